Context: an optimization exercise on an open-source flow, tuned for small area, a short achievable clock period and few clock cycles per item. The choices shown serve that exercise and are no tape-out recipe.
RTL that was checked went through simulation tests only; none was proved equivalent to the original.
Order is by start time. A run may have started before the one above it ended, and the first run may already hold edits.
Not every run is shown, and edits may drop behaviour that the tests do not exercise.
The RTL of runs 1 to 13, 16 to 23, 25, 26, 30, 31 and 34 to 37 was laid out without a check of its function.
In runs 10, 12, 13 and 15 to 42 the design's own scripts or RTL, not TritonCTS, make the clock network.
The flow treats the clock pin as an ideal source. Dropping or thinning the clock tree relies on that and would not hold on a real chip.

<file path="flow/config.mk">
export PLATFORM = sky130hd
export DESIGN_NAME = full_hash
export DESIGN_NICKNAME = full_hash
export VERILOG_FILES = /design/flow/design.v
export SDC_FILE = /design/flow/constraint.sdc
export NUM_CORES = 4
export LEC_CHECK = 0
export CAP_MARGIN = 20
export CORE_MARGIN = 2
export CORE_UTILIZATION = 40
export PLACE_DENSITY = 0.6
export SLEW_MARGIN = 20
</file>
<file path="flow/constraint.sdc">
create_clock -name core_clock -period 5.0 [get_ports {clk}]
set_input_delay 1.0000 -clock core_clock [delete_from_list [all_inputs] [get_ports {clk}]]
set_output_delay 1.0000 -clock core_clock [all_outputs]
set_load 0.01 [all_outputs]
</file>
<file path="flow/design.v">
module sbox (
    input   wire [5:0] in
    ,output wire [3:0] out
);
        reg [3:0] sup_out;
        assign out = sup_out;
        always_comb
          case (in)
            6'b000000: sup_out = 4'b0010;
            6'b000001: sup_out = 4'b1110;
            6'b000010: sup_out = 4'b1100;
            6'b000011: sup_out = 4'b1011;
            6'b000100: sup_out = 4'b0100;
            6'b000101: sup_out = 4'b0010;
            6'b000110: sup_out = 4'b0001;
            6'b000111: sup_out = 4'b1100;
            6'b001000: sup_out = 4'b0111;
            6'b001001: sup_out = 4'b0100;
            6'b001010: sup_out = 4'b1010;
            6'b001011: sup_out = 4'b0111;
            6'b001100: sup_out = 4'b1011;
            6'b001101: sup_out = 4'b1101;
            6'b001110: sup_out = 4'b0110;
            6'b001111: sup_out = 4'b0001;
            6'b010000: sup_out = 4'b1000;
            6'b010001: sup_out = 4'b0101;
            6'b010010: sup_out = 4'b0101;
            6'b010011: sup_out = 4'b0000;
            6'b010100: sup_out = 4'b0011;
            6'b010101: sup_out = 4'b1111;
            6'b010110: sup_out = 4'b1111;
            6'b010111: sup_out = 4'b1100;
            6'b011000: sup_out = 4'b1101;
            6'b011001: sup_out = 4'b0011;
            6'b011010: sup_out = 4'b0000;
            6'b011011: sup_out = 4'b1001;
            6'b011100: sup_out = 4'b1110;
            6'b011101: sup_out = 4'b1000;
            6'b011110: sup_out = 4'b1001;
            6'b011111: sup_out = 4'b0110;
            6'b100000: sup_out = 4'b0100;
            6'b100001: sup_out = 4'b1011;
            6'b100010: sup_out = 4'b0010;
            6'b100011: sup_out = 4'b1000;
            6'b100100: sup_out = 4'b0001;
            6'b100101: sup_out = 4'b1100;
            6'b100110: sup_out = 4'b1011;
            6'b100111: sup_out = 4'b0111;
            6'b101000: sup_out = 4'b1100;
            6'b101001: sup_out = 4'b0001;
            6'b101010: sup_out = 4'b1101;
            6'b101011: sup_out = 4'b1110;
            6'b101100: sup_out = 4'b0111;
            6'b101101: sup_out = 4'b0010;
            6'b101110: sup_out = 4'b1000;
            6'b101111: sup_out = 4'b1101;
            6'b110000: sup_out = 4'b1111;
            6'b110001: sup_out = 4'b0110;
            6'b110010: sup_out = 4'b1001;
            6'b110011: sup_out = 4'b1111;
            6'b110100: sup_out = 4'b1100;
            6'b110101: sup_out = 4'b0000;
            6'b110110: sup_out = 4'b0101;
            6'b110111: sup_out = 4'b1001;
            6'b111000: sup_out = 4'b0110;
            6'b111001: sup_out = 4'b1100;
            6'b111010: sup_out = 4'b0011;
            6'b111011: sup_out = 4'b0100;
            6'b111100: sup_out = 4'b0000;
            6'b111101: sup_out = 4'b0101;
            6'b111110: sup_out = 4'b1110;
            6'b111111: sup_out = 4'b0011;
        endcase
endmodule
module C6 (
    input   wire [7:0] C6_in
    ,output wire [5:0] C6_out
);
assign C6_out[0] = C6_in[6];
assign C6_out[1] = C6_in[4];
assign C6_out[2] = C6_in[5] ^ C6_in[0];
assign C6_out[3] = C6_in[2];
assign C6_out[4] = C6_in[3];
assign C6_out[5] = C6_in[7] ^ C6_in[1];
endmodule
module M6 (
     input  wire [7:0] a
    ,output wire [5:0] b 
);
assign b[0] = a[5] ^ a[4] ;
assign b[1] = a[6];
assign b[2] = a[7];
assign b[3] = a[0];
assign b[4] = a[1];
assign b[5] = a[3] ^ a[2];
endmodule
module full_hash (
    input wire clk
    ,input wire rst_n
    ,input wire start
    ,input wire [7:0] Byte
    ,input wire End_of_File
    ,input wire F_dr
    ,output wire [0:31] R_h
    ,output wire F_rtr
    ,output wire H_ready
);
    reg  [31:4] g;         
    reg  [3:0]  s;         
    reg         v;         
    reg  [15:0] R_c;       
    reg         done;      
    reg         rdy;       
    wire        xfer = F_dr & rdy;
    wire        start_now = start & (R_c == 16'd0);
    wire        fin = End_of_File & ~done;
    wire [5:0]  m6_out;
    wire [3:0]  s_in;
    wire [5:0]  c6_lo, c6_hi;
    wire [3:0]  s_lo, s_hi;
    M6 modulo_m6 (.a(Byte), .b(m6_out));
    sbox sbox_msg (.in(m6_out), .out(s_in));
    C6 modulo_c6_lo (.C6_in(R_c[7:0]), .C6_out(c6_lo));
    C6 modulo_c6_hi (.C6_in(R_c[15:8]), .C6_out(c6_hi));
    sbox sbox_lo (.in(c6_lo), .out(s_lo));
    sbox sbox_hi (.in(c6_hi), .out(s_hi));
    wire sp01, sp02, sp03, sp12, sp13, sp23;
    assign sp01 = s[0] ^ s[1];
    assign sp02 = s[0] ^ s[2];
    assign sp03 = s[0] ^ s[3];
    assign sp12 = s[1] ^ s[2];
    assign sp13 = s[1] ^ s[3];
    assign sp23 = s[2] ^ s[3];
    wire [31:4] f;
    assign f[4] = g[26] ^ s[3];
    assign f[5] = g[27] ^ s[0];
    assign f[6] = g[24] ^ s[1];
    assign f[7] = ~(g[25] ^ s[2]);
    assign f[8] = g[31] ^ s[0];
    assign f[9] = g[28] ^ s[1];
    assign f[10] = ~(g[29] ^ s[2]);
    assign f[11] = g[30] ^ s[3];
    assign f[12] = g[5] ^ sp01;
    assign f[13] = ~(g[6] ^ sp12);
    assign f[14] = g[7] ^ sp23;
    assign f[15] = g[4] ^ sp03;
    assign f[16] = g[10] ^ sp01;
    assign f[17] = ~(g[11] ^ sp12);
    assign f[18] = g[8] ^ sp23;
    assign f[19] = g[9] ^ sp03;
    assign f[20] = g[15] ^ sp02;
    assign f[21] = ~(g[12] ^ sp13);
    assign f[22] = ~(g[13] ^ sp02);
    assign f[23] = g[14] ^ sp13;
    assign f[24] = g[16] ^ sp02;
    assign f[25] = g[17] ^ sp13;
    assign f[26] = g[18] ^ sp02;
    assign f[27] = g[19] ^ sp13;
    assign f[28] = ~(g[21] ^ sp03);
    assign f[29] = ~(g[22] ^ sp01);
    assign f[30] = g[23] ^ sp12;
    assign f[31] = g[20] ^ sp23;
    wire [31:4] g_step = v ? f : g;
    wire [31:4] g_fin = g_step ^ {20'd0, s_hi & {4{fin}}, s_lo & {4{fin}}};
    always_ff @(posedge clk)
        s <= s_in;
    always_ff @(posedge clk or negedge rst_n)
        if (!rst_n) begin
            g    <= 28'h10DC3AF;
            v    <= 1'b0;
            R_c  <= 16'd0;
            done <= 1'b0;
            rdy  <= 1'b1;
        end else begin
            v    <= xfer;
            if (xfer)
                R_c <= R_c + 16'd1;
            done <= ~start_now & (done | End_of_File);
            rdy  <= start_now | (rdy & ~End_of_File);
            g    <= start_now ? 28'h10DC3AF : g_fin;
        end
    assign F_rtr = rdy;
    assign H_ready = done;
    assign R_h[3] = g[4];
    assign R_h[2] = g[5];
    assign R_h[1] = g[6];
    assign R_h[0] = g[7];
    assign R_h[7] = g[8];
    assign R_h[6] = g[9];
    assign R_h[5] = g[10];
    assign R_h[4] = g[11];
    assign R_h[11] = g[15];
    assign R_h[10] = g[12];
    assign R_h[9] = g[13];
    assign R_h[8] = g[14];
    assign R_h[15] = g[19];
    assign R_h[14] = g[16];
    assign R_h[13] = g[17];
    assign R_h[12] = g[18];
    assign R_h[19] = g[22];
    assign R_h[18] = g[23];
    assign R_h[17] = g[20];
    assign R_h[16] = g[21];
    assign R_h[23] = g[26];
    assign R_h[22] = g[27];
    assign R_h[21] = g[24];
    assign R_h[20] = g[25];
    assign R_h[27] = g[29];
    assign R_h[26] = g[30];
    assign R_h[25] = g[31];
    assign R_h[24] = g[28];
    assign R_h[31] = ~g[5];
    assign R_h[30] = g[6];
    assign R_h[29] = g[7];
    assign R_h[28] = g[4];
endmodule
</file>
<file path="flow/run.sh">
#!/bin/bash
# synth_recipe.tcl (not shown) runs the flow's synth.tcl, then flattens the netlist and writes it again
# the make line also repeats each setting of config.mk as NAME=value (left out here)
make -C /OpenROAD-flow-scripts/flow DESIGN_CONFIG=/design/flow/config.mk WORK_HOME=/design/flow/orfs CLKGATE_MAP_FILE= SYNTH_SCRIPT=/design/flow/synth_recipe.tcl finish
</file>
==> results.txt, run 1 <==
- Kind of critical path: input port to flip-flop
- Setup slack closes at approximately 1.9 ns.
* Die area: 12150 µm²
* Syn Std Cell Area: around 4500 µm²
* Gate count after technology mapping: 493
* Largest fanout on the critical path: 6
* Upper clock frequency limit: roughly 320 MHz
- Effective utilization at floorplan: 0.4127
- Share of cells above drive strength 1: 0.1070
- The floorplan has 38 rows.
* Half-perimeter wire length of the detailed placement result: 7.614 mm
- At the later pin of the worst-skew pair, clock insertion delay measures 0.29 ns.
- Vert. Die Dim: ~110 µm
- Sequential share of the synthesized area: 0.2825
* Die boundary width: 110.2 µm
* Total routed wirelength: 10.38 mm
- Met1 routed wirelength after detailed routing: 4.886 mm
- Yosys attributes the largest share of cell area to sky130_fd_sc_hd__dfrtp_1, sky130_fd_sc_hd__xnor2_1, sky130_fd_sc_hd__dfstp_2.
* Post-cts gate resize count: 0
* Fill cell total of the finished layout: 1050
- Post-layout min period: 3.139 ns
- In this run the deepest clock path goes through 2 buffers.
* Clock skew after layout: 0.01068 ns
- Aggregate global-route resource usage: 0.1800
- Yosys mapped the design onto 57 distinct sky130hd cell types.
- TritonCTS built the clock tree.
- In this run the mean area of a mapped cell was 9.154 µm².
* Worst-path clk slew: 0.07 ns
* Setup repair after global routing missed its margin: false
- The tree is rooted in a sky130_fd_sc_hd__clkbuf_16.
- Reg2reg setup slack: 2.20 ns
* Buffers added on ports: 46
- Wire length of the first global-routing pass: 17.48 mm
* Worst slack after detailed placement: 1.561 ns
* Result of the run: timing/DRC/antenna clean
- Clock Sinks: 51
* Total Neg Setup Slack: 0 ns
* Wire length on met2: 5.060 mm
* Worst rel slew slack: 0.2778
- Top Ports: 47
- The worst setup path is captured at a flip-flop.
- The initial antenna violation count came to 0.
* RD Place Congestion: 0.9119
- For the worst setup path, the data required time is 5.16 ns.
* Highest metal layer with signal wires: met4
- The biggest area contributor in the post-synthesis netlist is sky130_fd_sc_hd__dfrtp_1.
- Final Setup Violations: 0
- After detailed routing, the number of remaining DRC violations is 0.
- Placeable core region: 10940 µm²
* Count of max-cap constraint violations: 0
- The first TritonRoute pass finished after 4 iterations.
* Count of warnings emitted by yosys: 2
* Total inserted antenna cells: 0
* Clock buffer count from CTS: 5
* Post-synth EDFFs: 0
- Iteration-0 DRC Markers: 314
- Wire length on met3: 268 µm
- In the synthesized netlist the dominant register cell turns out to be sky130_fd_sc_hd__dfrtp_1.
* Worst min path class: flip-flop to flip-flop
- For the pin with the worst max-slew slack, the measured transition is around 1.1 ns.
- Dividing the detail-routed via count by the number of cells gives around 5.5.
- Count of vias placed by the detailed router: 3585
- Largest net degree at the start of global routing: 48
- After global routing the overflow that remains totals 0.
* Area share of the largest cell type after synthesis: 0.1774
* Number of pins with negative max-slew slack in the final report: 0
- CP Data Arrival Time: 3.30 ns
- #FFs+latches synth: 51
- Detail Route Antenna Nets: 0
- After clock tree synthesis, the setup repair step added 0 buffers.
- Synthesis produced a netlist with a net count of 532.
* Post-synthesis async set-or-reset flop share: 0.9216
- The via count of the first global-routing pass is around 3500.
- Type of origin of the critical path: input port
- The final layout contains 552 nets.
- For this run, the share of the core covered by cells in the final layout is 0.4732.
- Buffers inserted to repair hold after CTS numbered 0.
* Total count of hold-check failures in the final report: 0
* Share of the cycle needed by the critical path after routing: 0.6278
* H-tree depth: 2
* Growth of design area from synthesis to finish: 14.67%
* Average wire length per cell after detail routing: 15.87 µm
[layout make-up]
cell class / count / area [µm²] / area share
Sequential cell: 51 / 1275 / 0.2464
Tap cell: 140 / 175.2 / 0.03385
Clock buffer: 5 / 125.1 / 0.02418
Timing Repair Buffer: 50 / 485.5 / 0.09381
Multi-Input combinational cell: 380 / 2974 / 0.5747
Clock inverter: 3 / 46.29 / 0.008946
Inverter: 25 / 93.84 / 0.01813
[metal layers]
metal | vias to the layer above | GRT usage
met5 | - | 0
met4 | 0 | 0.05179
li1 | 1760 | -
met1 | 1732 | 0.2490
met2 | 78 | 0.3015
met3 | 15 | 0.01529
[critical path: stages]
cell and delay, ns:
sky130_fd_sc_hd__clkdlybuf4s50_1 0.47, sky130_fd_sc_hd__xor2_1 0.39, sky130_fd_sc_hd__inv_1 0.19, sky130_fd_sc_hd__ha_1 0.31, sky130_fd_sc_hd__o311ai_0 0.32, sky130_fd_sc_hd__o21ai_0 0.14, sky130_fd_sc_hd__mux4_2 0.48
[cell families (layout without fill, tap and decap cells)]
group	after synthesis	count (layout)	synth area share
AOI/OAI and AO/OA	95	95	0.1364
xor gates and xnor gates	69	69	0.1480
adders and majority gates	26	26	0.07208
buffers and inverters	62	83	0.05850
DFF	51	51	0.2825
muxes	49	49	0.1580
and+or+nand+nor	141	141	0.1444
[through the flow]
step | std cells | hold slack [ns] | cell area [µm²]
2_1_floorplan | 493 | 0.4782 | 4513
3_3_place_gp | 646 | 0.4667 | 5004
3_5_place_dp | 646 | 0.4708 | 5004
4_1_cts | 654 | 0.4854 | 5175
5_1_grt | 654 | 0.5208 | 5175
6_report | 654 | 0.4810 | 5175
[state kept, by name (all words and copies together), names as in the netlist]
register  count
rdy           1
done          1
g            28
s             4
v             1
R_c          16
[synthesized netlist by cell type (all sizes together), types with 8 or more instances]
| master | number |
|---|---|
| a211oi | 10 |
| a21oi | 15 |
| buf | 12 |
| clkbuf | 25 |
| dfrtp | 32 |
| dfstp | 15 |
| ha | 26 |
| inv | 25 |
| mux2i | 30 |
| mux4 | 17 |
| nand2 | 55 |
| nand3 | 11 |
| nor2 | 38 |
| o211ai | 8 |
| o21ai | 38 |
| xnor2 | 52 |
| xor2 | 16 |
[final timing paths]
| kind | cells after the start | end | startpoint |
|---|---|---|---|
| worst max-delay path | 7 | s[2] | Byte[5] |
| max in group asynchronous | 2 | g[29] | rst_n |
| worst min-delay path | 2 | rdy | rdy |
| worst min register to register | 2 | rdy | rdy |
| worst max register to register | 8 | g[11] | R_c[12] |
| min in group asynchronous | 2 | R_c[15] | rst_n |
[cells in the final DEF (no fill, tap or decap), types with 25 or more instances in the layout]
cell type                         count
sky130_fd_sc_hd__clkdlybuf4s50_1     45
sky130_fd_sc_hd__dfrtp_1             32
sky130_fd_sc_hd__inv_1               25
sky130_fd_sc_hd__xnor2_1             50
sky130_fd_sc_hd__ha_1                26
sky130_fd_sc_hd__mux2i_1             30
sky130_fd_sc_hd__nand2_1             55
sky130_fd_sc_hd__o21ai_0             38
sky130_fd_sc_hd__nor2_1              38
Power of run 1 is not shown: the default activity estimate is doubtful for this run.
==> run 2, diff against run 1 <==
--- a/flow/design.v
+++ b/flow/design.v
@@ -109,21 +109,19 @@
     reg  [3:0]  s;         
     reg         v;         
     reg  [15:0] R_c;       
+    reg         fin;       
     reg         done;      
     reg         rdy;       
     wire        xfer = F_dr & rdy;
     wire        start_now = start & (R_c == 16'd0);
-    wire        fin = End_of_File & ~done;
     wire [5:0]  m6_out;
-    wire [3:0]  s_in;
     wire [5:0]  c6_lo, c6_hi;
-    wire [3:0]  s_lo, s_hi;
+    wire [3:0]  s_out;
+    wire [5:0]  c6_sel = fin ? c6_hi : c6_lo;
     M6 modulo_m6 (.a(Byte), .b(m6_out));
-    sbox sbox_msg (.in(m6_out), .out(s_in));
     C6 modulo_c6_lo (.C6_in(R_c[7:0]), .C6_out(c6_lo));
     C6 modulo_c6_hi (.C6_in(R_c[15:8]), .C6_out(c6_hi));
-    sbox sbox_lo (.in(c6_lo), .out(s_lo));
-    sbox sbox_hi (.in(c6_hi), .out(s_hi));
+    sbox modulo_sbox (.in(F_dr ? m6_out : c6_sel), .out(s_out));
     wire sp01, sp02, sp03, sp12, sp13, sp23;
     assign sp01 = s[0] ^ s[1];
     assign sp02 = s[0] ^ s[2];
@@ -160,24 +158,25 @@
     assign f[29] = ~(g[22] ^ sp01);
     assign f[30] = g[23] ^ sp12;
     assign f[31] = g[20] ^ sp23;
-    wire [31:4] g_step = v ? f : g;
-    wire [31:4] g_fin = g_step ^ {20'd0, s_hi & {4{fin}}, s_lo & {4{fin}}};
+    wire [31:4] g_fold = g ^ {20'd0, s_out & {4{fin}}, s & {4{fin}}};
     always_ff @(posedge clk)
-        s <= s_in;
+        s <= s_out;
     always_ff @(posedge clk or negedge rst_n)
         if (!rst_n) begin
             g    <= 28'h10DC3AF;
             v    <= 1'b0;
             R_c  <= 16'd0;
+            fin  <= 1'b0;
             done <= 1'b0;
             rdy  <= 1'b1;
         end else begin
             v    <= xfer;
             if (xfer)
                 R_c <= R_c + 16'd1;
-            done <= ~start_now & (done | End_of_File);
+            fin  <= rdy & End_of_File;
+            done <= ~start_now & (done | fin);
             rdy  <= start_now | (rdy & ~End_of_File);
-            g    <= start_now ? 28'h10DC3AF : g_fin;
+            g    <= start_now ? 28'h10DC3AF : v ? f : g_fold;
         end
     assign F_rtr = rdy;
     assign H_ready = done;
==> run 2 against run 1 <==
  * Still clean
  * First-iteration DRC count decreased by 36%
  * Cell count decreased by 19%
  * Synthesized cell count decreased by 22%
  * Global-route usage increased by 1.4 points
  * Design area decreased by 20%
  * Die area decreased by 20%
  * Via count decreased by 17%
  * Sequential cell count increased by 1
  * Sequential share of layout area increased by 6.6 points
==> results.txt, run 2 <==
- The flow ran to the end and the layout has no timing, DRC or antenna violations.
- Placeable core region: 8721 µm² (-20%)
- Average wire length per cell after detail routing: 17.29 µm (+9.0%)
- The worst path required time came to 5.21 ns (+0.05 ns).
- The count of input and output buffers came to 46 (unchanged).
- Counting flops per register, the top entry is g.
- Setup repair after global routing missed its margin: false
- Top Ports: 47 (unchanged)
* Die area: 9738 µm² (-20%)
* Synth Net Count: 410 (-23%)
* Area contributors post-synth: sky130_fd_sc_hd__dfrtp_1, sky130_fd_sc_hd__dfstp_2, sky130_fd_sc_hd__xnor2_1
- The initial antenna violation count came to 0 (unchanged).
* Number of global-route vias before repair: 2906 (-16%)
* Kind of critical path: input port to flip-flop
- Clock skew after layout: 0.01185 ns (+0.001165 ns)
- H-tree depth: 2 (unchanged)
* Worst-Skew Late Latency: 0.32 ns (+0.03 ns)
- The effective utilization at floorplan is 0.4112 (-0.001509).
- Post-Synthesis Mean Instance Area: 9.266 µm² (+1.2%)
- Hold-fix buffers at CTS: 0 (unchanged)
* Number of distinct library cells after synthesis: 69 (+21%)
- The number of DRC markers after the initial detailed-route iteration was 202 (-36%).
* Post-cts gate resize count: 0 (unchanged)
* Cells along the critical path: clkdlybuf4s50_1, buf_4, inv_2, mux2i_1, ha_1, o211ai_1, o21ai_0, a21oi_1, a22o_1, or2_4, a311o_1
* Type of origin of the critical path: input port
- CP peak stage delay: 0.60 ns (+0.12 ns)
* Share of the cycle needed by the critical path after routing: 0.7564 (+0.1286)
- The wire length of the first global-routing pass was 15.10 mm (-14%).
- The HPWL after detailed placement came to 6.617 mm (-13%).
* Gate count after technology mapping: 387 (-22%)
* CTS tree: done
* Total count of hold-check failures in the final report: 0 (unchanged)
* Upper clock frequency limit: 264.4 MHz (-17%)
* Post-CTS Setup Repair Bufs: 0 (unchanged)
* Worst rel slew slack: 0.4342 (+0.1564)
* Post-layout min period: 3.782 ns (+0.6431 ns)
- Count of max-cap constraint violations: 0 (unchanged)
- The total of endpoints with negative setup slack in the final report came to 0 (unchanged).
- The count of TritonRoute iterations in the first routing pass is 4 (unchanged).
- Leading cell type in the layout, fill and taps excluded: sky130_fd_sc_hd__clkdlybuf4s50_1
- The area of the mapped netlist came to 3586 µm² (-21%).
- The placer's final routability congestion estimate was 0.9149 (+0.33%).
* Commonest cells in the synthesized netlist: sky130_fd_sc_hd__nand2_1, sky130_fd_sc_hd__xnor2_1, sky130_fd_sc_hd__dfrtp_1, sky130_fd_sc_hd__nor2_1, sky130_fd_sc_hd__xor2_1
- The number of antenna diodes is 0 (unchanged).
- Vert. Die Dim: 98.68 µm (-10%)
* Count of vias placed by the detailed router: 2959 (-17%)
- #FFs+latches synth: 52 (+2.0%)
- The fraction of layout instances using a drive strength above 1 was 0.1122 (+0.005168).
- Maximum root-to-sink buffer count: 2 (unchanged)
- CTS root buffer: sky130_fd_sc_hd__clkbuf_8
- The most common cell in the synthesized netlist is sky130_fd_sc_hd__nand2_1.
- Clock buffer count from CTS: 5 (unchanged)
- The biggest fanout along the worst timing path came to 18 (+12).
- The detailed-route DRC error count came to 0 (unchanged).
- Aggregate global-route resource usage: 0.1943 (+0.01434)
* Worst-path clk slew: 0.10 ns (+0.03 ns)
* FP Rows: 34 (-11%)
* Number of pins with negative max-slew slack in the final report: 0 (unchanged)
* Post-synth EDFFs: 0 (unchanged)
* Total routed wirelength: 9.114 mm (-12%)
- Among all flip-flop cells after synthesis, the most frequent one is sky130_fd_sc_hd__dfrtp_1.
- Broken down by cell family, the worst path's largest delay share belongs to compound AO/OA/AOI/OAI gates.
* Buf/Inv on CP: 3 (+1)
- The library cells used most frequently in the layout, excluding fill and tap cells, are sky130_fd_sc_hd__clkdlybuf4s50_1, sky130_fd_sc_hd__nand2_1, sky130_fd_sc_hd__xnor2_1, sky130_fd_sc_hd__dfrtp_1, sky130_fd_sc_hd__nor2_1.
- Largest net degree at the start of global routing: 49 (+2.1%)
* GR Overflow Total: 0 (unchanged)
- Number of flip-flops under the largest register name: 28 (unchanged)
- The share of the synthesized area in the top cell type came to 0.2303 (+0.05285).
- The number of synthesis warnings is 2 (unchanged).
* Total Neg Setup Slack: 0 ns (unchanged)
* Largest registers ranked by flip-flop count: g (28), R_c (16), s (4)
- sky130_fd_sc_hd__dfrtp_1 takes more of the synthesized area than any other cell.
- Detail Route Antenna Nets: 0 (unchanged)
- The CTS sink count was 52 (+2.0%).
* Die boundary width: 98.68 µm (-10%)
- Worst min path class: flip-flop to flip-flop
- The worst setup path is captured at a flip-flop.
* Measured slew at the worst slew-check pin: 0.8487 ns (-0.2196 ns)
- CP Data Arrival Time: 3.99 ns (+0.69 ns)
- The detailed-route vias per instance was 5.615 (+2.4%).
- Post-synthesis async set-or-reset flop share: 0.9231 (+0.001508)
- Growth of design area from synthesis to finish: 15.98%
* Final layout net count: 441 (-20%)
- CP max-delay cell: sky130_fd_sc_hd__mux2i_1
- Sequential share of the synthesized area: 0.3625 (+0.08002)
## run 2: cell types whose count changed in the layout (fill, tap and decap cells not counted), moves of 13 or more
| cell | delta |
|---|---|
| sky130_fd_sc_hd__mux2i_1 | -15 |
| sky130_fd_sc_hd__mux4_2 | -15 |
| sky130_fd_sc_hd__nor2_1 | -13 |
| sky130_fd_sc_hd__inv_1 | -14 |
| sky130_fd_sc_hd__ha_1 | -16 |
| sky130_fd_sc_hd__o21ai_0 | -22 |
## run 2: cells by family after synthesis
family / share of synthesized area
AND/OR/NAND/NOR: 0.1664
XOR/XNOR: 0.1507
multiplexers: 0.05233
buffers and inverters: 0.05303
AO/OA/AOI/OAI: 0.1800
adder cells (fa/ha/maj): 0.03489
flip-flops: 0.3625
## run 2: per-stage QoR
stage                     instances  cell area [µm²]  setup WS (ns)  hold WS, ns    util
after detailed placement        519             4069         0.8716       0.5095  0.4666
after CTS                       527             4159          1.208       0.5389  0.4769
after global placement          519             4069         0.8086       0.4986  0.4666
after global routing            527             4159         0.9611       0.5592  0.4769
after floorplan                 387             3586          1.605       0.4861       -
final                           527             4159          1.218       0.5292  0.4769
## run 2: worst min-delay path: cells and delay by family (launching register included)
kind	cells	cell delay [ns]
and+or+nand+nor	2	0.12
DFF	1	0.38
## run 2: routing by layer
| metal | track usage | vias to the layer above | routed length, µm |
|---|---|---|---|
| met4 | 0.05796 | 0 | 175 |
| met5 | 0 | - | 0 |
| met2 | 0.2983 | 82 | 4149 |
| met3 | 0.02908 | 15 | 528 |
| li1 | - | 1420 | - |
| met1 | 0.2846 | 1442 | 4261 |
## run 2: final cells by class
class / instances / area (µm²)
clock buffers: 5 / 68.82
clock inverters: 3 / 21.27
fillers: 824 / 4562
inverters: 12 / 45.04
multi-input cells: 296 / 2096
flip-flops and latches: 52 / 1300
well taps: 108 / 135.1
repair buffers: 51 / 493.0
## run 2: path summary, 6_finish.rpt
check	from	to	slack [ns]	cells past startpoint
setup / recovery	F_dr	g[8]	1.22	11
max in group asynchronous	rst_n	g[24]	3.82	2
hold reg to reg	done	done	0.53	2
setup reg to reg	fin	g[8]	1.40	9
min in group asynchronous	rst_n	R_c[13]	0.76	2
hold / removal	done	done	0.53	2
Power of run 2 is not shown: the default activity estimate is doubtful for this run.
==> run 3, diff against run 2 <==
--- a/flow/config.mk
+++ b/flow/config.mk
@@ -5,8 +5,10 @@
 export SDC_FILE = /design/flow/constraint.sdc
 export NUM_CORES = 4
 export LEC_CHECK = 0
+export ABC_CLOCK_PERIOD_IN_PS = 1700
 export CAP_MARGIN = 20
 export CORE_MARGIN = 2
 export CORE_UTILIZATION = 40
 export PLACE_DENSITY = 0.6
+export SETUP_SLACK_MARGIN = 3.3
 export SLEW_MARGIN = 20
==> run 3 against run 2 <==
  * Still clean on timing, DRC and antenna
  * Worst setup slack better by 1.0 ns
  * Synthesized cell count did not move
  * Clock skew is 0.0034 ns higher
  * Fmax grew 36%
  * Design area increased by 24%
  * Register-to-register slack improved by 0.84 ns
  * Sequential cell count did not move
  * Global-route usage up 1.7 points
  * Hold slack got worse by 0.0083 ns
  * Critical path type unchanged
==> results.txt, run 3 <==
- The residual overflow from global routing is 0 (unchanged).
- Kind of critical path: input port to flip-flop
* Drc violations: 0 (unchanged)
- The CTS sink count is 52 (unchanged).
* Number of distinct library cells after synthesis: 69 (unchanged)
- Hold-fix buffers at CTS: 0 (unchanged)
* Type of origin of the critical path: input port
- Aggregate global-route resource usage: 0.2114 (+0.01706)
- The count of TritonRoute iterations in the first routing pass is 4 (unchanged).
- Post-synthesis async set-or-reset flop share: 0.9231 (unchanged)
* Leading cell type by number of instances after synthesis: sky130_fd_sc_hd__nand2_1
- Count of vias placed by the detailed router: 3294 (+11%)
- The largest registers in the layout are g (28), R_c (16), s (4).
* Share of the cycle needed by the critical path after routing: 0.5554 (-0.2010)
* Total count of hold-check failures in the final report: 0 (unchanged)
* Highest metal layer with signal wires: met4
- The via count of the first global-routing pass came to 3262 (+12%).
- The number of synthesis warnings is 2 (unchanged).
- Largest fanout on the critical path: 8 (-10)
- The number of standard cells after synthesis was 387 (unchanged).
* Leading cell type in the layout, fill and taps excluded: sky130_fd_sc_hd__buf_4
- The total length of routed met3 wires was 358 µm (-32%).
- The number of DRC markers after the initial detailed-route iteration is 150 (-26%).
* Worst Setup Slack, final: 2.223 ns (+1.005 ns)
- The largest total area in the synthesized netlist belongs to sky130_fd_sc_hd__dfrtp_1.
* Top Ports: 47 (unchanged)
- The final sum of negative setup slack came to 0 ns (unchanged).
- The net count after synthesis came to 410 (unchanged).
* Total inserted antenna cells: 0 (unchanged)
* CTS root buffer: sky130_fd_sc_hd__clkbuf_8
* Post-Synthesis Mean Instance Area: 9.266 µm² (unchanged)
- The final period demand of the worst path was 2.777 ns (-1.005 ns).
- Area contributors post-synth: sky130_fd_sc_hd__dfrtp_1, sky130_fd_sc_hd__dfstp_2, sky130_fd_sc_hd__xnor2_1
* Syn Std Cell Area: 3586 µm² (unchanged)
- Most used cells in the layout excluding fill and tap cells: sky130_fd_sc_hd__buf_4, sky130_fd_sc_hd__xnor2_1, sky130_fd_sc_hd__nand2_1, sky130_fd_sc_hd__dfrtp_1, sky130_fd_sc_hd__buf_6
* Worst-Skew Late Latency: 0.31 ns (about the same)
* Kind of end point of the critical path: flip-flop
- The met2 wire length was 4.987 mm (+20%).
- Worst rel slew slack: 0.4461 (+0.01186)
- The count of input and output buffers is 46 (unchanged).
- The detail-routed net length per standard cell is 17.09 µm (-1.2%).
- Detail Route Antenna Nets: 0 (unchanged)
- Growth of design area from synthesis to finish: 43.72%
- Ranked by flip-flop count, first place goes to g.
* Routed vias/inst: 5.445 (-3.0%)
- The flow ran to the end and the layout has no timing, DRC or antenna violations.
- Worst slack after detailed placement: 0.9360 ns (+0.06438 ns)
- The maximum number of pins on one net before global-route repair came to 51 (+4.1%).
- Worst min path class: flip-flop to flip-flop
- The total of endpoints with negative setup slack in the final report was 0 (unchanged).
- The critical path data arrival time came to 2.97 ns (-1.02 ns).
- Half-perimeter wire length of the detailed placement result: 6.441 mm (-2.7%)
* Clock buffer count from CTS: 5 (unchanged)
* FP Rows: 34 (unchanged)
* Area share of the largest cell type after synthesis: 0.2303 (unchanged)
- Among all flip-flop cells after synthesis, the most frequent one is sky130_fd_sc_hd__dfrtp_1.
- The non-filler instance count after layout was 605 (+15%).
* Commonest cells in the synthesized netlist: sky130_fd_sc_hd__nand2_1, sky130_fd_sc_hd__xnor2_1, sky130_fd_sc_hd__dfrtp_1, sky130_fd_sc_hd__nor2_1, sky130_fd_sc_hd__xor2_1
- Upper clock frequency limit: 360.1 MHz (+36%)
* Setup repair after global routing missed its margin: true
- Clock skew after layout: 0.01526 ns (+0.003408 ns)
- The wire length of the first global-routing pass came to 16.61 mm (+10%).
* Measured slew at the worst slew-check pin: 0.8078 ns (-0.04090 ns)
- The clock-pin slew reported for the worst setup and hold paths after clock tree synthesis is 0.09 ns (about the same).
- The number of flip-flops under the largest register name came to 28 (unchanged).
- Required @ worst endpoint: 5.19 ns (-0.02 ns)
* CTS tree: done
- The die area came to 9738 µm² (unchanged).
* Die boundary width: 98.68 µm (unchanged)
- The net count of the finished layout was 519 (+18%).
- Placeable core region: 8721 µm² (unchanged)
* #FFs+latches synth: 52 (unchanged)
* Share of cells above drive strength 1: 0.4306 (+0.3184)
* Post-synth EDFFs: 0 (unchanged)
- Count of max-cap constraint violations: 0 (unchanged)
- The depth of the CTS H-tree is 2 (unchanged).
* Number of pins with negative max-slew slack in the final report: 0 (unchanged)
- The placer's final routability congestion estimate came to 0.9113 (-0.39%).
- The post-placement cell count came to 518 (-0.19%).
- The routed metal-1 wire length is 4.770 mm (+12%).
* Effective utilization at floorplan: 0.4112 (unchanged)
- The maximum number of buffers from clock root to sink came to 2 (unchanged).
- The initial antenna violation count came to 0 (unchanged).
- Total routed wirelength: 10.34 mm (+13%)
* Vert. Die Dim: 98.68 µm (unchanged)
- The part of the Yosys area used for sequential elements was 0.3625 (unchanged).
==> run 3: cell types whose count changed in the layout (fill, tap and decap cells not counted), moves of 6 or more <==
cell,before,now
sky130_fd_sc_hd__nor2_1,25,18
sky130_fd_sc_hd__nand2_2,0,8
sky130_fd_sc_hd__buf_6,0,29
sky130_fd_sc_hd__nand2_1,43,34
sky130_fd_sc_hd__ha_1,10,4
sky130_fd_sc_hd__clkdlybuf4s50_1,45,5
sky130_fd_sc_hd__buf_2,1,18
sky130_fd_sc_hd__buf_4,5,68
==> run 3: area by class of cell <==
cell class	count	area [µm²]
Timing Repair Buffer	129	1142
Inverter	12	52.55
Multi-Input combinational cell	296	2397
Fill cell	752	3567
Tap cell	108	135.1
Clock buffer	6	82.58
Clock inverter	2	38.79
Sequential cell	52	1305
==> run 3: final timing paths <==
check                        start  endpoint  slack, ns  cells past startpoint
max                        Byte[1]      g[8]       2.22                      7
min                           done      done       0.52                      2
min reg2reg                   done      done       0.52                      2
max in group asynchronous    rst_n       fin       3.75                      2
max reg2reg                    fin      g[8]       2.24                      7
min in group asynchronous    rst_n   R_c[11]       0.77                      2
==> run 3: critical path: stages <==
cell and delay [ns]:
sky130_fd_sc_hd__clkdlybuf4s50_1 0.46, sky130_fd_sc_hd__nand2_1 0.09, sky130_fd_sc_hd__o21ai_1 0.39, sky130_fd_sc_hd__a211oi_1 0.21, sky130_fd_sc_hd__a22o_1 0.30, sky130_fd_sc_hd__or2_4 0.26, sky130_fd_sc_hd__a311o_1 0.25
==> run 3: layer usage <==
| layer | vias to the layer above | GRT usage |
|---|---|---|
| met5 | - | 0 |
| met4 | 0 | 0.07482 |
| met3 | 18 | 0.02695 |
| met2 | 74 | 0.3370 |
| met1 | 1618 | 0.2969 |
| li1 | 1584 | - |
==> run 3: through the flow <==
stage / utilization / instance area (µm²) / hold slack, ns
finish: 0.5910 / 5154 / 0.5209
global route: 0.5910 / 5154 / 0.5552
CTS: 0.5492 / 4790 / 0.5293
detailed placement: 0.4746 / 4139 / 0.4882
global placement: 0.4746 / 4139 / 0.4987
floorplan: - / 3706 / 0.4861
==> run 3: repair_timing <==
action | in CTS | in global routing
cloned | 1 | 1
buffers inserted | 54 | 23
endpoints found under the setup margin | 85 | 63
gates resized for setup | 220 | 35
pin swaps | 26 | 16
==> run 3: kinds of logic after synthesis <==
kind of cell / share of synthesized area
AOI/OAI and AO/OA: 0.1800
adders and majority gates: 0.03489
buffers and inverters: 0.05303
and+or+nand+nor: 0.1664
xor gates and xnor gates: 0.1507
muxes: 0.05233
DFF: 0.3625
Power of run 3 is not shown: the default activity estimate is doubtful for this run.
==> run 4, diff against run 3 <==
--- a/flow/design.v
+++ b/flow/design.v
@@ -110,10 +110,12 @@
     reg         v;         
     reg  [15:0] R_c;       
     reg         fin;       
+    reg         fin2;      
     reg         done;      
     reg         rdy;       
     wire        xfer = F_dr & rdy;
-    wire        start_now = start & (R_c == 16'd0);
+    wire        hi_zero = (R_c[15:8] == 8'd0);
+    wire        start_now = start & hi_zero & (R_c[7:0] == 8'd0);
     wire [5:0]  m6_out;
     wire [5:0]  c6_lo, c6_hi;
     wire [3:0]  s_out;
@@ -158,7 +160,8 @@
     assign f[29] = ~(g[22] ^ sp01);
     assign f[30] = g[23] ^ sp12;
     assign f[31] = g[20] ^ sp23;
-    wire [31:4] g_fold = g ^ {20'd0, s_out & {4{fin}}, s & {4{fin}}};
+    wire        fin_short = fin & hi_zero;
+    wire [31:4] g_fold = g ^ {20'd0, s & {4{fin2}} | {2'b00, fin_short, 1'b0}, s & {4{fin}}};
     always_ff @(posedge clk)
         s <= s_out;
     always_ff @(posedge clk or negedge rst_n)
@@ -167,6 +170,7 @@
             v    <= 1'b0;
             R_c  <= 16'd0;
             fin  <= 1'b0;
+            fin2 <= 1'b0;
             done <= 1'b0;
             rdy  <= 1'b1;
         end else begin
@@ -174,7 +178,8 @@
             if (xfer)
                 R_c <= R_c + 16'd1;
             fin  <= rdy & End_of_File;
-            done <= ~start_now & (done | fin);
+            fin2 <= fin & ~hi_zero;
+            done <= ~start_now & (done | fin_short | fin2);
             rdy  <= start_now | (rdy & ~End_of_File);
             g    <= start_now ? 28'h10DC3AF : v ? f : g_fold;
         end
--- a/flow/config.mk
+++ b/flow/config.mk
@@ -5,7 +5,6 @@
 export SDC_FILE = /design/flow/constraint.sdc
 export NUM_CORES = 4
 export LEC_CHECK = 0
-export ABC_CLOCK_PERIOD_IN_PS = 1700
 export CAP_MARGIN = 20
 export CORE_MARGIN = 2
 export CORE_UTILIZATION = 40
==> run 4 against run 3 <==
  * Still clean
  * First-iteration DRC count is 12% lower
  * Fmax is 19% higher
  * Global-route usage is 0.54 points lower
  * Register-to-register slack better by 0.55 ns
  * Hold slack better by 0.0088 ns
  * Design area is 7.2% lower
  * Critical path type unchanged
  * Critical endpoint is now s[0]
  * Largest cell class unchanged
==> results.txt, run 4 <==
- The number of standard cells after synthesis came to 374 (-3.4%).
* CTS root buffer: sky130_fd_sc_hd__clkbuf_8
- The number of inserted filler cells in the final layout was 710 (-5.6%).
- The final period demand of the worst path came to 2.332 ns (-0.4448 ns).
- The part of the Yosys area used for sequential elements was 0.3881 (+0.02553).
- The final hold violation count was 0 (unchanged).
* GR Overflow Total: 0 (unchanged)
- Die area: 9291 µm² (-4.6%)
- Aggregate global-route resource usage: 0.2060 (-0.005397)
- In the synthesized netlist the dominant register cell turns out to be sky130_fd_sc_hd__dfrtp_1.
- The storage element area was 1335 µm² (+2.3%).
* Wire length of the first global-routing pass: 15.06 mm (-9.4%)
- The biggest fanout along the worst timing path was 5 (-3).
- The setup path with the least slack is of type input port to flip-flop.
* H-tree depth: 2 (unchanged)
- Cell taking the most area after synthesis: sky130_fd_sc_hd__dfrtp_1
- Worst Setup SP: Byte[5]
- Leading cell type in the layout, fill and taps excluded: sky130_fd_sc_hd__buf_4
- Type of origin of the critical path: input port
* Routed vias/inst: 5.414 (-0.57%)
- Top Ports: 47 (unchanged)
- The number of flip-flops under the largest register name is 28 (unchanged).
* Critical R2R Capture: s[0]
- In the post-synthesis netlist, the biggest area contributors are sky130_fd_sc_hd__dfrtp_1, sky130_fd_sc_hd__dfstp_2, sky130_fd_sc_hd__xnor2_1.
- The clock-pin slew reported for the worst setup and hold paths after clock tree synthesis was 0.10 ns (about the same).
* Post-Synthesis Mean Instance Area: 9.130 µm² (-1.5%)
* Total Neg Setup Slack: 0 ns (unchanged)
* Drc violations: 0 (unchanged)
* Largest registers ranked by flip-flop count: g (28), R_c (16), s (4)
- Source of the worst register-to-register timing path: fin
* Kind of end point of the critical path: flip-flop
* Commonest cells in the synthesized netlist: sky130_fd_sc_hd__nand2_1, sky130_fd_sc_hd__xnor2_1, sky130_fd_sc_hd__dfrtp_1, sky130_fd_sc_hd__nor2_1, sky130_fd_sc_hd__xor2_1
* Top reg by flops: g
- The initial antenna violation count is 0 (unchanged).
- The count of TritonRoute iterations in the first routing pass was 5 (+1).
- The worst slack on hold paths is 0.5297 ns (+0.008816 ns).
- The clock skew after layout is 0.01333 ns (-0.001921 ns).
- Leading cell type by number of instances after synthesis: sky130_fd_sc_hd__nand2_1
* Post-synth EDFFs: 0 (unchanged)
- Die boundary width: 96.39 µm (-2.3%)
- Setup repair after global routing missed its margin: true
* Buffers added on ports: 46 (unchanged)
* Final Setup Violations: 0 (unchanged)
- The final count of pins violating max slew is 0 (unchanged).
- The run finished with no timing, DRC or antenna violations.
- The final wirelength was 9.449 mm (-8.6%).
* Syn Std Cell Area: 3415 µm² (-4.8%)
- Worst min path class: flip-flop to flip-flop
- Area share of the largest cell type after synthesis: 0.2492 (+0.01889)
* Growth of design area from synthesis to finish: 40.05%
- The HPWL after detailed placement is 5.746 mm (-11%).
* RD Place Congestion: 0.9453 (+3.7%)
* Share of the cycle needed by the critical path after routing: 0.4664 (-0.08895)
- Required @ worst endpoint: 5.25 ns (+0.06 ns)
- The number of nets with antenna violations after routing was 0 (unchanged).
- The number of synthesis warnings came to 2 (unchanged).
* Vert. Die Dim: 96.39 µm (-2.3%)
- Reg2reg setup slack: 2.79 ns (+0.55 ns)
- The maximum number of pins on one net before global-route repair was 50 (-2.0%).
- CTS tree: done
- Post-synthesis async set-or-reset flop share: 0.9245 (+0.001451)
- The via count of the first global-routing pass was 3040 (-6.8%).
- The clock insertion delay at the later pin of the skew report is 0.31 ns (about the same).
- Utilization after layout: 0.5791 (-0.01187)
- Total inserted antenna cells: 0 (unchanged)
* Count of vias placed by the detailed router: 3102 (-5.8%)
- The number of standard-cell rows in the floorplan was 33 (-2.9%).
- The critical path data arrival time was 2.59 ns (-0.38 ns).
- Combined area of the multi-input logic cells: 2241 µm² (-6.5%)
- Final layout net count: 490 (-5.6%)
- The maximum number of buffers from clock root to sink is 2 (unchanged).
- Count of max-cap constraint violations: 0 (unchanged)
- The detail-routed net length per standard cell came to 16.49 µm (-3.5%).
* Worst rel slew slack: 0.5810 (+0.1349)
- The slew at the pin closest to its max-slew limit is 0.6285 ns (-0.1793 ns).
- The number of buffers created by CTS is 5 (unchanged).
- The number of distinct library cell variants in the gate-level netlist after synthesis was 47 (-32%).
* Share of cells above drive strength 1: 0.4017 (-0.02887)
- The number of cells traversed by the worst register-to-register path came to 9 (+2).
* Effective utilization at floorplan: 0.4135 (+0.002294)
- Most used cells in the layout excluding fill and tap cells: sky130_fd_sc_hd__buf_4, sky130_fd_sc_hd__nand2_1, sky130_fd_sc_hd__xnor2_1, sky130_fd_sc_hd__dfrtp_1, sky130_fd_sc_hd__buf_6
- The most critical setup path has its endpoint at s[0].
* Upper clock frequency limit: 428.8 MHz (+19%)
* Synth Net Count: 397 (-3.2%)
- Iteration-0 DRC Markers: 132 (-12%)
* #FFs+latches synth: 53 (+1.9%)
* Clock Sinks: 53 (+1.9%)
* Placeable core region: 8258 µm² (-5.3%)
## run 4: cell count changes after synthesis, sizes merged, moves of 4 or more
cell,before,now
nand2,43,58
nand3,17,7
a21oi,11,7
clkbuf,16,12
inv,12,8
xnor2,38,42
## run 4: cell type report
type,count,share of cell area
well taps,105,0.02747
clock buffers,6,0.01727
inverters,8,0.008373
repair buffers,107,0.1957
flip-flops and latches,53,0.2792
clock inverters,2,0.003401
multi-input cells,292,0.4686
## run 4: layer usage
| metal | part of all wire | up-vias | GRT usage | wire (µm) |
|---|---|---|---|---|
| met3 | 0.065 | 24 | 0.02793 | 616 |
| met1 | 0.42 | 1467 | 0.2664 | 3950 |
| met5 | 0 | - | 0 | 0 |
| met4 | 0.026 | 0 | 0.04930 | 242 |
| li1 | - | 1471 | - | - |
| met2 | 0.49 | 140 | 0.3646 | 4640 |
## run 4: worst min path at each step
stage	slack (ns)	from	endpoint	cells past startpoint
2_1_floorplan	0.47	R_c[12]	R_c[12]	1
3_3_place_gp	0.48	rdy	rdy	2
3_5_place_dp	0.50	rdy	rdy	2
4_1_cts	0.53	R_c[15]	R_c[15]	1
5_1_grt	0.57	R_c[13]	R_c[13]	1
6_report	0.53	R_c[13]	R_c[13]	1
## run 4: worst max-delay path, stage by stage
cell and delay (ns):
sky130_fd_sc_hd__buf_6 0.10, sky130_fd_sc_hd__xnor2_2 0.13, sky130_fd_sc_hd__mux2_4 0.31, sky130_fd_sc_hd__ha_4 0.34, sky130_fd_sc_hd__buf_4 0.13, sky130_fd_sc_hd__mux2i_1 0.06
sky130_fd_sc_hd__a221o_1 0.29, sky130_fd_sc_hd__o22ai_1 0.12, sky130_fd_sc_hd__a211o_1 0.11
## run 4: kinds of logic after synthesis
logic type | after synthesis | synth area share
buffers and inverters | 34 | 0.04947
adder cells (fa/ha/maj) | 10 | 0.03664
multiplexers | 22 | 0.06596
flip-flops | 53 | 0.3881
XOR/XNOR | 64 | 0.1642
AND/OR/NAND/NOR | 124 | 0.1609
AO/OA/AOI/OAI | 67 | 0.1348
## run 4: repair_timing
action / CTS / global route
endpoints found under the setup margin: 85 / 67
resized for setup: 213 / 31
hold buffers: 0 / 0
gates cloned: 5 / 2
setup buffers: 46 / 11
pin swaps: 16 / 11
## run 4: per-stage QoR
stage	std cells	setup slack, ns	instance area, µm²
6_report	573	2.668	4782
4_1_cts	560	2.659	4546
2_1_floorplan	374	2.547	3526
5_1_grt	573	2.618	4782
3_3_place_gp	501	1.617	3953
3_5_place_dp	501	1.649	3953
Power of run 4 is not shown: the default activity estimate is doubtful for this run.
==> run 5, diff against run 4 <==
==> flow/flow/run.sh (new file) <==
#!/bin/bash
# Standard ORFS layout, with the port buffers made of buf_2 cells instead of
# the cell buffer_ports picks by default (a slow delay buffer).
set -euo pipefail
export BUFFER_PORTS_ARGS="-buffer_cell sky130_fd_sc_hd__buf_2"
bash standard.sh > make.log 2>&1
==> flow/standard.sh (new file) <==
#!/bin/bash
# synth_recipe.tcl (not shown) runs the flow's synth.tcl, then flattens the netlist and writes it again
# the make line also repeats each setting of config.mk as NAME=value (left out here)
make -C /OpenROAD-flow-scripts/flow DESIGN_CONFIG=/design/flow/config.mk WORK_HOME=/design/flow/orfs CLKGATE_MAP_FILE= SYNTH_SCRIPT=/design/flow/synth_recipe.tcl "${@:-finish}"
removed: flow/run.sh
==> run 5 against run 4 <==
  * Die area stayed put
  * Non-clock buffer count decreased by 9
  * First-iteration DRC count grew 6.1%
  * Hold slack better by 0.0026 ns
  * Routed wire length down 5.5%
  * Clock-buffer cell count unchanged
  * Highest routed layer unchanged
==> results.txt, run 5 <==
- Antenna violations before repair: 0 (unchanged)
- Setup repair after global routing missed its margin: true
- The final wirelength was 8.925 mm (-5.5%).
* Half-perimeter wire length of the detailed placement result: 5.680 mm (-1.1%)
- Die boundary width: 96.39 µm (unchanged)
- Total count of hold-check failures in the final report: 0 (unchanged)
- The run finished with no timing, DRC or antenna violations.
- The detail-routed net length per standard cell is 15.91 µm (-3.5%).
- The number of standard cells after synthesis was 374 (unchanged).
- Effective utilization at floorplan: 0.4135 (unchanged)
- The met3 routing resource usage after global routing was 0.02793 (unchanged).
- CTS tree: done
- Placeable core region: 8258 µm² (unchanged)
- The library cells used most frequently in the layout, excluding fill and tap cells, are sky130_fd_sc_hd__nand2_1, sky130_fd_sc_hd__buf_4, sky130_fd_sc_hd__xnor2_1, sky130_fd_sc_hd__dfrtp_1, sky130_fd_sc_hd__buf_6.
* Number of distinct library cells after synthesis: 47 (unchanged)
- The count of pins on the block boundary is 47 (unchanged).
- The clock-pin slew reported for the worst setup and hold paths after clock tree synthesis was 0.10 ns (about the same).
* Most instantiated flip-flop cell in the synthesis netlist: sky130_fd_sc_hd__dfrtp_1
- Routing usage on met1: 0.2730 (+0.006632)
- The worst setup path is launched from an input port.
- The detailed-route vias per instance was 5.262 (-2.8%).
- Area share of the largest cell type after synthesis: 0.2492 (unchanged)
* Synth Net Count: 397 (unchanged)
* Met2 track utilization from global routing: 0.3293 (-0.03530)
* Final hold slack: 0.5324 ns (+0.002634 ns)
- Clock skew after layout: 0.01594 ns (+0.002603 ns)
- Share of cells above drive strength 1: 0.3640 (-0.03767)
- The global-route usage over all layers was 0.1968 (-0.009174).
- Leading cell type in the layout, fill and taps excluded: sky130_fd_sc_hd__nand2_1
* Number of global-route vias before repair: 2875 (-5.4%)
- Count of warnings emitted by yosys: 2 (unchanged)
- Syn Std Cell Area: 3415 µm² (unchanged)
* GR Overflow Total: 0 (unchanged)
- The biggest fanout along the worst timing path was 6 (+1).
- DRT Pass-1 Iters: 4 (-1)
* Clock buffer count from CTS: 5 (unchanged)
- The maximum number of pins on one net before global-route repair came to 50 (unchanged).
* Kind of critical path: input port to flip-flop
* Number of flip-flops under the largest register name: 28 (unchanged)
* Upper clock frequency limit: 428.8 MHz (about the same)
* Clock Sinks: 53 (unchanged)
* CTS root buffer: sky130_fd_sc_hd__clkbuf_8
- Maximum root-to-sink buffer count: 2 (unchanged)
* Worst min path class: flip-flop to flip-flop
* Area contributors post-synth: sky130_fd_sc_hd__dfrtp_1, sky130_fd_sc_hd__dfstp_2, sky130_fd_sc_hd__xnor2_1
- The largest registers in the layout are g (28), R_c (16), s (4).
- The relative max-transition margin came to 0.5830 (+0.001951).
- Worst-Skew Late Latency: 0.31 ns (about the same)
- The synthesized design spends more area on one cell type than any other, namely sky130_fd_sc_hd__dfrtp_1.
- Count of vias placed by the detailed router: 2952 (-4.8%)
* Post-Synthesis Mean Instance Area: 9.130 µm² (unchanged)
* FP Rows: 33 (unchanged)
- The slew at the pin closest to its max-slew limit is 0.6256 ns (-0.002928 ns).
- Commonest cells in the synthesized netlist: sky130_fd_sc_hd__nand2_1, sky130_fd_sc_hd__xnor2_1, sky130_fd_sc_hd__dfrtp_1, sky130_fd_sc_hd__nor2_1, sky130_fd_sc_hd__xor2_1
- Post-synth EDFFs: 0 (unchanged)
* Buffers added on ports: 46 (unchanged)
- The die area came to 9291 µm² (unchanged).
* H-tree depth: 2 (unchanged)
- The final period demand of the worst path came to 2.332 ns (-0.00005000 ns).
- The final sum of negative setup slack came to 0 ns (unchanged).
- The flop and latch count out of synthesis is 53 (unchanged).
- The wire length of the first global-routing pass came to 14.28 mm (-5.1%).
- Total inserted antenna cells: 0 (unchanged)
* Growth of design area from synthesis to finish: 32.10%
- Top reg by flops: g
- CP Data Arrival Time: 2.54 ns (-0.05 ns)
- Detail Route Antenna Nets: 0 (unchanged)
* Kind of end point of the critical path: flip-flop
- The final count of pins violating max slew was 0 (unchanged).
* Post-synthesis async set-or-reset flop share: 0.9245 (unchanged)
- Hold-fix buffers at CTS: 0 (unchanged)
- The post-route cell area is 4511 µm² (-5.7%).
- RD Place Congestion: 0.8977 (-5.0%)
- Final Setup Violations: 0 (unchanged)
* Iteration-0 DRC Markers: 140 (+6.1%)
- DP Area: 3727 µm² (-5.7%)
- The die extent in y was 96.39 µm (unchanged).
- The worst path required time is 5.21 ns (-0.04 ns).
* Sequential share of the synthesized area: 0.3881 (unchanged)
- The part of the cycle the worst path needs came to 0.4664 (about the same).
* Global-route layer with the greatest usage: met2
- In the post-synthesis netlist, the cell with the most instances is sky130_fd_sc_hd__nand2_1.
- The total of max-cap violations is 0 (unchanged).
- The net count of the finished layout came to 478 (-2.4%).
* Drc violations: 0 (unchanged)
run 5: cell count changes in the layout (fill, tap and decap cells not counted), sizes merged:
cell,previous run,this run
dlymetal6s2s,1,0
clkdlybuf4s50,5,0
o21a,7,5
dlygate4sd2,1,0
o21ai,18,17
clkinv,0,1
clkinvlp,1,0
buf,99,97
run 5: stage by stage:
stage / instances / utilization / setup WS [ns]
after detailed placement: 501 / 0.4514 / 2.208
after global routing: 561 / 0.5462 / 2.599
after floorplan: 374 / - / 2.547
final: 561 / 0.5462 / 2.668
after global placement: 501 / 0.4514 / 2.191
after CTS: 547 / 0.5261 / 2.692
run 5: area by class of cell:
class | count | area, µm²
clock buffers | 6 | 72.57
multi-input cells | 289 | 2123
flip-flops and latches | 53 | 1331
well taps | 105 | 131.4
repair buffers | 98 | 800.8
clock inverters | 2 | 13.76
inverters | 8 | 37.54
fillers | 766 | 3747
run 5: worst paths after layout:
kind | endpoint | startpoint | slack, ns | cells after the start
max in group asynchronous | fin | rst_n | 3.75 | 2
min in group asynchronous | g[26] | rst_n | 0.77 | 2
worst min-delay path | R_c[3] | R_c[3] | 0.53 | 1
worst min register to register | R_c[3] | R_c[3] | 0.53 | 1
worst max-delay path | s[0] | Byte[4] | 2.67 | 8
worst max register to register | s[0] | fin | 2.79 | 6
run 5: kinds of logic after synthesis:
| family | synth area share |
|---|---|
| AND/OR/NAND/NOR | 0.1609 |
| multiplexers | 0.06596 |
| AO/OA/AOI/OAI | 0.1348 |
| flip-flops | 0.3881 |
| buffers and inverters | 0.04947 |
| adder cells (fa/ha/maj) | 0.03664 |
| XOR/XNOR | 0.1642 |
run 5: what timing repair did:
action                                 in CTS  in global routing
resized for setup                          48                 14
buffers inserted                           37                 12
endpoints found under the hold margin       0                  0
pin swaps                                   8                  9
gates cloned                                1                  2
setup endpoints to repair                  81                 51
run 5: worst max-delay path, stage by stage:
cell	delay, ns
sky130_fd_sc_hd__buf_6	0.09
sky130_fd_sc_hd__xnor2_2	0.12
sky130_fd_sc_hd__mux2_4	0.31
sky130_fd_sc_hd__ha_4	0.26
sky130_fd_sc_hd__nor2_1	0.20
sky130_fd_sc_hd__nand2_1	0.12
sky130_fd_sc_hd__o2111a_1	0.14
sky130_fd_sc_hd__a211o_1	0.29
run 5: layer usage:
metal,part of all wire,up-vias,wire length (µm)
li1,-,1443,-
met1,0.46,1400,4119
met2,0.48,101,4290
met3,0.050,8,446
met4,0.0077,0,69
met5,0,-,0
Power of run 5 is not shown: the default activity estimate is doubtful for this run.
==> run 6, diff against run 5 <==
--- a/flow/design.v
+++ b/flow/design.v
@@ -2,75 +2,14 @@
     input   wire [5:0] in
     ,output wire [3:0] out
 );
-        reg [3:0] sup_out;
-        assign out = sup_out;
-        always_comb
-          case (in)
-            6'b000000: sup_out = 4'b0010;
-            6'b000001: sup_out = 4'b1110;
-            6'b000010: sup_out = 4'b1100;
-            6'b000011: sup_out = 4'b1011;
-            6'b000100: sup_out = 4'b0100;
-            6'b000101: sup_out = 4'b0010;
-            6'b000110: sup_out = 4'b0001;
-            6'b000111: sup_out = 4'b1100;
-            6'b001000: sup_out = 4'b0111;
-            6'b001001: sup_out = 4'b0100;
-            6'b001010: sup_out = 4'b1010;
-            6'b001011: sup_out = 4'b0111;
-            6'b001100: sup_out = 4'b1011;
-            6'b001101: sup_out = 4'b1101;
-            6'b001110: sup_out = 4'b0110;
-            6'b001111: sup_out = 4'b0001;
-            6'b010000: sup_out = 4'b1000;
-            6'b010001: sup_out = 4'b0101;
-            6'b010010: sup_out = 4'b0101;
-            6'b010011: sup_out = 4'b0000;
-            6'b010100: sup_out = 4'b0011;
-            6'b010101: sup_out = 4'b1111;
-            6'b010110: sup_out = 4'b1111;
-            6'b010111: sup_out = 4'b1100;
-            6'b011000: sup_out = 4'b1101;
-            6'b011001: sup_out = 4'b0011;
-            6'b011010: sup_out = 4'b0000;
-            6'b011011: sup_out = 4'b1001;
-            6'b011100: sup_out = 4'b1110;
-            6'b011101: sup_out = 4'b1000;
-            6'b011110: sup_out = 4'b1001;
-            6'b011111: sup_out = 4'b0110;
-            6'b100000: sup_out = 4'b0100;
-            6'b100001: sup_out = 4'b1011;
-            6'b100010: sup_out = 4'b0010;
-            6'b100011: sup_out = 4'b1000;
-            6'b100100: sup_out = 4'b0001;
-            6'b100101: sup_out = 4'b1100;
-            6'b100110: sup_out = 4'b1011;
-            6'b100111: sup_out = 4'b0111;
-            6'b101000: sup_out = 4'b1100;
-            6'b101001: sup_out = 4'b0001;
-            6'b101010: sup_out = 4'b1101;
-            6'b101011: sup_out = 4'b1110;
-            6'b101100: sup_out = 4'b0111;
-            6'b101101: sup_out = 4'b0010;
-            6'b101110: sup_out = 4'b1000;
-            6'b101111: sup_out = 4'b1101;
-            6'b110000: sup_out = 4'b1111;
-            6'b110001: sup_out = 4'b0110;
-            6'b110010: sup_out = 4'b1001;
-            6'b110011: sup_out = 4'b1111;
-            6'b110100: sup_out = 4'b1100;
-            6'b110101: sup_out = 4'b0000;
-            6'b110110: sup_out = 4'b0101;
-            6'b110111: sup_out = 4'b1001;
-            6'b111000: sup_out = 4'b0110;
-            6'b111001: sup_out = 4'b1100;
-            6'b111010: sup_out = 4'b0011;
-            6'b111011: sup_out = 4'b0100;
-            6'b111100: sup_out = 4'b0000;
-            6'b111101: sup_out = 4'b0101;
-            6'b111110: sup_out = 4'b1110;
-            6'b111111: sup_out = 4'b0011;
-        endcase
+    localparam [63:0] T0 = 64'hA4CD96D24B76B948;
+    localparam [63:0] T1 = 64'hC50B38C692705D2B;
+    localparam [63:0] T2 = 64'h6B5B9DA191E66B96;
+    localparam [63:0] T3 = 64'h429DCD6A79E1348E;
+    assign out[0] = T0[in];
+    assign out[1] = T1[in];
+    assign out[2] = T2[in];
+    assign out[3] = T3[in];
 endmodule
 module C6 (
     input   wire [7:0] C6_in
@@ -106,7 +45,7 @@
     ,output wire H_ready
 );
     reg  [31:4] g;         
-    reg  [3:0]  s;         
+    reg  [5:0]  x;         
     reg         v;         
     reg  [15:0] R_c;       
     reg         fin;       
@@ -118,12 +57,12 @@
     wire        start_now = start & hi_zero & (R_c[7:0] == 8'd0);
     wire [5:0]  m6_out;
     wire [5:0]  c6_lo, c6_hi;
-    wire [3:0]  s_out;
+    wire [3:0]  s;
     wire [5:0]  c6_sel = fin ? c6_hi : c6_lo;
     M6 modulo_m6 (.a(Byte), .b(m6_out));
     C6 modulo_c6_lo (.C6_in(R_c[7:0]), .C6_out(c6_lo));
     C6 modulo_c6_hi (.C6_in(R_c[15:8]), .C6_out(c6_hi));
-    sbox modulo_sbox (.in(F_dr ? m6_out : c6_sel), .out(s_out));
+    sbox modulo_sbox (.in(x), .out(s));
     wire sp01, sp02, sp03, sp12, sp13, sp23;
     assign sp01 = s[0] ^ s[1];
     assign sp02 = s[0] ^ s[2];
@@ -163,7 +102,7 @@
     wire        fin_short = fin & hi_zero;
     wire [31:4] g_fold = g ^ {20'd0, s & {4{fin2}} | {2'b00, fin_short, 1'b0}, s & {4{fin}}};
     always_ff @(posedge clk)
-        s <= s_out;
+        x <= F_dr ? m6_out : c6_sel;
     always_ff @(posedge clk or negedge rst_n)
         if (!rst_n) begin
             g    <= 28'h10DC3AF;
--- a/flow/config.mk
+++ b/flow/config.mk
@@ -9,5 +9,5 @@
 export CORE_MARGIN = 2
 export CORE_UTILIZATION = 40
 export PLACE_DENSITY = 0.6
-export SETUP_SLACK_MARGIN = 3.3
+export SETUP_SLACK_MARGIN = 3.0
 export SLEW_MARGIN = 20
==> run 6 against run 5 <==
  * Still clean on timing, DRC and antenna
  * Worst setup slack lost 0.22 ns
  * Critical path depth rose by 2
  * Core utilization rose by 3.6 points
  * Register-to-register slack got worse by 0.34 ns
  * First-iteration DRC count increased by 51%
  * Highest routed layer unchanged
==> results.txt, run 6 <==
- The CTS sink count came to 55 (+3.8%).
- Counting flops per register, the top entry is g.
- The overall die width was 97.07 µm (+0.70%).
- The relative max-transition margin came to 0.5787 (-0.004272).
- The tree is rooted in a sky130_fd_sc_hd__clkbuf_8.
* CP max-delay cell: sky130_fd_sc_hd__or4b_4
- The share of flip-flops with an asynchronous set or reset is 0.8909 (-0.03362).
* Worst slack after detailed placement: 1.924 ns (-0.2839 ns)
* Clock skew after layout: 0.009879 ns (-0.006059 ns)
* Measured slew at the worst slew-check pin: 0.6262 ns (+0.0006348 ns)
- Buf/Inv on CP: 2 (+1)
- CTS tree: done
* GR Overflow Total: 0 (unchanged)
* Worst Setup Slack, final: 2.453 ns (-0.2151 ns)
- Kind of end point of the critical path: flip-flop
* H-tree depth: 2 (unchanged)
- The setup slack of the most critical reg-to-reg path is 2.45 ns (-0.34 ns).
- The net count after synthesis came to 387 (-2.5%).
- The number of inserted filler cells in the final layout was 659 (-14%).
* Aggregate global-route resource usage: 0.1927 (-0.004114)
* Post-synth EDFFs: 0 (unchanged)
* Buffers added on ports: 46 (unchanged)
* Total count of hold-check failures in the final report: 0 (unchanged)
- Cells along the critical path: inv_6, ha_4, and2_4, or3_4, a211o_1, o211ai_4, buf_12, xnor2_4, or4b_4, o311a_1
* RD Place Congestion: 0.8503 (-5.3%)
* Wire length of the first global-routing pass: 14.83 mm (+3.8%)
- Stages on the worst setup path: 10 (+2)
- The HPWL after detailed placement was 5.566 mm (-2.0%).
- The detail-routed net length per standard cell is 16.91 µm (+6.3%).
- The via count of the first global-routing pass was 2886 (+0.38%).
* Type of origin of the critical path: flip-flop
- Sequential share of the synthesized area: 0.3940 (+0.005951)
- Commonest cells in the synthesized netlist: sky130_fd_sc_hd__dfrtp_1, sky130_fd_sc_hd__xnor2_1, sky130_fd_sc_hd__nor2_1, sky130_fd_sc_hd__nand2_1, sky130_fd_sc_hd__o21ai_0
- The library cell used most frequently in the layout, excluding fill and tap cells, is sky130_fd_sc_hd__buf_4.
- The mean post-synth cell area was 9.492 µm² (+4.0%).
* Drc violations: 0 (unchanged)
- The count of pins on the block boundary was 47 (unchanged).
- Cell taking the most area after synthesis: sky130_fd_sc_hd__dfrtp_1
- The clock insertion delay at the later pin of the skew report is 0.32 ns (about the same).
- Final hold slack: 0.5052 ns (-0.02721 ns)
* Clock buffer count from CTS: 5 (unchanged)
- The fraction of layout instances using a drive strength above 1 was 0.4120 (+0.04799).
- The final sum of negative setup slack is 0 ns (unchanged).
* Final Setup Violations: 0 (unchanged)
- The net count of the finished layout is 470 (-1.7%).
* Leading cell type by number of instances after synthesis: sky130_fd_sc_hd__dfrtp_1
- Setup repair after global routing could not meet its margin everywhere.
- The total of max-cap violations is 0 (unchanged).
- The share of the synthesized area in the top cell type was 0.2456 (-0.003600).
- The delay contributed by the slowest stage of the critical path was 0.50 ns (+0.19 ns).
* Routed vias/inst: 5.366 (+2.0%)
- The top cell types in the final layout, fill and taps aside, are sky130_fd_sc_hd__buf_4, sky130_fd_sc_hd__dfrtp_1, sky130_fd_sc_hd__xnor2_1, sky130_fd_sc_hd__buf_6, sky130_fd_sc_hd__buf_2.
- The clock-pin slew reported for the worst setup and hold paths after clock tree synthesis was 0.12 ns (+0.02 ns).
* Number of flip-flops under the largest register name: 28 (unchanged)
- The number of DRC markers after the initial detailed-route iteration came to 211 (+51%).
* Vert. Die Dim: 97.07 µm (+0.70%)
- Share of the cycle needed by the critical path after routing: 0.5094 (+0.04301)
* DP Cell Count: 492 (-1.8%)
- Area contributors post-synth: sky130_fd_sc_hd__dfrtp_1, sky130_fd_sc_hd__dfstp_2, sky130_fd_sc_hd__xnor2_1
- Grouping stages by cell kind, the critical path spends the most delay in simple AND/OR/NAND/NOR gates.
- Effective utilization at floorplan: 0.4175 (+0.003973)
- Compared with the post-synthesis result, the final layout area differs by 39.55%.
- Post-layout min period: 2.547 ns (+0.2151 ns)
- Largest fanout on the critical path: 7 (+1)
- Die area: 9422 µm² (+1.4%)
* Count of vias placed by the detailed router: 2973 (+0.71%)
* Placeable core region: 8299 µm² (+0.50%)
- The maximum number of buffers from clock root to sink came to 2 (unchanged).
* Required @ worst endpoint: 5.26 ns (+0.05 ns)
- The final count of pins violating max slew is 0 (unchanged).
- Syn Std Cell Area: 3465 µm² (+1.5%)
- The largest registers in the layout are g (28), R_c (16), x (6).
* Worst hold path cell count: 1 (unchanged)
- The number of standard-cell rows in the floorplan was 33 (unchanged).
- The maximum number of pins on one net before global-route repair came to 50 (unchanged).
- In this run the worst hold path is classified as flip-flop to flip-flop.
- The critical path is of the flip-flop to flip-flop type.
- The initial antenna violation count is 0 (unchanged).
- The critical path data arrival time came to 2.81 ns (+0.27 ns).
* Upper clock frequency limit: 392.6 MHz (-8.4%)
* Reg2Reg Depth: 10 (+4)
- Most instantiated flip-flop cell in the synthesis netlist: sky130_fd_sc_hd__dfrtp_1
- Count of warnings emitted by yosys: 1 (-1)
- Detail Route Antenna Nets: 0 (unchanged)
- Total inserted antenna cells: 0 (unchanged)
* DRT Pass-1 Iters: 4 (unchanged)
* Number of distinct library cells after synthesis: 57 (+21%)
- The number of standard cells after synthesis came to 365 (-2.4%).
- Total routed wirelength: 9.366 mm (+4.9%)
- Result of the run: timing/DRC/antenna clean
- The flop and latch count out of synthesis was 55 (+3.8%).
* Non-filler cells in the finished layout: 554 (-1.2%)
[run 6: metrics by stage]
| step | utilization | cell area (µm²) |
|---|---|---|
| CTS | 0.5584 | 4634 |
| global placement | 0.4604 | 3821 |
| finish | 0.5825 | 4835 |
| global route | 0.5825 | 4835 |
| detailed placement | 0.4604 | 3821 |
| floorplan | - | 3597 |
[run 6: path summary, 6_finish.rpt]
check                           to  startpoint
hold reg to reg            R_c[15]     R_c[15]
max in group asynchronous        v       rst_n
setup reg to reg             g[18]        x[0]
hold / removal             R_c[15]     R_c[15]
min in group asynchronous    g[14]       rst_n
setup / recovery             g[18]        x[0]
[run 6: layout make-up]
cell class	count	area [µm²]	area share
Sequential cell	55	1381	0.2857
Inverter	12	55.05	0.01139
Clock inverter	2	20.02	0.004141
Timing Repair Buffer	102	904.6	0.1871
Tap cell	105	131.4	0.02717
Clock buffer	6	82.58	0.01708
Multi-Input combinational cell	272	2260	0.4674
[run 6: worst register-to-register path, delay by kind of cell, from the launching register on]
| kind | cells | cell delay [ns] |
|---|---|---|
| adders and majority gates | 1 | 0.18 |
| xor gates and xnor gates | 1 | 0.08 |
| DFF | 1 | 0.41 |
| buffers and inverters | 2 | 0.22 |
| AOI/OAI and AO/OA | 3 | 0.58 |
| and+or+nand+nor | 3 | 1.02 |
[run 6: cells by family (layout without fill, tap and decap cells)]
kind of cell / count (synthesis) / count (layout) / synth area share
and+or+nand+nor: 124 / 124 / 0.1878
AOI/OAI and AO/OA: 71 / 71 / 0.1394
xor gates and xnor gates: 56 / 56 / 0.1481
DFF: 55 / 55 / 0.3940
buffers and inverters: 38 / 122 / 0.05020
muxes: 12 / 12 / 0.04803
adders and majority gates: 9 / 9 / 0.03250
[run 6: per-layer routing]
layer | track usage | up-vias | routed length, µm
met3 | 0.02590 | 15 | 359
met1 | 0.2585 | 1442 | 4204
met4 | 0.04009 | 0 | 132
met5 | 0 | - | 0
li1 | - | 1434 | -
met2 | 0.3339 | 82 | 4670
[run 6: what timing repair did]
| action | in CTS | in global routing |
|---|---|---|
| hold buffers | 0 | 0 |
| gates cloned | 0 | 0 |
| gates resized for setup | 53 | 34 |
| buffers inserted | 50 | 4 |
| pin swaps | 27 | 14 |
| setup endpoints to repair | 51 | 49 |
Power of run 6 is not shown: the default activity estimate is doubtful for this run.
==> run 7, diff against run 6 <==
--- a/flow/config.mk
+++ b/flow/config.mk
@@ -8,6 +8,8 @@
 export CAP_MARGIN = 20
 export CORE_MARGIN = 2
 export CORE_UTILIZATION = 40
+export CTS_CLUSTER_DIAMETER = 200
+export CTS_CLUSTER_SIZE = 64
 export PLACE_DENSITY = 0.6
 export SETUP_SLACK_MARGIN = 3.0
 export SLEW_MARGIN = 20
==> run 7 against run 6 <==
  * Cell count unchanged
  * Hold slack unchanged
  * Area after synthesis unchanged
  * Still clean on timing, DRC and antenna
  * Worst setup slack unchanged
==> results.txt, run 7 <==
- The detailed-route DRC error count came to 0 (unchanged).
- The worst path required time is 5.26 ns (about the same).
- Reg2reg setup slack: 2.45 ns (about the same)
- Most instantiated flip-flop cell in the synthesis netlist: sky130_fd_sc_hd__dfrtp_1
- Growth of design area from synthesis to finish: 39.55% (unchanged)
- Type of origin of the critical path: flip-flop
- Worst Hold Path EP: R_c[15]
- Wire length of the first global-routing pass: 14.83 mm (unchanged)
- The arithmetic-cell share of the synthesized area counting full adders, half adders and majority gates is 0.03250 (unchanged).
- RD Place Congestion: 0.8503 (unchanged)
* H-tree depth: 2 (unchanged)
- Total inserted antenna cells: 0 (unchanged)
* Top reg by flops: g
- The worst setup path is of the flip-flop to flip-flop kind.
- Beginning of the worst hold path: R_c[15]
- The worst register-to-register path ends at g[18].
- Area contributors post-synth: sky130_fd_sc_hd__dfrtp_1, sky130_fd_sc_hd__dfstp_2, sky130_fd_sc_hd__xnor2_1
- The number of instances on the worst hold path was 1 (unchanged).
- Post-layout min period: 2.547 ns (unchanged)
- The number of enable flip-flop cells after synthesis is 0 (unchanged).
- The detail-routed net length per standard cell came to 16.91 µm (unchanged).
* Clock Sinks: 55 (unchanged)
- The biggest fanout along the worst timing path is 7 (unchanged).
* CP Data Arrival Time: 2.81 ns (about the same)
- The die extent in y is 97.07 µm (unchanged).
- Count of max-cap constraint violations: 0 (unchanged)
* Upper clock frequency limit: 392.6 MHz (unchanged)
- #FFs+latches synth: 55 (unchanged)
* Worst rel slew slack: 0.5787 (unchanged)
- The number of buffers created by CTS came to 5 (unchanged).
* Maximum root-to-sink buffer count: 2 (unchanged)
- Die boundary width: 97.07 µm (unchanged)
- Cell taking the most area after synthesis: sky130_fd_sc_hd__dfrtp_1
* Worst-Skew Late Latency: 0.32 ns (about the same)
* Leading cell type in the layout, fill and taps excluded: sky130_fd_sc_hd__buf_4
- Clock tree synthesis selected as its root buffer the cell sky130_fd_sc_hd__clkbuf_8.
- The number of standard-cell rows in the floorplan is 33 (unchanged).
* Worst-path clk slew: 0.12 ns (about the same)
* Xor and xnor fraction of the mapped netlist area: 0.1481 (unchanged)
- Synth Area in Compound Gates: 0.1394 (unchanged)
* Dominant combinational cell family by area after synthesis: simple AND/OR/NAND/NOR gates
- Number of pins with negative max-slew slack in the final report: 0 (unchanged)
- The post-synthesis mux area share came to 0.04803 (unchanged).
- The initial antenna violation count was 0 (unchanged).
* Total routed wirelength: 9.366 mm (unchanged)
- The fraction of layout instances using a drive strength above 1 is 0.4120 (unchanged).
- Kind of end point of the critical path: flip-flop
- Total count of hold-check failures in the final report: 0 (unchanged)
- Result of the run: timing/DRC/antenna clean
- The share of the synthesized area in the top cell type came to 0.2456 (unchanged).
* GR Overflow Total: 0 (unchanged)
* Number of global-route vias before repair: 2886 (unchanged)
- The number of vias in the routed layout was 2973 (unchanged).
- Count of warnings emitted by yosys: 1 (unchanged)
- Largest net degree at the start of global routing: 50 (unchanged)
- The number of cells traversed by the worst register-to-register path is 10 (unchanged).
- The total core area was 8299 µm² (unchanged).
* Number of distinct library cells after synthesis: 57 (unchanged)
- Gate count after technology mapping: 365 (unchanged)
- Largest registers ranked by flip-flop count: g (28), R_c (16), x (6)
* Synth Net Count: 387 (unchanged)
- The total of endpoints with negative setup slack in the final report is 0 (unchanged).
- Simple-Gate Fraction of Synth Area: 0.1878 (unchanged)
- Iteration-0 DRC Markers: 211 (unchanged)
- The path class of the tightest hold or removal check is flip-flop to flip-flop.
- Measured slew at the worst slew-check pin: 0.6262 ns (unchanged)
* Most used cells in the layout excluding fill and tap cells: sky130_fd_sc_hd__buf_4, sky130_fd_sc_hd__dfrtp_1, sky130_fd_sc_hd__xnor2_1, sky130_fd_sc_hd__buf_6, sky130_fd_sc_hd__buf_2
- The number of nets with antenna violations after routing was 0 (unchanged).
- DRT Pass-1 Iters: 4 (unchanged)
- The net count of the finished layout came to 470 (unchanged).
* Commonest cells in the synthesized netlist: sky130_fd_sc_hd__dfrtp_1, sky130_fd_sc_hd__xnor2_1, sky130_fd_sc_hd__nor2_1, sky130_fd_sc_hd__nand2_1, sky130_fd_sc_hd__o21ai_0
* Total Neg Setup Slack: 0 ns (unchanged)
- Post-Synthesis Mean Instance Area: 9.492 µm² (unchanged)
* Leading cell type by number of instances after synthesis: sky130_fd_sc_hd__dfrtp_1
* Die area: 9422 µm² (unchanged)
- Fill cell total of the finished layout: 659 (unchanged)
- The HPWL after detailed placement came to 5.566 mm (unchanged).
- The number of flip-flops under the largest register name is 28 (unchanged).
- CTS tree: done
- The detailed-route vias per instance is 5.366 (unchanged).
- The clock skew after layout came to 0.009879 ns (unchanged).
- Buffers added on ports: 46 (unchanged)
- The worst register-to-register path begins at x[0].
* Syn Std Cell Area: 3465 µm² (unchanged)
* Sequential share of the synthesized area: 0.3940 (unchanged)
- Setup repair after global routing missed its margin: true
* Share of the cycle needed by the critical path after routing: 0.5094 (unchanged)
* Post-synthesis async set-or-reset flop share: 0.8909 (unchanged)
- The global-route usage over all layers came to 0.1927 (unchanged).
- Effective utilization at floorplan: 0.4175 (unchanged)
- The count of pins on the block boundary was 47 (unchanged).
==> run 7: cell families after synthesis <==
| kind of cell | after synthesis |
|---|---|
| AND/OR/NAND/NOR | 124 |
| AO/OA/AOI/OAI | 71 |
| XOR/XNOR | 56 |
| flip-flops | 55 |
| buffers and inverters | 38 |
| multiplexers | 12 |
| adder cells (fa/ha/maj) | 9 |
==> run 7: worst max-delay path by stage <==
| stage | from | endpoint | slack [ns] | depth (start not counted) |
|---|---|---|---|---|
| floorplan | x[0] | g[18] | 2.47 | 9 |
| global placement | x[3] | g[23] | 2.01 | 6 |
| detailed placement | x[3] | g[28] | 1.92 | 7 |
| CTS | x[1] | g[18] | 2.54 | 9 |
| global route | x[0] | g[18] | 2.40 | 10 |
| finish | x[0] | g[18] | 2.45 | 10 |
==> run 7: worst max-delay path, stage by stage (launching register included) <==
cell                       delay (ns)
sky130_fd_sc_hd__dfxtp_4         0.41
sky130_fd_sc_hd__inv_6           0.06
sky130_fd_sc_hd__ha_4            0.18
sky130_fd_sc_hd__and2_4          0.14
sky130_fd_sc_hd__or3_4           0.37
sky130_fd_sc_hd__a211o_1         0.35
sky130_fd_sc_hd__o211ai_4        0.09
sky130_fd_sc_hd__buf_12          0.16
sky130_fd_sc_hd__xnor2_4         0.08
sky130_fd_sc_hd__or4b_4          0.50
sky130_fd_sc_hd__o311a_1         0.14
==> run 7: metrics by stage <==
stage | area, µm² | hold slack [ns] | setup slack, ns | instances | utilization
finish | 4835 | 0.5052 | 2.453 | 554 | 0.5825
CTS | 4634 | 0.5128 | 2.537 | 550 | 0.5584
detailed placement | 3821 | 0.4819 | 1.924 | 492 | 0.4604
global route | 4835 | 0.5536 | 2.401 | 554 | 0.5825
global placement | 3821 | 0.4794 | 2.007 | 492 | 0.4604
floorplan | 3597 | 0.4691 | 2.474 | 365 | -
==> run 7: final cells by class <==
type / count / area [µm²] / area share
clock inverters: 2 / 20.02 / 0.004141
flip-flops and latches: 55 / 1381 / 0.2857
multi-input cells: 272 / 2260 / 0.4674
well taps: 105 / 131.4 / 0.02717
inverters: 12 / 55.05 / 0.01139
repair buffers: 102 / 904.6 / 0.1871
clock buffers: 6 / 82.58 / 0.01708
==> run 7: routing by layer <==
| layer | GRT usage | routed length (µm) | share of wire | up-vias |
|---|---|---|---|---|
| met1 | 0.2585 | 4204 | 0.45 | 1442 |
| li1 | - | - | - | 1434 |
| met4 | 0.04009 | 132 | 0.014 | 0 |
| met5 | 0 | 0 | 0 | - |
| met3 | 0.02590 | 359 | 0.038 | 15 |
| met2 | 0.3339 | 4670 | 0.50 | 82 |
==> run 7: timing repair <==
item | 4_1_cts | 5_1_grt
hold endpoints to repair | 0 | 0
hold buffers | 0 | 0
setup buffers | 50 | 4
setup endpoints to repair | 51 | 49
pin swaps | 27 | 14
resized for setup | 53 | 34
Power of run 7 is not shown: the default activity estimate is doubtful for this run.
==> run 8, diff against run 7 <==
==> flow/design.v (replaced) <==
module sbox (
    input   wire [5:0] in
    ,output wire [3:0] out
);
    localparam [63:0] T0 = 64'hA4CD96D24B76B948;
    localparam [63:0] T1 = 64'hC50B38C692705D2B;
    localparam [63:0] T2 = 64'h6B5B9DA191E66B96;
    localparam [63:0] T3 = 64'h429DCD6A79E1348E;
    assign out[0] = T0[in];
    assign out[1] = T1[in];
    assign out[2] = T2[in];
    assign out[3] = T3[in];
endmodule
module C6 (
    input   wire [7:0] C6_in
    ,output wire [5:0] C6_out
);
assign C6_out[0] = C6_in[6];
assign C6_out[1] = C6_in[4];
assign C6_out[2] = C6_in[5] ^ C6_in[0];
assign C6_out[3] = C6_in[2];
assign C6_out[4] = C6_in[3];
assign C6_out[5] = C6_in[7] ^ C6_in[1];
endmodule
module M6 (
     input  wire [7:0] a
    ,output wire [5:0] b 
);
assign b[0] = a[5] ^ a[4] ;
assign b[1] = a[6];
assign b[2] = a[7];
assign b[3] = a[0];
assign b[4] = a[1];
assign b[5] = a[3] ^ a[2];
endmodule
module full_hash (
    input wire clk
    ,input wire rst_n
    ,input wire start
    ,input wire [7:0] Byte
    ,input wire End_of_File
    ,input wire F_dr
    ,output wire [0:31] R_h
    ,output wire F_rtr
    ,output wire H_ready
);
    reg  [31:4] g;         
    reg  [5:0]  x;         
    reg  [3:0]  s;         
    reg         v1;        
    reg         v2;        
    reg  [15:0] R_c;       
    reg         eof1;      
    reg         fin;       
    reg         fin2;      
    reg         done;      
    wire        xfer = F_dr & ~done;
    wire        hi_zero = (R_c[15:8] == 8'd0);
    wire        start_now = start & hi_zero & (R_c[7:0] == 8'd0);
    wire [5:0]  m6_out;
    wire [5:0]  c6_lo, c6_hi;
    wire [3:0]  s_out;
    M6 modulo_m6 (.a(Byte), .b(m6_out));
    C6 modulo_c6_lo (.C6_in(R_c[7:0]), .C6_out(c6_lo));
    C6 modulo_c6_hi (.C6_in(R_c[15:8]), .C6_out(c6_hi));
    sbox modulo_sbox (.in(x), .out(s_out));
    wire sp01, sp02, sp03, sp12, sp13, sp23;
    assign sp01 = s[0] ^ s[1];
    assign sp02 = s[0] ^ s[2];
    assign sp03 = s[0] ^ s[3];
    assign sp12 = s[1] ^ s[2];
    assign sp13 = s[1] ^ s[3];
    assign sp23 = s[2] ^ s[3];
    wire [31:4] f;
    assign f[4] = ~(g[26] ^ s[3]);
    assign f[5] = ~(g[27] ^ s[0]);
    assign f[6] = ~(g[24] ^ s[1]);
    assign f[7] = g[25] ^ s[2];
    assign f[8] = g[31] ^ s[0];
    assign f[9] = g[28] ^ s[1];
    assign f[10] = ~(g[29] ^ s[2]);
    assign f[11] = ~(g[30] ^ s[3]);
    assign f[12] = g[5] ^ sp01;
    assign f[13] = ~(g[6] ^ sp12);
    assign f[14] = ~(g[7] ^ sp23);
    assign f[15] = ~(g[4] ^ sp03);
    assign f[16] = g[10] ^ sp01;
    assign f[17] = g[11] ^ sp12;
    assign f[18] = ~(g[8] ^ sp23);
    assign f[19] = g[9] ^ sp03;
    assign f[20] = ~(g[15] ^ sp02);
    assign f[21] = g[12] ^ sp13;
    assign f[22] = ~(g[13] ^ sp02);
    assign f[23] = ~(g[14] ^ sp13);
    assign f[24] = g[16] ^ sp02;
    assign f[25] = g[17] ^ sp13;
    assign f[26] = ~(g[18] ^ sp02);
    assign f[27] = ~(g[19] ^ sp13);
    assign f[28] = g[21] ^ sp03;
    assign f[29] = g[22] ^ sp01;
    assign f[30] = ~(g[23] ^ sp12);
    assign f[31] = ~(g[20] ^ sp23);
    wire        fin_short = fin & hi_zero;
    wire [31:4] g_fold = g ^ {20'd0, s & {4{fin2}} | {2'b00, fin_short, 1'b0}, s & {4{fin}}};
    always_ff @(posedge clk) begin
        x <= F_dr ? m6_out : eof1 ? c6_hi : c6_lo;
        s <= s_out;
    end
    always_ff @(posedge clk or negedge rst_n)
        if (!rst_n) begin
            g    <= 28'h0000000;
            v1   <= 1'b0;
            v2   <= 1'b0;
            R_c  <= 16'd0;
            eof1 <= 1'b0;
            fin  <= 1'b0;
            fin2 <= 1'b0;
            done <= 1'b0;
        end else begin
            v1   <= xfer;
            v2   <= v1 & ~start_now;
            if (xfer)
                R_c <= R_c + 16'd1;
            eof1 <= End_of_File & ~(eof1 | fin | fin2 | done);
            fin  <= eof1;
            fin2 <= fin & ~hi_zero;
            done <= ~start_now & (done | fin_short | fin2);
            g    <= start_now ? 28'h0000000 : v2 ? f : g_fold;
        end
    assign F_rtr = ~done;
    assign H_ready = done;
    assign R_h[3] = ~g[4];
    assign R_h[2] = ~g[5];
    assign R_h[1] = ~g[6];
    assign R_h[0] = ~g[7];
    assign R_h[7] = g[8];
    assign R_h[6] = ~g[9];
    assign R_h[5] = g[10];
    assign R_h[4] = ~g[11];
    assign R_h[11] = g[15];
    assign R_h[10] = ~g[12];
    assign R_h[9] = ~g[13];
    assign R_h[8] = g[14];
    assign R_h[15] = ~g[19];
    assign R_h[14] = g[16];
    assign R_h[13] = g[17];
    assign R_h[12] = ~g[18];
    assign R_h[19] = ~g[22];
    assign R_h[18] = ~g[23];
    assign R_h[17] = ~g[20];
    assign R_h[16] = g[21];
    assign R_h[23] = g[26];
    assign R_h[22] = g[27];
    assign R_h[21] = g[24];
    assign R_h[20] = g[25];
    assign R_h[27] = g[29];
    assign R_h[26] = g[30];
    assign R_h[25] = g[31];
    assign R_h[24] = ~g[28];
    assign R_h[31] = g[5];
    assign R_h[30] = ~g[6];
    assign R_h[29] = ~g[7];
    assign R_h[28] = ~g[4];
endmodule
--- a/flow/config.mk
+++ b/flow/config.mk
@@ -8,8 +8,6 @@
 export CAP_MARGIN = 20
 export CORE_MARGIN = 2
 export CORE_UTILIZATION = 40
-export CTS_CLUSTER_DIAMETER = 200
-export CTS_CLUSTER_SIZE = 64
 export PLACE_DENSITY = 0.6
 export SETUP_SLACK_MARGIN = 3.0
 export SLEW_MARGIN = 20
==> run 8 against run 7 <==
  * Sequential cell count grew 5
  * Area after synthesis grew 8.3%
  * Routed wire length shrank 19%
  * Core utilization shrank 13 points
  * Critical endpoint is now s[0]
  * Die area grew 8.0%
  * Non-clock buffer count shrank 46
  * Still clean on timing, DRC and antenna
  * Synthesized cell count grew 10%
  * Via count shrank 6.9%
==> results.txt, run 8 <==
* Clock skew after layout: 0.01108 ns (+0.001198 ns)
* Upper clock frequency limit: 504.5 MHz (+29%)
- Result of the run: timing/DRC/antenna clean
* Drc violations: 0 (unchanged)
* Worst min path class: flip-flop to flip-flop
- The CTS sink count was 60 (+9.1%).
- Layout Cell Area excl Fill: 4139 µm² (-14%)
- The number of standard-cell rows in the floorplan is 35 (+6.1%).
- CP peak stage delay: 0.44 ns (-0.06 ns)
* Detail Route Antenna Nets: 0 (unchanged)
* Hold-fix buffers at CTS: 0 (unchanged)
* Count of warnings emitted by yosys: 1 (unchanged)
- Relative to the synthesized area, the layout overhead comes to 10.27%.
- The part of the cycle the worst path needs was 0.3964 (-0.1130).
- The number of DRC markers after the initial detailed-route iteration came to 181 (-14%).
- The depth of the CTS H-tree was 3 (+1).
- The placer's final routability congestion estimate came to 0.9243 (+8.7%).
* Sequential share of the synthesized area: 0.3867 (-0.007338)
* Worst Setup Slack, final: 3.018 ns (+0.5650 ns)
* Leading cell type in the layout, fill and taps excluded: sky130_fd_sc_hd__dfrtp_1
* Area share of the largest cell type after synthesis: 0.3333 (+0.08776)
- Sorting the synthesized cells by area gives the leading types as sky130_fd_sc_hd__dfrtp_1, sky130_fd_sc_hd__xnor2_1, sky130_fd_sc_hd__dfxtp_1.
* Global-route layer with the greatest usage: met2
- Tracing the worst setup path back leads to its startpoint at x[0].
- Setup repair after global routing could not meet its margin everywhere.
- The detailed-route vias per instance is 5.145 (-4.1%).
- Critical R2R Capture: s[0]
* Number of flip-flops under the largest register name: 28 (unchanged)
- Worst slack after detailed placement: 2.718 ns (+0.7940 ns)
* Kind of end point of the critical path: flip-flop
- Kind of critical path: flip-flop to flip-flop
- The count of input and output buffers was 46 (unchanged).
- Number of global-route vias before repair: 2641 (-8.5%)
- Synth Net Count: 425 (+9.8%)
- Count of vias placed by the detailed router: 2768 (-6.9%)
* CTS root buffer: sky130_fd_sc_hd__clkbuf_8
- Met2 track utilization from global routing: 0.2456 (-0.08823)
* Top Ports: 47 (unchanged)
- Among all stages on the critical path, the largest delay is contributed by sky130_fd_sc_hd__mux4_2.
- g holds more flip-flops than any other register.
- Post-Synthesis Mean Instance Area: 9.337 µm² (-1.6%)
* Total Neg Setup Slack: 0 ns (unchanged)
* Buf/Inv on CP: 1 (-1)
* Die area: 10170 µm² (+8.0%)
- Number of distinct library cells after synthesis: 52 (-8.8%)
- The wire length of the first global-routing pass came to 12.79 mm (-14%).
- Final layout net count: 446 (-5.1%)
- CTS tree: done
* Largest net degree at the start of global routing: 54 (+8.0%)
- The global-route usage over all layers was 0.1588 (-0.03383).
- The residual overflow from global routing was 0 (unchanged).
- Most instantiated flip-flop cell in the synthesis netlist: sky130_fd_sc_hd__dfrtp_1
- The number of stages on the worst setup path is 6 (-4).
- The number of buffers created by CTS is 9 (+4).
- Yosys instantiated no cell more often than sky130_fd_sc_hd__dfrtp_1.
- The clock-pin slew reported for the worst setup and hold paths after clock tree synthesis came to 0.06 ns (-0.06 ns).
* Post-layout min period: 1.982 ns (-0.5650 ns)
- The slew at the pin closest to its max-slew limit was 0.8532 ns (+0.2270 ns).
- The final hold violation count came to 0 (unchanged).
- Half-perimeter wire length of the detailed placement result: 5.384 mm (-3.3%)
* Placeable core region: 9153 µm² (+10%)
- The synthesized design spends more area on one cell type than any other, namely sky130_fd_sc_hd__dfrtp_1.
- In the final layout, the registers with the most flip-flops are g (28), R_c (16), x (6).
- Fill cell total of the finished layout: 894 (+36%)
- Antenna violations before repair: 0 (unchanged)
* Source of the worst register-to-register timing path: x[0]
- The detail-routed net length per standard cell came to 14.17 µm (-16%).
- STA classifies the critical path startpoint as a flip-flop.
* #FFs+latches synth: 60 (+9.1%)
* Maximum root-to-sink buffer count: 2 (unchanged)
- The final count of pins violating max slew came to 0 (unchanged).
* Commonest cells in the synthesized netlist: sky130_fd_sc_hd__dfrtp_1, sky130_fd_sc_hd__xnor2_1, sky130_fd_sc_hd__nor2_1, sky130_fd_sc_hd__nand2_1, sky130_fd_sc_hd__inv_1
- Most used cells in the layout excluding fill and tap cells: sky130_fd_sc_hd__dfrtp_1, sky130_fd_sc_hd__buf_2, sky130_fd_sc_hd__xnor2_1, sky130_fd_sc_hd__nor2_1, sky130_fd_sc_hd__nand2_1
- The worst path required time was 5.22 ns (-0.04 ns).
* Routing usage on met1: 0.2127 (-0.04584)
* Die boundary width: 100.9 µm (+3.9%)
- In this run the worst setup path terminates at s[0].
* Share of cells above drive strength 1: 0.2155 (-0.1966)
- The effective utilization at floorplan came to 0.4101 (-0.007342).
- Worst rel slew slack: 0.4304 (-0.1483)
* Syn Std Cell Area: 3754 µm² (+8.3%)
* Count of max-cap constraint violations: 0 (unchanged)
- Post-synthesis async set-or-reset flop share: 0.8333 (-0.05758)
- The critical path data arrival time was 2.20 ns (-0.61 ns).
- The final wirelength is 7.625 mm (-19%).
- Worst-Skew Late Latency: 0.34 ns (+0.02 ns)
* Final Setup Violations: 0 (unchanged)
* DP Area: 3879 µm² (+1.5%)
- Walking the worst path, the cells encountered are inv_1, ha_4, nand2b_1, o21a_1, mux4_2, mux2_2.
- Gate family responsible for the most delay along the worst path: multiplexers
* Reg2reg setup slack: 3.02 ns (+0.57 ns)
* DRT Pass-1 Iters: 4 (unchanged)
- The number of standard cells after synthesis was 402 (+10%).
* Post-synth EDFFs: 0 (unchanged)
- Met3 track utilization from global routing: 0.04993 (+0.02403)
- The biggest fanout along the worst timing path was 9 (+2).
- The number of antenna diodes is 0 (unchanged).
* Reg2Reg Depth: 6 (-4)
- The die extent in y came to 100.9 µm (+3.9%).
## run 8: cell types whose count changed in the layout (fill, tap and decap cells not counted), moves of 10 or more
cell                       previous run  this run
sky130_fd_sc_hd__buf_6               29         0
sky130_fd_sc_hd__dfstp_2             15         0
sky130_fd_sc_hd__a211oi_1             9        19
sky130_fd_sc_hd__buf_2               26        46
sky130_fd_sc_hd__xnor2_1             30        44
sky130_fd_sc_hd__dfrtp_1             33        49
sky130_fd_sc_hd__nor2_1              24        42
sky130_fd_sc_hd__inv_1                8        21
sky130_fd_sc_hd__buf_4               39        10
## run 8: per-stage QoR
stage / hold slack [ns] / util / std cells
after CTS: 0.4741 / 0.4477 / 535
after detailed placement: 0.4586 / 0.4238 / 517
after global routing: 0.4859 / 0.4522 / 538
after global placement: 0.4679 / 0.4238 / 517
after floorplan: 0.3519 / - / 402
final: 0.4667 / 0.4522 / 538
## run 8: logic make-up (layout without fill, tap and decap cells)
group / Yosys count / count (layout) / share of synthesized area
AO/OA/AOI/OAI: 70 / 70 / 0.1230
XOR/XNOR: 61 / 61 / 0.1523
adder cells (fa/ha/maj): 10 / 10 / 0.03333
buffers and inverters: 70 / 95 / 0.09833
flip-flops: 60 / 60 / 0.3867
multiplexers: 18 / 18 / 0.06167
AND/OR/NAND/NOR: 113 / 113 / 0.1447
## run 8: how the worst min path moves through the flow
stage / from / depth (start not counted) / endpoint / slack, ns
2_1_floorplan: eof1 / 0 / fin / 0.35
3_3_place_gp: v1 / 1 / v2 / 0.47
3_5_place_dp: v1 / 1 / v2 / 0.46
4_1_cts: v1 / 1 / v2 / 0.47
5_1_grt: v1 / 1 / v2 / 0.49
6_report: v1 / 1 / v2 / 0.47
## run 8: area by class of cell
class,count,area [µm²],area share
multi-input combinational,272,1963,0.4743
clock buffer,13,148.9,0.03597
inverter,24,90.09,0.02177
clock inverter,2,35.03,0.008464
timing repair buffer,56,305.3,0.07376
sequential,60,1458,0.3522
tap,111,138.9,0.03355
## run 8: repair_timing
item                                    in CTS  in global routing
resized for setup                            2                  7
setup buffers                                3                  3
endpoints found under the setup margin       6                 14
## run 8: layer usage
| metal | wire, µm | vias to the layer above |
|---|---|---|
| met2 | 3476 | 75 |
| met3 | 418 | 4 |
| li1 | - | 1386 |
| met5 | 0 | - |
| met4 | 49 | 0 |
| met1 | 3680 | 1303 |
## run 8: worst register-to-register path: cells and delay by family, from the launching register on
family                     cells  cell delay [ns]
AOI/OAI and AO/OA              1             0.12
DFF                            1             0.39
and+or+nand+nor                1             0.18
adders and majority gates      1             0.30
buffers and inverters          1             0.15
muxes                          2             0.72
Power of run 8 is not shown: the default activity estimate is doubtful for this run.
==> run 9, diff against run 8 <==
--- a/flow/config.mk
+++ b/flow/config.mk
@@ -9,5 +9,5 @@
 export CORE_MARGIN = 2
 export CORE_UTILIZATION = 40
 export PLACE_DENSITY = 0.6
-export SETUP_SLACK_MARGIN = 3.0
+export SETUP_SLACK_MARGIN = 3.4
 export SLEW_MARGIN = 20
==> run 9 against run 8 <==
  * Critical path depth decreased by 4
  * Cell count up 12%
  * Still clean
  * Hold slack better by 0.055 ns
  * Sequential share of layout area down 6.3 points
  * First-iteration DRC count up 5.0%
  * Clock skew down 0.0011 ns
  * Fmax grew 2.9%
  * Core utilization up 11 points
==> results.txt, run 9 <==
* Kind of critical path: flip-flop to output pin
- Number of flip-flops under the largest register name: 28 (unchanged)
- The largest registers in the layout are g (28), R_c (16), x (6).
* RD Place Congestion: 0.8516 (-7.9%)
- The commonest cells after synthesis are sky130_fd_sc_hd__dfrtp_1, sky130_fd_sc_hd__xnor2_1, sky130_fd_sc_hd__nor2_1, sky130_fd_sc_hd__nand2_1, sky130_fd_sc_hd__inv_1.
- Share of cells above drive strength 1: 0.4370 (+0.2215)
- The share of flip-flops with an asynchronous set or reset came to 0.8333 (unchanged).
* CTS root buffer: sky130_fd_sc_hd__clkbuf_8
- Most used cells in the layout excluding fill and tap cells: sky130_fd_sc_hd__buf_4, sky130_fd_sc_hd__xnor2_1, sky130_fd_sc_hd__dfrtp_1, sky130_fd_sc_hd__buf_2, sky130_fd_sc_hd__nor2_1
- Kind of end point of the critical path: output pin
- Non-filler cells in the finished layout: 603 (+12%)
* CTS tree: done
- DP Area: 3906 µm² (+0.71%)
* Buffers added on ports: 46 (unchanged)
- Upper clock frequency limit: 519.4 MHz (+2.9%)
- Number of pins with negative max-slew slack in the final report: 0 (unchanged)
- The worst path required time came to 4.00 ns (-1.22 ns).
* Clock Sinks: 60 (unchanged)
- Growth of design area from synthesis to finish: 36.07%
- The area of the mapped netlist came to 3754 µm² (unchanged).
* Effective utilization at floorplan: 0.4101 (unchanged)
- The number of nets with antenna violations after routing was 0 (unchanged).
- The register with the most flip-flops in the final layout is g.
* Total routed wirelength: 9.203 mm (+21%)
* Gate count after technology mapping: 402 (unchanged)
- The HPWL after detailed placement is 5.293 mm (-1.7%).
- The depth of the CTS H-tree came to 3 (unchanged).
- The count of TritonRoute iterations in the first routing pass came to 4 (unchanged).
* Sequential share of the synthesized area: 0.3867 (unchanged)
- Count of vias placed by the detailed router: 3166 (+14%)
- The number of buffers created by CTS came to 9 (unchanged).
* Largest fanout on the critical path: 2 (-7)
* Count of warnings emitted by yosys: 1 (unchanged)
* Wire length of the first global-routing pass: 13.70 mm (+7.1%)
- The clock skew after layout came to 0.009942 ns (-0.001135 ns).
- #FFs+latches synth: 60 (unchanged)
- Routed vias/inst: 5.250 (+2.0%)
- The number of inserted filler cells in the final layout was 767 (-14%).
- The largest total area in the synthesized netlist belongs to sky130_fd_sc_hd__dfrtp_1.
- Total inserted antenna cells: 0 (unchanged)
* Final Setup Violations: 0 (unchanged)
- The detailed-route DRC error count was 0 (unchanged).
- Worst-Skew Late Latency: 0.34 ns (about the same)
* Final layout net count: 510 (+14%)
- Area share of the largest cell type after synthesis: 0.3333 (unchanged)
- Worst-path clk slew: 0.07 ns (about the same)
* Maximum root-to-sink buffer count: 2 (unchanged)
* Number of global-route vias before repair: 2881 (+9.1%)
- Total count of hold-check failures in the final report: 0 (unchanged)
* Total Neg Setup Slack: 0 ns (unchanged)
- Placeable core region: 9153 µm² (unchanged)
- The number of standard-cell rows in the floorplan was 35 (unchanged).
- Share of the cycle needed by the critical path after routing: 0.3851 (-0.01135)
- The run finished with no timing, DRC or antenna violations.
- Average wire length per cell after detail routing: 15.26 µm (+7.7%)
* Count of max-cap constraint violations: 0 (unchanged)
- GR Overflow Total: 0 (unchanged)
- Type of origin of the critical path: flip-flop
- Die boundary width: 100.9 µm (unchanged)
- Seq. cell area: 1475 µm² (+1.2%)
* Post-Synthesis Mean Instance Area: 9.337 µm² (unchanged)
- Reg2reg setup slack: 3.20 ns (+0.18 ns)
* Worst rel slew slack: 0.5613 (+0.1309)
- Leading cell type by number of instances after synthesis: sky130_fd_sc_hd__dfrtp_1
- Setup repair after global routing missed its margin: true
* CP Data Arrival Time: 0.93 ns (-1.27 ns)
- The die extent in y is 100.9 µm (unchanged).
* DP Cell Count: 517 (unchanged)
* Top Ports: 47 (unchanged)
- Antenna violations before repair: 0 (unchanged)
- The net count after synthesis came to 425 (unchanged).
- The final period demand of the worst path is 1.925 ns (-0.05673 ns).
- Number of distinct library cells after synthesis: 52 (unchanged)
* Combined area of the multi-input logic cells: 2231 µm² (+14%)
- The library cell used most frequently in the layout, excluding fill and tap cells, is sky130_fd_sc_hd__buf_4.
- The number of DRC markers after the initial detailed-route iteration is 190 (+5.0%).
* Measured slew at the worst slew-check pin: 0.6580 ns (-0.1952 ns)
- The global-route usage over all layers was 0.1695 (+0.01062).
* Area contributors post-synth: sky130_fd_sc_hd__dfrtp_1, sky130_fd_sc_hd__xnor2_1, sky130_fd_sc_hd__dfxtp_1
* Largest net degree at the start of global routing: 51 (-5.6%)
- Post-synth EDFFs: 0 (unchanged)
- The die area came to 10170 µm² (unchanged).
- The post-route cell area came to 5107 µm² (+23%).
* Most instantiated flip-flop cell in the synthesis netlist: sky130_fd_sc_hd__dfrtp_1
- Worst min path class: flip-flop to flip-flop
==> run 9: cell types whose count changed in the layout (fill, tap and decap cells not counted), sizes merged <==
| cell | previous run | this run |
|---|---|---|
| buf | 56 | 118 |
| clkinv | 1 | 3 |
| bufinv | 1 | 2 |
==> run 9: cell families (layout without fill, tap and decap cells) <==
group | after synthesis | count (layout) | synth area share
compound gates | 70 | 70 | 0.1230
xor+xnor | 61 | 61 | 0.1523
fa+ha+maj | 10 | 10 | 0.03333
buf+inv | 70 | 160 | 0.09833
flops | 60 | 60 | 0.3867
mux | 18 | 18 | 0.06167
simple gates | 113 | 113 | 0.1447
==> run 9: final timing paths <==
path | endpoint | cells after the start | startpoint
max | R_h[3] | 2 | g[4]
min | v2 | 1 | v1
max reg2reg | s[0] | 6 | x[0]
min reg2reg | v2 | 1 | v1
max in group asynchronous | v2 | 2 | rst_n
min in group asynchronous | g[17] | 2 | rst_n
==> run 9: layout make-up <==
cell class	count	share of cell area
Multi-Input combinational cell	272	0.4368
Tap cell	111	0.02719
Clock inverter	5	0.01470
Clock buffer	11	0.02768
Sequential cell	60	0.2888
Inverter	24	0.01911
Timing Repair Buffer	120	0.1857
==> run 9: critical path, stage by stage (launching register included) <==
cell                      delay [ns]
sky130_fd_sc_hd__dfrtp_1        0.40
sky130_fd_sc_hd__inv_2          0.09
sky130_fd_sc_hd__buf_6          0.10
==> run 9: metrics by stage <==
step	hold WS [ns]	worst slack, ns	utilization
6_report	0.5213	3.075	0.5580
5_1_grt	0.5662	3.038	0.5580
4_1_cts	0.5013	3.048	0.4991
3_5_place_dp	0.4779	2.707	0.4268
3_3_place_gp	0.4805	2.748	0.4268
2_1_floorplan	0.3519	3.125	-
==> run 9: what timing repair did <==
action,CTS,global route
gates resized for setup,33,71
gates cloned,0,3
hold buffers,0,0
endpoints found under the setup margin,79,77
buffers inserted,40,27
pin swaps,3,27
==> run 9: layer usage <==
layer	track usage	routed length, µm
met3	0.04161	368
met4	0.05479	129
met5	0	0
met2	0.2795	4558
met1	0.2184	4146
Power of run 9 is not shown: the default activity estimate is doubtful for this run.
==> run 10, diff against run 9 <==
==> flow/flow/run.sh (replaced) <==
#!/bin/bash
# Standard ORFS layout with two changes:
#  - the port buffers are buf_2 cells instead of the cell buffer_ports picks by
#    default (a slow delay buffer);
#  - after CTS, the clock tree is rebuilt with one level of buffers
#    (flow/post_cts.tcl): the clock port drives 3 clkbuf_16 cells, each
#    driving the registers of one slice of the core.
set -euo pipefail
export BUFFER_PORTS_ARGS="-buffer_cell sky130_fd_sc_hd__buf_2"
export POST_CTS_TCL="$PWD/flow/post_cts.tcl"
bash standard.sh > make.log 2>&1
==> flow/flow/post_cts.tcl (new file) <==
# POST_CTS hook: replace the clock tree TritonCTS built (two levels of
# buffers) by one level: the clock port drives 3 clkbuf_16 buffers, each driving
# the flip-flops in one slice of the core, split by x position. A shallower
# tree makes every register's clock arrive earlier by the same amount.
set block [ord::get_db_block]
set db [ord::get_db]
set clknet [$block findNet clk]

# every register clock pin reached from the clock port through buffers
proc clock_sinks {net} {
  set sinks {}
  foreach it [$net getITerms] {
    if {[$it isInputSignal] == 0 && [$it isOutputSignal]} continue
    set inst [$it getInst]
    set m [$inst getMaster]
    if {[string match "*clkbuf*" [$m getName]] && [[$it getMTerm] getName] eq "A"} {
      set out [$inst findITerm X]
      set onet [$out getNet]
      if {$onet ne "NULL"} { set sinks [concat $sinks [clock_sinks $onet]] }
    } else {
      lappend sinks $it
    }
  }
  return $sinks
}

set sinks [clock_sinks $clknet]
puts "manual clock tree: [llength $sinks] sinks"

# remove the buffers and nets of the old tree
proc clock_tree_bufs {net} {
  set bufs {}
  foreach it [$net getITerms] {
    set inst [$it getInst]
    if {[string match "*clkbuf*" [[$inst getMaster] getName]] && [[$it getMTerm] getName] eq "A"} {
      lappend bufs $inst
      set onet [[$inst findITerm X] getNet]
      if {$onet ne "NULL"} { set bufs [concat $bufs [clock_tree_bufs $onet]] }
    }
  }
  return $bufs
}
set old [clock_tree_bufs $clknet]
set oldnets {}
foreach inst $old {
  set onet [[$inst findITerm X] getNet]
  if {$onet ne "NULL"} { lappend oldnets $onet }
}
foreach it $sinks { $it disconnect }
foreach inst $old { odb::dbInst_destroy $inst }
foreach n $oldnets { if {[llength [$n getITerms]] == 0} { odb::dbNet_destroy $n } }
puts "removed [llength $old] clock buffers"

set nb 3
set master [$db findMaster sky130_fd_sc_hd__clkbuf_16]
set pts {}
foreach it $sinks {
  lassign [[$it getInst] getLocation] x y
  lappend pts [list $x $y $it]
}
set pts [lsort -integer -index 0 $pts]
set n [llength $pts]
set per [expr {int(ceil(double($n)/$nb))}]
for {set b 0} {$b < $nb} {incr b} {
  set grp [lrange $pts [expr {$b*$per}] [expr {min($n,($b+1)*$per)-1}]]
  if {[llength $grp] == 0} continue
  set sx 0; set sy 0
  foreach s $grp { set sx [expr {$sx+[lindex $s 0]}]; set sy [expr {$sy+[lindex $s 1]}] }
  set cx [expr {$sx/[llength $grp]}]; set cy [expr {$sy/[llength $grp]}]
  set inst [odb::dbInst_create $block $master "clkbuf_leaf_$b"]
  $inst setLocation $cx $cy
  $inst setPlacementStatus PLACED
  set net [odb::dbNet_create $block "clknet_leaf_$b"]
  $net setSigType CLOCK
  foreach s $grp { [lindex $s 2] connect $net }
  [$inst findITerm X] connect $net
  [$inst findITerm A] connect $clknet
  puts "clock buffer $b: [llength $grp] sinks"
}
detailed_placement
check_placement -verbose
estimate_parasitics -placement
report_clock_latency
--- a/flow/config.mk
+++ b/flow/config.mk
@@ -9,5 +9,5 @@
 export CORE_MARGIN = 2
 export CORE_UTILIZATION = 40
 export PLACE_DENSITY = 0.6
-export SETUP_SLACK_MARGIN = 3.4
+export SETUP_SLACK_MARGIN = 3.0
 export SLEW_MARGIN = 20
==> run 10 against run 9 <==
  * Still clean on timing, DRC and antenna
  * Area after synthesis is the same
  * Cell count shrank 12%
  * Synthesized cell count is the same
  * Worst setup slack gained 0.0059 ns
  * Global-route usage shrank 1.8 points
  * Sequential share of layout area grew 6.6 points
  * Core utilization shrank 11 points
  * Design area shrank 20%
  * Hold slack lost 0.050 ns
  * Routed wire length shrank 18%
  * Critical path type is now flip-flop to flip-flop
  * Largest cell class unchanged
==> results.txt, run 10 <==
- The global-route usage over all layers is 0.1514 (-0.01810).
* Leading cell type by number of instances after synthesis: sky130_fd_sc_hd__dfrtp_1
* Final Setup Violations: 0 (unchanged)
- The clock insertion delay at the later pin of the skew report is 0.16 ns (-0.18 ns).
- g holds more flip-flops than any other register.
- Cell taking the most area after synthesis: sky130_fd_sc_hd__dfrtp_1
- Count of warnings emitted by yosys: 1 (unchanged)
* Routed vias/inst: 5.138 (-2.1%)
* Share of cells above drive strength 1: 0.2129 (-0.2241)
* Commonest cells in the synthesized netlist: sky130_fd_sc_hd__dfrtp_1, sky130_fd_sc_hd__xnor2_1, sky130_fd_sc_hd__nor2_1, sky130_fd_sc_hd__nand2_1, sky130_fd_sc_hd__inv_1
- The part of the Yosys area used for sequential elements is 0.3867 (unchanged).
* Cells along the critical path: clkinvlp_4, ha_4, nand2b_4, o21a_1, mux4_2, mux2_2
- Post-Synth Adder-Cell Area: 0.03333 (unchanged)
- The residual overflow from global routing is 0 (unchanged).
- Clock skew after layout: 0.009576 ns (-0.0003663 ns)
- Area share of the largest cell type after synthesis: 0.3333 (unchanged)
- Placeable core region: 9153 µm² (unchanged)
* Gate count after technology mapping: 402 (unchanged)
- The number of antenna diodes was 0 (unchanged).
* Worst min path class: flip-flop to flip-flop
- Total count of hold-check failures in the final report: 0 (unchanged)
* Leading cell type in the layout, fill and taps excluded: sky130_fd_sc_hd__dfrtp_1
* CP max-delay cell: sky130_fd_sc_hd__mux4_2
* Seq. cell area: 1458 µm² (-1.2%)
- The maximum number of pins on one net before global-route repair was 54 (+5.9%).
- The flop and latch count out of synthesis was 60 (unchanged).
- The mean post-synth cell area is 9.337 µm² (unchanged).
- The number of enable flip-flop cells after synthesis came to 0 (unchanged).
- Number of global-route vias before repair: 2586 (-10%)
* Area contributors post-synth: sky130_fd_sc_hd__dfrtp_1, sky130_fd_sc_hd__xnor2_1, sky130_fd_sc_hd__dfxtp_1
* CP peak stage delay: 0.44 ns (+0.04 ns)
- Antenna violations before repair: 0 (unchanged)
- The worst setup path is captured at a flip-flop.
* Share of the cycle needed by the critical path after routing: 0.3839 (-0.001172)
- Most used cells in the layout excluding fill and tap cells: sky130_fd_sc_hd__dfrtp_1, sky130_fd_sc_hd__buf_2, sky130_fd_sc_hd__xnor2_1, sky130_fd_sc_hd__nor2_1, sky130_fd_sc_hd__nand2_1
* Required @ worst endpoint: 5.05 ns (+1.05 ns)
- Kind of critical path: flip-flop to flip-flop
- Final layout net count: 441 (-14%)
- Largest registers ranked by flip-flop count: g (28), R_c (16), x (6)
- The number of vias in the routed layout came to 2718 (-14%).
- The number of standard-cell rows in the floorplan was 35 (unchanged).
- The die extent in y was 100.9 µm (unchanged).
- The detail-routed net length per standard cell came to 14.24 µm (-6.7%).
- The biggest fanout along the worst timing path came to 8 (+6).
- After synthesis, the largest family of logic cells by area is XOR/XNOR gates.
- Die area: 10170 µm² (unchanged)
- The number of DRC markers after the initial detailed-route iteration was 144 (-24%).
- The multi-input logic area came to 1992 µm² (-11%).
- Top Ports: 47 (unchanged)
* Upper clock frequency limit: 521.0 MHz (+0.30%)
- Number of distinct library cells after synthesis: 52 (unchanged)
* DRT Pass-1 Iters: 4 (unchanged)
* Result of the run: timing/DRC/antenna clean
- Clock Sinks: 60 (unchanged)
- The number of nets with antenna violations after routing came to 0 (unchanged).
- Worst rel slew slack: 0.5649 (+0.003513)
- Buffers added on ports: 46 (unchanged)
- The area of the mapped netlist came to 3754 µm² (unchanged).
* Fill cell total of the finished layout: 893 (+16%)
- The overall die width was 100.9 µm (unchanged).
- Total Neg Setup Slack: 0 ns (unchanged)
- Measured slew at the worst slew-check pin: 0.6527 ns (-0.005270 ns)
- Simple-Gate Fraction of Synth Area: 0.1447 (unchanged)
- The placer's final routability congestion estimate is 0.9243 (+8.5%).
- The number of flip-flops under the largest register name came to 28 (unchanged).
* Half-perimeter wire length of the detailed placement result: 5.384 mm (+1.7%)
- The compound-cell area share of the yosys netlist was 0.1230 (unchanged).
- The post-synthesis mux area share came to 0.06167 (unchanged).
* Count of max-cap constraint violations: 0 (unchanged)
- The worst setup path is launched from a flip-flop.
* Number of pins with negative max-slew slack in the final report: 0 (unchanged)
- Relative to the synthesized area, the layout overhead comes to 9.533%.
* Post-layout min period: 1.920 ns (-0.005860 ns)
- For this run, the leading register cell type out of synthesis is sky130_fd_sc_hd__dfrtp_1.
- Setup repair after global routing could not meet its margin everywhere.
* Wire length of the first global-routing pass: 12.61 mm (-7.9%)
* Xor and xnor fraction of the mapped netlist area: 0.1523 (unchanged)
* Synth Net Count: 425 (unchanged)
* CP Data Arrival Time: 1.97 ns (+1.04 ns)
* Effective utilization at floorplan: 0.4101 (unchanged)
- Post-synthesis async set-or-reset flop share: 0.8333 (unchanged)
- The clock-pin slew reported for the worst setup and hold paths after clock tree synthesis was 0.09 ns (+0.02 ns).
- Drc violations: 0 (unchanged)
- The final wirelength is 7.532 mm (-18%).
-- run 10: final cells by class --
cell class / instances / share of cell area
repair buffers: 57 / 0.07760
inverters: 24 / 0.02282
well taps: 111 / 0.03378
clock inverters: 2 / 0.008521
multi-input cells: 272 / 0.4845
plain buffers: 3 / 0.01826
flip-flops and latches: 60 / 0.3545
-- run 10: kinds of logic (layout without fill, tap and decap cells) --
| family | Yosys count | in the layout |
|---|---|---|
| compound gates | 70 | 70 |
| xor+xnor | 61 | 61 |
| fa+ha+maj | 10 | 10 |
| buf+inv | 70 | 86 |
| flops | 60 | 60 |
| mux | 18 | 18 |
| simple gates | 113 | 113 |
-- run 10: per-layer routing --
layer  up-vias  GRT usage  wire [µm]  part of all wire
li1       1369          -          -                 -
met1      1282     0.2135       3661              0.49
met2        61     0.2477       3473              0.46
met3         6    0.02913        352             0.047
met4         0    0.02107         44            0.0058
met5         -          0          0                 0
-- run 10: per-stage QoR --
stage	setup WS [ns]	hold slack, ns	util	std cells	cell area [µm²]
6_report	3.080	0.4715	0.4492	529	4111
3_5_place_dp	2.718	0.4586	0.4238	517	3879
2_1_floorplan	3.048	0.3519	-	402	3756
3_3_place_gp	2.762	0.4679	0.4238	517	3879
5_1_grt	2.989	0.4965	0.4492	529	4111
-- run 10: worst paths after layout --
check                               to  slack, ns  cells past startpoint  startpoint
worst max-delay path              s[0]       3.08                      6        x[1]
worst min-delay path                v2       0.47                      1          v1
worst max register to register    s[0]       3.08                      6        x[1]
worst min register to register      v2       0.47                      1          v1
max in group asynchronous       R_c[4]       3.61                      2       rst_n
min in group asynchronous          fin       0.95                      2       rst_n
-- run 10: critical path: cells and delay by family, from the launching register on --
| kind | cells | cell delay [ns] |
|---|---|---|
| simple gates | 1 | 0.15 |
| buf+inv | 1 | 0.14 |
| mux | 2 | 0.72 |
| flops | 1 | 0.38 |
| compound gates | 1 | 0.11 |
| fa+ha+maj | 1 | 0.31 |
Power of run 10 is not shown: the default activity estimate is doubtful for this run.
==> run 11, diff against run 10 <==
--- a/flow/design.v
+++ b/flow/design.v
@@ -1,15 +1,28 @@
 module sbox (
-    input   wire [5:0] in
+    input   wire [3:0] col
+    ,input  wire [3:0] row_oh
     ,output wire [3:0] out
 );
-    localparam [63:0] T0 = 64'hA4CD96D24B76B948;
-    localparam [63:0] T1 = 64'hC50B38C692705D2B;
-    localparam [63:0] T2 = 64'h6B5B9DA191E66B96;
-    localparam [63:0] T3 = 64'h429DCD6A79E1348E;
-    assign out[0] = T0[in];
-    assign out[1] = T1[in];
-    assign out[2] = T2[in];
-    assign out[3] = T3[in];
+    localparam [15:0] R0_0 = 16'h9E58;
+    localparam [15:0] R0_1 = 16'h4CF1;
+    localparam [15:0] R0_2 = 16'h5A96;
+    localparam [15:0] R0_3 = 16'hD962;
+    localparam [15:0] R1_0 = 16'h35E2;
+    localparam [15:0] R1_1 = 16'h9427;
+    localparam [15:0] R1_2 = 16'h8D79;
+    localparam [15:0] R1_3 = 16'h6C4B;
+    localparam [15:0] R2_0 = 16'h2B6C;
+    localparam [15:0] R2_1 = 16'hB14A;
+    localparam [15:0] R2_2 = 16'h9D71;
+    localparam [15:0] R2_3 = 16'h87B8;
+    localparam [15:0] R3_0 = 16'hCA99;
+    localparam [15:0] R3_1 = 16'h8369;
+    localparam [15:0] R3_2 = 16'h73AC;
+    localparam [15:0] R3_3 = 16'h1AA7;
+    assign out[0] = |(row_oh & {R3_0[col], R2_0[col], R1_0[col], R0_0[col]});
+    assign out[1] = |(row_oh & {R3_1[col], R2_1[col], R1_1[col], R0_1[col]});
+    assign out[2] = |(row_oh & {R3_2[col], R2_2[col], R1_2[col], R0_2[col]});
+    assign out[3] = |(row_oh & {R3_3[col], R2_3[col], R1_3[col], R0_3[col]});
 endmodule
 module C6 (
     input   wire [7:0] C6_in
@@ -45,7 +58,8 @@
     ,output wire H_ready
 );
     reg  [31:4] g;         
-    reg  [5:0]  x;         
+    reg  [3:0]  x_col;     
+    reg  [3:0]  x_row;     
     reg  [3:0]  s;         
     reg         v1;        
     reg         v2;        
@@ -63,7 +77,8 @@
     M6 modulo_m6 (.a(Byte), .b(m6_out));
     C6 modulo_c6_lo (.C6_in(R_c[7:0]), .C6_out(c6_lo));
     C6 modulo_c6_hi (.C6_in(R_c[15:8]), .C6_out(c6_hi));
-    sbox modulo_sbox (.in(x), .out(s_out));
+    wire [5:0]  x = F_dr ? m6_out : eof1 ? c6_hi : c6_lo;
+    sbox modulo_sbox (.col(x_col), .row_oh(x_row), .out(s_out));
     wire sp01, sp02, sp03, sp12, sp13, sp23;
     assign sp01 = s[0] ^ s[1];
     assign sp02 = s[0] ^ s[2];
@@ -103,7 +118,8 @@
     wire        fin_short = fin & hi_zero;
     wire [31:4] g_fold = g ^ {20'd0, s & {4{fin2}} | {2'b00, fin_short, 1'b0}, s & {4{fin}}};
     always_ff @(posedge clk) begin
-        x <= F_dr ? m6_out : eof1 ? c6_hi : c6_lo;
+        x_col <= x[4:1];
+        x_row <= 4'b0001 << {x[5], x[0]};
         s <= s_out;
     end
     always_ff @(posedge clk or negedge rst_n)
==> run 11 against run 10 <==
  * Core utilization is 1.1 points lower
  * Hold slack better by 0.019 ns
  * Fmax is 3.8% lower
  * Worst setup slack worse by 0.077 ns
  * Design area is 2.9% lower
  * First-iteration DRC count is 1.4% lower
  * Synthesized cell count stayed put
==> results.txt, run 11 <==
- Routed vias/inst: 5.196 (+1.1%)
* Effective utilization at floorplan: 0.4071 (-0.002973)
* Count of warnings emitted by yosys: 1 (unchanged)
- Gate family responsible for the most delay along the worst path: simple AND/OR/NAND/NOR gates
- The setup path with the least slack is of type input port to flip-flop.
- Post-synthesis async set-or-reset flop share: 0.8065 (-0.02688)
- Final hold slack: 0.4910 ns (+0.01941 ns)
* Top Ports: 47 (unchanged)
* RD Place Congestion: 0.8840 (-4.4%)
- The count of input and output buffers came to 46 (unchanged).
* Post-Synthesis Mean Instance Area: 9.225 µm² (-1.2%)
- The detailed-route DRC error count was 0 (unchanged).
- The worst setup path is captured at a flip-flop.
* FP Rows: 35 (unchanged)
- Worst-path clk slew: 0.10 ns (about the same)
- The flop and latch count out of synthesis was 62 (+3.3%).
* Cell taking the most area after synthesis: sky130_fd_sc_hd__dfrtp_1
- Number of pins with negative max-slew slack in the final report: 0 (unchanged)
* Vert. Die Dim: 100.3 µm (-0.57%)
- Buf/Inv on CP: 1 (unchanged)
- The net count of the finished layout came to 437 (-0.91%).
- The die area came to 10060 µm² (-1.1%).
- Total routed wirelength: 7.652 mm (+1.6%)
* Clock Sinks: 62 (+3.3%)
- The number of cells traversed by the worst register-to-register path was 6 (unchanged).
* Number of distinct library cells after synthesis: 48 (-7.7%)
* Utilization after layout: 0.4383 (-0.01089)
- Average wire length per cell after detail routing: 14.44 µm (+1.4%)
- The maximum number of pins on one net before global-route repair is 54 (unchanged).
- Upper clock frequency limit: 501.0 MHz (-3.8%)
- Setup repair after global routing could not meet its margin everywhere.
* Number of flip-flops under the largest register name: 28 (unchanged)
* Placeable core region: 9109 µm² (-0.48%)
- The area of the mapped netlist was 3709 µm² (-1.2%).
* Most used cells in the layout excluding fill and tap cells: sky130_fd_sc_hd__dfrtp_1, sky130_fd_sc_hd__xnor2_1, sky130_fd_sc_hd__buf_2, sky130_fd_sc_hd__nor2_1, sky130_fd_sc_hd__nand2_1
* Half-perimeter wire length of the detailed placement result: 5.277 mm (-2.0%)
- Stages on the worst setup path: 5 (-1)
- Top reg by flops: g
- The via count of the first global-routing pass came to 2576 (-0.39%).
- Cells along the critical path: buf_2, nand2_1, nor3_1, and3_4, a211oi_1
- CP peak stage delay: 0.42 ns (-0.02 ns)
- Total inserted antenna cells: 0 (unchanged)
- The overall die width came to 100.3 µm (-0.57%).
- The number of vias in the routed layout came to 2754 (+1.3%).
- Largest registers ranked by flip-flop count: g (28), R_c (16)
- The slowest stage of the critical path is the sky130_fd_sc_hd__and3_4 cell.
- By count the netlist is led by sky130_fd_sc_hd__dfrtp_1, sky130_fd_sc_hd__xnor2_1, sky130_fd_sc_hd__nor2_1, sky130_fd_sc_hd__nand2_1, sky130_fd_sc_hd__inv_1.
- The fraction of layout instances using a drive strength above 1 is 0.1695 (-0.04347).
- Total Neg Setup Slack: 0 ns (unchanged)
- Total count of hold-check failures in the final report: 0 (unchanged)
* Wire length of the first global-routing pass: 12.54 mm (-0.60%)
- The initial antenna violation count came to 0 (unchanged).
- Area contributors post-synth: sky130_fd_sc_hd__dfrtp_1, sky130_fd_sc_hd__xnor2_1, sky130_fd_sc_hd__dfxtp_1
* Leading cell type in the layout, fill and taps excluded: sky130_fd_sc_hd__dfrtp_1
- Compared with the post-synthesis result, the final layout area differs by 7.659%.
* Leading cell type by number of instances after synthesis: sky130_fd_sc_hd__dfrtp_1
* Aggregate global-route resource usage: 0.1514 (about the same)
* Iteration-0 DRC Markers: 142 (-1.4%)
- The relative max-transition margin is 0.5727 (+0.007844).
* Final Setup Violations: 0 (unchanged)
- Global-route layer with the greatest usage: met2
- Type of origin of the critical path: input port
* Largest fanout on the critical path: 15 (+7)
* Post-layout min period: 1.996 ns (+0.07658 ns)
* DRT Pass-1 Iters: 4 (unchanged)
- Result of the run: timing/DRC/antenna clean
* Met2 track utilization from global routing: 0.2416 (-0.006082)
- Met3 track utilization from global routing: 0.02437 (-0.004753)
* Sequential share of the synthesized area: 0.4022 (+0.01549)
- The min-delay analysis places its worst path in the category flip-flop to flip-flop.
- The total of max-cap violations came to 0 (unchanged).
- Clock skew after layout: 0.007336 ns (-0.002239 ns)
- The slew at the pin closest to its max-slew limit is 0.6351 ns (-0.01762 ns).
* Detail Route Antenna Nets: 0 (unchanged)
- Routing usage on met1: 0.2212 (+0.007714)
* Most instantiated flip-flop cell in the synthesis netlist: sky130_fd_sc_hd__dfrtp_1
- The residual overflow from global routing came to 0 (unchanged).
- Post-synth EDFFs: 0 (unchanged)
- The worst path required time came to 5.02 ns (-0.03 ns).
- Worst-Skew Late Latency: 0.16 ns (about the same)
- The number of instances on the worst hold path is 1 (unchanged).
- Synth Net Count: 424 (-0.24%)
* Area share of the largest cell type after synthesis: 0.3374 (+0.004049)
- The critical path data arrival time was 2.01 ns (+0.04 ns).
- Share of the cycle needed by the critical path after routing: 0.3992 (+0.01532)
- Gate count after technology mapping: 402 (unchanged)
==> run 11: cell types whose count changed after synthesis, sizes merged, moves of 4 or more <==
cell / delta
buf: -6
a21oi: -6
nand3: +4
nand2: +5
nor3: +4
==> run 11: layout make-up <==
| class | instances | area [µm²] |
|---|---|---|
| Buffer | 3 | 75.07 |
| Clock inverter | 6 | 28.78 |
| Fill cell | 897 | 5116 |
| Inverter | 22 | 82.58 |
| Multi-Input combinational cell | 276 | 1904 |
| Sequential cell | 62 | 1500 |
| Tap cell | 111 | 138.9 |
| Timing Repair Buffer | 50 | 262.8 |
==> run 11: kinds of logic (layout without fill, tap and decap cells) <==
logic type	after synthesis	in the layout	share of synthesized area
AND/OR/NAND/NOR	127	128	0.1636
XOR/XNOR	60	60	0.1417
AO/OA/AOI/OAI	61	61	0.1144
buffers and inverters	65	81	0.09244
multiplexers	18	18	0.05533
flip-flops	62	62	0.4022
adder cells (fa/ha/maj)	9	9	0.03036
==> run 11: path summary, 6_finish.rpt <==
| check | startpoint | to | slack, ns |
|---|---|---|---|
| max in group asynchronous | rst_n | done | 3.60 |
| min in group asynchronous | rst_n | g[17] | 0.93 |
| max | start | g[13] | 3.00 |
| min | v1 | v2 | 0.49 |
| max reg2reg | x_col[1] | s[2] | 3.07 |
| min reg2reg | v1 | v2 | 0.49 |
==> run 11: stage by stage <==
stage / instance area (µm²) / cells / setup slack, ns
3_3_place_gp: 3842 / 518 / 2.860
6_report: 3993 / 530 / 3.004
3_5_place_dp: 3842 / 518 / 2.834
2_1_floorplan: 3719 / 402 / 3.000
5_1_grt: 3993 / 530 / 2.938
==> run 11: routing by layer <==
layer,up-vias,share of wire
li1,1372,-
met1,1299,0.51
met2,75,0.44
met3,8,0.040
met4,0,0.010
met5,-,0
Power of run 11 is not shown: the default activity estimate is doubtful for this run.
==> run 12, diff against run 11 <==
--- a/flow/design.v
+++ b/flow/design.v
@@ -1,28 +1,15 @@
 module sbox (
-    input   wire [3:0] col
-    ,input  wire [3:0] row_oh
+    input   wire [5:0] in
     ,output wire [3:0] out
 );
-    localparam [15:0] R0_0 = 16'h9E58;
-    localparam [15:0] R0_1 = 16'h4CF1;
-    localparam [15:0] R0_2 = 16'h5A96;
-    localparam [15:0] R0_3 = 16'hD962;
-    localparam [15:0] R1_0 = 16'h35E2;
-    localparam [15:0] R1_1 = 16'h9427;
-    localparam [15:0] R1_2 = 16'h8D79;
-    localparam [15:0] R1_3 = 16'h6C4B;
-    localparam [15:0] R2_0 = 16'h2B6C;
-    localparam [15:0] R2_1 = 16'hB14A;
-    localparam [15:0] R2_2 = 16'h9D71;
-    localparam [15:0] R2_3 = 16'h87B8;
-    localparam [15:0] R3_0 = 16'hCA99;
-    localparam [15:0] R3_1 = 16'h8369;
-    localparam [15:0] R3_2 = 16'h73AC;
-    localparam [15:0] R3_3 = 16'h1AA7;
-    assign out[0] = |(row_oh & {R3_0[col], R2_0[col], R1_0[col], R0_0[col]});
-    assign out[1] = |(row_oh & {R3_1[col], R2_1[col], R1_1[col], R0_1[col]});
-    assign out[2] = |(row_oh & {R3_2[col], R2_2[col], R1_2[col], R0_2[col]});
-    assign out[3] = |(row_oh & {R3_3[col], R2_3[col], R1_3[col], R0_3[col]});
+    localparam [63:0] T0 = 64'hA4CD96D24B76B948;
+    localparam [63:0] T1 = 64'hC50B38C692705D2B;
+    localparam [63:0] T2 = 64'h6B5B9DA191E66B96;
+    localparam [63:0] T3 = 64'h429DCD6A79E1348E;
+    assign out[0] = T0[in];
+    assign out[1] = T1[in];
+    assign out[2] = T2[in];
+    assign out[3] = T3[in];
 endmodule
 module C6 (
     input   wire [7:0] C6_in
@@ -58,8 +45,7 @@
     ,output wire H_ready
 );
     reg  [31:4] g;         
-    reg  [3:0]  x_col;     
-    reg  [3:0]  x_row;     
+    reg  [5:0]  x;         
     reg  [3:0]  s;         
     reg         v1;        
     reg         v2;        
@@ -68,6 +54,7 @@
     reg         fin;       
     reg         fin2;      
     reg         done;      
+    reg         restart;   
     wire        xfer = F_dr & ~done;
     wire        hi_zero = (R_c[15:8] == 8'd0);
     wire        start_now = start & hi_zero & (R_c[7:0] == 8'd0);
@@ -77,8 +64,7 @@
     M6 modulo_m6 (.a(Byte), .b(m6_out));
     C6 modulo_c6_lo (.C6_in(R_c[7:0]), .C6_out(c6_lo));
     C6 modulo_c6_hi (.C6_in(R_c[15:8]), .C6_out(c6_hi));
-    wire [5:0]  x = F_dr ? m6_out : eof1 ? c6_hi : c6_lo;
-    sbox modulo_sbox (.col(x_col), .row_oh(x_row), .out(s_out));
+    sbox modulo_sbox (.in(x), .out(s_out));
     wire sp01, sp02, sp03, sp12, sp13, sp23;
     assign sp01 = s[0] ^ s[1];
     assign sp02 = s[0] ^ s[2];
@@ -118,8 +104,7 @@
     wire        fin_short = fin & hi_zero;
     wire [31:4] g_fold = g ^ {20'd0, s & {4{fin2}} | {2'b00, fin_short, 1'b0}, s & {4{fin}}};
     always_ff @(posedge clk) begin
-        x_col <= x[4:1];
-        x_row <= 4'b0001 << {x[5], x[0]};
+        x <= F_dr ? m6_out : eof1 ? c6_hi : c6_lo;
         s <= s_out;
     end
     always_ff @(posedge clk or negedge rst_n)
@@ -132,6 +117,7 @@
             fin  <= 1'b0;
             fin2 <= 1'b0;
             done <= 1'b0;
+            restart <= 1'b0;
         end else begin
             v1   <= xfer;
             v2   <= v1 & ~start_now;
@@ -141,7 +127,8 @@
             fin  <= eof1;
             fin2 <= fin & ~hi_zero;
             done <= ~start_now & (done | fin_short | fin2);
-            g    <= start_now ? 28'h0000000 : v2 ? f : g_fold;
+            restart <= start_now;
+            g    <= restart ? 28'h0000000 : v2 ? f : g_fold;
         end
     assign F_rtr = ~done;
     assign H_ready = done;
==> run 12 against run 11 <==
  * Critical path type unchanged
  * Die area stayed put
  * Synthesized cell count is 2.5% lower
  * Fmax is 1.6% lower
  * Global-route usage is 0.054 points lower
  * Area after synthesis stayed put
  * Sequential cell count is 1 lower
  * Sequential share of layout area is 0.76 points lower
  * Via count is 2.5% lower
  * Critical path depth is 1 lower
  * Design area is 1.0% higher
  * Largest cell class unchanged
  * Hold slack better by 0.011 ns
==> results.txt, run 12 <==
* Result of the run: timing/DRC/antenna clean
- Effective utilization at floorplan: 0.4071 (unchanged)
- Count of vias placed by the detailed router: 2685 (-2.5%)
* Post-synthesis async set-or-reset flop share: 0.8361 (+0.02961)
- Top reg by flops: g
- Type of origin of the critical path: input port
- By area the synthesized netlist is led by sky130_fd_sc_hd__dfrtp_1, sky130_fd_sc_hd__xnor2_1, sky130_fd_sc_hd__dfxtp_1.
* Synth Net Count: 415 (-2.1%)
- The library cell used most frequently in the layout, excluding fill and tap cells, is sky130_fd_sc_hd__dfrtp_1.
* Beginning of the worst hold path: v1
- DP Cell Count: 508 (-1.9%)
- Upper clock frequency limit: 492.8 MHz (-1.6%)
* Reg2reg setup slack: 3.05 ns (-0.02 ns)
- The total core area is 9109 µm² (unchanged).
- The number of instances on the worst hold path came to 1 (unchanged).
- Share of the cycle needed by the critical path after routing: 0.4059 (+0.006654)
* Post-Synthesis Mean Instance Area: 9.461 µm² (+2.6%)
- Worst slack after detailed placement: 2.673 ns (-0.1612 ns)
* Top Ports: 47 (unchanged)
* Required @ worst endpoint: 5.03 ns (about the same)
- Source of the worst register-to-register timing path: x[0]
- Die boundary width: 100.3 µm (unchanged)
* Largest fanout on the critical path: 15 (unchanged)
- Die area: 10060 µm² (unchanged)
- The final count of pins violating max slew is 0 (unchanged).
- Antenna violations before repair: 0 (unchanged)
* Aggregate global-route resource usage: 0.1509 (-0.0005443)
- Count of warnings emitted by yosys: 1 (unchanged)
* DRT Pass-1 Iters: 4 (unchanged)
- The area of the mapped netlist is 3709 µm² (unchanged).
- The net count of the finished layout is 428 (-2.1%).
- Seq. cell area: 1485 µm² (-1.0%)
- FP Rows: 35 (unchanged)
* Detail Route Antenna Nets: 0 (unchanged)
- Average wire length per cell after detail routing: 14.46 µm (+0.14%)
- Worst Setup Slack, final: 2.971 ns (-0.03327 ns)
- The count of input and output buffers was 46 (unchanged).
- Commonest cells in the synthesized netlist: sky130_fd_sc_hd__dfrtp_1, sky130_fd_sc_hd__xnor2_1, sky130_fd_sc_hd__nor2_1, sky130_fd_sc_hd__a211oi_1, sky130_fd_sc_hd__nand2_1
- The clock skew after layout was 0.01649 ns (+0.009154 ns).
* Vert. Die Dim: 100.3 µm (unchanged)
* Final Setup Violations: 0 (unchanged)
- The wire length of the first global-routing pass came to 12.41 mm (-0.99%).
- From synthesis to final layout, the design area changed by 8.772%.
- The detailed-route DRC error count is 0 (unchanged).
- The placer's final routability congestion estimate came to 0.8761 (-0.89%).
- The clock insertion delay at the later pin of the skew report came to 0.16 ns (about the same).
- The maximum number of pins on one net before global-route repair was 52 (-3.7%).
- Most instantiated flip-flop cell in the synthesis netlist: sky130_fd_sc_hd__dfrtp_1
- The delay contributed by the slowest stage of the critical path is 0.60 ns (+0.18 ns).
* Total Neg Setup Slack: 0 ns (unchanged)
- Worst rel slew slack: 0.3512 (-0.2215)
- The worst setup path is of the input port to flip-flop kind.
- Total inserted antenna cells: 0 (unchanged)
- The post-route cell area is 4034 µm² (+1.0%).
- Leading cell type by number of instances after synthesis: sky130_fd_sc_hd__dfrtp_1
- Reg2Reg Depth: 6 (unchanged)
- For this design, the slowest cell found on the critical path is sky130_fd_sc_hd__or4_1.
- Cells along the critical path: buf_6, nand3b_1, or4_1, xnor2_1
* Sequential share of the synthesized area: 0.3981 (-0.004049)
- The number of distinct library cell variants in the gate-level netlist after synthesis is 46 (-4.2%).
* Iteration-0 DRC Markers: 170 (+20%)
* Worst Hold Path EP: v2
* Non-filler cells in the finished layout: 517 (-2.5%)
- In this run the critical register-to-register path is captured at s[0].
* Worst min path class: flip-flop to flip-flop
- Largest registers ranked by flip-flop count: g (28), R_c (16), x (6)
- Share of cells above drive strength 1: 0.1798 (+0.01035)
- The critical path data arrival time is 2.06 ns (+0.05 ns).
- The number of standard cells after synthesis was 392 (-2.5%).
- Number of global-route vias before repair: 2580 (+0.16%)
* Total routed wirelength: 7.475 mm (-2.3%)
- Setup repair after global routing could not meet its margin everywhere.
- The HPWL after detailed placement came to 5.252 mm (-0.49%).
- The flop and latch count out of synthesis came to 61 (-1.6%).
* Kind of end point of the critical path: flip-flop
- GR Overflow Total: 0 (unchanged)
* DP Area: 3840 µm² (about the same)
- The total of max-cap violations is 0 (unchanged).
* Area share of the largest cell type after synthesis: 0.3441 (+0.006748)
* Combined area of the multi-input logic cells: 1928 µm² (+1.2%)
- The number of enable flip-flop cells after synthesis is 0 (unchanged).
- Number of flip-flops under the largest register name: 28 (unchanged)
* Worst-path clk slew: 0.10 ns (about the same)
- The library cells used most frequently in the layout, excluding fill and tap cells, are sky130_fd_sc_hd__dfrtp_1, sky130_fd_sc_hd__xnor2_1, sky130_fd_sc_hd__buf_2, sky130_fd_sc_hd__nor2_1.
- Cell taking the most area after synthesis: sky130_fd_sc_hd__dfrtp_1
- Post-layout min period: 2.029 ns (+0.03327 ns)
- The CTS sink count was 61 (-1.6%).
- Total count of hold-check failures in the final report: 0 (unchanged)
- The slew at the pin closest to its max-slew limit came to 0.9731 ns (+0.3381 ns).
- The number of inserted filler cells in the final layout is 906 (+1.0%).
* Routed vias/inst: 5.193 (about the same)
run 12: cell count changes in the layout (fill, tap and decap cells not counted), sizes merged, moves of 4 or more:
| cell | delta |
|---|---|
| a21oi | +9 |
| xnor2 | +4 |
| nor2 | -4 |
| a211o | +4 |
| clkinv | -5 |
| nand3 | -4 |
| a211oi | +6 |
| o21ai | -5 |
| nand2 | -10 |
run 12: cells by family after synthesis:
logic type	count (synthesis)	synth area share
AND/OR/NAND/NOR	106	0.1366
XOR/XNOR	64	0.1552
buffers and inverters	65	0.09177
AO/OA/AOI/OAI	66	0.1201
multiplexers	20	0.06444
adder cells (fa/ha/maj)	10	0.03374
flip-flops	61	0.3981
run 12: area by class of cell:
class | instances | share of cell area
buffer | 3 | 0.01861
sequential | 61 | 0.3682
clock inverter | 3 | 0.01055
timing repair buffer | 52 | 0.06979
inverter | 21 | 0.02047
tap | 111 | 0.03443
multi-input combinational | 266 | 0.4780
run 12: how the worst max path moves through the flow:
stage,start,endpoint
finish,F_dr,R_c[10]
global route,F_dr,R_c[10]
detailed placement,F_dr,R_c[15]
global placement,F_dr,R_c[15]
floorplan,x[0],s[0]
run 12: worst max-delay path: cells and delay by family:
kind | cells | cell delay [ns]
XOR/XNOR | 1 | 0.16
buffers and inverters | 1 | 0.12
AND/OR/NAND/NOR | 2 | 0.78
run 12: routing by layer:
layer  vias up  routed length [µm]  track usage
met2        82                3499       0.2483
met4         0                 104      0.02845
met1      1257                3565       0.2127
met5         -                   0            0
li1       1334                   -            -
met3        12                 305      0.02298
run 12: stage by stage:
| step | hold WS, ns | utilization |
|---|---|---|
| global route | 0.5352 | 0.4429 |
| finish | 0.5020 | 0.4429 |
| detailed placement | 0.4911 | 0.4216 |
| floorplan | 0.3519 | - |
| global placement | 0.4643 | 0.4216 |
Power of run 12 is not shown: the default activity estimate is doubtful for this run.
==> run 13, diff against run 12 <==
--- a/flow/config.mk
+++ b/flow/config.mk
@@ -9,5 +9,5 @@
 export CORE_MARGIN = 2
 export CORE_UTILIZATION = 40
 export PLACE_DENSITY = 0.6
-export SETUP_SLACK_MARGIN = 3.0
+export SETUP_SLACK_MARGIN = 3.2
 export SLEW_MARGIN = 20
==> run 13 against run 12 <==
  * Sequential share of layout area decreased by 2.7 points
  * Routed wire length up 5.2%
  * Still clean on timing, DRC and antenna
  * Core utilization up 3.4 points
  * Cell count rose by 6.2%
  * Highest routed layer unchanged
  * Design area grew 7.8%
  * Critical path depth up 2
  * Worst setup slack improved by 0.23 ns
  * First-iteration DRC count increased by 24%
  * Area after synthesis stayed put
  * Hold slack worse by 0.026 ns
  * Via count increased by 4.0%
  * Critical path type is now flip-flop to flip-flop
==> results.txt, run 13 <==
- The flow ran to the end and the layout has no timing, DRC or antenna violations.
* Worst rel slew slack: 0.3823 (+0.03106)
- Share of the cycle needed by the critical path after routing: 0.3605 (-0.04537)
* Seq. cell area: 1485 µm² (unchanged)
* Growth of design area from synthesis to finish: 17.24%
* Detail Route Antenna Nets: 0 (unchanged)
* Clock skew after layout: 0.01560 ns (-0.0008945 ns)
- Fill cell total of the finished layout: 873 (-3.6%)
* Count of warnings emitted by yosys: 1 (unchanged)
- Syn Std Cell Area: 3709 µm² (unchanged)
- Aggregate global-route resource usage: 0.1594 (+0.008485)
* Kind of end point of the critical path: flip-flop
* Drc violations: 0 (unchanged)
* Measured slew at the worst slew-check pin: 0.9266 ns (-0.04659 ns)
- The residual overflow from global routing came to 0 (unchanged).
- The critical path data arrival time is 1.85 ns (-0.21 ns).
- The effective utilization at floorplan is 0.4071 (unchanged).
* Worst min path class: flip-flop to flip-flop
- The total of endpoints with negative setup slack in the final report was 0 (unchanged).
* Synth Net Count: 415 (unchanged)
* Commonest cells in the synthesized netlist: sky130_fd_sc_hd__dfrtp_1, sky130_fd_sc_hd__xnor2_1, sky130_fd_sc_hd__nor2_1, sky130_fd_sc_hd__a211oi_1, sky130_fd_sc_hd__nand2_1
* Die area: 10060 µm² (unchanged)
* Number of pins with negative max-slew slack in the final report: 0 (unchanged)
* Combined area of the multi-input logic cells: 1954 µm² (+1.4%)
- The maximum clock rate was 554.8 MHz (+13%).
* Largest net degree at the start of global routing: 52 (unchanged)
- The number of antenna diodes was 0 (unchanged).
* Top reg by flops: g
- The mean post-synth cell area is 9.461 µm² (unchanged).
- Cells along the critical path: inv_6, ha_4, nand2b_4, o21a_1, mux4_2, mux2_2
- The CTS sink count is 61 (unchanged).
* Count of max-cap constraint violations: 0 (unchanged)
* FP Rows: 35 (unchanged)
- Post-synth EDFFs: 0 (unchanged)
* #FFs+latches synth: 61 (unchanged)
- Half-perimeter wire length of the detailed placement result: 5.265 mm (+0.26%)
- The count of pins on the block boundary was 47 (unchanged).
- The part of the Yosys area used for sequential elements is 0.3981 (unchanged).
- The total core area came to 9109 µm² (unchanged).
- The via count of the first global-routing pass is 2729 (+5.8%).
- The detail-routed net length per standard cell was 14.33 µm (-0.90%).
- The overall die width is 100.3 µm (unchanged).
* Largest fanout on the critical path: 8 (-7)
* Leading cell type in the layout, fill and taps excluded: sky130_fd_sc_hd__dfrtp_1
- Setup repair after global routing could not meet its margin everywhere.
- Worst-Skew Late Latency: 0.16 ns (about the same)
- The largest registers in the layout are g (28), R_c (16), x (6).
* Required @ worst endpoint: 5.05 ns (+0.02 ns)
- Total routed wirelength: 7.866 mm (+5.2%)
* Iteration-0 DRC Markers: 211 (+24%)
* Post-synthesis async set-or-reset flop share: 0.8361 (unchanged)
- Gate count after technology mapping: 392 (unchanged)
- Most used cells in the layout excluding fill and tap cells: sky130_fd_sc_hd__dfrtp_1, sky130_fd_sc_hd__xnor2_1, sky130_fd_sc_hd__buf_2, sky130_fd_sc_hd__nor2_1, sky130_fd_sc_hd__buf_4
- The final hold violation count was 0 (unchanged).
- Ranked by total cell area, the synthesized netlist is headed by sky130_fd_sc_hd__dfrtp_1, sky130_fd_sc_hd__xnor2_1, sky130_fd_sc_hd__dfxtp_1.
- Post-layout min period: 1.803 ns (-0.2268 ns)
- Area share of the largest cell type after synthesis: 0.3441 (unchanged)
* Cell taking the most area after synthesis: sky130_fd_sc_hd__dfrtp_1
* Type of origin of the critical path: flip-flop
- The net count of the finished layout came to 460 (+7.5%).
* Worst-path clk slew: 0.09 ns (about the same)
- The setup path with the least slack is of type flip-flop to flip-flop.
- Share of cells above drive strength 1: 0.2557 (+0.07590)
- The wire length of the first global-routing pass is 13.12 mm (+5.7%).
* Buffers added on ports: 46 (unchanged)
- Number of distinct library cells after synthesis: 46 (unchanged)
- In the synthesized netlist the dominant register cell turns out to be sky130_fd_sc_hd__dfrtp_1.
- RD Place Congestion: 0.8812 (+0.58%)
* CP max-delay cell: sky130_fd_sc_hd__mux4_2
* Antenna violations before repair: 0 (unchanged)
- The detailed-route vias per instance came to 5.087 (-2.0%).
- Count of vias placed by the detailed router: 2793 (+4.0%)
- DRT Pass-1 Iters: 4 (unchanged)
- CP peak stage delay: 0.44 ns (-0.16 ns)
- Leading cell type by number of instances after synthesis: sky130_fd_sc_hd__dfrtp_1
- Vert. Die Dim: 100.3 µm (unchanged)
* Number of flip-flops under the largest register name: 28 (unchanged)
- The final sum of negative setup slack came to 0 ns (unchanged).
## run 13: worst paths after layout
kind | start | cells past startpoint | slack (ns) | endpoint
min reg2reg | v1 | 1 | 0.48 | v2
min | v1 | 1 | 0.48 | v2
max reg2reg | x[0] | 6 | 3.20 | s[0]
max | x[0] | 6 | 3.20 | s[0]
max in group asynchronous | rst_n | 2 | 3.61 | R_c[9]
min in group asynchronous | rst_n | 2 | 0.94 | g[29]
## run 13: through the flow
stage | util | instance area [µm²] | worst slack [ns] | std cells | hold slack (ns)
2_1_floorplan | - | 3731 | 3.126 | 392 | 0.3519
3_3_place_gp | 0.4232 | 3855 | 2.838 | 508 | 0.4616
3_5_place_dp | 0.4232 | 3855 | 2.823 | 508 | 0.4624
5_1_grt | 0.4773 | 4348 | 3.150 | 549 | 0.5249
6_report | 0.4773 | 4348 | 3.197 | 549 | 0.4764
## run 13: layout make-up
cell class,count,share of cell area
Multi-Input combinational cell,266,0.4495
Clock inverter,3,0.01554
Inverter,21,0.01986
Buffer,3,0.01727
Timing Repair Buffer,84,0.1243
Tap cell,111,0.03194
Sequential cell,61,0.3416
## run 13: metal layers
metal / up-vias / global-route usage / routed length (µm)
li1: 1390 / - / -
met1: 1330 / 0.2258 / 3832
met2: 61 / 0.2617 / 3699
met3: 12 / 0.02507 / 269
met4: 0 / 0.02740 / 64
met5: - / 0 / 0
## run 13: worst max-delay path: cells and delay by family (launching register included)
family                   cells  cell delay (ns)
multiplexers                 2             0.71
AND/OR/NAND/NOR              1             0.15
AO/OA/AOI/OAI                1             0.11
adder cells (fa/ha/maj)      1             0.28
buffers and inverters        1             0.05
flip-flops                   1             0.40
## run 13: cells by family after synthesis
logic type	after synthesis	synth area share
and+or+nand+nor	106	0.1366
DFF	61	0.3981
muxes	20	0.06444
AOI/OAI and AO/OA	66	0.1201
adders and majority gates	10	0.03374
buffers and inverters	65	0.09177
xor gates and xnor gates	64	0.1552
Power of run 13 is not shown: the default activity estimate is doubtful for this run.
==> run 14, diff against run 13 <==
--- a/flow/design.v
+++ b/flow/design.v
@@ -109,7 +109,6 @@
     end
     always_ff @(posedge clk or negedge rst_n)
         if (!rst_n) begin
-            g    <= 28'h0000000;
             v1   <= 1'b0;
             v2   <= 1'b0;
             R_c  <= 16'd0;
@@ -128,8 +127,9 @@
             fin2 <= fin & ~hi_zero;
             done <= ~start_now & (done | fin_short | fin2);
             restart <= start_now;
-            g    <= restart ? 28'h0000000 : v2 ? f : g_fold;
         end
+    always_ff @(posedge clk)
+        g <= (~rst_n | restart) ? 28'h0000000 : v2 ? f : g_fold;
     assign F_rtr = ~done;
     assign H_ready = done;
     assign R_h[3] = ~g[4];
==> run 14 against run 13 <==
  * Core utilization up 1.4 points
  * Worst setup slack better by 0.026 ns
  * Routed wire length down 3.1%
  * Critical path depth down 4
  * Synthesized cell count down 0.26%
  * Die area down 1.4%
  * Via count down 0.82%
  * Cell count down 0.91%
  * Hold slack about the same
  * Still clean on timing, DRC and antenna
  * Fmax up 1.5%
  * Clock skew down 0.0059 ns
==> results.txt, run 14 <==
* Fill cell total of the finished layout: 823 (-5.7%)
- Walking the worst path, the cells encountered are inv_1, buf_2.
- Number of pins with negative max-slew slack in the final report: 0 (unchanged)
- Clock Sinks: 61 (unchanged)
- Placeable core region: 8806 µm² (-3.3%)
- Growth of design area from synthesis to finish: 18.42%
* Top reg by flops: g
- CP Data Arrival Time: 0.78 ns (-1.07 ns)
* Antenna violations before repair: 0 (unchanged)
- Worst min path class: flip-flop to flip-flop
- Iteration-0 DRC Markers: 83 (-61%)
* Share of cells above drive strength 1: 0.3509 (+0.09521)
* Number of distinct library cells after synthesis: 53 (+15%)
- Average wire length per cell after detail routing: 14.01 µm (-2.2%)
* Buffers added on ports: 46 (unchanged)
* Wire length of the first global-routing pass: 12.92 mm (-1.5%)
* Worst-Skew Late Latency: 0.16 ns (about the same)
- The number of vias in the routed layout came to 2770 (-0.82%).
- Upper clock frequency limit: 563.0 MHz (+1.5%)
- Type of origin of the critical path: flip-flop
* CP peak stage delay: 0.45 ns (about the same)
* Routed vias/inst: 5.092 (about the same)
* Die area: 9914 µm² (-1.4%)
- The slew at the pin closest to its max-slew limit was 0.6133 ns (-0.3133 ns).
- The number of standard-cell rows in the floorplan is 34 (-2.9%).
- Total count of hold-check failures in the final report: 0 (unchanged)
- Most instantiated flip-flop cell in the synthesis netlist: sky130_fd_sc_hd__dfxtp_1
* Number of flip-flops under the largest register name: 28 (unchanged)
- Total Neg Setup Slack: 0 ns (unchanged)
- The residual overflow from global routing was 0 (unchanged).
* CP max-delay cell: sky130_fd_sc_hd__dfrtp_2
- The die extent in y is 99.57 µm (-0.72%).
* Post-layout min period: 1.776 ns (-0.02626 ns)
* Required @ worst endpoint: 4.00 ns (-1.05 ns)
- The area of the mapped netlist was 3654 µm² (-1.5%).
- Top Ports: 47 (unchanged)
* Number of global-route vias before repair: 2671 (-2.1%)
- Synth Net Count: 414 (-0.24%)
* Aggregate global-route resource usage: 0.1591 (-0.0002980)
- The relative max-transition margin came to 0.5906 (+0.2083).
- Kind of end point of the critical path: output pin
* Largest registers ranked by flip-flop count: g (28), R_c (16), x (6)
* DP Cell Count: 502 (-1.2%)
- Area contributors post-synth: sky130_fd_sc_hd__dfxtp_1, sky130_fd_sc_hd__dfrtp_1, sky130_fd_sc_hd__xnor2_1
* Half-perimeter wire length of the detailed placement result: 5.177 mm (-1.7%)
* Cell taking the most area after synthesis: sky130_fd_sc_hd__dfxtp_1
- The share of flip-flops with an asynchronous set or reset came to 0.3770 (-0.4590).
* Non-filler cells in the finished layout: 544 (-0.91%)
- Gate count after technology mapping: 391 (-0.26%)
- The maximum number of pins on one net before global-route repair was 49 (-5.8%).
* Kind of critical path: flip-flop to output pin
* DRT Pass-1 Iters: 4 (unchanged)
- The effective utilization at floorplan is 0.4149 (+0.007748).
- Most used cells in the layout excluding fill and tap cells: sky130_fd_sc_hd__nor2_1, sky130_fd_sc_hd__xnor2_1, sky130_fd_sc_hd__buf_4, sky130_fd_sc_hd__buf_2, sky130_fd_sc_hd__dfxtp_2
* Post-Synthesis Mean Instance Area: 9.344 µm² (-1.2%)
- Die boundary width: 99.57 µm (-0.72%)
* Drc violations: 0 (unchanged)
* Sequential share of the synthesized area: 0.3658 (-0.03236)
- Worst-path clk slew: 0.09 ns (about the same)
- The number of synthesis warnings is 1 (unchanged).
- The part of the cycle the worst path needs came to 0.3553 (-0.005252).
- Detail Route Antenna Nets: 0 (unchanged)
- Area share of the largest cell type after synthesis: 0.2082 (-0.1359)
- The final wirelength was 7.619 mm (-3.1%).
- The flow ran to the end and the layout has no timing, DRC or antenna violations.
- Largest fanout on the critical path: 5 (-3)
- The placer's final routability congestion estimate was 0.8230 (-6.6%).
- Final Setup Violations: 0 (unchanged)
- The number of enable flip-flop cells after synthesis was 0 (unchanged).
* Count of max-cap constraint violations: 0 (unchanged)
- Final layout net count: 456 (-0.87%)
* Total inserted antenna cells: 0 (unchanged)
- The flop and latch count out of synthesis is 61 (unchanged).
- Setup repair after global routing could not meet its margin everywhere.
- Clock skew after layout: 0.009684 ns (-0.005912 ns)
- Counting instances in the post-synthesis netlist gives the leading cell types as sky130_fd_sc_hd__nor2_1, sky130_fd_sc_hd__xnor2_1, sky130_fd_sc_hd__dfxtp_1, sky130_fd_sc_hd__nand2_1, sky130_fd_sc_hd__dfrtp_1.
## run 14: cell count changes in the layout (fill, tap and decap cells not counted), sizes merged, moves of 3 or more
cell    previous run  this run
clkinv             0         4
nand2b             7         4
dfrtp             51        23
buf               84        81
a21oi             12         9
dfxtp             10        38
a211o              4         1
nand2             22        25
o21ai             14        11
## run 14: cell families after synthesis
logic type / synth area share
adder cells (fa/ha/maj): 0.03425
XOR/XNOR: 0.1695
AO/OA/AOI/OAI: 0.1219
AND/OR/NAND/NOR: 0.1370
buffers and inverters: 0.1003
multiplexers: 0.07123
flip-flops: 0.3658
## run 14: critical path: cells and delay by family (launching register included)
kind | cells | cell delay (ns)
buffers and inverters | 2 | 0.18
DFF | 1 | 0.45
## run 14: layout make-up
type	count	area, µm²	share of cell area
Multi-Input combinational cell	263	2013	0.4653
Sequential cell	61	1388	0.3207
Inverter	23	95.09	0.02198
Clock inverter	5	27.53	0.006362
Tap cell	108	135.1	0.03123
Timing Repair Buffer	81	593.1	0.1371
Buffer	3	75.07	0.01735
## run 14: layer usage
layer,part of all wire,global-route usage,wire length [µm]
met1,0.45,0.2156,3397
met2,0.51,0.2677,3851
met3,0.038,0.02600,286
met4,0.011,0.03583,83
met5,0,0,0
## run 14: per-stage QoR
step	utilization	area, µm²	setup slack, ns	hold WS [ns]
after floorplan	-	3655	3.201	0.3519
after global placement	0.4257	3749	2.343	0.4616
after detailed placement	0.4257	3749	2.281	0.4553
after global routing	0.4913	4327	3.137	0.5153
final	0.4913	4327	3.224	0.4763
## run 14: worst paths after layout
| check | startpoint | endpoint | slack (ns) | cells after the start |
|---|---|---|---|---|
| setup / recovery | done | F_rtr | 3.22 | 2 |
| hold / removal | v1 | v2 | 0.48 | 1 |
| setup reg to reg | x[0] | s[3] | 3.27 | 4 |
| hold reg to reg | v1 | v2 | 0.48 | 1 |
| max in group asynchronous | rst_n | done | 4.11 | 1 |
| min in group asynchronous | rst_n | fin2 | 0.67 | 1 |
Testbench counts for the RTL of run 14, summed over its fixed seeds: cycles 8,189, bytes 7,421.
Power of run 14 is not shown: the default activity estimate is doubtful for this run.
==> run 15, diff against run 14 <==
--- a/flow/config.mk
+++ b/flow/config.mk
@@ -9,5 +9,5 @@
 export CORE_MARGIN = 2
 export CORE_UTILIZATION = 40
 export PLACE_DENSITY = 0.6
-export SETUP_SLACK_MARGIN = 3.2
+export SETUP_SLACK_MARGIN = 3.1
 export SLEW_MARGIN = 20
==> run 15 against run 14 <==
  * Highest routed layer unchanged
  * Area after synthesis stayed put
  * Cell count is 6.3% lower
  * Fmax is 2.0% lower
  * Worst setup slack worse by 0.037 ns
  * Register-to-register slack worse by 0.07 ns
  * Via count is 5.2% lower
==> results.txt, run 15 <==
* Clock skew after layout: 0.007978 ns (-0.001706 ns)
* Post-layout min period: 1.813 ns (+0.03696 ns)
- The die area is 9914 µm² (unchanged).
- The number of flip-flops under the largest register name came to 28 (unchanged).
- Antenna violations before repair: 0 (unchanged)
- The share of flip-flops with an asynchronous set or reset was 0.3770 (unchanged).
* Count of vias placed by the detailed router: 2625 (-5.2%)
- The fraction of layout instances using a drive strength above 1 came to 0.2413 (-0.1096).
* Final Setup Violations: 0 (unchanged)
- Sequential share of the synthesized area: 0.3658 (unchanged)
- Worst-path clk slew: 0.09 ns (about the same)
- Total count of hold-check failures in the final report: 0 (unchanged)
* Met2 track utilization from global routing: 0.2531 (-0.01455)
- The setup path with the least slack is of type input port to flip-flop.
- The number of synthesis warnings came to 1 (unchanged).
- The flop and latch count out of synthesis came to 61 (unchanged).
* CP peak stage delay: 0.20 ns (-0.25 ns)
- Post-synth EDFFs: 0 (unchanged)
* Largest fanout on the critical path: 14 (+9)
- Worst min path class: flip-flop to flip-flop
- The total of max-cap violations is 0 (unchanged).
* RD Place Congestion: 0.8307 (+0.94%)
- Combined area of the multi-input logic cells: 1999 µm² (-0.68%)
- The number of inserted filler cells in the final layout is 852 (+3.5%).
- The flow ran to the end and the layout has no timing, DRC or antenna violations.
- The clock insertion delay at the later pin of the skew report was 0.16 ns (about the same).
- Number of pins with negative max-slew slack in the final report: 0 (unchanged)
- Type of origin of the critical path: input port
- Final layout net count: 425 (-6.8%)
- The number of DRC markers after the initial detailed-route iteration came to 75 (-9.6%).
* Required @ worst endpoint: 5.07 ns (+1.07 ns)
- Number of distinct library cells after synthesis: 53 (unchanged)
- Met3 track utilization from global routing: 0.02811 (+0.002108)
- The number of buffer and inverter instances along the worst setup path came to 1 (-1).
* Aggregate global-route resource usage: 0.1489 (-0.01014)
- The residual overflow from global routing was 0 (unchanged).
- The number of antenna diodes came to 0 (unchanged).
- Routed vias/inst: 5.147 (+1.1%)
- The share of the core filled with cells in the final layout is 0.4498 (-0.04149).
- The maximum clock rate came to 551.5 MHz (-2.0%).
- Gate count after technology mapping: 391 (unchanged)
- CP Data Arrival Time: 1.89 ns (+1.11 ns)
* Cells along the critical path: clkbuf_4, nand3b_4, nor2_1, and3_1, xor2_1
* Average wire length per cell after detail routing: 14.08 µm (+0.56%)
* Setup repair after global routing missed its margin: false
- The area of the mapped netlist came to 3654 µm² (unchanged).
- The effective utilization at floorplan was 0.4149 (unchanged).
- The biggest area contributor in the post-synthesis netlist is sky130_fd_sc_hd__dfxtp_1.
- The number of standard-cell rows in the floorplan came to 34 (unchanged).
- Grouping stages by cell kind, the critical path spends the most delay in simple AND/OR/NAND/NOR gates.
- The via count of the first global-routing pass came to 2503 (-6.3%).
* Leading cell type in the layout, fill and taps excluded: sky130_fd_sc_hd__buf_2
- Clock Sinks: 61 (unchanged)
- Seq. cell area: 1363 µm² (-1.8%)
- Kind of end point of the critical path: flip-flop
- Post-Synthesis Mean Instance Area: 9.344 µm² (unchanged)
- Drc violations: 0 (unchanged)
- The setup slack of the most critical reg-to-reg path came to 3.20 ns (-0.07 ns).
- Largest registers ranked by flip-flop count: g (28), R_c (16), x (6)
* Commonest cells in the synthesized netlist: sky130_fd_sc_hd__nor2_1, sky130_fd_sc_hd__xnor2_1, sky130_fd_sc_hd__dfxtp_1, sky130_fd_sc_hd__nand2_1, sky130_fd_sc_hd__dfrtp_1
* CP max-delay cell: sky130_fd_sc_hd__clkbuf_4
* Buffers added on ports: 46 (unchanged)
- The share of the synthesized area in the top cell type came to 0.2082 (unchanged).
- The part of the cycle the worst path needs was 0.3627 (+0.007392).
- Most used cells in the layout excluding fill and tap cells: sky130_fd_sc_hd__buf_2, sky130_fd_sc_hd__nor2_1, sky130_fd_sc_hd__xnor2_1, sky130_fd_sc_hd__nand2_1, sky130_fd_sc_hd__dfrtp_1
- The final wirelength is 7.183 mm (-5.7%).
- Top reg by flops: g
- The maximum number of pins on one net before global-route repair was 49 (unchanged).
- The HPWL after detailed placement came to 5.111 mm (-1.3%).
- By area the synthesized netlist is led by sky130_fd_sc_hd__dfxtp_1, sky130_fd_sc_hd__dfrtp_1, sky130_fd_sc_hd__xnor2_1.
* Most instantiated flip-flop cell in the synthesis netlist: sky130_fd_sc_hd__dfxtp_1
- Total Neg Setup Slack: 0 ns (unchanged)
- Vert. Die Dim: 99.57 µm (unchanged)
- The met1 layer usage reported by global route is 0.2004 (-0.01513).
- Top Ports: 47 (unchanged)
* Worst rel slew slack: 0.5917 (+0.001157)
* Global-route layer with the greatest usage: met2
- Growth of design area from synthesis to finish: 8.425%
- Synth Net Count: 414 (unchanged)
* Wire length of the first global-routing pass: 12.10 mm (-6.4%)
* Placeable core region: 8806 µm² (unchanged)
* Final hold slack: 0.4718 ns (-0.004441 ns)
* Detail Route Antenna Nets: 0 (unchanged)
- Die boundary width: 99.57 µm (unchanged)
- DRT Pass-1 Iters: 4 (unchanged)
- The slew at the pin closest to its max-slew limit was 0.6116 ns (-0.001735 ns).
-- run 15: cell counts after synthesis --
No cell type changed its count.
-- run 15: metrics by stage --
stage	std cells	worst slack (ns)	area, µm²
final	510	3.187	3961
after global routing	510	3.114	3961
after detailed placement	502	2.302	3749
after global placement	502	2.335	3749
after floorplan	391	3.196	3654
-- run 15: layer usage --
layer,vias up,share of wire
met5,-,0
met4,0,0.012
met3,7,0.029
met2,37,0.47
met1,1257,0.49
li1,1324,-
-- run 15: worst reg2reg max path, delay by kind of cell (launching register included) --
kind                       cells  cell delay [ns]
DFF                            1             0.38
adders and majority gates      1             0.29
muxes                          1             0.46
AOI/OAI and AO/OA              1             0.35
buffers and inverters          2             0.22
-- run 15: cell type report --
class,instances,share of cell area
well taps,108,0.03411
repair buffers,50,0.06696
plain buffers,3,0.01895
flip-flops and latches,61,0.3440
multi-input cells,263,0.5047
inverters,23,0.02243
clock inverters,2,0.008844
-- run 15: path summary, 6_finish.rpt --
kind,start,end,cells past startpoint
max in group asynchronous,rst_n,R_c[11],1
worst min-delay path,v1,v2,1
worst max-delay path,F_dr,R_c[7],5
worst max register to register,x[1],s[3],5
min in group asynchronous,rst_n,v1,1
worst min register to register,v1,v2,1
-- run 15: cell families after synthesis --
kind of cell,count (synthesis),share of synthesized area
and+or+nand+nor,107,0.1370
buffers and inverters,67,0.1003
xor gates and xnor gates,63,0.1695
AOI/OAI and AO/OA,61,0.1219
DFF,61,0.3658
muxes,22,0.07123
adders and majority gates,10,0.03425
Power of run 15 is not shown: the default activity estimate is doubtful for this run.
==> run 16, diff against run 15 <==
--- a/flow/design.v
+++ b/flow/design.v
@@ -55,7 +55,8 @@
     reg         fin2;      
     reg         done;      
     reg         restart;   
-    wire        xfer = F_dr & ~done;
+    reg         rdy;       
+    wire        xfer = F_dr & rdy;
     wire        hi_zero = (R_c[15:8] == 8'd0);
     wire        start_now = start & hi_zero & (R_c[7:0] == 8'd0);
     wire [5:0]  m6_out;
@@ -73,35 +74,36 @@
     assign sp13 = s[1] ^ s[3];
     assign sp23 = s[2] ^ s[3];
     wire [31:4] f;
-    assign f[4] = ~(g[26] ^ s[3]);
-    assign f[5] = ~(g[27] ^ s[0]);
-    assign f[6] = ~(g[24] ^ s[1]);
-    assign f[7] = g[25] ^ s[2];
+    assign f[4] = g[26] ^ s[3];
+    assign f[5] = g[27] ^ s[0];
+    assign f[6] = g[24] ^ s[1];
+    assign f[7] = ~(g[25] ^ s[2]);
     assign f[8] = g[31] ^ s[0];
     assign f[9] = g[28] ^ s[1];
     assign f[10] = ~(g[29] ^ s[2]);
-    assign f[11] = ~(g[30] ^ s[3]);
+    assign f[11] = g[30] ^ s[3];
     assign f[12] = g[5] ^ sp01;
     assign f[13] = ~(g[6] ^ sp12);
-    assign f[14] = ~(g[7] ^ sp23);
-    assign f[15] = ~(g[4] ^ sp03);
+    assign f[14] = g[7] ^ sp23;
+    assign f[15] = g[4] ^ sp03;
     assign f[16] = g[10] ^ sp01;
-    assign f[17] = g[11] ^ sp12;
-    assign f[18] = ~(g[8] ^ sp23);
+    assign f[17] = ~(g[11] ^ sp12);
+    assign f[18] = g[8] ^ sp23;
     assign f[19] = g[9] ^ sp03;
-    assign f[20] = ~(g[15] ^ sp02);
-    assign f[21] = g[12] ^ sp13;
+    assign f[20] = g[15] ^ sp02;
+    assign f[21] = ~(g[12] ^ sp13);
     assign f[22] = ~(g[13] ^ sp02);
-    assign f[23] = ~(g[14] ^ sp13);
+    assign f[23] = g[14] ^ sp13;
     assign f[24] = g[16] ^ sp02;
     assign f[25] = g[17] ^ sp13;
-    assign f[26] = ~(g[18] ^ sp02);
-    assign f[27] = ~(g[19] ^ sp13);
-    assign f[28] = g[21] ^ sp03;
-    assign f[29] = g[22] ^ sp01;
-    assign f[30] = ~(g[23] ^ sp12);
-    assign f[31] = ~(g[20] ^ sp23);
+    assign f[26] = g[18] ^ sp02;
+    assign f[27] = g[19] ^ sp13;
+    assign f[28] = ~(g[21] ^ sp03);
+    assign f[29] = ~(g[22] ^ sp01);
+    assign f[30] = g[23] ^ sp12;
+    assign f[31] = g[20] ^ sp23;
     wire        fin_short = fin & hi_zero;
+    wire        done_next = ~start_now & (done | fin_short | fin2);
     wire [31:4] g_fold = g ^ {20'd0, s & {4{fin2}} | {2'b00, fin_short, 1'b0}, s & {4{fin}}};
     always_ff @(posedge clk) begin
         x <= F_dr ? m6_out : eof1 ? c6_hi : c6_lo;
@@ -125,32 +127,34 @@
             eof1 <= End_of_File & ~(eof1 | fin | fin2 | done);
             fin  <= eof1;
             fin2 <= fin & ~hi_zero;
-            done <= ~start_now & (done | fin_short | fin2);
+            done <= done_next;
             restart <= start_now;
         end
     always_ff @(posedge clk)
-        g <= (~rst_n | restart) ? 28'h0000000 : v2 ? f : g_fold;
-    assign F_rtr = ~done;
+        g <= (~rst_n | restart) ? 28'h10DC3AF : v2 ? f : g_fold;
+    always_ff @(posedge clk)
+        rdy <= ~rst_n | ~done_next;
+    assign F_rtr = rdy;
     assign H_ready = done;
-    assign R_h[3] = ~g[4];
-    assign R_h[2] = ~g[5];
-    assign R_h[1] = ~g[6];
-    assign R_h[0] = ~g[7];
+    assign R_h[3] = g[4];
+    assign R_h[2] = g[5];
+    assign R_h[1] = g[6];
+    assign R_h[0] = g[7];
     assign R_h[7] = g[8];
-    assign R_h[6] = ~g[9];
+    assign R_h[6] = g[9];
     assign R_h[5] = g[10];
-    assign R_h[4] = ~g[11];
+    assign R_h[4] = g[11];
     assign R_h[11] = g[15];
-    assign R_h[10] = ~g[12];
-    assign R_h[9] = ~g[13];
+    assign R_h[10] = g[12];
+    assign R_h[9] = g[13];
     assign R_h[8] = g[14];
-    assign R_h[15] = ~g[19];
+    assign R_h[15] = g[19];
     assign R_h[14] = g[16];
     assign R_h[13] = g[17];
-    assign R_h[12] = ~g[18];
-    assign R_h[19] = ~g[22];
-    assign R_h[18] = ~g[23];
-    assign R_h[17] = ~g[20];
+    assign R_h[12] = g[18];
+    assign R_h[19] = g[22];
+    assign R_h[18] = g[23];
+    assign R_h[17] = g[20];
     assign R_h[16] = g[21];
     assign R_h[23] = g[26];
     assign R_h[22] = g[27];
@@ -159,9 +163,9 @@
     assign R_h[27] = g[29];
     assign R_h[26] = g[30];
     assign R_h[25] = g[31];
-    assign R_h[24] = ~g[28];
-    assign R_h[31] = g[5];
-    assign R_h[30] = ~g[6];
-    assign R_h[29] = ~g[7];
-    assign R_h[28] = ~g[4];
+    assign R_h[24] = g[28];
+    assign R_h[31] = ~g[5];
+    assign R_h[30] = g[6];
+    assign R_h[29] = g[7];
+    assign R_h[28] = g[4];
 endmodule
--- a/flow/flow/post_cts.tcl
+++ b/flow/flow/post_cts.tcl
@@ -17,13 +17,17 @@
       set out [$inst findITerm X]
       set onet [$out getNet]
       if {$onet ne "NULL"} { set sinks [concat $sinks [clock_sinks $onet]] }
+    } elseif {[$m isSequential]} {
+      lappend sinks $it
     } else {
-      lappend sinks $it
+      # a dummy load CTS added for balancing
+      lappend ::dummy_loads $inst
     }
   }
   return $sinks
 }
 
+set ::dummy_loads {}
 set sinks [clock_sinks $clknet]
 puts "manual clock tree: [llength $sinks] sinks"
 
@@ -48,6 +52,8 @@
 }
 foreach it $sinks { $it disconnect }
 foreach inst $old { odb::dbInst_destroy $inst }
+foreach inst $::dummy_loads { odb::dbInst_destroy $inst }
+puts "removed [llength $::dummy_loads] dummy clock loads"
 foreach n $oldnets { if {[llength [$n getITerms]] == 0} { odb::dbNet_destroy $n } }
 puts "removed [llength $old] clock buffers"
 
==> run 16 against run 15 <==
  * Cell count decreased by 3.7%
  * Sequential cell count increased by 1
  * Global-route usage increased by 0.84 points
  * Die area decreased by 5.5%
  * Fmax decreased by 4.0%
  * Design area decreased by 0.85%
  * First-iteration DRC count increased by 11%
  * Critical path depth unchanged
  * Worst setup slack got worse by 0.076 ns
  * Via count decreased by 3.1%
  * Routed wire length increased by 1.7%
  * Largest cell class unchanged
  * Highest routed layer unchanged
==> results.txt, run 16 <==
* GR Overflow Total: 0 (unchanged)
* Number of global-route vias before repair: 2485 (-0.72%)
* Clock skew after layout: 0.005289 ns (-0.002689 ns)
- Summed over all instances, the cell type with the most area after synthesis is sky130_fd_sc_hd__dfxtp_1.
- The worst setup path is of the input port to flip-flop kind.
- Worst-Skew Late Latency: 0.15 ns (about the same)
* RD Place Congestion: 0.8565 (+3.1%)
* DRT Pass-1 Iters: 4 (unchanged)
* Growth of design area from synthesis to finish: 14.06%
- #FFs+latches synth: 62 (+1.6%)
* CP peak stage delay: 0.40 ns (+0.20 ns)
* Worst min path class: flip-flop to flip-flop
- The path with the worst hold slack has its endpoint at v2.
- Xor and xnor fraction of the mapped netlist area: 0.1715 (+0.001991)
* Result of the run: timing/DRC/antenna clean
* Final Setup Violations: 0 (unchanged)
* Area share of the largest cell type after synthesis: 0.2267 (+0.01853)
- The fraction of layout instances using a drive strength above 1 is 0.2383 (-0.002952).
* Gate count after technology mapping: 355 (-9.2%)
- DP Area: 3695 µm² (-1.4%)
- Leading cell type in the layout, fill and taps excluded: sky130_fd_sc_hd__buf_2
- Commonest cells in the synthesized netlist: sky130_fd_sc_hd__dfxtp_1, sky130_fd_sc_hd__nand2_1, sky130_fd_sc_hd__xnor2_1, sky130_fd_sc_hd__nor2_1, sky130_fd_sc_hd__mux2i_1
- The worst setup path is launched from an input port.
- The final period demand of the worst path came to 1.889 ns (+0.07587 ns).
- Average wire length per cell after detail routing: 14.88 µm (+5.6%)
- The setup slack of the most critical reg-to-reg path is 3.17 ns (-0.03 ns).
- Count of max-cap constraint violations: 0 (unchanged)
- The largest registers in the layout are g (28), R_c (16), x (6).
* Upper clock frequency limit: 529.3 MHz (-4.0%)
- The final hold violation count came to 0 (unchanged).
* Effective utilization at floorplan: 0.4149 (about the same)
* Number of distinct library cells after synthesis: 46 (-13%)
- The detailed-route vias per instance was 5.181 (+0.66%).
- Detail Route Antenna Nets: 0 (unchanged)
- Required @ worst endpoint: 5.04 ns (-0.03 ns)
- The HPWL after detailed placement was 5.267 mm (+3.1%).
- Combined area of the multi-input logic cells: 2002 µm² (+0.13%)
* Layout Cell Area excl Fill: 3928 µm² (-0.85%)
- The number of antenna diodes is 0 (unchanged).
- Reg2Reg Depth: 6 (+1)
- Count of warnings emitted by yosys: 1 (unchanged)
* Beginning of the worst hold path: v1
- The global-route usage over all layers was 0.1573 (+0.008356).
- The die extent in y came to 96.78 µm (-2.8%).
- STA classifies the critical path endpoint as a flip-flop.
* Synth Area in Compound Gates: 0.09557 (-0.02635)
- Die boundary width: 96.78 µm (-2.8%)
* Total Neg Setup Slack: 0 ns (unchanged)
- Sequential share of the synthesized area: 0.3939 (+0.02814)
- The post-synthesis mux area share was 0.1181 (+0.04686).
- The slowest stage of the critical path belongs to the cell sky130_fd_sc_hd__nor4_4.
- Leading cell type by number of instances after synthesis: sky130_fd_sc_hd__dfxtp_1
- The post-synthesis simple-gate area fraction came to 0.1381 (+0.001095).
- Share of the cycle needed by the critical path after routing: 0.3778 (+0.01517)
* Worst rel slew slack: 0.5120 (-0.07970)
* CP Data Arrival Time: 1.93 ns (+0.04 ns)
- Total routed wirelength: 7.304 mm (+1.7%)
- The arithmetic-cell share of the synthesized area counting full adders, half adders and majority gates is 0.03634 (+0.002091).
* Most instantiated flip-flop cell in the synthesis netlist: sky130_fd_sc_hd__dfxtp_1
* Top reg by flops: g
- The maximum number of pins on one net before global-route repair was 40 (-18%).
- Most used cells in the layout excluding fill and tap cells: sky130_fd_sc_hd__buf_2, sky130_fd_sc_hd__nand2_1, sky130_fd_sc_hd__xnor2_1, sky130_fd_sc_hd__nor2_1
- Antenna violations before repair: 0 (unchanged)
- Worst-path clk slew: 0.08 ns (about the same)
* Setup repair after global routing missed its margin: true
* Buffers added on ports: 46 (unchanged)
- The number of flip-flops under the largest register name is 28 (unchanged).
- The slew at the pin closest to its max-slew limit was 0.7253 ns (+0.1137 ns).
- Source of the worst register-to-register timing path: x[1]
- DP Cell Count: 484 (-3.6%)
- The number of inserted filler cells in the final layout was 817 (-4.1%).
- The area of the mapped netlist came to 3443 µm² (-5.8%).
* Die area: 9366 µm² (-5.5%)
* Number of pins with negative max-slew slack in the final report: 0 (unchanged)
* Critical R2R Capture: s[1]
- The net count of the finished layout was 411 (-3.3%).
- Sorting the synthesized cells by area gives the leading types as sky130_fd_sc_hd__dfxtp_1, sky130_fd_sc_hd__dfrtp_1, sky130_fd_sc_hd__xnor2_1.
- Drc violations: 0 (unchanged)
- The number of DRC markers after the initial detailed-route iteration came to 83 (+11%).
- Post-Synthesis Mean Instance Area: 9.699 µm² (+3.8%)
* Cells along the critical path: buf_12, nand4_1, nor4_4, nand3_2, xnor2_2
- Placeable core region: 8299 µm² (-5.8%)
- The non-filler instance count after layout is 491 (-3.7%).
* Largest fanout on the critical path: 4 (-10)
- The number of instances on the worst hold path came to 1 (unchanged).
- Post-synth EDFFs: 0 (unchanged)
- FP Rows: 33 (-2.9%)
* Seq. cell area: 1380 µm² (+1.3%)
- The net count after synthesis came to 378 (-8.7%).
- Count of vias placed by the detailed router: 2544 (-3.1%)
- The CTS sink count is 62 (+1.6%).
- Wire length of the first global-routing pass: 12.34 mm (+1.9%)
* Post-synthesis async set-or-reset flop share: 0.3710 (-0.006081)
- Top Ports: 47 (unchanged)
* Dominant combinational cell family by area after synthesis: XOR/XNOR gates
[run 16: through the flow]
step,utilization,setup slack (ns),hold WS [ns]
floorplan,-,3.111,0.3519
global placement,0.4452,2.390,0.4454
detailed placement,0.4452,2.331,0.4529
global route,0.4732,3.064,0.4873
finish,0.4732,3.111,0.4679
[run 16: cell type report]
cell class | instances | share of cell area
Multi-Input combinational cell | 259 | 0.5097
Tap cell | 105 | 0.03345
Sequential cell | 62 | 0.3514
Buffer | 3 | 0.01911
Timing Repair Buffer | 51 | 0.07582
Inverter | 11 | 0.01051
[run 16: logic make-up after synthesis]
kind of cell | count (synthesis)
AO/OA/AOI/OAI | 50
adder cells (fa/ha/maj) | 10
XOR/XNOR | 64
AND/OR/NAND/NOR | 101
flip-flops | 62
buffers and inverters | 34
multiplexers | 34
[run 16: routing by layer]
layer / GRT usage / wire [µm]
met5: 0 / 0
met4: 0.03034 / 64
met3: 0.02601 / 255
met2: 0.2612 / 3519
met1: 0.2186 / 3464
[run 16: how the worst max path moves through the flow]
stage	start	endpoint	slack (ns)	cells after the start
floorplan	x[0]	s[1]	3.11	6
global placement	rst_n	g[6]	2.39	3
detailed placement	rst_n	g[5]	2.33	3
global route	x[1]	s[1]	3.06	6
finish	F_dr	R_c[15]	3.11	5
[run 16: critical path, delay by kind of cell]
| kind | cells | cell delay, ns |
|---|---|---|
| and+or+nand+nor | 3 | 0.71 |
| xor gates and xnor gates | 1 | 0.14 |
| buffers and inverters | 1 | 0.07 |
Power of run 16 is not shown: the default activity estimate is doubtful for this run.
==> run 17, diff against run 16 <==
--- a/flow/config.mk
+++ b/flow/config.mk
@@ -7,7 +7,7 @@
 export LEC_CHECK = 0
 export CAP_MARGIN = 20
 export CORE_MARGIN = 2
-export CORE_UTILIZATION = 40
-export PLACE_DENSITY = 0.6
+export CORE_UTILIZATION = 55
+export PLACE_DENSITY = 0.7
 export SETUP_SLACK_MARGIN = 3.1
 export SLEW_MARGIN = 20
==> run 17 against run 16 <==
  * Fmax decreased by 0.93%
  * Sequential cell count unchanged
  * Synthesized cell count stayed put
  * Core utilization rose by 17 points
  * Clock skew decreased by 0.00086 ns
  * Critical path type unchanged
  * Critical endpoint is now R_c[13]
  * Largest cell class unchanged
  * Highest routed layer unchanged
==> results.txt, run 17 <==
- The final hold violation count came to 0 (unchanged).
- Count of warnings emitted by yosys: 1 (unchanged)
- Sorting the synthesized cells by how often they occur yields sky130_fd_sc_hd__dfxtp_1, sky130_fd_sc_hd__nand2_1, sky130_fd_sc_hd__xnor2_1, sky130_fd_sc_hd__nor2_1, sky130_fd_sc_hd__mux2i_1.
- The met3 routing resource usage after global routing came to 0.03181 (+0.005798).
- Share of cells above drive strength 1: 0.2320 (-0.006383)
- Worst-Skew Late Latency: 0.15 ns (about the same)
- Vert. Die Dim: 83.13 µm (-14%)
- Routed vias/inst: 5.419 (+4.6%)
- Growth of design area from synthesis to finish: 12.43%
* Count of max-cap constraint violations: 0 (unchanged)
- Average wire length per cell after detail routing: 15.26 µm (+2.6%)
* Final Setup Violations: 0 (unchanged)
- The net count after synthesis came to 378 (unchanged).
- STA classifies the critical path startpoint as an input port.
- The relative max-transition margin is 0.5912 (+0.07919).
* Final layout net count: 413 (+0.49%)
- g holds more flip-flops than any other register.
* Total Neg Setup Slack: 0 ns (unchanged)
- Detail Route Antenna Nets: 0 (unchanged)
- The maximum clock rate came to 524.4 MHz (-0.93%).
- The total core area came to 5991 µm² (-28%).
- The biggest fanout along the worst timing path is 4 (unchanged).
- Share of the cycle needed by the critical path after routing: 0.3814 (+0.003540)
- The flow ran to the end and the layout has no timing, DRC or antenna violations.
* Source of the worst register-to-register timing path: x[0]
- The biggest area contributor in the post-synthesis netlist is sky130_fd_sc_hd__dfxtp_1.
* Effective utilization at floorplan: 0.5748 (+0.1599)
* Measured slew at the worst slew-check pin: 0.6076 ns (-0.1177 ns)
* RD Place Congestion: 0.8664 (+1.2%)
- Number of pins with negative max-slew slack in the final report: 0 (unchanged)
- The CTS sink count was 62 (unchanged).
- The critical path data arrival time was 1.97 ns (+0.04 ns).
* Largest registers ranked by flip-flop count: g (28), R_c (16), x (6)
- Iteration-0 DRC Markers: 108 (+30%)
- GR Overflow Total: 0 (unchanged)
- In this run the most used layer during global routing was met2.
- The share of the synthesized area in the top cell type was 0.2267 (unchanged).
- The area of the mapped netlist was 3443 µm² (unchanged).
- Sequential share of the synthesized area: 0.3939 (unchanged)
- Most instantiated flip-flop cell in the synthesis netlist: sky130_fd_sc_hd__dfxtp_1
- The maximum number of pins on one net before global-route repair came to 40 (unchanged).
- DRT Pass-1 Iters: 4 (unchanged)
* Antenna violations before repair: 0 (unchanged)
- Worst Setup SP: F_dr
* Drc violations: 0 (unchanged)
- Count of vias placed by the detailed router: 2509 (-1.4%)
* Worst min path class: flip-flop to flip-flop
* Post-synth EDFFs: 0 (unchanged)
- Leaving out fill and tap cells, the most frequent cell in the layout is sky130_fd_sc_hd__buf_2.
* Met2 track utilization from global routing: 0.3350 (+0.07383)
* Number of global-route vias before repair: 2435 (-2.0%)
- Most used cells in the layout excluding fill and tap cells: sky130_fd_sc_hd__buf_2, sky130_fd_sc_hd__nand2_1, sky130_fd_sc_hd__xnor2_1, sky130_fd_sc_hd__nor2_1
* Wire length of the first global-routing pass: 12.02 mm (-2.6%)
- Buffers added on ports: 46 (unchanged)
* Worst-path clk slew: 0.08 ns (about the same)
- Post-layout min period: 1.907 ns (+0.01770 ns)
- FP Rows: 28 (-15%)
- Die boundary width: 83.13 µm (-14%)
- Top Ports: 47 (unchanged)
- Number of flip-flops under the largest register name: 28 (unchanged)
- Area contributors post-synth: sky130_fd_sc_hd__dfxtp_1, sky130_fd_sc_hd__dfrtp_1, sky130_fd_sc_hd__xnor2_1
* Die area: 6910 µm² (-26%)
* Kind of end point of the critical path: flip-flop
* Number of distinct library cells after synthesis: 46 (unchanged)
* Required @ worst endpoint: 5.06 ns (+0.02 ns)
- Post-synthesis async set-or-reset flop share: 0.3710 (unchanged)
* Clock skew after layout: 0.004428 ns (-0.0008610 ns)
* Routing usage on met1: 0.2956 (+0.07698)
* Setup repair after global routing missed its margin: true
- Gate count after technology mapping: 355 (unchanged)
* Aggregate global-route resource usage: 0.2063 (+0.04898)
- Total routed wirelength: 7.064 mm (-3.3%)
- Kind of critical path: input port to flip-flop
* Post-Synthesis Mean Instance Area: 9.699 µm² (unchanged)
* Half-perimeter wire length of the detailed placement result: 4.990 mm (-5.2%)
- The number of antenna diodes is 0 (unchanged).
- In the post-synthesis netlist, the cell with the most instances is sky130_fd_sc_hd__dfxtp_1.
* Fill cell total of the finished layout: 519 (-36%)
- #FFs+latches synth: 62 (unchanged)
- Beginning of the worst hold path: v1
[run 17: layout make-up]
type | instances | area [µm²] | share of cell area
Inverter | 11 | 41.29 | 0.01067
Multi-Input combinational cell | 259 | 1968 | 0.5084
Tap cell | 75 | 93.84 | 0.02424
Sequential cell | 62 | 1380 | 0.3565
Buffer | 3 | 75.07 | 0.01939
Timing Repair Buffer | 53 | 312.8 | 0.08080
[run 17: metrics by stage]
step / area [µm²] / utilization / cells / setup slack, ns / hold WS (ns)
floorplan: 3445 / - / 355 / 3.111 / 0.3519
global placement: 3657 / 0.6105 / 454 / 2.466 / 0.4494
detailed placement: 3657 / 0.6105 / 454 / 2.395 / 0.4754
global route: 3871 / 0.6462 / 463 / 3.035 / 0.5149
finish: 3871 / 0.6462 / 463 / 3.093 / 0.4847
[run 17: path summary, 6_finish.rpt]
| kind | endpoint | slack (ns) | cells after the start |
|---|---|---|---|
| worst min register to register | v2 | 0.48 | 1 |
| min in group asynchronous | R_c[4] | 0.74 | 1 |
| max in group asynchronous | eof1 | 4.00 | 1 |
| worst max-delay path | R_c[13] | 3.09 | 5 |
| worst min-delay path | v2 | 0.48 | 1 |
| worst max register to register | s[1] | 3.14 | 6 |
[run 17: worst max-delay path, cell delays in order]
cell and delay [ns]:
sky130_fd_sc_hd__buf_12 0.08, sky130_fd_sc_hd__nand4_1 0.16, sky130_fd_sc_hd__nor4_4 0.39, sky130_fd_sc_hd__nand3_1 0.14, sky130_fd_sc_hd__xnor2_1 0.20
[run 17: logic make-up after synthesis]
logic type	synth area share
buffers and inverters	0.04651
AND/OR/NAND/NOR	0.1381
flip-flops	0.3939
adder cells (fa/ha/maj)	0.03634
AO/OA/AOI/OAI	0.09557
multiplexers	0.1181
XOR/XNOR	0.1715
[run 17: per-layer routing]
layer	wire length (µm)	vias to the layer above	share of wire
met1	3336	1195	0.47
li1	-	1267	-
met5	0	-	0
met4	55	0	0.0078
met2	3447	42	0.49
met3	225	5	0.032
Power of run 17 is not shown: the default activity estimate is doubtful for this run.
==> run 18, diff against run 17 <==
--- a/flow/design.v
+++ b/flow/design.v
@@ -1,15 +1,77 @@
 module sbox (
-    input   wire [5:0] in
+    input   wire [3:0] row_oh
+    ,input  wire [3:0] col_hi
+    ,input  wire [3:0] col_lo
     ,output wire [3:0] out
 );
-    localparam [63:0] T0 = 64'hA4CD96D24B76B948;
-    localparam [63:0] T1 = 64'hC50B38C692705D2B;
-    localparam [63:0] T2 = 64'h6B5B9DA191E66B96;
-    localparam [63:0] T3 = 64'h429DCD6A79E1348E;
-    assign out[0] = T0[in];
-    assign out[1] = T1[in];
-    assign out[2] = T2[in];
-    assign out[3] = T3[in];
+    assign out[0] =
+          (row_oh[0] & (col_hi[0] & (col_lo[3])
+            | col_hi[1] & (col_lo[0] | col_lo[2])
+            | col_hi[2] & (col_lo[1] | col_lo[2] | col_lo[3])
+            | col_hi[3] & (col_lo[0] | col_lo[3])))
+        | (row_oh[1] & (col_hi[0] & (col_lo[1])
+            | col_hi[1] & (col_lo[1] | col_lo[2] | col_lo[3])
+            | col_hi[2] & (col_lo[0] | col_lo[2])
+            | col_hi[3] & (col_lo[0] | col_lo[1])))
+        | (row_oh[2] & (col_hi[0] & (col_lo[2] | col_lo[3])
+            | col_hi[1] & (col_lo[1] | col_lo[2])
+            | col_hi[2] & (col_lo[0] | col_lo[1] | col_lo[3])
+            | col_hi[3] & (col_lo[1])))
+        | (row_oh[3] & (col_hi[0] & (col_lo[0] | col_lo[3])
+            | col_hi[1] & (col_lo[0] | col_lo[3])
+            | col_hi[2] & (col_lo[1] | col_lo[3])
+            | col_hi[3] & (col_lo[2] | col_lo[3])));
+    assign out[1] =
+          (row_oh[0] & (col_hi[0] & (col_lo[0])
+            | col_hi[1]
+            | col_hi[2] & (col_lo[2] | col_lo[3])
+            | col_hi[3] & (col_lo[2])))
+        | (row_oh[1] & (col_hi[0] & (col_lo[0] | col_lo[1] | col_lo[2])
+            | col_hi[1] & (col_lo[1])
+            | col_hi[2] & (col_lo[2])
+            | col_hi[3] & (col_lo[0] | col_lo[3])))
+        | (row_oh[2] & (col_hi[0] & (col_lo[1] | col_lo[3])
+            | col_hi[1] & (col_lo[2])
+            | col_hi[2] & (col_lo[0])
+            | col_hi[3] & (col_lo[0] | col_lo[1] | col_lo[3])))
+        | (row_oh[3] & (col_hi[0] & (col_lo[0] | col_lo[3])
+            | col_hi[1] & (col_lo[1] | col_lo[2])
+            | col_hi[2] & (col_lo[0] | col_lo[1])
+            | col_hi[3] & (col_lo[3])));
+    assign out[2] =
+          (row_oh[0] & (col_hi[0] & (col_lo[1] | col_lo[2])
+            | col_hi[1] & (col_lo[0] | col_lo[3])
+            | col_hi[2] & (col_lo[1] | col_lo[3])
+            | col_hi[3] & (col_lo[0] | col_lo[2])))
+        | (row_oh[1] & (col_hi[0] & (col_lo[0] | col_lo[3])
+            | col_hi[1] & (col_lo[0] | col_lo[1] | col_lo[2])
+            | col_hi[2] & (col_lo[0] | col_lo[2] | col_lo[3])
+            | col_hi[3] & (col_lo[3])))
+        | (row_oh[2] & (col_hi[0] & (col_lo[0])
+            | col_hi[1] & (col_lo[0] | col_lo[1] | col_lo[2])
+            | col_hi[2] & (col_lo[0] | col_lo[2] | col_lo[3])
+            | col_hi[3] & (col_lo[0] | col_lo[3])))
+        | (row_oh[3] & (col_hi[0] & (col_lo[2] | col_lo[3])
+            | col_hi[1] & (col_lo[1] | col_lo[3])
+            | col_hi[2] & (col_lo[0] | col_lo[1])
+            | col_hi[3] & (col_lo[0] | col_lo[1] | col_lo[2])));
+    assign out[3] =
+          (row_oh[0] & (col_hi[0] & (col_lo[1])
+            | col_hi[1] & (col_lo[1] | col_lo[2])
+            | col_hi[2] & (col_lo[0] | col_lo[3])
+            | col_hi[3] & (col_lo[0] | col_lo[2] | col_lo[3])))
+        | (row_oh[1] & (col_hi[0] & (col_lo[0] | col_lo[1] | col_lo[3])
+            | col_hi[1] & (col_lo[2])
+            | col_hi[2] & (col_lo[2] | col_lo[3])
+            | col_hi[3] & (col_lo[1] | col_lo[2])))
+        | (row_oh[2] & (col_hi[0] & (col_lo[3])
+            | col_hi[1] & (col_lo[0] | col_lo[1] | col_lo[3])
+            | col_hi[2] & (col_lo[0] | col_lo[1] | col_lo[2])
+            | col_hi[3] & (col_lo[3])))
+        | (row_oh[3] & (col_hi[0] & (col_lo[0] | col_lo[1] | col_lo[2])
+            | col_hi[1] & (col_lo[1] | col_lo[3])
+            | col_hi[2] & (col_lo[1] | col_lo[3])
+            | col_hi[3] & (col_lo[0])));
 endmodule
 module C6 (
     input   wire [7:0] C6_in
@@ -45,7 +107,9 @@
     ,output wire H_ready
 );
     reg  [31:4] g;         
-    reg  [5:0]  x;         
+    reg  [3:0]  x_row;     
+    reg  [3:0]  x_hi;      
+    reg  [3:0]  x_lo;      
     reg  [3:0]  s;         
     reg         v1;        
     reg         v2;        
@@ -65,7 +129,8 @@
     M6 modulo_m6 (.a(Byte), .b(m6_out));
     C6 modulo_c6_lo (.C6_in(R_c[7:0]), .C6_out(c6_lo));
     C6 modulo_c6_hi (.C6_in(R_c[15:8]), .C6_out(c6_hi));
-    sbox modulo_sbox (.in(x), .out(s_out));
+    wire [5:0]  x = F_dr ? m6_out : eof1 ? c6_hi : c6_lo;
+    sbox modulo_sbox (.row_oh(x_row), .col_hi(x_hi), .col_lo(x_lo), .out(s_out));
     wire sp01, sp02, sp03, sp12, sp13, sp23;
     assign sp01 = s[0] ^ s[1];
     assign sp02 = s[0] ^ s[2];
@@ -106,7 +171,9 @@
     wire        done_next = ~start_now & (done | fin_short | fin2);
     wire [31:4] g_fold = g ^ {20'd0, s & {4{fin2}} | {2'b00, fin_short, 1'b0}, s & {4{fin}}};
     always_ff @(posedge clk) begin
-        x <= F_dr ? m6_out : eof1 ? c6_hi : c6_lo;
+        x_row <= 4'b0001 << {x[5], x[0]};
+        x_hi  <= 4'b0001 << x[4:3];
+        x_lo  <= 4'b0001 << x[2:1];
         s <= s_out;
     end
     always_ff @(posedge clk or negedge rst_n)
--- a/flow/config.mk
+++ b/flow/config.mk
@@ -7,7 +7,7 @@
 export LEC_CHECK = 0
 export CAP_MARGIN = 20
 export CORE_MARGIN = 2
-export CORE_UTILIZATION = 55
-export PLACE_DENSITY = 0.7
+export CORE_UTILIZATION = 40
+export PLACE_DENSITY = 0.6
 export SETUP_SLACK_MARGIN = 3.1
 export SLEW_MARGIN = 20
==> run 18 against run 17 <==
  * Critical path depth unchanged
  * Cell count up 10%
  * Fmax up 3.6%
  * Synthesized cell count up 7.3%
  * Worst setup slack better by 0.066 ns
  * Core utilization down 19 points
  * Die area up 42%
  * Sequential share of layout area up 1.9 points
  * Design area up 2.7%
  * Critical endpoint unchanged
  * First-iteration DRC count down 19%
==> results.txt, run 18 <==
* Largest registers ranked by flip-flop count: g (28), R_c (16)
- The mean post-synth cell area was 9.497 µm² (-2.1%).
* Total routed wirelength: 7.503 mm (+6.2%)
- Area share of the largest cell type after synthesis: 0.2490 (+0.02222)
* Measured slew at the worst slew-check pin: 0.7634 ns (+0.1558 ns)
* Top Ports: 47 (unchanged)
- Die boundary width: 99.11 µm (+19%)
- The final count of pins violating max slew was 0 (unchanged).
- The number of standard cells after synthesis came to 381 (+7.3%).
- Clock Sinks: 68 (+9.7%)
- Counting flops per register, the top entry is g.
- STA classifies the critical path endpoint as a flip-flop.
* Number of global-route vias before repair: 2590 (+6.4%)
* Count of vias placed by the detailed router: 2713 (+8.1%)
- Setup repair after global routing left no endpoint under its margin.
- Total inserted antenna cells: 0 (unchanged)
- FP Rows: 34 (+21%)
* Aggregate global-route resource usage: 0.1564 (-0.04991)
* Commonest cells in the synthesized netlist: sky130_fd_sc_hd__dfxtp_1, sky130_fd_sc_hd__nand2_1, sky130_fd_sc_hd__nor2_1, sky130_fd_sc_hd__xnor2_1, sky130_fd_sc_hd__o21ai_0
- Post-layout min period: 1.841 ns (-0.06573 ns)
* Area contributors post-synth: sky130_fd_sc_hd__dfxtp_1, sky130_fd_sc_hd__dfrtp_1, sky130_fd_sc_hd__xnor2_1
- Sequential share of the synthesized area: 0.4080 (+0.01413)
* Upper clock frequency limit: 543.2 MHz (+3.6%)
* Number of distinct library cells after synthesis: 43 (-6.5%)
- The flop and latch count out of synthesis was 68 (+9.7%).
- Leading cell type in the layout, fill and taps excluded: sky130_fd_sc_hd__nand2_1
- GR Overflow Total: 0 (unchanged)
- Iteration-0 DRC Markers: 88 (-19%)
- Placeable core region: 8763 µm² (+46%)
- The detail-routed net length per standard cell is 14.68 µm (-3.8%).
- Reg2reg setup slack: 3.48 ns (+0.34 ns)
- The number of enable flip-flop cells after synthesis came to 0 (unchanged).
- Cell taking the most area after synthesis: sky130_fd_sc_hd__dfxtp_1
* Type of origin of the critical path: input port
- From synthesis to final layout, the design area changed by 9.855%.
* Leading cell type by number of instances after synthesis: sky130_fd_sc_hd__dfxtp_1
- Wire length of the first global-routing pass: 12.81 mm (+6.5%)
- Drc violations: 0 (unchanged)
- The effective utilization at floorplan is 0.4129 (-0.1619).
* Most used cells in the layout excluding fill and tap cells: sky130_fd_sc_hd__nand2_1, sky130_fd_sc_hd__buf_2, sky130_fd_sc_hd__nor2_1, sky130_fd_sc_hd__xnor2_1, sky130_fd_sc_hd__dfxtp_1
- Detail Route Antenna Nets: 0 (unchanged)
* RD Place Congestion: 0.8231 (-5.0%)
- The clock skew after layout is 0.004543 ns (+0.0001145 ns).
- Largest fanout on the critical path: 21 (+17)
- Synth Net Count: 396 (+4.8%)
- The area of the mapped netlist came to 3618 µm² (+5.1%).
- The total of endpoints with negative setup slack in the final report came to 0 (unchanged).
* Total Neg Setup Slack: 0 ns (unchanged)
- The detailed-route vias per instance is 5.309 (-2.0%).
- Number of flip-flops under the largest register name: 28 (unchanged)
- Vert. Die Dim: 99.11 µm (+19%)
- The critical path data arrival time was 1.89 ns (-0.08 ns).
- The count of input and output buffers was 46 (unchanged).
* Result of the run: timing/DRC/antenna clean
- Count of max-cap constraint violations: 0 (unchanged)
- Fill cell total of the finished layout: 865 (+67%)
- The worst path required time is 5.05 ns (about the same).
- The count of TritonRoute iterations in the first routing pass is 4 (unchanged).
- Half-perimeter wire length of the detailed placement result: 5.336 mm (+6.9%)
* Die area: 9823 µm² (+42%)
- The maximum number of pins on one net before global-route repair was 40 (unchanged).
- The share of flip-flops with an asynchronous set or reset came to 0.3382 (-0.03273).
- The net count of the finished layout came to 420 (+1.7%).
* Worst rel slew slack: 0.4904 (-0.1008)
* Count of warnings emitted by yosys: 1 (unchanged)
- The fraction of layout instances using a drive strength above 1 is 0.2035 (-0.02848).
- Worst-path clk slew: 0.09 ns (about the same)
- The final hold violation count came to 0 (unchanged).
* Antenna violations before repair: 0 (unchanged)
- The clock insertion delay at the later pin of the skew report is 0.16 ns (about the same).
* Worst min path class: flip-flop to flip-flop
- Kind of critical path: input port to flip-flop
- Most instantiated flip-flop cell in the synthesis netlist: sky130_fd_sc_hd__dfxtp_1
- Share of the cycle needed by the critical path after routing: 0.3682 (-0.01315)
run 18: cell count changes after synthesis, moves of 6 or more:
cell,previous run,this run
sky130_fd_sc_hd__inv_1,11,5
sky130_fd_sc_hd__nand4_1,1,8
sky130_fd_sc_hd__nand3_1,6,12
sky130_fd_sc_hd__o21a_1,0,6
sky130_fd_sc_hd__ha_1,10,2
sky130_fd_sc_hd__nor2_1,29,37
sky130_fd_sc_hd__dfxtp_1,39,45
sky130_fd_sc_hd__o21ai_0,12,25
sky130_fd_sc_hd__nand2_1,38,44
run 18: per-stage QoR:
step	cells	setup slack [ns]	hold WS, ns	cell area (µm²)	util
floorplan	381	3.199	0.3487	3618	-
global placement	506	2.401	0.4561	3807	0.4345
detailed placement	506	2.326	0.4759	3807	0.4345
global route	511	3.112	0.5239	3975	0.4536
finish	511	3.159	0.4803	3975	0.4536
run 18: layout make-up:
cell class,instances,area (µm²),area share
Sequential cell,68,1494,0.3758
Buffer,3,75.07,0.01889
Tap cell,108,135.1,0.03399
Timing Repair Buffer,49,284.0,0.07145
Multi-Input combinational cell,278,1968,0.4951
Inverter,5,18.77,0.004721
run 18: worst max-delay path, cell delays in order:
cell and delay [ns]:
sky130_fd_sc_hd__buf_8 0.14, sky130_fd_sc_hd__and4_4 0.26, sky130_fd_sc_hd__and3_4 0.22, sky130_fd_sc_hd__nand4_1 0.12, sky130_fd_sc_hd__xnor2_1 0.15
run 18: kinds of logic after synthesis:
| kind of cell | count (synthesis) | share of synthesized area |
|---|---|---|
| simple gates | 117 | 0.1580 |
| flops | 68 | 0.4080 |
| xor+xnor | 63 | 0.1774 |
| buf+inv | 35 | 0.05602 |
| mux | 23 | 0.06362 |
| compound gates | 73 | 0.1300 |
| fa+ha+maj | 2 | 0.006915 |
run 18: per-layer routing:
metal / GRT usage / wire length [µm] / part of all wire / up-vias
li1: - / - / - / 1345
met1: 0.2207 / 3614 / 0.48 / 1304
met2: 0.2578 / 3524 / 0.47 / 57
met3: 0.02389 / 294 / 0.039 / 7
met4: 0.02845 / 70 / 0.0093 / 0
met5: 0 / 0 / 0 / -
run 18: final timing paths:
| kind | startpoint | end | cells after the start |
|---|---|---|---|
| min reg2reg | v1 | v2 | 1 |
| min | v1 | v2 | 1 |
| max | F_dr | R_c[13] | 5 |
| min in group asynchronous | rst_n | R_c[0] | 1 |
| max in group asynchronous | rst_n | R_c[9] | 1 |
| max reg2reg | s[1] | g[23] | 4 |
Power of run 18 is not shown: the default activity estimate is doubtful for this run.
==> run 19, diff against run 18 <==
--- a/flow/config.mk
+++ b/flow/config.mk
@@ -9,5 +9,5 @@
 export CORE_MARGIN = 2
 export CORE_UTILIZATION = 40
 export PLACE_DENSITY = 0.6
-export SETUP_SLACK_MARGIN = 3.1
+export SETUP_SLACK_MARGIN = 3.2
 export SLEW_MARGIN = 20
==> run 19 against run 18 <==
  * Area after synthesis did not move
  * Routed wire length rose by 7.6%
  * Still clean on timing, DRC and antenna
  * Critical endpoint is now R_c[15]
  * Die area did not move
  * Critical path depth did not move
  * Core utilization rose by 5.8 points
  * Synthesized cell count did not move
  * Via count rose by 3.7%
  * Sequential cell count did not move
  * Critical path type unchanged
==> results.txt, run 19 <==
- The slew at the pin closest to its max-slew limit came to 0.7404 ns (-0.02293 ns).
- Area share of the largest cell type after synthesis: 0.2490 (unchanged)
- The critical path data arrival time is 1.80 ns (-0.09 ns).
- Routing usage on met1: 0.2225 (+0.001773)
* Synth Net Count: 396 (unchanged)
* Upper clock frequency limit: 568.1 MHz (+4.6%)
* Worst Setup SP: F_dr
* Post-synth EDFFs: 0 (unchanged)
* CP max-delay cell: sky130_fd_sc_hd__and4_4
* Die boundary width: 99.11 µm (unchanged)
* Share of cells above drive strength 1: 0.3075 (+0.1040)
- Setup repair after global routing left no endpoint under its margin.
* Met3 track utilization from global routing: 0.02249 (-0.001405)
- Post-synthesis async set-or-reset flop share: 0.3382 (unchanged)
* Sequential share of the synthesized area: 0.4080 (unchanged)
- The number of inserted filler cells in the final layout is 793 (-8.3%).
- The number of flip-flops under the largest register name was 28 (unchanged).
- The biggest fanout along the worst timing path came to 4 (-81%).
* Buffers added on ports: 46 (unchanged)
* Most instantiated flip-flop cell in the synthesis netlist: sky130_fd_sc_hd__dfxtp_1
- g holds more flip-flops than any other register.
* CP peak stage delay: 0.24 ns (-0.02 ns)
- Half-perimeter wire length of the detailed placement result: 5.267 mm (-1.3%)
- Leaving out fill and tap cells, the most frequent cell in the layout is sky130_fd_sc_hd__nand2_1.
* Commonest cells in the synthesized netlist: sky130_fd_sc_hd__dfxtp_1, sky130_fd_sc_hd__nand2_1, sky130_fd_sc_hd__nor2_1, sky130_fd_sc_hd__xnor2_1, sky130_fd_sc_hd__o21ai_0
* DRT Pass-1 Iters: 4 (unchanged)
- Kind of end point of the critical path: flip-flop
- Count of max-cap constraint violations: 0 (unchanged)
- Aggregate global-route resource usage: 0.1647 (+0.008300)
* Number of distinct library cells after synthesis: 43 (unchanged)
- The final period demand of the worst path was 1.760 ns (-0.08081 ns).
* Largest registers ranked by flip-flop count: g (28), R_c (16)
- The initial antenna violation count is 0 (unchanged).
- FP Rows: 34 (unchanged)
- Beginning of the worst hold path: v1
- Gate count after technology mapping: 381 (unchanged)
- The number of vias in the routed layout was 2813 (+3.7%).
- Total count of hold-check failures in the final report: 0 (unchanged)
- The total of endpoints with negative setup slack in the final report came to 0 (unchanged).
* Placeable core region: 8763 µm² (unchanged)
- The final sum of negative setup slack was 0 ns (unchanged).
* Number of pins with negative max-slew slack in the final report: 0 (unchanged)
- Kind of critical path: input port to flip-flop
- The via count of the first global-routing pass is 2750 (+6.2%).
* Source of the worst register-to-register timing path: x_lo[1]
- Worst-path clk slew: 0.09 ns (about the same)
- Largest net degree at the start of global routing: 40 (unchanged)
* Post-Synthesis Mean Instance Area: 9.497 µm² (unchanged)
* Total routed wirelength: 8.071 mm (+7.6%)
* Global-route layer with the greatest usage: met2
- Met2 track utilization from global routing: 0.2890 (+0.03119)
- Required @ worst endpoint: 5.04 ns (about the same)
- Result of the run: timing/DRC/antenna clean
- The post-route cell area was 4486 µm² (+13%).
- Count of warnings emitted by yosys: 1 (unchanged)
- The detail-routed net length per standard cell was 14.76 µm (+0.49%).
- Vert. Die Dim: 99.11 µm (unchanged)
- Effective utilization at floorplan: 0.4129 (unchanged)
- The worst setup path is launched from an input port.
- Routed vias/inst: 5.143 (-3.1%)
- Final layout net count: 456 (+8.6%)
* Syn Std Cell Area: 3618 µm² (unchanged)
- Clock skew after layout: 0.007077 ns (+0.002534 ns)
- Growth of design area from synthesis to finish: 23.96%
* Most used cells in the layout excluding fill and tap cells: sky130_fd_sc_hd__nand2_1, sky130_fd_sc_hd__buf_4, sky130_fd_sc_hd__nor2_1, sky130_fd_sc_hd__xnor2_1, sky130_fd_sc_hd__buf_6
- Yosys attributes the largest share of cell area to sky130_fd_sc_hd__dfxtp_1, sky130_fd_sc_hd__dfrtp_1, sky130_fd_sc_hd__xnor2_1.
* Iteration-0 DRC Markers: 142 (+61%)
- The tightest min-delay check is of the flip-flop to flip-flop type.
- Detail Route Antenna Nets: 0 (unchanged)
* Share of the cycle needed by the critical path after routing: 0.3521 (-0.01616)
* Wire length of the first global-routing pass: 13.52 mm (+5.6%)
* Top Ports: 47 (unchanged)
- The detailed-route DRC error count was 0 (unchanged).
- The number of antenna diodes was 0 (unchanged).
* Clock Sinks: 68 (unchanged)
* GR Overflow Total: 0 (unchanged)
- The relative max-transition margin was 0.5057 (+0.01531).
* RD Place Congestion: 0.8689 (+5.6%)
- By instance count, the leading cell after synthesis is sky130_fd_sc_hd__dfxtp_1.
* Cells along the critical path: buf_12, and4_4, and3_4, nand4_1, xnor2_1
- DP Area: 3810 µm² (about the same)
- Die area: 9823 µm² (unchanged)
- #FFs+latches synth: 68 (unchanged)
- sky130_fd_sc_hd__dfxtp_1 takes more of the synthesized area than any other cell.
- Worst-Skew Late Latency: 0.15 ns (about the same)
-- run 19: per-stage QoR --
| stage | std cells | util | setup slack, ns | hold slack [ns] |
|---|---|---|---|---|
| final | 547 | 0.5119 | 3.240 | 0.4980 |
| after global routing | 547 | 0.5119 | 3.207 | 0.5487 |
| after detailed placement | 506 | 0.4348 | 2.328 | 0.4825 |
| after global placement | 506 | 0.4348 | 2.431 | 0.4612 |
| after floorplan | 381 | - | 3.216 | 0.3487 |
-- run 19: worst paths after layout --
| path | cells after the start | slack [ns] | end |
|---|---|---|---|
| min in group asynchronous | 1 | 0.68 | done |
| worst min register to register | 1 | 0.50 | v2 |
| max in group asynchronous | 1 | 4.10 | R_c[14] |
| worst min-delay path | 1 | 0.50 | v2 |
| worst max register to register | 4 | 3.41 | s[3] |
| worst max-delay path | 5 | 3.24 | R_c[15] |
-- run 19: critical path, delay by kind of cell --
kind	cells	cell delay, ns
xor gates and xnor gates	1	0.15
buffers and inverters	1	0.08
and+or+nand+nor	3	0.57
-- run 19: cells by family (layout without fill, tap and decap cells) --
logic type                 count (synthesis)  after routing  synth area share
AOI/OAI and AO/OA                         73             73            0.1300
and+or+nand+nor                          117            117            0.1580
xor gates and xnor gates                  63             63            0.1774
muxes                                     23             23           0.06362
buffers and inverters                     35             93           0.05602
adders and majority gates                  2              2          0.006915
DFF                                       68             68            0.4080
-- run 19: cell type report --
cell class	instances	area (µm²)	share of cell area
multi-input combinational	278	1968	0.4388
inverter	5	18.77	0.004184
sequential	68	1520	0.3389
tap	108	135.1	0.03013
buffer	3	75.07	0.01674
timing repair buffer	85	768.2	0.1713
-- run 19: metal layers --
metal,share of wire,up-vias
met5,0,-
met4,0.0057,0
met3,0.039,5
met2,0.50,70
met1,0.45,1318
li1,-,1420
Power of run 19 is not shown: the default activity estimate is doubtful for this run.
==> run 20, diff against run 19 <==
--- a/flow/design.v
+++ b/flow/design.v
@@ -121,14 +121,15 @@
     reg         restart;   
     reg         rdy;       
     wire        xfer = F_dr & rdy;
-    wire        hi_zero = (R_c[15:8] == 8'd0);
-    wire        start_now = start & hi_zero & (R_c[7:0] == 8'd0);
+    wire [15:0] count = R_c + {15'd0, v1};
+    wire        hi_zero = (count[15:8] == 8'd0);
+    wire        start_now = start & hi_zero & (count[7:0] == 8'd0);
     wire [5:0]  m6_out;
     wire [5:0]  c6_lo, c6_hi;
     wire [3:0]  s_out;
     M6 modulo_m6 (.a(Byte), .b(m6_out));
-    C6 modulo_c6_lo (.C6_in(R_c[7:0]), .C6_out(c6_lo));
-    C6 modulo_c6_hi (.C6_in(R_c[15:8]), .C6_out(c6_hi));
+    C6 modulo_c6_lo (.C6_in(count[7:0]), .C6_out(c6_lo));
+    C6 modulo_c6_hi (.C6_in(count[15:8]), .C6_out(c6_hi));
     wire [5:0]  x = F_dr ? m6_out : eof1 ? c6_hi : c6_lo;
     sbox modulo_sbox (.row_oh(x_row), .col_hi(x_hi), .col_lo(x_lo), .out(s_out));
     wire sp01, sp02, sp03, sp12, sp13, sp23;
@@ -189,8 +190,7 @@
         end else begin
             v1   <= xfer;
             v2   <= v1 & ~start_now;
-            if (xfer)
-                R_c <= R_c + 16'd1;
+            R_c  <= count;
             eof1 <= End_of_File & ~(eof1 | fin | fin2 | done);
             fin  <= eof1;
             fin2 <= fin & ~hi_zero;
--- a/flow/config.mk
+++ b/flow/config.mk
@@ -9,5 +9,5 @@
 export CORE_MARGIN = 2
 export CORE_UTILIZATION = 40
 export PLACE_DENSITY = 0.6
-export SETUP_SLACK_MARGIN = 3.2
+export SETUP_SLACK_MARGIN = 3.1
 export SLEW_MARGIN = 20
==> run 20 against run 19 <==
  * Worst setup slack got worse by 0.37 ns
  * Hold slack lost 0.026 ns
  * Register-to-register slack worse by 0.54 ns
  * Sequential share of layout area up 0.60 points
  * Design area is 2.7% lower
  * First-iteration DRC count decreased by 4.9%
  * Die area up 0.30%
  * Critical path type is now flip-flop to flip-flop
  * Clock skew is 0.0041 ns lower
  * Core utilization decreased by 1.4 points
  * Synthesized cell count grew 11%
==> results.txt, run 20 <==
- The flow ran to the end and the layout has no timing, DRC or antenna violations.
* Met2 track utilization from global routing: 0.2978 (+0.008836)
- Total Neg Setup Slack: 0 ns (unchanged)
* Number of pins with negative max-slew slack in the final report: 0 (unchanged)
- Average wire length per cell after detail routing: 15.06 µm (+2.1%)
* Most used cells in the layout excluding fill and tap cells: sky130_fd_sc_hd__nand2_1, sky130_fd_sc_hd__buf_2, sky130_fd_sc_hd__nor2_1, sky130_fd_sc_hd__o21ai_0, sky130_fd_sc_hd__dfxtp_1
- The initial antenna violation count came to 0 (unchanged).
- Buffers added on ports: 46 (unchanged)
* #FFs+latches synth: 68 (unchanged)
- Worst Setup SP: v1
- The met3 routing resource usage after global routing came to 0.02319 (+0.0007027).
- In this run the worst hold path is classified as flip-flop to flip-flop.
* Beginning of the worst hold path: rdy
- Fill cell total of the finished layout: 845 (+6.6%)
* Drc violations: 0 (unchanged)
- Total count of hold-check failures in the final report: 0 (unchanged)
- Post-synthesis async set-or-reset flop share: 0.3382 (unchanged)
- RD Place Congestion: 0.9106 (+4.8%)
- The number of standard-cell rows in the floorplan is 34 (unchanged).
- Cell taking the most area after synthesis: sky130_fd_sc_hd__dfxtp_1
* Kind of critical path: flip-flop to flip-flop
- Clock skew after layout: 0.002985 ns (-0.004092 ns)
- The part of the Yosys area used for sequential elements was 0.4068 (-0.001266).
- Kind of end point of the critical path: flip-flop
- For this run, the leading register cell type out of synthesis is sky130_fd_sc_hd__dfxtp_1.
- The number of enable flip-flop cells after synthesis came to 0 (unchanged).
- Worst hold path cell count: 1 (unchanged)
- Largest fanout on the critical path: 4 (unchanged)
- The number of flip-flops under the largest register name came to 28 (unchanged).
- Gate count after technology mapping: 422 (+11%)
- The number of vias in the routed layout was 3053 (+8.5%).
- The library cell used most frequently in the layout, excluding fill and tap cells, is sky130_fd_sc_hd__nand2_1.
* Total routed wirelength: 8.554 mm (+6.0%)
- Area contributors post-synth: sky130_fd_sc_hd__dfxtp_1, sky130_fd_sc_hd__dfrtp_1, sky130_fd_sc_hd__xnor2_1
- The number of nets with antenna violations after routing came to 0 (unchanged).
* Setup repair after global routing missed its margin: true
* Worst Hold Path EP: v1
* Source of the worst register-to-register timing path: v1
- Clock Sinks: 68 (unchanged)
- The total of endpoints with negative setup slack in the final report came to 0 (unchanged).
- Worst-Skew Late Latency: 0.15 ns (about the same)
* Syn Std Cell Area: 3630 µm² (+0.31%)
- Top Ports: 47 (unchanged)
* Worst-path clk slew: 0.09 ns (about the same)
* Share of cells above drive strength 1: 0.2891 (-0.01839)
- Upper clock frequency limit: 470.2 MHz (-17%)
* Required @ worst endpoint: 5.10 ns (+0.06 ns)
- The via count of the first global-routing pass is 2835 (+3.1%).
* Count of max-cap constraint violations: 0 (unchanged)
* Share of the cycle needed by the critical path after routing: 0.4253 (+0.07326)
- In the post-synthesis netlist, the cell with the most instances is sky130_fd_sc_hd__nand2_1.
- Post-Synthesis Mean Instance Area: 8.601 µm² (-9.4%)
- The relative max-transition margin was 0.6203 (+0.1145).
- The critical path data arrival time is 2.22 ns (+0.42 ns).
* Effective utilization at floorplan: 0.4142 (+0.001285)
* Growth of design area from synthesis to finish: 20.23%
- The overall die width came to 99.26 µm (+0.15%).
- In this run the critical register-to-register path is captured at rdy.
- By count the netlist is led by sky130_fd_sc_hd__nand2_1, sky130_fd_sc_hd__dfxtp_1, sky130_fd_sc_hd__nor2_1, sky130_fd_sc_hd__xnor2_1, sky130_fd_sc_hd__o21ai_0.
* Vert. Die Dim: 99.26 µm (+0.15%)
* Top reg by flops: g
- Area share of the largest cell type after synthesis: 0.2482 (-0.0007724)
- Aggregate global-route resource usage: 0.1740 (+0.009363)
* Number of distinct library cells after synthesis: 54 (+26%)
- The setup slack of the most critical reg-to-reg path was 2.87 ns (-0.54 ns).
- The slew at the pin closest to its max-slew limit came to 0.5656 ns (-0.1749 ns).
- Largest net degree at the start of global routing: 49 (+23%)
- The number of antenna diodes is 0 (unchanged).
* DRT Pass-1 Iters: 4 (unchanged)
- Final layout net count: 477 (+4.6%)
- The die area came to 9853 µm² (+0.30%).
- The met1 layer usage reported by global route came to 0.2395 (+0.01695).
- The final period demand of the worst path is 2.127 ns (+0.3663 ns).
* Placeable core region: 8763 µm² (unchanged)
- Routed vias/inst: 5.375 (+4.5%)
* Synth Net Count: 437 (+10%)
- Reg2Reg Depth: 9 (+5)
- The largest registers in the layout are g (28), R_c (16).
* Type of origin of the critical path: flip-flop
* Half-perimeter wire length of the detailed placement result: 5.973 mm (+13%)
- GR Overflow Total: 0 (unchanged)
* Global-route layer with the greatest usage: met2
- Count of warnings emitted by yosys: 1 (unchanged)
- Iteration-0 DRC Markers: 135 (-4.9%)
- The wire length of the first global-routing pass was 14.15 mm (+4.7%).
[run 20: kinds of logic (layout without fill, tap and decap cells)]
group                    count (synthesis)  after routing  share of synthesized area
AND/OR/NAND/NOR                        155            155                     0.2013
AO/OA/AOI/OAI                           82             82                     0.1431
flip-flops                              68             68                     0.4068
XOR/XNOR                                63             63                     0.1596
buffers and inverters                   40             78                    0.04895
multiplexers                            12             12                    0.03344
adder cells (fa/ha/maj)                  2              2                   0.006893
[run 20: how the worst max path moves through the flow]
stage	to	cells past startpoint
floorplan	v2	5
finish	rdy	9
global route	rdy	9
global placement	g[9]	4
detailed placement	g[9]	4
[run 20: stage by stage]
stage	utilization	worst slack, ns	instance area, µm²	cells	hold slack (ns)
2_1_floorplan	-	3.068	3662	422	0.3519
3_3_place_gp	0.4435	2.209	3886	546	0.4514
3_5_place_dp	0.4435	2.171	3886	546	0.4582
5_1_grt	0.4980	2.789	4364	568	0.5118
6_report	0.4980	2.873	4364	568	0.4720
[run 20: metal layers]
metal,up-vias,wire (µm)
met5,-,0
met4,0,108
met3,10,408
met2,92,4113
met1,1436,3924
li1,1515,-
[run 20: layout make-up]
class,count,area (µm²),area share
Inverter,9,33.78,0.007741
Multi-Input combinational cell,314,2216,0.5077
Tap cell,108,135.1,0.03096
Sequential cell,68,1505,0.3449
Timing Repair Buffer,66,399.1,0.09146
Buffer,3,75.07,0.01720
[run 20: worst max-delay path, stage by stage (launching register included)]
cell                       delay, ns
sky130_fd_sc_hd__dfrtp_1        0.40
sky130_fd_sc_hd__ha_4           0.18
sky130_fd_sc_hd__ha_4           0.16
sky130_fd_sc_hd__and4_4         0.24
sky130_fd_sc_hd__nand4_1        0.16
sky130_fd_sc_hd__xor2_2         0.26
sky130_fd_sc_hd__buf_4          0.16
sky130_fd_sc_hd__and4_4         0.22
sky130_fd_sc_hd__and3_4         0.19
sky130_fd_sc_hd__nand3b_1       0.11
Power of run 20 is not shown: the default activity estimate is doubtful for this run.
==> run 21, diff against run 20 <==
--- a/flow/config.mk
+++ b/flow/config.mk
@@ -9,5 +9,5 @@
 export CORE_MARGIN = 2
 export CORE_UTILIZATION = 40
 export PLACE_DENSITY = 0.6
-export SETUP_SLACK_MARGIN = 3.1
+export SETUP_SLACK_MARGIN = 3.2
 export SLEW_MARGIN = 20
==> run 21 against run 20 <==
  * Global-route usage increased by 0.82 points
  * Worst setup slack improved by 0.018 ns
  * Die area unchanged
  * Critical path type unchanged
  * Largest cell class unchanged
==> results.txt, run 21 <==
- Number of distinct library cells after synthesis: 54 (unchanged)
* Total Neg Setup Slack: 0 ns (unchanged)
- The fraction of layout instances using a drive strength above 1 came to 0.3137 (+0.02455).
- Wire length of the first global-routing pass: 14.86 mm (+5.0%)
* Layout Cell Area excl Fill: 4606 µm² (+5.5%)
- The worst setup path is captured at a flip-flop.
- The die area is 9853 µm² (unchanged).
* Clock Sinks: 68 (unchanged)
- CP max-delay cell: sky130_fd_sc_hd__or4_4
* Detail Route Antenna Nets: 0 (unchanged)
* Total routed wirelength: 8.847 mm (+3.4%)
- FP Rows: 34 (unchanged)
- Antenna violations before repair: 0 (unchanged)
- Largest net degree at the start of global routing: 49 (unchanged)
* Upper clock frequency limit: 474.3 MHz (+0.86%)
* Kind of critical path: flip-flop to flip-flop
- Total count of hold-check failures in the final report: 0 (unchanged)
- The mean post-synth cell area was 8.601 µm² (unchanged).
- Walking the worst path, the cells encountered are ha_4, ha_4, nand3_4, xnor2_2, or4_4, a211oi_2, and3_4, nand3b_1.
- Largest registers ranked by flip-flop count: g (28), R_c (16)
- Placeable core region: 8763 µm² (unchanged)
- Among the stages of the critical path, the cell type that occurs most often is sky130_fd_sc_hd__ha_4.
* Required @ worst endpoint: 5.10 ns (about the same)
- Die boundary width: 99.26 µm (unchanged)
- The net count of the finished layout is 492 (+3.1%).
- Post-synthesis async set-or-reset flop share: 0.3382 (unchanged)
* Syn Std Cell Area: 3630 µm² (unchanged)
- The residual overflow from global routing is 0 (unchanged).
* Synth Net Count: 437 (unchanged)
- Half-perimeter wire length of the detailed placement result: 6.095 mm (+2.0%)
- Leaving out fill and tap cells, the most frequent cell in the layout is sky130_fd_sc_hd__nand2_1.
* CP peak stage delay: 0.54 ns (+0.14 ns)
- The clock-pin slew reported for the worst setup and hold paths after clock tree synthesis was 0.09 ns (about the same).
* Worst-Skew Late Latency: 0.15 ns (about the same)
* DRT Pass-1 Iters: 4 (unchanged)
- Leading cell type by number of instances after synthesis: sky130_fd_sc_hd__nand2_1
- Number of flip-flops under the largest register name: 28 (unchanged)
- After synthesis, the cell types taking the most area are sky130_fd_sc_hd__dfxtp_1, sky130_fd_sc_hd__dfrtp_1, sky130_fd_sc_hd__xnor2_1.
- The number of buffer and inverter instances along the worst setup path is 0 (-1).
* Iteration-0 DRC Markers: 135 (unchanged)
* DP Area: 3897 µm² (+0.29%)
* Type of origin of the critical path: flip-flop
* Clock skew after layout: 0.004984 ns (+0.001999 ns)
* Growth of design area from synthesis to finish: 26.89%
- Count of max-cap constraint violations: 0 (unchanged)
* Aggregate global-route resource usage: 0.1822 (+0.008179)
- Vert. Die Dim: 99.26 µm (unchanged)
- Number of pins with negative max-slew slack in the final report: 0 (unchanged)
- Share of the cycle needed by the critical path after routing: 0.4217 (-0.003642)
- Worst min path class: flip-flop to flip-flop
- The critical path data arrival time is 2.21 ns (about the same).
- Count of vias placed by the detailed router: 3137 (+2.8%)
- Top reg by flops: g
- The final period demand of the worst path was 2.108 ns (-0.01821 ns).
- Final Setup Violations: 0 (unchanged)
* Result of the run: timing/DRC/antenna clean
- Top Ports: 47 (unchanged)
* Cell taking the most area after synthesis: sky130_fd_sc_hd__dfxtp_1
- The detail-routed net length per standard cell was 15.17 µm (+0.76%).
- Gate count after technology mapping: 422 (unchanged)
- Worst Setup Slack, final: 2.892 ns (+0.01821 ns)
- The part of the Yosys area used for sequential elements was 0.4068 (unchanged).
* Total inserted antenna cells: 0 (unchanged)
- Setup repair after global routing missed its margin: true
* Number of global-route vias before repair: 3065 (+8.1%)
- Grouping stages by cell kind, the critical path spends the most delay in simple AND/OR/NAND/NOR gates.
- The slew at the pin closest to its max-slew limit is 0.6533 ns (+0.08777 ns).
- Commonest cells in the synthesized netlist: sky130_fd_sc_hd__nand2_1, sky130_fd_sc_hd__dfxtp_1, sky130_fd_sc_hd__nor2_1, sky130_fd_sc_hd__xnor2_1, sky130_fd_sc_hd__o21ai_0
- Drc violations: 0 (unchanged)
- Fill cell total of the finished layout: 799 (-5.4%)
* Most instantiated flip-flop cell in the synthesis netlist: sky130_fd_sc_hd__dfxtp_1
- The effective utilization at floorplan is 0.4142 (unchanged).
- The count of input and output buffers came to 46 (unchanged).
* Utilization after layout: 0.5256 (+0.02756)
- The number of enable flip-flop cells after synthesis came to 0 (unchanged).
* Worst slack after detailed placement: 2.133 ns (-0.03777 ns)
- The flop and latch count out of synthesis is 68 (unchanged).
- The top cell types in the final layout, fill and taps aside, are sky130_fd_sc_hd__nand2_1, sky130_fd_sc_hd__nor2_1, sky130_fd_sc_hd__xnor2_1, sky130_fd_sc_hd__buf_4, sky130_fd_sc_hd__o21ai_0.
* Routed vias/inst: 5.381 (+0.11%)
- Largest fanout on the critical path: 4 (unchanged)
- The number of synthesis warnings is 1 (unchanged).
- RD Place Congestion: 0.8652 (-5.0%)
- Area share of the largest cell type after synthesis: 0.2482 (unchanged)
- Worst rel slew slack: 0.5613 (-0.05893)
## run 21: cell types whose count changed in the layout (fill, tap and decap cells not counted), moves of 4 or more
cell,before,now
sky130_fd_sc_hd__buf_6,1,33
sky130_fd_sc_hd__dfxtp_4,1,5
sky130_fd_sc_hd__buf_2,45,13
sky130_fd_sc_hd__xnor2_1,31,36
sky130_fd_sc_hd__buf_4,19,35
sky130_fd_sc_hd__dfxtp_2,11,23
sky130_fd_sc_hd__dfxtp_1,33,17
sky130_fd_sc_hd__xnor2_2,8,3
## run 21: cell families (layout without fill, tap and decap cells)
| group | count (synthesis) | count (layout) | synth area share |
|---|---|---|---|
| flip-flops | 68 | 68 | 0.4068 |
| buffers and inverters | 40 | 93 | 0.04895 |
| AO/OA/AOI/OAI | 82 | 82 | 0.1431 |
| adder cells (fa/ha/maj) | 2 | 2 | 0.006893 |
| AND/OR/NAND/NOR | 155 | 155 | 0.2013 |
| XOR/XNOR | 63 | 63 | 0.1596 |
| multiplexers | 12 | 12 | 0.03344 |
## run 21: metal layers
layer,up-vias,part of all wire,GRT usage
met5,-,0,0
met2,101,0.49,0.3160
met3,15,0.049,0.02952
li1,1540,-,-
met4,0,0.020,0.03899
met1,1481,0.44,0.2402
## run 21: final cells by class
cell class | instances | area, µm² | area share
buffer | 3 | 75.07 | 0.01630
timing repair buffer | 81 | 699.4 | 0.1519
inverter | 9 | 33.78 | 0.007335
tap | 108 | 135.1 | 0.02934
multi-input combinational | 314 | 2130 | 0.4624
sequential | 68 | 1533 | 0.3328
## run 21: worst paths after layout
check                      endpoint  slack (ns)  start  cells after the start
min reg2reg                      v1        0.48    rdy                      1
max reg2reg                     rdy        2.89     v1                      8
min                              v1        0.48    rdy                      1
min in group asynchronous        v1        0.69  rst_n                      1
max                             rdy        2.89     v1                      8
max in group asynchronous   R_c[11]        4.10  rst_n                      1
## run 21: per-stage QoR
stage	hold WS (ns)	instances
floorplan	0.3519	422
global placement	0.4548	546
detailed placement	0.4564	546
global route	0.5153	583
finish	0.4759	583
## run 21: worst register-to-register path: stages, from the launching register on
cell and delay (ns):
sky130_fd_sc_hd__dfrtp_1 0.39, sky130_fd_sc_hd__ha_4 0.17, sky130_fd_sc_hd__ha_4 0.16, sky130_fd_sc_hd__nand3_4 0.08, sky130_fd_sc_hd__xnor2_2 0.16, sky130_fd_sc_hd__or4_4 0.54, sky130_fd_sc_hd__a211oi_2 0.19, sky130_fd_sc_hd__and3_4 0.24
sky130_fd_sc_hd__nand3b_1 0.11
Power of run 21 is not shown: the default activity estimate is doubtful for this run.
==> run 22, diff against run 21 <==
--- a/flow/design.v
+++ b/flow/design.v
@@ -122,8 +122,9 @@
     reg         rdy;       
     wire        xfer = F_dr & rdy;
     wire [15:0] count = R_c + {15'd0, v1};
-    wire        hi_zero = (count[15:8] == 8'd0);
-    wire        start_now = start & hi_zero & (count[7:0] == 8'd0);
+    wire        count_zero = v1 ? (&R_c) : ~(|R_c);
+    wire        start_now = start & count_zero;
+    wire        hi_zero = (R_c[15:8] == 8'd0);
     wire [5:0]  m6_out;
     wire [5:0]  c6_lo, c6_hi;
     wire [3:0]  s_out;
--- a/flow/config.mk
+++ b/flow/config.mk
@@ -9,5 +9,5 @@
 export CORE_MARGIN = 2
 export CORE_UTILIZATION = 40
 export PLACE_DENSITY = 0.6
-export SETUP_SLACK_MARGIN = 3.2
+export SETUP_SLACK_MARGIN = 3.1
 export SLEW_MARGIN = 20
==> run 22 against run 21 <==
  * Critical path type is now input port to flip-flop
  * Sequential cell count did not move
  * Largest cell class unchanged
  * Area after synthesis fell by 3.1%
  * Design area fell by 11%
  * Global-route usage fell by 2.1 points
  * Cell count fell by 8.1%
  * Still clean on timing, DRC and antenna
  * Register-to-register slack improved by 0.11 ns
==> results.txt, run 22 <==
* Type of origin of the critical path: input port
- Post-layout min period: 2.031 ns (-0.07751 ns)
- Share of the cycle needed by the critical path after routing: 0.4062 (-0.01550)
* Cell taking the most area after synthesis: sky130_fd_sc_hd__dfxtp_1
- The final count of pins violating max slew is 0 (unchanged).
- In the synthesized netlist the dominant register cell turns out to be sky130_fd_sc_hd__dfxtp_1.
- Final Setup Violations: 0 (unchanged)
* Largest fanout on the critical path: 16 (+12)
* Number of distinct library cells after synthesis: 50 (-7.4%)
* Die boundary width: 97.76 µm (-1.5%)
- The slew at the pin closest to its max-slew limit was 0.6380 ns (-0.01536 ns).
* Total inserted antenna cells: 0 (unchanged)
* Buf/Inv on CP: 1 (+1)
- Fill cell total of the finished layout: 833 (+4.3%)
- #FFs+latches synth: 68 (unchanged)
- GR Overflow Total: 0 (unchanged)
- The die area came to 9556 µm² (-3.0%).
- The total length of routed met3 wires is 334 µm (-23%).
* Post-synthesis async set-or-reset flop share: 0.3382 (unchanged)
- Largest net degree at the start of global routing: 48 (-2.0%)
- The relative max-transition margin is 0.5716 (+0.01032).
- The clock-pin slew reported for the worst setup and hold paths after clock tree synthesis came to 0.09 ns (about the same).
* Met1 routed wirelength after detailed routing: 3.706 mm (-5.3%)
* Drc violations: 0 (unchanged)
- CP Data Arrival Time: 2.12 ns (-0.09 ns)
- Kind of critical path: input port to flip-flop
* Area contributors post-synth: sky130_fd_sc_hd__dfxtp_1, sky130_fd_sc_hd__dfrtp_1, sky130_fd_sc_hd__xnor2_1
- The path class of the tightest hold or removal check is flip-flop to flip-flop.
- Setup repair after global routing could not meet its margin everywhere.
* Top reg by flops: g
- Result of the run: timing/DRC/antenna clean
- Clock Sinks: 68 (unchanged)
* Gate count after technology mapping: 392 (-7.1%)
- Vert. Die Dim: 97.76 µm (-1.5%)
* Commonest cells in the synthesized netlist: sky130_fd_sc_hd__nand2_1, sky130_fd_sc_hd__nor2_1, sky130_fd_sc_hd__dfxtp_1, sky130_fd_sc_hd__xnor2_1, sky130_fd_sc_hd__o21ai_0
- Upper clock frequency limit: 492.4 MHz (+3.8%)
* Highest metal layer with signal wires: met4
- Combined area of the multi-input logic cells: 2037 µm² (-4.3%)
- Aggregate global-route resource usage: 0.1610 (-0.02120)
- Post-synth EDFFs: 0 (unchanged)
- The fraction of layout instances using a drive strength above 1 came to 0.2360 (-0.07770).
* DP Cell Count: 523 (-4.2%)
- The count of pins on the block boundary was 47 (unchanged).
- The net count after synthesis came to 407 (-6.9%).
- Largest registers ranked by flip-flop count: g (28), R_c (16)
- Final hold slack: 0.5043 ns (+0.02841 ns)
- Syn Std Cell Area: 3516 µm² (-3.1%)
* Worst-Skew Late Latency: 0.15 ns (about the same)
* CP peak stage delay: 0.28 ns (-0.26 ns)
* Half-perimeter wire length of the detailed placement result: 5.623 mm (-7.7%)
- The number of synthesis warnings is 1 (unchanged).
- The count of TritonRoute iterations in the first routing pass is 4 (unchanged).
- The number of DRC markers after the initial detailed-route iteration is 130 (-3.7%).
* Number of flip-flops under the largest register name: 28 (unchanged)
* Gate family responsible for the most delay along the worst path: simple AND/OR/NAND/NOR gates
* Clock skew after layout: 0.003023 ns (-0.001961 ns)
* Buffers added on ports: 46 (unchanged)
- Final layout net count: 445 (-9.6%)
* RD Place Congestion: 0.8435 (-2.5%)
- STA classifies the critical path endpoint as a flip-flop.
- The slowest stage of the critical path is the sky130_fd_sc_hd__mux2_4 cell.
* Total Neg Setup Slack: 0 ns (unchanged)
- Antenna violations before repair: 0 (unchanged)
- Count of max-cap constraint violations: 0 (unchanged)
* Sequential share of the synthesized area: 0.4199 (+0.01317)
* Wire length of the first global-routing pass: 12.78 mm (-14%)
- The storage element area came to 1489 µm² (-2.9%).
- Non-filler cells in the finished layout: 536 (-8.1%)
- Routed vias/inst: 5.259 (-2.3%)
- Total count of hold-check failures in the final report: 0 (unchanged)
- Count of vias placed by the detailed router: 2819 (-10%)
- The final wirelength is 7.908 mm (-11%).
- Area share of the largest cell type after synthesis: 0.2562 (+0.008037)
* Detail Route Antenna Nets: 0 (unchanged)
* Effective utilization at floorplan: 0.4071 (-0.007063)
- Required @ worst endpoint: 5.09 ns (about the same)
- Relative to the synthesized area, the layout overhead comes to 16.62%.
- The detail-routed net length per standard cell was 14.75 µm (-2.8%).
* Placeable core region: 8636 µm² (-1.5%)
- The number of standard-cell rows in the floorplan is 34 (unchanged).
- The met2 wire length was 3.838 mm (-11%).
* Number of global-route vias before repair: 2578 (-16%)
- Traced cell by cell, the critical path runs through buf_4, nand2b_4, nor2b_1, mux2_4, a221o_1, nor2_1.
- Leading cell type in the layout, fill and taps excluded: sky130_fd_sc_hd__nand2_1
- Post-Synthesis Mean Instance Area: 8.969 µm² (+4.3%)
- In the layout the commonest cells are sky130_fd_sc_hd__nand2_1, sky130_fd_sc_hd__nor2_1, sky130_fd_sc_hd__buf_2, sky130_fd_sc_hd__dfxtp_1, sky130_fd_sc_hd__xnor2_1.
==> run 22: per-stage QoR <==
step	util	setup WS (ns)	cell area (µm²)
detailed placement	0.4413	2.311	3811
global placement	0.4413	2.357	3811
global route	0.4748	2.907	4100
floorplan	-	3.116	3547
finish	0.4748	2.969	4100
==> run 22: final timing paths <==
path | from | to | slack (ns) | cells past startpoint
min in group asynchronous | rst_n | R_c[3] | 0.69 | 1
worst min register to register | rdy | v1 | 0.50 | 1
worst max-delay path | F_dr | x_lo[0] | 2.97 | 6
max in group asynchronous | rst_n | R_c[10] | 4.10 | 1
worst min-delay path | rdy | v1 | 0.50 | 1
worst max register to register | R_c[0] | x_lo[0] | 3.00 | 8
==> run 22: layer usage <==
layer / vias to the layer above / GRT usage
met1: 1316 / 0.2186
li1: 1417 / -
met5: - / 0
met3: 2 / 0.02434
met2: 84 / 0.2833
met4: 0 / 0.01603
==> run 22: layout make-up <==
cell class | instances | area share
Inverter | 8 | 0.007324
Buffer | 3 | 0.01831
Multi-Input combinational cell | 292 | 0.4968
Timing Repair Buffer | 57 | 0.08148
Tap cell | 108 | 0.03296
Sequential cell | 68 | 0.3631
==> run 22: cells by family after synthesis <==
kind of cell	after synthesis	synth area share
flops	68	0.4199
fa+ha+maj	2	0.007116
buf+inv	32	0.03950
compound gates	75	0.1349
xor+xnor	62	0.1648
simple gates	142	0.2011
mux	11	0.03274
==> run 22: worst reg2reg max path: cells and delay by family (launching register included) <==
family	cells	cell delay (ns)
simple gates	3	0.49
mux	2	0.43
flops	1	0.42
fa+ha+maj	2	0.32
compound gates	1	0.28
Power of run 22 is not shown: the default activity estimate is doubtful for this run.
==> run 23, diff against run 22 <==
--- a/flow/design.v
+++ b/flow/design.v
@@ -1,77 +1,28 @@
 module sbox (
-    input   wire [3:0] row_oh
-    ,input  wire [3:0] col_hi
-    ,input  wire [3:0] col_lo
+    input   wire [3:0] col
+    ,input  wire [3:0] row_oh
     ,output wire [3:0] out
 );
-    assign out[0] =
-          (row_oh[0] & (col_hi[0] & (col_lo[3])
-            | col_hi[1] & (col_lo[0] | col_lo[2])
-            | col_hi[2] & (col_lo[1] | col_lo[2] | col_lo[3])
-            | col_hi[3] & (col_lo[0] | col_lo[3])))
-        | (row_oh[1] & (col_hi[0] & (col_lo[1])
-            | col_hi[1] & (col_lo[1] | col_lo[2] | col_lo[3])
-            | col_hi[2] & (col_lo[0] | col_lo[2])
-            | col_hi[3] & (col_lo[0] | col_lo[1])))
-        | (row_oh[2] & (col_hi[0] & (col_lo[2] | col_lo[3])
-            | col_hi[1] & (col_lo[1] | col_lo[2])
-            | col_hi[2] & (col_lo[0] | col_lo[1] | col_lo[3])
-            | col_hi[3] & (col_lo[1])))
-        | (row_oh[3] & (col_hi[0] & (col_lo[0] | col_lo[3])
-            | col_hi[1] & (col_lo[0] | col_lo[3])
-            | col_hi[2] & (col_lo[1] | col_lo[3])
-            | col_hi[3] & (col_lo[2] | col_lo[3])));
-    assign out[1] =
-          (row_oh[0] & (col_hi[0] & (col_lo[0])
-            | col_hi[1]
-            | col_hi[2] & (col_lo[2] | col_lo[3])
-            | col_hi[3] & (col_lo[2])))
-        | (row_oh[1] & (col_hi[0] & (col_lo[0] | col_lo[1] | col_lo[2])
-            | col_hi[1] & (col_lo[1])
-            | col_hi[2] & (col_lo[2])
-            | col_hi[3] & (col_lo[0] | col_lo[3])))
-        | (row_oh[2] & (col_hi[0] & (col_lo[1] | col_lo[3])
-            | col_hi[1] & (col_lo[2])
-            | col_hi[2] & (col_lo[0])
-            | col_hi[3] & (col_lo[0] | col_lo[1] | col_lo[3])))
-        | (row_oh[3] & (col_hi[0] & (col_lo[0] | col_lo[3])
-            | col_hi[1] & (col_lo[1] | col_lo[2])
-            | col_hi[2] & (col_lo[0] | col_lo[1])
-            | col_hi[3] & (col_lo[3])));
-    assign out[2] =
-          (row_oh[0] & (col_hi[0] & (col_lo[1] | col_lo[2])
-            | col_hi[1] & (col_lo[0] | col_lo[3])
-            | col_hi[2] & (col_lo[1] | col_lo[3])
-            | col_hi[3] & (col_lo[0] | col_lo[2])))
-        | (row_oh[1] & (col_hi[0] & (col_lo[0] | col_lo[3])
-            | col_hi[1] & (col_lo[0] | col_lo[1] | col_lo[2])
-            | col_hi[2] & (col_lo[0] | col_lo[2] | col_lo[3])
-            | col_hi[3] & (col_lo[3])))
-        | (row_oh[2] & (col_hi[0] & (col_lo[0])
-            | col_hi[1] & (col_lo[0] | col_lo[1] | col_lo[2])
-            | col_hi[2] & (col_lo[0] | col_lo[2] | col_lo[3])
-            | col_hi[3] & (col_lo[0] | col_lo[3])))
-        | (row_oh[3] & (col_hi[0] & (col_lo[2] | col_lo[3])
-            | col_hi[1] & (col_lo[1] | col_lo[3])
-            | col_hi[2] & (col_lo[0] | col_lo[1])
-            | col_hi[3] & (col_lo[0] | col_lo[1] | col_lo[2])));
-    assign out[3] =
-          (row_oh[0] & (col_hi[0] & (col_lo[1])
-            | col_hi[1] & (col_lo[1] | col_lo[2])
-            | col_hi[2] & (col_lo[0] | col_lo[3])
-            | col_hi[3] & (col_lo[0] | col_lo[2] | col_lo[3])))
-        | (row_oh[1] & (col_hi[0] & (col_lo[0] | col_lo[1] | col_lo[3])
-            | col_hi[1] & (col_lo[2])
-            | col_hi[2] & (col_lo[2] | col_lo[3])
-            | col_hi[3] & (col_lo[1] | col_lo[2])))
-        | (row_oh[2] & (col_hi[0] & (col_lo[3])
-            | col_hi[1] & (col_lo[0] | col_lo[1] | col_lo[3])
-            | col_hi[2] & (col_lo[0] | col_lo[1] | col_lo[2])
-            | col_hi[3] & (col_lo[3])))
-        | (row_oh[3] & (col_hi[0] & (col_lo[0] | col_lo[1] | col_lo[2])
-            | col_hi[1] & (col_lo[1] | col_lo[3])
-            | col_hi[2] & (col_lo[1] | col_lo[3])
-            | col_hi[3] & (col_lo[0])));
+    localparam [15:0] R0_0 = 16'h9E58;
+    localparam [15:0] R0_1 = 16'h4CF1;
+    localparam [15:0] R0_2 = 16'h5A96;
+    localparam [15:0] R0_3 = 16'hD962;
+    localparam [15:0] R1_0 = 16'h35E2;
+    localparam [15:0] R1_1 = 16'h9427;
+    localparam [15:0] R1_2 = 16'h8D79;
+    localparam [15:0] R1_3 = 16'h6C4B;
+    localparam [15:0] R2_0 = 16'h2B6C;
+    localparam [15:0] R2_1 = 16'hB14A;
+    localparam [15:0] R2_2 = 16'h9D71;
+    localparam [15:0] R2_3 = 16'h87B8;
+    localparam [15:0] R3_0 = 16'hCA99;
+    localparam [15:0] R3_1 = 16'h8369;
+    localparam [15:0] R3_2 = 16'h73AC;
+    localparam [15:0] R3_3 = 16'h1AA7;
+    assign out[0] = |(row_oh & {R3_0[col], R2_0[col], R1_0[col], R0_0[col]});
+    assign out[1] = |(row_oh & {R3_1[col], R2_1[col], R1_1[col], R0_1[col]});
+    assign out[2] = |(row_oh & {R3_2[col], R2_2[col], R1_2[col], R0_2[col]});
+    assign out[3] = |(row_oh & {R3_3[col], R2_3[col], R1_3[col], R0_3[col]});
 endmodule
 module C6 (
     input   wire [7:0] C6_in
@@ -108,8 +59,7 @@
 );
     reg  [31:4] g;         
     reg  [3:0]  x_row;     
-    reg  [3:0]  x_hi;      
-    reg  [3:0]  x_lo;      
+    reg  [3:0]  x_col;     
     reg  [3:0]  s;         
     reg         v1;        
     reg         v2;        
@@ -132,7 +82,7 @@
     C6 modulo_c6_lo (.C6_in(count[7:0]), .C6_out(c6_lo));
     C6 modulo_c6_hi (.C6_in(count[15:8]), .C6_out(c6_hi));
     wire [5:0]  x = F_dr ? m6_out : eof1 ? c6_hi : c6_lo;
-    sbox modulo_sbox (.row_oh(x_row), .col_hi(x_hi), .col_lo(x_lo), .out(s_out));
+    sbox modulo_sbox (.col(x_col), .row_oh(x_row), .out(s_out));
     wire sp01, sp02, sp03, sp12, sp13, sp23;
     assign sp01 = s[0] ^ s[1];
     assign sp02 = s[0] ^ s[2];
@@ -174,8 +124,7 @@
     wire [31:4] g_fold = g ^ {20'd0, s & {4{fin2}} | {2'b00, fin_short, 1'b0}, s & {4{fin}}};
     always_ff @(posedge clk) begin
         x_row <= 4'b0001 << {x[5], x[0]};
-        x_hi  <= 4'b0001 << x[4:3];
-        x_lo  <= 4'b0001 << x[2:1];
+        x_col <= x[4:1];
         s <= s_out;
     end
     always_ff @(posedge clk or negedge rst_n)
==> run 23 against run 22 <==
  * Synthesized cell count grew 0.51%
  * Sequential share of layout area is 1.2 points lower
  * Routed wire length down 1.7%
  * Still clean
  * Area after synthesis fell by 0.36%
  * Worst setup slack gained 0.15 ns
  * Critical path depth grew 1
  * Largest cell class unchanged
  * Register-to-register slack gained 0.13 ns
  * First-iteration DRC count shrank 12%
  * Core utilization decreased by 0.35 points
  * Hold slack improved by 0.00070 ns
==> results.txt, run 23 <==
* Result of the run: timing/DRC/antenna clean
* Largest fanout on the critical path: 2 (-14)
- The final wirelength was 7.772 mm (-1.7%).
- The number of standard cells after synthesis came to 394 (+0.51%).
- Worst min path class: flip-flop to flip-flop
- Wire length on met3: 279 µm (-16%)
- The net count of the finished layout was 444 (-0.22%).
- The detailed-route DRC error count was 0 (unchanged).
* Post-layout min period: 1.880 ns (-0.1507 ns)
* Effective utilization at floorplan: 0.4077 (+0.0005594)
- The share of flip-flops with an asynchronous set or reset was 0.3594 (+0.02114).
- Number of distinct library cells after synthesis: 51 (+2.0%)
- The placer's final routability congestion estimate is 0.8723 (+3.4%).
- Gate family responsible for the most delay along the worst path: compound AO/OA/AOI/OAI gates
* Post-Synthesis Mean Instance Area: 8.892 µm² (-0.86%)
* Most instantiated flip-flop cell in the synthesis netlist: sky130_fd_sc_hd__dfxtp_1
* Detail Route Antenna Nets: 0 (unchanged)
* Worst hold path cell count: 1 (unchanged)
- Synth Net Count: 416 (+2.2%)
- Vert. Die Dim: 97.59 µm (-0.17%)
- Cell taking the most area after synthesis: sky130_fd_sc_hd__dfxtp_1
- The delay contributed by the slowest stage of the critical path is 0.20 ns (-0.08 ns).
- Beginning of the worst hold path: rdy
* Number of global-route vias before repair: 2691 (+4.4%)
- The number of inserted filler cells in the final layout is 823 (-1.2%).
- The number of vias in the routed layout is 2800 (-0.67%).
- The library cell used most frequently in the layout, excluding fill and tap cells, is sky130_fd_sc_hd__nand2_1.
- Buf/Inv on CP: 1 (unchanged)
* Largest registers ranked by flip-flop count: g (28), R_c (16)
- Average wire length per cell after detail routing: 14.72 µm (-0.23%)
- The area growth from synthesis to layout is 15.61%.
* Worst-path clk slew: 0.09 ns (about the same)
* Share of the cycle needed by the critical path after routing: 0.3760 (-0.03014)
- The die area was 9523 µm² (-0.35%).
- The part of the Yosys area used for sequential elements was 0.3986 (-0.02136).
* Die boundary width: 97.59 µm (-0.17%)
- The routed metal-1 wire length was 3.576 mm (-3.5%).
* Count of warnings emitted by yosys: 1 (unchanged)
- Seq. cell area: 1423 µm² (-4.5%)
- The global-route usage over all layers came to 0.1632 (+0.002155).
- Share of cells above drive strength 1: 0.2476 (+0.01164)
- Type of origin of the critical path: input port
- Wire length of the first global-routing pass: 12.93 mm (+1.2%)
- The area of the mapped netlist was 3503 µm² (-0.36%).
- The count of pins on the block boundary is 47 (unchanged).
* Leading cell type by number of instances after synthesis: sky130_fd_sc_hd__nand2_1
- The number of antenna diodes is 0 (unchanged).
- By area the synthesized netlist is led by sky130_fd_sc_hd__dfxtp_1, sky130_fd_sc_hd__dfrtp_1, sky130_fd_sc_hd__xnor2_1.
- The critical path starts at Byte[3].
* Commonest cells in the synthesized netlist: sky130_fd_sc_hd__nand2_1, sky130_fd_sc_hd__dfxtp_1, sky130_fd_sc_hd__nor2_1, sky130_fd_sc_hd__xnor2_1, sky130_fd_sc_hd__xor2_1
- The clock insertion delay at the later pin of the skew report came to 0.15 ns (about the same).
- The slowest stage of the critical path is the sky130_fd_sc_hd__o211a_1 cell.
- The worst setup path is of the input port to flip-flop kind.
- The critical path data arrival time was 1.93 ns (-0.19 ns).
- Number of flip-flops under the largest register name: 28 (unchanged)
- Half-perimeter wire length of the detailed placement result: 5.702 mm (+1.4%)
- The count of input and output buffers was 46 (unchanged).
* Most used cells in the layout excluding fill and tap cells: sky130_fd_sc_hd__nand2_1, sky130_fd_sc_hd__buf_2, sky130_fd_sc_hd__xnor2_1, sky130_fd_sc_hd__nor2_1, sky130_fd_sc_hd__dfxtp_1
* Largest net degree at the start of global routing: 48 (unchanged)
- Walking the worst path, the cells encountered are buf_8, xnor2_4, o21ai_2, nor2_2, a31oi_2, o211a_1, nor2_1.
- Clock skew after layout: 0.004496 ns (+0.001473 ns)
- The flop and latch count out of synthesis came to 64 (-5.9%).
* Highest metal layer with signal wires: met4
- Placeable core region: 8593 µm² (-0.49%)
- Area share of the largest cell type after synthesis: 0.2343 (-0.02194)
* Setup repair after global routing missed its margin: true
- The number of standard-cell rows in the floorplan was 34 (unchanged).
- g holds more flip-flops than any other register.
- GR Overflow Total: 0 (unchanged)
- Routed vias/inst: 5.303 (+0.83%)
- The final count of pins violating max slew is 0 (unchanged).
- Post-synth EDFFs: 0 (unchanged)
- Worst rel slew slack: 0.5798 (+0.008163)
- The number of DRC markers after the initial detailed-route iteration was 114 (-12%).
- Wire length on met2: 3.816 mm (-0.57%)
- Stages on the worst setup path: 7 (+1)
* DRT Pass-1 Iters: 5 (+1)
- Total count of hold-check failures in the final report: 0 (unchanged)
* Clock Sinks: 64 (-5.9%)
- The multi-input logic area came to 2088 µm² (+2.5%).
- Required @ worst endpoint: 5.05 ns (-0.04 ns)
- The initial antenna violation count came to 0 (unchanged).
* Source of the worst register-to-register timing path: R_c[5]
- The slew at the pin closest to its max-slew limit was 0.6258 ns (-0.01216 ns).
- Final Setup Violations: 0 (unchanged)
- The maximum clock rate is 531.9 MHz (+8.0%).
- The number of cells traversed by the worst register-to-register path came to 5 (-3).
* Kind of end point of the critical path: flip-flop
- Total Neg Setup Slack: 0 ns (unchanged)
* Count of max-cap constraint violations: 0 (unchanged)
## run 23: cell count changes after synthesis, moves of 3 or more
cell	change
sky130_fd_sc_hd__o21a_1	-3
sky130_fd_sc_hd__nand2_1	+7
sky130_fd_sc_hd__and2_1	+3
sky130_fd_sc_hd__nor4_1	+3
sky130_fd_sc_hd__nor2_1	-10
sky130_fd_sc_hd__o21ai_0	-3
sky130_fd_sc_hd__o221ai_1	+3
sky130_fd_sc_hd__dfxtp_1	-4
sky130_fd_sc_hd__o311ai_0	+3
sky130_fd_sc_hd__ha_1	+7
## run 23: worst paths after layout
path                       endpoint  slack [ns]
setup / recovery           x_row[0]        3.12
hold / removal                   v1        0.51
setup reg to reg               done        3.13
hold reg to reg                  v1        0.51
max in group asynchronous    R_c[9]        3.97
min in group asynchronous    R_c[2]        0.75
## run 23: final cells by class
| type | instances | share of cell area |
|---|---|---|
| timing repair buffer | 51 | 0.07291 |
| inverter | 9 | 0.008341 |
| sequential | 64 | 0.3513 |
| multi-input combinational | 293 | 0.5156 |
| tap | 108 | 0.03336 |
| buffer | 3 | 0.01854 |
## run 23: worst register-to-register path, cell delays in order, from the launching register on
cell	delay, ns
sky130_fd_sc_hd__dfrtp_2	0.44
sky130_fd_sc_hd__nand4_2	0.16
sky130_fd_sc_hd__or2_4	0.32
sky130_fd_sc_hd__nor4_1	0.49
sky130_fd_sc_hd__a32o_2	0.29
sky130_fd_sc_hd__nor2_2	0.05
## run 23: layer usage
metal	global-route usage	vias up
met5	0	-
met4	0.03419	0
met3	0.02446	7
met2	0.2875	59
met1	0.2122	1338
li1	-	1396
## run 23: cell families (layout without fill, tap and decap cells)
kind of cell,count (synthesis),after routing,synth area share
AO/OA/AOI/OAI,71,71,0.1346
XOR/XNOR,64,64,0.1621
adder cells (fa/ha/maj),9,9,0.03214
buffers and inverters,37,63,0.04678
flip-flops,64,64,0.3986
multiplexers,12,12,0.04143
AND/OR/NAND/NOR,137,137,0.1843
## run 23: metrics by stage
step | std cells | cell area (µm²) | hold WS (ns) | worst slack (ns) | utilization
floorplan | 394 | 3532 | 0.4406 | 3.027 | -
global placement | 521 | 3761 | 0.4789 | 2.426 | 0.4377
detailed placement | 521 | 3761 | 0.5048 | 2.369 | 0.4377
global route | 528 | 4050 | 0.5340 | 3.037 | 0.4713
finish | 528 | 4050 | 0.5050 | 3.120 | 0.4713
Power of run 23 is not shown: the default activity estimate is doubtful for this run.
==> run 24, diff against run 23 <==
--- a/flow/design.v
+++ b/flow/design.v
@@ -1,28 +1,15 @@
 module sbox (
-    input   wire [3:0] col
-    ,input  wire [3:0] row_oh
+    input   wire [5:0] in
     ,output wire [3:0] out
 );
-    localparam [15:0] R0_0 = 16'h9E58;
-    localparam [15:0] R0_1 = 16'h4CF1;
-    localparam [15:0] R0_2 = 16'h5A96;
-    localparam [15:0] R0_3 = 16'hD962;
-    localparam [15:0] R1_0 = 16'h35E2;
-    localparam [15:0] R1_1 = 16'h9427;
-    localparam [15:0] R1_2 = 16'h8D79;
-    localparam [15:0] R1_3 = 16'h6C4B;
-    localparam [15:0] R2_0 = 16'h2B6C;
-    localparam [15:0] R2_1 = 16'hB14A;
-    localparam [15:0] R2_2 = 16'h9D71;
-    localparam [15:0] R2_3 = 16'h87B8;
-    localparam [15:0] R3_0 = 16'hCA99;
-    localparam [15:0] R3_1 = 16'h8369;
-    localparam [15:0] R3_2 = 16'h73AC;
-    localparam [15:0] R3_3 = 16'h1AA7;
-    assign out[0] = |(row_oh & {R3_0[col], R2_0[col], R1_0[col], R0_0[col]});
-    assign out[1] = |(row_oh & {R3_1[col], R2_1[col], R1_1[col], R0_1[col]});
-    assign out[2] = |(row_oh & {R3_2[col], R2_2[col], R1_2[col], R0_2[col]});
-    assign out[3] = |(row_oh & {R3_3[col], R2_3[col], R1_3[col], R0_3[col]});
+    localparam [63:0] T0 = 64'hA4CD96D24B76B948;
+    localparam [63:0] T1 = 64'hC50B38C692705D2B;
+    localparam [63:0] T2 = 64'h6B5B9DA191E66B96;
+    localparam [63:0] T3 = 64'h429DCD6A79E1348E;
+    assign out[0] = T0[in];
+    assign out[1] = T1[in];
+    assign out[2] = T2[in];
+    assign out[3] = T3[in];
 endmodule
 module C6 (
     input   wire [7:0] C6_in
@@ -58,8 +45,7 @@
     ,output wire H_ready
 );
     reg  [31:4] g;         
-    reg  [3:0]  x_row;     
-    reg  [3:0]  x_col;     
+    reg  [5:0]  x;         
     reg  [3:0]  s;         
     reg         v1;        
     reg         v2;        
@@ -69,20 +55,16 @@
     reg         fin2;      
     reg         done;      
     reg         restart;   
-    reg         rdy;       
-    wire        xfer = F_dr & rdy;
-    wire [15:0] count = R_c + {15'd0, v1};
-    wire        count_zero = v1 ? (&R_c) : ~(|R_c);
-    wire        start_now = start & count_zero;
+    wire        xfer = F_dr & ~done;
     wire        hi_zero = (R_c[15:8] == 8'd0);
+    wire        start_now = start & hi_zero & (R_c[7:0] == 8'd0);
     wire [5:0]  m6_out;
     wire [5:0]  c6_lo, c6_hi;
     wire [3:0]  s_out;
     M6 modulo_m6 (.a(Byte), .b(m6_out));
-    C6 modulo_c6_lo (.C6_in(count[7:0]), .C6_out(c6_lo));
-    C6 modulo_c6_hi (.C6_in(count[15:8]), .C6_out(c6_hi));
-    wire [5:0]  x = F_dr ? m6_out : eof1 ? c6_hi : c6_lo;
-    sbox modulo_sbox (.col(x_col), .row_oh(x_row), .out(s_out));
+    C6 modulo_c6_lo (.C6_in(R_c[7:0]), .C6_out(c6_lo));
+    C6 modulo_c6_hi (.C6_in(R_c[15:8]), .C6_out(c6_hi));
+    sbox modulo_sbox (.in(x), .out(s_out));
     wire sp01, sp02, sp03, sp12, sp13, sp23;
     assign sp01 = s[0] ^ s[1];
     assign sp02 = s[0] ^ s[2];
@@ -120,11 +102,9 @@
     assign f[30] = g[23] ^ sp12;
     assign f[31] = g[20] ^ sp23;
     wire        fin_short = fin & hi_zero;
-    wire        done_next = ~start_now & (done | fin_short | fin2);
     wire [31:4] g_fold = g ^ {20'd0, s & {4{fin2}} | {2'b00, fin_short, 1'b0}, s & {4{fin}}};
     always_ff @(posedge clk) begin
-        x_row <= 4'b0001 << {x[5], x[0]};
-        x_col <= x[4:1];
+        x <= F_dr ? m6_out : eof1 ? c6_hi : c6_lo;
         s <= s_out;
     end
     always_ff @(posedge clk or negedge rst_n)
@@ -140,18 +120,17 @@
         end else begin
             v1   <= xfer;
             v2   <= v1 & ~start_now;
-            R_c  <= count;
+            if (xfer)
+                R_c <= R_c + 16'd1;
             eof1 <= End_of_File & ~(eof1 | fin | fin2 | done);
             fin  <= eof1;
             fin2 <= fin & ~hi_zero;
-            done <= done_next;
+            done <= ~start_now & (done | fin_short | fin2);
             restart <= start_now;
         end
     always_ff @(posedge clk)
         g <= (~rst_n | restart) ? 28'h10DC3AF : v2 ? f : g_fold;
-    always_ff @(posedge clk)
-        rdy <= ~rst_n | ~done_next;
-    assign F_rtr = rdy;
+    assign F_rtr = ~done;
     assign H_ready = done;
     assign R_h[3] = g[4];
     assign R_h[2] = g[5];
==> run 24 against run 23 <==
  * Die area decreased by 1.7%
  * Via count decreased by 5.2%
  * Critical path depth decreased by 2
  * Critical path type unchanged
  * Critical endpoint is now R_c[8]
==> results.txt, run 24 <==
- Yosys attributes the largest share of cell area to sky130_fd_sc_hd__dfxtp_1, sky130_fd_sc_hd__dfrtp_1, sky130_fd_sc_hd__xnor2_1.
* Vert. Die Dim: 96.75 µm (-0.86%)
- Worst rel slew slack: 0.6605 (+0.08073)
- Result of the run: timing/DRC/antenna clean
- The top cell types in the final layout, fill and taps aside, are sky130_fd_sc_hd__nand2_1, sky130_fd_sc_hd__buf_2, sky130_fd_sc_hd__xnor2_1, sky130_fd_sc_hd__nor2_1, sky130_fd_sc_hd__xor2_1.
- Required @ worst endpoint: 5.08 ns (+0.03 ns)
- The register with the most flip-flops in the final layout is g.
- Gate count after technology mapping: 370 (-6.1%)
* Leading cell type by number of instances after synthesis: sky130_fd_sc_hd__nand2_1
- Number of distinct library cells after synthesis: 48 (-5.9%)
- The final sum of negative setup slack came to 0 ns (unchanged).
* FP Rows: 33 (-2.9%)
- Measured slew at the worst slew-check pin: 0.5056 ns (-0.1202 ns)
* Post-layout min period: 1.807 ns (-0.07270 ns)
* Post-synthesis async set-or-reset flop share: 0.3770 (+0.01767)
- STA classifies the critical path startpoint as an input port.
- STA classifies the critical path endpoint as a flip-flop.
* Detail Route Antenna Nets: 0 (unchanged)
- Largest fanout on the critical path: 4 (+2)
- The die area was 9360 µm² (-1.7%).
- DRT Pass-1 Iters: 4 (-1)
- Count of warnings emitted by yosys: 1 (unchanged)
* Fill cell total of the finished layout: 818 (-0.61%)
- The number of DRC markers after the initial detailed-route iteration was 177 (+55%).
* Number of pins with negative max-slew slack in the final report: 0 (unchanged)
* Kind of critical path: input port to flip-flop
* Share of cells above drive strength 1: 0.2400 (-0.007619)
- The flop and latch count out of synthesis came to 61 (-4.7%).
- The number of flip-flops under the largest register name was 28 (unchanged).
- The overall die width is 96.75 µm (-0.86%).
- Share of the cycle needed by the critical path after routing: 0.3615 (-0.01454)
- The detailed-route vias per instance was 5.257 (-0.86%).
- Cell taking the most area after synthesis: sky130_fd_sc_hd__dfxtp_1
* Effective utilization at floorplan: 0.4167 (+0.008979)
- The via count of the first global-routing pass came to 2477 (-8.0%).
- The number of enable flip-flop cells after synthesis was 0 (unchanged).
- The total core area is 8258 µm² (-3.9%).
* Clock skew after layout: 0.005807 ns (+0.001311 ns)
- In the synthesized netlist, the cells that appear most often are sky130_fd_sc_hd__nand2_1, sky130_fd_sc_hd__dfxtp_1, sky130_fd_sc_hd__xnor2_1, sky130_fd_sc_hd__nor2_1, sky130_fd_sc_hd__xor2_1.
* Worst min path class: flip-flop to flip-flop
* Average wire length per cell after detail routing: 14.59 µm (-0.89%)
* Antenna violations before repair: 0 (unchanged)
- Drc violations: 0 (unchanged)
- Post-Synthesis Mean Instance Area: 9.299 µm² (+4.6%)
- The number of antenna diodes was 0 (unchanged).
- Half-perimeter wire length of the detailed placement result: 5.201 mm (-8.8%)
- The share of the core filled with cells in the final layout is 0.4752 (+0.003836).
- The part of the Yosys area used for sequential elements is 0.3884 (-0.01021).
* Final Setup Violations: 0 (unchanged)
- Wire length of the first global-routing pass: 12.29 mm (-5.0%)
- Worst-path clk slew: 0.08 ns (about the same)
- Buffers added on ports: 46 (unchanged)
* Aggregate global-route resource usage: 0.1545 (-0.008660)
- The total of max-cap violations came to 0 (unchanged).
- The maximum number of pins on one net before global-route repair was 40 (-17%).
- Final hold slack: 0.4711 ns (-0.03397 ns)
* GR Overflow Total: 0 (unchanged)
* Source of the worst register-to-register timing path: x[2]
* CP Data Arrival Time: 1.88 ns (-0.05 ns)
- The area growth from synthesis to layout is 14.04%.
- The net count of the finished layout came to 425 (-4.3%).
- Total count of hold-check failures in the final report: 0 (unchanged)
* Worst Setup SP: F_dr
* Area share of the largest cell type after synthesis: 0.2211 (-0.01319)
- Reg2reg setup slack: 3.23 ns (+0.10 ns)
- RD Place Congestion: 0.8345 (-4.3%)
* Synth Net Count: 393 (-5.5%)
- The most used flip-flop cell after synthesis is sky130_fd_sc_hd__dfxtp_1.
* Upper clock frequency limit: 553.3 MHz (+4.0%)
- The count of pins on the block boundary was 47 (unchanged).
* Beginning of the worst hold path: v1
* Setup repair after global routing missed its margin: false
* Clock Sinks: 61 (-4.7%)
- Worst-Skew Late Latency: 0.15 ns (about the same)
* Syn Std Cell Area: 3441 µm² (-1.8%)
- Count of vias placed by the detailed router: 2655 (-5.2%)
- Total routed wirelength: 7.367 mm (-5.2%)
- Largest registers ranked by flip-flop count: g (28), R_c (16), x (6)
-- run 24: cell types whose count changed in the layout (fill, tap and decap cells not counted), sizes merged, moves of 4 or more --
cell / change
nor2: -7
nor2b: +4
nand2: -10
mux2i: +13
o21ai: -7
and2: -4
nor4: -4
o221ai: -4
a22oi: -4
nand3: -5
-- run 24: final timing paths --
| check | endpoint | cells past startpoint |
|---|---|---|
| setup reg to reg | s[3] | 4 |
| min in group asynchronous | v2 | 1 |
| setup / recovery | R_c[8] | 5 |
| max in group asynchronous | done | 1 |
| hold / removal | v2 | 1 |
| hold reg to reg | v2 | 1 |
-- run 24: cell families after synthesis --
kind of cell,after synthesis,synth area share
flip-flops,61,0.3884
AO/OA/AOI/OAI,58,0.1142
buffers and inverters,37,0.05163
XOR/XNOR,63,0.1625
AND/OR/NAND/NOR,114,0.1538
multiplexers,27,0.09309
adder cells (fa/ha/maj),10,0.03636
-- run 24: per-layer routing --
| metal | share of wire | GRT usage | routed length, µm | vias up |
|---|---|---|---|---|
| li1 | - | - | - | 1316 |
| met1 | 0.48 | 0.2193 | 3556 | 1271 |
| met2 | 0.47 | 0.2511 | 3454 | 65 |
| met3 | 0.044 | 0.02746 | 321 | 3 |
| met4 | 0.0048 | 0.02600 | 35 | 0 |
| met5 | 0 | 0 | 0 | - |
-- run 24: per-stage QoR --
step | cell area [µm²] | worst slack [ns] | std cells
floorplan | 3447 | 3.117 | 370
global placement | 3680 | 2.447 | 496
detailed placement | 3680 | 2.391 | 496
global route | 3924 | 3.118 | 505
finish | 3924 | 3.193 | 505
-- run 24: area by class of cell --
| type | instances | area [µm²] | share of cell area |
|---|---|---|---|
| buffer | 3 | 75.07 | 0.01913 |
| inverter | 11 | 41.29 | 0.01052 |
| timing repair buffer | 53 | 312.8 | 0.07972 |
| tap | 105 | 131.4 | 0.03348 |
| sequential | 61 | 1358 | 0.3460 |
| multi-input combinational | 272 | 2006 | 0.5112 |
-- run 24: critical path, stage by stage --
cell and delay [ns]:
sky130_fd_sc_hd__buf_12 0.07, sky130_fd_sc_hd__nand3b_1 0.20, sky130_fd_sc_hd__nor3_2 0.28, sky130_fd_sc_hd__and3_1 0.19, sky130_fd_sc_hd__xor2_1 0.14
Testbench counts for the RTL of run 24, summed over its fixed seeds: cycles 8,189, bytes 7,421.
Power of run 24 is not shown: the default activity estimate is doubtful for this run.
==> run 25, diff against run 24 <==
--- a/flow/design.v
+++ b/flow/design.v
@@ -1,15 +1,28 @@
 module sbox (
-    input   wire [5:0] in
+    input   wire [3:0] col
+    ,input  wire [3:0] row_oh
     ,output wire [3:0] out
 );
-    localparam [63:0] T0 = 64'hA4CD96D24B76B948;
-    localparam [63:0] T1 = 64'hC50B38C692705D2B;
-    localparam [63:0] T2 = 64'h6B5B9DA191E66B96;
-    localparam [63:0] T3 = 64'h429DCD6A79E1348E;
-    assign out[0] = T0[in];
-    assign out[1] = T1[in];
-    assign out[2] = T2[in];
-    assign out[3] = T3[in];
+    localparam [15:0] R0_0 = 16'h9E58;
+    localparam [15:0] R0_1 = 16'h4CF1;
+    localparam [15:0] R0_2 = 16'h5A96;
+    localparam [15:0] R0_3 = 16'hD962;
+    localparam [15:0] R1_0 = 16'h35E2;
+    localparam [15:0] R1_1 = 16'h9427;
+    localparam [15:0] R1_2 = 16'h8D79;
+    localparam [15:0] R1_3 = 16'h6C4B;
+    localparam [15:0] R2_0 = 16'h2B6C;
+    localparam [15:0] R2_1 = 16'hB14A;
+    localparam [15:0] R2_2 = 16'h9D71;
+    localparam [15:0] R2_3 = 16'h87B8;
+    localparam [15:0] R3_0 = 16'hCA99;
+    localparam [15:0] R3_1 = 16'h8369;
+    localparam [15:0] R3_2 = 16'h73AC;
+    localparam [15:0] R3_3 = 16'h1AA7;
+    assign out[0] = |(row_oh & {R3_0[col], R2_0[col], R1_0[col], R0_0[col]});
+    assign out[1] = |(row_oh & {R3_1[col], R2_1[col], R1_1[col], R0_1[col]});
+    assign out[2] = |(row_oh & {R3_2[col], R2_2[col], R1_2[col], R0_2[col]});
+    assign out[3] = |(row_oh & {R3_3[col], R2_3[col], R1_3[col], R0_3[col]});
 endmodule
 module C6 (
     input   wire [7:0] C6_in
@@ -45,7 +58,8 @@
     ,output wire H_ready
 );
     reg  [31:4] g;         
-    reg  [5:0]  x;         
+    reg  [3:0]  x_row;     
+    reg  [3:0]  x_col;     
     reg  [3:0]  s;         
     reg         v1;        
     reg         v2;        
@@ -55,16 +69,20 @@
     reg         fin2;      
     reg         done;      
     reg         restart;   
-    wire        xfer = F_dr & ~done;
+    reg         rdy;       
+    wire        xfer = F_dr & rdy;
+    wire [15:0] count = R_c + {15'd0, v1};
+    wire        count_zero = v1 ? (&R_c) : ~(|R_c);
+    wire        start_now = start & count_zero;
     wire        hi_zero = (R_c[15:8] == 8'd0);
-    wire        start_now = start & hi_zero & (R_c[7:0] == 8'd0);
     wire [5:0]  m6_out;
     wire [5:0]  c6_lo, c6_hi;
     wire [3:0]  s_out;
     M6 modulo_m6 (.a(Byte), .b(m6_out));
-    C6 modulo_c6_lo (.C6_in(R_c[7:0]), .C6_out(c6_lo));
-    C6 modulo_c6_hi (.C6_in(R_c[15:8]), .C6_out(c6_hi));
-    sbox modulo_sbox (.in(x), .out(s_out));
+    C6 modulo_c6_lo (.C6_in(count[7:0]), .C6_out(c6_lo));
+    C6 modulo_c6_hi (.C6_in(count[15:8]), .C6_out(c6_hi));
+    wire [5:0]  c6_sel = eof1 ? c6_hi : c6_lo;
+    sbox modulo_sbox (.col(x_col), .row_oh(x_row), .out(s_out));
     wire sp01, sp02, sp03, sp12, sp13, sp23;
     assign sp01 = s[0] ^ s[1];
     assign sp02 = s[0] ^ s[2];
@@ -102,9 +120,11 @@
     assign f[30] = g[23] ^ sp12;
     assign f[31] = g[20] ^ sp23;
     wire        fin_short = fin & hi_zero;
+    wire        done_next = ~restart & (done | fin_short | fin2);
     wire [31:4] g_fold = g ^ {20'd0, s & {4{fin2}} | {2'b00, fin_short, 1'b0}, s & {4{fin}}};
     always_ff @(posedge clk) begin
-        x <= F_dr ? m6_out : eof1 ? c6_hi : c6_lo;
+        x_row <= F_dr ? 4'b0001 << {m6_out[5], m6_out[0]} : 4'b0001 << {c6_sel[5], c6_sel[0]};
+        x_col <= F_dr ? m6_out[4:1] : c6_sel[4:1];
         s <= s_out;
     end
     always_ff @(posedge clk or negedge rst_n)
@@ -120,17 +140,18 @@
         end else begin
             v1   <= xfer;
             v2   <= v1 & ~start_now;
-            if (xfer)
-                R_c <= R_c + 16'd1;
+            R_c  <= count;
             eof1 <= End_of_File & ~(eof1 | fin | fin2 | done);
             fin  <= eof1;
             fin2 <= fin & ~hi_zero;
-            done <= ~start_now & (done | fin_short | fin2);
+            done <= done_next;
             restart <= start_now;
         end
     always_ff @(posedge clk)
         g <= (~rst_n | restart) ? 28'h10DC3AF : v2 ? f : g_fold;
-    assign F_rtr = ~done;
+    always_ff @(posedge clk)
+        rdy <= ~rst_n | ~done_next;
+    assign F_rtr = rdy;
     assign H_ready = done;
     assign R_h[3] = g[4];
     assign R_h[2] = g[5];
==> run 25 against run 24 <==
  * Highest routed layer unchanged
  * Design area increased by 2.8%
  * Register-to-register slack worse by 0.05 ns
  * Sequential share of layout area grew 0.64 points
  * Core utilization decreased by 0.80 points
  * Still clean on timing, DRC and antenna
  * Critical path type unchanged
==> results.txt, run 25 <==
* Leading cell type by number of instances after synthesis: sky130_fd_sc_hd__nand2_1
- Wire length of the first global-routing pass: 13.14 mm (+6.9%)
- The number of enable flip-flop cells after synthesis came to 0 (unchanged).
- The worst hold path begins at rdy.
- The detailed-route vias per instance is 5.386 (+2.5%).
* Antenna violations before repair: 0 (unchanged)
- Reg2Reg Depth: 6 (+2)
- The CTS sink count came to 64 (+4.9%).
- Area share of the largest cell type after synthesis: 0.2316 (+0.01055)
- The arithmetic-cell share of the synthesized area counting full adders, half adders and majority gates was 0.03178 (-0.004584).
- Leaving out fill and tap cells, the most frequent cell in the layout is sky130_fd_sc_hd__nand2_1.
* Buffers added on ports: 46 (unchanged)
- DP Area: 3795 µm² (+3.1%)
- The most used flip-flop cell after synthesis is sky130_fd_sc_hd__dfxtp_1.
- Area contributors post-synth: sky130_fd_sc_hd__dfxtp_1, sky130_fd_sc_hd__dfrtp_1, sky130_fd_sc_hd__xnor2_1
- Top Ports: 47 (unchanged)
* #FFs+latches synth: 64 (+4.9%)
* Commonest cells in the synthesized netlist: sky130_fd_sc_hd__nand2_1, sky130_fd_sc_hd__dfxtp_1, sky130_fd_sc_hd__xnor2_1, sky130_fd_sc_hd__nor2_1, sky130_fd_sc_hd__o21ai_0
* Upper clock frequency limit: 536.8 MHz (-3.0%)
- Setup repair after global routing missed its margin: true
* Worst min path class: flip-flop to flip-flop
- The post-synthesis mux area share was 0.05297 (-0.04012).
- Post-layout min period: 1.863 ns (+0.05541 ns)
- By area, the combinational part of the netlist is dominated by simple AND/OR/NAND/NOR gates.
- Aggregate global-route resource usage: 0.1648 (+0.01026)
- The final count of pins violating max slew is 0 (unchanged).
- The worst register-to-register path ends at x_col[1].
* RD Place Congestion: 0.8531 (+2.2%)
- The via count of the first global-routing pass was 2629 (+6.1%).
* Top reg by flops: g
* Sequential share of the synthesized area: 0.3941 (+0.005704)
- The biggest fanout along the worst timing path is 2 (-2).
* Number of distinct library cells after synthesis: 48 (unchanged)
* CP Data Arrival Time: 1.96 ns (+0.08 ns)
* Count of vias placed by the detailed router: 2871 (+8.1%)
* Result of the run: timing/DRC/antenna clean
- Measured slew at the worst slew-check pin: 0.5610 ns (+0.05543 ns)
* Reg2reg setup slack: 3.18 ns (-0.05 ns)
- The number of instances on the worst hold path came to 1 (unchanged).
- FP Rows: 34 (+3.0%)
- Detail Route Antenna Nets: 0 (unchanged)
- For hold timing, the worst endpoint is v1.
- Share of the cycle needed by the critical path after routing: 0.3726 (+0.01108)
- Half-perimeter wire length of the detailed placement result: 5.573 mm (+7.2%)
- The residual overflow from global routing came to 0 (unchanged).
- The effective utilization at floorplan is 0.4103 (-0.006351).
- Total routed wirelength: 7.877 mm (+6.9%)
- Total count of hold-check failures in the final report: 0 (unchanged)
* Count of warnings emitted by yosys: 1 (unchanged)
- STA classifies the critical path startpoint as an input port.
- Post-Synthesis Mean Instance Area: 8.925 µm² (-4.0%)
- Drc violations: 0 (unchanged)
* Syn Std Cell Area: 3543 µm² (+3.0%)
* Worst-path clk slew: 0.09 ns (about the same)
- The worst path required time came to 5.10 ns (+0.02 ns).
* Gate count after technology mapping: 397 (+7.3%)
- Die area: 9628 µm² (+2.9%)
- The clock skew after layout was 0.007507 ns (+0.001699 ns).
* Most used cells in the layout excluding fill and tap cells: sky130_fd_sc_hd__nand2_1, sky130_fd_sc_hd__buf_2, sky130_fd_sc_hd__xnor2_1, sky130_fd_sc_hd__nor2_1, sky130_fd_sc_hd__dfxtp_1
- Kind of end point of the critical path: flip-flop
- Kind of critical path: input port to flip-flop
- The share of flip-flops with an asynchronous set or reset is 0.3594 (-0.01767).
- The overall die width came to 98.12 µm (+1.4%).
- The number of inserted filler cells in the final layout came to 837 (+2.3%).
- The total of endpoints with negative setup slack in the final report is 0 (unchanged).
- The post-route cell area came to 4034 µm² (+2.8%).
- Xor and xnor fraction of the mapped netlist area: 0.1571 (-0.005413)
- Synth Area in Compound Gates: 0.1239 (+0.009759)
- The relative max-transition margin came to 0.6233 (-0.03722).
- Source of the worst register-to-register timing path: R_c[4]
- The number of DRC markers after the initial detailed-route iteration was 105 (-41%).
- The number of antenna diodes was 0 (unchanged).
- The worst slack on hold paths was 0.4908 ns (+0.01978 ns).
* Synth Net Count: 419 (+6.6%)
* Largest net degree at the start of global routing: 48 (+20%)
- Growth of design area from synthesis to finish: 13.84%
- Worst-Skew Late Latency: 0.15 ns (about the same)
- Largest registers ranked by flip-flop count: g (28), R_c (16)
- Total Neg Setup Slack: 0 ns (unchanged)
- Placeable core region: 8636 µm² (+4.6%)
- Average wire length per cell after detail routing: 14.78 µm (+1.3%)
- Simple-Gate Fraction of Synth Area: 0.1910 (+0.03721)
- Number of flip-flops under the largest register name: 28 (unchanged)
* Count of max-cap constraint violations: 0 (unchanged)
- The die extent in y is 98.12 µm (+1.4%).
- The fraction of layout instances using a drive strength above 1 is 0.2235 (-0.01647).
- Of all cell types, the one taking the most synthesized area is sky130_fd_sc_hd__dfxtp_1.
* Final layout net count: 449 (+5.6%)
- The count of TritonRoute iterations in the first routing pass came to 5 (+1).
run 25: changes by cell type in the layout (fill, tap and decap cells not counted), sizes merged, moves of 5 or more:
cell   change
mux2i     -11
nor2       +8
nand2      +7
o21ai      +8
nand3      +7
nand4      +5
run 25: stage by stage:
step	worst slack (ns)	std cells	util
after floorplan	3.115	397	-
after global placement	2.295	525	0.4394
after detailed placement	2.265	525	0.4394
after global routing	3.080	533	0.4671
final	3.137	533	0.4671
run 25: cell families (layout without fill, tap and decap cells):
logic type / after synthesis / count (layout)
compound gates: 68 / 68
xor+xnor: 62 / 62
fa+ha+maj: 9 / 9
buf+inv: 41 / 69
flops: 64 / 64
mux: 16 / 16
simple gates: 137 / 137
run 25: layout make-up:
type	count	area, µm²	area share
plain buffers	3	75.07	0.01861
flip-flops and latches	64	1421	0.3524
well taps	108	135.1	0.03350
repair buffers	52	309.0	0.07661
multi-input cells	292	2041	0.5059
inverters	14	52.55	0.01303
run 25: worst max-delay path by stage:
stage / depth (start not counted) / endpoint / slack [ns] / startpoint
floorplan: 6 / x_row[2] / 3.11 / Byte[3]
global placement: 3 / g[5] / 2.29 / rst_n
detailed placement: 3 / g[4] / 2.27 / rst_n
global route: 7 / s[2] / 3.08 / x_col[0]
finish: 7 / x_row[2] / 3.14 / Byte[2]
run 25: worst max-delay path: stages:
cell	delay [ns]
sky130_fd_sc_hd__buf_6	0.09
sky130_fd_sc_hd__xnor2_2	0.13
sky130_fd_sc_hd__o21ai_2	0.13
sky130_fd_sc_hd__a31oi_1	0.06
sky130_fd_sc_hd__a31o_1	0.22
sky130_fd_sc_hd__or2_1	0.22
sky130_fd_sc_hd__nor2_1	0.10
run 25: routing by layer:
layer  track usage  part of all wire  vias to the layer above
met4       0.02885            0.0069                        0
met2        0.2803              0.48                       90
li1              -                 -                     1406
met5             0                 0                        -
met1        0.2263              0.46                     1370
met3       0.02362             0.054                        5
Power of run 25 is not shown: the default activity estimate is doubtful for this run.
==> run 26, diff against run 25 <==
==> flow/design.v: back to that of run 16 <==
--- a/flow/config.mk
+++ b/flow/config.mk
@@ -9,5 +9,5 @@
 export CORE_MARGIN = 2
 export CORE_UTILIZATION = 40
 export PLACE_DENSITY = 0.6
-export SETUP_SLACK_MARGIN = 3.1
+export SETUP_SLACK_MARGIN = 3.15
 export SLEW_MARGIN = 20
==> run 26 against run 25 <==
  * First-iteration DRC count down 9.5%
  * Highest routed layer unchanged
  * Clock skew shrank 0.0016 ns
  * Routed wire length is 3.1% lower
  * Die area is 2.7% lower
  * Sequential share of layout area is 1.2 points lower
  * Hold slack worse by 0.018 ns
  * Global-route usage down 0.44 points
==> results.txt, run 26 <==
- The via count of the first global-routing pass came to 2553 (-2.9%).
- Critical R2R Capture: s[2]
- The worst setup path is of the input port to flip-flop kind.
* Top Ports: 47 (unchanged)
- Growth of design area from synthesis to finish: 20.35%
- DP Area: 3696 µm² (-2.6%)
- Cells along the critical path: buf_12, nand4_1, nor4_4, nand3_2, xnor2_2
- Syn Std Cell Area: 3443 µm² (-2.8%)
* Layout Cell Area excl Fill: 4144 µm² (+2.7%)
- Counting flops per register, the top entry is g.
- The maximum number of pins on one net before global-route repair came to 40 (-17%).
- Share of cells above drive strength 1: 0.3350 (+0.1114)
- Vert. Die Dim: 96.78 µm (-1.4%)
- The number of standard cells after synthesis is 355 (-11%).
* Non-filler cells in the finished layout: 511 (-4.1%)
* Reg2reg setup slack: 3.19 ns (about the same)
* Effective utilization at floorplan: 0.4149 (+0.004579)
* Antenna violations before repair: 0 (unchanged)
- The worst hold path begins at v1.
- Aggregate global-route resource usage: 0.1603 (-0.004416)
* Upper clock frequency limit: 533.8 MHz (-0.56%)
- The biggest fanout along the worst timing path was 4 (+2).
- The clock insertion delay at the later pin of the skew report was 0.15 ns (about the same).
- The part of the Yosys area used for sequential elements came to 0.3939 (about the same).
* Die area: 9366 µm² (-2.7%)
* DP Cell Count: 484 (-7.8%)
- The number of flip-flops under the largest register name is 28 (unchanged).
- Half-perimeter wire length of the detailed placement result: 5.234 mm (-6.1%)
* Mux cell area share after synthesis: 0.1181 (+0.06513)
- The number of vias in the routed layout is 2611 (-9.1%).
* Total inserted antenna cells: 0 (unchanged)
* Count of max-cap constraint violations: 0 (unchanged)
- The count of TritonRoute iterations in the first routing pass was 4 (-1).
- Xor and xnor fraction of the mapped netlist area: 0.1715 (+0.01438)
- Placeable core region: 8299 µm² (-3.9%)
- Number of distinct library cells after synthesis: 46 (-4.2%)
- Total count of hold-check failures in the final report: 0 (unchanged)
* Commonest cells in the synthesized netlist: sky130_fd_sc_hd__dfxtp_1, sky130_fd_sc_hd__nand2_1, sky130_fd_sc_hd__xnor2_1, sky130_fd_sc_hd__nor2_1, sky130_fd_sc_hd__mux2i_1
- After synthesis, the largest family of logic cells by area is XOR/XNOR gates.
- Average wire length per cell after detail routing: 14.94 µm (+1.1%)
- The worst setup path is launched from an input port.
* FP Rows: 33 (-2.9%)
* Share of the cycle needed by the critical path after routing: 0.3747 (+0.002110)
* Wire length of the first global-routing pass: 12.53 mm (-4.6%)
- Source of the worst register-to-register timing path: x[2]
- Required @ worst endpoint: 5.04 ns (-0.06 ns)
- The net count of the finished layout came to 431 (-4.0%).
- Total Neg Setup Slack: 0 ns (unchanged)
* #FFs+latches synth: 62 (-3.1%)
* Worst-path clk slew: 0.08 ns (about the same)
* RD Place Congestion: 0.8437 (-1.1%)
- Worst min path class: flip-flop to flip-flop
- Buffers added on ports: 46 (unchanged)
- The arithmetic-cell share of the synthesized area counting full adders, half adders and majority gates was 0.03634 (+0.004558).
* Worst Hold Path EP: v2
- The overall die width is 96.78 µm (-1.4%).
- The number of instances on the worst hold path is 1 (unchanged).
- Simple-Gate Fraction of Synth Area: 0.1381 (-0.05295)
* Area contributors post-synth: sky130_fd_sc_hd__dfxtp_1, sky130_fd_sc_hd__dfrtp_1, sky130_fd_sc_hd__xnor2_1
- Leading cell type in the layout, fill and taps excluded: sky130_fd_sc_hd__buf_2
- Synth Net Count: 378 (-9.8%)
- The mean post-synth cell area is 9.699 µm² (+8.7%).
- Post-layout min period: 1.873 ns (+0.01055 ns)
* CP Data Arrival Time: 1.91 ns (-0.05 ns)
* Iteration-0 DRC Markers: 95 (-9.5%)
* CP peak stage delay: 0.39 ns (+0.17 ns)
- Among all stages on the critical path, the largest delay is contributed by sky130_fd_sc_hd__nor4_4.
* Drc violations: 0 (unchanged)
* Count of warnings emitted by yosys: 1 (unchanged)
- The slew at the pin closest to its max-slew limit was 0.6412 ns (+0.08022 ns).
- The number of buffer and inverter instances along the worst setup path was 1 (unchanged).
* Cell taking the most area after synthesis: sky130_fd_sc_hd__dfxtp_1
- GR Overflow Total: 0 (unchanged)
* Post-synthesis async set-or-reset flop share: 0.3710 (+0.01159)
- Post-synth EDFFs: 0 (unchanged)
- Leading cell type by number of instances after synthesis: sky130_fd_sc_hd__dfxtp_1
* Largest registers ranked by flip-flop count: g (28), R_c (16), x (6)
- Setup repair after global routing could not meet its margin everywhere.
- The final count of pins violating max slew is 0 (unchanged).
* Kind of end point of the critical path: flip-flop
- Routed vias/inst: 5.110 (-5.1%)
- Reg2Reg Depth: 4 (-2)
- The CTS sink count came to 62 (-3.1%).
- Result of the run: timing/DRC/antenna clean
- Most instantiated flip-flop cell in the synthesis netlist: sky130_fd_sc_hd__dfxtp_1
* Gate family responsible for the most delay along the worst path: simple AND/OR/NAND/NOR gates
- Detail Route Antenna Nets: 0 (unchanged)
- Final Setup Violations: 0 (unchanged)
* Worst rel slew slack: 0.5686 (-0.05474)
* Most used cells in the layout excluding fill and tap cells: sky130_fd_sc_hd__buf_2, sky130_fd_sc_hd__nand2_1, sky130_fd_sc_hd__xnor2_1, sky130_fd_sc_hd__nor2_1, sky130_fd_sc_hd__dfxtp_2
- The compound-cell area share of the yosys netlist was 0.09557 (-0.02837).
- Total routed wirelength: 7.636 mm (-3.1%)
- The clock skew after layout came to 0.005926 ns (-0.001581 ns).
- Area share of the largest cell type after synthesis: 0.2267 (-0.004894)
run 26: cell types whose count changed after synthesis, sizes merged, moves of 7 or more:
cell,previous run,this run
mux2i,12,26
nor2,37,29
nand4,8,1
nand2,51,39
o21ai,26,14
clkbuf,19,10
run 26: stage by stage:
| stage | setup WS, ns | utilization | hold WS [ns] |
|---|---|---|---|
| finish | 3.127 | 0.4993 | 0.4728 |
| global route | 3.017 | 0.4993 | 0.4930 |
| detailed placement | 2.383 | 0.4453 | 0.4576 |
| global placement | 2.453 | 0.4453 | 0.4462 |
| floorplan | 3.174 | - | 0.3519 |
run 26: worst max-delay path by stage:
stage | from | end | cells past startpoint
5_1_grt | F_dr | R_c[13] | 5
3_5_place_dp | rst_n | g[6] | 3
2_1_floorplan | x[1] | s[1] | 6
6_report | F_dr | R_c[15] | 5
3_3_place_gp | rst_n | g[6] | 3
run 26: final cells by class:
type	count	area, µm²
inverter	11	48.80
tap	105	131.4
multi-input combinational	260	2038
timing repair buffer	70	440.4
sequential	62	1410
buffer	3	75.07
fill	778	4155
run 26: kinds of logic after synthesis:
group / count (synthesis)
AO/OA/AOI/OAI: 50
XOR/XNOR: 64
adder cells (fa/ha/maj): 10
buffers and inverters: 34
flip-flops: 62
multiplexers: 34
AND/OR/NAND/NOR: 101
run 26: per-layer routing:
layer,share of wire,track usage,vias up
li1,-,-,1311
met1,0.48,0.2242,1256
met2,0.49,0.2671,39
met3,0.032,0.02529,5
met4,0.0047,0.02709,0
met5,0,0,-
Power of run 26 is not shown: the default activity estimate is doubtful for this run.
==> run 27, diff against run 26 <==
--- a/flow/design.v
+++ b/flow/design.v
@@ -55,8 +55,7 @@
     reg         fin2;      
     reg         done;      
     reg         restart;   
-    reg         rdy;       
-    wire        xfer = F_dr & rdy;
+    wire        xfer = F_dr & ~done;
     wire        hi_zero = (R_c[15:8] == 8'd0);
     wire        start_now = start & hi_zero & (R_c[7:0] == 8'd0);
     wire [5:0]  m6_out;
@@ -103,7 +102,6 @@
     assign f[30] = g[23] ^ sp12;
     assign f[31] = g[20] ^ sp23;
     wire        fin_short = fin & hi_zero;
-    wire        done_next = ~start_now & (done | fin_short | fin2);
     wire [31:4] g_fold = g ^ {20'd0, s & {4{fin2}} | {2'b00, fin_short, 1'b0}, s & {4{fin}}};
     always_ff @(posedge clk) begin
         x <= F_dr ? m6_out : eof1 ? c6_hi : c6_lo;
@@ -127,14 +125,12 @@
             eof1 <= End_of_File & ~(eof1 | fin | fin2 | done);
             fin  <= eof1;
             fin2 <= fin & ~hi_zero;
-            done <= done_next;
+            done <= ~start_now & (done | fin_short | fin2);
             restart <= start_now;
         end
     always_ff @(posedge clk)
         g <= (~rst_n | restart) ? 28'h10DC3AF : v2 ? f : g_fold;
-    always_ff @(posedge clk)
-        rdy <= ~rst_n | ~done_next;
-    assign F_rtr = rdy;
+    assign F_rtr = ~done;
     assign H_ready = done;
     assign R_h[3] = g[4];
     assign R_h[2] = g[5];
==> run 27 against run 26 <==
  * Clock skew decreased by 0.0012 ns
  * Worst setup slack got worse by 0.0046 ns
  * Via count increased by 2.8%
  * Hold slack improved by 0.0064 ns
  * Sequential share of layout area increased by 0.15 points
  * Routed wire length decreased by 2.0%
  * Die area about the same
==> results.txt, run 27 <==
- RD Place Congestion: 0.8718 (+3.3%)
- The wire length of the first global-routing pass came to 11.99 mm (-4.3%).
- Post-synth EDFFs: 0 (unchanged)
- The met3 routing resource usage after global routing is 0.02384 (-0.001445).
- Critical R2R Capture: s[1]
* Top reg by flops: g
- The net count after synthesis was 393 (+4.0%).
- Routed vias/inst: 5.202 (+1.8%)
- The flop and latch count out of synthesis is 61 (-1.6%).
- The relative max-transition margin came to 0.6600 (+0.09140).
* Half-perimeter wire length of the detailed placement result: 5.131 mm (-2.0%)
* Reg2reg setup slack: 3.12 ns (-0.07 ns)
- Total inserted antenna cells: 0 (unchanged)
- The final period demand of the worst path came to 1.878 ns (+0.004630 ns).
- The clock skew after layout is 0.004743 ns (-0.001183 ns).
- The overall die width is 96.75 µm (about the same).
* Number of distinct library cells after synthesis: 48 (+4.3%)
- sky130_fd_sc_hd__dfxtp_1 takes more of the synthesized area than any other cell.
- The fraction of layout instances using a drive strength above 1 was 0.3114 (-0.02354).
- The net count of the finished layout is 436 (+1.2%).
- Post-Synthesis Mean Instance Area: 9.299 µm² (-4.1%)
- Required @ worst endpoint: 5.05 ns (about the same)
- The tightest min-delay check is of the flip-flop to flip-flop type.
- DRT Pass-1 Iters: 5 (+1)
* Most instantiated flip-flop cell in the synthesis netlist: sky130_fd_sc_hd__dfxtp_1
- The layer flagged by global routing as most heavily used is met2.
- The largest registers in the layout are g (28), R_c (16), x (6).
- The detailed-route DRC error count came to 0 (unchanged).
- CP Data Arrival Time: 1.92 ns (about the same)
- Commonest cells in the synthesized netlist: sky130_fd_sc_hd__nand2_1, sky130_fd_sc_hd__dfxtp_1, sky130_fd_sc_hd__xnor2_1, sky130_fd_sc_hd__nor2_1, sky130_fd_sc_hd__xor2_1
- FP Rows: 33 (unchanged)
- Reg2Reg Depth: 6 (+2)
* Source of the worst register-to-register timing path: x[0]
- The residual overflow from global routing is 0 (unchanged).
* Detail Route Antenna Nets: 0 (unchanged)
- Kind of critical path: flip-flop to flip-flop
- The count of pins on the block boundary was 47 (unchanged).
- The final sum of negative setup slack is 0 ns (unchanged).
- The share of the synthesized area in the top cell type came to 0.2211 (-0.005653).
- The number of instances on the worst hold path came to 1 (unchanged).
- Antenna violations before repair: 0 (unchanged)
- The maximum clock rate came to 532.5 MHz (-0.25%).
- The flow ran to the end and the layout has no timing, DRC or antenna violations.
- Area contributors post-synth: sky130_fd_sc_hd__dfxtp_1, sky130_fd_sc_hd__dfrtp_1, sky130_fd_sc_hd__xnor2_1
* Count of warnings emitted by yosys: 1 (unchanged)
- The number of vias in the routed layout is 2684 (+2.8%).
- Gate count after technology mapping: 370 (+4.2%)
- Buffers added on ports: 46 (unchanged)
- Setup repair after global routing could not meet its margin everywhere.
- CP max-delay cell: sky130_fd_sc_hd__mux4_2
- Total count of hold-check failures in the final report: 0 (unchanged)
- Effective utilization at floorplan: 0.4167 (+0.001772)
- Leading cell type in the layout, fill and taps excluded: sky130_fd_sc_hd__nand2_1
- Leading cell type by number of instances after synthesis: sky130_fd_sc_hd__nand2_1
- Measured slew at the worst slew-check pin: 0.5064 ns (-0.1348 ns)
- Kind of end point of the critical path: flip-flop
- The multi-input logic area was 2037 µm² (about the same).
* Vert. Die Dim: 96.75 µm (about the same)
* Placeable core region: 8258 µm² (-0.50%)
- The area growth from synthesis to layout is 17.78%.
* Average wire length per cell after detail routing: 14.50 µm (-3.0%)
* Number of global-route vias before repair: 2413 (-5.5%)
- Met2 track utilization from global routing: 0.2527 (-0.01442)
* Number of flip-flops under the largest register name: 28 (unchanged)
* Cells along the critical path: clkinvlp_4, ha_2, nor2_1, o21ai_2, mux4_2, a22o_1
- Most used cells in the layout excluding fill and tap cells: sky130_fd_sc_hd__nand2_1, sky130_fd_sc_hd__buf_2, sky130_fd_sc_hd__xnor2_1, sky130_fd_sc_hd__nor2_1, sky130_fd_sc_hd__dfxtp_2
- Beginning of the worst hold path: v1
- Type of origin of the critical path: flip-flop
- Fill cell total of the finished layout: 778 (unchanged)
- The clock insertion delay at the later pin of the skew report is 0.15 ns (about the same).
- Total routed wirelength: 7.483 mm (-2.0%)
- Number of pins with negative max-slew slack in the final report: 0 (unchanged)
- The global-route usage over all layers was 0.1520 (-0.008324).
- Count of max-cap constraint violations: 0 (unchanged)
- Die area: 9360 µm² (about the same)
* Clock Sinks: 61 (-1.6%)
- The share of flip-flops with an asynchronous set or reset is 0.3770 (+0.006081).
- The biggest fanout along the worst timing path is 8 (+4).
* Seq. cell area: 1385 µm² (-1.8%)
- Sequential share of the synthesized area: 0.3884 (-0.005532)
* Largest net degree at the start of global routing: 40 (unchanged)
* Syn Std Cell Area: 3441 µm² (about the same)
- The part of the cycle the worst path needs is 0.3756 (+0.0009260).
- CP peak stage delay: 0.48 ns (+0.09 ns)
* Worst-path clk slew: 0.08 ns (about the same)
* Final Setup Violations: 0 (unchanged)
- The met1 layer usage reported by global route came to 0.2157 (-0.008550).
- The worst hold path terminates at v2.
- The number of DRC markers after the initial detailed-route iteration was 268 (+180%).
run 27: cell count changes in the layout (fill, tap and decap cells not counted), moves of 3 or more:
cell | before | now
sky130_fd_sc_hd__xnor2_2 | 5 | 1
sky130_fd_sc_hd__buf_4 | 25 | 17
sky130_fd_sc_hd__a21o_1 | 0 | 3
sky130_fd_sc_hd__mux2i_1 | 26 | 23
sky130_fd_sc_hd__nand2_1 | 38 | 44
sky130_fd_sc_hd__a21oi_1 | 9 | 6
sky130_fd_sc_hd__nor3_2 | 1 | 4
sky130_fd_sc_hd__o21ai_0 | 11 | 15
sky130_fd_sc_hd__a31oi_1 | 0 | 4
run 27: worst max path at each step:
stage | startpoint | end
2_1_floorplan | F_dr | R_c[13]
3_3_place_gp | rst_n | g[4]
3_5_place_dp | rst_n | g[5]
5_1_grt | x[0] | s[1]
6_report | x[0] | s[1]
run 27: layout make-up:
cell class | count | share of cell area
buffer | 3 | 0.01852
inverter | 11 | 0.01111
multi-input combinational | 273 | 0.5026
sequential | 61 | 0.3418
tap | 105 | 0.03242
timing repair buffer | 63 | 0.09355
run 27: cell families (layout without fill, tap and decap cells):
logic type | after synthesis | count (layout) | share of synthesized area
mux | 27 | 27 | 0.09309
simple gates | 114 | 115 | 0.1538
fa+ha+maj | 10 | 10 | 0.03636
flops | 61 | 61 | 0.3884
buf+inv | 37 | 77 | 0.05163
compound gates | 58 | 58 | 0.1142
xor+xnor | 63 | 63 | 0.1625
run 27: worst max-delay path: cells and delay by family, from the launching register on:
kind / cells / cell delay (ns)
fa+ha+maj: 1 / 0.28
compound gates: 2 / 0.30
flops: 1 / 0.40
mux: 1 / 0.48
simple gates: 1 / 0.16
buf+inv: 1 / 0.16
run 27: stage by stage:
stage	setup slack, ns	cell area [µm²]	instances	utilization	hold slack, ns
2_1_floorplan	3.117	3448	370	-	0.3519
3_3_place_gp	2.431	3681	496	0.4458	0.4598
3_5_place_dp	2.402	3681	496	0.4458	0.4625
5_1_grt	3.075	4053	516	0.4908	0.5125
6_report	3.122	4053	516	0.4908	0.4792
run 27: layer usage:
layer	vias to the layer above	wire [µm]	share of wire
met4	0	33	0.0044
met3	3	302	0.040
met1	1288	3495	0.47
met2	62	3651	0.49
li1	1331	-	-
met5	-	0	0
Testbench counts for the RTL of run 27, summed over its fixed seeds: cycles 8,189, bytes 7,421.
Power of run 27 is not shown: the default activity estimate is doubtful for this run.
==> run 28, diff against run 27 <==
--- a/flow/design.v
+++ b/flow/design.v
@@ -55,14 +55,17 @@
     reg         fin2;      
     reg         done;      
     reg         restart;   
-    wire        xfer = F_dr & ~done;
+    reg         rdy;       
+    wire        xfer = F_dr & rdy;
+    wire [15:0] count = R_c + {15'd0, v1};
+    wire        count_zero = v1 ? (&R_c) : ~(|R_c);
+    wire        start_now = start & count_zero;
     wire        hi_zero = (R_c[15:8] == 8'd0);
-    wire        start_now = start & hi_zero & (R_c[7:0] == 8'd0);
     wire [5:0]  m6_out;
     wire [5:0]  c6_lo, c6_hi;
     wire [3:0]  s_out;
     M6 modulo_m6 (.a(Byte), .b(m6_out));
-    C6 modulo_c6_lo (.C6_in(R_c[7:0]), .C6_out(c6_lo));
+    C6 modulo_c6_lo (.C6_in(count[7:0]), .C6_out(c6_lo));
     C6 modulo_c6_hi (.C6_in(R_c[15:8]), .C6_out(c6_hi));
     sbox modulo_sbox (.in(x), .out(s_out));
     wire sp01, sp02, sp03, sp12, sp13, sp23;
@@ -102,6 +105,7 @@
     assign f[30] = g[23] ^ sp12;
     assign f[31] = g[20] ^ sp23;
     wire        fin_short = fin & hi_zero;
+    wire        done_next = ~restart & (done | fin_short | fin2);
     wire [31:4] g_fold = g ^ {20'd0, s & {4{fin2}} | {2'b00, fin_short, 1'b0}, s & {4{fin}}};
     always_ff @(posedge clk) begin
         x <= F_dr ? m6_out : eof1 ? c6_hi : c6_lo;
@@ -120,17 +124,18 @@
         end else begin
             v1   <= xfer;
             v2   <= v1 & ~start_now;
-            if (xfer)
-                R_c <= R_c + 16'd1;
+            R_c  <= count;
             eof1 <= End_of_File & ~(eof1 | fin | fin2 | done);
             fin  <= eof1;
             fin2 <= fin & ~hi_zero;
-            done <= ~start_now & (done | fin_short | fin2);
+            done <= done_next;
             restart <= start_now;
         end
     always_ff @(posedge clk)
         g <= (~rst_n | restart) ? 28'h10DC3AF : v2 ? f : g_fold;
-    assign F_rtr = ~done;
+    always_ff @(posedge clk)
+        rdy <= ~rst_n | ~done_next;
+    assign F_rtr = rdy;
     assign H_ready = done;
     assign R_h[3] = g[4];
     assign R_h[2] = g[5];
--- a/flow/config.mk
+++ b/flow/config.mk
@@ -9,5 +9,5 @@
 export CORE_MARGIN = 2
 export CORE_UTILIZATION = 40
 export PLACE_DENSITY = 0.6
-export SETUP_SLACK_MARGIN = 3.15
+export SETUP_SLACK_MARGIN = 3.0
 export SLEW_MARGIN = 20
==> run 28 against run 27 <==
  * Still clean
  * Core utilization shrank 3.1 points
  * Synthesized cell count shrank 2.7%
  * First-iteration DRC count shrank 76%
  * Register-to-register slack is essentially flat
  * Cell count shrank 4.7%
  * Sequential cell count grew 1
  * Design area shrank 6.3%
  * Via count shrank 6.4%
  * Routed wire length shrank 6.1%
  * Sequential share of layout area grew 1.6 points
  * Worst setup slack lost 0.025 ns
  * Fmax shrank 1.3%
  * Largest cell class unchanged
==> results.txt, run 28 <==
- The flow ran to the end and the layout has no timing, DRC or antenna violations.
* Number of global-route vias before repair: 2353 (-2.5%)
* DP Cell Count: 486 (-2.0%)
- Largest registers ranked by flip-flop count: g (28), R_c (16), x (6)
* Largest net degree at the start of global routing: 40 (unchanged)
* Worst hold path cell count: 1 (unchanged)
* Seq. cell area: 1360 µm² (-1.8%)
* Clock Sinks: 62 (+1.6%)
* #FFs+latches synth: 62 (+1.6%)
- Count of vias placed by the detailed router: 2511 (-6.4%)
- The worst slack at placement is 2.184 ns (-0.2184 ns).
* Top reg by flops: g
- The number of DRC markers after the initial detailed-route iteration was 65 (-76%).
- Kind of end point of the critical path: flip-flop
- Area contributors post-synth: sky130_fd_sc_hd__dfxtp_1, sky130_fd_sc_hd__dfrtp_1, sky130_fd_sc_hd__xnor2_1
- The min-delay analysis places its worst path in the category flip-flop to flip-flop.
* Vert. Die Dim: 96.48 µm (-0.28%)
* Total inserted antenna cells: 0 (unchanged)
- The final count of pins violating max slew is 0 (unchanged).
- Aggregate global-route resource usage: 0.1571 (+0.005109)
- The final period demand of the worst path was 1.903 ns (+0.02495 ns).
- The die area was 9307 µm² (-0.56%).
- The placer's final routability congestion estimate is 0.8485 (-2.7%).
* Final Setup Violations: 0 (unchanged)
* Routed vias/inst: 5.104 (-1.9%)
- Syn Std Cell Area: 3421 µm² (-0.58%)
* Count of warnings emitted by yosys: 1 (unchanged)
- FP Rows: 33 (unchanged)
* GR Overflow Total: 0 (unchanged)
- The critical path data arrival time was 1.95 ns (+0.03 ns).
- Setup repair after global routing could not meet its margin everywhere.
- Stages on the worst setup path: 3 (-3)
- Placeable core region: 8258 µm² (unchanged)
- Critical R2R Capture: s[3]
* Die boundary width: 96.48 µm (-0.28%)
- Leaving out fill and tap cells, the most frequent cell in the layout is sky130_fd_sc_hd__buf_2.
* Effective utilization at floorplan: 0.4142 (-0.002424)
- The slew at the pin closest to its max-slew limit was 0.7885 ns (+0.2821 ns).
* Non-filler cells in the finished layout: 492 (-4.7%)
* Synth Net Count: 383 (-2.5%)
- The share of flip-flops with an asynchronous set or reset came to 0.3710 (-0.006081).
- CP peak stage delay: 0.34 ns (-0.14 ns)
- Type of origin of the critical path: input port
- The biggest fanout along the worst timing path is 25 (+17).
- The number of buffer and inverter instances along the worst setup path came to 1 (unchanged).
* Most instantiated flip-flop cell in the synthesis netlist: sky130_fd_sc_hd__dfxtp_1
* Share of cells above drive strength 1: 0.1757 (-0.1357)
- The number of standard cells after synthesis was 360 (-2.7%).
- Upper clock frequency limit: 525.5 MHz (-1.3%)
- The part of the cycle the worst path needs was 0.3806 (+0.004990).
* Worst-path clk slew: 0.08 ns (about the same)
- Buffers added on ports: 46 (unchanged)
* Gate family responsible for the most delay along the worst path: compound AO/OA/AOI/OAI gates
* Total Neg Setup Slack: 0 ns (unchanged)
* Average wire length per cell after detail routing: 14.28 µm (-1.6%)
- Source of the worst register-to-register timing path: x[0]
- The number of inserted filler cells in the final layout was 813 (+4.5%).
- Area share of the largest cell type after synthesis: 0.2282 (+0.007146)
* Half-perimeter wire length of the detailed placement result: 5.126 mm (about the same)
* Reg2Reg Depth: 6 (unchanged)
* Cells along the critical path: clkbuf_4, nand2b_2, o31a_1
- Drc violations: 0 (unchanged)
- Growth of design area from synthesis to finish: 11.05%
* Antenna violations before repair: 0 (unchanged)
- The number of distinct library cell variants in the gate-level netlist after synthesis was 47 (-2.1%).
* Reg2reg setup slack: 3.12 ns (about the same)
- The final setup slack of the worst path came to 3.097 ns (-0.02495 ns).
- The number of enable flip-flop cells after synthesis was 0 (unchanged).
- The net count of the finished layout came to 412 (-5.5%).
- Total count of hold-check failures in the final report: 0 (unchanged)
- sky130_fd_sc_hd__dfxtp_1 takes more of the synthesized area than any other cell.
- The worst hold path begins at restart.
- Worst rel slew slack: 0.4736 (-0.1864)
* Post-Synthesis Mean Instance Area: 9.502 µm² (+2.2%)
- Worst Hold Path EP: done
- The final wirelength came to 7.024 mm (-6.1%).
- Worst-Skew Late Latency: 0.15 ns (about the same)
- Combined area of the multi-input logic cells: 1927 µm² (-5.4%)
- CP max-delay cell: sky130_fd_sc_hd__o31a_1
- The count of pins on the block boundary came to 47 (unchanged).
* Number of flip-flops under the largest register name: 28 (unchanged)
- Wire length of the first global-routing pass: 11.58 mm (-3.5%)
- The top cell types in the final layout, fill and taps aside, are sky130_fd_sc_hd__buf_2, sky130_fd_sc_hd__xnor2_1, sky130_fd_sc_hd__dfxtp_1, sky130_fd_sc_hd__nand2_1, sky130_fd_sc_hd__nor2_1.
* DRT Pass-1 Iters: 4 (-1)
- The critical path is of the input port to flip-flop type.
- Required @ worst endpoint: 5.05 ns (about the same)
* Commonest cells in the synthesized netlist: sky130_fd_sc_hd__dfxtp_1, sky130_fd_sc_hd__xnor2_1, sky130_fd_sc_hd__nand2_1, sky130_fd_sc_hd__nor2_1
- Sequential share of the synthesized area: 0.3965 (+0.008125)
- The number of nets with antenna violations after routing was 0 (unchanged).
- Clock skew after layout: 0.006758 ns (+0.002015 ns)
* Count of max-cap constraint violations: 0 (unchanged)
[run 28: metrics by stage]
step / cell area [µm²] / util / hold slack (ns)
2_1_floorplan: 3421 / - / 0.4067
3_3_place_gp: 3657 / 0.4429 / 0.4428
3_5_place_dp: 3657 / 0.4429 / 0.4426
5_1_grt: 3799 / 0.4600 / 0.5325
6_report: 3799 / 0.4600 / 0.5070
[run 28: final cells by class]
| type | count | area share |
|---|---|---|
| Inverter | 8 | 0.007905 |
| Tap cell | 105 | 0.03459 |
| Buffer | 3 | 0.01976 |
| Sequential cell | 62 | 0.3580 |
| Timing Repair Buffer | 50 | 0.07246 |
| Multi-Input combinational cell | 264 | 0.5072 |
[run 28: worst max path at each step]
stage	from	endpoint	slack, ns
floorplan	x[0]	s[3]	3.01
global placement	rst_n	g[9]	2.24
detailed placement	rst_n	g[9]	2.18
global route	rst_n	g[9]	2.99
finish	rst_n	g[9]	3.10
[run 28: cells by family (layout without fill, tap and decap cells)]
kind of cell	Yosys count	count (layout)	share of synthesized area
simple gates	109	109	0.1529
flops	62	62	0.3965
xor+xnor	61	61	0.1584
compound gates	55	55	0.1013
buf+inv	34	61	0.04755
mux	29	29	0.1068
fa+ha+maj	10	10	0.03658
[run 28: per-layer routing]
layer | share of wire | GRT usage | vias to the layer above
met5 | 0 | 0 | -
met4 | 0.0051 | 0.02113 | 0
met3 | 0.042 | 0.02405 | 4
met2 | 0.46 | 0.2610 | 63
met1 | 0.50 | 0.2228 | 1160
li1 | - | - | 1284
[run 28: worst register-to-register path, cell delays in order, from the launching register on]
cell,delay (ns)
sky130_fd_sc_hd__dfxtp_2,0.42
sky130_fd_sc_hd__inv_1,0.14
sky130_fd_sc_hd__ha_4,0.31
sky130_fd_sc_hd__nor2b_2,0.20
sky130_fd_sc_hd__nor3_1,0.08
sky130_fd_sc_hd__a21o_1,0.19
sky130_fd_sc_hd__mux4_2,0.44
Testbench counts for the RTL of run 28, summed over its fixed seeds: cycles 8,189, bytes 7,421.
Power of run 28 is not shown: the default activity estimate is doubtful for this run.
==> run 29, diff against run 28 <==
--- a/flow/config.mk
+++ b/flow/config.mk
@@ -9,5 +9,5 @@
 export CORE_MARGIN = 2
 export CORE_UTILIZATION = 40
 export PLACE_DENSITY = 0.6
-export SETUP_SLACK_MARGIN = 3.0
+export SETUP_SLACK_MARGIN = 3.1
 export SLEW_MARGIN = 20
==> run 29 against run 28 <==
  * Die area did not move
  * Clock skew shrank 0.0032 ns
  * Hold slack better by 0.0092 ns
  * Still clean
  * Sequential cell count unchanged
  * Largest cell class unchanged
  * Via count increased by 0.76%
==> results.txt, run 29 <==
* Syn Std Cell Area: 3421 µm² (unchanged)
* Reg2Reg Depth: 4 (-2)
* Source of the worst register-to-register timing path: x[0]
* Beginning of the worst hold path: g[29]
- The path class of the tightest hold or removal check is flip-flop to flip-flop.
- Largest fanout on the critical path: 8 (-68%)
- In the post-synthesis netlist, the biggest area contributors are sky130_fd_sc_hd__dfxtp_1, sky130_fd_sc_hd__dfrtp_1, sky130_fd_sc_hd__xnor2_1.
- Placeable core region: 8258 µm² (unchanged)
* Buffers added on ports: 46 (unchanged)
* Final Setup Violations: 0 (unchanged)
* Wire length of the first global-routing pass: 11.54 mm (-0.36%)
- Kind of end point of the critical path: flip-flop
* DP Cell Count: 486 (unchanged)
* Result of the run: timing/DRC/antenna clean
- The share of the synthesized area in the top cell type was 0.2282 (unchanged).
- Post-layout min period: 1.833 ns (-0.07015 ns)
- The mean post-synth cell area came to 9.502 µm² (unchanged).
- Count of warnings emitted by yosys: 1 (unchanged)
- The number of DRC markers after the initial detailed-route iteration is 44 (-32%).
- Top reg by flops: g
* Number of global-route vias before repair: 2394 (+1.7%)
- The CTS sink count was 62 (unchanged).
- Upper clock frequency limit: 545.6 MHz (+3.8%)
- Number of flip-flops under the largest register name: 28 (unchanged)
- The die area came to 9307 µm² (unchanged).
- CP max-delay cell: sky130_fd_sc_hd__mux4_2
- The initial antenna violation count came to 0 (unchanged).
* Total inserted antenna cells: 0 (unchanged)
- Post-synthesis async set-or-reset flop share: 0.3710 (unchanged)
- Share of the cycle needed by the critical path after routing: 0.3666 (-0.01403)
* Reg2reg setup slack: 3.17 ns (+0.05 ns)
- Non-filler cells in the finished layout: 493 (+0.20%)
- #FFs+latches synth: 62 (unchanged)
- The detailed-route DRC error count came to 0 (unchanged).
- Total Neg Setup Slack: 0 ns (unchanged)
* Total routed wirelength: 6.975 mm (-0.70%)
- Detail Route Antenna Nets: 0 (unchanged)
- The clock insertion delay at the later pin of the skew report was 0.15 ns (about the same).
- Leading cell type in the layout, fill and taps excluded: sky130_fd_sc_hd__buf_2
- Kind of critical path: flip-flop to flip-flop
* Sequential share of the synthesized area: 0.3965 (unchanged)
- The net count after synthesis was 383 (unchanged).
- Critical R2R Capture: s[3]
* Average wire length per cell after detail routing: 14.15 µm (-0.90%)
* GR Overflow Total: 0 (unchanged)
- The placer's final routability congestion estimate is 0.8360 (-1.5%).
- Worst Hold Path EP: g[29]
* Type of origin of the critical path: flip-flop
- The number of inserted filler cells in the final layout is 820 (+0.86%).
* Effective utilization at floorplan: 0.4142 (unchanged)
- CP peak stage delay: 0.48 ns (+0.14 ns)
* DRT Pass-1 Iters: 4 (unchanged)
* Gate count after technology mapping: 360 (unchanged)
- The number of standard-cell rows in the floorplan was 33 (unchanged).
- Half-perimeter wire length of the detailed placement result: 5.091 mm (-0.69%)
- Most used cells in the layout excluding fill and tap cells: sky130_fd_sc_hd__buf_2, sky130_fd_sc_hd__xnor2_1, sky130_fd_sc_hd__nand2_1, sky130_fd_sc_hd__dfxtp_1, sky130_fd_sc_hd__nor2_1
- Number of distinct library cells after synthesis: 47 (unchanged)
- Aggregate global-route resource usage: 0.1559 (-0.001279)
- Post-synth EDFFs: 0 (unchanged)
* Vert. Die Dim: 96.48 µm (unchanged)
- Commonest cells in the synthesized netlist: sky130_fd_sc_hd__dfxtp_1, sky130_fd_sc_hd__xnor2_1, sky130_fd_sc_hd__nand2_1, sky130_fd_sc_hd__nor2_1
- CP Data Arrival Time: 1.86 ns (-0.09 ns)
* Measured slew at the worst slew-check pin: 0.5425 ns (-0.2460 ns)
- Relative to the synthesized area, the layout overhead comes to 11.52%.
* Count of max-cap constraint violations: 0 (unchanged)
- Routed vias/inst: 5.132 (+0.55%)
* Final layout net count: 413 (+0.24%)
- The fraction of layout instances using a drive strength above 1 was 0.2010 (+0.02532).
* Required @ worst endpoint: 5.02 ns (-0.03 ns)
- Top Ports: 47 (unchanged)
- Worst hold path cell count: 2 (+1)
- In the synthesized netlist the dominant register cell turns out to be sky130_fd_sc_hd__dfxtp_1.
* Worst rel slew slack: 0.6357 (+0.1621)
- Most numerous cell on the critical path: sky130_fd_sc_hd__mux4_2
- Summed over all instances, the cell type with the most area after synthesis is sky130_fd_sc_hd__dfxtp_1.
* Count of vias placed by the detailed router: 2530 (+0.76%)
* Largest registers ranked by flip-flop count: g (28), R_c (16), x (6)
- Die boundary width: 96.48 µm (unchanged)
- The clock skew after layout is 0.003605 ns (-0.003153 ns).
* Number of pins with negative max-slew slack in the final report: 0 (unchanged)
- Cells along the critical path: inv_1, ha_1, mux4_2, mux4_2
- Largest net degree at the start of global routing: 40 (unchanged)
- Total count of hold-check failures in the final report: 0 (unchanged)
* Worst-path clk slew: 0.08 ns (about the same)
- Setup repair after global routing left no endpoint under its margin.
## run 29: final cells by class
cell class,count,area (µm²),area share
Multi-Input combinational cell,264,1936,0.5074
Sequential cell,62,1373,0.3598
Timing Repair Buffer,51,270.3,0.07084
Tap cell,105,131.4,0.03444
Buffer,3,75.07,0.01968
Inverter,8,30.03,0.007871
## run 29: critical path: cells and delay by family (launching register included)
family                     cells  cell delay (ns)
adders and majority gates      1             0.26
buffers and inverters          1             0.11
DFF                            1             0.40
muxes                          2             0.95
## run 29: logic make-up after synthesis
logic type               Yosys count  share of synthesized area
flip-flops                        62                     0.3965
XOR/XNOR                          61                     0.1584
adder cells (fa/ha/maj)           10                    0.03658
AO/OA/AOI/OAI                     55                     0.1013
AND/OR/NAND/NOR                  109                     0.1529
multiplexers                      29                     0.1068
buffers and inverters             34                    0.04755
## run 29: how the worst max path moves through the flow
| stage | startpoint | endpoint | cells past startpoint |
|---|---|---|---|
| after floorplan | x[1] | s[3] | 7 |
| after global placement | rst_n | g[9] | 4 |
| after detailed placement | rst_n | g[9] | 4 |
| after global routing | R_c[0] | x[5] | 6 |
| final | x[0] | s[3] | 4 |
## run 29: layer usage
| layer | vias to the layer above | GRT usage | routed length [µm] |
|---|---|---|---|
| met5 | - | 0 | 0 |
| met4 | 0 | 0.01761 | 23 |
| met3 | 5 | 0.02560 | 349 |
| met2 | 53 | 0.2668 | 3242 |
| met1 | 1181 | 0.2144 | 3360 |
| li1 | 1291 | - | - |
## run 29: through the flow
step | hold WS (ns) | utilization | instance area (µm²) | setup WS [ns]
finish | 0.5162 | 0.4620 | 3815 | 3.167
global route | 0.5408 | 0.4620 | 3815 | 3.108
detailed placement | 0.4392 | 0.4433 | 3661 | 2.171
global placement | 0.4388 | 0.4433 | 3661 | 2.211
floorplan | 0.4067 | - | 3426 | 3.109
Power of run 29 is not shown: the default activity estimate is doubtful for this run.
==> run 30, diff against run 29 <==
--- a/flow/design.v
+++ b/flow/design.v
@@ -54,7 +54,7 @@
     reg         fin;       
     reg         fin2;      
     reg         done;      
-    reg         restart;   
+    reg         init;      
     reg         rdy;       
     wire        xfer = F_dr & rdy;
     wire [15:0] count = R_c + {15'd0, v1};
@@ -105,7 +105,7 @@
     assign f[30] = g[23] ^ sp12;
     assign f[31] = g[20] ^ sp23;
     wire        fin_short = fin & hi_zero;
-    wire        done_next = ~restart & (done | fin_short | fin2);
+    wire        done_next = ~init & (done | fin_short | fin2);
     wire [31:4] g_fold = g ^ {20'd0, s & {4{fin2}} | {2'b00, fin_short, 1'b0}, s & {4{fin}}};
     always_ff @(posedge clk) begin
         x <= F_dr ? m6_out : eof1 ? c6_hi : c6_lo;
@@ -120,7 +120,7 @@
             fin  <= 1'b0;
             fin2 <= 1'b0;
             done <= 1'b0;
-            restart <= 1'b0;
+            init <= 1'b1;
         end else begin
             v1   <= xfer;
             v2   <= v1 & ~start_now;
@@ -129,10 +129,10 @@
             fin  <= eof1;
             fin2 <= fin & ~hi_zero;
             done <= done_next;
-            restart <= start_now;
+            init <= start_now;
         end
     always_ff @(posedge clk)
-        g <= (~rst_n | restart) ? 28'h10DC3AF : v2 ? f : g_fold;
+        g <= init ? 28'h10DC3AF : v2 ? f : g_fold;
     always_ff @(posedge clk)
         rdy <= ~rst_n | ~done_next;
     assign F_rtr = rdy;
==> run 30 against run 29 <==
  * Via count up 4.0%
  * Critical path depth up 1
  * Global-route usage down 0.72 points
  * Core utilization down 0.84 points
  * Hold slack worse by 0.022 ns
  * Worst setup slack worse by 0.076 ns
  * Synthesized cell count up 3.9%
  * Fmax down 4.0%
  * First-iteration DRC count up 140%
  * Routed wire length up 2.4%
==> results.txt, run 30 <==
* CP Data Arrival Time: 1.93 ns (+0.07 ns)
* Antenna violations before repair: 0 (unchanged)
- Post-layout min period: 1.909 ns (+0.07589 ns)
- Number of distinct library cells after synthesis: 49 (+4.3%)
- Die boundary width: 97.34 µm (+0.89%)
* Worst min path class: flip-flop to flip-flop
* Total routed wirelength: 7.139 mm (+2.4%)
- Count of max-cap constraint violations: 0 (unchanged)
- Beginning of the worst hold path: rdy
- Clock Sinks: 62 (unchanged)
- The area growth from synthesis to layout is 11.85%.
- The worst setup path is captured at a flip-flop.
* Buf/Inv on CP: 2 (+1)
- The number of standard-cell rows in the floorplan was 34 (+3.0%).
- The routed metal-1 wire length was 3.540 mm (+5.4%).
* Post-synthesis async set-or-reset flop share: 0.3710 (unchanged)
- Worst hold path cell count: 1 (-1)
* Largest fanout on the critical path: 5 (-3)
- The maximum number of pins on one net before global-route repair is 48 (+20%).
- Share of the cycle needed by the critical path after routing: 0.3817 (+0.01518)
* Leading cell type in the layout, fill and taps excluded: sky130_fd_sc_hd__buf_2
- The mean post-synth cell area was 9.317 µm² (-1.9%).
* Aggregate global-route resource usage: 0.1487 (-0.007177)
- The total core area came to 8593 µm² (+4.1%).
* Detail Route Antenna Nets: 0 (unchanged)
- Effective utilization at floorplan: 0.4055 (-0.008739)
- Cells along the critical path: buf_4, buf_4, ha_1, mux4_2, mux4_2
* Reg2Reg Depth: 5 (+1)
* CP peak stage delay: 0.47 ns (about the same)
* Wire length on met2: 3.215 mm (-0.83%)
* Result of the run: timing/DRC/antenna clean
* Average wire length per cell after detail routing: 13.94 µm (-1.4%)
- The die extent in y was 97.34 µm (+0.89%).
- Source of the worst register-to-register timing path: x[1]
- Final Setup Violations: 0 (unchanged)
- Setup repair after global routing could not meet its margin everywhere.
- Gate family responsible for the most delay along the worst path: multiplexers
- The maximum clock rate is 523.9 MHz (-4.0%).
- Area contributors post-synth: sky130_fd_sc_hd__dfxtp_1, sky130_fd_sc_hd__dfrtp_1, sky130_fd_sc_hd__xnor2_1
* Half-perimeter wire length of the detailed placement result: 5.089 mm (about the same)
* CP max-delay cell: sky130_fd_sc_hd__mux4_2
- The number of flip-flops under the largest register name came to 28 (unchanged).
- In this run the top signal layer used is met4.
- The final count of pins violating max slew came to 0 (unchanged).
- Number of global-route vias before repair: 2398 (+0.17%)
* RD Place Congestion: 0.8895 (+6.4%)
* Buffers added on ports: 46 (unchanged)
* Gate count after technology mapping: 374 (+3.9%)
* DRT Pass-1 Iters: 4 (unchanged)
* Kind of critical path: flip-flop to flip-flop
* GR Overflow Total: 0 (unchanged)
* Count of warnings emitted by yosys: 1 (unchanged)
- Most instantiated flip-flop cell in the synthesis netlist: sky130_fd_sc_hd__dfxtp_1
- Routed vias/inst: 5.141 (+0.17%)
* Die area: 9474 µm² (+1.8%)
* Worst-Skew Late Latency: 0.15 ns (about the same)
* Final layout net count: 429 (+3.9%)
- The slew at the pin closest to its max-slew limit is 0.6532 ns (+0.1107 ns).
- The worst path required time was 5.02 ns (about the same).
- The part of the Yosys area used for sequential elements was 0.3896 (-0.006902).
* Most used cells in the layout excluding fill and tap cells: sky130_fd_sc_hd__buf_2, sky130_fd_sc_hd__nor2_1, sky130_fd_sc_hd__xnor2_1, sky130_fd_sc_hd__xor2_1, sky130_fd_sc_hd__dfxtp_1
- Syn Std Cell Area: 3485 µm² (+1.9%)
- Iteration-0 DRC Markers: 106 (+140%)
* Commonest cells in the synthesized netlist: sky130_fd_sc_hd__nor2_1, sky130_fd_sc_hd__dfxtp_1, sky130_fd_sc_hd__xnor2_1, sky130_fd_sc_hd__xor2_1
* Clock skew after layout: 0.01028 ns (+0.006675 ns)
- Wire length on met3: 355 µm (+1.7%)
- The flop and latch count out of synthesis was 62 (unchanged).
- The number of stages on the worst setup path came to 5 (+1).
- Total Neg Setup Slack: 0 ns (unchanged)
- Synth Net Count: 397 (+3.7%)
* Wire length of the first global-routing pass: 11.93 mm (+3.4%)
- Top reg by flops: g
* Area share of the largest cell type after synthesis: 0.2241 (-0.004180)
* Worst Setup SP: x[1]
- Top Ports: 47 (unchanged)
- Summed over all instances, the cell type with the most area after synthesis is sky130_fd_sc_hd__dfxtp_1.
- Type of origin of the critical path: flip-flop
- The clock-pin slew reported for the worst setup and hold paths after clock tree synthesis came to 0.08 ns (about the same).
- Post-synth EDFFs: 0 (unchanged)
- The setup slack of the most critical reg-to-reg path is 3.09 ns (-0.08 ns).
* Share of cells above drive strength 1: 0.2426 (+0.04154)
- The number of vias in the routed layout is 2632 (+4.0%).
- Leading cell type by number of instances after synthesis: sky130_fd_sc_hd__nor2_1
* Total inserted antenna cells: 0 (unchanged)
* Total count of hold-check failures in the final report: 0 (unchanged)
* Largest registers ranked by flip-flop count: g (28), R_c (16), x (6)
* Drc violations: 0 (unchanged)
* Worst rel slew slack: 0.5614 (-0.07432)
-- run 30: area by class of cell --
type                    count  area (µm²)
plain buffers               3       75.07
multi-input cells         276        1971
repair buffers             55       297.8
inverters                   8       37.54
flip-flops and latches     62        1381
well taps                 108       135.1
fillers                   864        4696
-- run 30: cell families after synthesis --
| kind of cell | count (synthesis) | synth area share |
|---|---|---|
| simple gates | 123 | 0.1785 |
| buf+inv | 36 | 0.05314 |
| xor+xnor | 60 | 0.1508 |
| mux | 21 | 0.08187 |
| flops | 62 | 0.3896 |
| fa+ha+maj | 10 | 0.03591 |
| compound gates | 62 | 0.1102 |
-- run 30: routing by layer --
layer  track usage  vias up
met5             0        -
met4       0.01603        0
met3       0.02662        3
met2        0.2388       69
met1        0.2179     1214
li1              -     1346
-- run 30: final timing paths --
path,endpoint
max,s[3]
min,v1
max reg2reg,s[3]
min reg2reg,v1
max in group asynchronous,init
min in group asynchronous,R_c[6]
-- run 30: per-stage QoR --
| step | worst slack [ns] | hold slack (ns) | instance area [µm²] | util | instances |
|---|---|---|---|---|---|
| after global routing | 3.030 | 0.5257 | 3897 | 0.4536 | 512 |
| final | 3.091 | 0.4942 | 3897 | 0.4536 | 512 |
| after global placement | 2.926 | 0.4690 | 3705 | 0.4311 | 501 |
| after detailed placement | 2.877 | 0.4771 | 3705 | 0.4311 | 501 |
| after floorplan | 3.101 | 0.4067 | 3487 | - | 374 |
Power of run 30 is not shown: the default activity estimate is doubtful for this run.
==> run 31, diff against run 30 <==
--- a/flow/design.v
+++ b/flow/design.v
@@ -51,7 +51,8 @@
     reg         v2;        
     reg  [15:0] R_c;       
     reg         eof1;      
-    reg         fin;       
+    reg         fin_s;     
+    reg         fin_l;     
     reg         fin2;      
     reg         done;      
     reg         init;      
@@ -104,9 +105,11 @@
     assign f[29] = ~(g[22] ^ sp01);
     assign f[30] = g[23] ^ sp12;
     assign f[31] = g[20] ^ sp23;
-    wire        fin_short = fin & hi_zero;
-    wire        done_next = ~init & (done | fin_short | fin2);
-    wire [31:4] g_fold = g ^ {20'd0, s & {4{fin2}} | {2'b00, fin_short, 1'b0}, s & {4{fin}}};
+    wire        fin = fin_s | fin_l;
+    wire        digest_ok = done | fin_s | fin2;
+    wire        done_next = ~init & digest_ok;
+    wire [31:4] g_fold = g ^ {20'd0, s & {4{fin2}} | {2'b00, fin_s, 1'b0}, s & {4{fin}}};
+    wire [31:4] gd = {g[31:12], g_fold[11:4]};
     always_ff @(posedge clk) begin
         x <= F_dr ? m6_out : eof1 ? c6_hi : c6_lo;
         s <= s_out;
@@ -117,7 +120,8 @@
             v2   <= 1'b0;
             R_c  <= 16'd0;
             eof1 <= 1'b0;
-            fin  <= 1'b0;
+            fin_s <= 1'b0;
+            fin_l <= 1'b0;
             fin2 <= 1'b0;
             done <= 1'b0;
             init <= 1'b1;
@@ -126,8 +130,9 @@
             v2   <= v1 & ~start_now;
             R_c  <= count;
             eof1 <= End_of_File & ~(eof1 | fin | fin2 | done);
-            fin  <= eof1;
-            fin2 <= fin & ~hi_zero;
+            fin_s <= eof1 & hi_zero;
+            fin_l <= eof1 & ~hi_zero;
+            fin2 <= fin_l;
             done <= done_next;
             init <= start_now;
         end
@@ -136,37 +141,37 @@
     always_ff @(posedge clk)
         rdy <= ~rst_n | ~done_next;
     assign F_rtr = rdy;
-    assign H_ready = done;
-    assign R_h[3] = g[4];
-    assign R_h[2] = g[5];
-    assign R_h[1] = g[6];
-    assign R_h[0] = g[7];
-    assign R_h[7] = g[8];
-    assign R_h[6] = g[9];
-    assign R_h[5] = g[10];
-    assign R_h[4] = g[11];
-    assign R_h[11] = g[15];
-    assign R_h[10] = g[12];
-    assign R_h[9] = g[13];
-    assign R_h[8] = g[14];
-    assign R_h[15] = g[19];
-    assign R_h[14] = g[16];
-    assign R_h[13] = g[17];
-    assign R_h[12] = g[18];
-    assign R_h[19] = g[22];
-    assign R_h[18] = g[23];
-    assign R_h[17] = g[20];
-    assign R_h[16] = g[21];
-    assign R_h[23] = g[26];
-    assign R_h[22] = g[27];
-    assign R_h[21] = g[24];
-    assign R_h[20] = g[25];
-    assign R_h[27] = g[29];
-    assign R_h[26] = g[30];
-    assign R_h[25] = g[31];
-    assign R_h[24] = g[28];
-    assign R_h[31] = ~g[5];
-    assign R_h[30] = g[6];
-    assign R_h[29] = g[7];
-    assign R_h[28] = g[4];
+    assign H_ready = digest_ok;
+    assign R_h[3] = gd[4];
+    assign R_h[2] = gd[5];
+    assign R_h[1] = gd[6];
+    assign R_h[0] = gd[7];
+    assign R_h[7] = gd[8];
+    assign R_h[6] = gd[9];
+    assign R_h[5] = gd[10];
+    assign R_h[4] = gd[11];
+    assign R_h[11] = gd[15];
+    assign R_h[10] = gd[12];
+    assign R_h[9] = gd[13];
+    assign R_h[8] = gd[14];
+    assign R_h[15] = gd[19];
+    assign R_h[14] = gd[16];
+    assign R_h[13] = gd[17];
+    assign R_h[12] = gd[18];
+    assign R_h[19] = gd[22];
+    assign R_h[18] = gd[23];
+    assign R_h[17] = gd[20];
+    assign R_h[16] = gd[21];
+    assign R_h[23] = gd[26];
+    assign R_h[22] = gd[27];
+    assign R_h[21] = gd[24];
+    assign R_h[20] = gd[25];
+    assign R_h[27] = gd[29];
+    assign R_h[26] = gd[30];
+    assign R_h[25] = gd[31];
+    assign R_h[24] = gd[28];
+    assign R_h[31] = ~gd[5];
+    assign R_h[30] = gd[6];
+    assign R_h[29] = gd[7];
+    assign R_h[28] = gd[4];
 endmodule
==> run 31 against run 30 <==
  * Clock skew decreased by 0.0016 ns
  * Cell count decreased by 0.59%
  * Via count down 0.27%
  * Area after synthesis grew 4.2%
  * First-iteration DRC count is 28% lower
  * Die area grew 4.1%
  * Fmax decreased by 10%
  * Global-route usage up 0.88 points
  * Critical endpoint is now R_h[31]
==> results.txt, run 31 <==
* Seq. cell area: 1406 µm² (+1.8%)
* Routed vias/inst: 5.157 (+0.32%)
- The maximum number of pins on one net before global-route repair was 39 (-19%).
- Buffers added on ports: 46 (unchanged)
* Number of distinct library cells after synthesis: 52 (+6.1%)
* Largest fanout on the critical path: 5 (unchanged)
- The residual overflow from global routing was 0 (unchanged).
- Kind of end point of the critical path: output pin
* Aggregate global-route resource usage: 0.1575 (+0.008843)
- The number of antenna diodes is 0 (unchanged).
* Kind of critical path: flip-flop to output pin
* Drc violations: 0 (unchanged)
- The part of the Yosys area used for sequential elements is 0.3806 (-0.008946).
* Synth Net Count: 402 (+1.3%)
- Worst hold path cell count: 1 (unchanged)
- The flow ran to the end and the layout has no timing, DRC or antenna violations.
- The clock insertion delay at the later pin of the skew report was 0.15 ns (about the same).
- Post-layout min period: 2.126 ns (+0.2177 ns)
- The die extent in y was 99.29 µm (+2.0%).
* CP Data Arrival Time: 1.13 ns (-0.80 ns)
- The clock-pin slew reported for the worst setup and hold paths after clock tree synthesis came to 0.08 ns (about the same).
- The die area is 9859 µm² (+4.1%).
* Leading cell type by number of instances after synthesis: sky130_fd_sc_hd__xnor2_1
- Total Neg Setup Slack: 0 ns (unchanged)
- STA classifies the critical path startpoint as a flip-flop.
- Gate count after technology mapping: 379 (+1.3%)
- The total core area came to 8763 µm² (+2.0%).
* Most instantiated flip-flop cell in the synthesis netlist: sky130_fd_sc_hd__dfxtp_1
- Upper clock frequency limit: 470.3 MHz (-10%)
- The signal on the critical path passes through o21ai_2, xnor2_2, inv_1, buf_2.
- Iteration-0 DRC Markers: 76 (-28%)
- The HPWL after detailed placement is 5.498 mm (+8.0%).
- The total of endpoints with negative setup slack in the final report came to 0 (unchanged).
* DP Area: 3784 µm² (+2.1%)
* Area contributors post-synth: sky130_fd_sc_hd__dfxtp_1, sky130_fd_sc_hd__dfrtp_1, sky130_fd_sc_hd__xnor2_1
- The via count of the first global-routing pass came to 2496 (+4.1%).
* FP Rows: 34 (unchanged)
- Wire length of the first global-routing pass: 12.50 mm (+4.7%)
- Clock Sinks: 63 (+1.6%)
- Worst rel slew slack: 0.6233 (+0.06192)
- The synthesized design spends more area on one cell type than any other, namely sky130_fd_sc_hd__dfxtp_1.
- The final wirelength was 7.587 mm (+6.3%).
- The fraction of layout instances using a drive strength above 1 came to 0.2918 (+0.04920).
- Average wire length per cell after detail routing: 14.91 µm (+6.9%)
* DRT Pass-1 Iters: 4 (unchanged)
* Syn Std Cell Area: 3632 µm² (+4.2%)
- Count of max-cap constraint violations: 0 (unchanged)
- Global-route layer with the greatest usage: met2
- The net count of the finished layout was 426 (-0.70%).
- Routing usage on met1: 0.2141 (-0.003798)
* Fill cell total of the finished layout: 863 (-0.12%)
* Reg2Reg Depth: 4 (-1)
- The number of flip-flops under the largest register name came to 28 (unchanged).
- The number of enable flip-flop cells after synthesis was 0 (unchanged).
- Total count of hold-check failures in the final report: 0 (unchanged)
- Setup repair after global routing missed its margin: true
- g holds more flip-flops than any other register.
* Effective utilization at floorplan: 0.4145 (+0.008974)
- For this design, the slowest cell found on the critical path is sky130_fd_sc_hd__dfrtp_2.
- Detail Route Antenna Nets: 0 (unchanged)
- The share of flip-flops with an asynchronous set or reset came to 0.3810 (+0.009985).
- The met3 routing resource usage after global routing came to 0.02670 (+0.00008544).
* Met2 track utilization from global routing: 0.2609 (+0.02213)
- Share of the cycle needed by the critical path after routing: 0.4253 (+0.04353)
- The worst path required time was 4.00 ns (-1.02 ns).
* CP peak stage delay: 0.47 ns (about the same)
* Beginning of the worst hold path: rdy
- Commonest cells in the synthesized netlist: sky130_fd_sc_hd__xnor2_1, sky130_fd_sc_hd__dfxtp_1, sky130_fd_sc_hd__nor2_1, sky130_fd_sc_hd__buf_4, sky130_fd_sc_hd__o21ai_0
- Largest registers ranked by flip-flop count: g (28), R_c (16), x (6)
- The startpoint identified for the worst register-to-register timing path is x[1].
- RD Place Congestion: 0.8513 (-4.3%)
- The initial antenna violation count is 0 (unchanged).
- The clock skew after layout came to 0.008676 ns (-0.001604 ns).
- Leaving out fill and tap cells, the most frequent cell in the layout is sky130_fd_sc_hd__buf_2.
- Die boundary width: 99.29 µm (+2.0%)
- Worst min path class: flip-flop to flip-flop
- The post-route cell area was 4055 µm² (+4.0%).
- The flop and latch count out of synthesis came to 63 (+1.6%).
* Final hold slack: 0.4743 ns (-0.01987 ns)
- The path with the worst hold slack has its endpoint at v1.
- Combined area of the multi-input logic cells: 2034 µm² (+3.2%)
* Growth of design area from synthesis to finish: 11.64%
* Reg2reg setup slack: 3.16 ns (+0.07 ns)
- Count of vias placed by the detailed router: 2625 (-0.27%)
* Post-Synthesis Mean Instance Area: 9.584 µm² (+2.9%)
- The count of pins on the block boundary was 47 (unchanged).
- Area share of the largest cell type after synthesis: 0.2150 (-0.009107)
- Critical R2R Capture: s[3]
- The final count of pins violating max slew is 0 (unchanged).
- The slew at the pin closest to its max-slew limit is 0.5643 ns (-0.08896 ns).
- Count of warnings emitted by yosys: 1 (unchanged)
- Leaving out fill and tap cells, the most frequent cells in the layout are sky130_fd_sc_hd__buf_2, sky130_fd_sc_hd__xnor2_1, sky130_fd_sc_hd__nor2_1, sky130_fd_sc_hd__dfxtp_1.
run 31: layer usage:
metal / vias up / wire length (µm)
met5: - / 0
met4: 0 / 81
met3: 5 / 296
met2: 53 / 3655
met1: 1263 / 3554
li1: 1304 / -
run 31: how the worst max path moves through the flow:
stage | depth (start not counted) | to | slack (ns) | startpoint
5_1_grt | 4 | R_h[31] | 2.83 | fin_s
3_3_place_gp | 3 | R_h[0] | 2.91 | s[3]
2_1_floorplan | 3 | R_h[0] | 3.05 | fin_s
3_5_place_dp | 4 | R_h[31] | 2.87 | s[1]
6_report | 4 | R_h[31] | 2.87 | fin_l
run 31: critical path: cells and delay by family, from the launching register on:
kind / cells / cell delay, ns
flops: 1 / 0.47
compound gates: 1 / 0.19
buf+inv: 2 / 0.18
xor+xnor: 1 / 0.14
run 31: through the flow:
| stage | setup WS (ns) | utilization | cells |
|---|---|---|---|
| after floorplan | 3.045 | - | 379 |
| after global placement | 2.914 | 0.4318 | 492 |
| after detailed placement | 2.871 | 0.4318 | 492 |
| after global routing | 2.826 | 0.4627 | 509 |
| final | 2.874 | 0.4627 | 509 |
run 31: cell type report:
| type | instances | area share |
|---|---|---|
| Buffer | 3 | 0.01851 |
| Inverter | 13 | 0.01265 |
| Multi-Input combinational cell | 261 | 0.5017 |
| Sequential cell | 63 | 0.3468 |
| Tap cell | 108 | 0.03332 |
| Timing Repair Buffer | 61 | 0.08701 |
run 31: cell families (layout without fill, tap and decap cells):
logic type | count (synthesis) | count (layout) | synth area share
XOR/XNOR | 63 | 63 | 0.1598
AND/OR/NAND/NOR | 104 | 104 | 0.1430
multiplexers | 25 | 25 | 0.09749
flip-flops | 63 | 63 | 0.3806
buffers and inverters | 55 | 77 | 0.08680
adder cells (fa/ha/maj) | 10 | 10 | 0.03445
AO/OA/AOI/OAI | 59 | 59 | 0.09784
Power of run 31 is not shown: the default activity estimate is doubtful for this run.
==> run 32, diff against run 31 <==
==> flow/design.v: back to that of run 28 <==
==> flow/flow/run.sh (replaced) <==
#!/bin/bash
# Standard ORFS layout with two changes:
#  - the port buffers are buf_1 cells instead of the cell buffer_ports picks by
#    default (a slow delay buffer);
#  - after CTS, the clock tree is rebuilt with one level of buffers
#    (flow/post_cts.tcl): the clock port drives 2 clkbuf_16 cells, each
#    driving the registers of one slice of the core.
set -euo pipefail
export BUFFER_PORTS_ARGS="-buffer_cell sky130_fd_sc_hd__buf_1"
export POST_CTS_TCL="$PWD/flow/post_cts.tcl"
bash standard.sh > make.log 2>&1
--- a/flow/flow/post_cts.tcl
+++ b/flow/flow/post_cts.tcl
@@ -1,5 +1,5 @@
 # POST_CTS hook: replace the clock tree TritonCTS built (two levels of
-# buffers) by one level: the clock port drives 3 clkbuf_16 buffers, each driving
+# buffers) by one level: the clock port drives 2 clkbuf_16 buffers, each driving
 # the flip-flops in one slice of the core, split by x position. A shallower
 # tree makes every register's clock arrive earlier by the same amount.
 set block [ord::get_db_block]
@@ -57,7 +57,7 @@
 foreach n $oldnets { if {[llength [$n getITerms]] == 0} { odb::dbNet_destroy $n } }
 puts "removed [llength $old] clock buffers"
 
-set nb 3
+set nb 2
 set master [$db findMaster sky130_fd_sc_hd__clkbuf_16]
 set pts {}
 foreach it $sinks {
==> run 32 against run 31 <==
  * Still clean
  * Design area down 6.1%
  * Register-to-register slack worse by 0.03 ns
  * Global-route usage up 0.25 points
  * Hold slack better by 0.047 ns
  * Die area down 5.6%
  * Critical path depth up 2
  * Cell count down 2.6%
  * Synthesized cell count down 5.0%
  * Clock skew down 0.0031 ns
  * Area after synthesis down 5.8%
  * Routed wire length down 5.5%
  * Largest cell class unchanged
==> results.txt, run 32 <==
- The flow ran to the end and the layout has no timing, DRC or antenna violations.
- The library cell used most frequently in the layout, excluding fill and tap cells, is sky130_fd_sc_hd__xnor2_1.
* Antenna violations before repair: 0 (unchanged)
- The count of pins on the block boundary was 47 (unchanged).
- The top cell types in the final layout, fill and taps aside, are sky130_fd_sc_hd__xnor2_1, sky130_fd_sc_hd__nand2_1, sky130_fd_sc_hd__buf_1, sky130_fd_sc_hd__dfxtp_1, sky130_fd_sc_hd__nor2_1.
- Number of distinct library cells after synthesis: 47 (-9.6%)
- Worst-path clk slew: 0.11 ns (+0.03 ns)
- Routed vias/inst: 5.185 (+0.55%)
* Total inserted antenna cells: 0 (unchanged)
* Fill cell total of the finished layout: 806 (-6.6%)
* Final layout net count: 416 (-2.3%)
- Wire length of the first global-routing pass: 11.83 mm (-5.4%)
- The die extent in y is 96.48 µm (-2.8%).
* Required @ worst endpoint: 5.06 ns (+1.06 ns)
- By area the synthesized netlist is led by sky130_fd_sc_hd__dfxtp_1, sky130_fd_sc_hd__dfrtp_1, sky130_fd_sc_hd__xnor2_1.
- Largest net degree at the start of global routing: 40 (+2.6%)
* Syn Std Cell Area: 3421 µm² (-5.8%)
- Buffers added on ports: 46 (unchanged)
- The post-detailed-placement cell area was 3611 µm² (-4.6%).
- The commonest cells after synthesis are sky130_fd_sc_hd__dfxtp_1, sky130_fd_sc_hd__xnor2_1, sky130_fd_sc_hd__nand2_1, sky130_fd_sc_hd__nor2_1.
* Count of max-cap constraint violations: 0 (unchanged)
- Area share of the largest cell type after synthesis: 0.2282 (+0.01329)
* Synth Net Count: 383 (-4.7%)
- Utilization after layout: 0.4612 (-0.001524)
* Number of global-route vias before repair: 2397 (-4.0%)
- Post-layout min period: 1.867 ns (-0.2594 ns)
* Detail Route Antenna Nets: 0 (unchanged)
* Largest registers ranked by flip-flop count: g (28), R_c (16), x (6)
- The clock insertion delay at the later pin of the skew report is 0.17 ns (+0.02 ns).
- Total routed wirelength: 7.167 mm (-5.5%)
- The detailed-route DRC error count came to 0 (unchanged).
* Gate count after technology mapping: 360 (-5.0%)
- The clock skew after layout was 0.005566 ns (-0.003110 ns).
- Die area: 9307 µm² (-5.6%)
- The part of the Yosys area used for sequential elements is 0.3965 (+0.01585).
* Total count of hold-check failures in the final report: 0 (unchanged)
* Total Neg Setup Slack: 0 ns (unchanged)
- The residual overflow from global routing was 0 (unchanged).
- Count of warnings emitted by yosys: 1 (unchanged)
- The register with the most flip-flops in the final layout is g.
- Kind of end point of the critical path: flip-flop
- The number of instances on the worst hold path came to 2 (+1).
- Largest fanout on the critical path: 9 (+4)
* Share of cells above drive strength 1: 0.1355 (-0.1562)
* Growth of design area from synthesis to finish: 11.34%
- The worst slack on hold paths came to 0.5212 ns (+0.04687 ns).
- The CTS sink count came to 62 (-1.6%).
- The effective utilization at floorplan came to 0.4142 (about the same).
- Setup repair after global routing left no endpoint under its margin.
- FP Rows: 33 (-2.9%)
- Final Setup Violations: 0 (unchanged)
* Iteration-0 DRC Markers: 63 (-17%)
- The placer's final routability congestion estimate came to 0.8417 (-1.1%).
- The final count of pins violating max slew is 0 (unchanged).
- The number of cells traversed by the worst register-to-register path was 6 (+2).
- Count of vias placed by the detailed router: 2572 (-2.0%)
* Most instantiated flip-flop cell in the synthesis netlist: sky130_fd_sc_hd__dfxtp_1
- The part of the cycle the worst path needs is 0.3734 (-0.05188).
* Post-synth EDFFs: 0 (unchanged)
* Measured slew at the worst slew-check pin: 0.5294 ns (-0.03488 ns)
- Half-perimeter wire length of the detailed placement result: 5.207 mm (-5.3%)
- The overall die width is 96.48 µm (-2.8%).
- Worst rel slew slack: 0.6471 (+0.02377)
- Average wire length per cell after detail routing: 14.45 µm (-3.1%)
- The global-route usage over all layers is 0.1600 (+0.002467).
- Layout Cell Area excl Fill: 3809 µm² (-6.1%)
* Post-synthesis async set-or-reset flop share: 0.3710 (-0.009985)
* Post-Synthesis Mean Instance Area: 9.502 µm² (-0.85%)
* Worst min path class: flip-flop to flip-flop
- The total core area is 8258 µm² (-5.8%).
- Upper clock frequency limit: 535.6 MHz (+14%)
- The critical path in this run is classified as flip-flop to flip-flop.
* #FFs+latches synth: 62 (-1.6%)
- Type of origin of the critical path: flip-flop
* Cell taking the most area after synthesis: sky130_fd_sc_hd__dfxtp_1
* Number of flip-flops under the largest register name: 28 (unchanged)
- The critical path data arrival time is 1.93 ns (+0.80 ns).
* DRT Pass-1 Iters: 4 (unchanged)
run 32: cell types whose count changed after synthesis, moves of 6 or more:
cell / before / now
sky130_fd_sc_hd__a211o_1: 6 / 0
sky130_fd_sc_hd__a21oi_1: 16 / 7
sky130_fd_sc_hd__buf_4: 24 / 4
sky130_fd_sc_hd__mux2i_1: 17 / 23
sky130_fd_sc_hd__nand2_1: 23 / 35
sky130_fd_sc_hd__nor2_1: 35 / 24
sky130_fd_sc_hd__nor3_1: 2 / 8
sky130_fd_sc_hd__xnor2_1: 47 / 39
sky130_fd_sc_hd__xor2_1: 13 / 21
run 32: layout make-up:
class,count,area [µm²],share of cell area
buffer,2,50.05,0.01314
inverter,8,33.78,0.008870
timing repair buffer,55,271.5,0.07129
tap,105,131.4,0.03449
multi-input combinational,264,1941,0.5095
sequential,62,1381,0.3627
run 32: worst paths after layout:
kind                            endpoint   from  slack [ns]
worst max-delay path                s[3]   x[1]        3.13
worst min-delay path               g[29]  g[29]        0.52
worst max register to register      s[3]   x[1]        3.13
worst min register to register     g[29]  g[29]        0.52
max in group asynchronous        R_c[12]  rst_n        4.03
min in group asynchronous         R_c[5]  rst_n        0.77
run 32: per-stage QoR:
step           setup slack, ns  cells
2_1_floorplan            3.109    360
3_3_place_gp             2.306    487
3_5_place_dp             2.317    487
5_1_grt                  3.097    496
6_report                 3.133    496
run 32: layer usage:
| metal | global-route usage | share of wire | vias to the layer above |
|---|---|---|---|
| met4 | 0.02347 | 0.0052 | 0 |
| li1 | - | - | 1291 |
| met1 | 0.2262 | 0.49 | 1210 |
| met5 | 0 | 0 | - |
| met2 | 0.2639 | 0.46 | 66 |
| met3 | 0.02638 | 0.050 | 5 |
run 32: cells by family (layout without fill, tap and decap cells):
kind of cell / count (synthesis) / in the layout / share of synthesized area
AO/OA/AOI/OAI: 55 / 55 / 0.1013
adder cells (fa/ha/maj): 10 / 10 / 0.03658
flip-flops: 62 / 62 / 0.3965
AND/OR/NAND/NOR: 109 / 109 / 0.1529
multiplexers: 29 / 29 / 0.1068
XOR/XNOR: 61 / 61 / 0.1584
buffers and inverters: 34 / 65 / 0.04755
run 32: worst max-delay path: stages, from the launching register on:
cell                         delay, ns
sky130_fd_sc_hd__dfxtp_4          0.42
sky130_fd_sc_hd__clkinvlp_4       0.15
sky130_fd_sc_hd__ha_4             0.36
sky130_fd_sc_hd__nor2b_4          0.06
sky130_fd_sc_hd__nor3_1           0.20
sky130_fd_sc_hd__a21oi_1          0.08
sky130_fd_sc_hd__mux4_2           0.48
Testbench counts for the RTL of run 32, summed over its fixed seeds: cycles 8,189, bytes 7,421.
Power of run 32 is not shown: the default activity estimate is doubtful for this run.
==> run 33, diff against run 32 <==
==> flow/flow/run.sh (replaced) <==
#!/bin/bash
# Standard ORFS layout with two changes:
#  - the port buffers are buf_2 cells instead of the cell buffer_ports picks by
#    default (a slow delay buffer);
#  - after CTS, the clock tree is rebuilt with one level of buffers
#    (flow/post_cts.tcl): the clock port drives 3 clkbuf_16 cells, each
#    driving the registers of one slice of the core.
set -euo pipefail
export BUFFER_PORTS_ARGS="-buffer_cell sky130_fd_sc_hd__buf_2"
export POST_CTS_TCL="$PWD/flow/post_cts.tcl"
bash standard.sh > make.log 2>&1
--- a/flow/flow/post_cts.tcl
+++ b/flow/flow/post_cts.tcl
@@ -1,5 +1,5 @@
 # POST_CTS hook: replace the clock tree TritonCTS built (two levels of
-# buffers) by one level: the clock port drives 2 clkbuf_16 buffers, each driving
+# buffers) by one level: the clock port drives 3 clkbuf_16 buffers, each driving
 # the flip-flops in one slice of the core, split by x position. A shallower
 # tree makes every register's clock arrive earlier by the same amount.
 set block [ord::get_db_block]
@@ -57,7 +57,7 @@
 foreach n $oldnets { if {[llength [$n getITerms]] == 0} { odb::dbNet_destroy $n } }
 puts "removed [llength $old] clock buffers"
 
-set nb 2
+set nb 3
 set master [$db findMaster sky130_fd_sc_hd__clkbuf_16]
 set pts {}
 foreach it $sinks {
--- a/flow/config.mk
+++ b/flow/config.mk
@@ -7,7 +7,7 @@
 export LEC_CHECK = 0
 export CAP_MARGIN = 20
 export CORE_MARGIN = 2
-export CORE_UTILIZATION = 40
-export PLACE_DENSITY = 0.6
+export CORE_UTILIZATION = 50
+export PLACE_DENSITY = 0.7
 export SETUP_SLACK_MARGIN = 3.1
 export SLEW_MARGIN = 20
==> run 33 against run 32 <==
  * Still clean on timing, DRC and antenna
  * Routed wire length is 6.9% lower
  * Worst setup slack better by 0.047 ns
  * Core utilization is 11 points higher
  * Critical path type unchanged
==> results.txt, run 33 <==
- The part of the cycle the worst path needs is 0.3640 (-0.009394).
* FP Rows: 30 (-9.1%)
- The worst path required time was 5.04 ns (-0.02 ns).
* Sequential share of the synthesized area: 0.3965 (unchanged)
- Worst Hold Path EP: g[29]
* Kind of critical path: flip-flop to flip-flop
* Combined area of the multi-input logic cells: 1959 µm² (+0.97%)
* GR Overflow Total: 0 (unchanged)
- The number of antenna diodes came to 0 (unchanged).
- The endpoint identified for the worst register-to-register timing path is v2.
- Area share of the largest cell type after synthesis: 0.2282 (unchanged)
- The final wirelength came to 6.669 mm (-6.9%).
- Post-layout min period: 1.820 ns (-0.04697 ns)
* Average wire length per cell after detail routing: 14.28 µm (-1.2%)
- The maximum clock rate is 549.4 MHz (+2.6%).
- The area of the mapped netlist is 3421 µm² (unchanged).
- The mean post-synth cell area came to 9.502 µm² (unchanged).
- The relative max-transition margin was 0.6509 (+0.003776).
- The number of distinct library cell variants in the gate-level netlist after synthesis came to 47 (unchanged).
* Half-perimeter wire length of the detailed placement result: 4.902 mm (-5.9%)
- The slew at the pin closest to its max-slew limit is 0.5200 ns (-0.009401 ns).
- Count of max-cap constraint violations: 0 (unchanged)
- Iteration-0 DRC Markers: 98 (+56%)
- After synthesis, the most frequently instantiated cells are sky130_fd_sc_hd__dfxtp_1, sky130_fd_sc_hd__xnor2_1, sky130_fd_sc_hd__nand2_1, sky130_fd_sc_hd__nor2_1.
- After synthesis, the cell types taking the most area are sky130_fd_sc_hd__dfxtp_1, sky130_fd_sc_hd__dfrtp_1, sky130_fd_sc_hd__xnor2_1.
- Source of the worst register-to-register timing path: R_c[5]
- Largest registers ranked by flip-flop count: g (28), R_c (16), x (6)
* Number of pins with negative max-slew slack in the final report: 0 (unchanged)
* Total Neg Setup Slack: 0 ns (unchanged)
* Synth Net Count: 383 (unchanged)
- Worst hold path cell count: 2 (unchanged)
- The total core area was 6719 µm² (-19%).
- Effective utilization at floorplan: 0.5091 (+0.09488)
- Reg2Reg Depth: 4 (-2)
* Worst Setup SP: R_c[5]
- The worst hold path belongs to the class flip-flop to flip-flop.
* Post-synthesis async set-or-reset flop share: 0.3710 (unchanged)
- Buffers added on ports: 46 (unchanged)
- Top Ports: 47 (unchanged)
- The net count of the finished layout was 412 (-0.96%).
- The final hold violation count was 0 (unchanged).
- CP Data Arrival Time: 1.86 ns (-0.07 ns)
- Fill cell total of the finished layout: 589 (-27%)
- Result of the run: timing/DRC/antenna clean
* Setup repair after global routing missed its margin: false
- The detailed-route DRC error count came to 0 (unchanged).
- The setup slack of the most critical reg-to-reg path was 3.18 ns (+0.05 ns).
- Die area: 7519 µm² (-19%)
- The CTS sink count was 62 (unchanged).
- The number of flip-flops under the largest register name was 28 (unchanged).
- Count of warnings emitted by yosys: 1 (unchanged)
* Top reg by flops: g
- The fraction of layout instances using a drive strength above 1 was 0.2119 (+0.07634).
- The most used flip-flop cell after synthesis is sky130_fd_sc_hd__dfxtp_1.
- The number of vias in the routed layout was 2568 (-0.16%).
* Final Setup Violations: 0 (unchanged)
- Antenna violations before repair: 0 (unchanged)
- The worst setup path is captured at a flip-flop.
- The top cell types in the final layout, fill and taps aside, are sky130_fd_sc_hd__buf_2, sky130_fd_sc_hd__xnor2_1, sky130_fd_sc_hd__nand2_1, sky130_fd_sc_hd__dfxtp_1, sky130_fd_sc_hd__nor2_1.
- The placer's final routability congestion estimate was 0.9191 (+9.2%).
- The maximum number of pins on one net before global-route repair is 40 (unchanged).
- Leading cell type in the layout, fill and taps excluded: sky130_fd_sc_hd__buf_2
- The overall die width is 86.72 µm (-10%).
* Vert. Die Dim: 86.72 µm (-10%)
- Number of global-route vias before repair: 2420 (+0.96%)
* Largest fanout on the critical path: 8 (-1)
- #FFs+latches synth: 62 (unchanged)
- Beginning of the worst hold path: g[29]
- Aggregate global-route resource usage: 0.1844 (+0.02439)
- The wire length of the first global-routing pass is 11.23 mm (-5.0%).
- Detail Route Antenna Nets: 0 (unchanged)
- DRT Pass-1 Iters: 4 (unchanged)
* Type of origin of the critical path: flip-flop
- The number of enable flip-flop cells after synthesis came to 0 (unchanged).
- Seq. cell area: 1374 µm² (-0.54%)
* Worst-Skew Late Latency: 0.15 ns (-0.02 ns)
* Cell taking the most area after synthesis: sky130_fd_sc_hd__dfxtp_1
- The clock-pin slew reported for the worst setup and hold paths after clock tree synthesis was 0.08 ns (-0.03 ns).
* Growth of design area from synthesis to finish: 11.49%
- The detailed-route vias per instance came to 5.499 (+6.0%).
- Clock skew after layout: 0.004861 ns (-0.0007055 ns)
* Gate count after technology mapping: 360 (unchanged)
[run 33: cell counts after synthesis]
Identical to the previous run, type by type.
[run 33: critical path, cell delays in order, from the launching register on]
cell,delay [ns]
sky130_fd_sc_hd__dfrtp_1,0.50
sky130_fd_sc_hd__nand4_1,0.36
sky130_fd_sc_hd__or2_0,0.35
sky130_fd_sc_hd__o31a_1,0.33
sky130_fd_sc_hd__o21a_1,0.18
[run 33: logic make-up after synthesis]
family                     synth area share
and+or+nand+nor                      0.1529
adders and majority gates           0.03658
DFF                                  0.3965
xor gates and xnor gates             0.1584
buffers and inverters               0.04755
AOI/OAI and AO/OA                    0.1013
muxes                                0.1068
[run 33: layout make-up]
cell class              count  share of cell area
inverters                   8            0.007874
plain buffers               3             0.01969
multi-input cells         264              0.5138
flip-flops and latches     62              0.3602
repair buffers             50             0.07218
well taps                  80             0.02625
[run 33: layer usage]
metal	wire, µm	share of wire	vias up	global-route usage
li1	-	-	1283	-
met3	266	0.040	7	0.03048
met2	3275	0.49	60	0.3315
met1	3086	0.46	1218	0.2403
met5	0	0	-	0
met4	40	0.0060	0	0.02131
[run 33: metrics by stage]
step	cells	utilization	area [µm²]	hold slack [ns]	setup WS, ns
2_1_floorplan	360	-	3426	0.4067	3.109
3_3_place_gp	461	0.5402	3630	0.4418	2.269
3_5_place_dp	461	0.5402	3630	0.4372	2.202
5_1_grt	467	0.5676	3814	0.5331	3.114
6_report	467	0.5676	3814	0.5115	3.180
[run 33: how the worst max path moves through the flow]
stage | end | cells past startpoint
2_1_floorplan | s[3] | 7
3_3_place_gp | g[9] | 4
3_5_place_dp | g[9] | 4
5_1_grt | v2 | 4
6_report | v2 | 4
Power of run 33 is not shown: the default activity estimate is doubtful for this run.
==> run 34, diff against run 33 <==
--- a/flow/design.v
+++ b/flow/design.v
@@ -1,15 +1,77 @@
 module sbox (
-    input   wire [5:0] in
+    input   wire [1:0] row
+    ,input  wire [3:0] col_hi
+    ,input  wire [3:0] col_lo
     ,output wire [3:0] out
 );
-    localparam [63:0] T0 = 64'hA4CD96D24B76B948;
-    localparam [63:0] T1 = 64'hC50B38C692705D2B;
-    localparam [63:0] T2 = 64'h6B5B9DA191E66B96;
-    localparam [63:0] T3 = 64'h429DCD6A79E1348E;
-    assign out[0] = T0[in];
-    assign out[1] = T1[in];
-    assign out[2] = T2[in];
-    assign out[3] = T3[in];
+    wire e0_0 = col_hi[0] & (col_lo[3])
+        | col_hi[1] & (col_lo[0] | col_lo[2])
+        | col_hi[2] & (col_lo[1] | col_lo[2] | col_lo[3])
+        | col_hi[3] & (col_lo[0] | col_lo[3]);
+    wire e1_0 = col_hi[0] & (col_lo[1])
+        | col_hi[1] & (col_lo[1] | col_lo[2] | col_lo[3])
+        | col_hi[2] & (col_lo[0] | col_lo[2])
+        | col_hi[3] & (col_lo[0] | col_lo[1]);
+    wire e2_0 = col_hi[0] & (col_lo[2] | col_lo[3])
+        | col_hi[1] & (col_lo[1] | col_lo[2])
+        | col_hi[2] & (col_lo[0] | col_lo[1] | col_lo[3])
+        | col_hi[3] & (col_lo[1]);
+    wire e3_0 = col_hi[0] & (col_lo[0] | col_lo[3])
+        | col_hi[1] & (col_lo[0] | col_lo[3])
+        | col_hi[2] & (col_lo[1] | col_lo[3])
+        | col_hi[3] & (col_lo[2] | col_lo[3]);
+    assign out[0] = row == 2'd0 ? e0_0 : row == 2'd1 ? e1_0 : row == 2'd2 ? e2_0 : e3_0;
+    wire e0_1 = col_hi[0] & (col_lo[0])
+        | col_hi[1]
+        | col_hi[2] & (col_lo[2] | col_lo[3])
+        | col_hi[3] & (col_lo[2]);
+    wire e1_1 = col_hi[0] & (col_lo[0] | col_lo[1] | col_lo[2])
+        | col_hi[1] & (col_lo[1])
+        | col_hi[2] & (col_lo[2])
+        | col_hi[3] & (col_lo[0] | col_lo[3]);
+    wire e2_1 = col_hi[0] & (col_lo[1] | col_lo[3])
+        | col_hi[1] & (col_lo[2])
+        | col_hi[2] & (col_lo[0])
+        | col_hi[3] & (col_lo[0] | col_lo[1] | col_lo[3]);
+    wire e3_1 = col_hi[0] & (col_lo[0] | col_lo[3])
+        | col_hi[1] & (col_lo[1] | col_lo[2])
+        | col_hi[2] & (col_lo[0] | col_lo[1])
+        | col_hi[3] & (col_lo[3]);
+    assign out[1] = row == 2'd0 ? e0_1 : row == 2'd1 ? e1_1 : row == 2'd2 ? e2_1 : e3_1;
+    wire e0_2 = col_hi[0] & (col_lo[1] | col_lo[2])
+        | col_hi[1] & (col_lo[0] | col_lo[3])
+        | col_hi[2] & (col_lo[1] | col_lo[3])
+        | col_hi[3] & (col_lo[0] | col_lo[2]);
+    wire e1_2 = col_hi[0] & (col_lo[0] | col_lo[3])
+        | col_hi[1] & (col_lo[0] | col_lo[1] | col_lo[2])
+        | col_hi[2] & (col_lo[0] | col_lo[2] | col_lo[3])
+        | col_hi[3] & (col_lo[3]);
+    wire e2_2 = col_hi[0] & (col_lo[0])
+        | col_hi[1] & (col_lo[0] | col_lo[1] | col_lo[2])
+        | col_hi[2] & (col_lo[0] | col_lo[2] | col_lo[3])
+        | col_hi[3] & (col_lo[0] | col_lo[3]);
+    wire e3_2 = col_hi[0] & (col_lo[2] | col_lo[3])
+        | col_hi[1] & (col_lo[1] | col_lo[3])
+        | col_hi[2] & (col_lo[0] | col_lo[1])
+        | col_hi[3] & (col_lo[0] | col_lo[1] | col_lo[2]);
+    assign out[2] = row == 2'd0 ? e0_2 : row == 2'd1 ? e1_2 : row == 2'd2 ? e2_2 : e3_2;
+    wire e0_3 = col_hi[0] & (col_lo[1])
+        | col_hi[1] & (col_lo[1] | col_lo[2])
+        | col_hi[2] & (col_lo[0] | col_lo[3])
+        | col_hi[3] & (col_lo[0] | col_lo[2] | col_lo[3]);
+    wire e1_3 = col_hi[0] & (col_lo[0] | col_lo[1] | col_lo[3])
+        | col_hi[1] & (col_lo[2])
+        | col_hi[2] & (col_lo[2] | col_lo[3])
+        | col_hi[3] & (col_lo[1] | col_lo[2]);
+    wire e2_3 = col_hi[0] & (col_lo[3])
+        | col_hi[1] & (col_lo[0] | col_lo[1] | col_lo[3])
+        | col_hi[2] & (col_lo[0] | col_lo[1] | col_lo[2])
+        | col_hi[3] & (col_lo[3]);
+    wire e3_3 = col_hi[0] & (col_lo[0] | col_lo[1] | col_lo[2])
+        | col_hi[1] & (col_lo[1] | col_lo[3])
+        | col_hi[2] & (col_lo[1] | col_lo[3])
+        | col_hi[3] & (col_lo[0]);
+    assign out[3] = row == 2'd0 ? e0_3 : row == 2'd1 ? e1_3 : row == 2'd2 ? e2_3 : e3_3;
 endmodule
 module C6 (
     input   wire [7:0] C6_in
@@ -45,7 +107,9 @@
     ,output wire H_ready
 );
     reg  [31:4] g;         
-    reg  [5:0]  x;         
+    reg  [1:0]  x_row;     
+    reg  [3:0]  x_hi;      
+    reg  [3:0]  x_lo;      
     reg  [3:0]  s;         
     reg         v1;        
     reg         v2;        
@@ -67,7 +131,8 @@
     M6 modulo_m6 (.a(Byte), .b(m6_out));
     C6 modulo_c6_lo (.C6_in(count[7:0]), .C6_out(c6_lo));
     C6 modulo_c6_hi (.C6_in(R_c[15:8]), .C6_out(c6_hi));
-    sbox modulo_sbox (.in(x), .out(s_out));
+    wire [5:0]  c6_sel = eof1 ? c6_hi : c6_lo;
+    sbox modulo_sbox (.row(x_row), .col_hi(x_hi), .col_lo(x_lo), .out(s_out));
     wire sp01, sp02, sp03, sp12, sp13, sp23;
     assign sp01 = s[0] ^ s[1];
     assign sp02 = s[0] ^ s[2];
@@ -108,7 +173,9 @@
     wire        done_next = ~restart & (done | fin_short | fin2);
     wire [31:4] g_fold = g ^ {20'd0, s & {4{fin2}} | {2'b00, fin_short, 1'b0}, s & {4{fin}}};
     always_ff @(posedge clk) begin
-        x <= F_dr ? m6_out : eof1 ? c6_hi : c6_lo;
+        x_row <= F_dr ? {m6_out[5], m6_out[0]} : {c6_sel[5], c6_sel[0]};
+        x_hi  <= F_dr ? 4'b0001 << m6_out[4:3] : 4'b0001 << c6_sel[4:3];
+        x_lo  <= F_dr ? 4'b0001 << m6_out[2:1] : 4'b0001 << c6_sel[2:1];
         s <= s_out;
     end
     always_ff @(posedge clk or negedge rst_n)
--- a/flow/config.mk
+++ b/flow/config.mk
@@ -7,7 +7,7 @@
 export LEC_CHECK = 0
 export CAP_MARGIN = 20
 export CORE_MARGIN = 2
-export CORE_UTILIZATION = 50
-export PLACE_DENSITY = 0.7
+export CORE_UTILIZATION = 40
+export PLACE_DENSITY = 0.6
 export SETUP_SLACK_MARGIN = 3.1
 export SLEW_MARGIN = 20
==> run 34 against run 33 <==
  * Still clean on timing, DRC and antenna
  * Global-route usage is 2.2 points lower
  * Area after synthesis is 2.4% higher
  * Routed wire length is 16% higher
  * Design area is 2.5% higher
  * Worst setup slack better by 0.0015 ns
  * Fmax hardly changed
  * Critical path type is now input port to flip-flop
==> results.txt, run 34 <==
* Antenna violations before repair: 0 (unchanged)
* Area contributors post-synth: sky130_fd_sc_hd__dfxtp_1, sky130_fd_sc_hd__dfrtp_1, sky130_fd_sc_hd__xnor2_1
* Setup repair after global routing missed its margin: false
- Detail Route Antenna Nets: 0 (unchanged)
- The fraction of layout instances using a drive strength above 1 was 0.1932 (-0.01873).
* Most used cells in the layout excluding fill and tap cells: sky130_fd_sc_hd__buf_2, sky130_fd_sc_hd__nand2_1, sky130_fd_sc_hd__xnor2_1, sky130_fd_sc_hd__dfxtp_1
- Placeable core region: 8593 µm² (+28%)
- The net count after synthesis came to 398 (+3.9%).
- The worst path required time is 5.02 ns (-0.02 ns).
* Die boundary width: 97.57 µm (+13%)
- The library cell used most frequently in the layout, excluding fill and tap cells, is sky130_fd_sc_hd__buf_2.
- Dominant combinational cell family by area after synthesis: simple AND/OR/NAND/NOR gates
- The total of max-cap violations was 0 (unchanged).
* Upper clock frequency limit: 549.9 MHz (about the same)
- Post-Synth Adder-Cell Area: 0.007145 (-0.02943)
* Total count of hold-check failures in the final report: 0 (unchanged)
- Simple-Gate Fraction of Synth Area: 0.1804 (+0.02753)
* Area share of the largest cell type after synthesis: 0.2458 (+0.01757)
* Wire length of the first global-routing pass: 12.99 mm (+16%)
- Non-filler cells in the finished layout: 517 (+11%)
- The area of the mapped netlist was 3502 µm² (+2.4%).
* Total Neg Setup Slack: 0 ns (unchanged)
- Kind of critical path: input port to flip-flop
- sky130_fd_sc_hd__dfxtp_1 takes more of the synthesized area than any other cell.
* DP Area: 3719 µm² (+2.4%)
- Beginning of the worst hold path: g[19]
- The clock skew after layout came to 0.005389 ns (+0.0005280 ns).
- Worst rel slew slack: 0.6294 (-0.02148)
* Source of the worst register-to-register timing path: v1
* #FFs+latches synth: 66 (+6.5%)
- Top reg by flops: g
* Number of global-route vias before repair: 2575 (+6.4%)
- The count of input and output buffers was 46 (unchanged).
- The biggest fanout along the worst timing path was 25 (+17).
* Post-synth EDFFs: 0 (unchanged)
- Gate count after technology mapping: 383 (+6.4%)
- The final period demand of the worst path is 1.819 ns (-0.001470 ns).
* Result of the run: timing/DRC/antenna clean
* Routed vias/inst: 5.453 (-0.84%)
- The number of synthesis warnings was 1 (unchanged).
- Kind of end point of the critical path: flip-flop
- For this run, the leading register cell type out of synthesis is sky130_fd_sc_hd__dfxtp_1.
- The detailed-route DRC error count came to 0 (unchanged).
- The most common cell in the synthesized netlist is sky130_fd_sc_hd__dfxtp_1.
- The post-route cell area is 3910 µm² (+2.5%).
* Largest registers ranked by flip-flop count: g (28), R_c (16)
* Half-perimeter wire length of the detailed placement result: 5.502 mm (+12%)
- Synth Area in Compound Gates: 0.1497 (+0.04838)
* RD Place Congestion: 0.7648 (-17%)
- DRT Pass-1 Iters: 5 (+1)
* Post-Synthesis Mean Instance Area: 9.144 µm² (-3.8%)
* GR Overflow Total: 0 (unchanged)
* Xor and xnor fraction of the mapped netlist area: 0.1472 (-0.01118)
- The area growth from synthesis to layout is 11.65%.
- The clock-pin slew reported for the worst setup and hold paths after clock tree synthesis is 0.09 ns (about the same).
- The slew at the pin closest to its max-slew limit is 0.5520 ns (+0.03199 ns).
* Share of the cycle needed by the critical path after routing: 0.3637 (about the same)
* Effective utilization at floorplan: 0.4075 (-0.1016)
- The most critical setup path has its startpoint at rst_n.
- Vert. Die Dim: 97.57 µm (+13%)
- Utilization after layout: 0.4550 (-0.1126)
* Number of flip-flops under the largest register name: 28 (unchanged)
- The detail-routed net length per standard cell is 14.90 µm (+4.3%).
* Sequential share of the synthesized area: 0.4101 (+0.01366)
* Commonest cells in the synthesized netlist: sky130_fd_sc_hd__dfxtp_1, sky130_fd_sc_hd__nand2_1, sky130_fd_sc_hd__xnor2_1, sky130_fd_sc_hd__dfrtp_1
- Final layout net count: 426 (+3.4%)
- The global-route usage over all layers is 0.1629 (-0.02152).
- The total of endpoints with negative setup slack in the final report is 0 (unchanged).
- The number of vias in the routed layout is 2819 (+9.8%).
- FP Rows: 34 (+13%)
- Iteration-0 DRC Markers: 90 (-8.2%)
- Worst-Skew Late Latency: 0.15 ns (about the same)
- Worst min path class: flip-flop to flip-flop
- The maximum number of pins on one net before global-route repair was 40 (unchanged).
- The final wirelength was 7.703 mm (+16%).
- The worst setup path is launched from an input port.
- DP Cell Count: 508 (+10%)
- The number of antenna diodes was 0 (unchanged).
- The final count of pins violating max slew is 0 (unchanged).
* Post-synthesis async set-or-reset flop share: 0.3485 (-0.02248)
- The CTS sink count came to 66 (+6.5%).
- CP Data Arrival Time: 1.84 ns (-0.02 ns)
* Reg2reg setup slack: 3.22 ns (+0.04 ns)
* Mux cell area share after synthesis: 0.05431 (-0.05250)
- Number of distinct library cells after synthesis: 56 (+19%)
* Die area: 9520 µm² (+27%)
- Top Ports: 47 (unchanged)
run 34: changes by cell type after synthesis, sizes merged, moves of 4 or more:
cell | before | now
mux4 | 6 | 0
and3 | 0 | 6
clkbuf | 10 | 19
ha | 10 | 2
o22ai | 1 | 6
dfxtp | 39 | 43
nand2 | 35 | 39
buf | 16 | 11
mux2i | 23 | 19
run 34: kinds of logic (layout without fill, tap and decap cells):
kind of cell / count (synthesis) / in the layout
and+or+nand+nor: 125 / 125
xor gates and xnor gates: 58 / 58
DFF: 66 / 66
muxes: 19 / 19
AOI/OAI and AO/OA: 77 / 77
buffers and inverters: 36 / 62
adders and majority gates: 2 / 2
run 34: path summary, 6_finish.rpt:
kind	end	cells after the start
worst min register to register	g[19]	2
min in group asynchronous	v2	1
worst max-delay path	g[7]	4
worst max register to register	x_lo[2]	5
worst min-delay path	g[19]	2
max in group asynchronous	v1	1
run 34: worst max-delay path: stages:
cell,delay (ns)
sky130_fd_sc_hd__buf_4,0.30
sky130_fd_sc_hd__nor2b_4,0.30
sky130_fd_sc_hd__buf_12,0.15
sky130_fd_sc_hd__o211ai_1,0.08
run 34: metrics by stage:
step	setup slack [ns]	hold WS [ns]
3_3_place_gp	2.236	0.4349
5_1_grt	3.106	0.5347
6_report	3.181	0.5081
2_1_floorplan	3.189	0.3953
3_5_place_dp	2.244	0.4368
run 34: layout make-up:
class,count,area (µm²)
Fill cell,856,4683
Timing Repair Buffer,53,297.8
Sequential cell,66,1451
Tap cell,108,135.1
Buffer,3,75.07
Multi-Input combinational cell,281,1928
Inverter,6,22.52
run 34: routing by layer:
layer	global-route usage	routed length, µm	up-vias
li1	-	-	1402
met1	0.2294	3672	1318
met2	0.2706	3614	96
met3	0.02590	374	3
met4	0.02350	42	0
met5	0	0	-
Power of run 34 is not shown: the default activity estimate is doubtful for this run.
==> run 35, diff against run 34 <==
--- a/flow/config.mk
+++ b/flow/config.mk
@@ -9,5 +9,5 @@
 export CORE_MARGIN = 2
 export CORE_UTILIZATION = 40
 export PLACE_DENSITY = 0.6
-export SETUP_SLACK_MARGIN = 3.1
+export SETUP_SLACK_MARGIN = 3.2
 export SLEW_MARGIN = 20
==> run 35 against run 34 <==
  * Global-route usage grew 0.78 points
  * Routed wire length grew 4.2%
  * Core utilization grew 5.2 points
  * Critical endpoint is now x_lo[3]
  * Worst setup slack gained 0.083 ns
==> results.txt, run 35 <==
- Mux cell area share after synthesis: 0.05431 (unchanged)
- Source of the worst register-to-register timing path: v1
* Critical R2R Capture: x_lo[3]
* #FFs+latches synth: 66 (unchanged)
- The worst path required time was 5.10 ns (+0.08 ns).
- The compound-cell area share of the yosys netlist was 0.1497 (unchanged).
- Antenna violations before repair: 0 (unchanged)
* DRT Pass-1 Iters: 4 (-1)
* Kind of end point of the critical path: flip-flop
* Clock skew after layout: 0.004228 ns (-0.001160 ns)
- Measured slew at the worst slew-check pin: 0.5762 ns (+0.02427 ns)
* Dominant combinational cell family by area after synthesis: simple AND/OR/NAND/NOR gates
- The maximum number of pins on one net before global-route repair came to 40 (unchanged).
- The share of the core filled with cells in the final layout is 0.5073 (+0.05227).
- Post-Synthesis Mean Instance Area: 9.144 µm² (unchanged)
- Worst Setup Slack, final: 3.265 ns (+0.08319 ns)
- Post-synthesis async set-or-reset flop share: 0.3485 (unchanged)
* CP Data Arrival Time: 1.83 ns (about the same)
- The post-synthesis simple-gate area fraction came to 0.1804 (unchanged).
* Wire length of the first global-routing pass: 13.59 mm (+4.6%)
* Detail Route Antenna Nets: 0 (unchanged)
* Largest fanout on the critical path: 5 (-80%)
- The area of the mapped netlist came to 3502 µm² (unchanged).
- Sorting the synthesized cells by how often they occur yields sky130_fd_sc_hd__dfxtp_1, sky130_fd_sc_hd__nand2_1, sky130_fd_sc_hd__xnor2_1, sky130_fd_sc_hd__dfrtp_1.
* RD Place Congestion: 0.8082 (+5.7%)
- Compared with the post-synthesis result, the final layout area differs by 24.47%.
- The effective utilization at floorplan is 0.4075 (unchanged).
- The die area was 9520 µm² (unchanged).
- Sequential share of the synthesized area: 0.4101 (unchanged)
* Worst-path clk slew: 0.08 ns (about the same)
* Worst Hold Path EP: v1
- Xor and xnor fraction of the mapped netlist area: 0.1472 (unchanged)
- Synth Net Count: 398 (unchanged)
- Largest registers ranked by flip-flop count: g (28), R_c (16)
* Number of flip-flops under the largest register name: 28 (unchanged)
- The count of pins on the block boundary is 47 (unchanged).
* Beginning of the worst hold path: rdy
* GR Overflow Total: 0 (unchanged)
- Count of max-cap constraint violations: 0 (unchanged)
- Reg2reg setup slack: 3.26 ns (+0.04 ns)
- The global-route usage over all layers is 0.1707 (+0.007797).
- The part of the cycle the worst path needs was 0.3471 (-0.01664).
- Number of pins with negative max-slew slack in the final report: 0 (unchanged)
- Setup repair after global routing could not meet its margin everywhere.
- Iteration-0 DRC Markers: 132 (+47%)
* Count of warnings emitted by yosys: 1 (unchanged)
* Worst-Skew Late Latency: 0.15 ns (about the same)
- Share of cells above drive strength 1: 0.2860 (+0.09289)
- The number of standard cells after synthesis is 383 (unchanged).
- The count of input and output buffers is 46 (unchanged).
* Die boundary width: 97.57 µm (unchanged)
- The number of inserted filler cells in the final layout is 802 (-6.3%).
* FP Rows: 34 (unchanged)
- The final wirelength came to 8.028 mm (+4.2%).
- Number of distinct library cells after synthesis: 56 (unchanged)
- Most used cells in the layout excluding fill and tap cells: sky130_fd_sc_hd__nand2_1, sky130_fd_sc_hd__xnor2_1, sky130_fd_sc_hd__buf_6, sky130_fd_sc_hd__buf_4, sky130_fd_sc_hd__dfxtp_2
- Vert. Die Dim: 97.57 µm (unchanged)
- Number of global-route vias before repair: 2756 (+7.0%)
* Top reg by flops: g
- Total count of hold-check failures in the final report: 0 (unchanged)
- Upper clock frequency limit: 576.3 MHz (+4.8%)
- Clock Sinks: 66 (unchanged)
- The total of endpoints with negative setup slack in the final report came to 0 (unchanged).
* Final layout net count: 454 (+6.6%)
- Type of origin of the critical path: flip-flop
- Half-perimeter wire length of the detailed placement result: 5.424 mm (-1.4%)
- Drc violations: 0 (unchanged)
- By area the synthesized netlist is led by sky130_fd_sc_hd__dfxtp_1, sky130_fd_sc_hd__dfrtp_1, sky130_fd_sc_hd__xnor2_1.
- The run finished with no timing, DRC or antenna violations.
- Worst slack after detailed placement: 2.206 ns (-0.03874 ns)
- The critical path is of the flip-flop to flip-flop type.
- sky130_fd_sc_hd__dfxtp_1 is the most common cell in the netlist.
- The arithmetic-cell share of the synthesized area counting full adders, half adders and majority gates is 0.007145 (unchanged).
* Worst hold path cell count: 1 (-1)
- Of all cell types, the one taking the most synthesized area is sky130_fd_sc_hd__dfxtp_1.
- The detailed-route vias per instance is 5.330 (-2.2%).
* Placeable core region: 8593 µm² (unchanged)
* Worst rel slew slack: 0.6131 (-0.01630)
- The library cell used most frequently in the layout, excluding fill and tap cells, is sky130_fd_sc_hd__nand2_1.
* Area share of the largest cell type after synthesis: 0.2458 (unchanged)
* Post-synth EDFFs: 0 (unchanged)
* Most instantiated flip-flop cell in the synthesis netlist: sky130_fd_sc_hd__dfxtp_1
* Count of vias placed by the detailed router: 2905 (+3.1%)
* Worst min path class: flip-flop to flip-flop
* Total inserted antenna cells: 0 (unchanged)
- Reg2Reg Depth: 5 (unchanged)
- The final period demand of the worst path came to 1.735 ns (-0.08319 ns).
* Average wire length per cell after detail routing: 14.73 µm (-1.1%)
- The final sum of negative setup slack came to 0 ns (unchanged).
==> run 35: cell counts after synthesis <==
No cell type changed its count.
==> run 35: cells by family (layout without fill, tap and decap cells) <==
kind of cell    count (synthesis)  count (layout)
mux                            19              19
simple gates                  125             125
compound gates                 77              77
buf+inv                        36              90
xor+xnor                       58              58
flops                          66              66
fa+ha+maj                       2               2
==> run 35: area by class of cell <==
cell class / instances / area, µm² / area share
plain buffers: 3 / 75.07 / 0.01722
multi-input cells: 281 / 1923 / 0.4412
inverters: 6 / 22.52 / 0.005166
well taps: 108 / 135.1 / 0.03100
repair buffers: 81 / 720.7 / 0.1653
flip-flops and latches: 66 / 1483 / 0.3401
==> run 35: critical path, stage by stage, from the launching register on <==
cell and delay [ns]:
sky130_fd_sc_hd__dfrtp_2 0.44, sky130_fd_sc_hd__ha_4 0.26, sky130_fd_sc_hd__or3_1 0.31, sky130_fd_sc_hd__a211o_1 0.27, sky130_fd_sc_hd__a32oi_2 0.24, sky130_fd_sc_hd__and2_1 0.16
==> run 35: metal layers <==
| layer | vias up | wire length, µm | GRT usage |
|---|---|---|---|
| met1 | 1382 | 3783 | 0.2329 |
| met3 | 3 | 283 | 0.02302 |
| met5 | - | 0 | 0 |
| met2 | 67 | 3918 | 0.2955 |
| li1 | 1453 | - | - |
| met4 | 0 | 42 | 0.02457 |
==> run 35: worst max-delay path by stage <==
| stage | cells after the start | slack (ns) | end | from |
|---|---|---|---|---|
| global placement | 4 | 2.23 | g[9] | rst_n |
| finish | 5 | 3.26 | x_lo[3] | v1 |
| detailed placement | 4 | 2.21 | g[9] | rst_n |
| global route | 5 | 3.19 | x_lo[3] | v1 |
| floorplan | 3 | 3.27 | g[6] | rst_n |
==> run 35: through the flow <==
step	hold slack, ns	cell area [µm²]	cells
finish	0.4997	4359	545
global route	0.5307	4359	545
detailed placement	0.4369	3719	508
global placement	0.4411	3719	508
floorplan	0.3953	3503	383
Power of run 35 is not shown: the default activity estimate is doubtful for this run.
==> run 36, diff against run 35 <==
--- a/flow/design.v
+++ b/flow/design.v
@@ -118,7 +118,7 @@
     reg         fin;       
     reg         fin2;      
     reg         done;      
-    reg         restart;   
+    reg         init;      
     reg         rdy;       
     wire        xfer = F_dr & rdy;
     wire [15:0] count = R_c + {15'd0, v1};
@@ -170,7 +170,7 @@
     assign f[30] = g[23] ^ sp12;
     assign f[31] = g[20] ^ sp23;
     wire        fin_short = fin & hi_zero;
-    wire        done_next = ~restart & (done | fin_short | fin2);
+    wire        done_next = ~init & (done | fin_short | fin2);
     wire [31:4] g_fold = g ^ {20'd0, s & {4{fin2}} | {2'b00, fin_short, 1'b0}, s & {4{fin}}};
     always_ff @(posedge clk) begin
         x_row <= F_dr ? {m6_out[5], m6_out[0]} : {c6_sel[5], c6_sel[0]};
@@ -187,7 +187,7 @@
             fin  <= 1'b0;
             fin2 <= 1'b0;
             done <= 1'b0;
-            restart <= 1'b0;
+            init <= 1'b1;
         end else begin
             v1   <= xfer;
             v2   <= v1 & ~start_now;
@@ -196,10 +196,10 @@
             fin  <= eof1;
             fin2 <= fin & ~hi_zero;
             done <= done_next;
-            restart <= start_now;
+            init <= start_now;
         end
     always_ff @(posedge clk)
-        g <= (~rst_n | restart) ? 28'h10DC3AF : v2 ? f : g_fold;
+        g <= init ? 28'h10DC3AF : v2 ? f : g_fold;
     always_ff @(posedge clk)
         rdy <= ~rst_n | ~done_next;
     assign F_rtr = rdy;
--- a/flow/config.mk
+++ b/flow/config.mk
@@ -9,5 +9,5 @@
 export CORE_MARGIN = 2
 export CORE_UTILIZATION = 40
 export PLACE_DENSITY = 0.6
-export SETUP_SLACK_MARGIN = 3.2
+export SETUP_SLACK_MARGIN = 3.1
 export SLEW_MARGIN = 20
==> run 36 against run 35 <==
  * Clock skew about the same
  * Area after synthesis shrank 0.39%
  * Global-route usage down 1.6 points
  * Worst setup slack worse by 0.11 ns
  * Routed wire length down 8.1%
  * Register-to-register slack worse by 0.11 ns
==> results.txt, run 36 <==
* Post-Synthesis Mean Instance Area: 8.967 µm² (-1.9%)
- Average wire length per cell after detail routing: 14.26 µm (-3.2%)
* Drc violations: 0 (unchanged)
- Number of global-route vias before repair: 2532 (-8.1%)
- Clock skew after layout: 0.003778 ns (-0.0004500 ns)
* Fill cell total of the finished layout: 875 (+9.1%)
- The commonest cells after synthesis are sky130_fd_sc_hd__dfxtp_1, sky130_fd_sc_hd__nor2_1, sky130_fd_sc_hd__xnor2_1, sky130_fd_sc_hd__xor2_1, sky130_fd_sc_hd__nand2_1.
- Vert. Die Dim: 97.39 µm (-0.19%)
- Syn Std Cell Area: 3488 µm² (-0.39%)
* Cell taking the most area after synthesis: sky130_fd_sc_hd__dfxtp_1
- Share of the cycle needed by the critical path after routing: 0.3696 (+0.02248)
- The initial antenna violation count is 0 (unchanged).
- Top reg by flops: g
* Result of the run: timing/DRC/antenna clean
* Top Ports: 47 (unchanged)
- The largest registers in the layout are g (28), R_c (16).
- The slew at the pin closest to its max-slew limit came to 0.7212 ns (+0.1450 ns).
- Growth of design area from synthesis to finish: 9.075%
* Placeable core region: 8593 µm² (unchanged)
* Number of distinct library cells after synthesis: 54 (-3.6%)
- The number of enable flip-flop cells after synthesis was 0 (unchanged).
* Type of origin of the critical path: flip-flop
* Routed vias/inst: 5.325 (about the same)
- Worst-path clk slew: 0.09 ns (about the same)
- Reg2reg setup slack: 3.15 ns (-0.11 ns)
- Total routed wirelength: 7.374 mm (-8.1%)
* Most instantiated flip-flop cell in the synthesis netlist: sky130_fd_sc_hd__dfxtp_1
- The final count of pins violating max slew was 0 (unchanged).
* RD Place Congestion: 0.8050 (-0.40%)
- Total count of hold-check failures in the final report: 0 (unchanged)
- Kind of end point of the critical path: flip-flop
* Post-layout min period: 1.848 ns (+0.1124 ns)
- Required @ worst endpoint: 5.08 ns (-0.02 ns)
- The setup path with the least slack is of type flip-flop to flip-flop.
* Share of cells above drive strength 1: 0.1883 (-0.09778)
- The share of the synthesized area in the top cell type came to 0.2468 (+0.0009698).
* Area contributors post-synth: sky130_fd_sc_hd__dfxtp_1, sky130_fd_sc_hd__dfrtp_1, sky130_fd_sc_hd__xnor2_1
* Critical R2R Capture: x_row[1]
- In this run the worst hold path is classified as flip-flop to flip-flop.
- The number of cells traversed by the worst register-to-register path was 6 (+1).
- The HPWL after detailed placement is 5.201 mm (-4.1%).
* DRT Pass-1 Iters: 4 (unchanged)
* Total inserted antenna cells: 0 (unchanged)
- Leading cell type by number of instances after synthesis: sky130_fd_sc_hd__dfxtp_1
- The overall die width is 97.39 µm (-0.19%).
- The net count after synthesis came to 404 (+1.5%).
- The number of synthesis warnings is 1 (unchanged).
- Gate count after technology mapping: 389 (+1.6%)
- Worst Hold Path EP: g[29]
- The number of nets with antenna violations after routing is 0 (unchanged).
- Die area: 9484 µm² (-0.38%)
- The maximum clock rate was 541.2 MHz (-6.1%).
- The number of flip-flops under the largest register name is 28 (unchanged).
- The clock insertion delay at the later pin of the skew report is 0.15 ns (about the same).
* Leading cell type in the layout, fill and taps excluded: sky130_fd_sc_hd__buf_2
- Worst hold path cell count: 2 (+1)
- The number of vias in the routed layout came to 2753 (-5.2%).
- The CTS sink count was 66 (unchanged).
- The part of the Yosys area used for sequential elements is 0.4121 (+0.001977).
- The effective utilization at floorplan is 0.4059 (-0.001602).
* Post-synthesis async set-or-reset flop share: 0.3485 (unchanged)
- Source of the worst register-to-register timing path: v1
- The number of DRC markers after the initial detailed-route iteration came to 138 (+4.5%).
- Worst rel slew slack: 0.5148 (-0.09832)
- Total Neg Setup Slack: 0 ns (unchanged)
* Largest net degree at the start of global routing: 48 (+20%)
* CP Data Arrival Time: 1.93 ns (+0.10 ns)
* Buffers added on ports: 46 (unchanged)
- The global-route usage over all layers is 0.1545 (-0.01613).
- #FFs+latches synth: 66 (unchanged)
* Setup repair after global routing missed its margin: true
- Final Setup Violations: 0 (unchanged)
* Beginning of the worst hold path: g[29]
* Final layout net count: 426 (-6.2%)
* FP Rows: 34 (unchanged)
* Wire length of the first global-routing pass: 12.38 mm (-8.9%)
* Most used cells in the layout excluding fill and tap cells: sky130_fd_sc_hd__buf_2, sky130_fd_sc_hd__nor2_1, sky130_fd_sc_hd__dfxtp_1, sky130_fd_sc_hd__xnor2_1, sky130_fd_sc_hd__xor2_1
* GR Overflow Total: 0 (unchanged)
* Count of max-cap constraint violations: 0 (unchanged)
- The biggest fanout along the worst timing path came to 4 (-1).
-- run 36: critical path, stage by stage (launching register included) --
cell                      delay, ns
sky130_fd_sc_hd__dfrtp_1       0.43
sky130_fd_sc_hd__ha_2          0.23
sky130_fd_sc_hd__ha_1          0.30
sky130_fd_sc_hd__xor2_1        0.15
sky130_fd_sc_hd__or3_1         0.31
sky130_fd_sc_hd__a21o_1        0.18
sky130_fd_sc_hd__a22oi_1       0.17
-- run 36: cells by family (layout without fill, tap and decap cells) --
family	Yosys count	in the layout	share of synthesized area
DFF	66	66	0.4121
and+or+nand+nor	123	123	0.1758
xor gates and xnor gates	58	58	0.1499
muxes	10	10	0.02870
AOI/OAI and AO/OA	92	92	0.1732
adders and majority gates	2	2	0.007172
buffers and inverters	38	58	0.05308
-- run 36: layer usage --
metal  vias to the layer above  track usage  part of all wire
met5                         -            0                 0
met4                         0      0.02457            0.0083
met3                         6      0.02590             0.046
met2                        74       0.2435              0.46
met1                      1276       0.2274              0.49
li1                       1397            -                 -
-- run 36: metrics by stage --
step                setup WS (ns)  utilization  cell area (µm²)  hold WS (ns)  instances
detailed placement          3.122       0.4308             3702        0.5098        513
global placement            3.193       0.4308             3702        0.4980        513
finish                      3.152       0.4428             3805        0.5129        517
global route                3.075       0.4428             3805        0.5590        517
floorplan                   3.238            -             3488        0.4145        389
-- run 36: cell type report --
type                    count  area (µm²)  area share
flip-flops and latches     66        1449      0.3808
plain buffers               3       75.07     0.01973
inverters                   7       26.28    0.006906
well taps                 108       135.1     0.03551
repair buffers             48       245.2     0.06445
multi-input cells         285        1874      0.4926
-- run 36: how the worst max path moves through the flow --
| stage | endpoint | startpoint | cells after the start |
|---|---|---|---|
| after global placement | x_row[1] | v1 | 6 |
| after global routing | x_row[1] | v1 | 6 |
| after floorplan | x_row[1] | v1 | 6 |
| final | x_row[1] | v1 | 6 |
| after detailed placement | x_row[1] | v1 | 6 |
Power of run 36 is not shown: the default activity estimate is doubtful for this run.
==> run 37, diff against run 36 <==
--- a/flow/config.mk
+++ b/flow/config.mk
@@ -9,5 +9,5 @@
 export CORE_MARGIN = 2
 export CORE_UTILIZATION = 40
 export PLACE_DENSITY = 0.6
-export SETUP_SLACK_MARGIN = 3.1
+export SETUP_SLACK_MARGIN = 3.0
 export SLEW_MARGIN = 20
==> run 37 against run 36 <==
  * Sequential share of layout area is essentially flat
  * Critical path type unchanged
  * Die area is the same
  * Critical path depth unchanged
==> results.txt, run 37 <==
- Result of the run: timing/DRC/antenna clean
* Number of flip-flops under the largest register name: 28 (unchanged)
* Total Neg Setup Slack: 0 ns (unchanged)
- The overall die width came to 97.39 µm (unchanged).
- Area contributors post-synth: sky130_fd_sc_hd__dfxtp_1, sky130_fd_sc_hd__dfrtp_1, sky130_fd_sc_hd__xnor2_1
- Share of cells above drive strength 1: 0.1569 (-0.03140)
- The number of vias in the routed layout was 2747 (-0.22%).
* Syn Std Cell Area: 3488 µm² (unchanged)
- The non-filler instance count after layout was 516 (-0.19%).
* Growth of design area from synthesis to finish: 8.285%
- CP peak stage delay: 0.42 ns (about the same)
- Effective utilization at floorplan: 0.4059 (unchanged)
* Final Setup Violations: 0 (unchanged)
- The path class of the tightest hold or removal check is flip-flop to flip-flop.
* Upper clock frequency limit: 530.1 MHz (-2.0%)
- The global-route usage over all layers is 0.1545 (about the same).
* Top Ports: 47 (unchanged)
- The initial antenna violation count is 0 (unchanged).
* Worst-Skew Late Latency: 0.15 ns (about the same)
- The relative max-transition margin came to 0.4592 (-0.05559).
- The residual overflow from global routing came to 0 (unchanged).
* Setup repair after global routing missed its margin: false
* Post-Synthesis Mean Instance Area: 8.967 µm² (unchanged)
- The number of antenna diodes came to 0 (unchanged).
- The final count of pins violating max slew came to 0 (unchanged).
- #FFs+latches synth: 66 (unchanged)
- Count of warnings emitted by yosys: 1 (unchanged)
- Worst-path clk slew: 0.09 ns (about the same)
- CP Data Arrival Time: 1.96 ns (+0.03 ns)
* Final layout net count: 425 (-0.23%)
- The slew at the pin closest to its max-slew limit was 0.8038 ns (+0.08263 ns).
* Kind of end point of the critical path: flip-flop
* Fill cell total of the finished layout: 872 (-0.34%)
* Buf/Inv on CP: 0 (unchanged)
- The via count of the first global-routing pass was 2520 (-0.47%).
- Most instantiated flip-flop cell in the synthesis netlist: sky130_fd_sc_hd__dfxtp_1
* Largest net degree at the start of global routing: 48 (unchanged)
- The part of the cycle the worst path needs is 0.3773 (+0.007730).
* Vert. Die Dim: 97.39 µm (unchanged)
* Area share of the largest cell type after synthesis: 0.2468 (unchanged)
- The worst setup path is of the flip-flop to flip-flop kind.
- On the critical path the largest part of the delay comes from adder cells.
- Largest fanout on the critical path: 4 (unchanged)
* Average wire length per cell after detail routing: 14.34 µm (+0.56%)
- The signal on the critical path passes through ha_1, ha_1, xor2_1, or3_1, a21o_1, a22oi_1.
* Synth Net Count: 404 (unchanged)
- Top reg by flops: g
* RD Place Congestion: 0.8050 (unchanged)
- Leading cell type by number of instances after synthesis: sky130_fd_sc_hd__dfxtp_1
* Total routed wirelength: 7.401 mm (+0.37%)
* DP Cell Count: 513 (unchanged)
* Routed vias/inst: 5.324 (about the same)
- The CTS sink count is 66 (unchanged).
* Required @ worst endpoint: 5.08 ns (about the same)
- The number of standard cells after synthesis came to 389 (unchanged).
* Commonest cells in the synthesized netlist: sky130_fd_sc_hd__dfxtp_1, sky130_fd_sc_hd__nor2_1, sky130_fd_sc_hd__xnor2_1, sky130_fd_sc_hd__xor2_1, sky130_fd_sc_hd__nand2_1
- Post-layout min period: 1.886 ns (+0.03865 ns)
- The count of input and output buffers is 46 (unchanged).
- Most used cells in the layout excluding fill and tap cells: sky130_fd_sc_hd__buf_2, sky130_fd_sc_hd__dfxtp_1, sky130_fd_sc_hd__nor2_1, sky130_fd_sc_hd__xnor2_1, sky130_fd_sc_hd__xor2_1
- Detail Route Antenna Nets: 0 (unchanged)
* Placeable core region: 8593 µm² (unchanged)
- The worst setup path is launched from a flip-flop.
- FP Rows: 34 (unchanged)
- Post-synth EDFFs: 0 (unchanged)
- Total count of hold-check failures in the final report: 0 (unchanged)
- Most numerous cell on the critical path: sky130_fd_sc_hd__ha_1
- The die area was 9484 µm² (unchanged).
* Count of max-cap constraint violations: 0 (unchanged)
- The HPWL after detailed placement is 5.201 mm (unchanged).
- DRT Pass-1 Iters: 4 (unchanged)
- The number of distinct library cell variants in the gate-level netlist after synthesis came to 54 (unchanged).
- The wire length of the first global-routing pass is 12.35 mm (-0.22%).
* Sequential share of the synthesized area: 0.4121 (unchanged)
- Largest registers ranked by flip-flop count: g (28), R_c (16)
- CP max-delay cell: sky130_fd_sc_hd__dfrtp_1
* Iteration-0 DRC Markers: 114 (-17%)
* Post-synthesis async set-or-reset flop share: 0.3485 (unchanged)
- The detailed-route DRC error count is 0 (unchanged).
- Leading cell type in the layout, fill and taps excluded: sky130_fd_sc_hd__buf_2
* Clock skew after layout: 0.004046 ns (+0.0002674 ns)
- Cell taking the most area after synthesis: sky130_fd_sc_hd__dfxtp_1
-- run 37: cell counts after synthesis --
No cell type changed its count.
-- run 37: cells by family (layout without fill, tap and decap cells) --
family / count (synthesis) / after routing / share of synthesized area
flip-flops: 66 / 66 / 0.4121
XOR/XNOR: 58 / 58 / 0.1499
buffers and inverters: 38 / 57 / 0.05308
AO/OA/AOI/OAI: 92 / 92 / 0.1732
multiplexers: 10 / 10 / 0.02870
AND/OR/NAND/NOR: 123 / 123 / 0.1758
adder cells (fa/ha/maj): 2 / 2 / 0.007172
-- run 37: stage by stage --
| step | utilization | hold WS [ns] | cell area, µm² | setup slack [ns] |
|---|---|---|---|---|
| floorplan | - | 0.4145 | 3488 | 3.238 |
| global placement | 0.4308 | 0.4980 | 3702 | 3.193 |
| global route | 0.4396 | 0.5590 | 3777 | 3.015 |
| finish | 0.4396 | 0.5148 | 3777 | 3.114 |
| detailed placement | 0.4308 | 0.5098 | 3702 | 3.122 |
-- run 37: metal layers --
| metal | GRT usage | vias up | share of wire |
|---|---|---|---|
| li1 | - | 1396 | - |
| met1 | 0.2291 | 1259 | 0.48 |
| met3 | 0.02590 | 4 | 0.050 |
| met5 | 0 | - | 0 |
| met4 | 0.02457 | 0 | 0.0077 |
| met2 | 0.2414 | 88 | 0.46 |
-- run 37: path summary, 6_finish.rpt --
kind,cells after the start,from,endpoint,slack (ns)
setup / recovery,6,v1,x_row[1],3.11
hold / removal,2,g[21],g[21],0.51
setup reg to reg,6,v1,x_row[1],3.11
hold reg to reg,2,g[21],g[21],0.51
max in group asynchronous,1,rst_n,init,3.81
min in group asynchronous,1,rst_n,R_c[3],0.82
-- run 37: worst register-to-register path: stages (launching register included) --
cell and delay [ns]:
sky130_fd_sc_hd__dfrtp_1 0.42, sky130_fd_sc_hd__ha_1 0.26, sky130_fd_sc_hd__ha_1 0.32, sky130_fd_sc_hd__xor2_1 0.15, sky130_fd_sc_hd__or3_1 0.31, sky130_fd_sc_hd__a21o_1 0.18
sky130_fd_sc_hd__a22oi_1 0.17
-- run 37: cell type report --
class / instances / area [µm²] / share of cell area
buffer: 3 / 75.07 / 0.01987
multi-input combinational: 285 / 1866 / 0.4939
timing repair buffer: 47 / 237.7 / 0.06293
sequential: 66 / 1438 / 0.3806
inverter: 7 / 26.28 / 0.006956
tap: 108 / 135.1 / 0.03577
Power of run 37 is not shown: the default activity estimate is doubtful for this run.
==> run 38, diff against run 37 <==
==> flow/design.v (replaced) <==
module sbox (
    input   wire [5:0] in
    ,output wire [3:0] out
);
    localparam [63:0] T0 = 64'hA4CD96D24B76B948;
    localparam [63:0] T1 = 64'hC50B38C692705D2B;
    localparam [63:0] T2 = 64'h6B5B9DA191E66B96;
    localparam [63:0] T3 = 64'h429DCD6A79E1348E;
    assign out[0] = T0[in];
    assign out[1] = T1[in];
    assign out[2] = T2[in];
    assign out[3] = T3[in];
endmodule
module C6 (
    input   wire [7:0] C6_in
    ,output wire [5:0] C6_out
);
assign C6_out[0] = C6_in[6];
assign C6_out[1] = C6_in[4];
assign C6_out[2] = C6_in[5] ^ C6_in[0];
assign C6_out[3] = C6_in[2];
assign C6_out[4] = C6_in[3];
assign C6_out[5] = C6_in[7] ^ C6_in[1];
endmodule
module M6 (
     input  wire [7:0] a
    ,output wire [5:0] b 
);
assign b[0] = a[5] ^ a[4] ;
assign b[1] = a[6];
assign b[2] = a[7];
assign b[3] = a[0];
assign b[4] = a[1];
assign b[5] = a[3] ^ a[2];
endmodule
module full_hash (
    input wire clk
    ,input wire rst_n
    ,input wire start
    ,input wire [7:0] Byte
    ,input wire End_of_File
    ,input wire F_dr
    ,output wire [0:31] R_h
    ,output wire F_rtr
    ,output wire H_ready
);
    reg  [31:4] g;         
    reg  [5:0]  x;         
    reg  [3:0]  s;         
    reg         v1;        
    reg         v2;        
    reg  [15:0] R_c;       
    reg         eof1;      
    reg         fin;       
    reg         fin2;      
    reg         done;      
    reg         restart;   
    wire        xfer = F_dr & ~done;
    wire [15:0] count = R_c + {15'd0, v1};
    wire        count_zero = v1 ? (&R_c) : ~(|R_c);
    wire        start_now = start & count_zero;
    wire        hi_zero = (R_c[15:8] == 8'd0);
    wire [5:0]  m6_out;
    wire [5:0]  c6_lo, c6_hi;
    wire [3:0]  s_out;
    M6 modulo_m6 (.a(Byte), .b(m6_out));
    C6 modulo_c6_lo (.C6_in(count[7:0]), .C6_out(c6_lo));
    C6 modulo_c6_hi (.C6_in(R_c[15:8]), .C6_out(c6_hi));
    sbox modulo_sbox (.in(x), .out(s_out));
    wire sp01, sp02, sp03, sp12, sp13, sp23;
    assign sp01 = s[0] ^ s[1];
    assign sp02 = s[0] ^ s[2];
    assign sp03 = s[0] ^ s[3];
    assign sp12 = s[1] ^ s[2];
    assign sp13 = s[1] ^ s[3];
    assign sp23 = s[2] ^ s[3];
    wire [31:4] f;
    assign f[4] = g[26] ^ s[3];
    assign f[5] = g[27] ^ s[0];
    assign f[6] = g[24] ^ s[1];
    assign f[7] = ~(g[25] ^ s[2]);
    assign f[8] = g[31] ^ s[0];
    assign f[9] = g[28] ^ s[1];
    assign f[10] = ~(g[29] ^ s[2]);
    assign f[11] = g[30] ^ s[3];
    assign f[12] = g[5] ^ sp01;
    assign f[13] = ~(g[6] ^ sp12);
    assign f[14] = g[7] ^ sp23;
    assign f[15] = g[4] ^ sp03;
    assign f[16] = g[10] ^ sp01;
    assign f[17] = ~(g[11] ^ sp12);
    assign f[18] = g[8] ^ sp23;
    assign f[19] = g[9] ^ sp03;
    assign f[20] = g[15] ^ sp02;
    assign f[21] = ~(g[12] ^ sp13);
    assign f[22] = ~(g[13] ^ sp02);
    assign f[23] = g[14] ^ sp13;
    assign f[24] = g[16] ^ sp02;
    assign f[25] = g[17] ^ sp13;
    assign f[26] = g[18] ^ sp02;
    assign f[27] = g[19] ^ sp13;
    assign f[28] = ~(g[21] ^ sp03);
    assign f[29] = ~(g[22] ^ sp01);
    assign f[30] = g[23] ^ sp12;
    assign f[31] = g[20] ^ sp23;
    wire        fin_short = fin & hi_zero;
    wire        done_next = ~restart & (done | fin_short | fin2);
    wire [31:4] g_fold = g ^ {20'd0, s & {4{fin2}} | {2'b00, fin_short, 1'b0}, s & {4{fin}}};
    always_ff @(posedge clk) begin
        x <= F_dr ? m6_out : eof1 ? c6_hi : c6_lo;
        s <= s_out;
    end
    always_ff @(posedge clk or negedge rst_n)
        if (!rst_n) begin
            v1   <= 1'b0;
            v2   <= 1'b0;
            R_c  <= 16'd0;
            eof1 <= 1'b0;
            fin  <= 1'b0;
            fin2 <= 1'b0;
            done <= 1'b0;
            restart <= 1'b0;
        end else begin
            v1   <= xfer;
            v2   <= v1 & ~start_now;
            R_c  <= count;
            eof1 <= End_of_File & ~(eof1 | fin | fin2 | done);
            fin  <= eof1;
            fin2 <= fin & ~hi_zero;
            done <= done_next;
            restart <= start_now;
        end
    always_ff @(posedge clk)
        g <= (~rst_n | restart) ? 28'h10DC3AF : v2 ? f : g_fold;
    assign F_rtr = ~done;
    assign H_ready = done;
    assign R_h[3] = g[4];
    assign R_h[2] = g[5];
    assign R_h[1] = g[6];
    assign R_h[0] = g[7];
    assign R_h[7] = g[8];
    assign R_h[6] = g[9];
    assign R_h[5] = g[10];
    assign R_h[4] = g[11];
    assign R_h[11] = g[15];
    assign R_h[10] = g[12];
    assign R_h[9] = g[13];
    assign R_h[8] = g[14];
    assign R_h[15] = g[19];
    assign R_h[14] = g[16];
    assign R_h[13] = g[17];
    assign R_h[12] = g[18];
    assign R_h[19] = g[22];
    assign R_h[18] = g[23];
    assign R_h[17] = g[20];
    assign R_h[16] = g[21];
    assign R_h[23] = g[26];
    assign R_h[22] = g[27];
    assign R_h[21] = g[24];
    assign R_h[20] = g[25];
    assign R_h[27] = g[29];
    assign R_h[26] = g[30];
    assign R_h[25] = g[31];
    assign R_h[24] = g[28];
    assign R_h[31] = ~g[5];
    assign R_h[30] = g[6];
    assign R_h[29] = g[7];
    assign R_h[28] = g[4];
endmodule
--- a/flow/config.mk
+++ b/flow/config.mk
@@ -9,5 +9,5 @@
 export CORE_MARGIN = 2
 export CORE_UTILIZATION = 40
 export PLACE_DENSITY = 0.6
-export SETUP_SLACK_MARGIN = 3.0
+export SETUP_SLACK_MARGIN = 3.1
 export SLEW_MARGIN = 20
==> run 38 against run 37 <==
  * Synthesized cell count down 7.5%
  * Core utilization grew 2.4 points
  * Sequential cell count fell by 5
  * Register-to-register slack improved by 0.05 ns
  * Die area is 2.5% lower
  * Largest cell class unchanged
  * Design area is 0.79% higher
==> results.txt, run 38 <==
- Setup repair after global routing left no endpoint under its margin.
- The maximum clock rate was 545.5 MHz (+2.9%).
- Total Neg Setup Slack: 0 ns (unchanged)
- Kind of end point of the critical path: flip-flop
- The fraction of layout instances using a drive strength above 1 was 0.2113 (+0.05448).
- The top cell types in the final layout, fill and taps aside, are sky130_fd_sc_hd__buf_2, sky130_fd_sc_hd__xnor2_1, sky130_fd_sc_hd__nand2_1, sky130_fd_sc_hd__nor2_1.
- Commonest cells in the synthesized netlist: sky130_fd_sc_hd__xnor2_1, sky130_fd_sc_hd__dfxtp_1, sky130_fd_sc_hd__nand2_1, sky130_fd_sc_hd__nor2_1, sky130_fd_sc_hd__mux2i_1
* Combined area of the multi-input logic cells: 1929 µm² (+3.4%)
- The number of antenna diodes came to 0 (unchanged).
* Iteration-0 DRC Markers: 74 (-35%)
- Seq. cell area: 1359 µm² (-5.5%)
- The worst hold path belongs to the class flip-flop to flip-flop.
- The overall die width was 96.17 µm (-1.2%).
* Number of distinct library cells after synthesis: 43 (-20%)
* Total count of hold-check failures in the final report: 0 (unchanged)
- The most common cell in the synthesized netlist is sky130_fd_sc_hd__xnor2_1.
- The die area was 9249 µm² (-2.5%).
* Kind of critical path: flip-flop to flip-flop
- Utilization after layout: 0.4634 (+0.02380)
- The worst register-to-register path begins at x[0].
* CP Data Arrival Time: 1.86 ns (-0.10 ns)
* Count of max-cap constraint violations: 0 (unchanged)
- Number of flip-flops under the largest register name: 28 (unchanged)
- The part of the cycle the worst path needs is 0.3666 (-0.01066).
- The final count of pins violating max slew came to 0 (unchanged).
- Antenna violations before repair: 0 (unchanged)
- Top Ports: 47 (unchanged)
- The number of inserted filler cells in the final layout was 815 (-6.5%).
- Post-layout min period: 1.833 ns (-0.05332 ns)
- Clock Sinks: 61 (-7.6%)
- The share of the synthesized area in the top cell type is 0.2239 (-0.02291).
- The detailed-route DRC error count came to 0 (unchanged).
- The library cell used most frequently in the layout, excluding fill and tap cells, is sky130_fd_sc_hd__buf_2.
* Worst Hold Path EP: g[23]
* Clock skew after layout: 0.005036 ns (+0.0009904 ns)
- Effective utilization at floorplan: 0.4136 (+0.007642)
- Gate count after technology mapping: 360 (-7.5%)
- Global-route layer with the greatest usage: met2
- The area growth from synthesis to layout is 12.04%.
- The met3 routing resource usage after global routing is 0.02506 (-0.0008405).
* Met2 track utilization from global routing: 0.2627 (+0.02135)
- Buffers added on ports: 46 (unchanged)
* Largest registers ranked by flip-flop count: g (28), R_c (16), x (6)
* Critical R2R Capture: s[3]
* Beginning of the worst hold path: g[23]
- Wire length of the first global-routing pass: 11.58 mm (-6.3%)
* Count of vias placed by the detailed router: 2514 (-8.5%)
- The net count after synthesis is 383 (-5.2%).
- Sequential share of the synthesized area: 0.3932 (-0.01890)
- RD Place Congestion: 0.8147 (+1.2%)
- The final wirelength came to 7.058 mm (-4.6%).
- The maximum number of pins on one net before global-route repair came to 40 (-17%).
- The number of cells traversed by the worst register-to-register path came to 4 (-2).
- The residual overflow from global routing was 0 (unchanged).
- The share of flip-flops with an asynchronous set or reset is 0.3770 (+0.02856).
* Final layout net count: 413 (-2.8%)
- The via count of the first global-routing pass is 2327 (-7.7%).
- The count of TritonRoute iterations in the first routing pass came to 4 (unchanged).
- The number of synthesis warnings is 1 (unchanged).
- Detail Route Antenna Nets: 0 (unchanged)
- Post-synth EDFFs: 0 (unchanged)
- The HPWL after detailed placement is 5.143 mm (-1.1%).
* Cell taking the most area after synthesis: sky130_fd_sc_hd__dfxtp_1
- The area of the mapped netlist is 3398 µm² (-2.6%).
- #FFs+latches synth: 61 (-7.6%)
- The worst slack on hold paths is 0.5093 ns (-0.005538 ns).
- The mean post-synth cell area was 9.440 µm² (+5.3%).
- Routed vias/inst: 5.099 (-4.2%)
- Reg2reg setup slack: 3.17 ns (+0.05 ns)
* Aggregate global-route resource usage: 0.1590 (+0.004543)
- Final Setup Violations: 0 (unchanged)
- STA classifies the critical path startpoint as a flip-flop.
- The number of standard-cell rows in the floorplan was 33 (-2.9%).
- The met1 layer usage reported by global route is 0.2243 (-0.004773).
- Worst rel slew slack: 0.6167 (+0.1575)
- Vert. Die Dim: 96.17 µm (-1.2%)
- Required @ worst endpoint: 5.03 ns (-0.05 ns)
- The slew at the pin closest to its max-slew limit was 0.5709 ns (-0.2330 ns).
* Placeable core region: 8217 µm² (-4.4%)
- The clock-pin slew reported for the worst setup and hold paths after clock tree synthesis came to 0.09 ns (about the same).
* Worst-Skew Late Latency: 0.15 ns (about the same)
- The number of instances on the worst hold path came to 2 (unchanged).
- Area contributors post-synth: sky130_fd_sc_hd__dfxtp_1, sky130_fd_sc_hd__dfrtp_1, sky130_fd_sc_hd__xnor2_1
- Largest fanout on the critical path: 8 (+4)
- In the synthesized netlist the dominant register cell turns out to be sky130_fd_sc_hd__dfxtp_1.
* Average wire length per cell after detail routing: 14.32 µm (-0.19%)
- Top reg by flops: g
- Result of the run: timing/DRC/antenna clean
-- run 38: cell types whose count changed after synthesis, sizes merged, moves of 8 or more --
cell    delta
a21oi     -13
clkbuf    -10
ha         +8
mux2i     +14
nand2     +13
nor2      -11
or2        -8
-- run 38: final cells by class --
class | instances | share of cell area
flip-flops and latches | 61 | 0.3569
well taps | 105 | 0.03451
inverters | 9 | 0.008873
plain buffers | 3 | 0.01972
multi-input cells | 265 | 0.5067
repair buffers | 50 | 0.07328
-- run 38: metrics by stage --
stage | std cells | cell area (µm²) | worst slack [ns]
finish | 493 | 3807 | 3.167
global route | 493 | 3807 | 3.111
floorplan | 360 | 3398 | 3.109
global placement | 487 | 3641 | 2.282
detailed placement | 487 | 3641 | 2.267
-- run 38: cell families after synthesis --
kind of cell / count (synthesis) / synth area share
flops: 61 / 0.3932
xor+xnor: 62 / 0.1598
buf+inv: 34 / 0.04713
fa+ha+maj: 10 / 0.03682
simple gates: 112 / 0.1602
compound gates: 51 / 0.09243
mux: 30 / 0.1105
-- run 38: worst max-delay path by stage --
stage           from  endpoint  slack (ns)  depth (start not counted)
2_1_floorplan   x[0]      s[3]        3.11                          7
6_report        x[0]      s[3]        3.17                          4
3_3_place_gp   rst_n      g[9]        2.28                          4
5_1_grt         x[0]      s[2]        3.11                          6
3_5_place_dp   rst_n      g[9]        2.27                          4
-- run 38: layer usage --
| metal | share of wire | vias up |
|---|---|---|
| li1 | - | 1281 |
| met1 | 0.50 | 1169 |
| met2 | 0.45 | 58 |
| met3 | 0.044 | 6 |
| met4 | 0.0062 | 0 |
| met5 | 0 | - |
-- run 38: worst max-delay path, stage by stage (launching register included) --
cell and delay [ns]:
sky130_fd_sc_hd__dfxtp_4 0.40, sky130_fd_sc_hd__inv_1 0.11, sky130_fd_sc_hd__ha_1 0.26, sky130_fd_sc_hd__mux4_2 0.47, sky130_fd_sc_hd__mux4_2 0.46
Testbench counts for the RTL of run 38, summed over its fixed seeds: cycles 8,189, bytes 7,421.
Power of run 38 is not shown: the default activity estimate is doubtful for this run.
==> run 39, diff against run 38 <==
--- a/flow/design.v
+++ b/flow/design.v
@@ -1,15 +1,77 @@
 module sbox (
-    input   wire [5:0] in
+    input   wire [1:0] row
+    ,input  wire [3:0] col_hi
+    ,input  wire [3:0] col_lo
     ,output wire [3:0] out
 );
-    localparam [63:0] T0 = 64'hA4CD96D24B76B948;
-    localparam [63:0] T1 = 64'hC50B38C692705D2B;
-    localparam [63:0] T2 = 64'h6B5B9DA191E66B96;
-    localparam [63:0] T3 = 64'h429DCD6A79E1348E;
-    assign out[0] = T0[in];
-    assign out[1] = T1[in];
-    assign out[2] = T2[in];
-    assign out[3] = T3[in];
+    wire e0_0 = col_hi[0] & (col_lo[3])
+        | col_hi[1] & (col_lo[0] | col_lo[2])
+        | col_hi[2] & (col_lo[1] | col_lo[2] | col_lo[3])
+        | col_hi[3] & (col_lo[0] | col_lo[3]);
+    wire e1_0 = col_hi[0] & (col_lo[1])
+        | col_hi[1] & (col_lo[1] | col_lo[2] | col_lo[3])
+        | col_hi[2] & (col_lo[0] | col_lo[2])
+        | col_hi[3] & (col_lo[0] | col_lo[1]);
+    wire e2_0 = col_hi[0] & (col_lo[2] | col_lo[3])
+        | col_hi[1] & (col_lo[1] | col_lo[2])
+        | col_hi[2] & (col_lo[0] | col_lo[1] | col_lo[3])
+        | col_hi[3] & (col_lo[1]);
+    wire e3_0 = col_hi[0] & (col_lo[0] | col_lo[3])
+        | col_hi[1] & (col_lo[0] | col_lo[3])
+        | col_hi[2] & (col_lo[1] | col_lo[3])
+        | col_hi[3] & (col_lo[2] | col_lo[3]);
+    assign out[0] = row == 2'd0 ? e0_0 : row == 2'd1 ? e1_0 : row == 2'd2 ? e2_0 : e3_0;
+    wire e0_1 = col_hi[0] & (col_lo[0])
+        | col_hi[1]
+        | col_hi[2] & (col_lo[2] | col_lo[3])
+        | col_hi[3] & (col_lo[2]);
+    wire e1_1 = col_hi[0] & (col_lo[0] | col_lo[1] | col_lo[2])
+        | col_hi[1] & (col_lo[1])
+        | col_hi[2] & (col_lo[2])
+        | col_hi[3] & (col_lo[0] | col_lo[3]);
+    wire e2_1 = col_hi[0] & (col_lo[1] | col_lo[3])
+        | col_hi[1] & (col_lo[2])
+        | col_hi[2] & (col_lo[0])
+        | col_hi[3] & (col_lo[0] | col_lo[1] | col_lo[3]);
+    wire e3_1 = col_hi[0] & (col_lo[0] | col_lo[3])
+        | col_hi[1] & (col_lo[1] | col_lo[2])
+        | col_hi[2] & (col_lo[0] | col_lo[1])
+        | col_hi[3] & (col_lo[3]);
+    assign out[1] = row == 2'd0 ? e0_1 : row == 2'd1 ? e1_1 : row == 2'd2 ? e2_1 : e3_1;
+    wire e0_2 = col_hi[0] & (col_lo[1] | col_lo[2])
+        | col_hi[1] & (col_lo[0] | col_lo[3])
+        | col_hi[2] & (col_lo[1] | col_lo[3])
+        | col_hi[3] & (col_lo[0] | col_lo[2]);
+    wire e1_2 = col_hi[0] & (col_lo[0] | col_lo[3])
+        | col_hi[1] & (col_lo[0] | col_lo[1] | col_lo[2])
+        | col_hi[2] & (col_lo[0] | col_lo[2] | col_lo[3])
+        | col_hi[3] & (col_lo[3]);
+    wire e2_2 = col_hi[0] & (col_lo[0])
+        | col_hi[1] & (col_lo[0] | col_lo[1] | col_lo[2])
+        | col_hi[2] & (col_lo[0] | col_lo[2] | col_lo[3])
+        | col_hi[3] & (col_lo[0] | col_lo[3]);
+    wire e3_2 = col_hi[0] & (col_lo[2] | col_lo[3])
+        | col_hi[1] & (col_lo[1] | col_lo[3])
+        | col_hi[2] & (col_lo[0] | col_lo[1])
+        | col_hi[3] & (col_lo[0] | col_lo[1] | col_lo[2]);
+    assign out[2] = row == 2'd0 ? e0_2 : row == 2'd1 ? e1_2 : row == 2'd2 ? e2_2 : e3_2;
+    wire e0_3 = col_hi[0] & (col_lo[1])
+        | col_hi[1] & (col_lo[1] | col_lo[2])
+        | col_hi[2] & (col_lo[0] | col_lo[3])
+        | col_hi[3] & (col_lo[0] | col_lo[2] | col_lo[3]);
+    wire e1_3 = col_hi[0] & (col_lo[0] | col_lo[1] | col_lo[3])
+        | col_hi[1] & (col_lo[2])
+        | col_hi[2] & (col_lo[2] | col_lo[3])
+        | col_hi[3] & (col_lo[1] | col_lo[2]);
+    wire e2_3 = col_hi[0] & (col_lo[3])
+        | col_hi[1] & (col_lo[0] | col_lo[1] | col_lo[3])
+        | col_hi[2] & (col_lo[0] | col_lo[1] | col_lo[2])
+        | col_hi[3] & (col_lo[3]);
+    wire e3_3 = col_hi[0] & (col_lo[0] | col_lo[1] | col_lo[2])
+        | col_hi[1] & (col_lo[1] | col_lo[3])
+        | col_hi[2] & (col_lo[1] | col_lo[3])
+        | col_hi[3] & (col_lo[0]);
+    assign out[3] = row == 2'd0 ? e0_3 : row == 2'd1 ? e1_3 : row == 2'd2 ? e2_3 : e3_3;
 endmodule
 module C6 (
     input   wire [7:0] C6_in
@@ -45,7 +107,9 @@
     ,output wire H_ready
 );
     reg  [31:4] g;         
-    reg  [5:0]  x;         
+    reg  [1:0]  x_row;     
+    reg  [3:0]  x_hi;      
+    reg  [3:0]  x_lo;      
     reg  [3:0]  s;         
     reg         v1;        
     reg         v2;        
@@ -54,9 +118,20 @@
     reg         fin;       
     reg         fin2;      
     reg         done;      
-    reg         restart;   
-    wire        xfer = F_dr & ~done;
-    wire [15:0] count = R_c + {15'd0, v1};
+    reg         init;      
+    reg         rdy;       
+    wire        xfer = F_dr & rdy;
+    wire [15:0] count;
+    genvar k;
+    generate
+        for (k = 0; k < 16; k = k + 1) begin : cnt
+            if (k == 0) begin : b0
+                assign count[k] = R_c[k] ^ v1;
+            end else begin : bk
+                assign count[k] = R_c[k] ^ (v1 & (&R_c[k-1:0]));
+            end
+        end
+    endgenerate
     wire        count_zero = v1 ? (&R_c) : ~(|R_c);
     wire        start_now = start & count_zero;
     wire        hi_zero = (R_c[15:8] == 8'd0);
@@ -66,7 +141,8 @@
     M6 modulo_m6 (.a(Byte), .b(m6_out));
     C6 modulo_c6_lo (.C6_in(count[7:0]), .C6_out(c6_lo));
     C6 modulo_c6_hi (.C6_in(R_c[15:8]), .C6_out(c6_hi));
-    sbox modulo_sbox (.in(x), .out(s_out));
+    wire [5:0]  c6_sel = eof1 ? c6_hi : c6_lo;
+    sbox modulo_sbox (.row(x_row), .col_hi(x_hi), .col_lo(x_lo), .out(s_out));
     wire sp01, sp02, sp03, sp12, sp13, sp23;
     assign sp01 = s[0] ^ s[1];
     assign sp02 = s[0] ^ s[2];
@@ -104,10 +180,12 @@
     assign f[30] = g[23] ^ sp12;
     assign f[31] = g[20] ^ sp23;
     wire        fin_short = fin & hi_zero;
-    wire        done_next = ~restart & (done | fin_short | fin2);
+    wire        done_next = ~init & (done | fin_short | fin2);
     wire [31:4] g_fold = g ^ {20'd0, s & {4{fin2}} | {2'b00, fin_short, 1'b0}, s & {4{fin}}};
     always_ff @(posedge clk) begin
-        x <= F_dr ? m6_out : eof1 ? c6_hi : c6_lo;
+        x_row <= F_dr ? {m6_out[5], m6_out[0]} : {c6_sel[5], c6_sel[0]};
+        x_hi  <= F_dr ? 4'b0001 << m6_out[4:3] : 4'b0001 << c6_sel[4:3];
+        x_lo  <= F_dr ? 4'b0001 << m6_out[2:1] : 4'b0001 << c6_sel[2:1];
         s <= s_out;
     end
     always_ff @(posedge clk or negedge rst_n)
@@ -119,7 +197,7 @@
             fin  <= 1'b0;
             fin2 <= 1'b0;
             done <= 1'b0;
-            restart <= 1'b0;
+            init <= 1'b1;
         end else begin
             v1   <= xfer;
             v2   <= v1 & ~start_now;
@@ -128,11 +206,13 @@
             fin  <= eof1;
             fin2 <= fin & ~hi_zero;
             done <= done_next;
-            restart <= start_now;
+            init <= start_now;
         end
     always_ff @(posedge clk)
-        g <= (~rst_n | restart) ? 28'h10DC3AF : v2 ? f : g_fold;
-    assign F_rtr = ~done;
+        g <= init ? 28'h10DC3AF : v2 ? f : g_fold;
+    always_ff @(posedge clk)
+        rdy <= ~rst_n | ~done_next;
+    assign F_rtr = rdy;
     assign H_ready = done;
     assign R_h[3] = g[4];
     assign R_h[2] = g[5];
--- a/flow/config.mk
+++ b/flow/config.mk
@@ -9,5 +9,5 @@
 export CORE_MARGIN = 2
 export CORE_UTILIZATION = 40
 export PLACE_DENSITY = 0.6
-export SETUP_SLACK_MARGIN = 3.1
+export SETUP_SLACK_MARGIN = 3.2
 export SLEW_MARGIN = 20
==> run 39 against run 38 <==
  * Still clean on timing, DRC and antenna
  * Sequential cell count up 5
  * Die area rose by 3.1%
  * Via count up 14%
  * Design area grew 11%
  * Sequential share of layout area decreased by 0.78 points
  * Clock skew about the same
  * Routed wire length is 12% higher
  * Global-route usage rose by 0.73 points
  * Register-to-register slack better by 0.19 ns
  * Critical path depth decreased by 3
  * Critical endpoint is now H_ready
==> results.txt, run 39 <==
* Result of the run: timing/DRC/antenna clean
- In this run the critical register-to-register path is launched from v1.
- Combined area of the multi-input logic cells: 1884 µm² (-2.3%)
- The final count of pins violating max slew came to 0 (unchanged).
- CP Data Arrival Time: 0.71 ns (-1.15 ns)
- The post-placement cell count is 515 (+5.7%).
- FP Rows: 34 (+3.0%)
- Number of global-route vias before repair: 2749 (+18%)
- Half-perimeter wire length of the detailed placement result: 5.343 mm (+3.9%)
- Yosys attributes the largest share of cell area to sky130_fd_sc_hd__dfxtp_1, sky130_fd_sc_hd__dfrtp_1, sky130_fd_sc_hd__xnor2_1.
* Seq. cell area: 1479 µm² (+8.8%)
* Share of the cycle needed by the critical path after routing: 0.3411 (-0.02554)
- The total of endpoints with negative setup slack in the final report came to 0 (unchanged).
- Leading cell type by number of instances after synthesis: sky130_fd_sc_hd__dfxtp_1
- Measured slew at the worst slew-check pin: 0.6010 ns (+0.03015 ns)
* Clock Sinks: 66 (+8.2%)
* Die boundary width: 97.66 µm (+1.5%)
- The count of input and output buffers is 46 (unchanged).
- Largest fanout on the critical path: 2 (-6)
- Effective utilization at floorplan: 0.4083 (-0.005313)
* Cells along the critical path: buf_2
- GR Overflow Total: 0 (unchanged)
* Iteration-0 DRC Markers: 206 (+180%)
- The net count of the finished layout was 455 (+10%).
* #FFs+latches synth: 66 (+8.2%)
- Growth of design area from synthesis to finish: 20.76%
* Fill cell total of the finished layout: 806 (-1.1%)
- Most used cells in the layout excluding fill and tap cells: sky130_fd_sc_hd__xnor2_1, sky130_fd_sc_hd__nor2_1, sky130_fd_sc_hd__o21ai_0, sky130_fd_sc_hd__buf_4
* Worst slack after detailed placement: 3.175 ns (+0.9077 ns)
* Area share of the largest cell type after synthesis: 0.2454 (+0.02151)
- The mean post-synth cell area was 8.927 µm² (-5.4%).
- Type of origin of the critical path: flip-flop
- The final wirelength came to 7.896 mm (+12%).
* Gate count after technology mapping: 393 (+9.2%)
- The wire length of the first global-routing pass came to 13.34 mm (+15%).
- The largest registers in the layout are g (28), R_c (16).
* Sequential share of the synthesized area: 0.4098 (+0.01655)
* Detail Route Antenna Nets: 0 (unchanged)
- Among all stages on the critical path, the largest delay is contributed by sky130_fd_sc_hd__dfrtp_1.
- The library cell used most frequently in the layout, excluding fill and tap cells, is sky130_fd_sc_hd__xnor2_1.
- Worst Setup Slack, final: 3.295 ns (+0.1277 ns)
- The global-route usage over all layers is 0.1664 (+0.007322).
- The commonest cells after synthesis are sky130_fd_sc_hd__dfxtp_1, sky130_fd_sc_hd__xnor2_1, sky130_fd_sc_hd__nor2_1, sky130_fd_sc_hd__o21ai_0, sky130_fd_sc_hd__nand2_1.
* Required @ worst endpoint: 4.00 ns (-1.03 ns)
- Worst min path class: flip-flop to flip-flop
- Total Neg Setup Slack: 0 ns (unchanged)
- Clock skew after layout: 0.005057 ns (+0.00002113 ns)
- Gate family responsible for the most delay along the worst path: flip-flops
* CP peak stage delay: 0.41 ns (-0.06 ns)
- The clock-pin slew reported for the worst setup and hold paths after clock tree synthesis came to 0.09 ns (about the same).
* Worst rel slew slack: 0.5988 (-0.01791)
- The die extent in y came to 97.66 µm (+1.5%).
* Drc violations: 0 (unchanged)
* Synth Net Count: 407 (+6.3%)
* Kind of end point of the critical path: output pin
- Post-layout min period: 1.705 ns (-0.1277 ns)
- The detail-routed net length per standard cell came to 14.44 µm (+0.83%).
- More flip-flops sit in one register than any other, and that register is g.
* Most instantiated flip-flop cell in the synthesis netlist: sky130_fd_sc_hd__dfxtp_1
- The worst setup path is of the flip-flop to output pin kind.
* Placeable core region: 8593 µm² (+4.6%)
* RD Place Congestion: 0.8929 (+9.6%)
- The biggest area contributor in the post-synthesis netlist is sky130_fd_sc_hd__dfxtp_1.
- Buf/Inv on CP: 1 (unchanged)
- The maximum number of pins on one net before global-route repair was 48 (+20%).
- The number of enable flip-flop cells after synthesis came to 0 (unchanged).
* Count of max-cap constraint violations: 0 (unchanged)
- Syn Std Cell Area: 3508 µm² (+3.2%)
* Die area: 9537 µm² (+3.1%)
* Critical R2R Capture: x_lo[0]
* Worst Setup SP: done
- The maximum clock rate was 586.4 MHz (+7.5%).
- Worst hold path cell count: 1 (-1)
- Total inserted antenna cells: 0 (unchanged)
- Antenna violations before repair: 0 (unchanged)
- Stages on the worst setup path: 1 (-3)
- Critical path capture point: H_ready
- Worst-Skew Late Latency: 0.15 ns (about the same)
- Count of warnings emitted by yosys: 1 (unchanged)
* DRT Pass-1 Iters: 5 (+1)
* Total count of hold-check failures in the final report: 0 (unchanged)
- Share of cells above drive strength 1: 0.2961 (+0.08479)
- The share of flip-flops with an asynchronous set or reset was 0.3485 (-0.02856).
* Reg2Reg Depth: 5 (+1)
* Number of flip-flops under the largest register name: 28 (unchanged)
- The count of pins on the block boundary is 47 (unchanged).
* Reg2reg setup slack: 3.36 ns (+0.19 ns)
- The detailed-route vias per instance came to 5.238 (+2.7%).
* Setup repair after global routing missed its margin: false
- The number of vias in the routed layout came to 2865 (+14%).
* Number of distinct library cells after synthesis: 51 (+19%)
* Non-filler cells in the finished layout: 547 (+11%)
-- run 39: cells by family after synthesis --
| logic type | Yosys count | share of synthesized area |
|---|---|---|
| AOI/OAI and AO/OA | 91 | 0.1587 |
| xor gates and xnor gates | 64 | 0.1641 |
| adders and majority gates | 1 | 0.003566 |
| buffers and inverters | 40 | 0.05314 |
| DFF | 66 | 0.4098 |
| muxes | 11 | 0.03138 |
| and+or+nand+nor | 120 | 0.1794 |
-- run 39: layout make-up --
| class | instances | area share |
|---|---|---|
| buffer | 3 | 0.01772 |
| sequential | 66 | 0.3491 |
| tap | 108 | 0.03190 |
| timing repair buffer | 76 | 0.1503 |
| multi-input combinational | 287 | 0.4448 |
| inverter | 7 | 0.006202 |
-- run 39: worst min-delay path by stage --
| stage | startpoint | to |
|---|---|---|
| finish | rdy | v1 |
| global route | R_c[4] | R_c[4] |
| detailed placement | rdy | v1 |
| global placement | g[29] | g[29] |
| floorplan | eof1 | fin |
-- run 39: metrics by stage --
| stage | cell area, µm² | hold WS, ns | utilization |
|---|---|---|---|
| after global routing | 4237 | 0.5593 | 0.4930 |
| after detailed placement | 3721 | 0.5133 | 0.4330 |
| after global placement | 3721 | 0.5035 | 0.4330 |
| final | 4237 | 0.5295 | 0.4930 |
| after floorplan | 3510 | 0.4117 | - |
-- run 39: routing by layer --
layer	wire [µm]	GRT usage	vias to the layer above
met1	3626	0.2246	1340
met5	0	0	-
met4	51	0.02564	0
li1	-	-	1436
met3	341	0.02590	7
met2	3876	0.2875	82
Testbench counts for the RTL of run 39, summed over its fixed seeds: cycles 8,189, bytes 7,421.
Power of run 39 is not shown: the default activity estimate is doubtful for this run.
==> run 40, diff against run 39 <==
--- a/flow/config.mk
+++ b/flow/config.mk
@@ -9,5 +9,5 @@
 export CORE_MARGIN = 2
 export CORE_UTILIZATION = 40
 export PLACE_DENSITY = 0.6
-export SETUP_SLACK_MARGIN = 3.2
+export SETUP_SLACK_MARGIN = 3.1
 export SLEW_MARGIN = 20
==> run 40 against run 39 <==
  * Sequential cell count unchanged
  * Area after synthesis unchanged
  * Fmax decreased by 1.0%
  * Routed wire length decreased by 5.9%
  * Core utilization decreased by 5.0 points
  * Critical path type unchanged
  * Via count decreased by 3.7%
  * Global-route usage decreased by 0.84 points
  * Register-to-register slack about the same
  * Synthesized cell count unchanged
  * Design area decreased by 10%
==> results.txt, run 40 <==
- Routed vias/inst: 5.314 (+1.5%)
- The residual overflow from global routing is 0 (unchanged).
- The worst setup path is of the flip-flop to output pin kind.
* Largest net degree at the start of global routing: 48 (unchanged)
- Effective utilization at floorplan: 0.4083 (unchanged)
- Die area: 9537 µm² (unchanged)
- The area of the mapped netlist is 3508 µm² (unchanged).
* Worst rel slew slack: 0.6033 (+0.004512)
- The die extent in y came to 97.66 µm (unchanged).
* Setup repair after global routing missed its margin: false
- The flop and latch count out of synthesis is 66 (unchanged).
- Top Ports: 47 (unchanged)
- The share of flip-flops with an asynchronous set or reset came to 0.3485 (unchanged).
* Leading cell type by number of instances after synthesis: sky130_fd_sc_hd__dfxtp_1
- The part of the Yosys area used for sequential elements is 0.4098 (unchanged).
* Growth of design area from synthesis to finish: 8.559%
- Total routed wirelength: 7.430 mm (-5.9%)
- Post-layout min period: 1.723 ns (+0.01793 ns)
- Result of the run: timing/DRC/antenna clean
* Number of global-route vias before repair: 2685 (-2.3%)
- Share of the cycle needed by the critical path after routing: 0.3447 (+0.003586)
- Antenna violations before repair: 0 (unchanged)
- Required @ worst endpoint: 4.00 ns (about the same)
* CP max-delay cell: sky130_fd_sc_hd__dfxtp_1
- The final count of pins violating max slew was 0 (unchanged).
- Ranked by instance count, the synthesized netlist is headed by sky130_fd_sc_hd__dfxtp_1, sky130_fd_sc_hd__xnor2_1, sky130_fd_sc_hd__nor2_1, sky130_fd_sc_hd__o21ai_0, sky130_fd_sc_hd__nand2_1.
- The biggest fanout along the worst timing path is 3 (+1).
- The net count after synthesis came to 407 (unchanged).
* Iteration-0 DRC Markers: 275 (+33%)
* Number of flip-flops under the largest register name: 28 (unchanged)
- The top cell types in the final layout, fill and taps aside, are sky130_fd_sc_hd__buf_2, sky130_fd_sc_hd__xnor2_1, sky130_fd_sc_hd__dfxtp_1, sky130_fd_sc_hd__nor2_1, sky130_fd_sc_hd__o21ai_0.
- Aggregate global-route resource usage: 0.1579 (-0.008421)
- The number of nets with antenna violations after routing was 0 (unchanged).
- CP Data Arrival Time: 0.72 ns (about the same)
* Worst Setup SP: g[5]
- The delay contributed by the slowest stage of the critical path is 0.36 ns (-0.05 ns).
* Worst-Skew Late Latency: 0.15 ns (about the same)
- The overall die width was 97.66 µm (unchanged).
* Clock Sinks: 66 (unchanged)
- STA classifies the critical path endpoint as an output pin.
* Source of the worst register-to-register timing path: x_hi[2]
- Final Setup Violations: 0 (unchanged)
* Type of origin of the critical path: flip-flop
- Share of cells above drive strength 1: 0.1873 (-0.1088)
- The net count of the finished layout came to 427 (-6.2%).
* Area contributors post-synth: sky130_fd_sc_hd__dfxtp_1, sky130_fd_sc_hd__dfrtp_1, sky130_fd_sc_hd__xnor2_1
- The startpoint identified for the worst hold timing path is rdy.
- Placeable core region: 8593 µm² (unchanged)
- The count of TritonRoute iterations in the first routing pass is 4 (-1).
- The placer's final routability congestion estimate was 0.8967 (+0.43%).
- The count of input and output buffers was 46 (unchanged).
- Post-Synthesis Mean Instance Area: 8.927 µm² (unchanged)
* FP Rows: 34 (unchanged)
- The HPWL after detailed placement came to 5.271 mm (-1.3%).
- Count of vias placed by the detailed router: 2758 (-3.7%)
- The share of the synthesized area in the top cell type came to 0.2454 (unchanged).
* Total inserted antenna cells: 0 (unchanged)
- Largest registers ranked by flip-flop count: g (28), R_c (16)
- Seq. cell area: 1443 µm² (-2.5%)
- Count of max-cap constraint violations: 0 (unchanged)
* Post-synth EDFFs: 0 (unchanged)
- Combined area of the multi-input logic cells: 1884 µm² (unchanged)
* Clock skew after layout: 0.006575 ns (+0.001518 ns)
* Drc violations: 0 (unchanged)
- Fill cell total of the finished layout: 864 (+7.2%)
- More flip-flops sit in one register than any other, and that register is g.
* Gate count after technology mapping: 393 (unchanged)
- The wire length of the first global-routing pass is 12.73 mm (-4.6%).
- Total Neg Setup Slack: 0 ns (unchanged)
* Most instantiated flip-flop cell in the synthesis netlist: sky130_fd_sc_hd__dfxtp_1
- Worst min path class: flip-flop to flip-flop
* Upper clock frequency limit: 580.3 MHz (-1.0%)
* Worst-path clk slew: 0.09 ns (about the same)
- The slew at the pin closest to its max-slew limit came to 0.5943 ns (-0.006758 ns).
- The number of distinct library cell variants in the gate-level netlist after synthesis was 51 (unchanged).
* Average wire length per cell after detail routing: 14.32 µm (-0.83%)
- Leading cell type in the layout, fill and taps excluded: sky130_fd_sc_hd__buf_2
- The signal on the critical path passes through inv_2, buf_2.
- The final hold violation count came to 0 (unchanged).
- Cell taking the most area after synthesis: sky130_fd_sc_hd__dfxtp_1
- The number of synthesis warnings was 1 (unchanged).
-- run 40: critical path, delay by kind of cell, from the launching register on --
kind     cells  cell delay, ns
flops        1            0.36
buf+inv      2            0.21
-- run 40: kinds of logic after synthesis --
group,count (synthesis),synth area share
AND/OR/NAND/NOR,120,0.1794
AO/OA/AOI/OAI,91,0.1587
flip-flops,66,0.4098
XOR/XNOR,64,0.1641
buffers and inverters,40,0.05314
multiplexers,11,0.03138
adder cells (fa/ha/maj),1,0.003566
-- run 40: area by class of cell --
cell class	count	area share
timing repair buffer	48	0.06439
buffer	3	0.01971
inverter	7	0.006899
sequential	66	0.3788
multi-input combinational	287	0.4947
tap	108	0.03548
-- run 40: stage by stage --
step	util	setup slack, ns	instance area (µm²)	cells	hold slack, ns
floorplan	-	3.179	3508	393	0.4117
global placement	0.4330	3.228	3721	515	0.5032
detailed placement	0.4330	3.186	3721	515	0.4789
global route	0.4432	3.212	3809	519	0.5345
finish	0.4432	3.277	3809	519	0.5172
-- run 40: path summary, 6_finish.rpt --
kind                            to  slack (ns)  depth (start not counted)
setup reg to reg              s[0]        3.37                          5
min in group asynchronous   R_c[3]        0.81                          1
setup / recovery           R_h[31]        3.28                          2
hold reg to reg                 v1        0.52                          1
hold / removal                  v1        0.52                          1
max in group asynchronous     init        3.82                          1
-- run 40: per-layer routing --
layer	share of wire	global-route usage	vias up
met5	0	0	-
met4	0.0069	0.02564	0
met3	0.047	0.03094	5
met2	0.48	0.2658	70
met1	0.47	0.2147	1299
li1	-	-	1384
Power of run 40 is not shown: the default activity estimate is doubtful for this run.
==> run 41, diff against run 40 <==
--- a/flow/config.mk
+++ b/flow/config.mk
@@ -9,5 +9,5 @@
 export CORE_MARGIN = 2
 export CORE_UTILIZATION = 40
 export PLACE_DENSITY = 0.6
-export SETUP_SLACK_MARGIN = 3.1
+export SETUP_SLACK_MARGIN = 3.0
 export SLEW_MARGIN = 20
==> run 41 against run 40 <==
  * Area after synthesis unchanged
  * Via count increased by 0.36%
  * Design area decreased by 0.33%
  * Worst setup slack got worse by 0.045 ns
  * Hold slack improved by 0.0062 ns
  * Cell count decreased by 0.19%
  * Clock skew increased by 0.00096 ns
  * Register-to-register slack about the same
  * Fmax decreased by 2.5%
  * Critical path depth unchanged
  * Critical endpoint unchanged
==> results.txt, run 41 <==
* Largest registers ranked by flip-flop count: g (28), R_c (16)
- Count of max-cap constraint violations: 0 (unchanged)
* Iteration-0 DRC Markers: 283 (+2.9%)
- Buf/Inv on CP: 2 (unchanged)
- Most instantiated flip-flop cell in the synthesis netlist: sky130_fd_sc_hd__dfxtp_1
- The fraction of layout instances using a drive strength above 1 was 0.1732 (-0.01418).
* Post-synthesis async set-or-reset flop share: 0.3485 (unchanged)
- DRT Pass-1 Iters: 4 (unchanged)
- Final layout net count: 426 (-0.23%)
- The delay contributed by the slowest stage of the critical path is 0.33 ns (-0.03 ns).
- The number of antenna diodes came to 0 (unchanged).
* Cell taking the most area after synthesis: sky130_fd_sc_hd__dfxtp_1
* Routed vias/inst: 5.344 (+0.56%)
* Buffers added on ports: 46 (unchanged)
- Upper clock frequency limit: 565.5 MHz (-2.5%)
* Total routed wirelength: 7.462 mm (+0.43%)
- Largest net degree at the start of global routing: 48 (unchanged)
- Synth Net Count: 407 (unchanged)
* Number of flip-flops under the largest register name: 28 (unchanged)
- The placer's final routability congestion estimate is 0.8967 (unchanged).
* Top reg by flops: g
* Kind of critical path: flip-flop to output pin
- The post-synthesis mux area share was 0.03138 (unchanged).
- The number of standard-cell rows in the floorplan came to 34 (unchanged).
- The die area came to 9537 µm² (unchanged).
- Final Setup Violations: 0 (unchanged)
* Gate family responsible for the most delay along the worst path: flip-flops
- Effective utilization at floorplan: 0.4083 (unchanged)
* Post-Synth Adder-Cell Area: 0.003566 (unchanged)
- CP max-delay cell: sky130_fd_sc_hd__dfxtp_1
- Vert. Die Dim: 97.66 µm (unchanged)
- CP Data Arrival Time: 0.77 ns (+0.05 ns)
* Post-layout min period: 1.768 ns (+0.04505 ns)
* Commonest cells in the synthesized netlist: sky130_fd_sc_hd__dfxtp_1, sky130_fd_sc_hd__xnor2_1, sky130_fd_sc_hd__nor2_1, sky130_fd_sc_hd__o21ai_0, sky130_fd_sc_hd__nand2_1
* Cells along the critical path: inv_1, buf_2
- Reg2reg setup slack: 3.37 ns (about the same)
- Post-synth EDFFs: 0 (unchanged)
- Number of global-route vias before repair: 2682 (-0.11%)
- The clock skew after layout was 0.007532 ns (+0.0009574 ns).
- The number of standard cells after synthesis was 393 (unchanged).
- The library cell used most frequently in the layout, excluding fill and tap cells, is sky130_fd_sc_hd__buf_2.
- Antenna violations before repair: 0 (unchanged)
- Half-perimeter wire length of the detailed placement result: 5.271 mm (unchanged)
- The detailed-route DRC error count came to 0 (unchanged).
* Final hold slack: 0.5233 ns (+0.006171 ns)
- The CTS sink count came to 66 (unchanged).
- Leading cell type by number of instances after synthesis: sky130_fd_sc_hd__dfxtp_1
* Detail Route Antenna Nets: 0 (unchanged)
- Utilization after layout: 0.4418 (-0.001456)
- The total core area is 8593 µm² (unchanged).
- Result of the run: timing/DRC/antenna clean
- Share of the cycle needed by the critical path after routing: 0.3537 (+0.009010)
* Type of origin of the critical path: flip-flop
- Measured slew at the worst slew-check pin: 0.5934 ns (-0.0009049 ns)
* Worst min path class: flip-flop to flip-flop
- Worst-Skew Late Latency: 0.15 ns (about the same)
- Count of vias placed by the detailed router: 2768 (+0.36%)
* Sequential share of the synthesized area: 0.4098 (unchanged)
* Syn Std Cell Area: 3508 µm² (unchanged)
- The worst setup path is captured at an output pin.
- Number of distinct library cells after synthesis: 51 (unchanged)
- The residual overflow from global routing is 0 (unchanged).
* Dominant combinational cell family by area after synthesis: simple AND/OR/NAND/NOR gates
- Total count of hold-check failures in the final report: 0 (unchanged)
* Wire length of the first global-routing pass: 12.74 mm (+0.11%)
- Total Neg Setup Slack: 0 ns (unchanged)
* Top Ports: 47 (unchanged)
* Required @ worst endpoint: 4.00 ns (about the same)
- The post-synthesis simple-gate area fraction was 0.1794 (unchanged).
- Most used cells in the layout excluding fill and tap cells: sky130_fd_sc_hd__buf_2, sky130_fd_sc_hd__dfxtp_1, sky130_fd_sc_hd__xnor2_1, sky130_fd_sc_hd__nor2_1, sky130_fd_sc_hd__o21ai_0
* Worst rel slew slack: 0.6039 (+0.0006040)
- Count of warnings emitted by yosys: 1 (unchanged)
* Number of pins with negative max-slew slack in the final report: 0 (unchanged)
- The share of the synthesized area in the top cell type came to 0.2454 (unchanged).
* Area contributors post-synth: sky130_fd_sc_hd__dfxtp_1, sky130_fd_sc_hd__dfrtp_1, sky130_fd_sc_hd__xnor2_1
- Growth of design area from synthesis to finish: 8.203%
- Fill cell total of the finished layout: 864 (unchanged)
- Largest fanout on the critical path: 3 (unchanged)
- Setup repair after global routing missed its margin: false
- Die boundary width: 97.66 µm (unchanged)
* Average wire length per cell after detail routing: 14.41 µm (+0.62%)
- The flop and latch count out of synthesis came to 66 (unchanged).
- The compound-cell area share of the yosys netlist was 0.1587 (unchanged).
- The global-route usage over all layers came to 0.1578 (about the same).
- Xor and xnor fraction of the mapped netlist area: 0.1641 (unchanged)
* Worst-path clk slew: 0.09 ns (about the same)
* Post-Synthesis Mean Instance Area: 8.927 µm² (unchanged)
[run 41: cell counts after synthesis]
Identical to the previous run, type by type.
[run 41: layer usage]
metal	global-route usage	vias up	wire, µm
li1	-	1377	-
met1	0.2163	1305	3524
met2	0.2637	77	3540
met3	0.03094	9	343
met4	0.02564	0	55
met5	0	-	0
[run 41: area by class of cell]
cell class / count / area, µm² / area share
plain buffers: 3 / 75.07 / 0.01978
inverters: 7 / 26.28 / 0.006922
multi-input cells: 287 / 1884 / 0.4964
flip-flops and latches: 66 / 1438 / 0.3787
well taps: 108 / 135.1 / 0.03560
repair buffers: 47 / 237.7 / 0.06262
[run 41: worst paths after layout]
path,start,endpoint,cells past startpoint
worst max-delay path,g[5],R_h[31],2
worst min-delay path,rdy,v1,1
worst max register to register,x_hi[2],s[0],5
worst min register to register,rdy,v1,1
max in group asynchronous,rst_n,init,1
min in group asynchronous,rst_n,R_c[3],1
[run 41: cell families after synthesis]
kind of cell             after synthesis
AND/OR/NAND/NOR                      120
XOR/XNOR                              64
adder cells (fa/ha/maj)                1
buffers and inverters                 40
multiplexers                          11
AO/OA/AOI/OAI                         91
flip-flops                            66
[run 41: worst register-to-register path, stage by stage (launching register included)]
cell,delay [ns]
sky130_fd_sc_hd__dfxtp_1,0.70
sky130_fd_sc_hd__o21ai_0,0.22
sky130_fd_sc_hd__and3_1,0.22
sky130_fd_sc_hd__nand4_1,0.08
sky130_fd_sc_hd__o21ai_0,0.12
sky130_fd_sc_hd__nor3_1,0.21
[run 41: stage by stage]
| stage | instances | worst slack, ns | cell area [µm²] |
|---|---|---|---|
| final | 518 | 3.232 | 3796 |
| after global routing | 518 | 3.196 | 3796 |
| after detailed placement | 515 | 3.186 | 3721 |
| after global placement | 515 | 3.228 | 3721 |
| after floorplan | 393 | 3.179 | 3508 |
Power of run 41 is not shown: the default activity estimate is doubtful for this run.
==> run 42, diff against run 41 <==
--- a/flow/flow/run.sh
+++ b/flow/flow/run.sh
@@ -4,7 +4,8 @@
 #    default (a slow delay buffer);
 #  - after CTS, the clock tree is rebuilt with one level of buffers
 #    (flow/post_cts.tcl): the clock port drives 3 clkbuf_16 cells, each
-#    driving the registers of one slice of the core.
+#    driving the registers of one slice of the core; the registers that drive
+#    output ports get drive strength 2.
 set -euo pipefail
 export BUFFER_PORTS_ARGS="-buffer_cell sky130_fd_sc_hd__buf_2"
 export POST_CTS_TCL="$PWD/flow/post_cts.tcl"
--- a/flow/flow/post_cts.tcl
+++ b/flow/flow/post_cts.tcl
@@ -83,6 +83,32 @@
   [$inst findITerm A] connect $clknet
   puts "clock buffer $b: [llength $grp] sinks"
 }
+# Registers that drive an output port (through its port buffer) get the
+# next drive strength of their cell type, for a faster clock-to-output path.
+set upsized 0
+foreach bterm [$block getBTerms] {
+  if {[$bterm getIoType] ne "OUTPUT"} continue
+  set net [$bterm getNet]
+  if {$net eq "NULL"} continue
+  foreach it [$net getITerms] {
+    if {![$it isOutputSignal]} continue
+    set buf [$it getInst]
+    set in [$buf findITerm A]
+    if {$in eq "NULL"} continue
+    set innet [$in getNet]
+    if {$innet eq "NULL"} continue
+    foreach dit [$innet getITerms] {
+      if {![$dit isOutputSignal]} continue
+      set ff [$dit getInst]
+      set mname [[$ff getMaster] getName]
+      if {[regexp {^(sky130_fd_sc_hd__df[a-z]+)_1$} $mname -> base]} {
+        set nm [$db findMaster ${base}_2]
+        if {$nm ne "NULL"} { $ff swapMaster $nm; incr upsized }
+      }
+    }
+  }
+}
+puts "upsized $upsized output registers"
 detailed_placement
 check_placement -verbose
 estimate_parasitics -placement
--- a/flow/config.mk
+++ b/flow/config.mk
@@ -9,5 +9,5 @@
 export CORE_MARGIN = 2
 export CORE_UTILIZATION = 40
 export PLACE_DENSITY = 0.6
-export SETUP_SLACK_MARGIN = 3.0
+export SETUP_SLACK_MARGIN = 3.1
 export SLEW_MARGIN = 20
==> run 42 against run 41 <==
  * Still clean
  * Synthesized cell count did not move
  * Area after synthesis did not move
  * Via count fell by 0.25%
  * Core utilization rose by 0.52 points
  * Sequential share of layout area rose by 0.53 points
  * Critical path depth did not move
  * Hold slack got worse by 0.031 ns
  * Die area did not move
  * Largest cell class unchanged
==> results.txt, run 42 <==
* Result of the run: timing/DRC/antenna clean
- Largest net degree at the start of global routing: 48 (unchanged)
* Average wire length per cell after detail routing: 14.51 µm (+0.74%)
* Count of vias placed by the detailed router: 2761 (-0.25%)
- Sorting the synthesized cells by how often they occur yields sky130_fd_sc_hd__dfxtp_1, sky130_fd_sc_hd__xnor2_1, sky130_fd_sc_hd__nor2_1, sky130_fd_sc_hd__o21ai_0, sky130_fd_sc_hd__nand2_1.
- The part of the cycle the worst path needs was 0.3426 (-0.01109).
- Number of distinct library cells after synthesis: 51 (unchanged)
- Count of max-cap constraint violations: 0 (unchanged)
- In this run the critical register-to-register path is captured at x_lo[2].
- The flop and latch count out of synthesis is 66 (unchanged).
- Total inserted antenna cells: 0 (unchanged)
* Setup repair after global routing missed its margin: false
- The min-delay analysis places its worst path in the category flip-flop to flip-flop.
- The critical path data arrival time was 0.71 ns (-0.06 ns).
* GR Overflow Total: 0 (unchanged)
* RD Place Congestion: 0.8967 (unchanged)
- The number of enable flip-flop cells after synthesis came to 0 (unchanged).
* Top reg by flops: g
* Routed vias/inst: 5.320 (-0.45%)
- Final Setup Violations: 0 (unchanged)
- The biggest fanout along the worst timing path is 3 (unchanged).
- The net count after synthesis was 407 (unchanged).
- The final period demand of the worst path is 1.713 ns (-0.05546 ns).
* Number of pins with negative max-slew slack in the final report: 0 (unchanged)
* Post-Synthesis Mean Instance Area: 8.927 µm² (unchanged)
- Share of cells above drive strength 1: 0.2506 (+0.07744)
* Cell taking the most area after synthesis: sky130_fd_sc_hd__dfxtp_1
- Largest registers ranked by flip-flop count: g (28), R_c (16)
- Worst Setup SP: g[5]
- Die boundary width: 97.66 µm (unchanged)
- Iteration-0 DRC Markers: 242 (-14%)
- The number of standard cells after synthesis is 393 (unchanged).
- Worst rel slew slack: 0.5976 (-0.006300)
- The initial antenna violation count came to 0 (unchanged).
* Number of global-route vias before repair: 2685 (+0.11%)
- The count of pins on the block boundary came to 47 (unchanged).
- Leading cell type in the layout, fill and taps excluded: sky130_fd_sc_hd__buf_2
- Final layout net count: 427 (+0.23%)
- Worst-path clk slew: 0.09 ns (about the same)
* Total routed wirelength: 7.532 mm (+0.94%)
- The number of flip-flops under the largest register name was 28 (unchanged).
- The final sum of negative setup slack is 0 ns (unchanged).
- The area of the mapped netlist was 3508 µm² (unchanged).
* Kind of end point of the critical path: output pin
- The part of the Yosys area used for sequential elements was 0.4098 (unchanged).
* Type of origin of the critical path: flip-flop
* Worst slack after detailed placement: 3.186 ns (unchanged)
- The detailed-route DRC error count was 0 (unchanged).
* Vert. Die Dim: 97.66 µm (unchanged)
- Wire length of the first global-routing pass: 12.77 mm (+0.16%)
* Count of warnings emitted by yosys: 1 (unchanged)
- The total core area is 8593 µm² (unchanged).
* FP Rows: 34 (unchanged)
- Upper clock frequency limit: 583.8 MHz (+3.2%)
* Required @ worst endpoint: 4.00 ns (about the same)
- The compound-cell area share of the yosys netlist came to 0.1587 (unchanged).
* Buffers added on ports: 46 (unchanged)
- Growth of design area from synthesis to finish: 9.486%
* Mux cell area share after synthesis: 0.03138 (unchanged)
* Area contributors post-synth: sky130_fd_sc_hd__dfxtp_1, sky130_fd_sc_hd__dfrtp_1, sky130_fd_sc_hd__xnor2_1
* Area share of the largest cell type after synthesis: 0.2454 (unchanged)
- The slew at the pin closest to its max-slew limit is 0.6028 ns (+0.009437 ns).
- Post-Synth Adder-Cell Area: 0.003566 (unchanged)
- Dominant combinational cell family by area after synthesis: simple AND/OR/NAND/NOR gates
- Worst-Skew Late Latency: 0.15 ns (about the same)
- The share of the synthesized netlist area taken by xor and xnor gates came to 0.1641 (unchanged).
* Leading cell type by number of instances after synthesis: sky130_fd_sc_hd__dfxtp_1
* Most used cells in the layout excluding fill and tap cells: sky130_fd_sc_hd__buf_2, sky130_fd_sc_hd__xnor2_1, sky130_fd_sc_hd__nor2_1, sky130_fd_sc_hd__o21ai_0
* Half-perimeter wire length of the detailed placement result: 5.271 mm (unchanged)
- Detail Route Antenna Nets: 0 (unchanged)
- Source of the worst register-to-register timing path: v1
- The effective utilization at floorplan is 0.4083 (unchanged).
- Reg2Reg Depth: 5 (unchanged)
- Die area: 9537 µm² (unchanged)
- Worst Setup Slack, final: 3.287 ns (+0.05546 ns)
- Among all flip-flop cells after synthesis, the most frequent one is sky130_fd_sc_hd__dfxtp_1.
* Critical path capture point: R_h[31]
* Simple-Gate Fraction of Synth Area: 0.1794 (unchanged)
* Clock Sinks: 66 (unchanged)
- The final hold violation count was 0 (unchanged).
* Kind of critical path: flip-flop to output pin
- Reg2reg setup slack: 3.38 ns (about the same)
- The count of TritonRoute iterations in the first routing pass was 4 (unchanged).
- Post-synthesis async set-or-reset flop share: 0.3485 (unchanged)
- The clock skew after layout was 0.005257 ns (-0.002275 ns).
- Aggregate global-route resource usage: 0.1584 (+0.0005334)
[run 42: cell counts after synthesis]
No cell type changed its count.
[run 42: kinds of logic after synthesis]
logic type / after synthesis
fa+ha+maj: 1
compound gates: 91
mux: 11
flops: 66
simple gates: 120
buf+inv: 40
xor+xnor: 64
[run 42: how the worst min path moves through the flow]
stage / startpoint / end / cells past startpoint / slack (ns)
finish: rdy / v1 / 1 / 0.49
global route: rdy / v1 / 1 / 0.51
detailed placement: rdy / v1 / 1 / 0.48
global placement: g[29] / g[29] / 2 / 0.50
floorplan: eof1 / fin / 0 / 0.41
[run 42: worst max-delay path, cell delays in order (launching register included)]
cell                      delay, ns
sky130_fd_sc_hd__dfxtp_2       0.34
sky130_fd_sc_hd__inv_2         0.09
sky130_fd_sc_hd__buf_2         0.14
[run 42: stage by stage]
step | util | instance area (µm²) | hold slack (ns) | instances
2_1_floorplan | - | 3508 | 0.4117 | 393
3_3_place_gp | 0.4330 | 3721 | 0.5032 | 515
3_5_place_dp | 0.4330 | 3721 | 0.4789 | 515
5_1_grt | 0.4470 | 3841 | 0.5117 | 519
6_report | 0.4470 | 3841 | 0.4924 | 519
[run 42: cell type report]
type,instances,area (µm²)
flip-flops and latches,66,1475
plain buffers,3,75.07
well taps,108,135.1
inverters,7,26.28
fillers,859,4752
repair buffers,48,245.2
multi-input cells,287,1884
[run 42: per-layer routing]
layer / part of all wire / routed length (µm) / track usage
met4: 0.0068 / 51 / 0.02564
met1: 0.47 / 3528 / 0.2151
met3: 0.050 / 375 / 0.03094
met2: 0.47 / 3577 / 0.2668
met5: 0 / 0 / 0
Power of run 42 is not shown: the default activity estimate is doubtful for this run.

-- re-timing with driven ports --
The results above use ideal ports. As a check the final layouts listed here were re-extracted and re-timed, cells and wires unchanged.
Step 1, drivers: a clkbuf_16 drives clk and a buf_2 each remaining input, both assumed.
Step 2 times the ports against the registers' clock, not the clock port: input delays grow and output delays shrink by t, the midpoint of the rising clock arrivals with the driver on.
a / b / c = no drivers / after step 1 / after step 2; a / b = the first two.
run | t (ns) | setup WS [ns] | worst setup path at the end | worst register clock-pin slew, ns | pins driven straight from the clock port
run 1 | 0.321 | 1.861 / 1.873 / 1.552 | input to register | 0.08 / 0.08 | 1
run 2 | 0.341 | 1.218 / 1.224 / 0.884 | input to register | 0.10 / 0.10 | 1
run 3 | 0.335 | 2.223 / 2.202 / 1.867 | input to register | 0.10 / 0.10 | 1
run 4 | 0.337 | 2.668 / 2.572 / 2.236 | input to register | 0.11 / 0.11 | 1
run 5 | 0.330 | 2.668 / 2.667 / 2.337 | input to register | 0.10 / 0.10 | 1
run 6 | 0.346 | 2.453 / 2.453 / 2.453 | register to register | 0.12 / 0.12 | 1
run 7 | 0.346 | 2.453 / 2.453 / 2.453 | register to register | 0.12 / 0.12 | 1
run 8 | 0.363 | 3.018 / 3.015 / 2.795 | input to register | 0.07 / 0.07 | 1
run 9 | 0.366 | 3.075 / 3.045 / 2.942 | input to register | 0.07 / 0.07 | 1
run 10 | 0.210 | 3.080 / 3.080 / 2.893 | input to register | 0.09 / 0.09 | 3
run 11 | 0.214 | 3.004 / 3.042 / 2.828 | input to register | 0.10 / 0.10 | 3
run 12 | 0.214 | 2.971 / 2.994 / 2.780 | input to register | 0.10 / 0.10 | 3
run 13 | 0.216 | 3.197 / 3.174 / 3.012 | input to register | 0.10 / 0.10 | 3
run 14 | 0.215 | 3.224 / 3.163 / 3.031 | input to register | 0.10 / 0.10 | 3
run 15 | 0.214 | 3.187 / 3.197 / 3.011 | input to register | 0.09 / 0.09 | 3
run 16 | 0.203 | 3.111 / 3.107 / 2.904 | input to register | 0.08 / 0.08 | 3
run 17 | 0.205 | 3.093 / 3.087 / 2.882 | input to register | 0.08 / 0.08 | 3
run 18 | 0.214 | 3.159 / 3.168 / 2.954 | input to register | 0.09 / 0.09 | 3
run 19 | 0.212 | 3.240 / 3.168 / 2.956 | input to register | 0.09 / 0.09 | 3
run 20 | 0.211 | 2.873 / 2.873 / 2.744 | input to register | 0.09 / 0.09 | 3
run 21 | 0.211 | 2.892 / 2.892 / 2.852 | input to register | 0.09 / 0.09 | 3
run 22 | 0.211 | 2.969 / 3.004 / 2.793 | input to register | 0.09 / 0.09 | 3
run 23 | 0.209 | 3.120 / 3.127 / 2.931 | input to register | 0.09 / 0.09 | 3
run 24 | 0.209 | 3.193 / 3.151 / 2.984 | input to register | 0.09 / 0.09 | 3
run 25 | 0.213 | 3.137 / 3.170 / 2.957 | input to register | 0.09 / 0.09 | 3
run 26 | 0.206 | 3.127 / 3.122 / 2.916 | input to register | 0.08 / 0.08 | 3
run 27 | 0.209 | 3.122 / 3.122 / 2.930 | input to register | 0.08 / 0.08 | 3
run 28 | 0.205 | 3.097 / 3.122 / 2.925 | input to register | 0.08 / 0.08 | 3
run 29 | 0.207 | 3.167 / 3.167 / 3.029 | input to register | 0.08 / 0.08 | 3
run 30 | 0.206 | 3.091 / 3.091 / 3.091 | register to register | 0.09 / 0.09 | 3
run 31 | 0.214 | 2.874 / 2.807 / 3.021 | register to output | 0.09 / 0.09 | 3
run 32 | 0.220 | 3.133 / 3.133 / 2.991 | input to register | 0.11 / 0.11 | 2
run 33 | 0.202 | 3.180 / 3.180 / 3.064 | input to register | 0.08 / 0.08 | 3
run 34 | 0.211 | 3.181 / 3.217 / 3.010 | input to register | 0.09 / 0.09 | 3
run 35 | 0.209 | 3.265 / 3.243 / 3.113 | input to register | 0.09 / 0.09 | 3
run 36 | 0.211 | 3.152 / 3.152 / 3.152 | register to register | 0.09 / 0.09 | 3
run 37 | 0.211 | 3.114 / 3.114 / 3.114 | register to register | 0.09 / 0.09 | 3
run 38 | 0.205 | 3.167 / 3.139 / 3.089 | input to register | 0.09 / 0.09 | 3
run 39 | 0.212 | 3.295 / 3.232 / 3.170 | input to register | 0.09 / 0.09 | 3
run 40 | 0.211 | 3.277 / 3.215 / 3.173 | input to register | 0.09 / 0.09 | 3
run 41 | 0.211 | 3.232 / 3.170 / 3.172 | input to register | 0.09 / 0.09 | 3
run 42 | 0.212 | 3.287 / 3.224 / 3.173 | input to register | 0.09 / 0.09 | 3
After both steps setup and hold are still met in every run listed. For run 4, which loses most, drivers alone change the setup slack by -0.096 ns; drivers and shift together by -0.432 ns.
